This design comes from an exercise in tuning for small area and a short achievable clock period on the open sky130 flow, not from production work. At most, simulation tests tie the RTL to the original design; equivalence was not proved. Order is by start time. A run may have started before the one above it ended, and the first run may already hold edits. Not every run is shown, and edits may drop behaviour that the tests do not exercise. The RTL of runs 3 to 6, 12 and 16 was laid out without a check of its function. Power is estimated from default activity; no workload was simulated.

<file path="flow/run.sh">
#!/bin/bash
# synth_recipe.tcl (not shown) runs the flow's synth.tcl, then flattens the netlist and writes it again
# the make line also repeats each setting of config.mk as NAME=value (left out here)
make -C /OpenROAD-flow-scripts/flow DESIGN_CONFIG=/design/flow/config.mk WORK_HOME=/design/flow/orfs CLKGATE_MAP_FILE= SYNTH_SCRIPT=/design/flow/synth_recipe.tcl finish
</file>
<file path="flow/design.v">
module calc_booth(
    input[2:0] a,
    input[15:0] b,
    output x,
    output[31:0] y  
);
wire s;
assign s = a[2];  
wire[1:0] ai;
assign ai = s ? ~a[1:0] : a[1:0];
wire[2:0] z;
assign z[0] = ~(ai[0]|ai[1]);    
assign z[1] = ai[0]^ai[1];       
assign z[2] = ai[0]&ai[1];       
reg[31:0] res;
always @(*)
begin
    case(z)
    3'b001:
        res = 32'b0;
    3'b010:
        res = {{16{b[15]}},b};       
    3'b100:
        res = {{15{b[15]}},b,1'b0};  
    default: res = 32'b0;
    endcase
end
assign x = s;
assign y = s ? ~res : res;
endmodule
module calc_addtree(
    input[31:0] a,
    input[31:0] b,
    input[31:0] c,
    output[31:0] x,
    output[31:0] y
);
genvar i;
generate
for(i = 0; i < 32; i = i + 1)
assign {x[i],y[i]} = a[i]+b[i]+c[i];
endgenerate
endmodule
module calc_mul(
    input[15:0]  a,
    input[15:0]  b,
    input[2:0]   m,
    input        EN,
    output[31:0] y
);
wire[16:0] ai;
assign ai = {a,1'b0};
wire[31:0] p[7:0];
wire[31:0] cin;
genvar i;
generate
for(i = 0; i < 8; i = i + 1)
begin
calc_booth enc(
    .a(ai[i*2+2:i*2]),
    .b(b),
    .x(cin[i*2]),
    .y(p[i])
);
assign cin[i*2+1] = 0;
end
endgenerate
assign cin[31:16] = (a[15] && m[1] ? b : 0) + (b[15] && m[0] ? a : 0);
wire[31:0] c[5:0];
wire[31:0] s[5:0];
wire[31:0] u, v;
calc_addtree csa_0(.a(p[0]),    .b(p[1]<<2), .c(p[2]<<4), .x(c[0]),.y(s[0]));
calc_addtree csa_1(.a(p[3]<<6), .b(p[4]<<8), .c(p[5]<<10),.x(c[1]),.y(s[1]));
calc_addtree csa_2(.a(p[6]<<12),.b(p[7]<<14),.c(cin),     .x(c[2]),.y(s[2]));
calc_addtree csa_3(.a(s[0]),    .b(s[1]),    .c(c[2]<<1), .x(c[3]),.y(s[3]));
calc_addtree csa_4(.a(c[0]<<1), .b(c[1]<<1), .c(s[2]),    .x(c[4]),.y(s[4]));
calc_addtree csa_5(.a(s[3]),    .b(s[4]),    .c(c[4]<<1), .x(c[5]),.y(s[5]));
calc_addtree csa_6(.a(s[5]),    .b(c[3]<<1), .c(c[5]<<1), .x(u),   .y(v));
wire[31:0] yi = EN ? (u << 1) + v : 0;
assign y = m[2] ? {16'h0, yi[31:16]} : yi;
endmodule
module calc_clz(
    input[15:0]  a,
    output[15:0] y
);
wire[3:0] ai;
wire[7:0] z;
genvar i;
generate
for (i = 0; i < 4; i = i + 1)
begin
    assign ai[i    ] = ~|a[i*4+3:i*4];
    assign  z[i*2+1] = ~(a[i*4+3]|a[i*4+2]);
    assign  z[i*2  ] = ~((~a[i*4+2]&a[i*4+1])|a[i*4+3]);
end
endgenerate
assign y =  ai[3] ? (
            ai[2] ? (
            ai[1] ? (
            ai[0] ? 16'h0010
                 : {14'h0003, z[1:0]})
                 : {14'h0002, z[3:2]})
                 : {14'h0001, z[5:4]})
                 : {14'h0000, z[7:6]};
endmodule
module calc_revbit(
    input[15:0]  a,
    output[15:0] y
);
genvar i;
generate
for (i = 0; i < 16; i = i + 1)
begin
    assign y[i] = a[15-i];
end
endgenerate
endmodule
module calc_bitfield(
    input[15:0]  a,
    input[15:0]  b,
    input        c,  
    output[15:0] y
);
wire[3:0] shift = b[3:0];
wire[3:0] range = b[11:8];  
wire[15:0] s = 'b1 << ((c ? shift : 0) + range);
wire[15:0] mask = (-s) ^ s;
wire[15:0] sext = {16{|(s & a) & b[12]}};
wire[15:0] ai = (a & ~mask) | (mask & sext);
assign y = c ? $signed(ai) >> shift : $signed(ai) << shift;
endmodule
module calc_minmax(
    input[15:0]  a,
    input[15:0]  b,
    input[1:0]   c,
    output reg[15:0] y
);
always @(*)
begin
    case(c)
    2'b00:  y <= $signed(a) < $signed(b) ? a : b;
    2'b10:  y <= $signed(a) < $signed(b) ? b : a;
    2'b01: y <= a < b ? a : b;
    2'b11: y <= a < b ? b : a;
    endcase
end
endmodule
module calc_pack(
    input[15:0]  a,
    input[15:0]  b,
    input[3:0]   c,
    output[15:0] y
);
wire[15:0] mask;  
genvar i;
generate
for (i = 0; i < 16; i = i + 1)
begin
    assign mask[i] = c > i;
end
endgenerate
assign y = (a << c) | (b & mask);
endmodule
module calc_arith(
    input[15:0] A,
    input[15:0] B,
    input[3:0] S,
    input      CTL,
    input[2:0] MODE,
    input EN,
    output reg[31:0] C
);
reg[15:0] Ai;
wire[3:0] Si = CTL && !MODE[0] ? B[3:0] : S;
always @(*)
begin
    case(MODE[2:1])
    2'b00: Ai <= A << Si;
    2'b01: Ai <= A >> Si;
    2'b10: Ai <= $signed($signed(A) >>> Si);
    2'b11: Ai <= {A, A} >> Si;
    default:  Ai <= A;
    endcase
end
wire[15:0] Bi = CTL && !MODE[0] ? 0 : B;
always @(*)
begin
    if(!EN)    begin C[31:16] <= 0;      C[15:0] <= 0; end
    else
    case(CTL ? 0 : MODE)
    3'b000:  begin C[31:16] <= 16'h0;  C[15:0] <= Ai + Bi; end
    3'b011:  begin C[31:16] <= 16'h0;  C[15:0] <= Ai - Bi; end
    3'b100:  begin C[31:16] <= 16'h0;  C[15:0] <= $signed(Ai) < $signed(Bi) ? 1 : 0; end
    3'b110: begin C[31:16] <= 16'h0;  C[15:0] <= Ai < Bi ? 1 : 0; end
    3'b101: begin C[31:16] <= 16'h0;  C[15:0] <= Bi; end
    3'b111: begin C[31:16] <= 16'h0;  C[15:0] <= Bi; end
    default:   begin C[31:0]  <= 32'h0; end
    endcase
end
endmodule
module calc_logic(
    input[15:0] A,
    input[15:0] B,
    input[2:0] MODE,
    input EN,
    output reg[31:0] C
);
always @(*)
begin
    C[31:16] <= 16'h0;
    if(!EN)    begin C[15:0] <= 0; end
    else
    case(MODE)
    3'b000:   begin C[15:0] <= A | B;  end
    3'b100:  begin C[15:0] <= A & B;  end
    3'b010:  begin C[15:0] <= A ^ B;  end
    3'b001:  begin C[15:0] <= A | ~B; end
    3'b101: begin C[15:0] <= A & ~B; end
    3'b011: begin C[15:0] <= A ^ ~B; end
    default:   begin C[15:0] <= 16'h0;  end
    endcase
end
endmodule
module calc_bitman(
    input[15:0] A,
    input[15:0] B,
    input[6:0] S,
    input[2:0] MODE,
    input EN,
    output reg[31:0] C
);
wire[15:0] Y1, Y2, Y3, Y4, Y5;
calc_revbit sfu1(
    .a(A),
    .y(Y1)
);
calc_clz sfu2(
    .a(A),
    .y(Y2)
);
calc_bitfield sfu3(
    .a(A),
    .b(B),
    .c(MODE[1]),
    .y(Y3)
);
calc_minmax sfu4(
    .a(A),
    .b(B),
    .c(S[1:0]),
    .y(Y4)
);
calc_pack sfu5(
    .a(A),
    .b(B),
    .c(S[3:0]),
    .y(Y5)
);
always @(*)
begin
    C[31:16] <= 16'h0;
    if(!EN)    begin C[15:0] <= 0;  end
    else
    case(MODE)
    3'b001:  begin C[15:0] <= Y1; end
    3'b101:  begin C[15:0] <= Y2; end
    3'b000:  begin C[15:0] <= Y3; end
    3'b010:  begin C[15:0] <= Y3; end
    3'b011:  begin C[15:0] <= Y4; end
    3'b111: begin C[15:0] <= Y5; end
    3'b110:  begin C[15:0] <= {A[15:8] == B[15:8] ? 8'h0 : 8'hff, A[7:0] == B[7:0] ? 8'h0 : 8'hff}; end
    default:   begin C[15:0] <= 16'h0; end
    endcase
end
endmodule
module mp_alu(
    input sys_clk,
    input sys_rst,
    input issue,
    input[2:0] tag3,
    input[2:0] func3,
    input[6:0] flag7,
    input[3:0] shift,
    input[15:0] data_in1,
    input[15:0] data_in2,
    input fwd_en1,
    input fwd_en2,
    input[15:0] fwd_data1,
    input[15:0] fwd_data2,
    output wb,
    output wb32,
    output[31:0] wb_data
);
reg         alu_issue;
reg[2:0]    alu_tag3;
reg[2:0]    alu_func3;
reg[6:0]    alu_flag7;
reg[3:0]    alu_cmd;
reg[15:0]   alu_data_in1;
reg[15:0]   alu_data_in2;
always @(posedge sys_clk or posedge sys_rst)
begin
    if(sys_rst) alu_issue <= 0;
    else alu_issue <= issue;
end
always @(posedge sys_clk)
begin
    alu_tag3     <= tag3;
    alu_func3    <= func3;
    alu_flag7    <= flag7;
    alu_cmd      <= !issue ? alu_cmd : shift;
    alu_data_in1 <= !issue ? alu_data_in1 : data_in1;
    alu_data_in2 <= !issue ? alu_data_in2 : data_in2;
end
wire[15:0] A = fwd_en1 ? fwd_data1 : alu_data_in1;
wire[15:0] B = fwd_en2 ? fwd_data2 : alu_data_in2;
wire alu_arith = alu_func3 == 3'b000;
wire alu_shift = alu_func3 == 3'b010;
wire alu_logic = alu_func3 == 3'b001;
wire alu_btman = alu_func3 == 3'b101;
wire alu_multi = alu_func3 == 3'b011;
wire[31:0] result_arith;
calc_arith arith(
    .A(A),
    .B(B),
    .S(alu_cmd),
    .MODE(alu_tag3),
    .EN(alu_arith || alu_shift),
    .CTL(alu_shift),
    .C(result_arith)
);
wire[31:0] result_logic;
calc_logic logic_u(
    .A(A),
    .B(B),
    .MODE(alu_tag3),
    .EN(alu_logic),
    .C(result_logic)
);
wire[31:0] result_btman;
calc_bitman btman(
    .A(A),
    .B(B),
    .S(alu_flag7),
    .MODE(alu_tag3),
    .EN(alu_btman),
    .C(result_btman)
);
wire[31:0] result_multi;
calc_mul multi(
    .a(A),
    .b(B),
    .m(alu_tag3),
    .EN(alu_multi),
    .y(result_multi)
);
wire alu_zero = A == 0;
wire alu_wb   = alu_func3 != 3'b000 || (
                alu_tag3 == 3'b101 ?  alu_zero : (
                alu_tag3 == 3'b111 ? !alu_zero :
                1'b1));
wire alu_wb32 = alu_func3 == 3'b000 ? !alu_tag3[2] & (alu_tag3[1] ^ alu_tag3[0]) : (
                alu_func3 == 3'b011 ? !alu_tag3[2] & (alu_tag3[1] | alu_tag3[0]) : 0);
assign wb   = alu_issue && alu_wb;
assign wb32 = alu_issue && alu_wb32;
assign wb_data = result_arith | result_btman | result_logic | result_multi;
endmodule
</file>
<file path="flow/config.mk">
export PLATFORM = sky130hd
export DESIGN_NAME = mp_alu
export DESIGN_NICKNAME = mp_alu
export VERILOG_FILES = /design/flow/design.v
export SDC_FILE = /design/flow/constraint.sdc
export NUM_CORES = 4
export LEC_CHECK = 0
export CAP_MARGIN = 20
export CORE_MARGIN = 2
export CORE_UTILIZATION = 40
export SLEW_MARGIN = 20
</file>
<file path="flow/constraint.sdc">
create_clock -name core_clock -period 16.0 [get_ports {sys_clk}]
set_input_delay 3.2000 -clock core_clock [delete_from_list [all_inputs] [get_ports {sys_clk}]]
set_output_delay 3.2000 -clock core_clock [all_outputs]
set_load 0.01 [all_outputs]
</file>
==> run_results.csv, run 1 <==
group,metric,value,unit
clock_tree,cts_sinks,47,
floorplan,rows,81,
grt,overflow,0,
detailed_routing,drt_iter0_drc,2738,
logic_synthesis,async_flop_share,2.13,%
floorplan,start_util,40.2,%
clock_tree,root_buffer,"clkbuf_16",
placement,dp_cells,3282,
grt,first_global_vias,20284,
detailed_routing,vias,21267,
logic_synthesis,yosys_warnings,7,
clock_tree,cts_inserted_buffers,5,
floorplan,die-area,0.0507,mm2
final_layout,areaGrowthSynthToFinish,11.7,%
sta,rsz0062_at_grt,"false",
sta,relSlewSlack,24.4,%
grt,grt_max_degree,71,
grt,antenna_found_initial,3,
sta,hold_violations,0,
detailed_routing,drt-pass1-iter-count,6,
worst_setup_path,required,12.80,ns
clock_tree,htree_levels,2,
worst_setup_path,worst_path_max_delay_cell,"clkdlybuf4s50_1",
worst_setup_path,worstPathMaxFanout,9,
min_path,hp-class,"primary input to asynchronous set/reset pin",
status,outcome,"no timing/DRC/antenna violations",
worst_setup_path,critical-path-top-delay-family,"adder cells",
logic_synthesis,synth_cells,2638,
floorplan,coreArea,0.0486,mm2
logic_synthesis,yosys_most_used_dff,"edfxtp_1",
worst_setup_path,path_common_cell,"fa_1",
logic_synthesis,ys_ff_latch,47,
clock_tree,clk_pin_slew,0.06,ns
clock_tree,cts_setup_buffers,0,
floorplan,io-pin-count,120,
sta,slew_violations,0,
detailed_routing,ant_nets,0,
sta,fin_tns_setup,0,ns
sta,worst-slew-pin-transition,1.11,ns
grt,grt_usage,34.0,%
final_layout,stdcell_count,3293,
logic_synthesis,yosysUniqueCellTypes,99,
floorplan,die_x,225,um
sta,hold_slack,3.03,ns
run,max_cap_violations,0,
detailed_routing,wl_per_cell,26.6,um
logic_synthesis,synth_nets,3016,
placement,gp_congestion,1.01,
detailed_routing,wirelength,87500,um
logic_synthesis,synthesis.area,0.0196,mm2
sta,finalSetupViolations,0,
logic_synthesis,synth_edf_count,36,
placement,place_hpwl,67700,um
sta,post-route-min-period,15.70,ns
worst_setup_path,critPathMaxStageDelay,0.63,ns
logic_synthesis,seq_area_frac_synth,6.68,%
final_layout,nets,3045,
sta,layout_worst_path_cycle_share,98.1,%
worst_setup_path,critPathBufInv,7,
clock_tree,clockBufferDepth,2,
worst_setup_path,critPathLaunchType,"primary input",
worst_setup_path,critPathKind,"primary input to output port",
clock_tree,cts_tree,"done",
placement,io_buffers,116,
sta,fmax,63.7,MHz
final_layout,layout-drive-gt1-share,8.77,%
worst_setup_path,cp_data_arrival_time,12.50,ns
worst_setup_path,cp-end-kind,"output port",
grt,grt_pass1_wl,130000,um
floorplan,die_h,225,um
detailed_routing,viasPerCell,6.46,
logic_synthesis,syn_avg_cell_area,7.42,um2
detailed_routing,drc_errors,0,
## metrics by stage
step	area, um2	worst slack [ns]	utilization [%]
after floorplan	19600	1.65	-
after global placement	21700	0.375	44.6
after detailed placement	21700	0.347	44.6
after CTS	21800	0.312	44.9
after global routing	21800	0.00503	44.9
final	21900	0.302	44.9
## logic make-up after synthesis
group / Yosys count / share of synthesized area (%)
xor gates and xnor gates: 248 / 11.3
AOI/OAI and AO/OA: 852 / 28.1
DFF: 47 / 6.68
buffers and inverters: 408 / 8.04
adders and majority gates: 292 / 24.0
muxes: 95 / 5.67
and+or+nand+nor: 696 / 16.2
## placed cells by master (no fill, tap or decap), drive strengths merged, types with 61 or more instances in the layout
| master | count |
|---|---|
| xnor2 | 203 |
| buf | 123 |
| ha | 154 |
| inv | 187 |
| clkdlybuf4s50 | 116 |
| o22ai | 176 |
| fa | 138 |
| o21ai | 160 |
| nor2 | 237 |
| a21oi | 197 |
| nand2 | 223 |
| mux2i | 61 |
## state kept, by name (all words and copies together), names as in the netlist
signal	count
alu_issue	1
alu_cmd	4
alu_tag3	3
alu_func3	3
alu_data_in1	16
alu_data_in2	16
alu_flag7	4
## cell usage after synthesis, drive strengths merged, types with 38 or more instances
cell type  number  area, um2
nor2          237        892
nand2         223        840
xnor2         203       1780
a21oi         197        997
inv           186        698
o22ai         176       1110
o21ai         160        801
clkbuf        155        582
ha            154       1930
fa            138       2760
buf            62        274
mux2i          61        618
nand3          42        210
xor2           42        368
a31oi          38        244
## path summary, 6_finish.rpt
check / from / endpoint / cells past startpoint
max in group asynchronous: sys_rst / alu_issue$_DFF_PP0_ / 2
max: fwd_en1 / wb_data[14] / 28
min in group core_clock: tag3[1] / alu_tag3[1]$_DFF_P_ / 1
min: sys_rst / alu_issue$_DFF_PP0_ / 2
## per-layer routing
layer	global-route usage (%)	part of all wire, %
met5	0	0
met4	19.2	6.7
met3	5.54	9.5
met2	51.8	43
met1	45.8	41
## cell type report
cell class / count / area (um2)
antenna: 3 / 7.51
clock buffer: 5 / 125
clock inverter: 3 / 23.8
fill: 5025 / 26800
inverter: 191 / 717
multi-input combinational: 2183 / 16800
sequential: 47 / 1310
tap: 622 / 778
timing repair buffer: 239 / 2080
## timing repair
| item | CTS | global route |
|---|---|---|
| setup endpoints to repair | 0 | 1 |
| gates resized for setup | 0 | 1 |
| hold buffers | 0 | 0 |
Power of run 1 is not shown: default switching activity piles up to over one toggle a cycle in this logic, so the estimate is an artifact.
==> run 2, diff against run 1 <==
==> flow/design.v (replaced) <==
module calc_fa(
    input a,
    input b,
    input c,
    output s,
    output co
);
assign s = a ^ b ^ c;
assign co = (a & b) | (a & c) | (b & c);
endmodule
module calc_ha(
    input a,
    input b,
    output s,
    output co
);
assign s = a ^ b;
assign co = a & b;
endmodule
module mp_alu(
    input sys_clk,
    input sys_rst,
    input issue,
    input[2:0] tag3,
    input[2:0] func3,
    input[6:0] flag7,
    input[3:0] shift,
    input[15:0] data_in1,
    input[15:0] data_in2,
    input fwd_en1,
    input fwd_en2,
    input[15:0] fwd_data1,
    input[15:0] fwd_data2,
    output wb,
    output wb32,
    output[31:0] wb_data
);
reg         alu_issue;
reg[2:0]    alu_tag3;
reg[2:0]    alu_func3;
reg[3:0]    alu_cmd;
reg[15:0]   alu_data_in1;
reg[15:0]   alu_data_in2;
always @(posedge sys_clk or posedge sys_rst)
begin
    if(sys_rst) alu_issue <= 0;
    else alu_issue <= issue;
end
always @(posedge sys_clk)
begin
    alu_tag3     <= tag3;
    alu_func3    <= func3;
    alu_cmd      <= func3 == 3'b101 ? flag7[3:0] : shift;
    alu_data_in1 <= data_in1;
    alu_data_in2 <= data_in2;
end
wire[15:0] A = fwd_en1 ? fwd_data1 : alu_data_in1;
wire[15:0] B = fwd_en2 ? fwd_data2 : alu_data_in2;
wire[2:0]  MODE = alu_tag3;
wire[3:0]  S = alu_cmd;
wire u_ar = alu_func3 == 3'b000;
wire u_sh = alu_func3 == 3'b010;
wire u_lu = alu_func3 == 3'b001;
wire u_bm = alu_func3 == 3'b101;
wire u_mu = alu_func3 == 3'b011;
wire bm_bfi  = u_bm && MODE == 3'b000;
wire bm_bfx  = u_bm && MODE == 3'b010;
wire bm_cmp  = u_bm && MODE == 3'b011;
wire bm_pack = u_bm && MODE == 3'b111;
wire bm_rev  = u_bm && MODE == 3'b001;
wire bm_clz  = u_bm && MODE == 3'b101;
wire bm_tbe  = u_bm && MODE == 3'b110;
wire ar_add  = u_ar && MODE == 3'b000;
wire ar_sub  = u_ar && MODE == 3'b011;
wire ar_slt  = u_ar && MODE == 3'b100;
wire ar_sltu = u_ar && MODE == 3'b110;
wire ar_mov  = u_ar && MODE[2] && MODE[0];
integer t;
wire       bf   = bm_bfi | bm_bfx;
wire[4:0]  kb   = bm_bfx ? B[3:0] + B[11:8] : {1'b0, B[11:8]};
wire       sext = A[kb[3:0]] & B[12];
reg[15:0]  bf_hi;
always @(*)
    for(t = 0; t < 16; t = t + 1) bf_hi[t] = t > kb[3:0];
wire[15:0] bf_m = (bf && !kb[4]) ? bf_hi : 16'h0;
wire[15:0] X    = (A & ~bf_m) | ({16{sext}} & bf_m);
wire[1:0]  kind = (u_ar | u_sh) ? MODE[2:1] : {1'b0, bm_bfx};
wire[3:0]  K    = (u_ar | (u_sh & MODE[0]) | bm_pack) ? S : bm_cmp ? 4'd0 : B[3:0];
wire       left = kind == 2'b00;
wire[15:0] X1   = left ? {X[0], X[15:1]} : X;
wire[3:0]  r    = left ? ~K : K;
wire[15:0] r0   = r[0] ? {X1[0],    X1[15:1]} : X1;
wire[15:0] r1   = r[1] ? {r0[1:0],  r0[15:2]} : r0;
wire[15:0] r2   = r[2] ? {r1[3:0],  r1[15:4]} : r1;
wire[15:0] rot  = r[3] ? {r2[7:0],  r2[15:8]} : r2;
reg[15:0]  tk, tk_rev;
always @(*)
    for(t = 0; t < 16; t = t + 1) begin
        tk[t] = t < K;
        tk_rev[t] = (15 - t) < K;
    end
wire[15:0] sh_m = left ? tk : (kind != 2'b11) ? tk_rev : 16'h0;
wire[15:0] sh_f = left ? ({16{bm_pack}} & B) : {16{(kind == 2'b10) & X[15]}};
wire[15:0] Sh   = (rot & ~sh_m) | (sh_f & sh_m);
wire       sub  = ar_sub | ar_slt | ar_sltu | bm_cmp;
wire       addb = ar_add | (u_sh & MODE[0]);
wire[15:0] Bop  = sub ? ~B : addb ? B : 16'h0;
wire[16:0] Sum1 = {Sh, 1'b1} + {Bop, sub};
wire[15:0] Sum  = Sum1[16:1];
wire       sgn  = ar_slt | (bm_cmp & !S[0]);
wire       lt   = (Sh[15] ^ B[15]) ? (sgn ? Sh[15] : B[15]) : Sum[15];
wire[15:0] Bx = MODE[0] ? ~B : B;
wire[15:0] lg = MODE[2:1] == 2'b00 ? A | Bx :
                MODE[2:1] == 2'b10 ? A & Bx :
                MODE[2:1] == 2'b01 ? A ^ Bx : 16'h0;
reg[4:0] clz;
always @(*)
begin
    clz = 5'd16;
    for(t = 0; t < 16; t = t + 1)
        if(A[t]) clz = 15 - t;
end
reg[15:0] rev;
always @(*)
    for(t = 0; t < 16; t = t + 1) rev[t] = A[15 - t];
wire[15:0] tbe = {{8{A[15:8] != B[15:8]}}, {8{A[7:0] != B[7:0]}}};
wire[16:0] mx = {!MODE[1] & A[15], A};
wire[16:0] my = {!MODE[0] & B[15], B};
wire m_neg0 = mx[1] & ~(mx[0] & 1'b0);
wire m_one0 = mx[0] ^ 1'b0;
wire m_two0 = (mx[1] & ~mx[0] & ~1'b0) | (~mx[1] & mx[0] & 1'b0);
wire m_neg1 = mx[3] & ~(mx[2] & mx[1]);
wire m_one1 = mx[2] ^ mx[1];
wire m_two1 = (mx[3] & ~mx[2] & ~mx[1]) | (~mx[3] & mx[2] & mx[1]);
wire m_neg2 = mx[5] & ~(mx[4] & mx[3]);
wire m_one2 = mx[4] ^ mx[3];
wire m_two2 = (mx[5] & ~mx[4] & ~mx[3]) | (~mx[5] & mx[4] & mx[3]);
wire m_neg3 = mx[7] & ~(mx[6] & mx[5]);
wire m_one3 = mx[6] ^ mx[5];
wire m_two3 = (mx[7] & ~mx[6] & ~mx[5]) | (~mx[7] & mx[6] & mx[5]);
wire m_neg4 = mx[9] & ~(mx[8] & mx[7]);
wire m_one4 = mx[8] ^ mx[7];
wire m_two4 = (mx[9] & ~mx[8] & ~mx[7]) | (~mx[9] & mx[8] & mx[7]);
wire m_neg5 = mx[11] & ~(mx[10] & mx[9]);
wire m_one5 = mx[10] ^ mx[9];
wire m_two5 = (mx[11] & ~mx[10] & ~mx[9]) | (~mx[11] & mx[10] & mx[9]);
wire m_neg6 = mx[13] & ~(mx[12] & mx[11]);
wire m_one6 = mx[12] ^ mx[11];
wire m_two6 = (mx[13] & ~mx[12] & ~mx[11]) | (~mx[13] & mx[12] & mx[11]);
wire m_neg7 = mx[15] & ~(mx[14] & mx[13]);
wire m_one7 = mx[14] ^ mx[13];
wire m_two7 = (mx[15] & ~mx[14] & ~mx[13]) | (~mx[15] & mx[14] & mx[13]);
wire m_neg8 = mx[16] & ~(mx[16] & mx[15]);
wire m_one8 = mx[16] ^ mx[15];
wire m_two8 = 1'b0;
wire m_pp0_0 = ((m_one0 & my[0]) | (m_two0 & 1'b0)) ^ m_neg0;
wire m_pp0_1 = ((m_one0 & my[1]) | (m_two0 & my[0])) ^ m_neg0;
wire m_pp0_2 = ((m_one0 & my[2]) | (m_two0 & my[1])) ^ m_neg0;
wire m_pp0_3 = ((m_one0 & my[3]) | (m_two0 & my[2])) ^ m_neg0;
wire m_pp0_4 = ((m_one0 & my[4]) | (m_two0 & my[3])) ^ m_neg0;
wire m_pp0_5 = ((m_one0 & my[5]) | (m_two0 & my[4])) ^ m_neg0;
wire m_pp0_6 = ((m_one0 & my[6]) | (m_two0 & my[5])) ^ m_neg0;
wire m_pp0_7 = ((m_one0 & my[7]) | (m_two0 & my[6])) ^ m_neg0;
wire m_pp0_8 = ((m_one0 & my[8]) | (m_two0 & my[7])) ^ m_neg0;
wire m_pp0_9 = ((m_one0 & my[9]) | (m_two0 & my[8])) ^ m_neg0;
wire m_pp0_10 = ((m_one0 & my[10]) | (m_two0 & my[9])) ^ m_neg0;
wire m_pp0_11 = ((m_one0 & my[11]) | (m_two0 & my[10])) ^ m_neg0;
wire m_pp0_12 = ((m_one0 & my[12]) | (m_two0 & my[11])) ^ m_neg0;
wire m_pp0_13 = ((m_one0 & my[13]) | (m_two0 & my[12])) ^ m_neg0;
wire m_pp0_14 = ((m_one0 & my[14]) | (m_two0 & my[13])) ^ m_neg0;
wire m_pp0_15 = ((m_one0 & my[15]) | (m_two0 & my[14])) ^ m_neg0;
wire m_pp0_16 = ((m_one0 & my[16]) | (m_two0 & my[15])) ^ m_neg0;
wire m_pp0_17 = ((m_one0 & my[16]) | (m_two0 & my[16])) ^ m_neg0;
wire m_pp1_0 = ((m_one1 & my[0]) | (m_two1 & 1'b0)) ^ m_neg1;
wire m_pp1_1 = ((m_one1 & my[1]) | (m_two1 & my[0])) ^ m_neg1;
wire m_pp1_2 = ((m_one1 & my[2]) | (m_two1 & my[1])) ^ m_neg1;
wire m_pp1_3 = ((m_one1 & my[3]) | (m_two1 & my[2])) ^ m_neg1;
wire m_pp1_4 = ((m_one1 & my[4]) | (m_two1 & my[3])) ^ m_neg1;
wire m_pp1_5 = ((m_one1 & my[5]) | (m_two1 & my[4])) ^ m_neg1;
wire m_pp1_6 = ((m_one1 & my[6]) | (m_two1 & my[5])) ^ m_neg1;
wire m_pp1_7 = ((m_one1 & my[7]) | (m_two1 & my[6])) ^ m_neg1;
wire m_pp1_8 = ((m_one1 & my[8]) | (m_two1 & my[7])) ^ m_neg1;
wire m_pp1_9 = ((m_one1 & my[9]) | (m_two1 & my[8])) ^ m_neg1;
wire m_pp1_10 = ((m_one1 & my[10]) | (m_two1 & my[9])) ^ m_neg1;
wire m_pp1_11 = ((m_one1 & my[11]) | (m_two1 & my[10])) ^ m_neg1;
wire m_pp1_12 = ((m_one1 & my[12]) | (m_two1 & my[11])) ^ m_neg1;
wire m_pp1_13 = ((m_one1 & my[13]) | (m_two1 & my[12])) ^ m_neg1;
wire m_pp1_14 = ((m_one1 & my[14]) | (m_two1 & my[13])) ^ m_neg1;
wire m_pp1_15 = ((m_one1 & my[15]) | (m_two1 & my[14])) ^ m_neg1;
wire m_pp1_16 = ((m_one1 & my[16]) | (m_two1 & my[15])) ^ m_neg1;
wire m_pp1_17 = ((m_one1 & my[16]) | (m_two1 & my[16])) ^ m_neg1;
wire m_pp2_0 = ((m_one2 & my[0]) | (m_two2 & 1'b0)) ^ m_neg2;
wire m_pp2_1 = ((m_one2 & my[1]) | (m_two2 & my[0])) ^ m_neg2;
wire m_pp2_2 = ((m_one2 & my[2]) | (m_two2 & my[1])) ^ m_neg2;
wire m_pp2_3 = ((m_one2 & my[3]) | (m_two2 & my[2])) ^ m_neg2;
wire m_pp2_4 = ((m_one2 & my[4]) | (m_two2 & my[3])) ^ m_neg2;
wire m_pp2_5 = ((m_one2 & my[5]) | (m_two2 & my[4])) ^ m_neg2;
wire m_pp2_6 = ((m_one2 & my[6]) | (m_two2 & my[5])) ^ m_neg2;
wire m_pp2_7 = ((m_one2 & my[7]) | (m_two2 & my[6])) ^ m_neg2;
wire m_pp2_8 = ((m_one2 & my[8]) | (m_two2 & my[7])) ^ m_neg2;
wire m_pp2_9 = ((m_one2 & my[9]) | (m_two2 & my[8])) ^ m_neg2;
wire m_pp2_10 = ((m_one2 & my[10]) | (m_two2 & my[9])) ^ m_neg2;
wire m_pp2_11 = ((m_one2 & my[11]) | (m_two2 & my[10])) ^ m_neg2;
wire m_pp2_12 = ((m_one2 & my[12]) | (m_two2 & my[11])) ^ m_neg2;
wire m_pp2_13 = ((m_one2 & my[13]) | (m_two2 & my[12])) ^ m_neg2;
wire m_pp2_14 = ((m_one2 & my[14]) | (m_two2 & my[13])) ^ m_neg2;
wire m_pp2_15 = ((m_one2 & my[15]) | (m_two2 & my[14])) ^ m_neg2;
wire m_pp2_16 = ((m_one2 & my[16]) | (m_two2 & my[15])) ^ m_neg2;
wire m_pp2_17 = ((m_one2 & my[16]) | (m_two2 & my[16])) ^ m_neg2;
wire m_pp3_0 = ((m_one3 & my[0]) | (m_two3 & 1'b0)) ^ m_neg3;
wire m_pp3_1 = ((m_one3 & my[1]) | (m_two3 & my[0])) ^ m_neg3;
wire m_pp3_2 = ((m_one3 & my[2]) | (m_two3 & my[1])) ^ m_neg3;
wire m_pp3_3 = ((m_one3 & my[3]) | (m_two3 & my[2])) ^ m_neg3;
wire m_pp3_4 = ((m_one3 & my[4]) | (m_two3 & my[3])) ^ m_neg3;
wire m_pp3_5 = ((m_one3 & my[5]) | (m_two3 & my[4])) ^ m_neg3;
wire m_pp3_6 = ((m_one3 & my[6]) | (m_two3 & my[5])) ^ m_neg3;
wire m_pp3_7 = ((m_one3 & my[7]) | (m_two3 & my[6])) ^ m_neg3;
wire m_pp3_8 = ((m_one3 & my[8]) | (m_two3 & my[7])) ^ m_neg3;
wire m_pp3_9 = ((m_one3 & my[9]) | (m_two3 & my[8])) ^ m_neg3;
wire m_pp3_10 = ((m_one3 & my[10]) | (m_two3 & my[9])) ^ m_neg3;
wire m_pp3_11 = ((m_one3 & my[11]) | (m_two3 & my[10])) ^ m_neg3;
wire m_pp3_12 = ((m_one3 & my[12]) | (m_two3 & my[11])) ^ m_neg3;
wire m_pp3_13 = ((m_one3 & my[13]) | (m_two3 & my[12])) ^ m_neg3;
wire m_pp3_14 = ((m_one3 & my[14]) | (m_two3 & my[13])) ^ m_neg3;
wire m_pp3_15 = ((m_one3 & my[15]) | (m_two3 & my[14])) ^ m_neg3;
wire m_pp3_16 = ((m_one3 & my[16]) | (m_two3 & my[15])) ^ m_neg3;
wire m_pp3_17 = ((m_one3 & my[16]) | (m_two3 & my[16])) ^ m_neg3;
wire m_pp4_0 = ((m_one4 & my[0]) | (m_two4 & 1'b0)) ^ m_neg4;
wire m_pp4_1 = ((m_one4 & my[1]) | (m_two4 & my[0])) ^ m_neg4;
wire m_pp4_2 = ((m_one4 & my[2]) | (m_two4 & my[1])) ^ m_neg4;
wire m_pp4_3 = ((m_one4 & my[3]) | (m_two4 & my[2])) ^ m_neg4;
wire m_pp4_4 = ((m_one4 & my[4]) | (m_two4 & my[3])) ^ m_neg4;
wire m_pp4_5 = ((m_one4 & my[5]) | (m_two4 & my[4])) ^ m_neg4;
wire m_pp4_6 = ((m_one4 & my[6]) | (m_two4 & my[5])) ^ m_neg4;
wire m_pp4_7 = ((m_one4 & my[7]) | (m_two4 & my[6])) ^ m_neg4;
wire m_pp4_8 = ((m_one4 & my[8]) | (m_two4 & my[7])) ^ m_neg4;
wire m_pp4_9 = ((m_one4 & my[9]) | (m_two4 & my[8])) ^ m_neg4;
wire m_pp4_10 = ((m_one4 & my[10]) | (m_two4 & my[9])) ^ m_neg4;
wire m_pp4_11 = ((m_one4 & my[11]) | (m_two4 & my[10])) ^ m_neg4;
wire m_pp4_12 = ((m_one4 & my[12]) | (m_two4 & my[11])) ^ m_neg4;
wire m_pp4_13 = ((m_one4 & my[13]) | (m_two4 & my[12])) ^ m_neg4;
wire m_pp4_14 = ((m_one4 & my[14]) | (m_two4 & my[13])) ^ m_neg4;
wire m_pp4_15 = ((m_one4 & my[15]) | (m_two4 & my[14])) ^ m_neg4;
wire m_pp4_16 = ((m_one4 & my[16]) | (m_two4 & my[15])) ^ m_neg4;
wire m_pp4_17 = ((m_one4 & my[16]) | (m_two4 & my[16])) ^ m_neg4;
wire m_pp5_0 = ((m_one5 & my[0]) | (m_two5 & 1'b0)) ^ m_neg5;
wire m_pp5_1 = ((m_one5 & my[1]) | (m_two5 & my[0])) ^ m_neg5;
wire m_pp5_2 = ((m_one5 & my[2]) | (m_two5 & my[1])) ^ m_neg5;
wire m_pp5_3 = ((m_one5 & my[3]) | (m_two5 & my[2])) ^ m_neg5;
wire m_pp5_4 = ((m_one5 & my[4]) | (m_two5 & my[3])) ^ m_neg5;
wire m_pp5_5 = ((m_one5 & my[5]) | (m_two5 & my[4])) ^ m_neg5;
wire m_pp5_6 = ((m_one5 & my[6]) | (m_two5 & my[5])) ^ m_neg5;
wire m_pp5_7 = ((m_one5 & my[7]) | (m_two5 & my[6])) ^ m_neg5;
wire m_pp5_8 = ((m_one5 & my[8]) | (m_two5 & my[7])) ^ m_neg5;
wire m_pp5_9 = ((m_one5 & my[9]) | (m_two5 & my[8])) ^ m_neg5;
wire m_pp5_10 = ((m_one5 & my[10]) | (m_two5 & my[9])) ^ m_neg5;
wire m_pp5_11 = ((m_one5 & my[11]) | (m_two5 & my[10])) ^ m_neg5;
wire m_pp5_12 = ((m_one5 & my[12]) | (m_two5 & my[11])) ^ m_neg5;
wire m_pp5_13 = ((m_one5 & my[13]) | (m_two5 & my[12])) ^ m_neg5;
wire m_pp5_14 = ((m_one5 & my[14]) | (m_two5 & my[13])) ^ m_neg5;
wire m_pp5_15 = ((m_one5 & my[15]) | (m_two5 & my[14])) ^ m_neg5;
wire m_pp5_16 = ((m_one5 & my[16]) | (m_two5 & my[15])) ^ m_neg5;
wire m_pp5_17 = ((m_one5 & my[16]) | (m_two5 & my[16])) ^ m_neg5;
wire m_pp6_0 = ((m_one6 & my[0]) | (m_two6 & 1'b0)) ^ m_neg6;
wire m_pp6_1 = ((m_one6 & my[1]) | (m_two6 & my[0])) ^ m_neg6;
wire m_pp6_2 = ((m_one6 & my[2]) | (m_two6 & my[1])) ^ m_neg6;
wire m_pp6_3 = ((m_one6 & my[3]) | (m_two6 & my[2])) ^ m_neg6;
wire m_pp6_4 = ((m_one6 & my[4]) | (m_two6 & my[3])) ^ m_neg6;
wire m_pp6_5 = ((m_one6 & my[5]) | (m_two6 & my[4])) ^ m_neg6;
wire m_pp6_6 = ((m_one6 & my[6]) | (m_two6 & my[5])) ^ m_neg6;
wire m_pp6_7 = ((m_one6 & my[7]) | (m_two6 & my[6])) ^ m_neg6;
wire m_pp6_8 = ((m_one6 & my[8]) | (m_two6 & my[7])) ^ m_neg6;
wire m_pp6_9 = ((m_one6 & my[9]) | (m_two6 & my[8])) ^ m_neg6;
wire m_pp6_10 = ((m_one6 & my[10]) | (m_two6 & my[9])) ^ m_neg6;
wire m_pp6_11 = ((m_one6 & my[11]) | (m_two6 & my[10])) ^ m_neg6;
wire m_pp6_12 = ((m_one6 & my[12]) | (m_two6 & my[11])) ^ m_neg6;
wire m_pp6_13 = ((m_one6 & my[13]) | (m_two6 & my[12])) ^ m_neg6;
wire m_pp6_14 = ((m_one6 & my[14]) | (m_two6 & my[13])) ^ m_neg6;
wire m_pp6_15 = ((m_one6 & my[15]) | (m_two6 & my[14])) ^ m_neg6;
wire m_pp6_16 = ((m_one6 & my[16]) | (m_two6 & my[15])) ^ m_neg6;
wire m_pp6_17 = ((m_one6 & my[16]) | (m_two6 & my[16])) ^ m_neg6;
wire m_pp7_0 = ((m_one7 & my[0]) | (m_two7 & 1'b0)) ^ m_neg7;
wire m_pp7_1 = ((m_one7 & my[1]) | (m_two7 & my[0])) ^ m_neg7;
wire m_pp7_2 = ((m_one7 & my[2]) | (m_two7 & my[1])) ^ m_neg7;
wire m_pp7_3 = ((m_one7 & my[3]) | (m_two7 & my[2])) ^ m_neg7;
wire m_pp7_4 = ((m_one7 & my[4]) | (m_two7 & my[3])) ^ m_neg7;
wire m_pp7_5 = ((m_one7 & my[5]) | (m_two7 & my[4])) ^ m_neg7;
wire m_pp7_6 = ((m_one7 & my[6]) | (m_two7 & my[5])) ^ m_neg7;
wire m_pp7_7 = ((m_one7 & my[7]) | (m_two7 & my[6])) ^ m_neg7;
wire m_pp7_8 = ((m_one7 & my[8]) | (m_two7 & my[7])) ^ m_neg7;
wire m_pp7_9 = ((m_one7 & my[9]) | (m_two7 & my[8])) ^ m_neg7;
wire m_pp7_10 = ((m_one7 & my[10]) | (m_two7 & my[9])) ^ m_neg7;
wire m_pp7_11 = ((m_one7 & my[11]) | (m_two7 & my[10])) ^ m_neg7;
wire m_pp7_12 = ((m_one7 & my[12]) | (m_two7 & my[11])) ^ m_neg7;
wire m_pp7_13 = ((m_one7 & my[13]) | (m_two7 & my[12])) ^ m_neg7;
wire m_pp7_14 = ((m_one7 & my[14]) | (m_two7 & my[13])) ^ m_neg7;
wire m_pp7_15 = ((m_one7 & my[15]) | (m_two7 & my[14])) ^ m_neg7;
wire m_pp7_16 = ((m_one7 & my[16]) | (m_two7 & my[15])) ^ m_neg7;
wire m_pp7_17 = ((m_one7 & my[16]) | (m_two7 & my[16])) ^ m_neg7;
wire m_pp8_0 = ((m_one8 & my[0]) | (m_two8 & 1'b0)) ^ m_neg8;
wire m_pp8_1 = ((m_one8 & my[1]) | (m_two8 & my[0])) ^ m_neg8;
wire m_pp8_2 = ((m_one8 & my[2]) | (m_two8 & my[1])) ^ m_neg8;
wire m_pp8_3 = ((m_one8 & my[3]) | (m_two8 & my[2])) ^ m_neg8;
wire m_pp8_4 = ((m_one8 & my[4]) | (m_two8 & my[3])) ^ m_neg8;
wire m_pp8_5 = ((m_one8 & my[5]) | (m_two8 & my[4])) ^ m_neg8;
wire m_pp8_6 = ((m_one8 & my[6]) | (m_two8 & my[5])) ^ m_neg8;
wire m_pp8_7 = ((m_one8 & my[7]) | (m_two8 & my[6])) ^ m_neg8;
wire m_pp8_8 = ((m_one8 & my[8]) | (m_two8 & my[7])) ^ m_neg8;
wire m_pp8_9 = ((m_one8 & my[9]) | (m_two8 & my[8])) ^ m_neg8;
wire m_pp8_10 = ((m_one8 & my[10]) | (m_two8 & my[9])) ^ m_neg8;
wire m_pp8_11 = ((m_one8 & my[11]) | (m_two8 & my[10])) ^ m_neg8;
wire m_pp8_12 = ((m_one8 & my[12]) | (m_two8 & my[11])) ^ m_neg8;
wire m_pp8_13 = ((m_one8 & my[13]) | (m_two8 & my[12])) ^ m_neg8;
wire m_pp8_14 = ((m_one8 & my[14]) | (m_two8 & my[13])) ^ m_neg8;
wire m_pp8_15 = ((m_one8 & my[15]) | (m_two8 & my[14])) ^ m_neg8;
wire m_k1 = ~m_pp8_1;
wire m_k2 = ~m_pp8_1;
wire m_k3 = ~m_pp8_4;
wire m_k4 = ~m_pp8_6;
wire m_k5 = ~m_pp8_8;
wire m_k6 = ~m_pp8_10;
wire m_k7 = ~m_pp8_12;
wire m_k8 = ~m_pp8_14;
wire m_s9, m_c10;
calc_ha m_s9_ha(.a(m_pp0_16), .b(m_pp1_14), .s(m_s9), .co(m_c10));
wire m_s11, m_c12;
calc_ha m_s11_ha(.a(~m_pp0_17), .b(m_pp1_15), .s(m_s11), .co(m_c12));
wire m_s13, m_c14;
calc_ha m_s13_ha(.a(m_pp1_16), .b(m_pp2_14), .s(m_s13), .co(m_c14));
wire m_s15, m_c16;
calc_ha m_s15_ha(.a(~m_pp1_17), .b(m_pp2_15), .s(m_s15), .co(m_c16));
wire m_s17, m_c18;
calc_ha m_s17_ha(.a(m_pp0_10), .b(m_pp1_8), .s(m_s17), .co(m_c18));
wire m_s19, m_c20;
calc_ha m_s19_ha(.a(m_pp0_11), .b(m_pp1_9), .s(m_s19), .co(m_c20));
wire m_s21, m_c22;
calc_fa m_s21_fa(.a(m_pp0_12), .b(m_pp1_10), .c(m_pp2_8), .s(m_s21), .co(m_c22));
wire m_s23, m_c24;
calc_ha m_s23_ha(.a(m_pp3_6), .b(m_pp4_4), .s(m_s23), .co(m_c24));
wire m_s25, m_c26;
calc_fa m_s25_fa(.a(m_pp0_13), .b(m_pp1_11), .c(m_pp2_9), .s(m_s25), .co(m_c26));
wire m_s27, m_c28;
calc_ha m_s27_ha(.a(m_pp3_7), .b(m_pp4_5), .s(m_s27), .co(m_c28));
wire m_s29, m_c30;
calc_fa m_s29_fa(.a(m_pp0_14), .b(m_pp1_12), .c(m_pp2_10), .s(m_s29), .co(m_c30));
wire m_s31, m_c32;
calc_fa m_s31_fa(.a(m_pp3_8), .b(m_pp4_6), .c(m_pp5_4), .s(m_s31), .co(m_c32));
wire m_s33, m_c34;
calc_ha m_s33_ha(.a(m_pp6_2), .b(m_pp7_0), .s(m_s33), .co(m_c34));
wire m_s35, m_c36;
calc_fa m_s35_fa(.a(m_pp0_15), .b(m_pp1_13), .c(m_pp2_11), .s(m_s35), .co(m_c36));
wire m_s37, m_c38;
calc_fa m_s37_fa(.a(m_pp3_9), .b(m_pp4_7), .c(m_pp5_5), .s(m_s37), .co(m_c38));
wire m_s39, m_c40;
calc_ha m_s39_ha(.a(m_pp6_3), .b(m_pp7_1), .s(m_s39), .co(m_c40));
wire m_s41, m_c42;
calc_fa m_s41_fa(.a(m_s9), .b(m_pp2_12), .c(m_pp3_10), .s(m_s41), .co(m_c42));
wire m_s43, m_c44;
calc_fa m_s43_fa(.a(m_pp4_8), .b(m_pp5_6), .c(m_pp6_4), .s(m_s43), .co(m_c44));
wire m_s45, m_c46;
calc_fa m_s45_fa(.a(m_pp7_2), .b(m_pp8_0), .c(m_neg8), .s(m_s45), .co(m_c46));
wire m_s47, m_c48;
calc_fa m_s47_fa(.a(m_s11), .b(m_pp2_13), .c(m_pp3_11), .s(m_s47), .co(m_c48));
wire m_s49, m_c50;
calc_fa m_s49_fa(.a(m_pp4_9), .b(m_pp5_7), .c(m_pp6_5), .s(m_s49), .co(m_c50));
wire m_s51, m_c52;
calc_fa m_s51_fa(.a(m_pp7_3), .b(m_k1), .c(m_c10), .s(m_s51), .co(m_c52));
wire m_s53, m_c54;
calc_fa m_s53_fa(.a(m_s13), .b(m_pp3_12), .c(m_pp4_10), .s(m_s53), .co(m_c54));
wire m_s55, m_c56;
calc_fa m_s55_fa(.a(m_pp5_8), .b(m_pp6_6), .c(m_pp7_4), .s(m_s55), .co(m_c56));
wire m_s57, m_c58;
calc_fa m_s57_fa(.a(m_pp8_2), .b(m_k2), .c(m_c12), .s(m_s57), .co(m_c58));
wire m_s59, m_c60;
calc_fa m_s59_fa(.a(m_s15), .b(m_pp3_13), .c(m_pp4_11), .s(m_s59), .co(m_c60));
wire m_s61, m_c62;
calc_fa m_s61_fa(.a(m_pp5_9), .b(m_pp6_7), .c(m_pp7_5), .s(m_s61), .co(m_c62));
wire m_s63, m_c64;
calc_fa m_s63_fa(.a(m_pp8_3), .b(m_pp8_1), .c(m_c14), .s(m_s63), .co(m_c64));
wire m_s65, m_c66;
calc_fa m_s65_fa(.a(m_pp2_16), .b(m_pp3_14), .c(m_pp4_12), .s(m_s65), .co(m_c66));
wire m_s67, m_c68;
calc_fa m_s67_fa(.a(m_pp5_10), .b(m_pp6_8), .c(m_pp7_6), .s(m_s67), .co(m_c68));
wire m_s69, m_c70;
calc_ha m_s69_ha(.a(m_k3), .b(m_c16), .s(m_s69), .co(m_c70));
wire m_s71, m_c72;
calc_fa m_s71_fa(.a(~m_pp2_17), .b(m_pp3_15), .c(m_pp4_13), .s(m_s71), .co(m_c72));
wire m_s73, m_c74;
calc_fa m_s73_fa(.a(m_pp5_11), .b(m_pp6_9), .c(m_pp7_7), .s(m_s73), .co(m_c74));
wire m_s75, m_c76;
calc_ha m_s75_ha(.a(m_pp8_5), .b(m_pp8_4), .s(m_s75), .co(m_c76));
wire m_s77, m_c78;
calc_fa m_s77_fa(.a(m_pp3_16), .b(m_pp4_14), .c(m_pp5_12), .s(m_s77), .co(m_c78));
wire m_s79, m_c80;
calc_ha m_s79_ha(.a(m_pp6_10), .b(m_pp7_8), .s(m_s79), .co(m_c80));
wire m_s81, m_c82;
calc_fa m_s81_fa(.a(~m_pp3_17), .b(m_pp4_15), .c(m_pp5_13), .s(m_s81), .co(m_c82));
wire m_s83, m_c84;
calc_ha m_s83_ha(.a(m_pp6_11), .b(m_pp7_9), .s(m_s83), .co(m_c84));
wire m_s85, m_c86;
calc_ha m_s85_ha(.a(m_pp4_16), .b(m_pp5_14), .s(m_s85), .co(m_c86));
wire m_s87, m_c88;
calc_ha m_s87_ha(.a(~m_pp4_17), .b(m_pp5_15), .s(m_s87), .co(m_c88));
wire m_s89, m_c90;
calc_ha m_s89_ha(.a(m_pp0_6), .b(m_pp1_4), .s(m_s89), .co(m_c90));
wire m_s91, m_c92;
calc_ha m_s91_ha(.a(m_pp0_7), .b(m_pp1_5), .s(m_s91), .co(m_c92));
wire m_s93, m_c94;
calc_fa m_s93_fa(.a(m_pp0_8), .b(m_pp1_6), .c(m_pp2_4), .s(m_s93), .co(m_c94));
wire m_s95, m_c96;
calc_ha m_s95_ha(.a(m_pp3_2), .b(m_pp4_0), .s(m_s95), .co(m_c96));
wire m_s97, m_c98;
calc_fa m_s97_fa(.a(m_pp0_9), .b(m_pp1_7), .c(m_pp2_5), .s(m_s97), .co(m_c98));
wire m_s99, m_c100;
calc_ha m_s99_ha(.a(m_pp3_3), .b(m_pp4_1), .s(m_s99), .co(m_c100));
wire m_s101, m_c102;
calc_fa m_s101_fa(.a(m_s17), .b(m_pp2_6), .c(m_pp3_4), .s(m_s101), .co(m_c102));
wire m_s103, m_c104;
calc_fa m_s103_fa(.a(m_pp4_2), .b(m_pp5_0), .c(m_neg5), .s(m_s103), .co(m_c104));
wire m_s105, m_c106;
calc_fa m_s105_fa(.a(m_s19), .b(m_pp2_7), .c(m_pp3_5), .s(m_s105), .co(m_c106));
wire m_s107, m_c108;
calc_fa m_s107_fa(.a(m_pp4_3), .b(m_pp5_1), .c(m_c18), .s(m_s107), .co(m_c108));
wire m_s109, m_c110;
calc_fa m_s109_fa(.a(m_s21), .b(m_s23), .c(m_pp5_2), .s(m_s109), .co(m_c110));
wire m_s111, m_c112;
calc_fa m_s111_fa(.a(m_pp6_0), .b(m_neg6), .c(m_c20), .s(m_s111), .co(m_c112));
wire m_s113, m_c114;
calc_fa m_s113_fa(.a(m_s25), .b(m_s27), .c(m_pp5_3), .s(m_s113), .co(m_c114));
wire m_s115, m_c116;
calc_fa m_s115_fa(.a(m_pp6_1), .b(m_c22), .c(m_c24), .s(m_s115), .co(m_c116));
wire m_s117, m_c118;
calc_fa m_s117_fa(.a(m_s29), .b(m_s31), .c(m_s33), .s(m_s117), .co(m_c118));
wire m_s119, m_c120;
calc_fa m_s119_fa(.a(m_neg7), .b(m_c26), .c(m_c28), .s(m_s119), .co(m_c120));
wire m_s121, m_c122;
calc_fa m_s121_fa(.a(m_s35), .b(m_s37), .c(m_s39), .s(m_s121), .co(m_c122));
wire m_s123, m_c124;
calc_fa m_s123_fa(.a(m_c30), .b(m_c32), .c(m_c34), .s(m_s123), .co(m_c124));
wire m_s125, m_c126;
calc_fa m_s125_fa(.a(m_s41), .b(m_s43), .c(m_s45), .s(m_s125), .co(m_c126));
wire m_s127, m_c128;
calc_fa m_s127_fa(.a(m_c36), .b(m_c38), .c(m_c40), .s(m_s127), .co(m_c128));
wire m_s129, m_c130;
calc_fa m_s129_fa(.a(m_s47), .b(m_s49), .c(m_s51), .s(m_s129), .co(m_c130));
wire m_s131, m_c132;
calc_fa m_s131_fa(.a(m_c42), .b(m_c44), .c(m_c46), .s(m_s131), .co(m_c132));
wire m_s133, m_c134;
calc_fa m_s133_fa(.a(m_s53), .b(m_s55), .c(m_s57), .s(m_s133), .co(m_c134));
wire m_s135, m_c136;
calc_fa m_s135_fa(.a(m_c48), .b(m_c50), .c(m_c52), .s(m_s135), .co(m_c136));
wire m_s137, m_c138;
calc_fa m_s137_fa(.a(m_s59), .b(m_s61), .c(m_s63), .s(m_s137), .co(m_c138));
wire m_s139, m_c140;
calc_fa m_s139_fa(.a(m_c54), .b(m_c56), .c(m_c58), .s(m_s139), .co(m_c140));
wire m_s141, m_c142;
calc_fa m_s141_fa(.a(m_s65), .b(m_s67), .c(m_s69), .s(m_s141), .co(m_c142));
wire m_s143, m_c144;
calc_fa m_s143_fa(.a(m_c60), .b(m_c62), .c(m_c64), .s(m_s143), .co(m_c144));
wire m_s145, m_c146;
calc_fa m_s145_fa(.a(m_s71), .b(m_s73), .c(m_s75), .s(m_s145), .co(m_c146));
wire m_s147, m_c148;
calc_fa m_s147_fa(.a(m_c66), .b(m_c68), .c(m_c70), .s(m_s147), .co(m_c148));
wire m_s149, m_c150;
calc_fa m_s149_fa(.a(m_s77), .b(m_s79), .c(m_k4), .s(m_s149), .co(m_c150));
wire m_s151, m_c152;
calc_fa m_s151_fa(.a(m_c72), .b(m_c74), .c(m_c76), .s(m_s151), .co(m_c152));
wire m_s153, m_c154;
calc_fa m_s153_fa(.a(m_s81), .b(m_s83), .c(m_pp8_7), .s(m_s153), .co(m_c154));
wire m_s155, m_c156;
calc_fa m_s155_fa(.a(m_pp8_6), .b(m_c78), .c(m_c80), .s(m_s155), .co(m_c156));
wire m_s157, m_c158;
calc_fa m_s157_fa(.a(m_s85), .b(m_pp6_12), .c(m_pp7_10), .s(m_s157), .co(m_c158));
wire m_s159, m_c160;
calc_fa m_s159_fa(.a(m_k5), .b(m_c82), .c(m_c84), .s(m_s159), .co(m_c160));
wire m_s161, m_c162;
calc_fa m_s161_fa(.a(m_s87), .b(m_pp6_13), .c(m_pp7_11), .s(m_s161), .co(m_c162));
wire m_s163, m_c164;
calc_fa m_s163_fa(.a(m_pp8_9), .b(m_pp8_8), .c(m_c86), .s(m_s163), .co(m_c164));
wire m_s165, m_c166;
calc_fa m_s165_fa(.a(m_pp5_16), .b(m_pp6_14), .c(m_pp7_12), .s(m_s165), .co(m_c166));
wire m_s167, m_c168;
calc_ha m_s167_ha(.a(m_k6), .b(m_c88), .s(m_s167), .co(m_c168));
wire m_s169, m_c170;
calc_fa m_s169_fa(.a(~m_pp5_17), .b(m_pp6_15), .c(m_pp7_13), .s(m_s169), .co(m_c170));
wire m_s171, m_c172;
calc_ha m_s171_ha(.a(m_pp8_11), .b(m_pp8_10), .s(m_s171), .co(m_c172));
wire m_s173, m_c174;
calc_ha m_s173_ha(.a(m_pp6_16), .b(m_pp7_14), .s(m_s173), .co(m_c174));
wire m_s175, m_c176;
calc_ha m_s175_ha(.a(~m_pp6_17), .b(m_pp7_15), .s(m_s175), .co(m_c176));
wire m_s177, m_c178;
calc_ha m_s177_ha(.a(m_pp0_4), .b(m_pp1_2), .s(m_s177), .co(m_c178));
wire m_s179, m_c180;
calc_ha m_s179_ha(.a(m_pp0_5), .b(m_pp1_3), .s(m_s179), .co(m_c180));
wire m_s181, m_c182;
calc_fa m_s181_fa(.a(m_s89), .b(m_pp2_2), .c(m_pp3_0), .s(m_s181), .co(m_c182));
wire m_s183, m_c184;
calc_fa m_s183_fa(.a(m_s91), .b(m_pp2_3), .c(m_pp3_1), .s(m_s183), .co(m_c184));
wire m_s185, m_c186;
calc_fa m_s185_fa(.a(m_s93), .b(m_s95), .c(m_neg4), .s(m_s185), .co(m_c186));
wire m_s187, m_c188;
calc_fa m_s187_fa(.a(m_s97), .b(m_s99), .c(m_c94), .s(m_s187), .co(m_c188));
wire m_s189, m_c190;
calc_fa m_s189_fa(.a(m_s101), .b(m_s103), .c(m_c98), .s(m_s189), .co(m_c190));
wire m_s191, m_c192;
calc_fa m_s191_fa(.a(m_s105), .b(m_s107), .c(m_c102), .s(m_s191), .co(m_c192));
wire m_s193, m_c194;
calc_fa m_s193_fa(.a(m_s109), .b(m_s111), .c(m_c106), .s(m_s193), .co(m_c194));
wire m_s195, m_c196;
calc_fa m_s195_fa(.a(m_s113), .b(m_s115), .c(m_c110), .s(m_s195), .co(m_c196));
wire m_s197, m_c198;
calc_fa m_s197_fa(.a(m_s117), .b(m_s119), .c(m_c114), .s(m_s197), .co(m_c198));
wire m_s199, m_c200;
calc_fa m_s199_fa(.a(m_s121), .b(m_s123), .c(m_c118), .s(m_s199), .co(m_c200));
wire m_s201, m_c202;
calc_fa m_s201_fa(.a(m_s125), .b(m_s127), .c(m_c122), .s(m_s201), .co(m_c202));
wire m_s203, m_c204;
calc_fa m_s203_fa(.a(m_s129), .b(m_s131), .c(m_c126), .s(m_s203), .co(m_c204));
wire m_s205, m_c206;
calc_fa m_s205_fa(.a(m_s133), .b(m_s135), .c(m_c130), .s(m_s205), .co(m_c206));
wire m_s207, m_c208;
calc_fa m_s207_fa(.a(m_s137), .b(m_s139), .c(m_c134), .s(m_s207), .co(m_c208));
wire m_s209, m_c210;
calc_fa m_s209_fa(.a(m_s141), .b(m_s143), .c(m_c138), .s(m_s209), .co(m_c210));
wire m_s211, m_c212;
calc_fa m_s211_fa(.a(m_s145), .b(m_s147), .c(m_c142), .s(m_s211), .co(m_c212));
wire m_s213, m_c214;
calc_fa m_s213_fa(.a(m_s149), .b(m_s151), .c(m_c146), .s(m_s213), .co(m_c214));
wire m_s215, m_c216;
calc_fa m_s215_fa(.a(m_s153), .b(m_s155), .c(m_c150), .s(m_s215), .co(m_c216));
wire m_s217, m_c218;
calc_fa m_s217_fa(.a(m_s157), .b(m_s159), .c(m_c154), .s(m_s217), .co(m_c218));
wire m_s219, m_c220;
calc_fa m_s219_fa(.a(m_s161), .b(m_s163), .c(m_c158), .s(m_s219), .co(m_c220));
wire m_s221, m_c222;
calc_fa m_s221_fa(.a(m_s165), .b(m_s167), .c(m_c162), .s(m_s221), .co(m_c222));
wire m_s223, m_c224;
calc_fa m_s223_fa(.a(m_s169), .b(m_s171), .c(m_c166), .s(m_s223), .co(m_c224));
wire m_s225, m_c226;
calc_fa m_s225_fa(.a(m_s173), .b(m_k7), .c(m_c170), .s(m_s225), .co(m_c226));
wire m_s227, m_c228;
calc_fa m_s227_fa(.a(m_s175), .b(m_pp8_13), .c(m_pp8_12), .s(m_s227), .co(m_c228));
wire m_s229, m_c230;
calc_ha m_s229_ha(.a(m_pp7_16), .b(m_k8), .s(m_s229), .co(m_c230));
wire m_s231, m_c232;
calc_ha m_s231_ha(.a(~m_pp7_17), .b(m_pp8_15), .s(m_s231), .co(m_c232));
wire m_s233, m_c234;
calc_ha m_s233_ha(.a(m_pp0_2), .b(m_pp1_0), .s(m_s233), .co(m_c234));
wire m_s235, m_c236;
calc_ha m_s235_ha(.a(m_pp0_3), .b(m_pp1_1), .s(m_s235), .co(m_c236));
wire m_s237, m_c238;
calc_fa m_s237_fa(.a(m_s177), .b(m_pp2_0), .c(m_neg2), .s(m_s237), .co(m_c238));
wire m_s239, m_c240;
calc_fa m_s239_fa(.a(m_s179), .b(m_pp2_1), .c(m_c178), .s(m_s239), .co(m_c240));
wire m_s241, m_c242;
calc_fa m_s241_fa(.a(m_s181), .b(m_neg3), .c(m_c180), .s(m_s241), .co(m_c242));
wire m_s243, m_c244;
calc_fa m_s243_fa(.a(m_s183), .b(m_c90), .c(m_c182), .s(m_s243), .co(m_c244));
wire m_s245, m_c246;
calc_fa m_s245_fa(.a(m_s185), .b(m_c92), .c(m_c184), .s(m_s245), .co(m_c246));
wire m_s247, m_c248;
calc_fa m_s247_fa(.a(m_s187), .b(m_c96), .c(m_c186), .s(m_s247), .co(m_c248));
wire m_s249, m_c250;
calc_fa m_s249_fa(.a(m_s189), .b(m_c100), .c(m_c188), .s(m_s249), .co(m_c250));
wire m_s251, m_c252;
calc_fa m_s251_fa(.a(m_s191), .b(m_c104), .c(m_c190), .s(m_s251), .co(m_c252));
wire m_s253, m_c254;
calc_fa m_s253_fa(.a(m_s193), .b(m_c108), .c(m_c192), .s(m_s253), .co(m_c254));
wire m_s255, m_c256;
calc_fa m_s255_fa(.a(m_s195), .b(m_c112), .c(m_c194), .s(m_s255), .co(m_c256));
wire m_s257, m_c258;
calc_fa m_s257_fa(.a(m_s197), .b(m_c116), .c(m_c196), .s(m_s257), .co(m_c258));
wire m_s259, m_c260;
calc_fa m_s259_fa(.a(m_s199), .b(m_c120), .c(m_c198), .s(m_s259), .co(m_c260));
wire m_s261, m_c262;
calc_fa m_s261_fa(.a(m_s201), .b(m_c124), .c(m_c200), .s(m_s261), .co(m_c262));
wire m_s263, m_c264;
calc_fa m_s263_fa(.a(m_s203), .b(m_c128), .c(m_c202), .s(m_s263), .co(m_c264));
wire m_s265, m_c266;
calc_fa m_s265_fa(.a(m_s205), .b(m_c132), .c(m_c204), .s(m_s265), .co(m_c266));
wire m_s267, m_c268;
calc_fa m_s267_fa(.a(m_s207), .b(m_c136), .c(m_c206), .s(m_s267), .co(m_c268));
wire m_s269, m_c270;
calc_fa m_s269_fa(.a(m_s209), .b(m_c140), .c(m_c208), .s(m_s269), .co(m_c270));
wire m_s271, m_c272;
calc_fa m_s271_fa(.a(m_s211), .b(m_c144), .c(m_c210), .s(m_s271), .co(m_c272));
wire m_s273, m_c274;
calc_fa m_s273_fa(.a(m_s213), .b(m_c148), .c(m_c212), .s(m_s273), .co(m_c274));
wire m_s275, m_c276;
calc_fa m_s275_fa(.a(m_s215), .b(m_c152), .c(m_c214), .s(m_s275), .co(m_c276));
wire m_s277, m_c278;
calc_fa m_s277_fa(.a(m_s217), .b(m_c156), .c(m_c216), .s(m_s277), .co(m_c278));
wire m_s279, m_c280;
calc_fa m_s279_fa(.a(m_s219), .b(m_c160), .c(m_c218), .s(m_s279), .co(m_c280));
wire m_s281, m_c282;
calc_fa m_s281_fa(.a(m_s221), .b(m_c164), .c(m_c220), .s(m_s281), .co(m_c282));
wire m_s283, m_c284;
calc_fa m_s283_fa(.a(m_s223), .b(m_c168), .c(m_c222), .s(m_s283), .co(m_c284));
wire m_s285, m_c286;
calc_fa m_s285_fa(.a(m_s225), .b(m_c172), .c(m_c224), .s(m_s285), .co(m_c286));
wire m_s287, m_c288;
calc_fa m_s287_fa(.a(m_s227), .b(m_c174), .c(m_c226), .s(m_s287), .co(m_c288));
wire m_s289, m_c290;
calc_fa m_s289_fa(.a(m_s229), .b(m_c176), .c(m_c228), .s(m_s289), .co(m_c290));
wire m_s291, m_c292;
calc_fa m_s291_fa(.a(m_s231), .b(m_pp8_14), .c(m_c230), .s(m_s291), .co(m_c292));
wire[31:0] m_u = {m_s291, m_s289, m_s287, m_s285, m_s283, m_s281, m_s279, m_s277, m_s275, m_s273, m_s271, m_s269, m_s267, m_s265, m_s263, m_s261, m_s259, m_s257, m_s255, m_s253, m_s251, m_s249, m_s247, m_s245, m_s243, m_s241, m_s239, m_s237, m_s235, m_s233, m_pp0_1, m_pp0_0};
wire[31:0] m_v = {m_c290, m_c288, m_c286, m_c284, m_c282, m_c280, m_c278, m_c276, m_c274, m_c272, m_c270, m_c268, m_c266, m_c264, m_c262, m_c260, m_c258, m_c256, m_c254, m_c252, m_c250, m_c248, m_c246, m_c244, m_c242, m_c240, m_c238, m_c236, m_c234, m_neg1, 1'b0, m_neg0};
wire[31:0] m_g0 = m_u & m_v;
wire[31:0] m_p0 = m_u ^ m_v;
wire m_pg293_g = m_g0[1] | (m_p0[1] & m_g0[0]);
wire m_pg293_p = m_p0[1] & m_p0[0];
wire m_pg294_g = m_g0[3] | (m_p0[3] & m_g0[2]);
wire m_pg294_p = m_p0[3] & m_p0[2];
wire m_pg295_g = m_g0[5] | (m_p0[5] & m_g0[4]);
wire m_pg295_p = m_p0[5] & m_p0[4];
wire m_pg296_g = m_g0[7] | (m_p0[7] & m_g0[6]);
wire m_pg296_p = m_p0[7] & m_p0[6];
wire m_pg297_g = m_g0[9] | (m_p0[9] & m_g0[8]);
wire m_pg297_p = m_p0[9] & m_p0[8];
wire m_pg298_g = m_g0[11] | (m_p0[11] & m_g0[10]);
wire m_pg298_p = m_p0[11] & m_p0[10];
wire m_pg299_g = m_g0[13] | (m_p0[13] & m_g0[12]);
wire m_pg299_p = m_p0[13] & m_p0[12];
wire m_pg300_g = m_g0[15] | (m_p0[15] & m_g0[14]);
wire m_pg300_p = m_p0[15] & m_p0[14];
wire m_pg301_g = m_g0[17] | (m_p0[17] & m_g0[16]);
wire m_pg301_p = m_p0[17] & m_p0[16];
wire m_pg302_g = m_g0[19] | (m_p0[19] & m_g0[18]);
wire m_pg302_p = m_p0[19] & m_p0[18];
wire m_pg303_g = m_g0[21] | (m_p0[21] & m_g0[20]);
wire m_pg303_p = m_p0[21] & m_p0[20];
wire m_pg304_g = m_g0[23] | (m_p0[23] & m_g0[22]);
wire m_pg304_p = m_p0[23] & m_p0[22];
wire m_pg305_g = m_g0[25] | (m_p0[25] & m_g0[24]);
wire m_pg305_p = m_p0[25] & m_p0[24];
wire m_pg306_g = m_g0[27] | (m_p0[27] & m_g0[26]);
wire m_pg306_p = m_p0[27] & m_p0[26];
wire m_pg307_g = m_g0[29] | (m_p0[29] & m_g0[28]);
wire m_pg307_p = m_p0[29] & m_p0[28];
wire m_pg308_g = m_g0[31] | (m_p0[31] & m_g0[30]);
wire m_pg308_p = m_p0[31] & m_p0[30];
wire m_pg309_g = m_g0[2] | (m_p0[2] & m_pg293_g);
wire m_pg309_p = m_p0[2] & m_pg293_p;
wire m_pg310_g = m_pg294_g | (m_pg294_p & m_pg293_g);
wire m_pg310_p = m_pg294_p & m_pg293_p;
wire m_pg311_g = m_g0[6] | (m_p0[6] & m_pg295_g);
wire m_pg311_p = m_p0[6] & m_pg295_p;
wire m_pg312_g = m_pg296_g | (m_pg296_p & m_pg295_g);
wire m_pg312_p = m_pg296_p & m_pg295_p;
wire m_pg313_g = m_g0[10] | (m_p0[10] & m_pg297_g);
wire m_pg313_p = m_p0[10] & m_pg297_p;
wire m_pg314_g = m_pg298_g | (m_pg298_p & m_pg297_g);
wire m_pg314_p = m_pg298_p & m_pg297_p;
wire m_pg315_g = m_g0[14] | (m_p0[14] & m_pg299_g);
wire m_pg315_p = m_p0[14] & m_pg299_p;
wire m_pg316_g = m_pg300_g | (m_pg300_p & m_pg299_g);
wire m_pg316_p = m_pg300_p & m_pg299_p;
wire m_pg317_g = m_g0[18] | (m_p0[18] & m_pg301_g);
wire m_pg317_p = m_p0[18] & m_pg301_p;
wire m_pg318_g = m_pg302_g | (m_pg302_p & m_pg301_g);
wire m_pg318_p = m_pg302_p & m_pg301_p;
wire m_pg319_g = m_g0[22] | (m_p0[22] & m_pg303_g);
wire m_pg319_p = m_p0[22] & m_pg303_p;
wire m_pg320_g = m_pg304_g | (m_pg304_p & m_pg303_g);
wire m_pg320_p = m_pg304_p & m_pg303_p;
wire m_pg321_g = m_g0[26] | (m_p0[26] & m_pg305_g);
wire m_pg321_p = m_p0[26] & m_pg305_p;
wire m_pg322_g = m_pg306_g | (m_pg306_p & m_pg305_g);
wire m_pg322_p = m_pg306_p & m_pg305_p;
wire m_pg323_g = m_g0[30] | (m_p0[30] & m_pg307_g);
wire m_pg323_p = m_p0[30] & m_pg307_p;
wire m_pg324_g = m_pg308_g | (m_pg308_p & m_pg307_g);
wire m_pg324_p = m_pg308_p & m_pg307_p;
wire m_pg325_g = m_g0[4] | (m_p0[4] & m_pg310_g);
wire m_pg325_p = m_p0[4] & m_pg310_p;
wire m_pg326_g = m_pg295_g | (m_pg295_p & m_pg310_g);
wire m_pg326_p = m_pg295_p & m_pg310_p;
wire m_pg327_g = m_pg311_g | (m_pg311_p & m_pg310_g);
wire m_pg327_p = m_pg311_p & m_pg310_p;
wire m_pg328_g = m_pg312_g | (m_pg312_p & m_pg310_g);
wire m_pg328_p = m_pg312_p & m_pg310_p;
wire m_pg329_g = m_g0[12] | (m_p0[12] & m_pg314_g);
wire m_pg329_p = m_p0[12] & m_pg314_p;
wire m_pg330_g = m_pg299_g | (m_pg299_p & m_pg314_g);
wire m_pg330_p = m_pg299_p & m_pg314_p;
wire m_pg331_g = m_pg315_g | (m_pg315_p & m_pg314_g);
wire m_pg331_p = m_pg315_p & m_pg314_p;
wire m_pg332_g = m_pg316_g | (m_pg316_p & m_pg314_g);
wire m_pg332_p = m_pg316_p & m_pg314_p;
wire m_pg333_g = m_g0[20] | (m_p0[20] & m_pg318_g);
wire m_pg333_p = m_p0[20] & m_pg318_p;
wire m_pg334_g = m_pg303_g | (m_pg303_p & m_pg318_g);
wire m_pg334_p = m_pg303_p & m_pg318_p;
wire m_pg335_g = m_pg319_g | (m_pg319_p & m_pg318_g);
wire m_pg335_p = m_pg319_p & m_pg318_p;
wire m_pg336_g = m_pg320_g | (m_pg320_p & m_pg318_g);
wire m_pg336_p = m_pg320_p & m_pg318_p;
wire m_pg337_g = m_g0[28] | (m_p0[28] & m_pg322_g);
wire m_pg337_p = m_p0[28] & m_pg322_p;
wire m_pg338_g = m_pg307_g | (m_pg307_p & m_pg322_g);
wire m_pg338_p = m_pg307_p & m_pg322_p;
wire m_pg339_g = m_pg323_g | (m_pg323_p & m_pg322_g);
wire m_pg339_p = m_pg323_p & m_pg322_p;
wire m_pg340_g = m_pg324_g | (m_pg324_p & m_pg322_g);
wire m_pg340_p = m_pg324_p & m_pg322_p;
wire m_pg341_g = m_g0[8] | (m_p0[8] & m_pg328_g);
wire m_pg341_p = m_p0[8] & m_pg328_p;
wire m_pg342_g = m_pg297_g | (m_pg297_p & m_pg328_g);
wire m_pg342_p = m_pg297_p & m_pg328_p;
wire m_pg343_g = m_pg313_g | (m_pg313_p & m_pg328_g);
wire m_pg343_p = m_pg313_p & m_pg328_p;
wire m_pg344_g = m_pg314_g | (m_pg314_p & m_pg328_g);
wire m_pg344_p = m_pg314_p & m_pg328_p;
wire m_pg345_g = m_pg329_g | (m_pg329_p & m_pg328_g);
wire m_pg345_p = m_pg329_p & m_pg328_p;
wire m_pg346_g = m_pg330_g | (m_pg330_p & m_pg328_g);
wire m_pg346_p = m_pg330_p & m_pg328_p;
wire m_pg347_g = m_pg331_g | (m_pg331_p & m_pg328_g);
wire m_pg347_p = m_pg331_p & m_pg328_p;
wire m_pg348_g = m_pg332_g | (m_pg332_p & m_pg328_g);
wire m_pg348_p = m_pg332_p & m_pg328_p;
wire m_pg349_g = m_g0[24] | (m_p0[24] & m_pg336_g);
wire m_pg349_p = m_p0[24] & m_pg336_p;
wire m_pg350_g = m_pg305_g | (m_pg305_p & m_pg336_g);
wire m_pg350_p = m_pg305_p & m_pg336_p;
wire m_pg351_g = m_pg321_g | (m_pg321_p & m_pg336_g);
wire m_pg351_p = m_pg321_p & m_pg336_p;
wire m_pg352_g = m_pg322_g | (m_pg322_p & m_pg336_g);
wire m_pg352_p = m_pg322_p & m_pg336_p;
wire m_pg353_g = m_pg337_g | (m_pg337_p & m_pg336_g);
wire m_pg353_p = m_pg337_p & m_pg336_p;
wire m_pg354_g = m_pg338_g | (m_pg338_p & m_pg336_g);
wire m_pg354_p = m_pg338_p & m_pg336_p;
wire m_pg355_g = m_pg339_g | (m_pg339_p & m_pg336_g);
wire m_pg355_p = m_pg339_p & m_pg336_p;
wire m_pg356_g = m_pg340_g | (m_pg340_p & m_pg336_g);
wire m_pg356_p = m_pg340_p & m_pg336_p;
wire m_pg357_g = m_g0[16] | (m_p0[16] & m_pg348_g);
wire m_pg357_p = m_p0[16] & m_pg348_p;
wire m_pg358_g = m_pg301_g | (m_pg301_p & m_pg348_g);
wire m_pg358_p = m_pg301_p & m_pg348_p;
wire m_pg359_g = m_pg317_g | (m_pg317_p & m_pg348_g);
wire m_pg359_p = m_pg317_p & m_pg348_p;
wire m_pg360_g = m_pg318_g | (m_pg318_p & m_pg348_g);
wire m_pg360_p = m_pg318_p & m_pg348_p;
wire m_pg361_g = m_pg333_g | (m_pg333_p & m_pg348_g);
wire m_pg361_p = m_pg333_p & m_pg348_p;
wire m_pg362_g = m_pg334_g | (m_pg334_p & m_pg348_g);
wire m_pg362_p = m_pg334_p & m_pg348_p;
wire m_pg363_g = m_pg335_g | (m_pg335_p & m_pg348_g);
wire m_pg363_p = m_pg335_p & m_pg348_p;
wire m_pg364_g = m_pg336_g | (m_pg336_p & m_pg348_g);
wire m_pg364_p = m_pg336_p & m_pg348_p;
wire m_pg365_g = m_pg349_g | (m_pg349_p & m_pg348_g);
wire m_pg365_p = m_pg349_p & m_pg348_p;
wire m_pg366_g = m_pg350_g | (m_pg350_p & m_pg348_g);
wire m_pg366_p = m_pg350_p & m_pg348_p;
wire m_pg367_g = m_pg351_g | (m_pg351_p & m_pg348_g);
wire m_pg367_p = m_pg351_p & m_pg348_p;
wire m_pg368_g = m_pg352_g | (m_pg352_p & m_pg348_g);
wire m_pg368_p = m_pg352_p & m_pg348_p;
wire m_pg369_g = m_pg353_g | (m_pg353_p & m_pg348_g);
wire m_pg369_p = m_pg353_p & m_pg348_p;
wire m_pg370_g = m_pg354_g | (m_pg354_p & m_pg348_g);
wire m_pg370_p = m_pg354_p & m_pg348_p;
wire m_pg371_g = m_pg355_g | (m_pg355_p & m_pg348_g);
wire m_pg371_p = m_pg355_p & m_pg348_p;
wire m_pg372_g = m_pg356_g | (m_pg356_p & m_pg348_g);
wire m_pg372_p = m_pg356_p & m_pg348_p;
wire[31:0] mp;
assign mp[0] = m_p0[0];
assign mp[1] = m_p0[1] ^ m_g0[0];
assign mp[2] = m_p0[2] ^ m_pg293_g;
assign mp[3] = m_p0[3] ^ m_pg309_g;
assign mp[4] = m_p0[4] ^ m_pg310_g;
assign mp[5] = m_p0[5] ^ m_pg325_g;
assign mp[6] = m_p0[6] ^ m_pg326_g;
assign mp[7] = m_p0[7] ^ m_pg327_g;
assign mp[8] = m_p0[8] ^ m_pg328_g;
assign mp[9] = m_p0[9] ^ m_pg341_g;
assign mp[10] = m_p0[10] ^ m_pg342_g;
assign mp[11] = m_p0[11] ^ m_pg343_g;
assign mp[12] = m_p0[12] ^ m_pg344_g;
assign mp[13] = m_p0[13] ^ m_pg345_g;
assign mp[14] = m_p0[14] ^ m_pg346_g;
assign mp[15] = m_p0[15] ^ m_pg347_g;
assign mp[16] = m_p0[16] ^ m_pg348_g;
assign mp[17] = m_p0[17] ^ m_pg357_g;
assign mp[18] = m_p0[18] ^ m_pg358_g;
assign mp[19] = m_p0[19] ^ m_pg359_g;
assign mp[20] = m_p0[20] ^ m_pg360_g;
assign mp[21] = m_p0[21] ^ m_pg361_g;
assign mp[22] = m_p0[22] ^ m_pg362_g;
assign mp[23] = m_p0[23] ^ m_pg363_g;
assign mp[24] = m_p0[24] ^ m_pg364_g;
assign mp[25] = m_p0[25] ^ m_pg365_g;
assign mp[26] = m_p0[26] ^ m_pg366_g;
assign mp[27] = m_p0[27] ^ m_pg367_g;
assign mp[28] = m_p0[28] ^ m_pg368_g;
assign mp[29] = m_p0[29] ^ m_pg369_g;
assign mp[30] = m_p0[30] ^ m_pg370_g;
assign mp[31] = m_p0[31] ^ m_pg371_g;
wire sel_sum = ar_add | ar_sub | u_sh | bf | bm_pack;
wire sel_lt  = ar_slt | ar_sltu;
wire sel_a   = bm_cmp & (lt ^ S[1]);
wire sel_b   = ar_mov | (bm_cmp & !(lt ^ S[1]));
wire mu_hi   = u_mu & MODE[2];
wire mu_lo   = u_mu & !MODE[2];
wire alu_zero = A == 16'h0;
wire alu_wb   = !u_ar || (
                MODE == 3'b101 ?  alu_zero : (
                MODE == 3'b111 ? !alu_zero :
                1'b1));
wire alu_wb32 = u_ar ? !MODE[2] & (MODE[1] ^ MODE[0]) : (
                u_mu ? !MODE[2] & (MODE[1] | MODE[0]) : 0);
assign wb   = alu_issue && alu_wb;
assign wb32 = alu_issue && alu_wb32;
assign wb_data[15:0] = ({16{sel_sum}} & Sum)
                     | {15'h0, sel_lt & lt}
                     | ({16{sel_a}} & A)
                     | ({16{sel_b}} & B)
                     | ({16{u_lu}} & lg)
                     | ({16{bm_rev}} & rev)
                     | ({16{bm_clz}} & {11'h0, clz})
                     | ({16{bm_tbe}} & tbe)
                     | ({16{mu_hi}} & mp[31:16])
                     | ({16{mu_lo}} & mp[15:0]);
assign wb_data[31:16] = {16{mu_lo}} & mp[31:16];
endmodule
--- a/flow/config.mk
+++ b/flow/config.mk
@@ -5,7 +5,9 @@
 export SDC_FILE = /design/flow/constraint.sdc
 export NUM_CORES = 4
 export LEC_CHECK = 0
+export ABC_AREA = 1
 export CAP_MARGIN = 20
 export CORE_MARGIN = 2
 export CORE_UTILIZATION = 40
 export SLEW_MARGIN = 20
+export SYNTH_HIERARCHICAL = 1
==> run 2 against run 1 <==
Compared with the run above: global-route usage down 4.7 points; die area down 30%; critical path type unchanged; still clean on timing, DRC and antenna; worst hold slack better by 0.024 ns; routed wire length down 39%; count of clock-buffer cells in the layout unchanged; first-iteration DRC count down 52%; utilization up 1.8 points; sequential share of layout area down 0.47 points.
==> run_results.csv, run 2 <==
group,metric,value,unit
status,outcome,"no timing/DRC/antenna violations",
detailed_routing,met3_length,4410,um
logic_synthesis,synth_cells,1951,
floorplan,rows,67,
clock_tree,cts_sinks,43,
floorplan,die_x,189,um
clock_tree,clk_pin_slew,0.06,ns
worst_setup_path,critPathLaunchType,"primary input",
final_layout,areaGrowthSynthToFinish,14.6,%
grt,grt_pass1_wl,81200,um
detailed_routing,ant_nets,0,
worst_setup_path,path_common_cell,"nand2_1",
clock_tree,htree_levels,2,
detailed_routing,wl_met2,23300,um
logic_synthesis,synth_edf_count,0,
grt,overflow,0,
detailed_routing,vias,14412,
grt,first_global_vias,13867,
logic_synthesis,synth_nets,2280,
logic_synthesis,syn_avg_cell_area,7.02,um2
detailed_routing,wirelength,53100,um
grt,grt_usage,29.3,%
sta,fmax,67.1,MHz
detailed_routing,wl_per_cell,21.4,um
worst_setup_path,required,12.80,ns
final_layout,n_fill_cell,3388,
detailed_routing,highest_layer,"met4",
floorplan,coreArea,0.0336,mm2
final_layout,final_common_cell,"nand2_1",
final_layout,stdcell_count,2477,
detailed_routing,drc_errors,0,
worst_setup_path,worstPathMaxFanout,22,
final_layout,final_cell_mix,"nand2_1 (312), inv_1 (176), xor2_1 (164)",
logic_synthesis,seq_area_frac_synth,6.32,%
logic_synthesis,async_flop_share,2.33,%
final_layout,nets,2356,
worst_setup_path,worst_path_max_delay_cell,"clkdlybuf4s50_1",
clock_tree,cts_setup_buffers,0,
sta,hold_slack,3.05,ns
sta,relSlewSlack,26.8,%
sta,finalSetupViolations,0,
logic_synthesis,yosys_most_used_dff,"dfxtp_1",
run,max_cap_violations,0,
logic_synthesis,synthesis.area,0.0137,mm2
logic_synthesis,ys_ff_latch,43,
logic_synthesis,synth_area_leaders,"fa_1 (17%), ha_1 (11%), xor2_1 (11%)",
grt,grt_max_degree,35,
logic_synthesis,yosys_warnings,7,
sta,post-route-min-period,14.91,ns
sta,rsz0062_at_grt,"false",
detailed_routing,drt-pass1-iter-count,6,
placement,gp_congestion,1.00,
min_path,hp-class,"primary input to asynchronous set/reset pin",
worst_setup_path,cp-end-kind,"output port",
final_layout,layout-drive-gt1-share,9.22,%
sta,hold_violations,0,
detailed_routing,viasPerCell,5.82,
placement,io_buffers,116,
final_layout,top_regs,"alu_data_in1 x16, alu_data_in2 x16, alu_cmd x4",
placement,place_hpwl,41800,um
logic_synthesis,yosysUniqueCellTypes,63,
clock_tree,cts_inserted_buffers,5,
worst_setup_path,cp_data_arrival_time,11.71,ns
final_layout,seq_area,866,um2
detailed_routing,wl_met1,23300,um
floorplan,die_h,189,um
detailed_routing,drt_iter0_drc,1323,
grt,antenna_found_initial,0,
placement,dp_cells,2468,
clock_tree,ctsResizeCount,0,
worst_setup_path,critPathKind,"primary input to output port",
logic_synthesis,yosysMostFrequentCell,"nand2_1",
clock_tree,cts_tree,"done",
logic_synthesis,synth_top_cell_area_share,17.2,%
floorplan,start_util,40.7,%
sta,slew_violations,0,
worst_setup_path,critPathMaxStageDelay,0.69,ns
logic_synthesis,yosys-top-cells-count,"nand2_1 (312), inv_1 (176), xor2_1 (165)",
sta,layout_worst_path_cycle_share,93.2,%
clock_tree,cts_hold_buffers,0,
final_layout,multi_input_area,0.0116,mm2
floorplan,die-area,0.0357,mm2
clock_tree,root_buffer,"clkbuf_16",
sta,worst-slew-pin-transition,1.09,ns
logic_synthesis,yosys.area.top_type,"fa_1",
floorplan,io-pin-count,120,
sta,fin_tns_setup,0,ns
clock_tree,clockBufferDepth,2,
run 2: changes by cell type in the layout (fill, tap and decap cells not counted), sizes merged, moves of 60 or more:
cell   before  now
xor2       42  166
nor2      237  143
a21oi     197   73
buf       123   62
nand2     223  325
nand3      42  177
mux2i      61    1
xnor2     203   21
run 2: logic make-up after synthesis:
family | synth area share (%)
flip-flops | 6.32
adder cells (fa/ha/maj) | 28.7
AND/OR/NAND/NOR | 23.2
buffers and inverters | 9.25
other | 0.0274
XOR/XNOR | 12.0
AO/OA/AOI/OAI | 20.1
multiplexers | 0.402
run 2: critical path: cells and delay by family:
family | cells | cell delay, ns
AO/OA/AOI/OAI | 6 | 1.68
XOR/XNOR | 2 | 0.56
adder cells (fa/ha/maj) | 6 | 2.68
buffers and inverters | 6 | 2.34
AND/OR/NAND/NOR | 10 | 1.24
run 2: per-layer routing:
| layer | global-route usage (%) | vias to the layer above |
|---|---|---|
| li1 | - | 6770 |
| met5 | 0 | - |
| met1 | 40.7 | 6846 |
| met4 | 11.7 | 0 |
| met3 | 3.87 | 107 |
| met2 | 45.9 | 689 |
run 2: how the worst max path moves through the flow:
stage                       start  cells after the start  slack [ns]           to
after floorplan           fwd_en1                     28        2.82  wb_data[14]
after global placement    fwd_en1                     32        1.22  wb_data[15]
after detailed placement  fwd_en1                     30        1.10  wb_data[15]
after CTS                 fwd_en1                     30        1.07  wb_data[15]
after global routing      fwd_en1                     30        0.52  wb_data[15]
final                     fwd_en1                     30        1.09  wb_data[15]
run 2: area by class of cell:
class,instances,share of cell area [%]
Sequential cell,43,5.51
Antenna cell,1,0.0159
Multi-Input combinational cell,1583,74.1
Timing Repair Buffer,178,10.4
Clock buffer,5,0.797
Tap cell,448,3.57
Clock inverter,3,0.430
Inverter,216,5.18
run 2: metrics by stage:
step / setup WS, ns / area, um2 / utilization [%]
after CTS: 1.07 / 15700 / 46.7
final: 1.09 / 15700 / 46.7
after global routing: 0.522 / 15700 / 46.7
after floorplan: 2.82 / 13700 / -
after detailed placement: 1.10 / 15500 / 46.1
after global placement: 1.22 / 15500 / 46.1
run 2: per-module statistics from Yosys (local to each module, per instance):
module	cells	cell area (um2)	flops+latches
calc_fa	1	20.0	0
mp_alu	1809	11100	43
calc_ha	1	12.5	0
Power of run 2 is left out for the same reason.
==> run 3, diff against run 2 <==
--- a/flow/design.v
+++ b/flow/design.v
@@ -105,14 +105,25 @@
 wire       sub  = ar_sub | ar_slt | ar_sltu | bm_cmp;
 wire       addb = ar_add | (u_sh & MODE[0]);
 wire[15:0] Bop  = sub ? ~B : addb ? B : 16'h0;
-wire[16:0] Sum1 = {Sh, 1'b1} + {Bop, sub};
-wire[15:0] Sum  = Sum1[16:1];
+wire[15:0] ShM  = u_mu ? 16'h0 : Sh;
+wire[15:0] Sum  = mp[15:0];    
 wire       sgn  = ar_slt | (bm_cmp & !S[0]);
 wire       lt   = (Sh[15] ^ B[15]) ? (sgn ? Sh[15] : B[15]) : Sum[15];
-wire[15:0] Bx = MODE[0] ? ~B : B;
-wire[15:0] lg = MODE[2:1] == 2'b00 ? A | Bx :
-                MODE[2:1] == 2'b10 ? A & Bx :
-                MODE[2:1] == 2'b01 ? A ^ Bx : 16'h0;
+reg[3:0] tt;
+always @(*)
+    case(MODE)
+    3'b000:   tt = 4'b1110;
+    3'b100:  tt = 4'b1000;
+    3'b010:  tt = 4'b0110;
+    3'b001:  tt = 4'b1101;
+    3'b101: tt = 4'b0100;
+    3'b011: tt = 4'b1001;
+    default:   tt = 4'b0000;
+    endcase
+reg[15:0] lg;
+always @(*)
+    for(t = 0; t < 16; t = t + 1)
+        lg[t] = A[t] ? (B[t] ? tt[3] : tt[2]) : (B[t] ? tt[1] : tt[0]);
 reg[4:0] clz;
 always @(*)
 begin
@@ -124,7 +135,7 @@
 always @(*)
     for(t = 0; t < 16; t = t + 1) rev[t] = A[15 - t];
 wire[15:0] tbe = {{8{A[15:8] != B[15:8]}}, {8{A[7:0] != B[7:0]}}};
-wire[16:0] mx = {!MODE[1] & A[15], A};
+wire[16:0] mx = u_mu ? {!MODE[1] & A[15], A} : 17'h0;
 wire[16:0] my = {!MODE[0] & B[15], B};
 wire m_neg0 = mx[1] & ~(mx[0] & 1'b0);
 wire m_one0 = mx[0] ^ 1'b0;
@@ -605,11 +616,14 @@
 calc_fa m_s289_fa(.a(m_s229), .b(m_c176), .c(m_c228), .s(m_s289), .co(m_c290));
 wire m_s291, m_c292;
 calc_fa m_s291_fa(.a(m_s231), .b(m_pp8_14), .c(m_c230), .s(m_s291), .co(m_c292));
-wire[31:0] m_u = {m_s291, m_s289, m_s287, m_s285, m_s283, m_s281, m_s279, m_s277, m_s275, m_s273, m_s271, m_s269, m_s267, m_s265, m_s263, m_s261, m_s259, m_s257, m_s255, m_s253, m_s251, m_s249, m_s247, m_s245, m_s243, m_s241, m_s239, m_s237, m_s235, m_s233, m_pp0_1, m_pp0_0};
-wire[31:0] m_v = {m_c290, m_c288, m_c286, m_c284, m_c282, m_c280, m_c278, m_c276, m_c274, m_c272, m_c270, m_c268, m_c266, m_c264, m_c262, m_c260, m_c258, m_c256, m_c254, m_c252, m_c250, m_c248, m_c246, m_c244, m_c242, m_c240, m_c238, m_c236, m_c234, m_neg1, 1'b0, m_neg0};
+wire[31:0] m_ut = {m_s291, m_s289, m_s287, m_s285, m_s283, m_s281, m_s279, m_s277, m_s275, m_s273, m_s271, m_s269, m_s267, m_s265, m_s263, m_s261, m_s259, m_s257, m_s255, m_s253, m_s251, m_s249, m_s247, m_s245, m_s243, m_s241, m_s239, m_s237, m_s235, m_s233, m_pp0_1, m_pp0_0};
+wire[31:0] m_vt = {m_c290, m_c288, m_c286, m_c284, m_c282, m_c280, m_c278, m_c276, m_c274, m_c272, m_c270, m_c268, m_c266, m_c264, m_c262, m_c260, m_c258, m_c256, m_c254, m_c252, m_c250, m_c248, m_c246, m_c244, m_c242, m_c240, m_c238, m_c236, m_c234, m_neg1, 1'b0, m_neg0};
+wire[31:0] m_u = {m_ut[31:16], m_ut[15:0] | ShM};
+wire[31:0] m_v = {m_vt[31:16], m_vt[15:0] | Bop};
 wire[31:0] m_g0 = m_u & m_v;
 wire[31:0] m_p0 = m_u ^ m_v;
-wire m_pg293_g = m_g0[1] | (m_p0[1] & m_g0[0]);
+wire m_g0c = m_g0[0] | (m_p0[0] & sub);
+wire m_pg293_g = m_g0[1] | (m_p0[1] & m_g0c);
 wire m_pg293_p = m_p0[1] & m_p0[0];
 wire m_pg294_g = m_g0[3] | (m_p0[3] & m_g0[2]);
 wire m_pg294_p = m_p0[3] & m_p0[2];
@@ -770,8 +784,8 @@
 wire m_pg372_g = m_pg356_g | (m_pg356_p & m_pg348_g);
 wire m_pg372_p = m_pg356_p & m_pg348_p;
 wire[31:0] mp;
-assign mp[0] = m_p0[0];
-assign mp[1] = m_p0[1] ^ m_g0[0];
+assign mp[0] = m_p0[0] ^ sub;
+assign mp[1] = m_p0[1] ^ m_g0c;
 assign mp[2] = m_p0[2] ^ m_pg293_g;
 assign mp[3] = m_p0[3] ^ m_pg309_g;
 assign mp[4] = m_p0[4] ^ m_pg310_g;
--- a/flow/config.mk
+++ b/flow/config.mk
@@ -9,5 +9,6 @@
 export CAP_MARGIN = 20
 export CORE_MARGIN = 2
 export CORE_UTILIZATION = 40
+export SETUP_SLACK_MARGIN = 0
 export SLEW_MARGIN = 20
 export SYNTH_HIERARCHICAL = 1
==> run 3 against run 2 <==
Compared with the run above: worst hold slack worse by 0.0028 ns; non-clock buffer count increased by 21; first-iteration DRC count is 25% higher; synthesized area fell by 5.3%; count of clock-buffer cells in the layout is the same; critical endpoint is now wb_data[0]; largest cell class unchanged.
==> run_results.csv, run 3 <==
group,metric,value,unit
status,outcome,"no timing/DRC/antenna violations",
detailed_routing,drc_errors,0,
logic_synthesis,yosys_most_used_dff,"dfxtp_1",
logic_synthesis,synth_top_family_by_area,"adder cells",
logic_synthesis,synth_top_cell_area_share,18.4,%
logic_synthesis,yosys_warnings,7,
logic_synthesis,synth_cells,1917,
detailed_routing,wl_per_cell,23.1,um
worst_setup_path,worst_path_max_delay_cell,"o21ai_1",
grt,overflow,0,
sta,layout_worst_path_cycle_share,95.6,%
logic_synthesis,synth_edf_count,0,
power_and_ir_drop,pwr_density_cell,122,mW/mm2
detailed_routing,wirelength,55800,um
clock_tree,cts_tree,"done",
sta,finalSetupViolations,0,
clock_tree,clockBufferDepth,2,
sta,fin_tns_setup,0,ns
floorplan,io-pin-count,120,
worst_setup_path,path_common_cell,"nand2_1",
logic_synthesis,synth_fa_ha_area_share,25.6,%
logic_synthesis,yosys-top-cells-count,"nand2_1 (334), inv_1 (187), xor2_1 (161)",
worst_setup_path,critPathMaxStageDelay,0.86,ns
final_layout,n_fill_cell,3269,
detailed_routing,drt-pass1-iter-count,6,
placement,place_hpwl,42800,um
sta,rsz0062_at_grt,"false",
logic_synthesis,synthXorXnorAreaFrac,11.9,%
worst_setup_path,cp_data_arrival_time,12.09,ns
grt,grt_pass1_wl,84100,um
worst_setup_path,critPathLaunchType,"primary input",
placement,gp_congestion,1.05,
run,max_cap_violations,0,
sta,slew_violations,0,
grt,use_met1,45.0,%
clock_tree,clk_pin_slew,0.06,ns
clock_tree,root_buffer,"clkbuf_16",
detailed_routing,viasPerCell,6.01,
grt,grt_max_degree,38,
sta,worst-slew-pin-transition,1.06,ns
min_path,hp-class,"primary input to asynchronous set/reset pin",
grt,grt_use_met3,6.15,%
logic_synthesis,synth_nets,2197,
power_and_ir_drop,p_leak,7.62,nW
final_layout,final_cell_mix,"nand2_1 (334), inv_1 (187), xor2_1 (161)",
logic_synthesis,ys_ff_latch,43,
worst_setup_path,worstPathMaxFanout,18,
grt,use_met2,52.0,%
sta,hold_violations,0,
detailed_routing,vias,14529,
clock_tree,htree_levels,2,
logic_synthesis,yosysMostFrequentCell,"nand2_1",
grt,top_usage_layer,"met2",
final_layout,final_common_cell,"nand2_1",
clock_tree,cts_hold_buffers,0,
grt,grt_usage,32.8,%
detailed_routing,ant_nets,0,
floorplan,coreArea,0.0317,mm2
final_layout,fin_util,47.3,%
worst_setup_path,cp-end-kind,"output port",
logic_synthesis,async_flop_share,2.33,%
worst_setup_path,critPathKind,"primary input to output port",
sta,fmax,65.4,MHz
final_layout,top_regs,"alu_data_in1 x16, alu_data_in2 x16, alu_cmd x4",
worst_setup_path,required,12.80,ns
logic_synthesis,yosysUniqueCellTypes,58,
logic_synthesis,syn_avg_cell_area,6.77,um2
logic_synthesis,synthesis.area,0.0130,mm2
clock_tree,cts_sinks,43,
placement,io_buffers,116,
clock_tree,cts_inserted_buffers,5,
detailed_routing,drt_iter0_drc,1650,
floorplan,start_util,40.9,%
power_and_ir_drop,ir_drop,0.000130,V
sta,post-route-min-period,15.29,ns
final_layout,diodes,0,
sta,relSlewSlack,29.5,%
final_layout,areaGrowthSynthToFinish,15.6,%
final_layout,nets,2293,
grt,antenna_found_initial,1,
floorplan,rows,65,
floorplan,die_h,184,um
floorplan,die_x,184,um
grt,first_global_vias,13953,
logic_synthesis,seq_area_frac_synth,6.67,%
logic_synthesis,yosys.area_share.simple,23.9,%
logic_synthesis,yosys.area.top_type,"fa_1",
logic_synthesis,synth_compound_area_share,21.6,%
final_layout,layout-drive-gt1-share,9.83,%
logic_synthesis,synth.area.mux_share,0.501,%
logic_synthesis,synth_area_leaders,"fa_1 (18%), xor2_1 (11%), nand2_1 (9.7%)",
floorplan,die-area,0.0339,mm2
==> run 3: stage by stage <==
| stage | cells | hold slack [ns] | cell area [um2] | setup WS (ns) | power [W] |
|---|---|---|---|---|---|
| global placement | 2408 | 3.35 | 14900 | 0.553 | 0.00169 |
| global route | 2416 | 3.05 | 15000 | 0.135 | 0.00199 |
| floorplan | 1917 | 2.93 | 13000 | 2.99 | 0.00115 |
| finish | 2416 | 3.05 | 15000 | 0.708 | 0.00183 |
| detailed placement | 2408 | 3.36 | 14900 | 0.461 | 0.00170 |
| CTS | 2416 | 3.05 | 15000 | 0.435 | 0.00182 |
==> run 3: worst max-delay path: cells and delay by family <==
| family | cells | cell delay [ns] |
|---|---|---|
| AND/OR/NAND/NOR | 12 | 1.51 |
| AO/OA/AOI/OAI | 8 | 2.51 |
| buffers and inverters | 6 | 2.12 |
| XOR/XNOR | 1 | 0.21 |
| adder cells (fa/ha/maj) | 5 | 2.51 |
==> run 3: final timing paths <==
path	endpoint	startpoint
max in group asynchronous	alu_issue$_DFF_PP0_	sys_rst
worst min-delay path	alu_issue$_DFF_PP0_	sys_rst
worst max-delay path	wb_data[0]	fwd_en1
min in group core_clock	alu_data_in2[0]$_DFF_P_	data_in2[0]
==> run 3: Yosys stat by module (local to each module, per instance) <==
| module | flip-flops and latches | cells | area [um2] | copies in the design |
|---|---|---|---|---|
| mp_alu | 43 | 1775 | 10400 | 1 |
| calc_fa | 0 | 1 | 20.0 | 112 |
| calc_ha | 0 | 1 | 12.5 | 30 |
==> run 3: final cells by class <==
type	count	area, um2	share of cell area [%]
Tap cell	402	503	3.35
Timing Repair Buffer	199	1780	11.9
Multi-Input combinational cell	1549	10900	72.6
Clock buffer	5	125	0.834
Inverter	215	810	5.40
Clock inverter	3	23.8	0.159
Sequential cell	43	866	5.77
==> run 3: power by group <==
group	switching [W]	internal, W	total (W)
combinational	0.00102	0.000592	0.00161
clock	0.0000446	0.0000583	0.000103
sequential	0.00000352	0.000113	0.000117
==> run 3: timing repair <==
| item | CTS | global route |
|---|---|---|
| setup buffers | 0 | 0 |
| endpoints found under the setup margin | 0 | 6 |
| resized for setup | 0 | 2 |
==> run 3: logic make-up (layout without fill, tap and decap cells) <==
logic type | Yosys count | count (layout)
simple gates | 698 | 698
compound gates | 477 | 477
buf+inv | 325 | 422
fa+ha+maj | 194 | 194
xor+xnor | 174 | 174
flops | 43 | 43
mux | 6 | 6
==> run 3: metal layers <==
metal,up-vias,share of wire (%)
met5,-,0.020
li1,6634,-
met1,6964,42
met2,803,44
met3,126,9.7
met4,2,3.6
==> run 4, diff against run 3 <==
--- a/flow/config.mk
+++ b/flow/config.mk
@@ -9,6 +9,6 @@
 export CAP_MARGIN = 20
 export CORE_MARGIN = 2
 export CORE_UTILIZATION = 40
-export SETUP_SLACK_MARGIN = 0
+export SETUP_SLACK_MARGIN = 3
 export SLEW_MARGIN = 20
 export SYNTH_HIERARCHICAL = 1
==> run 4 against run 3 <==
Compared with the run above: still clean on timing, DRC and antenna; critical path depth increased by 21; combinational power increased by 26%; global-route usage increased by 0.76 points; design area increased by 13%; synthesized area unchanged; worst hold slack got worse by 0.022 ns; count of clock-buffer cells in the layout unchanged; non-clock buffer count increased by 94; highest routed layer is now met4.
==> run_results.csv, run 4 <==
group,metric,value,unit
grt,use_met2,52.5,%
placement,place_hpwl,41300,um
grt,antenna_found_initial,0,
clock_tree,cts_hold_buffers,0,
clock_tree,clk_pin_slew,0.06,ns
detailed_routing,drc_errors,0,
sta,finalSetupViolations,0,
logic_synthesis,synth_nets,2197,
logic_synthesis,syn_avg_cell_area,6.77,um2
final_layout,final_cell_mix,"nand2_1 (286), inv_1 (174), buf_4 (162)",
sta,relSlewSlack,18.1,%
final_layout,top_regs,"alu_data_in1 x16, alu_data_in2 x16, alu_cmd x4",
detailed_routing,drt_iter0_drc,1939,
logic_synthesis,async_flop_share,2.33,%
final_layout,layout-drive-gt1-share,22.9,%
logic_synthesis,yosysMostFrequentCell,"nand2_1",
worst_setup_path,worstPathMaxFanout,8,
sta,fin_tns_setup,0,ns
sta,hold_slack,3.03,ns
grt,grt_max_degree,38,
grt,grt_pass1_wl,86600,um
sta,slew_violations,0,
logic_synthesis,synth_cells,1917,
worst_setup_path,critPathLaunchType,"primary input",
grt,first_global_vias,14666,
final_layout,seq_area,866,um2
final_layout,n_fill_cell,3082,
grt,grt_usage,33.6,%
logic_synthesis,ys_ff_latch,43,
floorplan,coreArea,0.0317,mm2
sta,rsz0062_at_grt,"true",
sta,layout_worst_path_cycle_share,84.0,%
run,max_cap_violations,0,
power_and_ir_drop,p_seq_share,5.2,%
power_and_ir_drop,internal-power,0.000981,W
logic_synthesis,yosys-top-cells-count,"nand2_1 (334), inv_1 (187), xor2_1 (161)",
clock_tree,clockBufferDepth,2,
floorplan,start_util,40.9,%
sta,fmax,74.4,MHz
sta,worst-slew-pin-transition,1.22,ns
detailed_routing,wl_per_cell,22.9,um
final_layout,diodes,0,
final_layout,nets,2388,
logic_synthesis,synthesis.area,0.0130,mm2
worst_setup_path,cp-end-kind,"output port",
logic_synthesis,yosys_warnings,7,
floorplan,die_x,184,um
worst_setup_path,cp_data_arrival_time,10.25,ns
clock_tree,cts_sinks,43,
floorplan,die_h,184,um
detailed_routing,ant_nets,0,
detailed_routing,wirelength,57500,um
floorplan,die-area,0.0339,mm2
logic_synthesis,synth_area_leaders,"fa_1 (18%), xor2_1 (11%), nand2_1 (9.7%)",
logic_synthesis,yosys_most_used_dff,"dfxtp_1",
clock_tree,htree_levels,2,
detailed_routing,vias,15261,
sta,hold_violations,0,
status,outcome,"no timing/DRC/antenna violations",
logic_synthesis,yosys.area.top_type,"fa_1",
sta,post-route-min-period,13.45,ns
floorplan,rows,65,
logic_synthesis,seq_area_frac_synth,6.67,%
grt,grt_use_met3,7.33,%
power_and_ir_drop,p_leak,8.49,nW
final_layout,final_common_cell,"nand2_1",
power_and_ir_drop,swShare,56.4,%
final_layout,areaGrowthSynthToFinish,30.0,%
grt,use_met1,44.8,%
final_layout,multi_input_area,0.0119,mm2
clock_tree,root_buffer,"clkbuf_16",
power_and_ir_drop,p_switching,0.00127,W
power_and_ir_drop,pwr_density_cell,133,mW/mm2
grt,overflow,0,
clock_tree,cts_tree,"done",
worst_setup_path,path_common_cell,"nand2_2",
worst_setup_path,worst_path_max_delay_cell,"fa_2",
logic_synthesis,synth_top_cell_area_share,18.4,%
logic_synthesis,synth_edf_count,0,
clock_tree,cts_inserted_buffers,5,
grt,top_usage_layer,"met2",
detailed_routing,viasPerCell,6.08,
floorplan,io-pin-count,120,
power_and_ir_drop,p_comb_share,90.2,%
worst_setup_path,required,12.80,ns
logic_synthesis,yosysUniqueCellTypes,58,
placement,io_buffers,116,
min_path,hp-class,"primary input to asynchronous set/reset pin",
worst_setup_path,critPathMaxStageDelay,0.58,ns
power_and_ir_drop,ir_drop,0.000195,V
placement,gp_congestion,1.06,
worst_setup_path,critPathKind,"primary input to output port",
power_and_ir_drop,clkPwrFrac,4.6,%
detailed_routing,drt-pass1-iter-count,6,
-- run 4: what timing repair did --
item                                    in CTS  in global routing
gates resized for setup                    233                140
cloned                                       2                  0
pin swaps                                   70                 67
setup buffers                               85                 19
endpoints found under the setup margin      32                 32
-- run 4: worst max-delay path: cells and delay by family --
family / cells / cell delay, ns
adders and majority gates: 4 / 1.58
AOI/OAI and AO/OA: 12 / 1.53
and+or+nand+nor: 29 / 3.25
buffers and inverters: 8 / 0.67
-- run 4: Yosys stat by module (local to each module, per instance) --
module   flops+latches  cell area [um2]
mp_alu              43            10400
calc_ha              0             12.5
calc_fa              0             20.0
-- run 4: stage by stage --
step                power [W]  worst slack (ns)  cells  instance area, um2  util [%]
floorplan             0.00115              3.04   1917               13000         -
global placement      0.00169             0.524   2397               14800      46.6
detailed placement    0.00171             0.371   2397               14800      46.6
CTS                   0.00199              2.65   2492               16300      51.3
global route          0.00241              2.27   2511               16900      53.2
finish                0.00225              2.55   2511               16900      53.2
-- run 4: final timing paths --
kind                              from                       to
worst max-delay path           fwd_en2               wb_data[0]
worst min-delay path           sys_rst      alu_issue$_DFF_PP0_
max in group asynchronous      sys_rst      alu_issue$_DFF_PP0_
min in group core_clock    data_in2[9]  alu_data_in2[9]$_DFF_P_
-- run 4: kinds of logic (layout without fill, tap and decap cells) --
group | Yosys count | in the layout | synth area share, %
buffers and inverters | 325 | 517 | 9.85
muxes | 6 | 6 | 0.501
adders and majority gates | 194 | 194 | 25.6
DFF | 43 | 43 | 6.67
xor gates and xnor gates | 174 | 174 | 11.9
AOI/OAI and AO/OA | 477 | 477 | 21.6
and+or+nand+nor | 698 | 698 | 23.9
-- run 4: power groups by stage --
stage                     Clock [W]  Combinational [W]  Sequential [W]
after floorplan                   0            0.00104        0.000117
after global routing       0.000110            0.00218        0.000117
after CTS                  0.000105            0.00177        0.000117
after global placement            0            0.00158        0.000119
after detailed placement          0            0.00159        0.000119
final                      0.000103            0.00203        0.000117
-- run 4: routing by layer --
layer | wire (um) | part of all wire [%]
met1 | 23100 | 40
met2 | 25400 | 44
met3 | 6070 | 11
met4 | 2870 | 5.0
met5 | 0 | 0
-- run 4: layout make-up --
cell class | instances | area share, %
clock buffer | 5 | 0.742
clock inverter | 3 | 0.141
inverter | 215 | 5.12
multi-input combinational | 1549 | 70.6
sequential | 43 | 5.13
tap | 402 | 2.98
timing repair buffer | 293 | 15.2
timing repair inverter | 1 | 0.0445
==> run 5, diff against run 4 <==
--- a/flow/config.mk
+++ b/flow/config.mk
@@ -8,7 +8,7 @@
 export ABC_AREA = 1
 export CAP_MARGIN = 20
 export CORE_MARGIN = 2
-export CORE_UTILIZATION = 40
-export SETUP_SLACK_MARGIN = 3
+export CORE_UTILIZATION = 65
+export SETUP_SLACK_MARGIN = 1.5
 export SLEW_MARGIN = 20
 export SYNTH_HIERARCHICAL = 1
==> run 5 against run 4 <==
Compared with the run above: still clean on timing, DRC and antenna; first-iteration DRC count rose by 29%; critical path depth fell by 20; sequential share of layout area increased by 0.63 points; utilization is 24 points higher; worst hold slack gained 0.0056 ns; sequential power barely moved; critical endpoint is now wb_data[10].
==> run_results.csv, run 5 <==
group,metric,value,unit
placement,gp_congestion,1.12,
grt,grt_pass1_wl,83700,um
detailed_routing,wl_per_cell,24.4,um
min_path,hp-class,"primary input to asynchronous set/reset pin",
detailed_routing,vias,15671,
placement,io_buffers,116,
final_layout,n_fill_cell,1427,
logic_synthesis,async_flop_share,2.33,%
grt,antenna_found_initial,2,
sta,finalSetupViolations,0,
logic_synthesis,synth_fa_ha_area_share,25.6,%
detailed_routing,drt_iter0_drc,2506,
final_layout,top_regs,"alu_data_in1 x16, alu_data_in2 x16, alu_cmd x4",
status,outcome,"no timing/DRC/antenna violations",
logic_synthesis,synth_area_leaders,"fa_1 (18%), xor2_1 (11%), nand2_1 (9.7%)",
logic_synthesis,yosys.area_share.simple,23.9,%
floorplan,start_util,66.4,%
logic_synthesis,synth_top_cell_area_share,18.4,%
floorplan,die-area,0.0211,mm2
sta,layout_worst_path_cycle_share,89.6,%
power_and_ir_drop,p_leak,7.68,nW
clock_tree,cts_inserted_buffers,5,
final_layout,nets,2291,
logic_synthesis,synth_nets,2197,
clock_tree,cts_tree,"done",
clock_tree,htree_levels,2,
clock_tree,clk_pin_slew,0.07,ns
logic_synthesis,yosys_most_used_dff,"dfxtp_1",
worst_setup_path,critPathLaunchType,"primary input",
final_layout,areaGrowthSynthToFinish,15.8,%
logic_synthesis,syn_avg_cell_area,6.77,um2
sta,fin_tns_setup,0,ns
floorplan,rows,51,
final_layout,final_cell_mix,"nand2_1 (326), inv_1 (184), xor2_1 (157)",
detailed_routing,viasPerCell,6.88,
worst_setup_path,required,12.80,ns
final_layout,stdcell_count,2278,
clock_tree,root_buffer,"clkbuf_16",
logic_synthesis,yosysMostFrequentCell,"nand2_1",
logic_synthesis,synthXorXnorAreaFrac,11.9,%
worst_setup_path,cp-end-kind,"output port",
worst_setup_path,worstPathMaxFanout,11,
logic_synthesis,yosys-top-cells-count,"nand2_1 (334), inv_1 (187), xor2_1 (161)",
logic_synthesis,synth_compound_area_share,21.6,%
floorplan,io-pin-count,120,
grt,grt_usage,50.4,%
grt,overflow,0,
worst_setup_path,critPathMaxStageDelay,0.68,ns
sta,relSlewSlack,27.1,%
floorplan,die_x,145,um
power_and_ir_drop,ir_drop,0.000203,V
logic_synthesis,yosys.area.top_type,"fa_1",
sta,post-route-min-period,14.33,ns
power_and_ir_drop,pwr_density_cell,130,mW/mm2
final_layout,layout-drive-gt1-share,11.4,%
worst_setup_path,cp_data_arrival_time,11.13,ns
logic_synthesis,synth_edf_count,0,
clock_tree,cts_hold_buffers,0,
logic_synthesis,yosys_warnings,7,
sta,worst-slew-pin-transition,1.09,ns
floorplan,die_h,145,um
detailed_routing,drt-pass1-iter-count,12,
sta,slew_violations,0,
sta,rsz0062_at_grt,"false",
logic_synthesis,synthesis.area,0.0130,mm2
final_layout,seq_area,866,um2
grt,grt_max_degree,38,
logic_synthesis,synth_cells,1917,
worst_setup_path,path_common_cell,"nand2_1",
placement,place_hpwl,40800,um
sta,fmax,69.8,MHz
detailed_routing,drc_errors,0,
final_layout,multi_input_area,0.0110,mm2
detailed_routing,ant_nets,0,
logic_synthesis,ys_ff_latch,43,
final_layout,fin_util,76.9,%
logic_synthesis,synth_top_family_by_area,"adder cells",
placement,dp_cells,2254,
grt,first_global_vias,15447,
logic_synthesis,synth.area.mux_share,0.501,%
run,max_cap_violations,0,
final_layout,final_common_cell,"nand2_1",
logic_synthesis,yosysUniqueCellTypes,58,
clock_tree,cts_sinks,43,
floorplan,coreArea,0.0195,mm2
logic_synthesis,seq_area_frac_synth,6.67,%
clock_tree,clockBufferDepth,2,
worst_setup_path,critPathKind,"primary input to output port",
detailed_routing,wirelength,55500,um
sta,hold_violations,0,
worst_setup_path,worst_path_max_delay_cell,"nor2_2",
-- run 5: cell types whose count changed in the layout (fill, tap and decap cells not counted), moves of 9 or more --
cell / change
nand2_4: -9
inv_1: +10
clkdlybuf4s50_1: +33
dlygate4sd2_1: -12
nand3_2: -27
o21ai_0: +12
buf_4: -83
buf_6: -15
nand2_2: -29
nand3_1: +37
nand2_1: +40
nand3_4: -10
-- run 5: layout make-up --
class	instances	share of cell area (%)
sequential	43	5.77
timing repair buffer	197	11.8
tap	265	2.21
inverter	215	5.53
antenna	1	0.0167
clock buffer	5	0.833
clock inverter	3	0.317
multi-input combinational	1549	73.5
-- run 5: report_power, final --
group	leakage, nW	switching, W	total (W)	internal, W
Sequential	0.366	0.00000391	0.000117	0.000113
Combinational	7.23	0.00107	0.00171	0.000634
Clock	0.0844	0.0000465	0.000121	0.0000745
Total	7.68	0.00113	0.00195	0.000822
-- run 5: worst max path at each step --
stage                            start           to  slack [ns]  depth (start not counted)
after floorplan                fwd_en2   wb_data[0]        2.99                         56
after global placement         fwd_en2   wb_data[1]        0.91                         55
after global routing      fwd_data2[8]  wb_data[10]        1.36                         58
final                     fwd_data1[9]  wb_data[10]        1.67                         33
after detailed placement       fwd_en2   wb_data[1]        0.68                         56
after CTS                 fwd_data2[9]   wb_data[1]        1.53                         56
-- run 5: per-module statistics from Yosys (local to each module, per instance) --
module	cells inside	flip-flops and latches	copies in the design	area [um2]
calc_fa	1	0	112	20.0
calc_ha	1	0	30	12.5
mp_alu	1775	43	1	10400
-- run 5: critical path: cells and delay by family --
family	cells	cell delay, ns
adders and majority gates	5	2.39
AOI/OAI and AO/OA	6	1.23
buffers and inverters	10	2.27
xor gates and xnor gates	1	0.24
and+or+nand+nor	11	1.77
-- run 5: metal layers --
layer	wire length, um	track usage (%)
met3	8880	17.1
met1	18700	62.4
met2	22900	74.1
met5	29	0
met4	4920	34.2
-- run 5: logic make-up after synthesis --
| kind of cell | Yosys count |
|---|---|
| xor gates and xnor gates | 174 |
| adders and majority gates | 194 |
| AOI/OAI and AO/OA | 477 |
| DFF | 43 |
| muxes | 6 |
| and+or+nand+nor | 698 |
| buffers and inverters | 325 |
-- run 5: repair_timing --
item,4_1_cts,5_1_grt
gates resized for setup,21,50
buffers inserted,3,12
pin swaps,1,14
setup endpoints to repair,29,29
-- run 5: stage by stage --
stage          area (um2)  total power (W)  setup WS (ns)  hold WS (ns)
2_1_floorplan       13000          0.00115           2.99          2.93
5_1_grt             15000          0.00205           1.36          3.08
4_1_cts             14800          0.00180           1.53          3.04
6_report            15000          0.00195           1.67          3.03
3_5_place_dp        14500          0.00166          0.676          3.34
3_3_place_gp        14500          0.00159          0.907          3.34
==> run 6, diff against run 5 <==
==> flow/flow/run.sh (new file) <==
#!/bin/bash
cp standard.sh standard_copy.log
export BUFFER_PORTS_ARGS="-buffer_cell sky130_fd_sc_hd__buf_2"
bash standard.sh > standard_flow.log 2>&1
==> flow/standard.sh (new file) <==
#!/bin/bash
# synth_recipe.tcl (not shown) runs the flow's synth.tcl, then flattens the netlist and writes it again
# the make line also repeats each setting of config.mk as NAME=value (left out here)
make -C /OpenROAD-flow-scripts/flow DESIGN_CONFIG=/design/flow/config.mk WORK_HOME=/design/flow/orfs CLKGATE_MAP_FILE= SYNTH_SCRIPT=/design/flow/synth_recipe.tcl "${@:-finish}"
--- a/flow/config.mk
+++ b/flow/config.mk
@@ -8,7 +8,6 @@
 export ABC_AREA = 1
 export CAP_MARGIN = 20
 export CORE_MARGIN = 2
-export CORE_UTILIZATION = 65
-export SETUP_SLACK_MARGIN = 1.5
+export CORE_UTILIZATION = 40
 export SLEW_MARGIN = 20
 export SYNTH_HIERARCHICAL = 1
removed: flow/run.sh
==> run 6 against run 5 <==
Compared with the run above: maximum frequency down 3.0%; critical path depth up 23; design area down 5.0%; setup slack worse by 0.45 ns; utilization down 32 points.
==> run_results.csv, run 6 <==
group,metric,value,unit
clock_tree,cts_hold_buffers,0,
placement,post-place-ws,1.45,ns
clock_tree,cts_inserted_buffers,5,
clock_tree,clk_pin_slew,0.07,ns
logic_synthesis,yosysMostFrequentCell,"nand2_1",
sta,layout_worst_path_cycle_share,92.4,%
placement,io_buffers,116,
worst_setup_path,worstPathMaxFanout,18,
floorplan,die_x,184,um
grt,first_global_vias,13662,
worst_setup_path,cp_data_arrival_time,11.58,ns
final_layout,final_common_cell,"nand2_1",
floorplan,coreArea,0.0317,mm2
detailed_routing,ant_nets,0,
final_layout,layout-drive-gt1-share,14.7,%
clock_tree,cts_tree,"done",
sta,hold_violations,0,
logic_synthesis,yosysUniqueCellTypes,58,
placement,gp_congestion,1.01,
logic_synthesis,synthesis.area,0.0130,mm2
power_and_ir_drop,swShare,59.7,%
worst_setup_path,worst_path_max_delay_cell,"fa_1",
detailed_routing,drt_iter0_drc,1679,
sta,rsz0062_at_grt,"false",
run,max_cap_violations,0,
clock_tree,cts_sinks,43,
final_layout,areaGrowthSynthToFinish,10.0,%
worst_setup_path,critPathLaunchType,"primary input",
grt,overflow,0,
detailed_routing,wl_per_cell,22.4,um
power_and_ir_drop,pwr_density_cell,125,mW/mm2
logic_synthesis,syn_avg_cell_area,6.77,um2
detailed_routing,wirelength,53700,um
logic_synthesis,yosys-top-cells-count,"nand2_1 (334), inv_1 (187), xor2_1 (161)",
floorplan,die_h,184,um
floorplan,rows,65,
worst_setup_path,required,12.80,ns
final_layout,top_regs,"alu_data_in1 x16, alu_data_in2 x16, alu_cmd x4",
clock_tree,cts_setup_buffers,0,
logic_synthesis,synth_top_cell_area_share,18.4,%
status,outcome,"no timing/DRC/antenna violations",
clock_tree,clockBufferDepth,2,
floorplan,die-area,0.0339,mm2
power_and_ir_drop,p_switching,0.00107,W
final_layout,fin_util,45.0,%
logic_synthesis,synth_area_leaders,"fa_1 (18%), xor2_1 (11%), nand2_1 (9.7%)",
sta,post-route-min-period,14.78,ns
power_and_ir_drop,internal-power,0.000721,W
grt,grt_usage,31.7,%
worst_setup_path,cp-end-kind,"output port",
sta,relSlewSlack,31.3,%
power_and_ir_drop,ir_drop,0.000198,V
grt,antenna_found_initial,0,
final_layout,final_cell_mix,"nand2_1 (334), inv_1 (187), xor2_1 (161)",
worst_setup_path,critical-path-top-delay-family,"simple AND/OR/NAND/NOR gates",
worst_setup_path,critPathMaxStageDelay,0.44,ns
logic_synthesis,yosys_warnings,7,
logic_synthesis,async_flop_share,2.33,%
floorplan,io-pin-count,120,
detailed_routing,viasPerCell,6.01,
final_layout,nets,2271,
power_and_ir_drop,clkPwrFrac,5.8,%
sta,fmax,67.7,MHz
worst_setup_path,path_common_cell,"nand2_1",
grt,grt_pass1_wl,82000,um
power_and_ir_drop,power,0.00179,W
final_layout,diodes,0,
power_and_ir_drop,p_leak,7.57,nW
detailed_routing,drt-pass1-iter-count,6,
sta,fin_ws,1.22,ns
logic_synthesis,yosys_most_used_dff,"dfxtp_1",
logic_synthesis,synth_nets,2197,
sta,worst-slew-pin-transition,1.03,ns
logic_synthesis,synth_edf_count,0,
final_layout,n_fill_cell,3348,
sta,fin_tns_setup,0,ns
detailed_routing,vias,14380,
sta,slew_violations,0,
worst_setup_path,critPathKind,"primary input to output port",
sta,finalSetupViolations,0,
clock_tree,ctsResizeCount,0,
grt,grt_max_degree,38,
logic_synthesis,ys_ff_latch,43,
clock_tree,htree_levels,2,
logic_synthesis,seq_area_frac_synth,6.67,%
power_and_ir_drop,p_comb_share,87.7,%
detailed_routing,drc_errors,0,
min_path,hp-class,"primary input to asynchronous set/reset pin",
worst_setup_path,critPathBufInv,8,
power_and_ir_drop,p_seq_share,6.5,%
logic_synthesis,yosys.area.top_type,"fa_1",
placement,place_hpwl,40400,um
floorplan,start_util,40.9,%
clock_tree,root_buffer,"clkbuf_16",
logic_synthesis,synth_cells,1917,
[run 6: worst paths after layout]
path	from	slack, ns	end	cells after the start
worst max-delay path	fwd_en2	1.22	wb_data[1]	56
max in group asynchronous	sys_rst	13.19	alu_issue$_DFF_PP0_	2
min in group core_clock	data_in1[1]	3.00	alu_data_in1[1]$_DFF_P_	1
worst min-delay path	sys_rst	2.73	alu_issue$_DFF_PP0_	2
[run 6: layout make-up]
cell class	count	area, um2	share of cell area [%]
Multi-Input combinational cell	1549	10900	76.4
Inverter	215	810	5.67
Tap cell	402	503	3.52
Clock buffer	5	125	0.877
Clock inverter	3	23.8	0.167
Timing Repair Buffer	177	1040	7.28
Sequential cell	43	866	6.07
[run 6: logic make-up (layout without fill, tap and decap cells)]
kind of cell    after synthesis  after routing  share of synthesized area (%)
simple gates                698            698                           23.9
compound gates              477            477                           21.6
flops                        43             43                           6.67
xor+xnor                    174            174                           11.9
fa+ha+maj                   194            194                           25.6
mux                           6              6                          0.501
buf+inv                     325            400                           9.85
[run 6: through the flow]
step,std cells,hold WS (ns),area (um2)
after global placement,2386,3.03,14100
after CTS,2394,2.73,14300
after floorplan,1917,2.93,13000
final,2394,2.73,14300
after detailed placement,2386,3.04,14100
after global routing,2394,2.73,14300
[run 6: power by group through the flow]
stage / Sequential, W / Clock, W / Combinational [W]
after floorplan: 0.000117 / 0 / 0.00104
after detailed placement: 0.000119 / 0 / 0.00154
after global placement: 0.000119 / 0 / 0.00153
final: 0.000116 / 0.000103 / 0.00157
after global routing: 0.000117 / 0.000110 / 0.00173
after CTS: 0.000116 / 0.000105 / 0.00155
[run 6: per-layer routing]
metal	track usage, %	wire, um	up-vias
met5	0	0	-
met4	9.70	2010	0
met3	5.12	5100	144
met2	49.6	23400	797
met1	44.7	23200	6834
li1	-	-	6605
[run 6: Yosys stat by module, one instance, submodules excluded]
module   flops+latches  cells inside  times used
calc_ha              0             1          30
calc_fa              0             1         112
mp_alu              43          1775           1
==> run 7, diff against run 6 <==
==> flow/design.v (replaced) <==
module calc_fa(
    input a,
    input b,
    input c,
    output s,
    output co
);
assign s = a ^ b ^ c;
assign co = (a & b) | (a & c) | (b & c);
endmodule
module calc_ha(
    input a,
    input b,
    output s,
    output co
);
assign s = a ^ b;
assign co = a & b;
endmodule
module mp_alu(
    input sys_clk,
    input sys_rst,
    input issue,
    input[2:0] tag3,
    input[2:0] func3,
    input[6:0] flag7,
    input[3:0] shift,
    input[15:0] data_in1,
    input[15:0] data_in2,
    input fwd_en1,
    input fwd_en2,
    input[15:0] fwd_data1,
    input[15:0] fwd_data2,
    output wb,
    output wb32,
    output[31:0] wb_data
);
reg         alu_issue;
reg[2:0]    alu_tag3;
reg[2:0]    alu_func3;
reg[3:0]    alu_cmd;
reg[15:0]   alu_data_in1;
reg[15:0]   alu_data_in2;
always @(posedge sys_clk or posedge sys_rst)
begin
    if(sys_rst) alu_issue <= 0;
    else alu_issue <= issue;
end
always @(posedge sys_clk)
begin
    alu_tag3     <= tag3;
    alu_func3    <= func3;
    alu_cmd      <= func3 == 3'b101 ? flag7[3:0] : shift;
    alu_data_in1 <= data_in1;
    alu_data_in2 <= data_in2;
end
wire[15:0] A = fwd_en1 ? fwd_data1 : alu_data_in1;
wire[15:0] B = fwd_en2 ? fwd_data2 : alu_data_in2;
wire[2:0]  MODE = alu_tag3;
wire[3:0]  S = alu_cmd;
wire u_ar = alu_func3 == 3'b000;
wire u_sh = alu_func3 == 3'b010;
wire u_lu = alu_func3 == 3'b001;
wire u_bm = alu_func3 == 3'b101;
wire u_mu = alu_func3 == 3'b011;
wire bm_bfi  = u_bm && MODE == 3'b000;
wire bm_bfx  = u_bm && MODE == 3'b010;
wire bm_cmp  = u_bm && MODE == 3'b011;
wire bm_pack = u_bm && MODE == 3'b111;
wire bm_rev  = u_bm && MODE == 3'b001;
wire bm_clz  = u_bm && MODE == 3'b101;
wire bm_tbe  = u_bm && MODE == 3'b110;
wire ar_add  = u_ar && MODE == 3'b000;
wire ar_sub  = u_ar && MODE == 3'b011;
wire ar_slt  = u_ar && MODE == 3'b100;
wire ar_sltu = u_ar && MODE == 3'b110;
wire ar_mov  = u_ar && MODE[2] && MODE[0];
integer t;
wire       bf   = bm_bfi | bm_bfx;
wire[4:0]  kb   = bm_bfx ? B[3:0] + B[11:8] : {1'b0, B[11:8]};
wire       sext = A[kb[3:0]] & B[12];
reg[15:0]  bf_hi;
always @(*)
    for(t = 0; t < 16; t = t + 1) bf_hi[t] = t > kb[3:0];
wire[15:0] bf_m = (bf && !kb[4]) ? bf_hi : 16'h0;
wire[15:0] X    = (A & ~bf_m) | ({16{sext}} & bf_m);
wire[1:0]  kind = (u_ar | u_sh) ? MODE[2:1] : {1'b0, bm_bfx};
wire[3:0]  K    = (u_ar | (u_sh & MODE[0]) | bm_pack) ? S : bm_cmp ? 4'd0 : B[3:0];
wire       left = kind == 2'b00;
wire[15:0] X1   = left ? {X[0], X[15:1]} : X;
wire[3:0]  r    = left ? ~K : K;
wire[15:0] r0   = r[0] ? {X1[0],    X1[15:1]} : X1;
wire[15:0] r1   = r[1] ? {r0[1:0],  r0[15:2]} : r0;
wire[15:0] r2   = r[2] ? {r1[3:0],  r1[15:4]} : r1;
wire[15:0] rot  = r[3] ? {r2[7:0],  r2[15:8]} : r2;
reg[15:0]  tk, tk_rev;
always @(*)
    for(t = 0; t < 16; t = t + 1) begin
        tk[t] = t < K;
        tk_rev[t] = (15 - t) < K;
    end
wire[15:0] sh_m = left ? tk : (kind != 2'b11) ? tk_rev : 16'h0;
wire[15:0] sh_f = left ? ({16{bm_pack}} & B) : {16{(kind == 2'b10) & X[15]}};
wire[15:0] Sh   = (rot & ~sh_m) | (sh_f & sh_m);
wire       sub  = ar_sub | ar_slt | ar_sltu | bm_cmp;
wire       addb = ar_add | (u_sh & MODE[0]);
wire[15:0] Bop  = sub ? ~B : addb ? B : 16'h0;
wire[15:0] ShM  = u_mu ? 16'h0 : Sh;
wire[15:0] Sum  = mp[15:0];    
wire       sgn  = ar_slt | (bm_cmp & !S[0]);
wire       lt   = (Sh[15] ^ B[15]) ? (sgn ? Sh[15] : B[15]) : Sum[15];
reg[3:0] tt;
always @(*)
    case(MODE)
    3'b000:   tt = 4'b1110;
    3'b100:  tt = 4'b1000;
    3'b010:  tt = 4'b0110;
    3'b001:  tt = 4'b1101;
    3'b101: tt = 4'b0100;
    3'b011: tt = 4'b1001;
    default:   tt = 4'b0000;
    endcase
reg[15:0] lg;
always @(*)
    for(t = 0; t < 16; t = t + 1)
        lg[t] = A[t] ? (B[t] ? tt[3] : tt[2]) : (B[t] ? tt[1] : tt[0]);
reg[4:0] clz;
always @(*)
begin
    clz = 5'd16;
    for(t = 0; t < 16; t = t + 1)
        if(A[t]) clz = 15 - t;
end
reg[15:0] rev;
always @(*)
    for(t = 0; t < 16; t = t + 1) rev[t] = A[15 - t];
wire[15:0] tbe = {{8{A[15:8] != B[15:8]}}, {8{A[7:0] != B[7:0]}}};
wire[15:0] mx  = u_mu ? A : 16'h0;
wire       mxu = u_mu & MODE[1] & A[15];    
wire[16:0] my = {!MODE[0] & B[15], B};
wire m_neg0 = mx[1] & ~(mx[0] & 1'b0);
wire m_one0 = mx[0] ^ 1'b0;
wire m_two0 = (mx[1] & ~mx[0] & ~1'b0) | (~mx[1] & mx[0] & 1'b0);
wire m_neg1 = mx[3] & ~(mx[2] & mx[1]);
wire m_one1 = mx[2] ^ mx[1];
wire m_two1 = (mx[3] & ~mx[2] & ~mx[1]) | (~mx[3] & mx[2] & mx[1]);
wire m_neg2 = mx[5] & ~(mx[4] & mx[3]);
wire m_one2 = mx[4] ^ mx[3];
wire m_two2 = (mx[5] & ~mx[4] & ~mx[3]) | (~mx[5] & mx[4] & mx[3]);
wire m_neg3 = mx[7] & ~(mx[6] & mx[5]);
wire m_one3 = mx[6] ^ mx[5];
wire m_two3 = (mx[7] & ~mx[6] & ~mx[5]) | (~mx[7] & mx[6] & mx[5]);
wire m_neg4 = mx[9] & ~(mx[8] & mx[7]);
wire m_one4 = mx[8] ^ mx[7];
wire m_two4 = (mx[9] & ~mx[8] & ~mx[7]) | (~mx[9] & mx[8] & mx[7]);
wire m_neg5 = mx[11] & ~(mx[10] & mx[9]);
wire m_one5 = mx[10] ^ mx[9];
wire m_two5 = (mx[11] & ~mx[10] & ~mx[9]) | (~mx[11] & mx[10] & mx[9]);
wire m_neg6 = mx[13] & ~(mx[12] & mx[11]);
wire m_one6 = mx[12] ^ mx[11];
wire m_two6 = (mx[13] & ~mx[12] & ~mx[11]) | (~mx[13] & mx[12] & mx[11]);
wire m_neg7 = mx[15] & ~(mx[14] & mx[13]);
wire m_one7 = mx[14] ^ mx[13];
wire m_two7 = (mx[15] & ~mx[14] & ~mx[13]) | (~mx[15] & mx[14] & mx[13]);
wire m_pp0_0 = ((m_one0 & my[0]) | (m_two0 & 1'b0)) ^ m_neg0;
wire m_pp0_1 = ((m_one0 & my[1]) | (m_two0 & my[0])) ^ m_neg0;
wire m_pp0_2 = ((m_one0 & my[2]) | (m_two0 & my[1])) ^ m_neg0;
wire m_pp0_3 = ((m_one0 & my[3]) | (m_two0 & my[2])) ^ m_neg0;
wire m_pp0_4 = ((m_one0 & my[4]) | (m_two0 & my[3])) ^ m_neg0;
wire m_pp0_5 = ((m_one0 & my[5]) | (m_two0 & my[4])) ^ m_neg0;
wire m_pp0_6 = ((m_one0 & my[6]) | (m_two0 & my[5])) ^ m_neg0;
wire m_pp0_7 = ((m_one0 & my[7]) | (m_two0 & my[6])) ^ m_neg0;
wire m_pp0_8 = ((m_one0 & my[8]) | (m_two0 & my[7])) ^ m_neg0;
wire m_pp0_9 = ((m_one0 & my[9]) | (m_two0 & my[8])) ^ m_neg0;
wire m_pp0_10 = ((m_one0 & my[10]) | (m_two0 & my[9])) ^ m_neg0;
wire m_pp0_11 = ((m_one0 & my[11]) | (m_two0 & my[10])) ^ m_neg0;
wire m_pp0_12 = ((m_one0 & my[12]) | (m_two0 & my[11])) ^ m_neg0;
wire m_pp0_13 = ((m_one0 & my[13]) | (m_two0 & my[12])) ^ m_neg0;
wire m_pp0_14 = ((m_one0 & my[14]) | (m_two0 & my[13])) ^ m_neg0;
wire m_pp0_15 = ((m_one0 & my[15]) | (m_two0 & my[14])) ^ m_neg0;
wire m_pp0_16 = ((m_one0 & my[16]) | (m_two0 & my[15])) ^ m_neg0;
wire m_pp0_17 = ((m_one0 & my[16]) | (m_two0 & my[16])) ^ m_neg0;
wire m_pp1_0 = ((m_one1 & my[0]) | (m_two1 & 1'b0)) ^ m_neg1;
wire m_pp1_1 = ((m_one1 & my[1]) | (m_two1 & my[0])) ^ m_neg1;
wire m_pp1_2 = ((m_one1 & my[2]) | (m_two1 & my[1])) ^ m_neg1;
wire m_pp1_3 = ((m_one1 & my[3]) | (m_two1 & my[2])) ^ m_neg1;
wire m_pp1_4 = ((m_one1 & my[4]) | (m_two1 & my[3])) ^ m_neg1;
wire m_pp1_5 = ((m_one1 & my[5]) | (m_two1 & my[4])) ^ m_neg1;
wire m_pp1_6 = ((m_one1 & my[6]) | (m_two1 & my[5])) ^ m_neg1;
wire m_pp1_7 = ((m_one1 & my[7]) | (m_two1 & my[6])) ^ m_neg1;
wire m_pp1_8 = ((m_one1 & my[8]) | (m_two1 & my[7])) ^ m_neg1;
wire m_pp1_9 = ((m_one1 & my[9]) | (m_two1 & my[8])) ^ m_neg1;
wire m_pp1_10 = ((m_one1 & my[10]) | (m_two1 & my[9])) ^ m_neg1;
wire m_pp1_11 = ((m_one1 & my[11]) | (m_two1 & my[10])) ^ m_neg1;
wire m_pp1_12 = ((m_one1 & my[12]) | (m_two1 & my[11])) ^ m_neg1;
wire m_pp1_13 = ((m_one1 & my[13]) | (m_two1 & my[12])) ^ m_neg1;
wire m_pp1_14 = ((m_one1 & my[14]) | (m_two1 & my[13])) ^ m_neg1;
wire m_pp1_15 = ((m_one1 & my[15]) | (m_two1 & my[14])) ^ m_neg1;
wire m_pp1_16 = ((m_one1 & my[16]) | (m_two1 & my[15])) ^ m_neg1;
wire m_pp1_17 = ((m_one1 & my[16]) | (m_two1 & my[16])) ^ m_neg1;
wire m_pp2_0 = ((m_one2 & my[0]) | (m_two2 & 1'b0)) ^ m_neg2;
wire m_pp2_1 = ((m_one2 & my[1]) | (m_two2 & my[0])) ^ m_neg2;
wire m_pp2_2 = ((m_one2 & my[2]) | (m_two2 & my[1])) ^ m_neg2;
wire m_pp2_3 = ((m_one2 & my[3]) | (m_two2 & my[2])) ^ m_neg2;
wire m_pp2_4 = ((m_one2 & my[4]) | (m_two2 & my[3])) ^ m_neg2;
wire m_pp2_5 = ((m_one2 & my[5]) | (m_two2 & my[4])) ^ m_neg2;
wire m_pp2_6 = ((m_one2 & my[6]) | (m_two2 & my[5])) ^ m_neg2;
wire m_pp2_7 = ((m_one2 & my[7]) | (m_two2 & my[6])) ^ m_neg2;
wire m_pp2_8 = ((m_one2 & my[8]) | (m_two2 & my[7])) ^ m_neg2;
wire m_pp2_9 = ((m_one2 & my[9]) | (m_two2 & my[8])) ^ m_neg2;
wire m_pp2_10 = ((m_one2 & my[10]) | (m_two2 & my[9])) ^ m_neg2;
wire m_pp2_11 = ((m_one2 & my[11]) | (m_two2 & my[10])) ^ m_neg2;
wire m_pp2_12 = ((m_one2 & my[12]) | (m_two2 & my[11])) ^ m_neg2;
wire m_pp2_13 = ((m_one2 & my[13]) | (m_two2 & my[12])) ^ m_neg2;
wire m_pp2_14 = ((m_one2 & my[14]) | (m_two2 & my[13])) ^ m_neg2;
wire m_pp2_15 = ((m_one2 & my[15]) | (m_two2 & my[14])) ^ m_neg2;
wire m_pp2_16 = ((m_one2 & my[16]) | (m_two2 & my[15])) ^ m_neg2;
wire m_pp2_17 = ((m_one2 & my[16]) | (m_two2 & my[16])) ^ m_neg2;
wire m_pp3_0 = ((m_one3 & my[0]) | (m_two3 & 1'b0)) ^ m_neg3;
wire m_pp3_1 = ((m_one3 & my[1]) | (m_two3 & my[0])) ^ m_neg3;
wire m_pp3_2 = ((m_one3 & my[2]) | (m_two3 & my[1])) ^ m_neg3;
wire m_pp3_3 = ((m_one3 & my[3]) | (m_two3 & my[2])) ^ m_neg3;
wire m_pp3_4 = ((m_one3 & my[4]) | (m_two3 & my[3])) ^ m_neg3;
wire m_pp3_5 = ((m_one3 & my[5]) | (m_two3 & my[4])) ^ m_neg3;
wire m_pp3_6 = ((m_one3 & my[6]) | (m_two3 & my[5])) ^ m_neg3;
wire m_pp3_7 = ((m_one3 & my[7]) | (m_two3 & my[6])) ^ m_neg3;
wire m_pp3_8 = ((m_one3 & my[8]) | (m_two3 & my[7])) ^ m_neg3;
wire m_pp3_9 = ((m_one3 & my[9]) | (m_two3 & my[8])) ^ m_neg3;
wire m_pp3_10 = ((m_one3 & my[10]) | (m_two3 & my[9])) ^ m_neg3;
wire m_pp3_11 = ((m_one3 & my[11]) | (m_two3 & my[10])) ^ m_neg3;
wire m_pp3_12 = ((m_one3 & my[12]) | (m_two3 & my[11])) ^ m_neg3;
wire m_pp3_13 = ((m_one3 & my[13]) | (m_two3 & my[12])) ^ m_neg3;
wire m_pp3_14 = ((m_one3 & my[14]) | (m_two3 & my[13])) ^ m_neg3;
wire m_pp3_15 = ((m_one3 & my[15]) | (m_two3 & my[14])) ^ m_neg3;
wire m_pp3_16 = ((m_one3 & my[16]) | (m_two3 & my[15])) ^ m_neg3;
wire m_pp3_17 = ((m_one3 & my[16]) | (m_two3 & my[16])) ^ m_neg3;
wire m_pp4_0 = ((m_one4 & my[0]) | (m_two4 & 1'b0)) ^ m_neg4;
wire m_pp4_1 = ((m_one4 & my[1]) | (m_two4 & my[0])) ^ m_neg4;
wire m_pp4_2 = ((m_one4 & my[2]) | (m_two4 & my[1])) ^ m_neg4;
wire m_pp4_3 = ((m_one4 & my[3]) | (m_two4 & my[2])) ^ m_neg4;
wire m_pp4_4 = ((m_one4 & my[4]) | (m_two4 & my[3])) ^ m_neg4;
wire m_pp4_5 = ((m_one4 & my[5]) | (m_two4 & my[4])) ^ m_neg4;
wire m_pp4_6 = ((m_one4 & my[6]) | (m_two4 & my[5])) ^ m_neg4;
wire m_pp4_7 = ((m_one4 & my[7]) | (m_two4 & my[6])) ^ m_neg4;
wire m_pp4_8 = ((m_one4 & my[8]) | (m_two4 & my[7])) ^ m_neg4;
wire m_pp4_9 = ((m_one4 & my[9]) | (m_two4 & my[8])) ^ m_neg4;
wire m_pp4_10 = ((m_one4 & my[10]) | (m_two4 & my[9])) ^ m_neg4;
wire m_pp4_11 = ((m_one4 & my[11]) | (m_two4 & my[10])) ^ m_neg4;
wire m_pp4_12 = ((m_one4 & my[12]) | (m_two4 & my[11])) ^ m_neg4;
wire m_pp4_13 = ((m_one4 & my[13]) | (m_two4 & my[12])) ^ m_neg4;
wire m_pp4_14 = ((m_one4 & my[14]) | (m_two4 & my[13])) ^ m_neg4;
wire m_pp4_15 = ((m_one4 & my[15]) | (m_two4 & my[14])) ^ m_neg4;
wire m_pp4_16 = ((m_one4 & my[16]) | (m_two4 & my[15])) ^ m_neg4;
wire m_pp4_17 = ((m_one4 & my[16]) | (m_two4 & my[16])) ^ m_neg4;
wire m_pp5_0 = ((m_one5 & my[0]) | (m_two5 & 1'b0)) ^ m_neg5;
wire m_pp5_1 = ((m_one5 & my[1]) | (m_two5 & my[0])) ^ m_neg5;
wire m_pp5_2 = ((m_one5 & my[2]) | (m_two5 & my[1])) ^ m_neg5;
wire m_pp5_3 = ((m_one5 & my[3]) | (m_two5 & my[2])) ^ m_neg5;
wire m_pp5_4 = ((m_one5 & my[4]) | (m_two5 & my[3])) ^ m_neg5;
wire m_pp5_5 = ((m_one5 & my[5]) | (m_two5 & my[4])) ^ m_neg5;
wire m_pp5_6 = ((m_one5 & my[6]) | (m_two5 & my[5])) ^ m_neg5;
wire m_pp5_7 = ((m_one5 & my[7]) | (m_two5 & my[6])) ^ m_neg5;
wire m_pp5_8 = ((m_one5 & my[8]) | (m_two5 & my[7])) ^ m_neg5;
wire m_pp5_9 = ((m_one5 & my[9]) | (m_two5 & my[8])) ^ m_neg5;
wire m_pp5_10 = ((m_one5 & my[10]) | (m_two5 & my[9])) ^ m_neg5;
wire m_pp5_11 = ((m_one5 & my[11]) | (m_two5 & my[10])) ^ m_neg5;
wire m_pp5_12 = ((m_one5 & my[12]) | (m_two5 & my[11])) ^ m_neg5;
wire m_pp5_13 = ((m_one5 & my[13]) | (m_two5 & my[12])) ^ m_neg5;
wire m_pp5_14 = ((m_one5 & my[14]) | (m_two5 & my[13])) ^ m_neg5;
wire m_pp5_15 = ((m_one5 & my[15]) | (m_two5 & my[14])) ^ m_neg5;
wire m_pp5_16 = ((m_one5 & my[16]) | (m_two5 & my[15])) ^ m_neg5;
wire m_pp5_17 = ((m_one5 & my[16]) | (m_two5 & my[16])) ^ m_neg5;
wire m_pp6_0 = ((m_one6 & my[0]) | (m_two6 & 1'b0)) ^ m_neg6;
wire m_pp6_1 = ((m_one6 & my[1]) | (m_two6 & my[0])) ^ m_neg6;
wire m_pp6_2 = ((m_one6 & my[2]) | (m_two6 & my[1])) ^ m_neg6;
wire m_pp6_3 = ((m_one6 & my[3]) | (m_two6 & my[2])) ^ m_neg6;
wire m_pp6_4 = ((m_one6 & my[4]) | (m_two6 & my[3])) ^ m_neg6;
wire m_pp6_5 = ((m_one6 & my[5]) | (m_two6 & my[4])) ^ m_neg6;
wire m_pp6_6 = ((m_one6 & my[6]) | (m_two6 & my[5])) ^ m_neg6;
wire m_pp6_7 = ((m_one6 & my[7]) | (m_two6 & my[6])) ^ m_neg6;
wire m_pp6_8 = ((m_one6 & my[8]) | (m_two6 & my[7])) ^ m_neg6;
wire m_pp6_9 = ((m_one6 & my[9]) | (m_two6 & my[8])) ^ m_neg6;
wire m_pp6_10 = ((m_one6 & my[10]) | (m_two6 & my[9])) ^ m_neg6;
wire m_pp6_11 = ((m_one6 & my[11]) | (m_two6 & my[10])) ^ m_neg6;
wire m_pp6_12 = ((m_one6 & my[12]) | (m_two6 & my[11])) ^ m_neg6;
wire m_pp6_13 = ((m_one6 & my[13]) | (m_two6 & my[12])) ^ m_neg6;
wire m_pp6_14 = ((m_one6 & my[14]) | (m_two6 & my[13])) ^ m_neg6;
wire m_pp6_15 = ((m_one6 & my[15]) | (m_two6 & my[14])) ^ m_neg6;
wire m_pp6_16 = ((m_one6 & my[16]) | (m_two6 & my[15])) ^ m_neg6;
wire m_pp6_17 = ((m_one6 & my[16]) | (m_two6 & my[16])) ^ m_neg6;
wire m_pp7_0 = ((m_one7 & my[0]) | (m_two7 & 1'b0)) ^ m_neg7;
wire m_pp7_1 = ((m_one7 & my[1]) | (m_two7 & my[0])) ^ m_neg7;
wire m_pp7_2 = ((m_one7 & my[2]) | (m_two7 & my[1])) ^ m_neg7;
wire m_pp7_3 = ((m_one7 & my[3]) | (m_two7 & my[2])) ^ m_neg7;
wire m_pp7_4 = ((m_one7 & my[4]) | (m_two7 & my[3])) ^ m_neg7;
wire m_pp7_5 = ((m_one7 & my[5]) | (m_two7 & my[4])) ^ m_neg7;
wire m_pp7_6 = ((m_one7 & my[6]) | (m_two7 & my[5])) ^ m_neg7;
wire m_pp7_7 = ((m_one7 & my[7]) | (m_two7 & my[6])) ^ m_neg7;
wire m_pp7_8 = ((m_one7 & my[8]) | (m_two7 & my[7])) ^ m_neg7;
wire m_pp7_9 = ((m_one7 & my[9]) | (m_two7 & my[8])) ^ m_neg7;
wire m_pp7_10 = ((m_one7 & my[10]) | (m_two7 & my[9])) ^ m_neg7;
wire m_pp7_11 = ((m_one7 & my[11]) | (m_two7 & my[10])) ^ m_neg7;
wire m_pp7_12 = ((m_one7 & my[12]) | (m_two7 & my[11])) ^ m_neg7;
wire m_pp7_13 = ((m_one7 & my[13]) | (m_two7 & my[12])) ^ m_neg7;
wire m_pp7_14 = ((m_one7 & my[14]) | (m_two7 & my[13])) ^ m_neg7;
wire m_pp7_15 = ((m_one7 & my[15]) | (m_two7 & my[14])) ^ m_neg7;
wire m_pp7_16 = ((m_one7 & my[16]) | (m_two7 & my[15])) ^ m_neg7;
wire m_pp7_17 = ((m_one7 & my[16]) | (m_two7 & my[16])) ^ m_neg7;
wire m_px_16 = my[0] & mxu;
wire m_px_17 = my[1] & mxu;
wire m_px_18 = my[2] & mxu;
wire m_px_19 = my[3] & mxu;
wire m_px_20 = my[4] & mxu;
wire m_px_21 = my[5] & mxu;
wire m_px_22 = my[6] & mxu;
wire m_px_23 = my[7] & mxu;
wire m_px_24 = my[8] & mxu;
wire m_px_25 = my[9] & mxu;
wire m_px_26 = my[10] & mxu;
wire m_px_27 = my[11] & mxu;
wire m_px_28 = my[12] & mxu;
wire m_px_29 = my[13] & mxu;
wire m_px_30 = my[14] & mxu;
wire m_px_31 = my[15] & mxu;
wire m_k1 = ~m_px_17;
wire m_k2 = ~m_px_17;
wire m_k3 = ~m_px_20;
wire m_k4 = ~m_px_22;
wire m_k5 = ~m_px_24;
wire m_k6 = ~m_px_26;
wire m_k7 = ~m_px_28;
wire m_k8 = ~m_px_30;
wire m_s9, m_c10;
calc_ha m_s9_ha(.a(m_pp0_10), .b(m_pp1_8), .s(m_s9), .co(m_c10));
wire m_s11, m_c12;
calc_ha m_s11_ha(.a(m_pp0_11), .b(m_pp1_9), .s(m_s11), .co(m_c12));
wire m_s13, m_c14;
calc_fa m_s13_fa(.a(m_pp0_12), .b(m_pp1_10), .c(m_pp2_8), .s(m_s13), .co(m_c14));
wire m_s15, m_c16;
calc_ha m_s15_ha(.a(m_pp3_6), .b(m_pp4_4), .s(m_s15), .co(m_c16));
wire m_s17, m_c18;
calc_fa m_s17_fa(.a(m_pp0_13), .b(m_pp1_11), .c(m_pp2_9), .s(m_s17), .co(m_c18));
wire m_s19, m_c20;
calc_ha m_s19_ha(.a(m_pp3_7), .b(m_pp4_5), .s(m_s19), .co(m_c20));
wire m_s21, m_c22;
calc_fa m_s21_fa(.a(m_pp0_14), .b(m_pp1_12), .c(m_pp2_10), .s(m_s21), .co(m_c22));
wire m_s23, m_c24;
calc_fa m_s23_fa(.a(m_pp3_8), .b(m_pp4_6), .c(m_pp5_4), .s(m_s23), .co(m_c24));
wire m_s25, m_c26;
calc_ha m_s25_ha(.a(m_pp6_2), .b(m_pp7_0), .s(m_s25), .co(m_c26));
wire m_s27, m_c28;
calc_fa m_s27_fa(.a(m_pp0_15), .b(m_pp1_13), .c(m_pp2_11), .s(m_s27), .co(m_c28));
wire m_s29, m_c30;
calc_fa m_s29_fa(.a(m_pp3_9), .b(m_pp4_7), .c(m_pp5_5), .s(m_s29), .co(m_c30));
wire m_s31, m_c32;
calc_ha m_s31_ha(.a(m_pp6_3), .b(m_pp7_1), .s(m_s31), .co(m_c32));
wire m_s33, m_c34;
calc_fa m_s33_fa(.a(m_pp0_16), .b(m_pp1_14), .c(m_pp2_12), .s(m_s33), .co(m_c34));
wire m_s35, m_c36;
calc_fa m_s35_fa(.a(m_pp3_10), .b(m_pp4_8), .c(m_pp5_6), .s(m_s35), .co(m_c36));
wire m_s37, m_c38;
calc_fa m_s37_fa(.a(m_pp6_4), .b(m_pp7_2), .c(m_px_16), .s(m_s37), .co(m_c38));
wire m_s39, m_c40;
calc_fa m_s39_fa(.a(~m_pp0_17), .b(m_pp1_15), .c(m_pp2_13), .s(m_s39), .co(m_c40));
wire m_s41, m_c42;
calc_fa m_s41_fa(.a(m_pp3_11), .b(m_pp4_9), .c(m_pp5_7), .s(m_s41), .co(m_c42));
wire m_s43, m_c44;
calc_fa m_s43_fa(.a(m_pp6_5), .b(m_pp7_3), .c(m_k1), .s(m_s43), .co(m_c44));
wire m_s45, m_c46;
calc_fa m_s45_fa(.a(m_pp1_16), .b(m_pp2_14), .c(m_pp3_12), .s(m_s45), .co(m_c46));
wire m_s47, m_c48;
calc_fa m_s47_fa(.a(m_pp4_10), .b(m_pp5_8), .c(m_pp6_6), .s(m_s47), .co(m_c48));
wire m_s49, m_c50;
calc_fa m_s49_fa(.a(m_pp7_4), .b(m_px_18), .c(m_k2), .s(m_s49), .co(m_c50));
wire m_s51, m_c52;
calc_fa m_s51_fa(.a(~m_pp1_17), .b(m_pp2_15), .c(m_pp3_13), .s(m_s51), .co(m_c52));
wire m_s53, m_c54;
calc_fa m_s53_fa(.a(m_pp4_11), .b(m_pp5_9), .c(m_pp6_7), .s(m_s53), .co(m_c54));
wire m_s55, m_c56;
calc_fa m_s55_fa(.a(m_pp7_5), .b(m_px_19), .c(m_px_17), .s(m_s55), .co(m_c56));
wire m_s57, m_c58;
calc_fa m_s57_fa(.a(m_pp2_16), .b(m_pp3_14), .c(m_pp4_12), .s(m_s57), .co(m_c58));
wire m_s59, m_c60;
calc_fa m_s59_fa(.a(m_pp5_10), .b(m_pp6_8), .c(m_pp7_6), .s(m_s59), .co(m_c60));
wire m_s61, m_c62;
calc_fa m_s61_fa(.a(~m_pp2_17), .b(m_pp3_15), .c(m_pp4_13), .s(m_s61), .co(m_c62));
wire m_s63, m_c64;
calc_fa m_s63_fa(.a(m_pp5_11), .b(m_pp6_9), .c(m_pp7_7), .s(m_s63), .co(m_c64));
wire m_s65, m_c66;
calc_fa m_s65_fa(.a(m_pp3_16), .b(m_pp4_14), .c(m_pp5_12), .s(m_s65), .co(m_c66));
wire m_s67, m_c68;
calc_fa m_s67_fa(.a(~m_pp3_17), .b(m_pp4_15), .c(m_pp5_13), .s(m_s67), .co(m_c68));
wire m_s69, m_c70;
calc_ha m_s69_ha(.a(m_pp0_6), .b(m_pp1_4), .s(m_s69), .co(m_c70));
wire m_s71, m_c72;
calc_ha m_s71_ha(.a(m_pp0_7), .b(m_pp1_5), .s(m_s71), .co(m_c72));
wire m_s73, m_c74;
calc_fa m_s73_fa(.a(m_pp0_8), .b(m_pp1_6), .c(m_pp2_4), .s(m_s73), .co(m_c74));
wire m_s75, m_c76;
calc_ha m_s75_ha(.a(m_pp3_2), .b(m_pp4_0), .s(m_s75), .co(m_c76));
wire m_s77, m_c78;
calc_fa m_s77_fa(.a(m_pp0_9), .b(m_pp1_7), .c(m_pp2_5), .s(m_s77), .co(m_c78));
wire m_s79, m_c80;
calc_ha m_s79_ha(.a(m_pp3_3), .b(m_pp4_1), .s(m_s79), .co(m_c80));
wire m_s81, m_c82;
calc_fa m_s81_fa(.a(m_s9), .b(m_pp2_6), .c(m_pp3_4), .s(m_s81), .co(m_c82));
wire m_s83, m_c84;
calc_fa m_s83_fa(.a(m_pp4_2), .b(m_pp5_0), .c(m_neg5), .s(m_s83), .co(m_c84));
wire m_s85, m_c86;
calc_fa m_s85_fa(.a(m_s11), .b(m_pp2_7), .c(m_pp3_5), .s(m_s85), .co(m_c86));
wire m_s87, m_c88;
calc_fa m_s87_fa(.a(m_pp4_3), .b(m_pp5_1), .c(m_c10), .s(m_s87), .co(m_c88));
wire m_s89, m_c90;
calc_fa m_s89_fa(.a(m_s13), .b(m_s15), .c(m_pp5_2), .s(m_s89), .co(m_c90));
wire m_s91, m_c92;
calc_fa m_s91_fa(.a(m_pp6_0), .b(m_neg6), .c(m_c12), .s(m_s91), .co(m_c92));
wire m_s93, m_c94;
calc_fa m_s93_fa(.a(m_s17), .b(m_s19), .c(m_pp5_3), .s(m_s93), .co(m_c94));
wire m_s95, m_c96;
calc_fa m_s95_fa(.a(m_pp6_1), .b(m_c14), .c(m_c16), .s(m_s95), .co(m_c96));
wire m_s97, m_c98;
calc_fa m_s97_fa(.a(m_s21), .b(m_s23), .c(m_s25), .s(m_s97), .co(m_c98));
wire m_s99, m_c100;
calc_fa m_s99_fa(.a(m_neg7), .b(m_c18), .c(m_c20), .s(m_s99), .co(m_c100));
wire m_s101, m_c102;
calc_fa m_s101_fa(.a(m_s27), .b(m_s29), .c(m_s31), .s(m_s101), .co(m_c102));
wire m_s103, m_c104;
calc_fa m_s103_fa(.a(m_c22), .b(m_c24), .c(m_c26), .s(m_s103), .co(m_c104));
wire m_s105, m_c106;
calc_fa m_s105_fa(.a(m_s33), .b(m_s35), .c(m_s37), .s(m_s105), .co(m_c106));
wire m_s107, m_c108;
calc_fa m_s107_fa(.a(m_c28), .b(m_c30), .c(m_c32), .s(m_s107), .co(m_c108));
wire m_s109, m_c110;
calc_fa m_s109_fa(.a(m_s39), .b(m_s41), .c(m_s43), .s(m_s109), .co(m_c110));
wire m_s111, m_c112;
calc_fa m_s111_fa(.a(m_c34), .b(m_c36), .c(m_c38), .s(m_s111), .co(m_c112));
wire m_s113, m_c114;
calc_fa m_s113_fa(.a(m_s45), .b(m_s47), .c(m_s49), .s(m_s113), .co(m_c114));
wire m_s115, m_c116;
calc_fa m_s115_fa(.a(m_c40), .b(m_c42), .c(m_c44), .s(m_s115), .co(m_c116));
wire m_s117, m_c118;
calc_fa m_s117_fa(.a(m_s51), .b(m_s53), .c(m_s55), .s(m_s117), .co(m_c118));
wire m_s119, m_c120;
calc_fa m_s119_fa(.a(m_c46), .b(m_c48), .c(m_c50), .s(m_s119), .co(m_c120));
wire m_s121, m_c122;
calc_fa m_s121_fa(.a(m_s57), .b(m_s59), .c(m_k3), .s(m_s121), .co(m_c122));
wire m_s123, m_c124;
calc_fa m_s123_fa(.a(m_c52), .b(m_c54), .c(m_c56), .s(m_s123), .co(m_c124));
wire m_s125, m_c126;
calc_fa m_s125_fa(.a(m_s61), .b(m_s63), .c(m_px_21), .s(m_s125), .co(m_c126));
wire m_s127, m_c128;
calc_fa m_s127_fa(.a(m_px_20), .b(m_c58), .c(m_c60), .s(m_s127), .co(m_c128));
wire m_s129, m_c130;
calc_fa m_s129_fa(.a(m_s65), .b(m_pp6_10), .c(m_pp7_8), .s(m_s129), .co(m_c130));
wire m_s131, m_c132;
calc_fa m_s131_fa(.a(m_k4), .b(m_c62), .c(m_c64), .s(m_s131), .co(m_c132));
wire m_s133, m_c134;
calc_fa m_s133_fa(.a(m_s67), .b(m_pp6_11), .c(m_pp7_9), .s(m_s133), .co(m_c134));
wire m_s135, m_c136;
calc_fa m_s135_fa(.a(m_px_23), .b(m_px_22), .c(m_c66), .s(m_s135), .co(m_c136));
wire m_s137, m_c138;
calc_fa m_s137_fa(.a(m_pp4_16), .b(m_pp5_14), .c(m_pp6_12), .s(m_s137), .co(m_c138));
wire m_s139, m_c140;
calc_fa m_s139_fa(.a(m_pp7_10), .b(m_k5), .c(m_c68), .s(m_s139), .co(m_c140));
wire m_s141, m_c142;
calc_fa m_s141_fa(.a(~m_pp4_17), .b(m_pp5_15), .c(m_pp6_13), .s(m_s141), .co(m_c142));
wire m_s143, m_c144;
calc_fa m_s143_fa(.a(m_pp7_11), .b(m_px_25), .c(m_px_24), .s(m_s143), .co(m_c144));
wire m_s145, m_c146;
calc_fa m_s145_fa(.a(m_pp5_16), .b(m_pp6_14), .c(m_pp7_12), .s(m_s145), .co(m_c146));
wire m_s147, m_c148;
calc_fa m_s147_fa(.a(~m_pp5_17), .b(m_pp6_15), .c(m_pp7_13), .s(m_s147), .co(m_c148));
wire m_s149, m_c150;
calc_ha m_s149_ha(.a(m_pp0_4), .b(m_pp1_2), .s(m_s149), .co(m_c150));
wire m_s151, m_c152;
calc_ha m_s151_ha(.a(m_pp0_5), .b(m_pp1_3), .s(m_s151), .co(m_c152));
wire m_s153, m_c154;
calc_fa m_s153_fa(.a(m_s69), .b(m_pp2_2), .c(m_pp3_0), .s(m_s153), .co(m_c154));
wire m_s155, m_c156;
calc_fa m_s155_fa(.a(m_s71), .b(m_pp2_3), .c(m_pp3_1), .s(m_s155), .co(m_c156));
wire m_s157, m_c158;
calc_fa m_s157_fa(.a(m_s73), .b(m_s75), .c(m_neg4), .s(m_s157), .co(m_c158));
wire m_s159, m_c160;
calc_fa m_s159_fa(.a(m_s77), .b(m_s79), .c(m_c74), .s(m_s159), .co(m_c160));
wire m_s161, m_c162;
calc_fa m_s161_fa(.a(m_s81), .b(m_s83), .c(m_c78), .s(m_s161), .co(m_c162));
wire m_s163, m_c164;
calc_fa m_s163_fa(.a(m_s85), .b(m_s87), .c(m_c82), .s(m_s163), .co(m_c164));
wire m_s165, m_c166;
calc_fa m_s165_fa(.a(m_s89), .b(m_s91), .c(m_c86), .s(m_s165), .co(m_c166));
wire m_s167, m_c168;
calc_fa m_s167_fa(.a(m_s93), .b(m_s95), .c(m_c90), .s(m_s167), .co(m_c168));
wire m_s169, m_c170;
calc_fa m_s169_fa(.a(m_s97), .b(m_s99), .c(m_c94), .s(m_s169), .co(m_c170));
wire m_s171, m_c172;
calc_fa m_s171_fa(.a(m_s101), .b(m_s103), .c(m_c98), .s(m_s171), .co(m_c172));
wire m_s173, m_c174;
calc_fa m_s173_fa(.a(m_s105), .b(m_s107), .c(m_c102), .s(m_s173), .co(m_c174));
wire m_s175, m_c176;
calc_fa m_s175_fa(.a(m_s109), .b(m_s111), .c(m_c106), .s(m_s175), .co(m_c176));
wire m_s177, m_c178;
calc_fa m_s177_fa(.a(m_s113), .b(m_s115), .c(m_c110), .s(m_s177), .co(m_c178));
wire m_s179, m_c180;
calc_fa m_s179_fa(.a(m_s117), .b(m_s119), .c(m_c114), .s(m_s179), .co(m_c180));
wire m_s181, m_c182;
calc_fa m_s181_fa(.a(m_s121), .b(m_s123), .c(m_c118), .s(m_s181), .co(m_c182));
wire m_s183, m_c184;
calc_fa m_s183_fa(.a(m_s125), .b(m_s127), .c(m_c122), .s(m_s183), .co(m_c184));
wire m_s185, m_c186;
calc_fa m_s185_fa(.a(m_s129), .b(m_s131), .c(m_c126), .s(m_s185), .co(m_c186));
wire m_s187, m_c188;
calc_fa m_s187_fa(.a(m_s133), .b(m_s135), .c(m_c130), .s(m_s187), .co(m_c188));
wire m_s189, m_c190;
calc_fa m_s189_fa(.a(m_s137), .b(m_s139), .c(m_c134), .s(m_s189), .co(m_c190));
wire m_s191, m_c192;
calc_fa m_s191_fa(.a(m_s141), .b(m_s143), .c(m_c138), .s(m_s191), .co(m_c192));
wire m_s193, m_c194;
calc_fa m_s193_fa(.a(m_s145), .b(m_k6), .c(m_c142), .s(m_s193), .co(m_c194));
wire m_s195, m_c196;
calc_fa m_s195_fa(.a(m_s147), .b(m_px_27), .c(m_px_26), .s(m_s195), .co(m_c196));
wire m_s197, m_c198;
calc_fa m_s197_fa(.a(m_pp6_16), .b(m_pp7_14), .c(m_k7), .s(m_s197), .co(m_c198));
wire m_s199, m_c200;
calc_fa m_s199_fa(.a(~m_pp6_17), .b(m_pp7_15), .c(m_px_29), .s(m_s199), .co(m_c200));
wire m_s201, m_c202;
calc_ha m_s201_ha(.a(m_pp0_2), .b(m_pp1_0), .s(m_s201), .co(m_c202));
wire m_s203, m_c204;
calc_ha m_s203_ha(.a(m_pp0_3), .b(m_pp1_1), .s(m_s203), .co(m_c204));
wire m_s205, m_c206;
calc_fa m_s205_fa(.a(m_s149), .b(m_pp2_0), .c(m_neg2), .s(m_s205), .co(m_c206));
wire m_s207, m_c208;
calc_fa m_s207_fa(.a(m_s151), .b(m_pp2_1), .c(m_c150), .s(m_s207), .co(m_c208));
wire m_s209, m_c210;
calc_fa m_s209_fa(.a(m_s153), .b(m_neg3), .c(m_c152), .s(m_s209), .co(m_c210));
wire m_s211, m_c212;
calc_fa m_s211_fa(.a(m_s155), .b(m_c70), .c(m_c154), .s(m_s211), .co(m_c212));
wire m_s213, m_c214;
calc_fa m_s213_fa(.a(m_s157), .b(m_c72), .c(m_c156), .s(m_s213), .co(m_c214));
wire m_s215, m_c216;
calc_fa m_s215_fa(.a(m_s159), .b(m_c76), .c(m_c158), .s(m_s215), .co(m_c216));
wire m_s217, m_c218;
calc_fa m_s217_fa(.a(m_s161), .b(m_c80), .c(m_c160), .s(m_s217), .co(m_c218));
wire m_s219, m_c220;
calc_fa m_s219_fa(.a(m_s163), .b(m_c84), .c(m_c162), .s(m_s219), .co(m_c220));
wire m_s221, m_c222;
calc_fa m_s221_fa(.a(m_s165), .b(m_c88), .c(m_c164), .s(m_s221), .co(m_c222));
wire m_s223, m_c224;
calc_fa m_s223_fa(.a(m_s167), .b(m_c92), .c(m_c166), .s(m_s223), .co(m_c224));
wire m_s225, m_c226;
calc_fa m_s225_fa(.a(m_s169), .b(m_c96), .c(m_c168), .s(m_s225), .co(m_c226));
wire m_s227, m_c228;
calc_fa m_s227_fa(.a(m_s171), .b(m_c100), .c(m_c170), .s(m_s227), .co(m_c228));
wire m_s229, m_c230;
calc_fa m_s229_fa(.a(m_s173), .b(m_c104), .c(m_c172), .s(m_s229), .co(m_c230));
wire m_s231, m_c232;
calc_fa m_s231_fa(.a(m_s175), .b(m_c108), .c(m_c174), .s(m_s231), .co(m_c232));
wire m_s233, m_c234;
calc_fa m_s233_fa(.a(m_s177), .b(m_c112), .c(m_c176), .s(m_s233), .co(m_c234));
wire m_s235, m_c236;
calc_fa m_s235_fa(.a(m_s179), .b(m_c116), .c(m_c178), .s(m_s235), .co(m_c236));
wire m_s237, m_c238;
calc_fa m_s237_fa(.a(m_s181), .b(m_c120), .c(m_c180), .s(m_s237), .co(m_c238));
wire m_s239, m_c240;
calc_fa m_s239_fa(.a(m_s183), .b(m_c124), .c(m_c182), .s(m_s239), .co(m_c240));
wire m_s241, m_c242;
calc_fa m_s241_fa(.a(m_s185), .b(m_c128), .c(m_c184), .s(m_s241), .co(m_c242));
wire m_s243, m_c244;
calc_fa m_s243_fa(.a(m_s187), .b(m_c132), .c(m_c186), .s(m_s243), .co(m_c244));
wire m_s245, m_c246;
calc_fa m_s245_fa(.a(m_s189), .b(m_c136), .c(m_c188), .s(m_s245), .co(m_c246));
wire m_s247, m_c248;
calc_fa m_s247_fa(.a(m_s191), .b(m_c140), .c(m_c190), .s(m_s247), .co(m_c248));
wire m_s249, m_c250;
calc_fa m_s249_fa(.a(m_s193), .b(m_c144), .c(m_c192), .s(m_s249), .co(m_c250));
wire m_s251, m_c252;
calc_fa m_s251_fa(.a(m_s195), .b(m_c146), .c(m_c194), .s(m_s251), .co(m_c252));
wire m_s253, m_c254;
calc_fa m_s253_fa(.a(m_s197), .b(m_c148), .c(m_c196), .s(m_s253), .co(m_c254));
wire m_s255, m_c256;
calc_fa m_s255_fa(.a(m_s199), .b(m_px_28), .c(m_c198), .s(m_s255), .co(m_c256));
wire m_s257, m_c258;
calc_fa m_s257_fa(.a(m_pp7_16), .b(m_k8), .c(m_c200), .s(m_s257), .co(m_c258));
wire m_s259, m_c260;
calc_fa m_s259_fa(.a(~m_pp7_17), .b(m_px_31), .c(m_px_30), .s(m_s259), .co(m_c260));
wire[31:0] m_ut = {m_s259, m_s257, m_s255, m_s253, m_s251, m_s249, m_s247, m_s245, m_s243, m_s241, m_s239, m_s237, m_s235, m_s233, m_s231, m_s229, m_s227, m_s225, m_s223, m_s221, m_s219, m_s217, m_s215, m_s213, m_s211, m_s209, m_s207, m_s205, m_s203, m_s201, m_pp0_1, m_pp0_0};
wire[31:0] m_vt = {m_c258, m_c256, m_c254, m_c252, m_c250, m_c248, m_c246, m_c244, m_c242, m_c240, m_c238, m_c236, m_c234, m_c232, m_c230, m_c228, m_c226, m_c224, m_c222, m_c220, m_c218, m_c216, m_c214, m_c212, m_c210, m_c208, m_c206, m_c204, m_c202, m_neg1, 1'b0, m_neg0};
wire[31:0] m_u = {m_ut[31:16], m_ut[15:0] | ShM};
wire[31:0] m_v = {m_vt[31:16], m_vt[15:0] | Bop};
wire[31:0] m_g0 = m_u & m_v;
wire[31:0] m_p0 = m_u ^ m_v;
wire m_g0c = m_g0[0] | (m_p0[0] & sub);
wire m_pg261_g = m_g0[1] | (m_p0[1] & m_g0c);
wire m_pg261_p = m_p0[1] & m_p0[0];
wire m_pg262_g = m_g0[3] | (m_p0[3] & m_g0[2]);
wire m_pg262_p = m_p0[3] & m_p0[2];
wire m_pg263_g = m_g0[5] | (m_p0[5] & m_g0[4]);
wire m_pg263_p = m_p0[5] & m_p0[4];
wire m_pg264_g = m_g0[7] | (m_p0[7] & m_g0[6]);
wire m_pg264_p = m_p0[7] & m_p0[6];
wire m_pg265_g = m_g0[9] | (m_p0[9] & m_g0[8]);
wire m_pg265_p = m_p0[9] & m_p0[8];
wire m_pg266_g = m_g0[11] | (m_p0[11] & m_g0[10]);
wire m_pg266_p = m_p0[11] & m_p0[10];
wire m_pg267_g = m_g0[13] | (m_p0[13] & m_g0[12]);
wire m_pg267_p = m_p0[13] & m_p0[12];
wire m_pg268_g = m_g0[15] | (m_p0[15] & m_g0[14]);
wire m_pg268_p = m_p0[15] & m_p0[14];
wire m_pg269_g = m_g0[17] | (m_p0[17] & m_g0[16]);
wire m_pg269_p = m_p0[17] & m_p0[16];
wire m_pg270_g = m_g0[19] | (m_p0[19] & m_g0[18]);
wire m_pg270_p = m_p0[19] & m_p0[18];
wire m_pg271_g = m_g0[21] | (m_p0[21] & m_g0[20]);
wire m_pg271_p = m_p0[21] & m_p0[20];
wire m_pg272_g = m_g0[23] | (m_p0[23] & m_g0[22]);
wire m_pg272_p = m_p0[23] & m_p0[22];
wire m_pg273_g = m_g0[25] | (m_p0[25] & m_g0[24]);
wire m_pg273_p = m_p0[25] & m_p0[24];
wire m_pg274_g = m_g0[27] | (m_p0[27] & m_g0[26]);
wire m_pg274_p = m_p0[27] & m_p0[26];
wire m_pg275_g = m_g0[29] | (m_p0[29] & m_g0[28]);
wire m_pg275_p = m_p0[29] & m_p0[28];
wire m_pg276_g = m_g0[31] | (m_p0[31] & m_g0[30]);
wire m_pg276_p = m_p0[31] & m_p0[30];
wire m_pg277_g = m_g0[2] | (m_p0[2] & m_pg261_g);
wire m_pg277_p = m_p0[2] & m_pg261_p;
wire m_pg278_g = m_pg262_g | (m_pg262_p & m_pg261_g);
wire m_pg278_p = m_pg262_p & m_pg261_p;
wire m_pg279_g = m_g0[6] | (m_p0[6] & m_pg263_g);
wire m_pg279_p = m_p0[6] & m_pg263_p;
wire m_pg280_g = m_pg264_g | (m_pg264_p & m_pg263_g);
wire m_pg280_p = m_pg264_p & m_pg263_p;
wire m_pg281_g = m_g0[10] | (m_p0[10] & m_pg265_g);
wire m_pg281_p = m_p0[10] & m_pg265_p;
wire m_pg282_g = m_pg266_g | (m_pg266_p & m_pg265_g);
wire m_pg282_p = m_pg266_p & m_pg265_p;
wire m_pg283_g = m_g0[14] | (m_p0[14] & m_pg267_g);
wire m_pg283_p = m_p0[14] & m_pg267_p;
wire m_pg284_g = m_pg268_g | (m_pg268_p & m_pg267_g);
wire m_pg284_p = m_pg268_p & m_pg267_p;
wire m_pg285_g = m_g0[18] | (m_p0[18] & m_pg269_g);
wire m_pg285_p = m_p0[18] & m_pg269_p;
wire m_pg286_g = m_pg270_g | (m_pg270_p & m_pg269_g);
wire m_pg286_p = m_pg270_p & m_pg269_p;
wire m_pg287_g = m_g0[22] | (m_p0[22] & m_pg271_g);
wire m_pg287_p = m_p0[22] & m_pg271_p;
wire m_pg288_g = m_pg272_g | (m_pg272_p & m_pg271_g);
wire m_pg288_p = m_pg272_p & m_pg271_p;
wire m_pg289_g = m_g0[26] | (m_p0[26] & m_pg273_g);
wire m_pg289_p = m_p0[26] & m_pg273_p;
wire m_pg290_g = m_pg274_g | (m_pg274_p & m_pg273_g);
wire m_pg290_p = m_pg274_p & m_pg273_p;
wire m_pg291_g = m_g0[30] | (m_p0[30] & m_pg275_g);
wire m_pg291_p = m_p0[30] & m_pg275_p;
wire m_pg292_g = m_pg276_g | (m_pg276_p & m_pg275_g);
wire m_pg292_p = m_pg276_p & m_pg275_p;
wire m_pg293_g = m_g0[4] | (m_p0[4] & m_pg278_g);
wire m_pg293_p = m_p0[4] & m_pg278_p;
wire m_pg294_g = m_pg263_g | (m_pg263_p & m_pg278_g);
wire m_pg294_p = m_pg263_p & m_pg278_p;
wire m_pg295_g = m_pg279_g | (m_pg279_p & m_pg278_g);
wire m_pg295_p = m_pg279_p & m_pg278_p;
wire m_pg296_g = m_pg280_g | (m_pg280_p & m_pg278_g);
wire m_pg296_p = m_pg280_p & m_pg278_p;
wire m_pg297_g = m_g0[12] | (m_p0[12] & m_pg282_g);
wire m_pg297_p = m_p0[12] & m_pg282_p;
wire m_pg298_g = m_pg267_g | (m_pg267_p & m_pg282_g);
wire m_pg298_p = m_pg267_p & m_pg282_p;
wire m_pg299_g = m_pg283_g | (m_pg283_p & m_pg282_g);
wire m_pg299_p = m_pg283_p & m_pg282_p;
wire m_pg300_g = m_pg284_g | (m_pg284_p & m_pg282_g);
wire m_pg300_p = m_pg284_p & m_pg282_p;
wire m_pg301_g = m_g0[20] | (m_p0[20] & m_pg286_g);
wire m_pg301_p = m_p0[20] & m_pg286_p;
wire m_pg302_g = m_pg271_g | (m_pg271_p & m_pg286_g);
wire m_pg302_p = m_pg271_p & m_pg286_p;
wire m_pg303_g = m_pg287_g | (m_pg287_p & m_pg286_g);
wire m_pg303_p = m_pg287_p & m_pg286_p;
wire m_pg304_g = m_pg288_g | (m_pg288_p & m_pg286_g);
wire m_pg304_p = m_pg288_p & m_pg286_p;
wire m_pg305_g = m_g0[28] | (m_p0[28] & m_pg290_g);
wire m_pg305_p = m_p0[28] & m_pg290_p;
wire m_pg306_g = m_pg275_g | (m_pg275_p & m_pg290_g);
wire m_pg306_p = m_pg275_p & m_pg290_p;
wire m_pg307_g = m_pg291_g | (m_pg291_p & m_pg290_g);
wire m_pg307_p = m_pg291_p & m_pg290_p;
wire m_pg308_g = m_pg292_g | (m_pg292_p & m_pg290_g);
wire m_pg308_p = m_pg292_p & m_pg290_p;
wire m_pg309_g = m_g0[8] | (m_p0[8] & m_pg296_g);
wire m_pg309_p = m_p0[8] & m_pg296_p;
wire m_pg310_g = m_pg265_g | (m_pg265_p & m_pg296_g);
wire m_pg310_p = m_pg265_p & m_pg296_p;
wire m_pg311_g = m_pg281_g | (m_pg281_p & m_pg296_g);
wire m_pg311_p = m_pg281_p & m_pg296_p;
wire m_pg312_g = m_pg282_g | (m_pg282_p & m_pg296_g);
wire m_pg312_p = m_pg282_p & m_pg296_p;
wire m_pg313_g = m_pg297_g | (m_pg297_p & m_pg296_g);
wire m_pg313_p = m_pg297_p & m_pg296_p;
wire m_pg314_g = m_pg298_g | (m_pg298_p & m_pg296_g);
wire m_pg314_p = m_pg298_p & m_pg296_p;
wire m_pg315_g = m_pg299_g | (m_pg299_p & m_pg296_g);
wire m_pg315_p = m_pg299_p & m_pg296_p;
wire m_pg316_g = m_pg300_g | (m_pg300_p & m_pg296_g);
wire m_pg316_p = m_pg300_p & m_pg296_p;
wire m_pg317_g = m_g0[24] | (m_p0[24] & m_pg304_g);
wire m_pg317_p = m_p0[24] & m_pg304_p;
wire m_pg318_g = m_pg273_g | (m_pg273_p & m_pg304_g);
wire m_pg318_p = m_pg273_p & m_pg304_p;
wire m_pg319_g = m_pg289_g | (m_pg289_p & m_pg304_g);
wire m_pg319_p = m_pg289_p & m_pg304_p;
wire m_pg320_g = m_pg290_g | (m_pg290_p & m_pg304_g);
wire m_pg320_p = m_pg290_p & m_pg304_p;
wire m_pg321_g = m_pg305_g | (m_pg305_p & m_pg304_g);
wire m_pg321_p = m_pg305_p & m_pg304_p;
wire m_pg322_g = m_pg306_g | (m_pg306_p & m_pg304_g);
wire m_pg322_p = m_pg306_p & m_pg304_p;
wire m_pg323_g = m_pg307_g | (m_pg307_p & m_pg304_g);
wire m_pg323_p = m_pg307_p & m_pg304_p;
wire m_pg324_g = m_pg308_g | (m_pg308_p & m_pg304_g);
wire m_pg324_p = m_pg308_p & m_pg304_p;
wire m_pg325_g = m_g0[16] | (m_p0[16] & m_pg316_g);
wire m_pg325_p = m_p0[16] & m_pg316_p;
wire m_pg326_g = m_pg269_g | (m_pg269_p & m_pg316_g);
wire m_pg326_p = m_pg269_p & m_pg316_p;
wire m_pg327_g = m_pg285_g | (m_pg285_p & m_pg316_g);
wire m_pg327_p = m_pg285_p & m_pg316_p;
wire m_pg328_g = m_pg286_g | (m_pg286_p & m_pg316_g);
wire m_pg328_p = m_pg286_p & m_pg316_p;
wire m_pg329_g = m_pg301_g | (m_pg301_p & m_pg316_g);
wire m_pg329_p = m_pg301_p & m_pg316_p;
wire m_pg330_g = m_pg302_g | (m_pg302_p & m_pg316_g);
wire m_pg330_p = m_pg302_p & m_pg316_p;
wire m_pg331_g = m_pg303_g | (m_pg303_p & m_pg316_g);
wire m_pg331_p = m_pg303_p & m_pg316_p;
wire m_pg332_g = m_pg304_g | (m_pg304_p & m_pg316_g);
wire m_pg332_p = m_pg304_p & m_pg316_p;
wire m_pg333_g = m_pg317_g | (m_pg317_p & m_pg316_g);
wire m_pg333_p = m_pg317_p & m_pg316_p;
wire m_pg334_g = m_pg318_g | (m_pg318_p & m_pg316_g);
wire m_pg334_p = m_pg318_p & m_pg316_p;
wire m_pg335_g = m_pg319_g | (m_pg319_p & m_pg316_g);
wire m_pg335_p = m_pg319_p & m_pg316_p;
wire m_pg336_g = m_pg320_g | (m_pg320_p & m_pg316_g);
wire m_pg336_p = m_pg320_p & m_pg316_p;
wire m_pg337_g = m_pg321_g | (m_pg321_p & m_pg316_g);
wire m_pg337_p = m_pg321_p & m_pg316_p;
wire m_pg338_g = m_pg322_g | (m_pg322_p & m_pg316_g);
wire m_pg338_p = m_pg322_p & m_pg316_p;
wire m_pg339_g = m_pg323_g | (m_pg323_p & m_pg316_g);
wire m_pg339_p = m_pg323_p & m_pg316_p;
wire m_pg340_g = m_pg324_g | (m_pg324_p & m_pg316_g);
wire m_pg340_p = m_pg324_p & m_pg316_p;
wire[31:0] mp;
assign mp[0] = m_p0[0] ^ sub;
assign mp[1] = m_p0[1] ^ m_g0c;
assign mp[2] = m_p0[2] ^ m_pg261_g;
assign mp[3] = m_p0[3] ^ m_pg277_g;
assign mp[4] = m_p0[4] ^ m_pg278_g;
assign mp[5] = m_p0[5] ^ m_pg293_g;
assign mp[6] = m_p0[6] ^ m_pg294_g;
assign mp[7] = m_p0[7] ^ m_pg295_g;
assign mp[8] = m_p0[8] ^ m_pg296_g;
assign mp[9] = m_p0[9] ^ m_pg309_g;
assign mp[10] = m_p0[10] ^ m_pg310_g;
assign mp[11] = m_p0[11] ^ m_pg311_g;
assign mp[12] = m_p0[12] ^ m_pg312_g;
assign mp[13] = m_p0[13] ^ m_pg313_g;
assign mp[14] = m_p0[14] ^ m_pg314_g;
assign mp[15] = m_p0[15] ^ m_pg315_g;
assign mp[16] = m_p0[16] ^ m_pg316_g;
assign mp[17] = m_p0[17] ^ m_pg325_g;
assign mp[18] = m_p0[18] ^ m_pg326_g;
assign mp[19] = m_p0[19] ^ m_pg327_g;
assign mp[20] = m_p0[20] ^ m_pg328_g;
assign mp[21] = m_p0[21] ^ m_pg329_g;
assign mp[22] = m_p0[22] ^ m_pg330_g;
assign mp[23] = m_p0[23] ^ m_pg331_g;
assign mp[24] = m_p0[24] ^ m_pg332_g;
assign mp[25] = m_p0[25] ^ m_pg333_g;
assign mp[26] = m_p0[26] ^ m_pg334_g;
assign mp[27] = m_p0[27] ^ m_pg335_g;
assign mp[28] = m_p0[28] ^ m_pg336_g;
assign mp[29] = m_p0[29] ^ m_pg337_g;
assign mp[30] = m_p0[30] ^ m_pg338_g;
assign mp[31] = m_p0[31] ^ m_pg339_g;
wire sel_sum = ar_add | ar_sub | u_sh | bf | bm_pack;
wire sel_lt  = ar_slt | ar_sltu;
wire sel_a   = bm_cmp & (lt ^ S[1]);
wire sel_b   = ar_mov | (bm_cmp & !(lt ^ S[1]));
wire mu_hi   = u_mu & MODE[2];
wire mu_lo   = u_mu & !MODE[2];
wire alu_zero = A == 16'h0;
wire alu_wb   = !u_ar || (
                MODE == 3'b101 ?  alu_zero : (
                MODE == 3'b111 ? !alu_zero :
                1'b1));
wire alu_wb32 = u_ar ? !MODE[2] & (MODE[1] ^ MODE[0]) : (
                u_mu ? !MODE[2] & (MODE[1] | MODE[0]) : 0);
assign wb   = alu_issue && alu_wb;
assign wb32 = alu_issue && alu_wb32;
assign wb_data[15:0] = ({16{sel_sum | mu_lo}} & mp[15:0])
                     | {15'h0, sel_lt & lt}
                     | ({16{sel_a}} & A)
                     | ({16{sel_b}} & B)
                     | ({16{u_lu}} & lg)
                     | ({16{bm_rev}} & rev)
                     | ({16{bm_clz}} & {11'h0, clz})
                     | ({16{bm_tbe}} & tbe)
                     | ({16{mu_hi}} & mp[31:16])
;
assign wb_data[31:16] = {16{mu_lo}} & mp[31:16];
endmodule
==> flow/flow/run.sh (replaced) <==
#!/bin/bash

export BUFFER_PORTS_ARGS="-buffer_cell sky130_fd_sc_hd__buf_2"
bash standard.sh > standard_flow.log 2>&1
==> run 7 against run 6 <==
Compared with the run above: highest routed layer unchanged; routed wire length decreased by 5.9%; critical path type unchanged; global-route usage decreased by 1.1 points; critical path depth decreased by 5; sequential power about the same; largest power group unchanged; power decreased by 8.0%; maximum frequency about the same; synthesized cell count decreased by 1.4%; die area decreased by 2.3%; cell count decreased by 1.5%.
==> run_results.csv, run 7 <==
group,metric,value,unit
worst_setup_path,cp-end-kind,"output port",
final_layout,top_regs,"alu_data_in1 x16, alu_data_in2 x16, alu_cmd x4",
logic_synthesis,yosysUniqueCellTypes,63,
grt,antenna_found_initial,0,
clock_tree,clk_pin_slew,0.06,ns
placement,post_dp_cell_area,0.0138,mm2
detailed_routing,drt-pass1-iter-count,6,
sta,slew_violations,0,
detailed_routing,viasPerCell,5.95,
grt,grt_usage,30.6,%
logic_synthesis,ys_ff_latch,43,
logic_synthesis,yosys-top-cells-count,"nand2_1 (291), inv_1 (190), nor2_1 (157)",
clock_tree,cts_inserted_buffers,5,
clock_tree,cts_setup_buffers,0,
detailed_routing,drc_errors,0,
final_layout,final_cell_mix,"nand2_1 (291), inv_1 (190), nor2_1 (153)",
logic_synthesis,synth_edf_count,0,
logic_synthesis,synth_nets,2154,
logic_synthesis,async_flop_share,2.33,%
power_and_ir_drop,ir_drop,0.000157,V
detailed_routing,drt_iter0_drc,1544,
placement,place_hpwl,38100,um
worst_setup_path,worst_path_max_delay_cell,"a2111oi_0",
power_and_ir_drop,pwr_density_cell,118,mW/mm2
clock_tree,htree_levels,2,
floorplan,die-area,0.0331,mm2
worst_setup_path,cp_data_arrival_time,11.59,ns
detailed_routing,wl_per_cell,21.4,um
sta,layout_worst_path_cycle_share,92.4,%
detailed_routing,wirelength,50500,um
placement,gp_congestion,0.971,
sta,worst-slew-pin-transition,1.14,ns
sta,relSlewSlack,23.8,%
sta,fin_tns_setup,0,ns
clock_tree,ctsResizeCount,0,
sta,finalSetupViolations,0,
worst_setup_path,critPathKind,"primary input to output port",
floorplan,die_x,182,um
logic_synthesis,yosys.area.top_type,"fa_1",
logic_synthesis,synth_cells,1891,
worst_setup_path,required,12.80,ns
sta,hold_violations,0,
floorplan,rows,65,
floorplan,coreArea,0.0314,mm2
sta,post-route-min-period,14.79,ns
worst_setup_path,worstPathMaxFanout,17,
placement,io_buffers,116,
logic_synthesis,synth_top_cell_area_share,18.8,%
run,max_cap_violations,0,
grt,grt_pass1_wl,79100,um
floorplan,io-pin-count,120,
min_path,hp-class,"primary input to asynchronous set/reset pin",
grt,grt_max_degree,40,
logic_synthesis,yosys_warnings,7,
clock_tree,root_buffer,"clkbuf_16",
logic_synthesis,yosys_most_used_dff,"dfxtp_1",
final_layout,areaGrowthSynthToFinish,9.91,%
floorplan,start_util,40.4,%
logic_synthesis,synthesis.area,0.0127,mm2
grt,first_global_vias,13483,
detailed_routing,ant_nets,0,
worst_setup_path,path_common_cell,"nand2_1",
detailed_routing,vias,14042,
logic_synthesis,synth_area_leaders,"fa_1 (19%), xor2_1 (9.3%), nand2_1 (8.6%)",
logic_synthesis,yosysMostFrequentCell,"nand2_1",
sta,rsz0062_at_grt,"false",
final_layout,final_common_cell,"nand2_1",
worst_setup_path,critPathMaxStageDelay,0.44,ns
final_layout,post-route-cell-area,0.0139,mm2
clock_tree,clockBufferDepth,2,
final_layout,layout-drive-gt1-share,14.0,%
worst_setup_path,critPathLaunchType,"primary input",
status,outcome,"no timing/DRC/antenna violations",
logic_synthesis,seq_area_frac_synth,6.83,%
power_and_ir_drop,p_leak,7.12,nW
grt,overflow,0,
sta,hold_slack,2.73,ns
final_layout,nets,2218,
clock_tree,cts_tree,"done",
final_layout,n_fill_cell,3357,
sta,fmax,67.6,MHz
floorplan,die_h,182,um
clock_tree,cts_sinks,43,
clock_tree,cts_hold_buffers,0,
logic_synthesis,syn_avg_cell_area,6.70,um2
## run 7: cell count changes in the layout (fill, tap and decap cells not counted), moves of 8 or more
cell,change
ha_1,-17
nand2_1,-43
nor2_1,+23
o211ai_1,+21
o21ai_0,+14
o22ai_1,-10
or2_2,-8
xor2_1,-26
## run 7: path summary, 6_finish.rpt
path | slack (ns) | end | from | cells after the start
max | 1.21 | wb_data[1] | fwd_en2 | 51
min | 2.73 | alu_issue$_DFF_PP0_ | sys_rst | 2
max in group asynchronous | 13.17 | alu_issue$_DFF_PP0_ | sys_rst | 2
min in group core_clock | 3.00 | alu_data_in1[1]$_DFF_P_ | data_in1[1] | 1
## run 7: cell type report
type / instances / area, um2 / share of cell area (%)
Multi-Input combinational cell: 1512 / 10600 / 75.8
Inverter: 220 / 833 / 5.98
Antenna cell: 1 / 2.50 / 0.0180
Sequential cell: 43 / 866 / 6.22
Timing Repair Buffer: 173 / 1010 / 7.24
Clock buffer: 6 / 139 / 0.997
Tap cell: 402 / 503 / 3.61
Clock inverter: 2 / 16.3 / 0.117
## run 7: cell families (layout without fill, tap and decap cells)
group                    after synthesis  after routing  synth area share (%)
AND/OR/NAND/NOR                      677            677                  23.5
AO/OA/AOI/OAI                        498            498                  23.5
buffers and inverters                336            401                  10.3
adder cells (fa/ha/maj)              177            177                  24.5
XOR/XNOR                             152            152                  10.7
flip-flops                            43             43                  6.83
multiplexers                           8              8                 0.672
other                                  0              1                     0
## run 7: through the flow
step / instances / setup WS [ns] / total power, W / utilization, %
after floorplan: 1891 / 2.70 / 0.00105 / -
after global placement: 2350 / 1.39 / 0.00150 / 43.9
after detailed placement: 2350 / 1.38 / 0.00152 / 43.9
after CTS: 2358 / 1.32 / 0.00164 / 44.3
after global routing: 2358 / 0.368 / 0.00180 / 44.3
final: 2359 / 1.21 / 0.00165 / 44.4
## run 7: routing by layer
| layer | up-vias | track usage [%] | part of all wire [%] |
|---|---|---|---|
| met5 | - | 0 | 0 |
| met4 | 0 | 9.77 | 3.4 |
| met3 | 110 | 4.79 | 9.3 |
| met2 | 769 | 47.5 | 43 |
| met1 | 6646 | 43.5 | 44 |
| li1 | 6517 | - | - |
## run 7: Yosys stat by module, one instance, submodules excluded
module   cells  area (um2)
calc_fa      1        20.0
mp_alu    1765       10300
calc_ha      1        12.5
## run 7: report_power, final
| part | internal, W | switching, W |
|---|---|---|
| Combinational | 0.000482 | 0.000941 |
| Clock | 0.0000624 | 0.0000448 |
| Sequential | 0.000113 | 0.00000344 |
| Total | 0.000657 | 0.000989 |
## run 7: worst max-delay path, delay by kind of cell
kind	cells	cell delay, ns
compound gates	15	2.69
xor+xnor	1	0.38
fa+ha+maj	4	1.59
buf+inv	9	1.29
mux	1	0.24
simple gates	21	2.18
==> run 8, diff against run 7 <==
--- a/flow/config.mk
+++ b/flow/config.mk
@@ -9,5 +9,6 @@
 export CAP_MARGIN = 20
 export CORE_MARGIN = 2
 export CORE_UTILIZATION = 40
+export SETUP_SLACK_MARGIN = 1
 export SLEW_MARGIN = 20
 export SYNTH_HIERARCHICAL = 1
==> run 8 against run 7 <==
Compared with the run above: setup slack gained 0.37 ns; clock power about the same; design area grew 0.49%; largest power group unchanged.
==> run_results.csv, run 8 <==
group,metric,value,unit
status,outcome,"no timing/DRC/antenna violations",
final_layout,final_cell_mix,"nand2_1 (291), inv_1 (190), nor2_1 (153)",
clock_tree,cts_tree,"done",
sta,fmax,69.4,MHz
clock_tree,cts_sinks,43,
placement,place_hpwl,38100,um
grt,grt_max_degree,40,
detailed_routing,viasPerCell,5.95,
logic_synthesis,seq_area_frac_synth,6.83,%
detailed_routing,wl_per_cell,21.4,um
power_and_ir_drop,power,0.00167,W
logic_synthesis,synth_top_cell_area_share,18.8,%
worst_setup_path,path_common_cell,"nand2_1",
final_layout,seq_area,866,um2
logic_synthesis,synthesis.area,0.0127,mm2
detailed_routing,drt_iter0_drc,1506,
placement,gp_congestion,0.971,
clock_tree,htree_levels,2,
grt,overflow,0,
sta,rsz0062_at_grt,"false",
sta,finalSetupViolations,0,
logic_synthesis,synth_area_leaders,"fa_1 (19%), xor2_1 (9.3%), nand2_1 (8.6%)",
logic_synthesis,yosys_most_used_dff,"dfxtp_1",
detailed_routing,ant_nets,0,
power_and_ir_drop,ir_drop,0.000158,V
final_layout,n_fill_cell,3348,
worst_setup_path,startpoint,"fwd_en2",
final_layout,final_common_cell,"nand2_1",
power_and_ir_drop,p_leak,7.15,nW
run,max_cap_violations,0,
sta,layout_worst_path_cycle_share,90.1,%
final_layout,top_regs,"alu_data_in1 x16, alu_data_in2 x16, alu_cmd x4",
logic_synthesis,synth_nets,2154,
logic_synthesis,async_flop_share,2.33,%
sta,worst-slew-pin-transition,1.14,ns
final_layout,multi_input_area,0.0106,mm2
grt,grt_use_met3,4.79,%
worst_setup_path,worst_path_max_delay_cell,"fa_1",
detailed_routing,drt-pass1-iter-count,6,
clock_tree,clk_pin_slew,0.06,ns
worst_setup_path,cp.depth,55,
sta,slew_violations,0,
sta,relSlewSlack,24.3,%
worst_setup_path,cp_data_arrival_time,11.22,ns
worst_setup_path,critical-path-top-delay-family,"simple AND/OR/NAND/NOR gates",
grt,top_usage_layer,"met2",
min_path,hp-class,"primary input to asynchronous set/reset pin",
worst_setup_path,critPathMaxStageDelay,0.63,ns
detailed_routing,vias,14057,
clock_tree,cts_inserted_buffers,5,
detailed_routing,drc_errors,0,
logic_synthesis,yosys-top-cells-count,"nand2_1 (291), inv_1 (190), nor2_1 (157)",
worst_setup_path,critPathLaunchType,"primary input",
worst_setup_path,critPathBufInv,9,
worst_setup_path,required,12.80,ns
floorplan,die_x,182,um
worst_setup_path,worstPathMaxFanout,17,
sta,post-route-min-period,14.42,ns
grt,first_global_vias,13483,
final_layout,layout-drive-gt1-share,14.3,%
floorplan,rows,65,
clock_tree,clockBufferDepth,2,
grt,grt_usage,30.6,%
final_layout,areaGrowthSynthToFinish,10.4,%
logic_synthesis,synth_cells,1891,
power_and_ir_drop,pwr_density_cell,120,mW/mm2
floorplan,coreArea,0.0314,mm2
logic_synthesis,synth_edf_count,0,
floorplan,die_h,182,um
logic_synthesis,yosys.area.top_type,"fa_1",
grt,use_met1,43.5,%
worst_setup_path,cp-end-kind,"output port",
floorplan,start_util,40.4,%
grt,grt_pass1_wl,79100,um
sta,hold_violations,0,
final_layout,nets,2222,
detailed_routing,wirelength,50500,um
logic_synthesis,ys_ff_latch,43,
worst_setup_path,critPathKind,"primary input to output port",
clock_tree,cts_hold_buffers,0,
logic_synthesis,yosysUniqueCellTypes,63,
logic_synthesis,syn_avg_cell_area,6.70,um2
sta,fin_tns_setup,0,ns
placement,io_buffers,116,
clock_tree,root_buffer,"clkbuf_16",
logic_synthesis,yosysMostFrequentCell,"nand2_1",
grt,antenna_found_initial,0,
floorplan,die-area,0.0331,mm2
grt,use_met2,47.5,%
floorplan,io-pin-count,120,
logic_synthesis,yosys_warnings,7,
-- run 8: metrics by stage --
stage / cell area (um2) / worst slack [ns] / utilization, % / hold WS, ns / std cells
2_1_floorplan: 12700 / 2.70 / - / 2.93 / 1891
5_1_grt: 14000 / 0.990 / 44.6 / 2.75 / 2362
4_1_cts: 13900 / 1.32 / 44.3 / 2.74 / 2358
3_5_place_dp: 13800 / 1.38 / 43.9 / 3.04 / 2350
6_report: 14000 / 1.58 / 44.6 / 2.74 / 2363
3_3_place_gp: 13800 / 1.39 / 43.9 / 3.04 / 2350
-- run 8: report_power, final --
part / internal, W / switching (W)
logic: 0.000498 / 0.000952
registers: 0.000113 / 0.00000345
clock network: 0.0000624 / 0.0000440
-- run 8: layout make-up --
cell class,count,share of cell area [%]
diodes,1,0.0179
clock buffers,6,0.992
clock inverters,2,0.116
inverters,220,5.97
multi-input cells,1512,75.6
flip-flops and latches,43,6.19
well taps,402,3.59
repair buffers,177,7.53
-- run 8: final timing paths --
path	slack [ns]	to
max	1.58	wb_data[0]
min	2.74	alu_issue$_DFF_PP0_
max in group asynchronous	13.17	alu_issue$_DFF_PP0_
min in group core_clock	3.00	alu_data_in1[1]$_DFF_P_
-- run 8: kinds of logic after synthesis --
group,after synthesis,share of synthesized area [%]
flops,43,6.83
fa+ha+maj,177,24.5
buf+inv,336,10.3
compound gates,498,23.5
mux,8,0.672
xor+xnor,152,10.7
simple gates,677,23.5
-- run 8: layer usage --
metal	share of wire, %	wire, um
met2	44	22100
met3	9.8	4940
met1	43	21900
met5	0	0
met4	3.2	1640
-- run 8: timing repair --
item	in CTS	in global routing
gates resized for setup	0	10
buffers inserted	0	4
setup endpoints to repair	0	17
-- run 8: per-module statistics from Yosys, one instance, submodules excluded --
| module | cell area (um2) | cells inside | flip-flops and latches | copies in the design |
|---|---|---|---|---|
| calc_fa | 20.0 | 1 | 0 | 112 |
| mp_alu | 10300 | 1765 | 43 | 1 |
| calc_ha | 12.5 | 1 | 0 | 14 |
==> run 9, diff against run 8 <==
--- a/flow/config.mk
+++ b/flow/config.mk
@@ -9,6 +9,6 @@
 export CAP_MARGIN = 20
 export CORE_MARGIN = 2
 export CORE_UTILIZATION = 40
-export SETUP_SLACK_MARGIN = 1
+export SETUP_SLACK_MARGIN = 2
 export SLEW_MARGIN = 20
 export SYNTH_HIERARCHICAL = 1
==> run 9 against run 8 <==
Compared with the run above: still clean; synthesized cell count unchanged; maximum frequency up 5.5%; first-iteration DRC count increased by 8.2%; worst hold slack worse by 0.0017 ns; non-clock buffer count grew 19; combinational power hardly changed; die area unchanged; cell count increased by 0.85%; via count is 1.3% higher; sequential cell count did not move; synthesized area did not move; design area up 3.4%; critical path type unchanged.
==> run_results.csv, run 9 <==
group,metric,value,unit
power_and_ir_drop,swShare,59.7,%
final_layout,multi_input_area,0.0109,mm2
power_and_ir_drop,p_switching,0.00101,W
logic_synthesis,yosysMostFrequentCell,"nand2_1",
power_and_ir_drop,clkPwrFrac,6.3,%
final_layout,seq_area,866,um2
worst_setup_path,critPathMaxStageDelay,0.60,ns
status,outcome,"no timing/DRC/antenna violations",
grt,grt_pass1_wl,79400,um
clock_tree,clk_pin_slew,0.06,ns
floorplan,rows,65,
clock_tree,cts_inserted_buffers,5,
sta,rsz0062_at_grt,"false",
power_and_ir_drop,p_seq_share,6.9,%
final_layout,final_cell_mix,"nand2_1 (286), inv_1 (184), nor2_1 (151)",
detailed_routing,ant_nets,0,
detailed_routing,wirelength,51300,um
floorplan,coreArea,0.0314,mm2
detailed_routing,drt_iter0_drc,1630,
logic_synthesis,syn_avg_cell_area,6.70,um2
logic_synthesis,yosys_warnings,7,
sta,fin_tns_setup,0,ns
clock_tree,cts_tree,"done",
sta,relSlewSlack,35.0,%
placement,place_hpwl,38100,um
floorplan,die_x,182,um
sta,finalSetupViolations,0,
logic_synthesis,yosys_most_used_dff,"dfxtp_1",
sta,worst-slew-pin-transition,0.971,ns
logic_synthesis,synthesis.area,0.0127,mm2
power_and_ir_drop,power,0.00170,W
clock_tree,clockBufferDepth,2,
final_layout,final_common_cell,"nand2_1",
worst_setup_path,worst_path_max_delay_cell,"fa_2",
detailed_routing,vias,14240,
floorplan,die_h,182,um
grt,grt_usage,30.7,%
worst_setup_path,path_common_cell,"nand2_1",
final_layout,post-route-cell-area,0.0145,mm2
detailed_routing,drc_errors,0,
logic_synthesis,synth_top_cell_area_share,18.8,%
detailed_routing,drt-pass1-iter-count,6,
grt,first_global_vias,13524,
placement,gp_congestion,0.971,
power_and_ir_drop,pwr_density_cell,117,mW/mm2
logic_synthesis,ys_ff_latch,43,
sta,layout_worst_path_cycle_share,85.4,%
min_path,hp-class,"primary input to asynchronous set/reset pin",
logic_synthesis,yosysUniqueCellTypes,63,
sta,hold_violations,0,
worst_setup_path,critPathLaunchType,"primary input",
logic_synthesis,yosys-top-cells-count,"nand2_1 (291), inv_1 (190), nor2_1 (157)",
sta,slew_violations,0,
final_layout,top_regs,"alu_data_in1 x16, alu_data_in2 x16, alu_cmd x4",
sta,fin_ws,2.33,ns
floorplan,io-pin-count,120,
logic_synthesis,synth_edf_count,0,
grt,grt_max_degree,40,
floorplan,start_util,40.4,%
power_and_ir_drop,ir_drop,0.000156,V
placement,post_dp_cell_area,0.0138,mm2
logic_synthesis,seq_area_frac_synth,6.83,%
detailed_routing,wl_per_cell,21.5,um
logic_synthesis,synth_cells,1891,
power_and_ir_drop,p_comb_share,86.8,%
placement,post-place-ws,1.38,ns
worst_setup_path,cp_data_arrival_time,10.47,ns
clock_tree,htree_levels,2,
sta,post-route-min-period,13.67,ns
sta,fmax,73.2,MHz
power_and_ir_drop,p_leak,7.28,nW
final_layout,layout-drive-gt1-share,17.7,%
grt,antenna_found_initial,0,
worst_setup_path,critPathKind,"primary input to output port",
final_layout,nets,2242,
final_layout,areaGrowthSynthToFinish,14.2,%
final_layout,n_fill_cell,3293,
grt,overflow,0,
worst_setup_path,worstPathMaxFanout,16,
worst_setup_path,cp-end-kind,"output port",
logic_synthesis,synth_nets,2154,
detailed_routing,viasPerCell,5.98,
clock_tree,cts_hold_buffers,0,
power_and_ir_drop,internal-power,0.000683,W
logic_synthesis,synth_area_leaders,"fa_1 (19%), xor2_1 (9.3%), nand2_1 (8.6%)",
worst_setup_path,required,12.80,ns
logic_synthesis,yosys.area.top_type,"fa_1",
floorplan,die-area,0.0331,mm2
run,max_cap_violations,0,
clock_tree,root_buffer,"clkbuf_16",
placement,io_buffers,116,
logic_synthesis,async_flop_share,2.33,%
clock_tree,cts_sinks,43,
[run 9: changes by cell type in the layout (fill, tap and decap cells not counted), moves of 7 or more]
| cell | before | now |
|---|---|---|
| o21ai_0 | 141 | 133 |
| buf_4 | 61 | 79 |
| nand3_1 | 138 | 128 |
| nand3_2 | 4 | 14 |
| o21ai_4 | 1 | 8 |
[run 9: path summary, 6_finish.rpt]
kind / cells after the start / endpoint / slack [ns] / startpoint
setup / recovery: 55 / wb_data[0] / 2.33 / fwd_en2
hold / removal: 2 / alu_issue$_DFF_PP0_ / 2.73 / sys_rst
max in group asynchronous: 2 / alu_issue$_DFF_PP0_ / 13.17 / sys_rst
min in group core_clock: 1 / alu_data_in1[1]$_DFF_P_ / 3.00 / data_in1[1]
[run 9: routing by layer]
metal	global-route usage, %	share of wire [%]	vias up
met1	43.5	43	6737
li1	-	-	6563
met4	9.52	3.6	0
met2	47.8	44	812
met3	5.07	10	128
met5	0	0	-
[run 9: cells by family after synthesis]
logic type	share of synthesized area, %
AOI/OAI and AO/OA	23.5
xor gates and xnor gates	10.7
adders and majority gates	24.5
buffers and inverters	10.3
DFF	6.83
muxes	0.672
and+or+nand+nor	23.5
[run 9: final cells by class]
type	instances	area share [%]
antenna	1	0.0173
multi-input combinational	1513	75.0
sequential	43	5.98
inverter	220	6.07
timing repair buffer	196	8.36
tap	402	3.48
clock buffer	6	0.960
clock inverter	2	0.112
[run 9: per-stage QoR]
stage / std cells / utilization, % / hold slack [ns]
2_1_floorplan: 1891 / - / 2.93
3_3_place_gp: 2350 / 43.9 / 3.04
3_5_place_dp: 2350 / 43.9 / 3.04
4_1_cts: 2362 / 44.6 / 2.74
5_1_grt: 2382 / 46.1 / 2.75
6_report: 2383 / 46.1 / 2.73
[run 9: modules after synthesis (local to each module, per instance)]
| module | flip-flops and latches | times used | area (um2) |
|---|---|---|---|
| calc_ha | 0 | 14 | 12.5 |
| calc_fa | 0 | 112 | 20.0 |
| mp_alu | 43 | 1 | 10300 |
[run 9: power by group through the flow]
stage                     clock network (W)  registers, W  logic (W)
final                              0.000107      0.000117    0.00147
after global routing               0.000113      0.000117    0.00162
after CTS                          0.000107      0.000117    0.00143
after detailed placement                  0      0.000119    0.00140
after global placement                    0      0.000119    0.00139
after floorplan                           0      0.000117   0.000934
[run 9: what timing repair did]
action / 4_1_cts / 5_1_grt
setup endpoints to repair: 18 / 26
pin swaps: 4 / 23
resized for setup: 18 / 82
cloned: 1 / 0
setup buffers: 3 / 20
[run 9: critical path: cells and delay by family]
family	cells	cell delay, ns
simple gates	27	2.56
buf+inv	8	0.63
compound gates	14	1.92
xor+xnor	1	0.17
fa+ha+maj	5	1.94
==> run 10, diff against run 9 <==
--- a/flow/design.v
+++ b/flow/design.v
@@ -87,9 +87,8 @@
 wire[1:0]  kind = (u_ar | u_sh) ? MODE[2:1] : {1'b0, bm_bfx};
 wire[3:0]  K    = (u_ar | (u_sh & MODE[0]) | bm_pack) ? S : bm_cmp ? 4'd0 : B[3:0];
 wire       left = kind == 2'b00;
-wire[15:0] X1   = left ? {X[0], X[15:1]} : X;
-wire[3:0]  r    = left ? ~K : K;
-wire[15:0] r0   = r[0] ? {X1[0],    X1[15:1]} : X1;
+wire[3:0]  r    = left ? -K : K;
+wire[15:0] r0   = r[0] ? {X[0],     X[15:1]} : X;
 wire[15:0] r1   = r[1] ? {r0[1:0],  r0[15:2]} : r0;
 wire[15:0] r2   = r[2] ? {r1[3:0],  r1[15:4]} : r1;
 wire[15:0] rot  = r[3] ? {r2[7:0],  r2[15:8]} : r2;
--- a/flow/config.mk
+++ b/flow/config.mk
@@ -9,6 +9,6 @@
 export CAP_MARGIN = 20
 export CORE_MARGIN = 2
 export CORE_UTILIZATION = 40
-export SETUP_SLACK_MARGIN = 2
+export SETUP_SLACK_MARGIN = 1
 export SLEW_MARGIN = 20
 export SYNTH_HIERARCHICAL = 1
==> run 10 against run 9 <==
Compared with the run above: sequential power about the same; sequential share of layout area up 0.27 points; sequential cell count unchanged; still clean; die area decreased by 0.99%; maximum frequency down 5.2%.
==> run_results.csv, run 10 <==
group,metric,value,unit
status,outcome,"no timing/DRC/antenna violations",
sta,rsz0062_at_grt,"false",
logic_synthesis,synth_top_cell_area_share,19.0,%
final_layout,nets,2183,
final_layout,fin_util,45.0,%
power_and_ir_drop,p_leak,7.07,nW
worst_setup_path,cp-end-kind,"output port",
detailed_routing,wirelength,49700,um
grt,overflow,0,
final_layout,final_common_cell,"nand2_1",
detailed_routing,wl_per_cell,21.4,um
worst_setup_path,critPathMaxStageDelay,0.68,ns
logic_synthesis,yosys_warnings,7,
logic_synthesis,yosys_most_used_dff,"dfxtp_1",
final_layout,post-route-cell-area,0.0138,mm2
logic_synthesis,seq_area_frac_synth,6.90,%
floorplan,rows,64,
final_layout,diodes,0,
floorplan,io-pin-count,120,
grt,grt_max_degree,36,
grt,grt_pass1_wl,77600,um
logic_synthesis,ys_ff_latch,43,
logic_synthesis,yosys.area.top_type,"fa_1",
placement,io_buffers,116,
logic_synthesis,synth_area_leaders,"fa_1 (19%), xor2_1 (9.6%), nand2_1 (8.7%)",
worst_setup_path,worstPathMaxFanout,18,
grt,grt_usage,30.3,%
worst_setup_path,worst_path_max_delay_cell,"fa_1",
logic_synthesis,yosysMostFrequentCell,"nand2_1",
logic_synthesis,yosysUniqueCellTypes,61,
final_layout,areaGrowthSynthToFinish,10.4,%
grt,first_global_vias,13245,
placement,post_dp_cell_area,0.0136,mm2
sta,fin_tns_setup,0,ns
floorplan,coreArea,0.0307,mm2
floorplan,die-area,0.0328,mm2
placement,gp_congestion,1.03,
power_and_ir_drop,pwr_density_cell,121,mW/mm2
sta,relSlewSlack,25.1,%
clock_tree,htree_levels,2,
grt,antenna_found_initial,0,
detailed_routing,viasPerCell,5.89,
clock_tree,cts_inserted_buffers,5,
min_path,hp-class,"primary input to asynchronous set/reset pin",
logic_synthesis,async_flop_share,2.33,%
power_and_ir_drop,ir_drop,0.000126,V
clock_tree,cts_tree,"done",
sta,post-route-min-period,14.42,ns
clock_tree,clk_pin_slew,0.06,ns
detailed_routing,ant_nets,0,
placement,dp_cells,2304,
detailed_routing,vias,13630,
sta,hold_violations,0,
floorplan,die_h,181,um
logic_synthesis,synthesis.area,0.0125,mm2
final_layout,layout-drive-gt1-share,15.6,%
worst_setup_path,path_common_cell,"nand2_1",
logic_synthesis,synth_edf_count,0,
run,max_cap_violations,0,
clock_tree,cts_sinks,43,
final_layout,n_fill_cell,3252,
sta,fmax,69.3,MHz
detailed_routing,drc_errors,0,
sta,worst-slew-pin-transition,1.12,ns
clock_tree,clockBufferDepth,2,
detailed_routing,drt_iter0_drc,1389,
sta,slew_violations,0,
worst_setup_path,cp_data_arrival_time,11.22,ns
logic_synthesis,syn_avg_cell_area,6.80,um2
worst_setup_path,critPathKind,"primary input to output port",
placement,place_hpwl,38000,um
final_layout,final_cell_mix,"nand2_1 (288), inv_1 (201), o21ai_0 (141)",
floorplan,die_x,181,um
sta,finalSetupViolations,0,
final_layout,top_regs,"alu_data_in1 x16, alu_data_in2 x16, alu_cmd x4",
worst_setup_path,critPathLaunchType,"primary input",
logic_synthesis,synth_nets,2110,
final_layout,stdcell_count,2315,
sta,layout_worst_path_cycle_share,90.1,%
clock_tree,cts_hold_buffers,0,
worst_setup_path,required,12.80,ns
logic_synthesis,yosys-top-cells-count,"nand2_1 (290), inv_1 (201), o21ai_0 (144)",
detailed_routing,drt-pass1-iter-count,6,
logic_synthesis,synth_cells,1845,
floorplan,start_util,40.8,%
clock_tree,root_buffer,"clkbuf_16",
[run 10: where the power goes]
group / internal (W) / switching (W)
sequential: 0.000113 / 0.00000363
clock: 0.0000623 / 0.0000430
combinational: 0.000494 / 0.000955
[run 10: cell families (layout without fill, tap and decap cells)]
family                   Yosys count  count (layout)  synth area share (%)
XOR/XNOR                         150             150                  10.6
AND/OR/NAND/NOR                  638             638                  22.8
multiplexers                       5               5                 0.439
buffers and inverters            332             406                  10.4
adder cells (fa/ha/maj)          179             179                  25.0
AO/OA/AOI/OAI                    498             498                  23.9
flip-flops                        43              43                  6.90
[run 10: worst max-delay path by stage]
stage	slack, ns	endpoint	cells past startpoint	start
after floorplan	3.26	wb_data[0]	48	fwd_en2
after global placement	1.41	wb_data[6]	54	fwd_en2
after detailed placement	1.33	wb_data[6]	54	fwd_en2
after CTS	1.32	wb_data[6]	54	fwd_en2
after global routing	0.99	wb_data[6]	56	fwd_en2
final	1.58	wb_data[0]	46	fwd_en2
[run 10: final cells by class]
type                       count  area (um2)  share of cell area [%]
sequential                    43         866                    6.26
timing repair buffer         177        1040                    7.52
multi-input combinational   1470       10500                    75.5
inverter                     221         830                    5.99
clock inverter                 2        16.3                   0.118
clock buffer                   6         139                    1.00
tap                          396         495                    3.58
[run 10: per-layer routing]
metal	vias up	GRT usage [%]	routed length [um]
met5	-	0	0
met4	0	11.3	2040
met3	119	3.79	4120
met2	709	47.6	21900
met1	6449	42.6	21600
li1	6353	-	-
[run 10: what timing repair did]
action,4_1_cts,5_1_grt
buffers inserted,0,3
resized for setup,0,9
setup endpoints to repair,0,13
[run 10: critical path: cells and delay by family]
family / cells / cell delay, ns
fa+ha+maj: 4 / 1.99
simple gates: 21 / 2.25
compound gates: 12 / 2.33
buf+inv: 9 / 1.46
[run 10: Yosys stat by module (local to each module, per instance)]
module / times used / area, um2
calc_fa: 112 / 20.0
calc_ha: 14 / 12.5
mp_alu: 1 / 10100
[run 10: through the flow]
stage / power (W) / setup WS [ns] / hold WS [ns]
CTS: 0.00164 / 1.32 / 2.73
global placement: 0.00151 / 1.41 / 3.03
detailed placement: 0.00153 / 1.33 / 3.04
finish: 0.00167 / 1.58 / 2.73
floorplan: 0.00105 / 3.26 / 2.93
global route: 0.00183 / 0.993 / 2.74
==> run 11, diff against run 10 <==
--- a/flow/config.mk
+++ b/flow/config.mk
@@ -9,6 +9,7 @@
 export CAP_MARGIN = 20
 export CORE_MARGIN = 2
 export CORE_UTILIZATION = 40
-export SETUP_SLACK_MARGIN = 1
+export SETUP_SLACK_MARGIN = 3
 export SLEW_MARGIN = 20
 export SYNTH_HIERARCHICAL = 1
+export TNS_END_PERCENT = 0
==> run 11 against run 10 <==
Compared with the run above: still clean on timing, DRC and antenna; die area stayed put; utilization is 4.4 points higher; count of clock-buffer cells in the layout stayed put; critical path type unchanged; largest cell class unchanged.
==> run_results.csv, run 11 <==
group,metric,value,unit
status,outcome,"no timing/DRC/antenna violations",
logic_synthesis,yosys_most_used_dff,"dfxtp_1",
min_path,hp-class,"primary input to asynchronous set/reset pin",
sta,worst-slew-pin-transition,1.10,ns
logic_synthesis,synth_edf_count,0,
worst_setup_path,critPathMaxStageDelay,0.62,ns
logic_synthesis,synth_area_leaders,"fa_1 (19%), xor2_1 (9.6%), nand2_1 (8.7%)",
worst_setup_path,cp_data_arrival_time,9.89,ns
floorplan,start_util,40.8,%
placement,post_dp_cell_area,0.0136,mm2
clock_tree,cts_inserted_buffers,5,
final_layout,layout-drive-gt1-share,23.7,%
logic_synthesis,syn_avg_cell_area,6.80,um2
clock_tree,clockBufferDepth,2,
detailed_routing,vias,14285,
logic_synthesis,async_flop_share,2.33,%
power_and_ir_drop,clkPwrFrac,5.7,%
sta,rsz0062_at_grt,"true",
logic_synthesis,synth_nets,2110,
worst_setup_path,worstPathMaxFanout,32,
worst_setup_path,cp-end-kind,"output port",
logic_synthesis,yosys_warnings,7,
grt,grt_pass1_wl,79400,um
sta,relSlewSlack,24.5,%
placement,post-place-ws,1.33,ns
power_and_ir_drop,p_comb_share,88.1,%
run,max_cap_violations,0,
worst_setup_path,critPathLaunchType,"primary input",
worst_setup_path,path_common_cell,"fa_1",
logic_synthesis,yosys-top-cells-count,"nand2_1 (290), inv_1 (201), o21ai_0 (144)",
floorplan,io-pin-count,120,
detailed_routing,drc_errors,0,
clock_tree,cts_hold_buffers,0,
placement,gp_congestion,1.03,
sta,finalSetupViolations,0,
placement,dp_cells,2304,
sta,layout_worst_path_cycle_share,81.8,%
clock_tree,cts_sinks,43,
detailed_routing,wl_per_cell,21.7,um
floorplan,die-area,0.0328,mm2
final_layout,stdcell_count,2397,
grt,overflow,0,
worst_setup_path,required,12.80,ns
final_layout,nets,2265,
sta,fin_ws,2.91,ns
grt,grt_max_degree,36,
logic_synthesis,seq_area_frac_synth,6.90,%
placement,place_hpwl,38000,um
power_and_ir_drop,pwr_density_cell,123,mW/mm2
sta,fin_tns_setup,0,ns
logic_synthesis,yosys.area.top_type,"fa_1",
power_and_ir_drop,power,0.00187,W
logic_synthesis,synthesis.area,0.0125,mm2
logic_synthesis,yosysUniqueCellTypes,61,
final_layout,n_fill_cell,3161,
power_and_ir_drop,swShare,57.9,%
power_and_ir_drop,p_switching,0.00108,W
clock_tree,htree_levels,2,
logic_synthesis,yosysMostFrequentCell,"nand2_1",
final_layout,top_regs,"alu_data_in1 x16, alu_data_in2 x16, alu_cmd x4",
floorplan,die_x,181,um
final_layout,final_common_cell,"nand2_1",
final_layout,post-route-cell-area,0.0152,mm2
worst_setup_path,worst_path_max_delay_cell,"fa_2",
sta,post-route-min-period,13.09,ns
power_and_ir_drop,ir_drop,0.000135,V
logic_synthesis,ys_ff_latch,43,
sta,hold_violations,0,
final_layout,areaGrowthSynthToFinish,21.3,%
placement,io_buffers,116,
final_layout,final_cell_mix,"nand2_1 (276), inv_1 (183), xor2_1 (133)",
floorplan,rows,64,
grt,antenna_found_initial,2,
detailed_routing,viasPerCell,5.96,
clock_tree,clk_pin_slew,0.06,ns
power_and_ir_drop,p_leak,7.57,nW
sta,slew_violations,0,
detailed_routing,drt-pass1-iter-count,6,
floorplan,coreArea,0.0307,mm2
logic_synthesis,synth_cells,1845,
logic_synthesis,synth_top_cell_area_share,19.0,%
detailed_routing,drt_iter0_drc,1480,
clock_tree,cts_tree,"done",
worst_setup_path,critPathKind,"primary input to output port",
grt,first_global_vias,13661,
floorplan,die_h,181,um
detailed_routing,ant_nets,0,
power_and_ir_drop,internal-power,0.000786,W
power_and_ir_drop,p_seq_share,6.3,%
sta,fmax,76.4,MHz
clock_tree,root_buffer,"clkbuf_16",
detailed_routing,wirelength,52100,um
final_layout,diodes,0,
grt,grt_usage,31.0,%
## run 11: cell counts after synthesis
No cell type changed its count.
## run 11: timing repair
action | in CTS | in global routing
buffers inserted | 41 | 40
pin swaps | 16 | 49
endpoints found under the setup margin | 32 | 29
gates resized for setup | 88 | 109
gates cloned | 1 | 3
## run 11: cell type report
class                      instances  area, um2  share of cell area [%]
multi-input combinational       1471      11000                    72.4
timing repair buffer             255       1770                    11.6
inverter                         221        900                    5.92
sequential                        43        866                    5.69
tap                              396        495                    3.26
clock buffer                       6        139                   0.913
timing repair inverter             3       18.8                   0.123
clock inverter                     2       16.3                   0.107
## run 11: critical path, delay by kind of cell
family                   cells  cell delay (ns)
AND/OR/NAND/NOR              8             0.76
buffers and inverters        9             1.17
XOR/XNOR                     1             0.19
AO/OA/AOI/OAI                7             1.22
adder cells (fa/ha/maj)      7             3.31
## run 11: logic make-up after synthesis
family,after synthesis,synth area share [%]
buf+inv,332,10.4
compound gates,498,23.9
simple gates,638,22.8
flops,43,6.90
fa+ha+maj,179,25.0
xor+xnor,150,10.6
mux,5,0.439
## run 11: Yosys stat by module, one instance, submodules excluded
module | copies in the design | flip-flops and latches | cells inside | cell area (um2)
mp_alu | 1 | 43 | 1719 | 10100
calc_ha | 14 | 0 | 1 | 12.5
calc_fa | 112 | 0 | 1 | 20.0
## run 11: metal layers
layer | vias to the layer above | share of wire, % | track usage [%]
li1 | 6539 | - | -
met2 | 817 | 44 | 48.3
met4 | 4 | 4.3 | 13.5
met3 | 135 | 9.2 | 3.95
met1 | 6790 | 42 | 43.0
met5 | - | 0.054 | 0
## run 11: worst paths after layout
kind | from | to | slack, ns | depth (start not counted)
max in group asynchronous | sys_rst | alu_issue$_DFF_PP0_ | 13.19 | 2
setup / recovery | fwd_en1 | wb_data[0] | 2.91 | 32
hold / removal | sys_rst | alu_issue$_DFF_PP0_ | 2.73 | 2
min in group core_clock | data_in2[8] | alu_data_in2[8]$_DFF_P_ | 3.01 | 1
## run 11: power groups by stage
stage	Combinational (W)	Clock, W	Sequential [W]
2_1_floorplan	0.000935	0	0.000118
3_3_place_gp	0.00139	0	0.000119
3_5_place_dp	0.00141	0	0.000119
4_1_cts	0.00152	0.000107	0.000117
5_1_grt	0.00179	0.000113	0.000118
6_report	0.00165	0.000106	0.000117
## run 11: stage by stage
step | hold WS (ns) | utilization, %
floorplan | 2.93 | -
global placement | 3.03 | 44.3
detailed placement | 3.04 | 44.3
CTS | 2.73 | 47.0
global route | 2.74 | 49.5
finish | 2.73 | 49.5
==> run 12, diff against run 11 <==
--- a/flow/design.v
+++ b/flow/design.v
@@ -76,14 +76,14 @@
 wire ar_sltu = u_ar && MODE == 3'b110;
 wire ar_mov  = u_ar && MODE[2] && MODE[0];
 integer t;
-wire       bf   = bm_bfi | bm_bfx;
-wire[4:0]  kb   = bm_bfx ? B[3:0] + B[11:8] : {1'b0, B[11:8]};
-wire       sext = A[kb[3:0]] & B[12];
-reg[15:0]  bf_hi;
+reg[15:0]  rng_hi;
 always @(*)
-    for(t = 0; t < 16; t = t + 1) bf_hi[t] = t > kb[3:0];
-wire[15:0] bf_m = (bf && !kb[4]) ? bf_hi : 16'h0;
-wire[15:0] X    = (A & ~bf_m) | ({16{sext}} & bf_m);
+    for(t = 0; t < 16; t = t + 1) rng_hi[t] = t > B[11:8];
+wire       bfi_f = A[B[11:8]] & B[12];
+wire[3:0]  kx    = B[3:0] + B[11:8];
+wire       bfx_f = A[kx] & B[12];
+wire[15:0] bfi_m = bm_bfi ? rng_hi : 16'h0;
+wire[15:0] X     = (A & ~bfi_m) | ({16{bfi_f}} & bfi_m);
 wire[1:0]  kind = (u_ar | u_sh) ? MODE[2:1] : {1'b0, bm_bfx};
 wire[3:0]  K    = (u_ar | (u_sh & MODE[0]) | bm_pack) ? S : bm_cmp ? 4'd0 : B[3:0];
 wire       left = kind == 2'b00;
@@ -98,13 +98,17 @@
         tk[t] = t < K;
         tk_rev[t] = (15 - t) < K;
     end
-wire[15:0] sh_m = left ? tk : (kind != 2'b11) ? tk_rev : 16'h0;
-wire[15:0] sh_f = left ? ({16{bm_pack}} & B) : {16{(kind == 2'b10) & X[15]}};
-wire[15:0] Sh   = (rot & ~sh_m) | (sh_f & sh_m);
+wire[15:0] sr_m = (kind != 2'b11) ? tk_rev : 16'h0;
+wire[15:0] bfx_m = bm_bfx ? rng_hi : 16'h0;
+wire[15:0] sh_m = u_mu ? 16'hffff : left ? tk : sr_m | bfx_m;
+wire[15:0] sh_f = u_mu ? 16'h0 :
+                  left ? ({16{bm_pack}} & B) :
+                  {16{(kind == 2'b10) & A[15]}} | ({16{bfx_f}} & bfx_m & ~sr_m);
+wire[15:0] ShM  = (rot & ~sh_m) | (sh_f & sh_m);    
+wire[15:0] Sh   = ShM;
 wire       sub  = ar_sub | ar_slt | ar_sltu | bm_cmp;
 wire       addb = ar_add | (u_sh & MODE[0]);
 wire[15:0] Bop  = sub ? ~B : addb ? B : 16'h0;
-wire[15:0] ShM  = u_mu ? 16'h0 : Sh;
 wire[15:0] Sum  = mp[15:0];    
 wire       sgn  = ar_slt | (bm_cmp & !S[0]);
 wire       lt   = (Sh[15] ^ B[15]) ? (sgn ? Sh[15] : B[15]) : Sum[15];
@@ -781,7 +785,7 @@
 assign mp[29] = m_p0[29] ^ m_pg337_g;
 assign mp[30] = m_p0[30] ^ m_pg338_g;
 assign mp[31] = m_p0[31] ^ m_pg339_g;
-wire sel_sum = ar_add | ar_sub | u_sh | bf | bm_pack;
+wire sel_sum = ar_add | ar_sub | u_sh | bm_bfi | bm_bfx | bm_pack;
 wire sel_lt  = ar_slt | ar_sltu;
 wire sel_a   = bm_cmp & (lt ^ S[1]);
 wire sel_b   = ar_mov | (bm_cmp & !(lt ^ S[1]));
--- a/flow/config.mk
+++ b/flow/config.mk
@@ -9,7 +9,6 @@
 export CAP_MARGIN = 20
 export CORE_MARGIN = 2
 export CORE_UTILIZATION = 40
-export SETUP_SLACK_MARGIN = 3
+export SETUP_SLACK_MARGIN = 2.5
 export SLEW_MARGIN = 20
 export SYNTH_HIERARCHICAL = 1
-export TNS_END_PERCENT = 0
==> run 12 against run 11 <==
Compared with the run above: clock power about the same; highest routed layer is now met4; routed wire length is 9.2% higher; critical path type unchanged; synthesized cell count up 6.1%; combinational power shrank 14%; critical path depth unchanged; critical endpoint unchanged; sequential cell count stayed put; non-clock buffer count shrank 61; still clean on timing, DRC and antenna; die area grew 3.4%; sequential power barely moved; global-route usage increased by 2.5 points; first-iteration DRC count grew 28%; count of clock-buffer cells in the layout is 1 lower.
==> run_results.csv, run 12 <==
group,metric,value,unit
floorplan,io-pin-count,120,
logic_synthesis,yosysMostFrequentCell,"nand2_1",
clock_tree,cts_tree,"done",
power_and_ir_drop,ir_drop,0.000135,V
final_layout,n_fill_cell,3318,
detailed_routing,wirelength,56900,um
logic_synthesis,synth_edf_count,0,
worst_setup_path,startpoint,"fwd_en1",
sta,slew_violations,0,
worst_setup_path,worst_path_max_delay_cell,"fa_2",
sta,finalSetupViolations,0,
sta,layout_worst_path_cycle_share,82.7,%
detailed_routing,wl_per_cell,23.2,um
detailed_routing,drc_errors,0,
grt,grt_max_degree,32,
power_and_ir_drop,swShare,60.4,%
logic_synthesis,ys_ff_latch,43,
worst_setup_path,critPathKind,"primary input to output port",
detailed_routing,drt_iter0_drc,1889,
sta,worst-slew-pin-transition,1.04,ns
final_layout,layout-drive-gt1-share,17.1,%
final_layout,multi_input_area,0.0110,mm2
worst_setup_path,critPathMaxStageDelay,0.59,ns
min_path,hp-class,"primary input to asynchronous set/reset pin",
final_layout,top_regs,"alu_data_in1 x16, alu_data_in2 x16, alu_cmd x4",
logic_synthesis,yosys_most_used_dff,"dfxtp_1",
worst_setup_path,critPathBufInv,7,
logic_synthesis,yosys.area.top_type,"fa_1",
worst_setup_path,cp-end-kind,"output port",
detailed_routing,vias,14906,
power_and_ir_drop,p_switching,0.000988,W
logic_synthesis,synthesis.area,0.0130,mm2
placement,place_hpwl,41900,um
status,outcome,"no timing/DRC/antenna violations",
power_and_ir_drop,pwr_density_cell,111,mW/mm2
floorplan,rows,65,
worst_setup_path,worstPathMaxFanout,17,
placement,io_buffers,116,
sta,hold_violations,0,
worst_setup_path,path_common_cell,"nand2_1",
logic_synthesis,yosysUniqueCellTypes,64,
floorplan,die_x,184,um
logic_synthesis,async_flop_share,2.33,%
logic_synthesis,seq_area_frac_synth,6.67,%
logic_synthesis,synth_area_leaders,"fa_1 (18%), nand2_1 (9.5%), xor2_1 (9.5%)",
worst_setup_path,critical-path-top-delay-family,"adder cells",
detailed_routing,viasPerCell,6.08,
logic_synthesis,synth_nets,2221,
logic_synthesis,syn_avg_cell_area,6.63,um2
logic_synthesis,synth_cells,1958,
grt,grt_pass1_wl,86100,um
grt,first_global_vias,14326,
floorplan,die_h,184,um
power_and_ir_drop,p_comb_share,86.6,%
final_layout,seq_area,866,um2
worst_setup_path,critPathLaunchType,"primary input",
logic_synthesis,synth_top_cell_area_share,18.4,%
grt,overflow,0,
power_and_ir_drop,clkPwrFrac,6.3,%
grt,grt_usage,33.5,%
clock_tree,cts_inserted_buffers,5,
detailed_routing,drt-pass1-iter-count,7,
detailed_routing,ant_nets,0,
worst_setup_path,required,12.80,ns
power_and_ir_drop,internal-power,0.000649,W
power_and_ir_drop,p_seq_share,7.1,%
power_and_ir_drop,p_leak,7.40,nW
sta,fmax,75.5,MHz
final_layout,final_common_cell,"nand2_1",
logic_synthesis,yosys-top-cells-count,"nand2_1 (330), inv_1 (193), nor2_1 (176)",
placement,gp_congestion,1.01,
floorplan,start_util,40.9,%
placement,post_dp_cell_area,0.0140,mm2
final_layout,nets,2313,
final_layout,final_cell_mix,"nand2_1 (322), inv_1 (182), nor2_1 (166)",
final_layout,post-route-cell-area,0.0148,mm2
run,max_cap_violations,0,
sta,rsz0062_at_grt,"false",
worst_setup_path,cp_data_arrival_time,10.04,ns
floorplan,die-area,0.0339,mm2
final_layout,fin_util,46.6,%
clock_tree,htree_levels,2,
clock_tree,cts_sinks,43,
final_layout,areaGrowthSynthToFinish,13.9,%
logic_synthesis,yosys_warnings,7,
floorplan,coreArea,0.0317,mm2
grt,antenna_found_initial,1,
clock_tree,clk_pin_slew,0.06,ns
sta,post-route-min-period,13.24,ns
sta,relSlewSlack,30.4,%
clock_tree,root_buffer,"clkbuf_16",
sta,fin_tns_setup,0,ns
final_layout,diodes,0,
clock_tree,clockBufferDepth,2,
## run 12: metrics by stage
step | hold WS [ns] | cells | power [W] | setup WS, ns
3_3_place_gp | 3.03 | 2418 | 0.00146 | 1.77
3_5_place_dp | 3.04 | 2418 | 0.00147 | 1.69
2_1_floorplan | 2.93 | 1958 | 0.00102 | 3.18
6_report | 2.73 | 2453 | 0.00164 | 2.76
5_1_grt | 2.73 | 2453 | 0.00177 | 2.49
4_1_cts | 2.73 | 2435 | 0.00159 | 2.51
## run 12: worst paths after layout
| check | end | slack, ns | cells after the start |
|---|---|---|---|
| min in group core_clock | alu_data_in1[15]$_DFF_P_ | 3.00 | 1 |
| max in group asynchronous | alu_issue$_DFF_PP0_ | 13.18 | 2 |
| worst max-delay path | wb_data[0] | 2.76 | 32 |
| worst min-delay path | alu_issue$_DFF_PP0_ | 2.73 | 2 |
## run 12: final cells by class
type / instances / share of cell area, %
multi-input combinational: 1571 / 74.5
timing repair buffer: 194 / 8.83
inverter: 235 / 6.40
sequential: 43 / 5.86
tap: 402 / 3.40
clock buffer: 5 / 0.847
clock inverter: 3 / 0.161
## run 12: cells by family after synthesis
kind of cell    synth area share, %
xor+xnor                       10.6
flops                          6.67
buf+inv                        10.6
mux                           0.424
fa+ha+maj                      24.0
compound gates                 23.6
simple gates                   24.2
## run 12: per-module statistics from Yosys (local to each module, per instance)
| module | flip-flops and latches | cells inside |
|---|---|---|
| calc_ha | 0 | 1 |
| calc_fa | 0 | 1 |
| mp_alu | 43 | 1832 |
## run 12: routing by layer
layer / GRT usage [%] / share of wire [%] / up-vias / wire (um)
met3: 6.15 / 10 / 148 / 5890
met4: 14.5 / 4.3 / 0 / 2430
li1: - / - / 6758 / -
met2: 51.5 / 44 / 835 / 25100
met5: 0 / 0 / - / 0
met1: 46.0 / 41 / 7165 / 23500
## run 12: power by group through the flow
| stage | clock (W) | sequential [W] | combinational [W] |
|---|---|---|---|
| final | 0.000103 | 0.000117 | 0.00142 |
| after global routing | 0.000109 | 0.000117 | 0.00154 |
| after CTS | 0.000104 | 0.000117 | 0.00137 |
| after detailed placement | 0 | 0.000119 | 0.00135 |
| after global placement | 0 | 0.000119 | 0.00134 |
| after floorplan | 0 | 0.000118 | 0.000898 |
## run 12: repair_timing
| action | in CTS | in global routing |
|---|---|---|
| setup endpoints to repair | 31 | 29 |
| hold buffers | 0 | 0 |
| resized for setup | 42 | 57 |
| buffers inserted | 9 | 16 |
| hold endpoints to repair | 0 | 0 |
| pin swaps | 2 | 5 |
| gates cloned | 0 | 2 |
==> run 13, diff against run 12 <==
--- a/flow/design.v
+++ b/flow/design.v
@@ -76,14 +76,14 @@
 wire ar_sltu = u_ar && MODE == 3'b110;
 wire ar_mov  = u_ar && MODE[2] && MODE[0];
 integer t;
-reg[15:0]  rng_hi;
+wire       bf   = bm_bfi | bm_bfx;
+wire[4:0]  kb   = bm_bfx ? B[3:0] + B[11:8] : {1'b0, B[11:8]};
+wire       sext = A[kb[3:0]] & B[12];
+reg[15:0]  bf_hi;
 always @(*)
-    for(t = 0; t < 16; t = t + 1) rng_hi[t] = t > B[11:8];
-wire       bfi_f = A[B[11:8]] & B[12];
-wire[3:0]  kx    = B[3:0] + B[11:8];
-wire       bfx_f = A[kx] & B[12];
-wire[15:0] bfi_m = bm_bfi ? rng_hi : 16'h0;
-wire[15:0] X     = (A & ~bfi_m) | ({16{bfi_f}} & bfi_m);
+    for(t = 0; t < 16; t = t + 1) bf_hi[t] = t > kb[3:0];
+wire[15:0] bf_m = (bf && !kb[4]) ? bf_hi : 16'h0;
+wire[15:0] X    = (A & ~bf_m) | ({16{sext}} & bf_m);
 wire[1:0]  kind = (u_ar | u_sh) ? MODE[2:1] : {1'b0, bm_bfx};
 wire[3:0]  K    = (u_ar | (u_sh & MODE[0]) | bm_pack) ? S : bm_cmp ? 4'd0 : B[3:0];
 wire       left = kind == 2'b00;
@@ -98,17 +98,13 @@
         tk[t] = t < K;
         tk_rev[t] = (15 - t) < K;
     end
-wire[15:0] sr_m = (kind != 2'b11) ? tk_rev : 16'h0;
-wire[15:0] bfx_m = bm_bfx ? rng_hi : 16'h0;
-wire[15:0] sh_m = u_mu ? 16'hffff : left ? tk : sr_m | bfx_m;
-wire[15:0] sh_f = u_mu ? 16'h0 :
-                  left ? ({16{bm_pack}} & B) :
-                  {16{(kind == 2'b10) & A[15]}} | ({16{bfx_f}} & bfx_m & ~sr_m);
-wire[15:0] ShM  = (rot & ~sh_m) | (sh_f & sh_m);    
-wire[15:0] Sh   = ShM;
+wire[15:0] sh_m = left ? tk : (kind != 2'b11) ? tk_rev : 16'h0;
+wire[15:0] sh_f = left ? ({16{bm_pack}} & B) : {16{(kind == 2'b10) & X[15]}};
+wire[15:0] Sh   = (rot & ~sh_m) | (sh_f & sh_m);
 wire       sub  = ar_sub | ar_slt | ar_sltu | bm_cmp;
 wire       addb = ar_add | (u_sh & MODE[0]);
 wire[15:0] Bop  = sub ? ~B : addb ? B : 16'h0;
+wire[15:0] ShM  = u_mu ? 16'h0 : Sh;
 wire[15:0] Sum  = mp[15:0];    
 wire       sgn  = ar_slt | (bm_cmp & !S[0]);
 wire       lt   = (Sh[15] ^ B[15]) ? (sgn ? Sh[15] : B[15]) : Sum[15];
@@ -785,7 +781,7 @@
 assign mp[29] = m_p0[29] ^ m_pg337_g;
 assign mp[30] = m_p0[30] ^ m_pg338_g;
 assign mp[31] = m_p0[31] ^ m_pg339_g;
-wire sel_sum = ar_add | ar_sub | u_sh | bm_bfi | bm_bfx | bm_pack;
+wire sel_sum = ar_add | ar_sub | u_sh | bf | bm_pack;
 wire sel_lt  = ar_slt | ar_sltu;
 wire sel_a   = bm_cmp & (lt ^ S[1]);
 wire sel_b   = ar_mov | (bm_cmp & !(lt ^ S[1]));
--- a/flow/config.mk
+++ b/flow/config.mk
@@ -12,3 +12,4 @@
 export SETUP_SLACK_MARGIN = 2.5
 export SLEW_MARGIN = 20
 export SYNTH_HIERARCHICAL = 1
+export TNS_END_PERCENT = 0
==> run 13 against run 12 <==
Compared with the run above: still clean; synthesized area down 3.3%; routed wire length down 12%; via count down 6.4%; design area down 2.2%; count of clock-buffer cells in the layout up 1; non-clock buffer count up 13; first-iteration DRC count down 24%; combinational power up 9.9%; critical path depth down 1; cell count down 4.4%; sequential power about the same; global-route usage down 3.1 points; critical endpoint unchanged; highest routed layer unchanged.
==> run_results.csv, run 13 <==
group,metric,value,unit
worst_setup_path,critPathMaxStageDelay,0.63,ns
worst_setup_path,critPathLaunchType,"primary input",
detailed_routing,ant_nets,0,
detailed_routing,drt-pass1-iter-count,6,
logic_synthesis,yosys_warnings,7,
sta,hold_violations,0,
grt,first_global_vias,13340,
sta,slew_violations,0,
logic_synthesis,synth_edf_count,0,
grt,overflow,0,
detailed_routing,wl_per_cell,21.4,um
worst_setup_path,startpoint,"fwd_en1",
detailed_routing,drt_iter0_drc,1434,
sta,relSlewSlack,29.6,%
logic_synthesis,yosysUniqueCellTypes,61,
power_and_ir_drop,p_switching,0.00104,W
final_layout,nets,2214,
final_layout,n_fill_cell,3231,
floorplan,rows,64,
logic_synthesis,syn_avg_cell_area,6.80,um2
clock_tree,clockBufferDepth,2,
worst_setup_path,crit_path_end,"wb_data[0]",
logic_synthesis,yosys.area.top_type,"fa_1",
final_layout,areaGrowthSynthToFinish,15.2,%
worst_setup_path,worst_path_max_delay_cell,"fa_2",
logic_synthesis,async_flop_share,2.33,%
clock_tree,htree_levels,2,
power_and_ir_drop,p_comb_share,87.5,%
final_layout,final_common_cell,"nand2_1",
placement,post_dp_cell_area,0.0136,mm2
run,max_cap_violations,0,
final_layout,post-route-cell-area,0.0144,mm2
logic_synthesis,yosys-top-cells-count,"nand2_1 (290), inv_1 (201), o21ai_0 (144)",
floorplan,coreArea,0.0307,mm2
power_and_ir_drop,p_seq_share,6.6,%
sta,post-route-min-period,13.34,ns
power_and_ir_drop,swShare,58.5,%
floorplan,die_h,181,um
grt,grt_usage,30.4,%
detailed_routing,viasPerCell,5.94,
sta,worst-slew-pin-transition,1.03,ns
final_layout,top_regs,"alu_data_in1 x16, alu_data_in2 x16, alu_cmd x4",
min_path,hp-class,"primary input to asynchronous set/reset pin",
worst_setup_path,cp-end-kind,"output port",
clock_tree,clk_pin_slew,0.06,ns
power_and_ir_drop,clkPwrFrac,5.9,%
clock_tree,root_buffer,"clkbuf_16",
detailed_routing,vias,13946,
logic_synthesis,yosys_most_used_dff,"dfxtp_1",
sta,fin_ws,2.66,ns
logic_synthesis,synthesis.area,0.0125,mm2
floorplan,start_util,40.8,%
sta,finalSetupViolations,0,
detailed_routing,wirelength,50100,um
logic_synthesis,synth_nets,2110,
final_layout,layout-drive-gt1-share,19.5,%
power_and_ir_drop,pwr_density_cell,123,mW/mm2
worst_setup_path,critPathKind,"primary input to output port",
floorplan,die_x,181,um
logic_synthesis,synth_area_leaders,"fa_1 (19%), xor2_1 (9.6%), nand2_1 (8.7%)",
floorplan,io-pin-count,120,
floorplan,die-area,0.0328,mm2
status,outcome,"no timing/DRC/antenna violations",
placement,io_buffers,116,
sta,fin_tns_setup,0,ns
worst_setup_path,cp_data_arrival_time,10.14,ns
detailed_routing,drc_errors,0,
placement,place_hpwl,38000,um
clock_tree,cts_inserted_buffers,5,
worst_setup_path,worstPathMaxFanout,32,
grt,antenna_found_initial,0,
placement,gp_congestion,1.03,
sta,rsz0062_at_grt,"true",
grt,grt_pass1_wl,77900,um
logic_synthesis,yosysMostFrequentCell,"nand2_1",
power_and_ir_drop,p_leak,7.27,nW
final_layout,diodes,0,
clock_tree,cts_sinks,43,
sta,fmax,74.9,MHz
logic_synthesis,synth_top_cell_area_share,19.0,%
grt,grt_max_degree,36,
power_and_ir_drop,ir_drop,0.000137,V
final_layout,final_cell_mix,"nand2_1 (282), inv_1 (192), nor2_1 (134)",
logic_synthesis,ys_ff_latch,43,
logic_synthesis,synth_cells,1845,
placement,post-place-ws,1.33,ns
clock_tree,cts_tree,"done",
power_and_ir_drop,internal-power,0.000740,W
worst_setup_path,required,12.80,ns
sta,layout_worst_path_cycle_share,83.4,%
logic_synthesis,seq_area_frac_synth,6.90,%
==> run 13: cell families (layout without fill, tap and decap cells) <==
| group | count (synthesis) | after routing | share of synthesized area [%] |
|---|---|---|---|
| simple gates | 638 | 638 | 22.8 |
| compound gates | 498 | 499 | 23.9 |
| buf+inv | 332 | 436 | 10.4 |
| fa+ha+maj | 179 | 179 | 25.0 |
| xor+xnor | 150 | 150 | 10.6 |
| flops | 43 | 43 | 6.90 |
| mux | 5 | 5 | 0.439 |
==> run 13: stage by stage <==
stage          power [W]  hold WS, ns  util [%]  cells
6_report         0.00178         2.73      47.0   2346
3_3_place_gp     0.00151         3.03      44.3   2304
5_1_grt          0.00194         2.74      47.0   2346
3_5_place_dp     0.00153         3.04      44.3   2304
4_1_cts          0.00167         2.73      45.4   2318
2_1_floorplan    0.00105         2.93         -   1845
==> run 13: worst min-delay path by stage <==
| stage | from | end | slack [ns] | depth (start not counted) |
|---|---|---|---|---|
| 2_1_floorplan | sys_rst | alu_issue$_DFF_PP0_ | 2.93 | 1 |
| 3_3_place_gp | sys_rst | alu_issue$_DFF_PP0_ | 3.03 | 2 |
| 3_5_place_dp | sys_rst | alu_issue$_DFF_PP0_ | 3.04 | 2 |
| 4_1_cts | sys_rst | alu_issue$_DFF_PP0_ | 2.73 | 2 |
| 5_1_grt | sys_rst | alu_issue$_DFF_PP0_ | 2.74 | 2 |
| 6_report | sys_rst | alu_issue$_DFF_PP0_ | 2.73 | 2 |
==> run 13: per-module statistics from Yosys, one instance, submodules excluded <==
module / cell area (um2) / times used / flip-flops and latches / cells
calc_fa: 20.0 / 112 / 0 / 1
calc_ha: 12.5 / 14 / 0 / 1
mp_alu: 10100 / 1 / 43 / 1719
==> run 13: cell type report <==
class | count | area [um2] | area share (%)
Multi-Input combinational cell | 1471 | 10700 | 74.2
Inverter | 221 | 870 | 6.02
Tap cell | 396 | 495 | 3.43
Clock inverter | 2 | 16.3 | 0.113
Clock buffer | 6 | 139 | 0.961
Timing Repair Buffer | 207 | 1340 | 9.27
Sequential cell | 43 | 866 | 5.99
==> run 13: power groups by stage <==
stage	sequential, W	clock (W)	combinational (W)
2_1_floorplan	0.000118	0	0.000935
3_3_place_gp	0.000119	0	0.00139
3_5_place_dp	0.000119	0	0.00141
4_1_cts	0.000117	0.000107	0.00145
5_1_grt	0.000117	0.000113	0.00171
6_report	0.000117	0.000106	0.00156
==> run 13: critical path, delay by kind of cell <==
kind / cells / cell delay (ns)
xor+xnor: 1 / 0.17
buf+inv: 8 / 1.38
simple gates: 8 / 0.84
compound gates: 8 / 1.76
fa+ha+maj: 6 / 2.75
==> run 13: what timing repair did <==
item | in CTS | in global routing
setup endpoints to repair | 31 | 29
hold buffers | 0 | 0
pin swaps | 5 | 29
gates resized for setup | 39 | 68
buffers inserted | 6 | 27
gates cloned | 0 | 1
==> run 13: per-layer routing <==
layer  GRT usage [%]  vias to the layer above  share of wire, %
li1                -                     6420                 -
met4            10.9                        0               4.2
met3            3.69                      124               9.0
met2            48.1                      748                44
met1            42.7                     6654                42
met5               0                        -                 0
==> run 14, diff against run 13 <==
--- a/flow/config.mk
+++ b/flow/config.mk
@@ -12,4 +12,3 @@
 export SETUP_SLACK_MARGIN = 2.5
 export SLEW_MARGIN = 20
 export SYNTH_HIERARCHICAL = 1
-export TNS_END_PERCENT = 0
==> run 14 against run 13 <==
Compared with the run above: critical path type unchanged; sequential share of layout area about the same; non-clock buffer count is 8 lower; first-iteration DRC count up 1.6%; synthesized cell count unchanged; largest cell class unchanged; die area did not move; power shrank 0.15%; utilization shrank 0.19 points; synthesized area did not move; highest routed layer is now met5; critical path depth is the same; still clean on timing, DRC and antenna; combinational power barely moved; count of clock-buffer cells in the layout unchanged; critical endpoint unchanged.
==> run_results.csv, run 14 <==
group,metric,value,unit
status,outcome,"no timing/DRC/antenna violations",
worst_setup_path,critPathMaxStageDelay,0.63,ns
clock_tree,cts_sinks,43,
clock_tree,clockBufferDepth,2,
sta,relSlewSlack,37.0,%
detailed_routing,wl_per_cell,21.5,um
clock_tree,cts_hold_buffers,0,
floorplan,die_h,181,um
detailed_routing,vias,13868,
sta,worst-slew-pin-transition,0.922,ns
sta,rsz0062_at_grt,"false",
final_layout,diodes,0,
logic_synthesis,yosysUniqueCellTypes,61,
final_layout,top_regs,"alu_data_in1 x16, alu_data_in2 x16, alu_cmd x4",
grt,first_global_vias,13380,
logic_synthesis,synth_top_cell_area_share,19.0,%
worst_setup_path,crit_path_end,"wb_data[0]",
logic_synthesis,syn_avg_cell_area,6.80,um2
final_layout,stdcell_count,2338,
logic_synthesis,synthesis.area,0.0125,mm2
detailed_routing,drt-pass1-iter-count,6,
final_layout,layout-drive-gt1-share,19.1,%
final_layout,multi_input_area,0.0107,mm2
power_and_ir_drop,p_leak,7.23,nW
final_layout,final_cell_mix,"nand2_1 (284), inv_1 (192), nor2_1 (134)",
logic_synthesis,yosysMostFrequentCell,"nand2_1",
grt,grt_max_degree,36,
logic_synthesis,synth_cells,1845,
worst_setup_path,required,12.80,ns
logic_synthesis,ys_ff_latch,43,
clock_tree,root_buffer,"clkbuf_16",
placement,post-place-ws,1.33,ns
logic_synthesis,yosys-top-cells-count,"nand2_1 (290), inv_1 (201), o21ai_0 (144)",
logic_synthesis,yosys.area.top_type,"fa_1",
grt,antenna_found_initial,1,
sta,fin_tns_setup,0,ns
worst_setup_path,cp.depth,31,
logic_synthesis,synth_edf_count,0,
logic_synthesis,yosys_most_used_dff,"dfxtp_1",
sta,post-route-min-period,13.27,ns
sta,finalSetupViolations,0,
logic_synthesis,async_flop_share,2.33,%
floorplan,coreArea,0.0307,mm2
clock_tree,cts_inserted_buffers,5,
final_layout,n_fill_cell,3229,
detailed_routing,viasPerCell,5.93,
final_layout,seq_area,866,um2
floorplan,die-area,0.0328,mm2
placement,place_hpwl,38000,um
worst_setup_path,critPathLaunchType,"primary input",
final_layout,areaGrowthSynthToFinish,14.8,%
worst_setup_path,startpoint,"fwd_en1",
floorplan,die_x,181,um
power_and_ir_drop,pwr_density_cell,124,mW/mm2
clock_tree,cts_tree,"done",
final_layout,nets,2206,
floorplan,rows,64,
worst_setup_path,cp_data_arrival_time,10.07,ns
sta,hold_violations,0,
placement,io_buffers,116,
logic_synthesis,seq_area_frac_synth,6.90,%
clock_tree,htree_levels,2,
logic_synthesis,synth_area_leaders,"fa_1 (19%), xor2_1 (9.6%), nand2_1 (8.7%)",
floorplan,io-pin-count,120,
worst_setup_path,worstPathMaxFanout,32,
worst_setup_path,critical-path-top-delay-family,"adder cells",
detailed_routing,drc_errors,0,
grt,grt_usage,30.5,%
sta,fin_ws,2.73,ns
grt,overflow,0,
detailed_routing,ant_nets,0,
detailed_routing,drt_iter0_drc,1457,
power_and_ir_drop,ir_drop,0.000136,V
sta,layout_worst_path_cycle_share,82.9,%
worst_setup_path,worst_path_max_delay_cell,"fa_2",
sta,fmax,75.4,MHz
min_path,hp-class,"primary input to asynchronous set/reset pin",
placement,dp_cells,2304,
detailed_routing,wirelength,50300,um
run,max_cap_violations,0,
worst_setup_path,path_common_cell,"fa_1",
logic_synthesis,yosys_warnings,7,
worst_setup_path,critPathBufInv,9,
sta,slew_violations,0,
clock_tree,clk_pin_slew,0.07,ns
worst_setup_path,cp-end-kind,"output port",
placement,gp_congestion,1.03,
worst_setup_path,critPathKind,"primary input to output port",
grt,grt_pass1_wl,78100,um
floorplan,start_util,40.8,%
logic_synthesis,synth_nets,2110,
final_layout,final_common_cell,"nand2_1",
## run 14: cell counts after synthesis
Identical to the previous run, type by type.
## run 14: cell families after synthesis
logic type,after synthesis,synth area share (%)
buffers and inverters,332,10.4
XOR/XNOR,150,10.6
AO/OA/AOI/OAI,498,23.9
adder cells (fa/ha/maj),179,25.0
multiplexers,5,0.439
AND/OR/NAND/NOR,638,22.8
flip-flops,43,6.90
## run 14: area by class of cell
cell class / count / share of cell area, %
Multi-Input combinational cell: 1471 / 74.5
Timing Repair Buffer: 199 / 8.89
Inverter: 221 / 6.05
Sequential cell: 43 / 6.02
Tap cell: 396 / 3.44
Clock buffer: 6 / 0.965
Clock inverter: 2 / 0.113
## run 14: layer usage
metal  vias to the layer above  part of all wire, %  track usage, %
met3                       120                  8.4            3.99
li1                       6409                    -               -
met1                      6604                   43            42.7
met2                       733                   45            48.2
met4                         2                  3.7            11.0
met5                         -                0.026               0
## run 14: how the worst min path moves through the flow
stage,startpoint,endpoint,depth (start not counted)
detailed placement,sys_rst,alu_issue$_DFF_PP0_,2
global placement,sys_rst,alu_issue$_DFF_PP0_,2
finish,sys_rst,alu_issue$_DFF_PP0_,2
CTS,sys_rst,alu_issue$_DFF_PP0_,2
floorplan,sys_rst,alu_issue$_DFF_PP0_,1
global route,sys_rst,alu_issue$_DFF_PP0_,2
## run 14: what timing repair did
action,4_1_cts,5_1_grt
cloned,0,1
endpoints found under the setup margin,31,28
hold endpoints to repair,0,0
pin swaps,6,21
resized for setup,43,63
buffers inserted,7,18
## run 14: power breakdown
| group | switching [W] | internal [W] | total, W |
|---|---|---|---|
| Combinational | 0.000997 | 0.000561 | 0.00156 |
| Clock | 0.0000433 | 0.0000623 | 0.000106 |
| Sequential | 0.00000373 | 0.000113 | 0.000117 |
| Total | 0.00104 | 0.000736 | 0.00178 |
## run 14: per-stage QoR
step	util [%]	hold slack, ns	instance area (um2)	total power, W
floorplan	-	2.93	12500	0.00105
global placement	44.3	3.03	13600	0.00151
detailed placement	44.3	3.04	13600	0.00153
CTS	45.5	2.73	14000	0.00169
global route	46.8	2.74	14400	0.00194
finish	46.8	2.73	14400	0.00178
## run 14: modules after synthesis (local to each module, per instance)
| module | area (um2) | flip-flops and latches |
|---|---|---|
| calc_fa | 20.0 | 0 |
| calc_ha | 12.5 | 0 |
| mp_alu | 10100 | 43 |
==> run 15, diff against run 14 <==
--- a/flow/config.mk
+++ b/flow/config.mk
@@ -8,7 +8,7 @@
 export ABC_AREA = 1
 export CAP_MARGIN = 20
 export CORE_MARGIN = 2
-export CORE_UTILIZATION = 40
+export CORE_UTILIZATION = 50
 export SETUP_SLACK_MARGIN = 2.5
 export SLEW_MARGIN = 20
 export SYNTH_HIERARCHICAL = 1
==> run 15 against run 14 <==
Compared with the run above: setup slack worse by 0.055 ns; global-route usage grew 7.7 points; largest cell class unchanged; cell count fell by 2.4%; sequential share of layout area hardly changed; design area rose by 0.46%; synthesized cell count is the same; critical path depth unchanged; non-clock buffer count increased by 16; first-iteration DRC count grew 23%; largest power group unchanged; synthesized area stayed put; utilization is 12 points higher; critical path type unchanged; sequential power is essentially flat.
==> run_results.csv, run 15 <==
group,metric,value,unit
clock_tree,root_buffer,"clkbuf_16",
clock_tree,cts_hold_buffers,0,
detailed_routing,wl_met2,21600,um
clock_tree,cts_sinks,43,
grt,overflow,0,
logic_synthesis,yosysMostFrequentCell,"nand2_1",
detailed_routing,met3_length,6260,um
logic_synthesis,synth_cells,1845,
status,outcome,"no timing/DRC/antenna violations",
final_layout,seq_area,866,um2
logic_synthesis,synth_nets,2110,
detailed_routing,vias,13924,
clock_tree,clockBufferDepth,2,
floorplan,die-area,0.0264,mm2
final_layout,multi_input_area,0.0107,mm2
final_layout,final_cell_mix,"nand2_1 (287), inv_1 (191), nor2_1 (133), xor2_1 (133), o21ai_0 (132)",
detailed_routing,drc_errors,0,
sta,post-route-min-period,13.32,ns
detailed_routing,drt_iter0_drc,1790,
worst_setup_path,worst_path_max_delay_cell,"fa_2",
logic_synthesis,async_flop_share,2.33,%
logic_synthesis,syn_avg_cell_area,6.80,um2
power_and_ir_drop,ir_drop,0.000192,V
clock_tree,cts_inserted_buffers,5,
run,max_cap_violations,0,
logic_synthesis,yosys.area.top_type,"fa_1",
logic_synthesis,synth_top_cell_area_share,19.0,%
placement,io_buffers,116,
worst_setup_path,cp_data_arrival_time,10.12,ns
detailed_routing,viasPerCell,6.10,
final_layout,nets,2221,
power_and_ir_drop,power,0.00177,W
placement,place_hpwl,37500,um
power_and_ir_drop,p_leak,7.33,nW
sta,relSlewSlack,37.9,%
detailed_routing,wirelength,50500,um
worst_setup_path,cp-end-kind,"output port",
worst_setup_path,critPathKind,"primary input to output port",
final_layout,top_regs,"alu_data_in1 x16, alu_data_in2 x16, alu_cmd x4",
placement,gp_congestion,1.01,
logic_synthesis,synth_area_leaders,"fa_1 (19%), xor2_1 (9.6%), nand2_1 (8.7%)",
final_layout,final_common_cell,"nand2_1",
sta,fmax,75.1,MHz
grt,grt_pass1_wl,76700,um
detailed_routing,wl_per_cell,22.1,um
logic_synthesis,yosys_warnings,7,
detailed_routing,highest_layer,"met4",
logic_synthesis,yosysUniqueCellTypes,61,
power_and_ir_drop,pwr_density_cell,122,mW/mm2
clock_tree,clk_pin_slew,0.07,ns
floorplan,die_h,162,um
floorplan,io-pin-count,120,
logic_synthesis,yosys-top-cells-count,"nand2_1 (290), inv_1 (201), o21ai_0 (144)",
sta,rsz0062_at_grt,"true",
grt,antenna_found_initial,0,
grt,grt_max_degree,38,
floorplan,start_util,51.3,%
worst_setup_path,required,12.80,ns
sta,layout_worst_path_cycle_share,83.3,%
worst_setup_path,critPathLaunchType,"primary input",
clock_tree,cts_tree,"done",
clock_tree,htree_levels,2,
worst_setup_path,path_common_cell,"nand2_1",
sta,finalSetupViolations,0,
floorplan,coreArea,0.0245,mm2
detailed_routing,drt-pass1-iter-count,7,
sta,hold_violations,0,
final_layout,n_fill_cell,2375,
logic_synthesis,ys_ff_latch,43,
logic_synthesis,seq_area_frac_synth,6.90,%
min_path,hp-class,"primary input to asynchronous set/reset pin",
grt,first_global_vias,13183,
detailed_routing,wl_met1,20500,um
logic_synthesis,synth_edf_count,0,
worst_setup_path,worstPathMaxFanout,32,
final_layout,areaGrowthSynthToFinish,15.3,%
floorplan,die_x,162,um
sta,worst-slew-pin-transition,0.919,ns
logic_synthesis,synthesis.area,0.0125,mm2
logic_synthesis,yosys_most_used_dff,"dfxtp_1",
floorplan,rows,57,
final_layout,layout-drive-gt1-share,19.9,%
final_layout,diodes,0,
sta,slew_violations,0,
sta,fin_tns_setup,0,ns
detailed_routing,ant_nets,0,
worst_setup_path,critPathMaxStageDelay,0.60,ns
grt,grt_usage,38.2,%
-- run 15: cell types whose count changed in the layout (fill, tap and decap cells not counted), moves of 3 or more --
cell      before  now
a211oi_1       2    5
buf_4         75   90
nand3_2       12   16
nand2_1      284  287
inv_2         13   16
a211oi_2       3    0
nand3_1      117  113
a21oi_2        5    9
a21oi_1       96   92
-- run 15: cell families after synthesis --
logic type	Yosys count	synth area share (%)
adders and majority gates	179	25.0
xor gates and xnor gates	150	10.6
muxes	5	0.439
and+or+nand+nor	638	22.8
DFF	43	6.90
buffers and inverters	332	10.4
AOI/OAI and AO/OA	498	23.9
-- run 15: through the flow --
stage / area, um2 / util [%] / cells / worst slack (ns) / hold slack, ns
2_1_floorplan: 12500 / - / 1845 / 3.26 / 2.93
3_3_place_gp: 13600 / 55.4 / 2234 / 1.48 / 3.05
3_5_place_dp: 13600 / 55.4 / 2234 / 1.46 / 3.04
4_1_cts: 14100 / 57.6 / 2265 / 2.51 / 2.74
5_1_grt: 14500 / 59.1 / 2281 / 2.44 / 2.74
6_report: 14500 / 59.1 / 2281 / 2.68 / 2.74
-- run 15: per-module statistics from Yosys (local to each module, per instance) --
module	flip-flops and latches	area (um2)	cells inside
calc_fa	0	20.0	1
calc_ha	0	12.5	1
mp_alu	43	10100	1719
-- run 15: layout make-up --
cell class / count / share of cell area [%]
tap: 324 / 2.80
inverter: 221 / 5.96
multi-input combinational: 1470 / 74.3
clock buffer: 6 / 0.891
timing repair buffer: 215 / 9.82
sequential: 43 / 5.99
clock inverter: 2 / 0.260
-- run 15: worst max-delay path: cells and delay by family --
family	cells	cell delay, ns
xor+xnor	1	0.16
simple gates	9	0.97
compound gates	6	1.64
buf+inv	8	1.06
fa+ha+maj	7	3.07
-- run 15: power breakdown --
group	leakage (nW)	total, W	internal (W)	switching (W)
logic	6.88	0.00154	0.000549	0.000988
registers	0.366	0.000117	0.000113	0.00000368
clock network	0.0771	0.000116	0.0000737	0.0000426
-- run 15: worst max path at each step --
| stage | startpoint | to | slack [ns] | cells past startpoint |
|---|---|---|---|---|
| final | fwd_en1 | wb_data[0] | 2.68 | 31 |
| after CTS | fwd_en2 | wb_data[0] | 2.51 | 51 |
| after floorplan | fwd_en2 | wb_data[0] | 3.26 | 48 |
| after global routing | fwd_en2 | wb_data[0] | 2.44 | 50 |
| after detailed placement | fwd_en2 | wb_data[1] | 1.46 | 50 |
| after global placement | fwd_en2 | wb_data[1] | 1.48 | 50 |
-- run 15: repair_timing --
action | in CTS | in global routing
pin swaps | 7 | 14
hold endpoints to repair | 0 | 0
gates resized for setup | 50 | 57
setup buffers | 23 | 16
setup endpoints to repair | 31 | 28
-- run 15: per-layer routing --
metal	global-route usage, %	up-vias
met1	52.9	6466
met3	9.04	158
met2	58.0	863
met4	14.2	0
li1	-	6437
met5	0	-
==> run 16, diff against run 15 <==
--- a/flow/design.v
+++ b/flow/design.v
@@ -110,6 +110,8 @@
 wire       lt   = (Sh[15] ^ B[15]) ? (sgn ? Sh[15] : B[15]) : Sum[15];
 reg[3:0] tt;
 always @(*)
+    if(bm_tbe) tt = 4'b0110;    
+    else
     case(MODE)
     3'b000:   tt = 4'b1110;
     3'b100:  tt = 4'b1000;
@@ -133,7 +135,7 @@
 reg[15:0] rev;
 always @(*)
     for(t = 0; t < 16; t = t + 1) rev[t] = A[15 - t];
-wire[15:0] tbe = {{8{A[15:8] != B[15:8]}}, {8{A[7:0] != B[7:0]}}};
+wire[15:0] tbe = {{8{|lg[15:8]}}, {8{|lg[7:0]}}};
 wire[15:0] mx  = u_mu ? A : 16'h0;
 wire       mxu = u_mu & MODE[1] & A[15];    
 wire[16:0] my = {!MODE[0] & B[15], B};
--- a/flow/config.mk
+++ b/flow/config.mk
@@ -8,7 +8,7 @@
 export ABC_AREA = 1
 export CAP_MARGIN = 20
 export CORE_MARGIN = 2
-export CORE_UTILIZATION = 50
+export CORE_UTILIZATION = 40
 export SETUP_SLACK_MARGIN = 2.5
 export SLEW_MARGIN = 20
 export SYNTH_HIERARCHICAL = 1
==> run 16 against run 15 <==
Compared with the run above: combinational power up 15%; setup slack better by 0.019 ns; first-iteration DRC count down 14%; sequential cell count unchanged; routed wire length up 0.86%; synthesized area down 0.95%; via count down 0.93%; critical path depth up 23; critical endpoint is now wb_data[1].
==> run_results.csv, run 16 <==
group,metric,value,unit
floorplan,die_x,180,um
logic_synthesis,synthesis.area,0.0124,mm2
grt,overflow,0,
final_layout,top_regs,"alu_data_in1 x16, alu_data_in2 x16, alu_cmd x4",
power_and_ir_drop,swShare,57.8,%
final_layout,post-route-cell-area,0.0147,mm2
power_and_ir_drop,p_leak,7.47,nW
run,max_cap_violations,0,
status,outcome,"no timing/DRC/antenna violations",
logic_synthesis,async_flop_share,2.33,%
clock_tree,htree_levels,2,
detailed_routing,drc_errors,0,
grt,first_global_vias,13163,
logic_synthesis,synth_top_cell_area_share,19.2,%
floorplan,die_h,180,um
placement,place_hpwl,37700,um
logic_synthesis,ys_ff_latch,43,
power_and_ir_drop,ir_drop,0.000144,V
placement,post_dp_cell_area,0.0135,mm2
worst_setup_path,critical-path-top-delay-family,"simple AND/OR/NAND/NOR gates",
floorplan,io-pin-count,120,
sta,post-route-min-period,13.30,ns
power_and_ir_drop,power,0.00201,W
worst_setup_path,critPathMaxStageDelay,0.44,ns
clock_tree,cts_inserted_buffers,5,
worst_setup_path,cp_data_arrival_time,10.10,ns
worst_setup_path,required,12.80,ns
grt,top_usage_layer,"met2",
final_layout,final_common_cell,"nand2_1",
clock_tree,clk_pin_slew,0.06,ns
sta,hold_slack,2.72,ns
logic_synthesis,yosysMostFrequentCell,"nand2_1",
detailed_routing,wl_per_cell,21.8,um
placement,gp_congestion,1.01,
power_and_ir_drop,p_switching,0.00116,W
final_layout,n_fill_cell,3093,
sta,layout_worst_path_cycle_share,83.2,%
grt,use_met1,42.3,%
sta,worst-slew-pin-transition,1.07,ns
logic_synthesis,synth_nets,2082,
sta,fmax,75.2,MHz
worst_setup_path,critPathLaunchType,"primary input",
worst_setup_path,path_common_cell,"nand2_2",
clock_tree,cts_sinks,43,
logic_synthesis,yosysUniqueCellTypes,55,
clock_tree,cts_tree,"done",
final_layout,diodes,0,
logic_synthesis,synth_edf_count,0,
grt,antenna_found_initial,3,
worst_setup_path,critPathBufInv,11,
logic_synthesis,synth_cells,1816,
power_and_ir_drop,internal-power,0.000847,W
detailed_routing,ant_nets,0,
sta,fin_tns_setup,0,ns
clock_tree,clockBufferDepth,2,
detailed_routing,drt_iter0_drc,1540,
detailed_routing,vias,13794,
logic_synthesis,yosys_most_used_dff,"dfxtp_1",
logic_synthesis,synth_area_leaders,"fa_1 (19%), xor2_1 (10%), nand2_1 (8.0%)",
worst_setup_path,cp-end-kind,"output port",
floorplan,coreArea,0.0306,mm2
detailed_routing,viasPerCell,5.90,
final_layout,final_cell_mix,"nand2_1 (245), nor2_1 (166), inv_1 (159)",
final_layout,layout-drive-gt1-share,21.8,%
final_layout,fin_util,47.9,%
sta,finalSetupViolations,0,
power_and_ir_drop,pwr_density_cell,137,mW/mm2
logic_synthesis,syn_avg_cell_area,6.84,um2
min_path,hp-class,"primary input to asynchronous set/reset pin",
worst_setup_path,worstPathMaxFanout,7,
logic_synthesis,yosys.area.top_type,"fa_1",
worst_setup_path,worst_path_max_delay_cell,"fa_2",
final_layout,nets,2207,
floorplan,die-area,0.0325,mm2
grt,grt_pass1_wl,76800,um
floorplan,rows,64,
sta,rsz0062_at_grt,"true",
grt,grt_use_met3,5.52,%
sta,relSlewSlack,28.8,%
grt,grt_max_degree,36,
power_and_ir_drop,clkPwrFrac,6.1,%
detailed_routing,wirelength,50900,um
sta,slew_violations,0,
logic_synthesis,yosys-top-cells-count,"nand2_1 (266), nor2_1 (180), inv_1 (168)",
clock_tree,cts_hold_buffers,0,
clock_tree,root_buffer,"clkbuf_16",
sta,hold_violations,0,
worst_setup_path,critPathKind,"primary input to output port",
power_and_ir_drop,p_seq_share,5.8,%
floorplan,start_util,40.6,%
logic_synthesis,seq_area_frac_synth,6.97,%
final_layout,areaGrowthSynthToFinish,18.0,%
power_and_ir_drop,p_comb_share,88.1,%
grt,use_met2,45.7,%
grt,grt_usage,30.1,%
placement,io_buffers,116,
logic_synthesis,yosys_warnings,7,
detailed_routing,drt-pass1-iter-count,6,
==> run 16: timing repair <==
| action | CTS | global route |
|---|---|---|
| resized for setup | 60 | 97 |
| setup endpoints to repair | 32 | 32 |
| buffers inserted | 16 | 36 |
| pin swaps | 11 | 48 |
| cloned | 1 | 0 |
==> run 16: through the flow <==
stage          instances  setup slack, ns
5_1_grt             2338             2.27
6_report            2338             2.70
4_1_cts             2302             2.50
2_1_floorplan       1816             2.89
3_3_place_gp        2277             1.30
3_5_place_dp        2277             1.19
==> run 16: power groups by stage <==
stage | Combinational, W | Clock [W] | Sequential (W)
CTS | 0.00157 | 0.000125 | 0.000116
finish | 0.00177 | 0.000123 | 0.000117
global route | 0.00191 | 0.000129 | 0.000117
global placement | 0.00147 | 0 | 0.000119
detailed placement | 0.00150 | 0 | 0.000119
floorplan | 0.00100 | 0 | 0.000117
==> run 16: routing by layer <==
metal	routed length, um	share of wire [%]
met5	26	0.051
met4	2160	4.2
met3	4820	9.5
met2	22000	43
met1	21900	43
==> run 16: cell families after synthesis <==
family                   after synthesis  share of synthesized area (%)
buffers and inverters                304                           9.69
adder cells (fa/ha/maj)              180                           25.3
XOR/XNOR                             160                           11.4
flip-flops                            43                           6.97
AO/OA/AOI/OAI                        473                           22.8
multiplexers                           5                          0.443
AND/OR/NAND/NOR                      651                           23.3
==> run 16: cell type report <==
type,instances,area (um2),area share (%)
inverters,205,828,5.65
repair buffers,216,1430,9.77
clock buffers,6,139,0.947
multi-input cells,1470,10900,74.1
flip-flops and latches,43,866,5.91
clock inverters,2,38.8,0.265
well taps,396,495,3.38
==> run 16: worst max-delay path by stage <==
stage | start | end | slack [ns] | cells after the start
finish | fwd_en2 | wb_data[1] | 2.70 | 54
global route | fwd_en2 | wb_data[0] | 2.27 | 51
CTS | fwd_en2 | wb_data[0] | 2.50 | 54
detailed placement | fwd_en2 | wb_data[1] | 1.19 | 53
global placement | fwd_en2 | wb_data[1] | 1.30 | 53
floorplan | fwd_en2 | wb_data[1] | 2.89 | 50
==> run 16: Yosys stat by module, one instance, submodules excluded <==
module   cells  copies in the design  flops+latches
mp_alu    1690                     1             43
calc_fa      1                   112              0
calc_ha      1                    14              0
==> run 17, diff against run 16 <==
--- a/flow/design.v
+++ b/flow/design.v
@@ -110,8 +110,6 @@
 wire       lt   = (Sh[15] ^ B[15]) ? (sgn ? Sh[15] : B[15]) : Sum[15];
 reg[3:0] tt;
 always @(*)
-    if(bm_tbe) tt = 4'b0110;    
-    else
     case(MODE)
     3'b000:   tt = 4'b1110;
     3'b100:  tt = 4'b1000;
@@ -135,7 +133,7 @@
 reg[15:0] rev;
 always @(*)
     for(t = 0; t < 16; t = t + 1) rev[t] = A[15 - t];
-wire[15:0] tbe = {{8{|lg[15:8]}}, {8{|lg[7:0]}}};
+wire[15:0] tbe = {{8{A[15:8] != B[15:8]}}, {8{A[7:0] != B[7:0]}}};
 wire[15:0] mx  = u_mu ? A : 16'h0;
 wire       mxu = u_mu & MODE[1] & A[15];    
 wire[16:0] my = {!MODE[0] & B[15], B};
==> flow/flow/run.sh (replaced) <==
#!/bin/bash

export BUFFER_PORTS_ARGS="-buffer_cell sky130_fd_sc_hd__buf_1"
bash standard.sh > standard_flow.log 2>&1
==> run 17 against run 16 <==
Compared with the run above: power fell by 9.3%; sequential power about the same; via count up 1.1%; clock power is 8% lower; first-iteration DRC count down 3.6%; non-clock buffer count grew 23; critical path depth shrank 4; utilization shrank 0.24 points; count of clock-buffer cells in the layout is 1 lower; setup slack got worse by 0.015 ns; critical path type unchanged; largest power group unchanged; highest routed layer unchanged.
==> run_results.csv, run 17 <==
group,metric,value,unit
run,max_cap_violations,0,
sta,rsz0062_at_grt,"false",
floorplan,coreArea,0.0307,mm2
final_layout,top_regs,"alu_data_in1 x16, alu_data_in2 x16, alu_cmd x4",
grt,grt_max_degree,38,
worst_setup_path,critPathKind,"primary input to output port",
placement,place_hpwl,38900,um
power_and_ir_drop,p_switching,0.00107,W
placement,io_buffers,116,
worst_setup_path,cp_data_arrival_time,10.12,ns
final_layout,nets,2245,
final_layout,final_cell_mix,"nand2_1 (276), inv_1 (187), xor2_1 (132)",
grt,use_met1,41.3,%
worst_setup_path,critPathLaunchType,"primary input",
logic_synthesis,synth_area_leaders,"fa_1 (19%), xor2_1 (9.6%), nand2_1 (8.7%)",
power_and_ir_drop,ir_drop,0.000164,V
detailed_routing,drc_errors,0,
logic_synthesis,synth_nets,2110,
detailed_routing,wirelength,50000,um
logic_synthesis,synth_edf_count,0,
clock_tree,cts_sinks,43,
worst_setup_path,critPathMaxStageDelay,0.63,ns
floorplan,die_x,181,um
grt,use_met2,46.5,%
sta,fmax,75.1,MHz
clock_tree,cts_tree,"done",
worst_setup_path,worstPathMaxFanout,8,
logic_synthesis,yosysMostFrequentCell,"nand2_1",
floorplan,rows,64,
floorplan,io-pin-count,120,
sta,slew_violations,0,
logic_synthesis,seq_area_frac_synth,6.90,%
logic_synthesis,synth_cells,1845,
sta,relSlewSlack,36.5,%
detailed_routing,vias,13946,
grt,grt_use_met3,5.68,%
worst_setup_path,required,12.80,ns
clock_tree,clockBufferDepth,2,
sta,hold_slack,2.71,ns
power_and_ir_drop,power,0.00182,W
power_and_ir_drop,swShare,58.8,%
logic_synthesis,yosys_most_used_dff,"dfxtp_1",
logic_synthesis,yosys_warnings,7,
grt,antenna_found_initial,2,
power_and_ir_drop,internal-power,0.000750,W
sta,hold_violations,0,
logic_synthesis,synthXorXnorAreaFrac,10.6,%
logic_synthesis,async_flop_share,2.33,%
clock_tree,cts_inserted_buffers,5,
worst_setup_path,cp-end-kind,"output port",
logic_synthesis,synth_compound_area_share,23.9,%
floorplan,die-area,0.0328,mm2
clock_tree,cts_hold_buffers,0,
logic_synthesis,synthesis.area,0.0125,mm2
grt,top_usage_layer,"met2",
logic_synthesis,yosys.area_share.simple,22.8,%
final_layout,layout-drive-gt1-share,16.5,%
clock_tree,clk_pin_slew,0.06,ns
detailed_routing,wl_per_cell,21.1,um
floorplan,die_h,181,um
logic_synthesis,synth_fa_ha_area_share,25.0,%
power_and_ir_drop,pwr_density_cell,124,mW/mm2
sta,worst-slew-pin-transition,0.929,ns
sta,layout_worst_path_cycle_share,83.2,%
status,outcome,"no timing/DRC/antenna violations",
grt,grt_usage,30.0,%
power_and_ir_drop,p_seq_share,6.4,%
sta,post-route-min-period,13.32,ns
power_and_ir_drop,p_leak,7.10,nW
sta,finalSetupViolations,0,
power_and_ir_drop,clkPwrFrac,6.2,%
final_layout,final_common_cell,"nand2_1",
worst_setup_path,path_common_cell,"nand2_1",
detailed_routing,ant_nets,0,
logic_synthesis,syn_avg_cell_area,6.80,um2
clock_tree,htree_levels,2,
min_path,hp-class,"primary input to asynchronous set/reset pin",
final_layout,areaGrowthSynthToFinish,16.9,%
logic_synthesis,yosys-top-cells-count,"nand2_1 (290), inv_1 (201), o21ai_0 (144)",
final_layout,n_fill_cell,3179,
grt,overflow,0,
grt,grt_pass1_wl,76700,um
logic_synthesis,ys_ff_latch,43,
worst_setup_path,worst_path_max_delay_cell,"fa_2",
logic_synthesis,yosys.area.top_type,"fa_1",
logic_synthesis,yosysUniqueCellTypes,61,
logic_synthesis,synth.area.mux_share,0.439,%
grt,first_global_vias,13317,
detailed_routing,drt_iter0_drc,1484,
sta,fin_tns_setup,0,ns
clock_tree,root_buffer,"clkbuf_16",
logic_synthesis,synth_top_cell_area_share,19.0,%
floorplan,start_util,40.8,%
placement,gp_congestion,0.990,
detailed_routing,viasPerCell,5.87,
logic_synthesis,synth_top_family_by_area,"adder cells",
power_and_ir_drop,p_comb_share,87.3,%
detailed_routing,drt-pass1-iter-count,6,
-- run 17: cell type report --
| class | count | area, um2 | share of cell area [%] |
|---|---|---|---|
| multi-input cells | 1470 | 10800 | 73.8 |
| repair buffers | 239 | 1440 | 9.79 |
| inverters | 221 | 877 | 5.98 |
| flip-flops and latches | 43 | 866 | 5.90 |
| well taps | 396 | 495 | 3.38 |
| clock buffers | 5 | 125 | 0.853 |
| clock inverters | 2 | 37.5 | 0.256 |
| diodes | 1 | 2.50 | 0.0171 |
-- run 17: power by group through the flow --
| stage | Sequential, W | Combinational, W | Clock [W] |
|---|---|---|---|
| floorplan | 0.000118 | 0.000935 | 0 |
| global placement | 0.000119 | 0.00140 | 0 |
| detailed placement | 0.000119 | 0.00142 | 0 |
| CTS | 0.000117 | 0.00149 | 0.000116 |
| global route | 0.000118 | 0.00173 | 0.000119 |
| finish | 0.000117 | 0.00159 | 0.000113 |
-- run 17: critical path, delay by kind of cell --
family | cells | cell delay [ns]
adder cells (fa/ha/maj) | 4 | 1.72
AO/OA/AOI/OAI | 11 | 1.95
AND/OR/NAND/NOR | 22 | 1.94
buffers and inverters | 13 | 1.27
-- run 17: metrics by stage --
stage | cells | cell area (um2) | setup slack [ns] | utilization, %
floorplan | 1845 | 12500 | 3.26 | -
global placement | 2314 | 13600 | 1.62 | 44.1
detailed placement | 2314 | 13600 | 1.41 | 44.1
CTS | 2345 | 14100 | 2.50 | 45.7
global route | 2376 | 14700 | 2.37 | 47.7
finish | 2377 | 14700 | 2.68 | 47.7
-- run 17: layer usage --
metal / vias to the layer above / wire length (um)
met5: - / 42
met4: 2 / 2230
met3: 133 / 4780
met2: 739 / 21900
met1: 6593 / 21000
li1: 6479 / -
-- run 17: cell families after synthesis --
logic type / after synthesis
buffers and inverters: 332
DFF: 43
xor gates and xnor gates: 150
muxes: 5
AOI/OAI and AO/OA: 498
and+or+nand+nor: 638
adders and majority gates: 179
-- run 17: final timing paths --
kind	start	end	slack (ns)
worst max-delay path	fwd_en2	wb_data[0]	2.68
worst min-delay path	sys_rst	alu_issue$_DFF_PP0_	2.71
max in group asynchronous	sys_rst	alu_issue$_DFF_PP0_	13.20
min in group core_clock	data_in1[12]	alu_data_in1[12]$_DFF_P_	3.00
-- run 17: Yosys stat by module (local to each module, per instance) --
module / flip-flops and latches / times used / cells inside / cell area [um2]
calc_fa: 0 / 112 / 1 / 20.0
calc_ha: 0 / 14 / 1 / 12.5
mp_alu: 43 / 1 / 1719 / 10100
-- run 17: repair_timing --
item / CTS / global route
endpoints found under the hold margin: 0 / 0
gates resized for setup: 39 / 103
buffers inserted: 24 / 30
pin swaps: 5 / 39
gates cloned: 0 / 1
setup endpoints to repair: 31 / 27
==> run 18, diff against run 17 <==
==> flow/flow/run.sh (replaced) <==
#!/bin/bash

export BUFFER_PORTS_ARGS="-buffer_cell sky130_fd_sc_hd__buf_2"
bash standard.sh > standard_flow.log 2>&1
--- a/flow/config.mk
+++ b/flow/config.mk
@@ -9,6 +9,6 @@
 export CAP_MARGIN = 20
 export CORE_MARGIN = 2
 export CORE_UTILIZATION = 40
-export SETUP_SLACK_MARGIN = 2.5
+export SETUP_SLACK_MARGIN = 2.75
 export SLEW_MARGIN = 20
 export SYNTH_HIERARCHICAL = 1
==> run 18 against run 17 <==
Compared with the run above: still clean on timing, DRC and antenna; critical path depth is 19 lower; routed wire length is 4.3% higher; sequential share of layout area is 0.19 points lower; critical endpoint unchanged.
==> run_results.csv, run 18 <==
group,metric,value,unit
status,outcome,"no timing/DRC/antenna violations",
worst_setup_path,worstPathMaxFanout,32,
logic_synthesis,synth_nets,2110,
clock_tree,clockBufferDepth,2,
grt,grt_pass1_wl,79000,um
clock_tree,cts_tree,"done",
grt,grt_max_degree,36,
sta,hold_slack,2.73,ns
sta,relSlewSlack,37.1,%
worst_setup_path,worst_path_max_delay_cell,"fa_2",
floorplan,rows,64,
logic_synthesis,synth_cells,1845,
worst_setup_path,critPathLaunchType,"primary input",
detailed_routing,viasPerCell,5.99,
floorplan,io-pin-count,120,
detailed_routing,wirelength,52200,um
final_layout,final_cell_mix,"nand2_1 (277), inv_1 (180), xor2_1 (133)",
run,max_cap_violations,0,
logic_synthesis,yosysUniqueCellTypes,61,
logic_synthesis,synth_area_leaders,"fa_1 (19%), xor2_1 (9.6%), nand2_1 (8.7%)",
detailed_routing,drc_errors,0,
clock_tree,cts_hold_buffers,0,
detailed_routing,drt_iter0_drc,1471,
min_path,hp-class,"primary input to asynchronous set/reset pin",
grt,first_global_vias,13600,
floorplan,die_h,181,um
sta,fmax,76.5,MHz
sta,fin_tns_setup,0,ns
final_layout,nets,2265,
floorplan,die_x,181,um
final_layout,stdcell_count,2397,
sta,slew_violations,0,
final_layout,layout-drive-gt1-share,23.8,%
clock_tree,root_buffer,"clkbuf_16",
logic_synthesis,synth_edf_count,0,
clock_tree,htree_levels,2,
placement,io_buffers,116,
floorplan,coreArea,0.0307,mm2
sta,fin_ws,2.93,ns
placement,post-place-ws,1.33,ns
sta,layout_worst_path_cycle_share,81.7,%
worst_setup_path,cp_data_arrival_time,9.87,ns
grt,antenna_found_initial,2,
worst_setup_path,required,12.80,ns
logic_synthesis,async_flop_share,2.33,%
placement,place_hpwl,38000,um
logic_synthesis,syn_avg_cell_area,6.80,um2
worst_setup_path,critPathMaxStageDelay,0.63,ns
clock_tree,cts_sinks,43,
logic_synthesis,synthesis.area,0.0125,mm2
grt,overflow,0,
sta,hold_violations,0,
clock_tree,cts_inserted_buffers,5,
logic_synthesis,yosys_warnings,7,
logic_synthesis,yosys_most_used_dff,"dfxtp_1",
sta,post-route-min-period,13.07,ns
worst_setup_path,path_common_cell,"fa_1",
logic_synthesis,seq_area_frac_synth,6.90,%
power_and_ir_drop,pwr_density_cell,123,mW/mm2
detailed_routing,wl_per_cell,21.8,um
grt,grt_usage,30.8,%
power_and_ir_drop,p_leak,7.54,nW
final_layout,top_regs,"alu_data_in1 x16, alu_data_in2 x16, alu_cmd x4",
sta,finalSetupViolations,0,
sta,worst-slew-pin-transition,0.920,ns
logic_synthesis,yosys.area.top_type,"fa_1",
placement,gp_congestion,1.03,
floorplan,die-area,0.0328,mm2
placement,dp_cells,2304,
worst_setup_path,critPathKind,"primary input to output port",
final_layout,diodes,0,
logic_synthesis,yosysMostFrequentCell,"nand2_1",
final_layout,final_common_cell,"nand2_1",
worst_setup_path,cp-end-kind,"output port",
detailed_routing,ant_nets,0,
floorplan,start_util,40.8,%
logic_synthesis,synth_top_cell_area_share,19.0,%
final_layout,areaGrowthSynthToFinish,20.8,%
detailed_routing,vias,14357,
power_and_ir_drop,ir_drop,0.000135,V
logic_synthesis,ys_ff_latch,43,
detailed_routing,drt-pass1-iter-count,5,
logic_synthesis,yosys-top-cells-count,"nand2_1 (290), inv_1 (201), o21ai_0 (144)",
clock_tree,clk_pin_slew,0.06,ns
sta,rsz0062_at_grt,"true",
==> run 18: cell types whose count changed in the layout (fill, tap and decap cells not counted), moves of 4 or more <==
cell / before / now
buf_1: 113 / 0
buf_2: 0 / 113
buf_6: 4 / 14
buf_4: 116 / 123
inv_1: 187 / 180
clkinvlp_4: 7 / 12
nand2_2: 20 / 16
nand2_4: 7 / 11
nand3_1: 112 / 108
o21ai_0: 125 / 121
o21ai_1: 19 / 23
==> run 18: worst paths after layout <==
| kind | start | end | slack (ns) | cells after the start |
|---|---|---|---|---|
| max in group asynchronous | sys_rst | alu_issue$_DFF_PP0_ | 13.18 | 2 |
| max | fwd_en1 | wb_data[0] | 2.93 | 31 |
| min in group core_clock | data_in1[6] | alu_data_in1[6]$_DFF_P_ | 3.01 | 1 |
| min | sys_rst | alu_issue$_DFF_PP0_ | 2.73 | 2 |
==> run 18: kinds of logic after synthesis <==
group / after synthesis / share of synthesized area [%]
mux: 5 / 0.439
fa+ha+maj: 179 / 25.0
flops: 43 / 6.90
compound gates: 498 / 23.9
xor+xnor: 150 / 10.6
simple gates: 638 / 22.8
buf+inv: 332 / 10.4
==> run 18: metal layers <==
layer | track usage [%] | vias up | wire, um
met5 | 0 | - | 27
met3 | 4.37 | 149 | 4530
met1 | 42.6 | 6905 | 22000
li1 | - | 6524 | -
met2 | 48.5 | 775 | 23200
met4 | 12.5 | 4 | 2450
==> run 18: where the power goes <==
part,switching (W),internal [W]
sequential,0.00000385,0.000113
clock,0.0000430,0.0000623
combinational,0.00103,0.000602
==> run 18: cell type report <==
class	count	area, um2
sequential	43	866
timing repair inverter	2	13.8
multi-input combinational	1472	11000
clock inverter	2	16.3
timing repair buffer	255	1750
tap	396	495
clock buffer	6	139
fill	3176	15600
inverter	221	903
==> run 18: critical path, delay by kind of cell <==
kind | cells | cell delay, ns
AOI/OAI and AO/OA | 6 | 1.34
xor gates and xnor gates | 1 | 0.19
adders and majority gates | 7 | 3.28
buffers and inverters | 8 | 0.94
and+or+nand+nor | 9 | 0.91
==> run 18: through the flow <==
stage / util [%] / power (W) / area (um2)
global placement: 44.3 / 0.00151 / 13600
detailed placement: 44.3 / 0.00153 / 13600
global route: 49.2 / 0.00200 / 15100
floorplan: - / 0.00105 / 12500
finish: 49.2 / 0.00186 / 15100
CTS: 46.2 / 0.00171 / 14200
==> run 18: Yosys stat by module, one instance, submodules excluded <==
| module | flops+latches | cell area (um2) | cells |
|---|---|---|---|
| calc_fa | 0 | 20.0 | 1 |
| calc_ha | 0 | 12.5 | 1 |
| mp_alu | 43 | 10100 | 1719 |
==> run 18: repair_timing <==
| action | in CTS | in global routing |
|---|---|---|
| gates cloned | 0 | 4 |
| setup endpoints to repair | 32 | 28 |
| pin swaps | 12 | 47 |
| setup buffers | 27 | 54 |
| resized for setup | 62 | 130 |
==> run 19, diff against run 18 <==
--- a/flow/config.mk
+++ b/flow/config.mk
@@ -9,6 +9,6 @@
 export CAP_MARGIN = 20
 export CORE_MARGIN = 2
 export CORE_UTILIZATION = 40
-export SETUP_SLACK_MARGIN = 2.75
+export SETUP_SLACK_MARGIN = 2
 export SLEW_MARGIN = 20
 export SYNTH_HIERARCHICAL = 1
==> run 19 against run 18 <==
Compared with the run above: still clean on timing, DRC and antenna; synthesized area stayed put; combinational power decreased by 8%; count of clock-buffer cells in the layout is the same; clock power hardly changed; global-route usage fell by 0.50 points; via count down 4.4%; first-iteration DRC count decreased by 6.1%; cell count down 3.0%; sequential share of layout area rose by 0.44 points; die area unchanged; routed wire length is 4.8% lower; non-clock buffer count is 69 lower; critical path type unchanged; largest cell class unchanged; highest routed layer is now met4.
==> run_results.csv, run 19 <==
group,metric,value,unit
status,outcome,"no timing/DRC/antenna violations",
logic_synthesis,seq_area_frac_synth,6.90,%
clock_tree,root_buffer,"clkbuf_16",
sta,post-route-min-period,13.63,ns
placement,place_hpwl,38000,um
worst_setup_path,cp_data_arrival_time,10.43,ns
logic_synthesis,synth_top_cell_area_share,19.0,%
sta,layout_worst_path_cycle_share,85.2,%
clock_tree,cts_tree,"done",
detailed_routing,drt_iter0_drc,1381,
logic_synthesis,synthesis.area,0.0125,mm2
clock_tree,clk_pin_slew,0.06,ns
grt,antenna_found_initial,0,
floorplan,rows,64,
floorplan,io-pin-count,120,
worst_setup_path,critPathMaxStageDelay,0.51,ns
worst_setup_path,critPathLaunchType,"primary input",
grt,overflow,0,
grt,first_global_vias,13269,
logic_synthesis,syn_avg_cell_area,6.80,um2
floorplan,die-area,0.0328,mm2
detailed_routing,highest_layer,"met4",
detailed_routing,drt-pass1-iter-count,6,
logic_synthesis,synth_cells,1845,
run,max_cap_violations,0,
sta,slew_violations,0,
placement,io_buffers,116,
final_layout,nets,2192,
power_and_ir_drop,power,0.00172,W
floorplan,start_util,40.8,%
detailed_routing,ant_nets,0,
logic_synthesis,yosys_warnings,7,
clock_tree,cts_sinks,43,
detailed_routing,wl_per_cell,21.4,um
final_layout,layout-drive-gt1-share,17.1,%
logic_synthesis,yosysMostFrequentCell,"nand2_1",
clock_tree,cts_inserted_buffers,5,
placement,gp_congestion,1.03,
detailed_routing,drc_errors,0,
sta,fin_tns_setup,0,ns
logic_synthesis,yosysUniqueCellTypes,61,
logic_synthesis,async_flop_share,2.33,%
worst_setup_path,required,12.80,ns
logic_synthesis,ys_ff_latch,43,
worst_setup_path,cp-end-kind,"output port",
worst_setup_path,path_common_cell,"nor2_1",
worst_setup_path,worstPathMaxFanout,32,
floorplan,die_x,181,um
grt,grt_usage,30.3,%
detailed_routing,vias,13727,
detailed_routing,viasPerCell,5.91,
grt,grt_pass1_wl,77700,um
final_layout,areaGrowthSynthToFinish,12.1,%
sta,worst-slew-pin-transition,0.941,ns
floorplan,coreArea,0.0307,mm2
worst_setup_path,critPathKind,"primary input to output port",
logic_synthesis,yosys.area.top_type,"fa_1",
min_path,hp-class,"primary input to asynchronous set/reset pin",
sta,rsz0062_at_grt,"false",
logic_synthesis,synth_nets,2110,
detailed_routing,wl_met1,21300,um
sta,finalSetupViolations,0,
clock_tree,cts_hold_buffers,0,
power_and_ir_drop,pwr_density_cell,123,mW/mm2
sta,relSlewSlack,35.6,%
worst_setup_path,worst_path_max_delay_cell,"fa_1",
power_and_ir_drop,ir_drop,0.000134,V
detailed_routing,wirelength,49700,um
final_layout,diodes,0,
sta,hold_violations,0,
logic_synthesis,yosys_most_used_dff,"dfxtp_1",
detailed_routing,wl_met2,21800,um
logic_synthesis,synth_area_leaders,"fa_1 (19%), xor2_1 (9.6%), nand2_1 (8.7%)",
final_layout,final_common_cell,"nand2_1",
grt,grt_max_degree,36,
power_and_ir_drop,p_leak,7.14,nW
logic_synthesis,synth_edf_count,0,
logic_synthesis,yosys-top-cells-count,"nand2_1 (290), inv_1 (201), o21ai_0 (144)",
sta,fmax,73.3,MHz
final_layout,top_regs,"alu_data_in1 x16, alu_data_in2 x16, alu_cmd x4",
floorplan,die_h,181,um
clock_tree,htree_levels,2,
clock_tree,clockBufferDepth,2,
detailed_routing,met3_length,4360,um
final_layout,final_cell_mix,"nand2_1 (287), inv_1 (196), o21ai_0 (137)",
## run 19: worst max-delay path, delay by kind of cell
family          cells  cell delay, ns
xor+xnor            2            0.68
simple gates       10            1.41
buf+inv             7            1.40
fa+ha+maj           6            2.55
compound gates      6            1.15
## run 19: report_power, final
group          total [W]  switching (W)  internal (W)
clock           0.000105      0.0000428     0.0000623
sequential      0.000117     0.00000369      0.000113
combinational    0.00150       0.000976      0.000526
total            0.00172        0.00102      0.000701
## run 19: final cells by class
cell class / instances / area (um2)
Fill cell: 3252 / 16700
Multi-Input combinational cell: 1470 / 10600
Sequential cell: 43 / 866
Tap cell: 396 / 495
Timing Repair Buffer: 186 / 1130
Clock inverter: 2 / 16.3
Clock buffer: 6 / 139
Inverter: 221 / 840
## run 19: kinds of logic (layout without fill, tap and decap cells)
| group | Yosys count | in the layout | synth area share (%) |
|---|---|---|---|
| and+or+nand+nor | 638 | 638 | 22.8 |
| AOI/OAI and AO/OA | 498 | 498 | 23.9 |
| buffers and inverters | 332 | 415 | 10.4 |
| adders and majority gates | 179 | 179 | 25.0 |
| xor gates and xnor gates | 150 | 150 | 10.6 |
| DFF | 43 | 43 | 6.90 |
| muxes | 5 | 5 | 0.439 |
## run 19: worst max path at each step
| stage | startpoint | end | slack (ns) | depth (start not counted) |
|---|---|---|---|---|
| 2_1_floorplan | fwd_en2 | wb_data[0] | 3.26 | 48 |
| 3_3_place_gp | fwd_en2 | wb_data[6] | 1.41 | 54 |
| 3_5_place_dp | fwd_en2 | wb_data[6] | 1.33 | 54 |
| 4_1_cts | fwd_en1 | wb_data[14] | 2.02 | 34 |
| 5_1_grt | fwd_en2 | wb_data[0] | 2.02 | 50 |
| 6_report | fwd_en1 | wb_data[15] | 2.37 | 31 |
## run 19: modules after synthesis (local to each module, per instance)
module	copies in the design	cell area, um2	cells inside	flops+latches
mp_alu	1	10100	1719	43
calc_fa	112	20.0	1	0
calc_ha	14	12.5	1	0
## run 19: metrics by stage
stage	utilization [%]	instance area [um2]	instances	hold slack, ns	setup WS [ns]
2_1_floorplan	-	12500	1845	2.93	3.26
3_3_place_gp	44.3	13600	2304	3.03	1.41
3_5_place_dp	44.3	13600	2304	3.04	1.33
4_1_cts	45.0	13800	2314	2.73	2.02
5_1_grt	45.7	14100	2324	2.74	2.02
6_report	45.7	14100	2324	2.73	2.37
## run 19: per-layer routing
metal  GRT usage, %  vias up
met3           3.79      127
met4           11.3        0
met1           42.6     6495
met5              0        -
met2           47.8      739
li1               -     6366
## run 19: repair_timing
| item | CTS | global route |
|---|---|---|
| setup buffers | 2 | 10 |
| setup endpoints to repair | 16 | 29 |
| hold endpoints to repair | 0 | 0 |
| pin swaps | 1 | 5 |
| gates cloned | 0 | 0 |
| gates resized for setup | 14 | 35 |
==> run 20, diff against run 19 <==
--- a/flow/design.v
+++ b/flow/design.v
@@ -330,23 +330,23 @@
 wire m_k7 = ~m_px_28;
 wire m_k8 = ~m_px_30;
 wire m_s9, m_c10;
-calc_ha m_s9_ha(.a(m_pp0_10), .b(m_pp1_8), .s(m_s9), .co(m_c10));
+calc_ha m_s9_ha(.a(m_neg5), .b(m_pp0_10), .s(m_s9), .co(m_c10));
 wire m_s11, m_c12;
 calc_ha m_s11_ha(.a(m_pp0_11), .b(m_pp1_9), .s(m_s11), .co(m_c12));
 wire m_s13, m_c14;
-calc_fa m_s13_fa(.a(m_pp0_12), .b(m_pp1_10), .c(m_pp2_8), .s(m_s13), .co(m_c14));
+calc_fa m_s13_fa(.a(m_neg6), .b(m_pp0_12), .c(m_pp1_10), .s(m_s13), .co(m_c14));
 wire m_s15, m_c16;
-calc_ha m_s15_ha(.a(m_pp3_6), .b(m_pp4_4), .s(m_s15), .co(m_c16));
+calc_ha m_s15_ha(.a(m_pp2_8), .b(m_pp3_6), .s(m_s15), .co(m_c16));
 wire m_s17, m_c18;
 calc_fa m_s17_fa(.a(m_pp0_13), .b(m_pp1_11), .c(m_pp2_9), .s(m_s17), .co(m_c18));
 wire m_s19, m_c20;
 calc_ha m_s19_ha(.a(m_pp3_7), .b(m_pp4_5), .s(m_s19), .co(m_c20));
 wire m_s21, m_c22;
-calc_fa m_s21_fa(.a(m_pp0_14), .b(m_pp1_12), .c(m_pp2_10), .s(m_s21), .co(m_c22));
+calc_fa m_s21_fa(.a(m_neg7), .b(m_pp0_14), .c(m_pp1_12), .s(m_s21), .co(m_c22));
 wire m_s23, m_c24;
-calc_fa m_s23_fa(.a(m_pp3_8), .b(m_pp4_6), .c(m_pp5_4), .s(m_s23), .co(m_c24));
+calc_fa m_s23_fa(.a(m_pp2_10), .b(m_pp3_8), .c(m_pp4_6), .s(m_s23), .co(m_c24));
 wire m_s25, m_c26;
-calc_ha m_s25_ha(.a(m_pp6_2), .b(m_pp7_0), .s(m_s25), .co(m_c26));
+calc_ha m_s25_ha(.a(m_pp5_4), .b(m_pp6_2), .s(m_s25), .co(m_c26));
 wire m_s27, m_c28;
 calc_fa m_s27_fa(.a(m_pp0_15), .b(m_pp1_13), .c(m_pp2_11), .s(m_s27), .co(m_c28));
 wire m_s29, m_c30;
@@ -354,235 +354,235 @@
 wire m_s31, m_c32;
 calc_ha m_s31_ha(.a(m_pp6_3), .b(m_pp7_1), .s(m_s31), .co(m_c32));
 wire m_s33, m_c34;
-calc_fa m_s33_fa(.a(m_pp0_16), .b(m_pp1_14), .c(m_pp2_12), .s(m_s33), .co(m_c34));
+calc_fa m_s33_fa(.a(m_px_16), .b(m_pp0_16), .c(m_pp1_14), .s(m_s33), .co(m_c34));
 wire m_s35, m_c36;
-calc_fa m_s35_fa(.a(m_pp3_10), .b(m_pp4_8), .c(m_pp5_6), .s(m_s35), .co(m_c36));
+calc_fa m_s35_fa(.a(m_pp2_12), .b(m_pp3_10), .c(m_pp4_8), .s(m_s35), .co(m_c36));
 wire m_s37, m_c38;
-calc_fa m_s37_fa(.a(m_pp6_4), .b(m_pp7_2), .c(m_px_16), .s(m_s37), .co(m_c38));
+calc_fa m_s37_fa(.a(m_pp5_6), .b(m_pp6_4), .c(m_pp7_2), .s(m_s37), .co(m_c38));
 wire m_s39, m_c40;
-calc_fa m_s39_fa(.a(~m_pp0_17), .b(m_pp1_15), .c(m_pp2_13), .s(m_s39), .co(m_c40));
+calc_fa m_s39_fa(.a(m_pp1_15), .b(m_pp2_13), .c(m_pp3_11), .s(m_s39), .co(m_c40));
 wire m_s41, m_c42;
-calc_fa m_s41_fa(.a(m_pp3_11), .b(m_pp4_9), .c(m_pp5_7), .s(m_s41), .co(m_c42));
+calc_fa m_s41_fa(.a(m_pp4_9), .b(m_pp5_7), .c(m_pp6_5), .s(m_s41), .co(m_c42));
 wire m_s43, m_c44;
-calc_fa m_s43_fa(.a(m_pp6_5), .b(m_pp7_3), .c(m_k1), .s(m_s43), .co(m_c44));
+calc_fa m_s43_fa(.a(m_pp7_3), .b(m_k1), .c(~m_pp0_17), .s(m_s43), .co(m_c44));
 wire m_s45, m_c46;
-calc_fa m_s45_fa(.a(m_pp1_16), .b(m_pp2_14), .c(m_pp3_12), .s(m_s45), .co(m_c46));
+calc_fa m_s45_fa(.a(m_px_18), .b(m_pp1_16), .c(m_pp2_14), .s(m_s45), .co(m_c46));
 wire m_s47, m_c48;
-calc_fa m_s47_fa(.a(m_pp4_10), .b(m_pp5_8), .c(m_pp6_6), .s(m_s47), .co(m_c48));
+calc_fa m_s47_fa(.a(m_pp3_12), .b(m_pp4_10), .c(m_pp5_8), .s(m_s47), .co(m_c48));
 wire m_s49, m_c50;
-calc_fa m_s49_fa(.a(m_pp7_4), .b(m_px_18), .c(m_k2), .s(m_s49), .co(m_c50));
+calc_fa m_s49_fa(.a(m_pp6_6), .b(m_pp7_4), .c(m_k2), .s(m_s49), .co(m_c50));
 wire m_s51, m_c52;
-calc_fa m_s51_fa(.a(~m_pp1_17), .b(m_pp2_15), .c(m_pp3_13), .s(m_s51), .co(m_c52));
+calc_fa m_s51_fa(.a(m_px_19), .b(m_px_17), .c(m_pp2_15), .s(m_s51), .co(m_c52));
 wire m_s53, m_c54;
-calc_fa m_s53_fa(.a(m_pp4_11), .b(m_pp5_9), .c(m_pp6_7), .s(m_s53), .co(m_c54));
+calc_fa m_s53_fa(.a(m_pp3_13), .b(m_pp4_11), .c(m_pp5_9), .s(m_s53), .co(m_c54));
 wire m_s55, m_c56;
-calc_fa m_s55_fa(.a(m_pp7_5), .b(m_px_19), .c(m_px_17), .s(m_s55), .co(m_c56));
+calc_fa m_s55_fa(.a(m_pp6_7), .b(m_pp7_5), .c(~m_pp1_17), .s(m_s55), .co(m_c56));
 wire m_s57, m_c58;
 calc_fa m_s57_fa(.a(m_pp2_16), .b(m_pp3_14), .c(m_pp4_12), .s(m_s57), .co(m_c58));
 wire m_s59, m_c60;
 calc_fa m_s59_fa(.a(m_pp5_10), .b(m_pp6_8), .c(m_pp7_6), .s(m_s59), .co(m_c60));
 wire m_s61, m_c62;
-calc_fa m_s61_fa(.a(~m_pp2_17), .b(m_pp3_15), .c(m_pp4_13), .s(m_s61), .co(m_c62));
+calc_fa m_s61_fa(.a(m_px_21), .b(m_px_20), .c(m_pp3_15), .s(m_s61), .co(m_c62));
 wire m_s63, m_c64;
-calc_fa m_s63_fa(.a(m_pp5_11), .b(m_pp6_9), .c(m_pp7_7), .s(m_s63), .co(m_c64));
+calc_fa m_s63_fa(.a(m_pp4_13), .b(m_pp5_11), .c(m_pp6_9), .s(m_s63), .co(m_c64));
 wire m_s65, m_c66;
 calc_fa m_s65_fa(.a(m_pp3_16), .b(m_pp4_14), .c(m_pp5_12), .s(m_s65), .co(m_c66));
 wire m_s67, m_c68;
-calc_fa m_s67_fa(.a(~m_pp3_17), .b(m_pp4_15), .c(m_pp5_13), .s(m_s67), .co(m_c68));
+calc_fa m_s67_fa(.a(m_px_23), .b(m_px_22), .c(m_pp4_15), .s(m_s67), .co(m_c68));
 wire m_s69, m_c70;
-calc_ha m_s69_ha(.a(m_pp0_6), .b(m_pp1_4), .s(m_s69), .co(m_c70));
+calc_ha m_s69_ha(.a(m_neg3), .b(m_pp0_6), .s(m_s69), .co(m_c70));
 wire m_s71, m_c72;
 calc_ha m_s71_ha(.a(m_pp0_7), .b(m_pp1_5), .s(m_s71), .co(m_c72));
 wire m_s73, m_c74;
-calc_fa m_s73_fa(.a(m_pp0_8), .b(m_pp1_6), .c(m_pp2_4), .s(m_s73), .co(m_c74));
+calc_fa m_s73_fa(.a(m_neg4), .b(m_pp0_8), .c(m_pp1_6), .s(m_s73), .co(m_c74));
 wire m_s75, m_c76;
-calc_ha m_s75_ha(.a(m_pp3_2), .b(m_pp4_0), .s(m_s75), .co(m_c76));
+calc_ha m_s75_ha(.a(m_pp2_4), .b(m_pp3_2), .s(m_s75), .co(m_c76));
 wire m_s77, m_c78;
 calc_fa m_s77_fa(.a(m_pp0_9), .b(m_pp1_7), .c(m_pp2_5), .s(m_s77), .co(m_c78));
 wire m_s79, m_c80;
 calc_ha m_s79_ha(.a(m_pp3_3), .b(m_pp4_1), .s(m_s79), .co(m_c80));
 wire m_s81, m_c82;
-calc_fa m_s81_fa(.a(m_s9), .b(m_pp2_6), .c(m_pp3_4), .s(m_s81), .co(m_c82));
+calc_fa m_s81_fa(.a(m_pp1_8), .b(m_pp2_6), .c(m_pp3_4), .s(m_s81), .co(m_c82));
 wire m_s83, m_c84;
-calc_fa m_s83_fa(.a(m_pp4_2), .b(m_pp5_0), .c(m_neg5), .s(m_s83), .co(m_c84));
+calc_fa m_s83_fa(.a(m_pp4_2), .b(m_pp5_0), .c(m_s9), .s(m_s83), .co(m_c84));
 wire m_s85, m_c86;
-calc_fa m_s85_fa(.a(m_s11), .b(m_pp2_7), .c(m_pp3_5), .s(m_s85), .co(m_c86));
+calc_fa m_s85_fa(.a(m_pp2_7), .b(m_pp3_5), .c(m_pp4_3), .s(m_s85), .co(m_c86));
 wire m_s87, m_c88;
-calc_fa m_s87_fa(.a(m_pp4_3), .b(m_pp5_1), .c(m_c10), .s(m_s87), .co(m_c88));
+calc_fa m_s87_fa(.a(m_pp5_1), .b(m_c10), .c(m_s11), .s(m_s87), .co(m_c88));
 wire m_s89, m_c90;
-calc_fa m_s89_fa(.a(m_s13), .b(m_s15), .c(m_pp5_2), .s(m_s89), .co(m_c90));
+calc_fa m_s89_fa(.a(m_pp4_4), .b(m_pp5_2), .c(m_pp6_0), .s(m_s89), .co(m_c90));
 wire m_s91, m_c92;
-calc_fa m_s91_fa(.a(m_pp6_0), .b(m_neg6), .c(m_c12), .s(m_s91), .co(m_c92));
+calc_fa m_s91_fa(.a(m_c12), .b(m_s15), .c(m_s13), .s(m_s91), .co(m_c92));
 wire m_s93, m_c94;
-calc_fa m_s93_fa(.a(m_s17), .b(m_s19), .c(m_pp5_3), .s(m_s93), .co(m_c94));
+calc_fa m_s93_fa(.a(m_pp5_3), .b(m_pp6_1), .c(m_c16), .s(m_s93), .co(m_c94));
 wire m_s95, m_c96;
-calc_fa m_s95_fa(.a(m_pp6_1), .b(m_c14), .c(m_c16), .s(m_s95), .co(m_c96));
+calc_fa m_s95_fa(.a(m_s19), .b(m_c14), .c(m_s17), .s(m_s95), .co(m_c96));
 wire m_s97, m_c98;
-calc_fa m_s97_fa(.a(m_s21), .b(m_s23), .c(m_s25), .s(m_s97), .co(m_c98));
+calc_fa m_s97_fa(.a(m_pp7_0), .b(m_c20), .c(m_s25), .s(m_s97), .co(m_c98));
 wire m_s99, m_c100;
-calc_fa m_s99_fa(.a(m_neg7), .b(m_c18), .c(m_c20), .s(m_s99), .co(m_c100));
+calc_fa m_s99_fa(.a(m_c18), .b(m_s21), .c(m_s23), .s(m_s99), .co(m_c100));
 wire m_s101, m_c102;
-calc_fa m_s101_fa(.a(m_s27), .b(m_s29), .c(m_s31), .s(m_s101), .co(m_c102));
+calc_fa m_s101_fa(.a(m_c26), .b(m_s31), .c(m_c22), .s(m_s101), .co(m_c102));
 wire m_s103, m_c104;
-calc_fa m_s103_fa(.a(m_c22), .b(m_c24), .c(m_c26), .s(m_s103), .co(m_c104));
+calc_fa m_s103_fa(.a(m_c24), .b(m_s27), .c(m_s29), .s(m_s103), .co(m_c104));
 wire m_s105, m_c106;
-calc_fa m_s105_fa(.a(m_s33), .b(m_s35), .c(m_s37), .s(m_s105), .co(m_c106));
+calc_fa m_s105_fa(.a(m_c32), .b(m_c28), .c(m_c30), .s(m_s105), .co(m_c106));
 wire m_s107, m_c108;
-calc_fa m_s107_fa(.a(m_c28), .b(m_c30), .c(m_c32), .s(m_s107), .co(m_c108));
+calc_fa m_s107_fa(.a(m_s33), .b(m_s35), .c(m_s37), .s(m_s107), .co(m_c108));
 wire m_s109, m_c110;
-calc_fa m_s109_fa(.a(m_s39), .b(m_s41), .c(m_s43), .s(m_s109), .co(m_c110));
+calc_fa m_s109_fa(.a(m_c34), .b(m_c36), .c(m_c38), .s(m_s109), .co(m_c110));
 wire m_s111, m_c112;
-calc_fa m_s111_fa(.a(m_c34), .b(m_c36), .c(m_c38), .s(m_s111), .co(m_c112));
+calc_fa m_s111_fa(.a(m_s39), .b(m_s41), .c(m_s43), .s(m_s111), .co(m_c112));
 wire m_s113, m_c114;
-calc_fa m_s113_fa(.a(m_s45), .b(m_s47), .c(m_s49), .s(m_s113), .co(m_c114));
+calc_fa m_s113_fa(.a(m_c40), .b(m_c42), .c(m_c44), .s(m_s113), .co(m_c114));
 wire m_s115, m_c116;
-calc_fa m_s115_fa(.a(m_c40), .b(m_c42), .c(m_c44), .s(m_s115), .co(m_c116));
+calc_fa m_s115_fa(.a(m_s45), .b(m_s47), .c(m_s49), .s(m_s115), .co(m_c116));
 wire m_s117, m_c118;
-calc_fa m_s117_fa(.a(m_s51), .b(m_s53), .c(m_s55), .s(m_s117), .co(m_c118));
+calc_fa m_s117_fa(.a(m_c46), .b(m_c48), .c(m_c50), .s(m_s117), .co(m_c118));
 wire m_s119, m_c120;
-calc_fa m_s119_fa(.a(m_c46), .b(m_c48), .c(m_c50), .s(m_s119), .co(m_c120));
+calc_fa m_s119_fa(.a(m_s51), .b(m_s53), .c(m_s55), .s(m_s119), .co(m_c120));
 wire m_s121, m_c122;
-calc_fa m_s121_fa(.a(m_s57), .b(m_s59), .c(m_k3), .s(m_s121), .co(m_c122));
+calc_fa m_s121_fa(.a(m_k3), .b(m_c52), .c(m_c54), .s(m_s121), .co(m_c122));
 wire m_s123, m_c124;
-calc_fa m_s123_fa(.a(m_c52), .b(m_c54), .c(m_c56), .s(m_s123), .co(m_c124));
+calc_fa m_s123_fa(.a(m_c56), .b(m_s57), .c(m_s59), .s(m_s123), .co(m_c124));
 wire m_s125, m_c126;
-calc_fa m_s125_fa(.a(m_s61), .b(m_s63), .c(m_px_21), .s(m_s125), .co(m_c126));
+calc_fa m_s125_fa(.a(m_pp7_7), .b(~m_pp2_17), .c(m_c58), .s(m_s125), .co(m_c126));
 wire m_s127, m_c128;
-calc_fa m_s127_fa(.a(m_px_20), .b(m_c58), .c(m_c60), .s(m_s127), .co(m_c128));
+calc_fa m_s127_fa(.a(m_c60), .b(m_s61), .c(m_s63), .s(m_s127), .co(m_c128));
 wire m_s129, m_c130;
-calc_fa m_s129_fa(.a(m_s65), .b(m_pp6_10), .c(m_pp7_8), .s(m_s129), .co(m_c130));
+calc_fa m_s129_fa(.a(m_pp6_10), .b(m_pp7_8), .c(m_k4), .s(m_s129), .co(m_c130));
 wire m_s131, m_c132;
-calc_fa m_s131_fa(.a(m_k4), .b(m_c62), .c(m_c64), .s(m_s131), .co(m_c132));
+calc_fa m_s131_fa(.a(m_c62), .b(m_c64), .c(m_s65), .s(m_s131), .co(m_c132));
 wire m_s133, m_c134;
-calc_fa m_s133_fa(.a(m_s67), .b(m_pp6_11), .c(m_pp7_9), .s(m_s133), .co(m_c134));
+calc_fa m_s133_fa(.a(m_pp5_13), .b(m_pp6_11), .c(m_pp7_9), .s(m_s133), .co(m_c134));
 wire m_s135, m_c136;
-calc_fa m_s135_fa(.a(m_px_23), .b(m_px_22), .c(m_c66), .s(m_s135), .co(m_c136));
+calc_fa m_s135_fa(.a(~m_pp3_17), .b(m_c66), .c(m_s67), .s(m_s135), .co(m_c136));
 wire m_s137, m_c138;
 calc_fa m_s137_fa(.a(m_pp4_16), .b(m_pp5_14), .c(m_pp6_12), .s(m_s137), .co(m_c138));
 wire m_s139, m_c140;
 calc_fa m_s139_fa(.a(m_pp7_10), .b(m_k5), .c(m_c68), .s(m_s139), .co(m_c140));
 wire m_s141, m_c142;
-calc_fa m_s141_fa(.a(~m_pp4_17), .b(m_pp5_15), .c(m_pp6_13), .s(m_s141), .co(m_c142));
+calc_fa m_s141_fa(.a(m_px_25), .b(m_px_24), .c(m_pp5_15), .s(m_s141), .co(m_c142));
 wire m_s143, m_c144;
-calc_fa m_s143_fa(.a(m_pp7_11), .b(m_px_25), .c(m_px_24), .s(m_s143), .co(m_c144));
+calc_fa m_s143_fa(.a(m_pp6_13), .b(m_pp7_11), .c(~m_pp4_17), .s(m_s143), .co(m_c144));
 wire m_s145, m_c146;
 calc_fa m_s145_fa(.a(m_pp5_16), .b(m_pp6_14), .c(m_pp7_12), .s(m_s145), .co(m_c146));
 wire m_s147, m_c148;
-calc_fa m_s147_fa(.a(~m_pp5_17), .b(m_pp6_15), .c(m_pp7_13), .s(m_s147), .co(m_c148));
+calc_fa m_s147_fa(.a(m_px_27), .b(m_px_26), .c(m_pp6_15), .s(m_s147), .co(m_c148));
 wire m_s149, m_c150;
-calc_ha m_s149_ha(.a(m_pp0_4), .b(m_pp1_2), .s(m_s149), .co(m_c150));
+calc_ha m_s149_ha(.a(m_neg2), .b(m_pp0_4), .s(m_s149), .co(m_c150));
 wire m_s151, m_c152;
 calc_ha m_s151_ha(.a(m_pp0_5), .b(m_pp1_3), .s(m_s151), .co(m_c152));
 wire m_s153, m_c154;
-calc_fa m_s153_fa(.a(m_s69), .b(m_pp2_2), .c(m_pp3_0), .s(m_s153), .co(m_c154));
+calc_fa m_s153_fa(.a(m_pp1_4), .b(m_pp2_2), .c(m_pp3_0), .s(m_s153), .co(m_c154));
 wire m_s155, m_c156;
-calc_fa m_s155_fa(.a(m_s71), .b(m_pp2_3), .c(m_pp3_1), .s(m_s155), .co(m_c156));
+calc_fa m_s155_fa(.a(m_pp2_3), .b(m_pp3_1), .c(m_c70), .s(m_s155), .co(m_c156));
 wire m_s157, m_c158;
-calc_fa m_s157_fa(.a(m_s73), .b(m_s75), .c(m_neg4), .s(m_s157), .co(m_c158));
+calc_fa m_s157_fa(.a(m_pp4_0), .b(m_c72), .c(m_s75), .s(m_s157), .co(m_c158));
 wire m_s159, m_c160;
-calc_fa m_s159_fa(.a(m_s77), .b(m_s79), .c(m_c74), .s(m_s159), .co(m_c160));
+calc_fa m_s159_fa(.a(m_c76), .b(m_s79), .c(m_c74), .s(m_s159), .co(m_c160));
 wire m_s161, m_c162;
-calc_fa m_s161_fa(.a(m_s81), .b(m_s83), .c(m_c78), .s(m_s161), .co(m_c162));
+calc_fa m_s161_fa(.a(m_c80), .b(m_c78), .c(m_s81), .s(m_s161), .co(m_c162));
 wire m_s163, m_c164;
-calc_fa m_s163_fa(.a(m_s85), .b(m_s87), .c(m_c82), .s(m_s163), .co(m_c164));
+calc_fa m_s163_fa(.a(m_c82), .b(m_s85), .c(m_c84), .s(m_s163), .co(m_c164));
 wire m_s165, m_c166;
-calc_fa m_s165_fa(.a(m_s89), .b(m_s91), .c(m_c86), .s(m_s165), .co(m_c166));
+calc_fa m_s165_fa(.a(m_c86), .b(m_s89), .c(m_c88), .s(m_s165), .co(m_c166));
 wire m_s167, m_c168;
-calc_fa m_s167_fa(.a(m_s93), .b(m_s95), .c(m_c90), .s(m_s167), .co(m_c168));
+calc_fa m_s167_fa(.a(m_c90), .b(m_s93), .c(m_c92), .s(m_s167), .co(m_c168));
 wire m_s169, m_c170;
-calc_fa m_s169_fa(.a(m_s97), .b(m_s99), .c(m_c94), .s(m_s169), .co(m_c170));
+calc_fa m_s169_fa(.a(m_c94), .b(m_s97), .c(m_c96), .s(m_s169), .co(m_c170));
 wire m_s171, m_c172;
-calc_fa m_s171_fa(.a(m_s101), .b(m_s103), .c(m_c98), .s(m_s171), .co(m_c172));
+calc_fa m_s171_fa(.a(m_c98), .b(m_s101), .c(m_c100), .s(m_s171), .co(m_c172));
 wire m_s173, m_c174;
-calc_fa m_s173_fa(.a(m_s105), .b(m_s107), .c(m_c102), .s(m_s173), .co(m_c174));
+calc_fa m_s173_fa(.a(m_c102), .b(m_c104), .c(m_s105), .s(m_s173), .co(m_c174));
 wire m_s175, m_c176;
-calc_fa m_s175_fa(.a(m_s109), .b(m_s111), .c(m_c106), .s(m_s175), .co(m_c176));
+calc_fa m_s175_fa(.a(m_c106), .b(m_s109), .c(m_c108), .s(m_s175), .co(m_c176));
 wire m_s177, m_c178;
-calc_fa m_s177_fa(.a(m_s113), .b(m_s115), .c(m_c110), .s(m_s177), .co(m_c178));
+calc_fa m_s177_fa(.a(m_c110), .b(m_s113), .c(m_c112), .s(m_s177), .co(m_c178));
 wire m_s179, m_c180;
-calc_fa m_s179_fa(.a(m_s117), .b(m_s119), .c(m_c114), .s(m_s179), .co(m_c180));
+calc_fa m_s179_fa(.a(m_c114), .b(m_s117), .c(m_c116), .s(m_s179), .co(m_c180));
 wire m_s181, m_c182;
-calc_fa m_s181_fa(.a(m_s121), .b(m_s123), .c(m_c118), .s(m_s181), .co(m_c182));
+calc_fa m_s181_fa(.a(m_c118), .b(m_s121), .c(m_c120), .s(m_s181), .co(m_c182));
 wire m_s183, m_c184;
-calc_fa m_s183_fa(.a(m_s125), .b(m_s127), .c(m_c122), .s(m_s183), .co(m_c184));
+calc_fa m_s183_fa(.a(m_c122), .b(m_s125), .c(m_c124), .s(m_s183), .co(m_c184));
 wire m_s185, m_c186;
-calc_fa m_s185_fa(.a(m_s129), .b(m_s131), .c(m_c126), .s(m_s185), .co(m_c186));
+calc_fa m_s185_fa(.a(m_s129), .b(m_c126), .c(m_c128), .s(m_s185), .co(m_c186));
 wire m_s187, m_c188;
-calc_fa m_s187_fa(.a(m_s133), .b(m_s135), .c(m_c130), .s(m_s187), .co(m_c188));
+calc_fa m_s187_fa(.a(m_c130), .b(m_s133), .c(m_c132), .s(m_s187), .co(m_c188));
 wire m_s189, m_c190;
-calc_fa m_s189_fa(.a(m_s137), .b(m_s139), .c(m_c134), .s(m_s189), .co(m_c190));
+calc_fa m_s189_fa(.a(m_c134), .b(m_s137), .c(m_s139), .s(m_s189), .co(m_c190));
 wire m_s191, m_c192;
-calc_fa m_s191_fa(.a(m_s141), .b(m_s143), .c(m_c138), .s(m_s191), .co(m_c192));
+calc_fa m_s191_fa(.a(m_c138), .b(m_s141), .c(m_s143), .s(m_s191), .co(m_c192));
 wire m_s193, m_c194;
-calc_fa m_s193_fa(.a(m_s145), .b(m_k6), .c(m_c142), .s(m_s193), .co(m_c194));
+calc_fa m_s193_fa(.a(m_k6), .b(m_c142), .c(m_c144), .s(m_s193), .co(m_c194));
 wire m_s195, m_c196;
-calc_fa m_s195_fa(.a(m_s147), .b(m_px_27), .c(m_px_26), .s(m_s195), .co(m_c196));
+calc_fa m_s195_fa(.a(m_pp7_13), .b(~m_pp5_17), .c(m_c146), .s(m_s195), .co(m_c196));
 wire m_s197, m_c198;
 calc_fa m_s197_fa(.a(m_pp6_16), .b(m_pp7_14), .c(m_k7), .s(m_s197), .co(m_c198));
 wire m_s199, m_c200;
-calc_fa m_s199_fa(.a(~m_pp6_17), .b(m_pp7_15), .c(m_px_29), .s(m_s199), .co(m_c200));
+calc_fa m_s199_fa(.a(m_px_29), .b(m_px_28), .c(m_pp7_15), .s(m_s199), .co(m_c200));
 wire m_s201, m_c202;
-calc_ha m_s201_ha(.a(m_pp0_2), .b(m_pp1_0), .s(m_s201), .co(m_c202));
+calc_ha m_s201_ha(.a(m_neg1), .b(m_pp0_2), .s(m_s201), .co(m_c202));
 wire m_s203, m_c204;
 calc_ha m_s203_ha(.a(m_pp0_3), .b(m_pp1_1), .s(m_s203), .co(m_c204));
 wire m_s205, m_c206;
-calc_fa m_s205_fa(.a(m_s149), .b(m_pp2_0), .c(m_neg2), .s(m_s205), .co(m_c206));
+calc_fa m_s205_fa(.a(m_pp1_2), .b(m_pp2_0), .c(m_s149), .s(m_s205), .co(m_c206));
 wire m_s207, m_c208;
-calc_fa m_s207_fa(.a(m_s151), .b(m_pp2_1), .c(m_c150), .s(m_s207), .co(m_c208));
+calc_fa m_s207_fa(.a(m_pp2_1), .b(m_c150), .c(m_s151), .s(m_s207), .co(m_c208));
 wire m_s209, m_c210;
-calc_fa m_s209_fa(.a(m_s153), .b(m_neg3), .c(m_c152), .s(m_s209), .co(m_c210));
+calc_fa m_s209_fa(.a(m_c152), .b(m_s69), .c(m_s153), .s(m_s209), .co(m_c210));
 wire m_s211, m_c212;
-calc_fa m_s211_fa(.a(m_s155), .b(m_c70), .c(m_c154), .s(m_s211), .co(m_c212));
+calc_fa m_s211_fa(.a(m_s71), .b(m_c154), .c(m_s155), .s(m_s211), .co(m_c212));
 wire m_s213, m_c214;
-calc_fa m_s213_fa(.a(m_s157), .b(m_c72), .c(m_c156), .s(m_s213), .co(m_c214));
+calc_fa m_s213_fa(.a(m_s73), .b(m_c156), .c(m_s157), .s(m_s213), .co(m_c214));
 wire m_s215, m_c216;
-calc_fa m_s215_fa(.a(m_s159), .b(m_c76), .c(m_c158), .s(m_s215), .co(m_c216));
+calc_fa m_s215_fa(.a(m_s77), .b(m_c158), .c(m_s159), .s(m_s215), .co(m_c216));
 wire m_s217, m_c218;
-calc_fa m_s217_fa(.a(m_s161), .b(m_c80), .c(m_c160), .s(m_s217), .co(m_c218));
+calc_fa m_s217_fa(.a(m_c160), .b(m_s83), .c(m_s161), .s(m_s217), .co(m_c218));
 wire m_s219, m_c220;
-calc_fa m_s219_fa(.a(m_s163), .b(m_c84), .c(m_c162), .s(m_s219), .co(m_c220));
+calc_fa m_s219_fa(.a(m_s87), .b(m_c162), .c(m_s163), .s(m_s219), .co(m_c220));
 wire m_s221, m_c222;
-calc_fa m_s221_fa(.a(m_s165), .b(m_c88), .c(m_c164), .s(m_s221), .co(m_c222));
+calc_fa m_s221_fa(.a(m_s91), .b(m_c164), .c(m_s165), .s(m_s221), .co(m_c222));
 wire m_s223, m_c224;
-calc_fa m_s223_fa(.a(m_s167), .b(m_c92), .c(m_c166), .s(m_s223), .co(m_c224));
+calc_fa m_s223_fa(.a(m_s95), .b(m_c166), .c(m_s167), .s(m_s223), .co(m_c224));
 wire m_s225, m_c226;
-calc_fa m_s225_fa(.a(m_s169), .b(m_c96), .c(m_c168), .s(m_s225), .co(m_c226));
+calc_fa m_s225_fa(.a(m_s99), .b(m_c168), .c(m_s169), .s(m_s225), .co(m_c226));
 wire m_s227, m_c228;
-calc_fa m_s227_fa(.a(m_s171), .b(m_c100), .c(m_c170), .s(m_s227), .co(m_c228));
+calc_fa m_s227_fa(.a(m_s103), .b(m_c170), .c(m_s171), .s(m_s227), .co(m_c228));
 wire m_s229, m_c230;
-calc_fa m_s229_fa(.a(m_s173), .b(m_c104), .c(m_c172), .s(m_s229), .co(m_c230));
+calc_fa m_s229_fa(.a(m_s107), .b(m_c172), .c(m_s173), .s(m_s229), .co(m_c230));
 wire m_s231, m_c232;
-calc_fa m_s231_fa(.a(m_s175), .b(m_c108), .c(m_c174), .s(m_s231), .co(m_c232));
+calc_fa m_s231_fa(.a(m_s111), .b(m_c174), .c(m_s175), .s(m_s231), .co(m_c232));
 wire m_s233, m_c234;
-calc_fa m_s233_fa(.a(m_s177), .b(m_c112), .c(m_c176), .s(m_s233), .co(m_c234));
+calc_fa m_s233_fa(.a(m_s115), .b(m_c176), .c(m_s177), .s(m_s233), .co(m_c234));
 wire m_s235, m_c236;
-calc_fa m_s235_fa(.a(m_s179), .b(m_c116), .c(m_c178), .s(m_s235), .co(m_c236));
+calc_fa m_s235_fa(.a(m_s119), .b(m_c178), .c(m_s179), .s(m_s235), .co(m_c236));
 wire m_s237, m_c238;
-calc_fa m_s237_fa(.a(m_s181), .b(m_c120), .c(m_c180), .s(m_s237), .co(m_c238));
+calc_fa m_s237_fa(.a(m_s123), .b(m_c180), .c(m_s181), .s(m_s237), .co(m_c238));
 wire m_s239, m_c240;
-calc_fa m_s239_fa(.a(m_s183), .b(m_c124), .c(m_c182), .s(m_s239), .co(m_c240));
+calc_fa m_s239_fa(.a(m_s127), .b(m_c182), .c(m_s183), .s(m_s239), .co(m_c240));
 wire m_s241, m_c242;
-calc_fa m_s241_fa(.a(m_s185), .b(m_c128), .c(m_c184), .s(m_s241), .co(m_c242));
+calc_fa m_s241_fa(.a(m_s131), .b(m_c184), .c(m_s185), .s(m_s241), .co(m_c242));
 wire m_s243, m_c244;
-calc_fa m_s243_fa(.a(m_s187), .b(m_c132), .c(m_c186), .s(m_s243), .co(m_c244));
+calc_fa m_s243_fa(.a(m_s135), .b(m_c186), .c(m_s187), .s(m_s243), .co(m_c244));
 wire m_s245, m_c246;
-calc_fa m_s245_fa(.a(m_s189), .b(m_c136), .c(m_c188), .s(m_s245), .co(m_c246));
+calc_fa m_s245_fa(.a(m_c136), .b(m_c188), .c(m_s189), .s(m_s245), .co(m_c246));
 wire m_s247, m_c248;
-calc_fa m_s247_fa(.a(m_s191), .b(m_c140), .c(m_c190), .s(m_s247), .co(m_c248));
+calc_fa m_s247_fa(.a(m_c140), .b(m_s191), .c(m_c190), .s(m_s247), .co(m_c248));
 wire m_s249, m_c250;
-calc_fa m_s249_fa(.a(m_s193), .b(m_c144), .c(m_c192), .s(m_s249), .co(m_c250));
+calc_fa m_s249_fa(.a(m_s145), .b(m_c192), .c(m_s193), .s(m_s249), .co(m_c250));
 wire m_s251, m_c252;
-calc_fa m_s251_fa(.a(m_s195), .b(m_c146), .c(m_c194), .s(m_s251), .co(m_c252));
+calc_fa m_s251_fa(.a(m_s147), .b(m_c194), .c(m_s195), .s(m_s251), .co(m_c252));
 wire m_s253, m_c254;
-calc_fa m_s253_fa(.a(m_s197), .b(m_c148), .c(m_c196), .s(m_s253), .co(m_c254));
+calc_fa m_s253_fa(.a(m_c148), .b(m_s197), .c(m_c196), .s(m_s253), .co(m_c254));
 wire m_s255, m_c256;
-calc_fa m_s255_fa(.a(m_s199), .b(m_px_28), .c(m_c198), .s(m_s255), .co(m_c256));
+calc_fa m_s255_fa(.a(~m_pp6_17), .b(m_c198), .c(m_s199), .s(m_s255), .co(m_c256));
 wire m_s257, m_c258;
 calc_fa m_s257_fa(.a(m_pp7_16), .b(m_k8), .c(m_c200), .s(m_s257), .co(m_c258));
 wire m_s259, m_c260;
-calc_fa m_s259_fa(.a(~m_pp7_17), .b(m_px_31), .c(m_px_30), .s(m_s259), .co(m_c260));
-wire[31:0] m_ut = {m_s259, m_s257, m_s255, m_s253, m_s251, m_s249, m_s247, m_s245, m_s243, m_s241, m_s239, m_s237, m_s235, m_s233, m_s231, m_s229, m_s227, m_s225, m_s223, m_s221, m_s219, m_s217, m_s215, m_s213, m_s211, m_s209, m_s207, m_s205, m_s203, m_s201, m_pp0_1, m_pp0_0};
-wire[31:0] m_vt = {m_c258, m_c256, m_c254, m_c252, m_c250, m_c248, m_c246, m_c244, m_c242, m_c240, m_c238, m_c236, m_c234, m_c232, m_c230, m_c228, m_c226, m_c224, m_c222, m_c220, m_c218, m_c216, m_c214, m_c212, m_c210, m_c208, m_c206, m_c204, m_c202, m_neg1, 1'b0, m_neg0};
+calc_fa m_s259_fa(.a(m_px_31), .b(m_px_30), .c(~m_pp7_17), .s(m_s259), .co(m_c260));
+wire[31:0] m_ut = {m_s259, m_s257, m_s255, m_s253, m_s251, m_s249, m_s247, m_s245, m_s243, m_s241, m_s239, m_s237, m_s235, m_s233, m_s231, m_s229, m_s227, m_s225, m_s223, m_s221, m_s219, m_s217, m_s215, m_s213, m_s211, m_s209, m_s207, m_s205, m_s203, m_s201, m_pp0_1, m_neg0};
+wire[31:0] m_vt = {m_c258, m_c256, m_c254, m_c252, m_c250, m_c248, m_c246, m_c244, m_c242, m_c240, m_c238, m_c236, m_c234, m_c232, m_c230, m_c228, m_c226, m_c224, m_c222, m_c220, m_c218, m_c216, m_c214, m_c212, m_c210, m_c208, m_c206, m_c204, m_c202, m_pp1_0, 1'b0, m_pp0_0};
 wire[31:0] m_u = {m_ut[31:16], m_ut[15:0] | ShM};
 wire[31:0] m_v = {m_vt[31:16], m_vt[15:0] | Bop};
 wire[31:0] m_g0 = m_u & m_v;
--- a/flow/config.mk
+++ b/flow/config.mk
@@ -9,6 +9,6 @@
 export CAP_MARGIN = 20
 export CORE_MARGIN = 2
 export CORE_UTILIZATION = 40
-export SETUP_SLACK_MARGIN = 2
+export SETUP_SLACK_MARGIN = 2.5
 export SLEW_MARGIN = 20
 export SYNTH_HIERARCHICAL = 1
==> run 20 against run 19 <==
Compared with the run above: still clean on timing, DRC and antenna; clock power increased by 26%; via count grew 2.5%; combinational power is 3% lower; maximum frequency grew 3.1%; cell count fell by 0.77%; die area shrank 0.69%; utilization rose by 0.62 points; first-iteration DRC count up 15%; synthesized area down 0.71%; sequential power about the same; design area up 0.83%; routed wire length increased by 6.3%; largest cell class unchanged.
==> run_results.csv, run 20 <==
group,metric,value,unit
logic_synthesis,async_flop_share,2.33,%
sta,rsz0062_at_grt,"true",
detailed_routing,drt-pass1-iter-count,7,
clock_tree,root_buffer,"clkbuf_16",
logic_synthesis,yosys-top-cells-count,"nand2_1 (263), inv_1 (191), xor2_1 (154)",
final_layout,post-route-cell-area,0.0142,mm2
sta,relSlewSlack,39.8,%
grt,top_usage_layer,"met2",
clock_tree,clockBufferDepth,2,
worst_setup_path,critPathMaxStageDelay,0.52,ns
floorplan,io-pin-count,120,
detailed_routing,ant_nets,0,
grt,overflow,0,
worst_setup_path,required,12.80,ns
sta,fin_tns_setup,0,ns
power_and_ir_drop,swShare,58.5,%
detailed_routing,viasPerCell,6.10,
final_layout,final_common_cell,"nand2_1",
grt,antenna_found_initial,2,
detailed_routing,vias,14077,
grt,grt_max_degree,34,
final_layout,layout-drive-gt1-share,18.2,%
status,outcome,"no timing/DRC/antenna violations",
sta,hold_violations,0,
run,max_cap_violations,0,
clock_tree,htree_levels,2,
worst_setup_path,worstPathMaxFanout,32,
grt,use_met2,48.6,%
clock_tree,cts_tree,"done",
sta,hold_slack,2.73,ns
final_layout,n_fill_cell,3182,
logic_synthesis,synth_area_leaders,"fa_1 (19%), xor2_1 (11%), nand2_1 (7.9%)",
logic_synthesis,synth_cells,1818,
sta,post-route-min-period,13.22,ns
logic_synthesis,yosys.area.top_type,"fa_1",
worst_setup_path,cp_data_arrival_time,10.02,ns
grt,grt_pass1_wl,80300,um
clock_tree,cts_sinks,43,
sta,fmax,75.6,MHz
logic_synthesis,yosysUniqueCellTypes,65,
worst_setup_path,worst_path_max_delay_cell,"fa_1",
floorplan,die-area,0.0326,mm2
logic_synthesis,syn_avg_cell_area,6.85,um2
power_and_ir_drop,ir_drop,0.0000907,V
logic_synthesis,synthesis.area,0.0125,mm2
placement,io_buffers,116,
power_and_ir_drop,p_switching,0.000991,W
floorplan,start_util,40.7,%
placement,gp_congestion,1.05,
final_layout,top_regs,"alu_data_in1 x16, alu_data_in2 x16, alu_cmd x4",
logic_synthesis,synth_nets,2083,
final_layout,areaGrowthSynthToFinish,13.8,%
floorplan,die_h,180,um
logic_synthesis,synth_top_cell_area_share,19.1,%
placement,post-place-ws,1.55,ns
sta,finalSetupViolations,0,
grt,grt_use_met3,6.24,%
power_and_ir_drop,p_seq_share,6.9,%
worst_setup_path,critPathLaunchType,"primary input",
power_and_ir_drop,clkPwrFrac,7.8,%
sta,layout_worst_path_cycle_share,82.6,%
sta,fin_ws,2.78,ns
detailed_routing,drc_errors,0,
min_path,hp-class,"primary input to asynchronous set/reset pin",
sta,slew_violations,0,
logic_synthesis,ys_ff_latch,43,
power_and_ir_drop,internal-power,0.000704,W
detailed_routing,wirelength,52800,um
worst_setup_path,path_common_cell,"nand2_1",
power_and_ir_drop,pwr_density_cell,120,mW/mm2
placement,place_hpwl,39500,um
floorplan,coreArea,0.0306,mm2
worst_setup_path,critPathKind,"primary input to output port",
logic_synthesis,yosysMostFrequentCell,"nand2_1",
logic_synthesis,yosys_warnings,7,
clock_tree,cts_inserted_buffers,5,
logic_synthesis,yosys_most_used_dff,"dfxtp_1",
power_and_ir_drop,p_comb_share,85.3,%
worst_setup_path,cp-end-kind,"output port",
logic_synthesis,seq_area_frac_synth,6.95,%
detailed_routing,wl_per_cell,22.9,um
grt,grt_usage,31.6,%
logic_synthesis,synth_edf_count,0,
placement,post_dp_cell_area,0.0136,mm2
sta,worst-slew-pin-transition,0.898,ns
final_layout,fin_util,46.3,%
clock_tree,clk_pin_slew,0.06,ns
floorplan,rows,64,
grt,first_global_vias,13566,
final_layout,final_cell_mix,"nand2_1 (256), inv_1 (185), xor2_1 (149)",
power_and_ir_drop,p_leak,7.27,nW
detailed_routing,drt_iter0_drc,1582,
grt,use_met1,44.7,%
floorplan,die_x,180,um
final_layout,nets,2173,
==> run 20: kinds of logic (layout without fill, tap and decap cells) <==
| kind of cell | after synthesis | in the layout | synth area share (%) |
|---|---|---|---|
| simple gates | 601 | 602 | 21.2 |
| compound gates | 501 | 501 | 24.2 |
| buf+inv | 323 | 413 | 10.2 |
| fa+ha+maj | 179 | 179 | 25.2 |
| xor+xnor | 166 | 166 | 11.8 |
| flops | 43 | 43 | 6.95 |
| mux | 5 | 5 | 0.442 |
| other cells | 0 | 1 | 0 |
==> run 20: area by class of cell <==
class                      instances  area (um2)  area share (%)
antenna                            1        2.50          0.0177
clock buffer                       5         125           0.883
clock inverter                     3        67.6           0.477
inverter                         218         858            6.06
multi-input combinational       1453       10600            74.8
sequential                        43         866            6.11
tap                              396         495            3.50
timing repair buffer             187        1150            8.15
==> run 20: metal layers <==
metal / vias to the layer above / wire length [um] / share of wire [%]
li1: 6336 / - / -
met1: 6752 / 22100 / 42
met2: 855 / 23300 / 44
met3: 134 / 5810 / 11
met4: 0 / 1640 / 3.1
met5: - / 0 / 0
==> run 20: worst paths after layout <==
| path | from | to | cells after the start |
|---|---|---|---|
| max | fwd_en1 | wb_data[9] | 34 |
| min | sys_rst | alu_issue$_DFF_PP0_ | 2 |
| max in group asynchronous | sys_rst | alu_issue$_DFF_PP0_ | 2 |
| min in group core_clock | data_in2[15] | alu_data_in2[15]$_DFF_P_ | 1 |
==> run 20: power by group through the flow <==
stage,clock network (W),registers [W],logic (W)
final,0.000132,0.000117,0.00145
after global routing,0.000139,0.000118,0.00157
after CTS,0.000134,0.000117,0.00135
after detailed placement,0,0.000119,0.00133
after global placement,0,0.000119,0.00132
after floorplan,0,0.000117,0.000889
==> run 20: per-module statistics from Yosys (local to each module, per instance) <==
module | area, um2 | flip-flops and latches | cells
mp_alu | 10000 | 43 | 1692
calc_fa | 20.0 | 0 | 1
calc_ha | 12.5 | 0 | 1
==> run 20: per-stage QoR <==
stage,instances,total power (W)
2_1_floorplan,1818,0.00101
3_3_place_gp,2279,0.00144
3_5_place_dp,2279,0.00145
4_1_cts,2288,0.00161
5_1_grt,2305,0.00182
6_report,2306,0.00169
==> run 20: what timing repair did <==
item | CTS | global route
resized for setup | 25 | 66
setup buffers | 0 | 17
endpoints found under the setup margin | 32 | 32
hold buffers | 0 | 0
gates cloned | 1 | 0
pin swaps | 1 | 16
endpoints found under the hold margin | 0 | 0
==> run 20: critical path, delay by kind of cell <==
kind | cells | cell delay (ns)
XOR/XNOR | 2 | 0.51
AO/OA/AOI/OAI | 7 | 1.44
adder cells (fa/ha/maj) | 5 | 2.20
buffers and inverters | 11 | 1.63
AND/OR/NAND/NOR | 9 | 0.99
==> run 21, diff against run 20 <==
--- a/flow/config.mk
+++ b/flow/config.mk
@@ -9,6 +9,6 @@
 export CAP_MARGIN = 20
 export CORE_MARGIN = 2
 export CORE_UTILIZATION = 40
-export SETUP_SLACK_MARGIN = 2.5
+export SETUP_SLACK_MARGIN = 2.25
 export SLEW_MARGIN = 20
 export SYNTH_HIERARCHICAL = 1
==> run 21 against run 20 <==
Compared with the run above: clock power about the same; first-iteration DRC count up 0.19%; worst hold slack worse by 0.00088 ns; cell count down 0.39%; critical path depth down 2; non-clock buffer count down 9; sequential share of layout area up 0.065 points; design area down 1.0%; largest cell class unchanged; highest routed layer unchanged.
==> run_results.csv, run 21 <==
group,metric,value,unit
status,outcome,"no timing/DRC/antenna violations",
logic_synthesis,syn_avg_cell_area,6.85,um2
logic_synthesis,synth_nets,2083,
final_layout,final_common_cell,"nand2_1",
sta,hold_violations,0,
sta,finalSetupViolations,0,
final_layout,top_regs,"alu_data_in1 x16, alu_data_in2 x16, alu_cmd x4",
sta,post-route-min-period,13.46,ns
worst_setup_path,worstPathMaxFanout,32,
clock_tree,clk_pin_slew,0.06,ns
power_and_ir_drop,clkPwrFrac,7.9,%
grt,overflow,0,
sta,fin_tns_setup,0,ns
min_path,hp-class,"primary input to asynchronous set/reset pin",
worst_setup_path,required,12.80,ns
detailed_routing,ant_nets,0,
detailed_routing,wirelength,52600,um
logic_synthesis,yosys.area.top_type,"fa_1",
sta,fmax,74.3,MHz
floorplan,coreArea,0.0306,mm2
placement,io_buffers,116,
logic_synthesis,async_flop_share,2.33,%
logic_synthesis,synth_edf_count,0,
detailed_routing,viasPerCell,6.10,
logic_synthesis,yosys_most_used_dff,"dfxtp_1",
worst_setup_path,critPathLaunchType,"primary input",
sta,worst-slew-pin-transition,0.894,ns
power_and_ir_drop,p_leak,7.22,nW
detailed_routing,wl_met1,22100,um
sta,relSlewSlack,40.0,%
logic_synthesis,yosysUniqueCellTypes,65,
clock_tree,cts_inserted_buffers,5,
detailed_routing,met3_length,5720,um
grt,grt_pass1_wl,80300,um
grt,grt_usage,31.6,%
worst_setup_path,cp-end-kind,"output port",
placement,place_hpwl,39500,um
sta,rsz0062_at_grt,"false",
run,max_cap_violations,0,
worst_setup_path,worst_path_max_delay_cell,"fa_1",
final_layout,n_fill_cell,3193,
placement,gp_congestion,1.05,
logic_synthesis,yosys_warnings,7,
clock_tree,htree_levels,2,
power_and_ir_drop,p_switching,0.000980,W
logic_synthesis,synth_cells,1818,
detailed_routing,drt_iter0_drc,1585,
worst_setup_path,startpoint,"fwd_en1",
final_layout,areaGrowthSynthToFinish,12.6,%
final_layout,final_cell_mix,"nand2_1 (257), inv_1 (188), xor2_1 (149)",
grt,antenna_found_initial,2,
floorplan,die_x,180,um
final_layout,nets,2164,
grt,grt_max_degree,34,
power_and_ir_drop,power,0.00167,W
power_and_ir_drop,internal-power,0.000688,W
clock_tree,cts_hold_buffers,0,
floorplan,rows,64,
grt,first_global_vias,13546,
worst_setup_path,critPathBufInv,9,
sta,layout_worst_path_cycle_share,84.1,%
final_layout,multi_input_area,0.0106,mm2
logic_synthesis,synth_area_leaders,"fa_1 (19%), xor2_1 (11%), nand2_1 (7.9%)",
detailed_routing,wl_met2,23100,um
power_and_ir_drop,p_seq_share,7.0,%
logic_synthesis,synthesis.area,0.0125,mm2
clock_tree,cts_tree,"done",
worst_setup_path,path_common_cell,"nand2_1",
logic_synthesis,ys_ff_latch,43,
logic_synthesis,yosysMostFrequentCell,"nand2_1",
power_and_ir_drop,swShare,58.7,%
logic_synthesis,seq_area_frac_synth,6.95,%
worst_setup_path,critical-path-top-delay-family,"adder cells",
clock_tree,root_buffer,"clkbuf_16",
detailed_routing,vias,14005,
logic_synthesis,yosys-top-cells-count,"nand2_1 (263), inv_1 (191), xor2_1 (154)",
sta,slew_violations,0,
floorplan,io-pin-count,120,
worst_setup_path,critPathMaxStageDelay,0.53,ns
floorplan,die_h,180,um
worst_setup_path,critPathKind,"primary input to output port",
power_and_ir_drop,ir_drop,0.0000937,V
final_layout,fin_util,45.9,%
clock_tree,clockBufferDepth,2,
detailed_routing,drc_errors,0,
floorplan,die-area,0.0326,mm2
clock_tree,cts_sinks,43,
final_layout,layout-drive-gt1-share,16.9,%
sta,hold_slack,2.73,ns
detailed_routing,wl_per_cell,22.9,um
floorplan,start_util,40.7,%
final_layout,seq_area,866,um2
detailed_routing,highest_layer,"met4",
logic_synthesis,synth_top_cell_area_share,19.1,%
detailed_routing,drt-pass1-iter-count,7,
worst_setup_path,cp_data_arrival_time,10.26,ns
power_and_ir_drop,pwr_density_cell,119,mW/mm2
power_and_ir_drop,p_comb_share,85.1,%
[run 21: changes by cell type in the layout (fill, tap and decap cells not counted), sizes merged]
cell	delta
clkinv	+1
buf	-9
inv	+1
clkinvlp	-2
[run 21: metrics by stage]
stage | instance area [um2] | worst slack [ns] | std cells
after floorplan | 12500 | 3.07 | 1818
after global placement | 13600 | 1.60 | 2279
after detailed placement | 13600 | 1.55 | 2279
after CTS | 13800 | 2.25 | 2288
after global routing | 14000 | 2.25 | 2296
final | 14000 | 2.54 | 2297
[run 21: path summary, 6_finish.rpt]
path / endpoint / cells past startpoint
max in group asynchronous: alu_issue$_DFF_PP0_ / 2
worst max-delay path: wb_data[9] / 32
worst min-delay path: alu_issue$_DFF_PP0_ / 2
min in group core_clock: alu_data_in2[15]$_DFF_P_ / 1
[run 21: cell type report]
class,count,area share (%)
Antenna cell,1,0.0178
Clock buffer,5,0.892
Clock inverter,3,0.482
Inverter,218,6.06
Multi-Input combinational cell,1453,75.2
Sequential cell,43,6.17
Tap cell,396,3.53
Timing Repair Buffer,178,7.60
[run 21: per-module statistics from Yosys (local to each module, per instance)]
module	cells	flip-flops and latches	times used
calc_ha	1	0	14
calc_fa	1	0	112
mp_alu	1692	43	1
[run 21: logic make-up after synthesis]
group,Yosys count,synth area share (%)
xor+xnor,166,11.8
buf+inv,323,10.2
compound gates,501,24.2
simple gates,601,21.2
fa+ha+maj,179,25.2
flops,43,6.95
mux,5,0.442
[run 21: power by group through the flow]
stage / Combinational (W) / Sequential (W) / Clock [W]
CTS: 0.00134 / 0.000117 / 0.000134
global placement: 0.00132 / 0.000119 / 0
global route: 0.00154 / 0.000118 / 0.000139
finish: 0.00142 / 0.000117 / 0.000132
floorplan: 0.000889 / 0.000117 / 0
detailed placement: 0.00133 / 0.000119 / 0
[run 21: timing repair]
| item | in CTS | in global routing |
|---|---|---|
| gates cloned | 1 | 0 |
| pin swaps | 1 | 10 |
| gates resized for setup | 12 | 55 |
| buffers inserted | 0 | 8 |
| setup endpoints to repair | 30 | 32 |
[run 21: per-layer routing]
metal  global-route usage (%)  vias to the layer above
met2                     48.7                      867
li1                         -                     6316
met3                     6.35                      143
met1                     44.6                     6679
met5                        0                        -
met4                     9.71                        0
==> run 22, diff against run 21 <==
--- a/flow/design.v
+++ b/flow/design.v
@@ -110,6 +110,9 @@
 wire       lt   = (Sh[15] ^ B[15]) ? (sgn ? Sh[15] : B[15]) : Sum[15];
 reg[3:0] tt;
 always @(*)
+    if(bm_cmp)      tt = (lt ^ S[1]) ? 4'b1100 : 4'b1010;   
+    else if(ar_mov) tt = 4'b1010;                           
+    else
     case(MODE)
     3'b000:   tt = 4'b1110;
     3'b100:  tt = 4'b1000;
@@ -783,8 +786,7 @@
 assign mp[31] = m_p0[31] ^ m_pg339_g;
 wire sel_sum = ar_add | ar_sub | u_sh | bf | bm_pack;
 wire sel_lt  = ar_slt | ar_sltu;
-wire sel_a   = bm_cmp & (lt ^ S[1]);
-wire sel_b   = ar_mov | (bm_cmp & !(lt ^ S[1]));
+wire sel_lg  = u_lu | bm_cmp | ar_mov;
 wire mu_hi   = u_mu & MODE[2];
 wire mu_lo   = u_mu & !MODE[2];
 wire alu_zero = A == 16'h0;
@@ -798,9 +800,7 @@
 assign wb32 = alu_issue && alu_wb32;
 assign wb_data[15:0] = ({16{sel_sum | mu_lo}} & mp[15:0])
                      | {15'h0, sel_lt & lt}
-                     | ({16{sel_a}} & A)
-                     | ({16{sel_b}} & B)
-                     | ({16{u_lu}} & lg)
+                     | ({16{sel_lg}} & lg)
                      | ({16{bm_rev}} & rev)
                      | ({16{bm_clz}} & {11'h0, clz})
                      | ({16{bm_tbe}} & tbe)
--- a/flow/config.mk
+++ b/flow/config.mk
@@ -9,6 +9,6 @@
 export CAP_MARGIN = 20
 export CORE_MARGIN = 2
 export CORE_UTILIZATION = 40
-export SETUP_SLACK_MARGIN = 2.25
+export SETUP_SLACK_MARGIN = 2.5
 export SLEW_MARGIN = 20
 export SYNTH_HIERARCHICAL = 1
==> run 22 against run 21 <==
Compared with the run above: sequential cell count unchanged; via count is 3.4% lower; still clean; global-route usage shrank 1.0 points; critical path depth grew 22; cell count down 0.17%; clock power shrank 11%; routed wire length shrank 6.3%; sequential power about the same; largest cell class unchanged; first-iteration DRC count decreased by 1.1%; combinational power is 5% higher; die area fell by 1.8%; utilization grew 1.8 points.
==> run_results.csv, run 22 <==
group,metric,value,unit
worst_setup_path,cp_data_arrival_time,10.09,ns
final_layout,diodes,0,
sta,worst-slew-pin-transition,0.930,ns
sta,rsz0062_at_grt,"false",
placement,post_dp_cell_area,0.0133,mm2
logic_synthesis,synth_cells,1780,
placement,io_buffers,116,
logic_synthesis,synth_area_leaders,"fa_1 (19%), xor2_1 (10%), nand2_1 (8.1%)",
sta,fin_tns_setup,0,ns
clock_tree,cts_tree,"done",
logic_synthesis,ys_ff_latch,43,
sta,post-route-min-period,13.29,ns
sta,hold_violations,0,
clock_tree,cts_sinks,43,
sta,slew_violations,0,
grt,antenna_found_initial,0,
clock_tree,cts_hold_buffers,0,
logic_synthesis,synth_fa_ha_area_share,25.6,%
grt,grt_usage,30.6,%
grt,grt_pass1_wl,74500,um
detailed_routing,drc_errors,0,
final_layout,stdcell_count,2293,
worst_setup_path,critPathMaxStageDelay,0.61,ns
final_layout,layout-drive-gt1-share,19.6,%
detailed_routing,vias,13522,
worst_setup_path,worst_path_max_delay_cell,"fa_2",
logic_synthesis,syn_avg_cell_area,6.87,um2
final_layout,n_fill_cell,2995,
power_and_ir_drop,ir_drop,0.000119,V
placement,place_hpwl,36800,um
grt,overflow,0,
detailed_routing,viasPerCell,5.90,
logic_synthesis,yosysUniqueCellTypes,58,
run,max_cap_violations,0,
sta,fin_ws,2.71,ns
floorplan,coreArea,0.0299,mm2
grt,grt_max_degree,36,
logic_synthesis,seq_area_frac_synth,7.08,%
logic_synthesis,synth_compound_area_share,22.4,%
floorplan,start_util,40.9,%
worst_setup_path,critPathKind,"primary input to output port",
logic_synthesis,yosys-top-cells-count,"nand2_1 (263), inv_1 (182), nor2_1 (154)",
worst_setup_path,worstPathMaxFanout,16,
worst_setup_path,required,12.80,ns
logic_synthesis,synthesis.area,0.0122,mm2
min_path,hp-class,"primary input to asynchronous set/reset pin",
grt,first_global_vias,12898,
logic_synthesis,synthXorXnorAreaFrac,11.2,%
placement,dp_cells,2239,
worst_setup_path,critPathLaunchType,"primary input",
clock_tree,clockBufferDepth,2,
logic_synthesis,yosysMostFrequentCell,"nand2_1",
sta,hold_slack,2.73,ns
final_layout,nets,2167,
detailed_routing,wl_per_cell,21.5,um
detailed_routing,ant_nets,0,
status,outcome,"no timing/DRC/antenna violations",
power_and_ir_drop,pwr_density_cell,121,mW/mm2
detailed_routing,wirelength,49300,um
floorplan,die-area,0.0320,mm2
floorplan,rows,63,
logic_synthesis,synth_top_cell_area_share,19.5,%
sta,fmax,75.3,MHz
sta,layout_worst_path_cycle_share,83.0,%
logic_synthesis,synth_nets,2045,
logic_synthesis,synth_edf_count,0,
final_layout,top_regs,"alu_data_in1 x16, alu_data_in2 x16, alu_cmd x4",
clock_tree,root_buffer,"clkbuf_16",
clock_tree,clk_pin_slew,0.06,ns
floorplan,io-pin-count,120,
final_layout,areaGrowthSynthToFinish,16.4,%
detailed_routing,drt_iter0_drc,1568,
logic_synthesis,synth.area.mux_share,0.532,%
logic_synthesis,yosys.area.top_type,"fa_1",
logic_synthesis,async_flop_share,2.33,%
power_and_ir_drop,p_leak,7.28,nW
placement,post-place-ws,1.41,ns
logic_synthesis,yosys.area_share.simple,23.2,%
logic_synthesis,yosys_warnings,7,
final_layout,final_cell_mix,"nand2_1 (253), inv_1 (172), nor2_1 (146)",
clock_tree,htree_levels,2,
clock_tree,cts_inserted_buffers,5,
placement,gp_congestion,0.990,
floorplan,die_h,179,um
detailed_routing,drt-pass1-iter-count,5,
final_layout,final_common_cell,"nand2_1",
worst_setup_path,startpoint,"fwd_en2",
sta,finalSetupViolations,0,
logic_synthesis,synth_top_family_by_area,"adder cells",
final_layout,post-route-cell-area,0.0142,mm2
floorplan,die_x,179,um
sta,relSlewSlack,37.9,%
logic_synthesis,yosys_most_used_dff,"dfxtp_1",
worst_setup_path,cp-end-kind,"output port",
==> run 22: timing repair <==
action	in CTS	in global routing
resized for setup	35	67
setup buffers	17	27
cloned	0	2
setup endpoints to repair	32	31
pin swaps	6	22
==> run 22: layout make-up <==
| cell class | instances | area, um2 | share of cell area [%] |
|---|---|---|---|
| Clock inverter | 3 | 47.5 | 0.334 |
| Clock buffer | 5 | 125 | 0.880 |
| Inverter | 208 | 806 | 5.66 |
| Tap cell | 390 | 488 | 3.43 |
| Timing Repair Buffer | 216 | 1420 | 9.96 |
| Multi-Input combinational cell | 1428 | 10500 | 73.6 |
| Sequential cell | 43 | 866 | 6.09 |
==> run 22: layer usage <==
metal | GRT usage (%) | routed length [um] | share of wire (%)
met1 | 42.5 | 20500 | 41
met2 | 45.4 | 21100 | 43
met3 | 5.47 | 5080 | 10
met4 | 15.1 | 2690 | 5.5
met5 | 0 | 0 | 0
==> run 22: modules after synthesis, one instance, submodules excluded <==
module	flops+latches	area (um2)
mp_alu	43	9800
calc_fa	0	20.0
calc_ha	0	12.5
==> run 22: how the worst max path moves through the flow <==
stage                     depth (start not counted)          to  slack (ns)
final                                            54  wb_data[0]        2.71
after detailed placement                         55  wb_data[1]        1.41
after global routing                             56  wb_data[0]        2.41
after CTS                                        57  wb_data[1]        2.50
after floorplan                                  54  wb_data[1]        3.61
after global placement                           55  wb_data[1]        1.56
==> run 22: cell families after synthesis <==
kind of cell             count (synthesis)
XOR/XNOR                               155
AO/OA/AOI/OAI                          451
AND/OR/NAND/NOR                        637
multiplexers                             6
buffers and inverters                  309
adder cells (fa/ha/maj)                179
flip-flops                              43
==> run 22: stage by stage <==
step	util, %	total power, W
after floorplan	-	0.000974
after global placement	44.5	0.00142
after detailed placement	44.6	0.00143
after CTS	45.9	0.00160
after global routing	47.6	0.00185
final	47.6	0.00172
==> run 22: critical path, delay by kind of cell <==
kind	cells	cell delay [ns]
simple gates	22	2.08
fa+ha+maj	4	1.59
compound gates	9	1.27
buf+inv	18	1.67
mux	1	0.24
==> run 22: where the power goes <==
part           leakage (nW)  internal [W]  switching, W
Clock                0.0844     0.0000744     0.0000431
Sequential            0.366      0.000113    0.00000339
Combinational          6.83      0.000532      0.000953
Total                  7.28      0.000720       0.00100

==> afterwards: timing with drivers on the ports <==
The flow's constraints put no driver on any port. The routed layouts listed below were extracted and timed again, unchanged, in two steps. Step 1: set_driving_cell puts a clkbuf_16 on sys_clk and a buf_2 on each other input, an assumption about the parent block. Step 2, shift: input delay + t, output delay - t, t = (earliest + latest rising clock arrival at the registers) / 2. This alone moves slack from input paths to output paths. Three values: ideal ports, drivers, drivers and shift; two values: the first two.
run	shift t [ns]	slack for setup (ns)	worst data-port slew with drivers (ns)
run 1	0.332	0.302 / 0.276 / 0.276	0.07
run 2	0.314	1.092 / 1.068 / 1.068	0.07
run 3	0.329	0.708 / 0.684 / 0.684	0.06
run 4	0.334	2.552 / 2.500 / 2.500	0.07
run 5	0.332	1.669 / 1.632 / 1.632	0.06
run 6	0.325	1.222 / 1.197 / 1.197	0.05
run 7	0.325	1.212 / 1.189 / 1.189	0.05
run 8	0.326	1.584 / 1.559 / 1.559	0.05
run 9	0.324	2.334 / 2.257 / 2.257	0.08
run 10	0.324	1.578 / 1.555 / 1.555	0.05
run 11	0.324	2.905 / 2.856 / 2.856	0.08
run 12	0.326	2.762 / 2.737 / 2.737	0.06
run 13	0.324	2.656 / 2.612 / 2.612	0.08
run 14	0.326	2.733 / 2.688 / 2.688	0.08
run 15	0.320	2.677 / 2.634 / 2.634	0.08
run 16	0.329	2.696 / 2.612 / 2.612	0.08
run 17	0.321	2.680 / 2.660 / 2.660	0.06
run 18	0.323	2.929 / 2.884 / 2.884	0.08
run 19	0.323	2.366 / 2.335 / 2.335	0.05
run 20	0.326	2.777 / 2.738 / 2.738	0.08
run 21	0.327	2.543 / 2.516 / 2.516	0.06
run 22	0.321	2.715 / 2.627 / 2.627	0.08
After both steps every run listed still meets setup and hold. The setup slack of run 22, which loses most, moves by -0.088 ns with the drivers and by -0.088 ns with both steps.
